Source: an optimization exercise on an open RTL-to-GDS flow (aim: small area, a short achievable clock period and few clock cycles). Production flows keep margins and buffers that such runs may drop. RTL that was checked went through simulation tests only; none was proved equivalent to the original. The runs stand in the order in which they began. Some may have run side by side, so a run need not build on the results above it, and the first need not be the original design. Not every run is shown, and edits may drop behaviour that the tests do not exercise. Function not checked in runs 6 to 11, 20, 22 to 25, 28 to 30, 33 and 37: the RTL went through the layout flow alone. The clock input has no modelled driver; a real chip could not lean on it and would need a root buffer or a full tree. Power and IR drop assume default switching activity.

==> flow/config.mk <==
export PLATFORM = sky130hd
export DESIGN_NAME = wr_interconnect
export DESIGN_NICKNAME = wr_interconnect
export VERILOG_FILES = /design/flow/design.v
export SDC_FILE = /design/flow/constraint.sdc
export NUM_CORES = 4
export LEC_CHECK = 0
export CAP_MARGIN = 20
export CORE_MARGIN = 2
export CORE_UTILIZATION = 40
export SLEW_MARGIN = 20
==> flow/constraint.sdc <==
create_clock -name core_clock -period 5.0 [get_ports {clk}]
set_input_delay 1.0000 -clock core_clock [delete_from_list [all_inputs] [get_ports {clk}]]
set_output_delay 1.0000 -clock core_clock [all_outputs]
set_load 0.01 [all_outputs]
==> flow/design.v <==
module fifo # (
	parameter DATA_WIDTH = 8,
	parameter FIFO_DEPTH = 8
) 
(
	input                       clk,
	input                       rst_n,
	input      [DATA_WIDTH-1:0] idata,
	input                       ivalid,
	output reg                  iready,
	output reg [DATA_WIDTH-1:0] odata,
	output reg                  ovalid,
	input                       oready,
	output reg                  full,
	output                      almost_full
);
	wire [DATA_WIDTH-1:0] n_odata;
	wire n_almost_full, n_full, n_iready, n_ovalid;
	wire send, received;
	parameter PTR_WIDTH = $clog2(FIFO_DEPTH);   
	reg [DATA_WIDTH-1:0] fifo_data [FIFO_DEPTH-1:0];
	wire [DATA_WIDTH-1:0] n_fifo_data [FIFO_DEPTH-1:0];
	reg [ PTR_WIDTH-1:0] read_ptr, write_ptr;
	wire [ PTR_WIDTH-1:0] n_read_ptr, n_write_ptr;
	reg [PTR_WIDTH : 0] size, n_size;
	assign send = oready & ovalid;
	assign received = iready & ivalid;
	assign almost_full = n_full;
	assign n_full = (size >= FIFO_DEPTH-1 & received & ~send) | (full & ~send);
	assign n_iready = ~n_full;
	assign n_ovalid = ( size != 0 ) && ~send;
	assign n_odata = fifo_data[read_ptr];
	assign n_read_ptr = send ? (read_ptr == FIFO_DEPTH -1 ? 0 : read_ptr +1) : read_ptr;
	assign n_write_ptr = received ? (write_ptr == FIFO_DEPTH -1 ? 0 : write_ptr +1) : write_ptr;
	genvar idx;
	generate 
		for ( idx= 0;idx < FIFO_DEPTH ; idx = idx+1) begin
			assign n_fifo_data[idx] = (write_ptr == idx && received) ? idata : fifo_data[idx];
		end
	endgenerate
	always @(*) begin
		case({received, send})
			2'b10 : n_size = size +1;
			2'b01 : n_size = size -1;
			default : n_size = size;
		endcase
	end
	integer i;
	always @ (posedge clk or negedge rst_n) begin
		if (~rst_n) begin
			iready <= 1'd1;
			odata <= 0;
			ovalid <= 1'd0;
			full <= 1'd0;
			read_ptr <= 0;
			write_ptr <= 0;
			size <= 0;
			for (i = 0;i < FIFO_DEPTH ;i = i+1 )fifo_data[i] <= 0;
		end else begin
			iready <= n_iready;
			odata <= n_odata;
			ovalid <= n_ovalid;
			full <= n_full;
			read_ptr <= n_read_ptr;
			write_ptr <= n_write_ptr;
			size <= n_size;
			for (i = 0;i < FIFO_DEPTH ;i = i+1 )fifo_data[i] <= n_fifo_data[i];
		end
	end
endmodule
module MicroController #(parameter SWITCH = 8)(
    input clk,
    input rst_n,
    output reg m0_ready, m1_ready,
    input  m0_valid, m1_valid,
    output reg select,
    input fifo_iready,
    input fifo_almost_full, fifo_full
);
wire n_m0_ready, n_m1_ready;
wire n_select;
parameter SWITCH_BIT = $clog2(SWITCH);
reg [SWITCH_BIT-1 : 0] counter, n_counter;
assign n_m0_ready = ~fifo_almost_full & ~n_select;
assign n_m1_ready = ~fifo_almost_full &  n_select;
assign n_select = select ? ~(counter == SWITCH-1 && m1_ready && m1_valid) : (counter == SWITCH-1 && m0_ready && m0_valid);
always @(*) begin
    if ( (m0_ready & m0_valid) | (m1_ready & m1_valid) )n_counter = (counter == SWITCH-1) ? 0 : counter +1;
    else n_counter = counter;
end
always @(posedge clk or negedge rst_n) begin
    if (~rst_n) begin
        counter <= 0;
        m0_ready <= 1'b0;
        m1_ready <= 1'b0;
        select <= 1'b0;
    end else begin
        counter <= n_counter;
        m0_ready <= n_m0_ready;
        m1_ready <= n_m1_ready;
        select <= n_select;
    end
end
endmodule
module controller #(parameter SWITCH = 8)(
    input clk,
    input rst_n,
    output m0_awready, m1_awready, m0_wready, m1_wready,
    input  m0_awvalid, m1_awvalid, m0_wvalid, m1_wvalid,
    output aw_select, w_select,
    input awfifo_iready, wfifo_iready,
    input awfifo_almost_full, awfifo_full, wfifo_almost_full, wfifo_full
);
MicroController #(.SWITCH(SWITCH)) aw (.clk(clk), .rst_n(rst_n), .m0_ready(m0_awready), .m1_ready(m1_awready), 
    .m0_valid(m0_awvalid), .m1_valid(m1_awvalid), 
    .select(aw_select), .fifo_iready(awfifo_iready), .fifo_almost_full(awfifo_almost_full), .fifo_full(awfifo_full));
MicroController #(.SWITCH(SWITCH))  w(.clk(clk), .rst_n(rst_n), .m0_ready(m0_wready), .m1_ready(m1_wready), 
    .m0_valid(m0_wvalid), .m1_valid(m1_wvalid), 
    .select(w_select), .fifo_iready(wfifo_iready), .fifo_almost_full(wfifo_almost_full), .fifo_full(wfifo_full));
endmodule
module wr_interconnect #
(
    parameter DATA_WIDTH = 8,
    parameter ADDR_WIDTH = 16
)
(
	input         			clk,
	input         			rst_n,
	input  [ADDR_WIDTH-1:0] m0_awaddr,
	input         			m0_awvalid,
	output        			m0_awready,
	input  [DATA_WIDTH-1:0] m0_wdata,
	input         			m0_wvalid,
	output        			m0_wready,
	input  [ADDR_WIDTH-1:0] m1_awaddr,
	input         			m1_awvalid,
	output        			m1_awready,
	input  [DATA_WIDTH-1:0] m1_wdata,
	input         			m1_wvalid,
	output        			m1_wready,
	output [ADDR_WIDTH-1:0] mem_awaddr,
	output        			mem_awvalid,
	input         			mem_awready,
	output [DATA_WIDTH-1:0] mem_wdata,
	output        			mem_wvalid,
	input         			mem_wready
);
wire AWFIFO_iready, AWFIFO_full, AWFIFO_almost_full;
wire  WFIFO_iready,  WFIFO_full,  WFIFO_almost_full;
wire control_aw_sel, control_w_sel;
wire [ADDR_WIDTH-1 : 0] awaddr_sel;
wire [DATA_WIDTH-1 : 0] wdata_sel;
wire awvalid_sel, wvalid_sel;
assign awaddr_sel  = control_aw_sel ? m1_awaddr  : m0_awaddr;
assign awvalid_sel = (m0_awready & m0_awvalid) | (m1_awready & m1_awvalid);
assign  wdata_sel  = control_w_sel  ? m1_wdata   : m0_wdata;
assign  wvalid_sel = (m0_wready & m0_wvalid) | (m1_wready & m1_wvalid);
fifo #(.DATA_WIDTH(ADDR_WIDTH)) AWFIFO (.clk(clk), .rst_n(rst_n), .idata(awaddr_sel), .ivalid(awvalid_sel), 
	.iready(AWFIFO_iready), .odata(mem_awaddr), .ovalid(mem_awvalid), .oready(mem_awready), 
	.full(AWFIFO_full), .almost_full(AWFIFO_almost_full)); 
fifo #(.DATA_WIDTH(DATA_WIDTH)) WFIFO (.clk(clk), .rst_n(rst_n), .idata(wdata_sel), .ivalid(wvalid_sel), 
	.iready(WFIFO_iready), .odata(mem_wdata), .ovalid(mem_wvalid), .oready(mem_wready), 
	.full(WFIFO_full), .almost_full(WFIFO_almost_full));
controller Controller (.clk(clk), .rst_n(rst_n), .m0_awready(m0_awready), .m1_awready(m1_awready), 
	.m0_wready(m0_wready), .m1_wready(m1_wready), .m0_awvalid(m0_awvalid), .m1_awvalid(m1_awvalid), 
	.m0_wvalid(m0_wvalid), .m1_wvalid(m1_wvalid), .aw_select(control_aw_sel), .w_select(control_w_sel), 
	.awfifo_iready(AWFIFO_iready), .wfifo_iready(WFIFO_iready), .awfifo_almost_full(AWFIFO_almost_full), 
	.wfifo_almost_full(WFIFO_almost_full), .awfifo_full(AWFIFO_full), .wfifo_full(WFIFO_full)); 
endmodule
==> flow/run.sh <==
#!/bin/bash
# synth_recipe.tcl (not shown) runs the flow's synth.tcl, then flattens the netlist and writes it again
# the make line also repeats each setting of config.mk as NAME=value (left out here)
make -C /OpenROAD-flow-scripts/flow DESIGN_CONFIG=/design/flow/config.mk WORK_HOME=/design/flow/orfs CLKGATE_MAP_FILE= SYNTH_SCRIPT=/design/flow/synth_recipe.tcl finish
==> results of run 1 <==
## per-stage QoR
stage	setup WS, ns	total power [mW]	hold WS [ns]
2_1_floorplan	2.36	5.81	0.443
3_5_place_dp	1.60	6.87	0.465
4_1_cts	2.16	8.93	0.478
6_report	2.16	8.83	0.469
3_3_place_gp	1.66	6.78	0.456
5_1_grt	2.02	9.52	0.499
## power by group through the flow
| stage | registers (mW) | clock network [mW] | logic, mW |
|---|---|---|---|
| 6_report | 3.63 | 2.03 | 3.17 |
| 3_3_place_gp | 3.64 | 0 | 3.14 |
| 2_1_floorplan | 3.50 | 0 | 2.31 |
| 5_1_grt | 3.77 | 2.17 | 3.58 |
| 3_5_place_dp | 3.67 | 0 | 3.20 |
| 4_1_cts | 3.64 | 2.08 | 3.21 |
## cell usage in the layout, fill, tap and decap left out, drive strengths merged, types with 19 or more instances in the layout
cell / count
a21oi: 67
dfrtp: 252
nand2: 186
a221oi: 24
clkbuf: 45
nor2: 74
mux2: 19
mux2i: 24
a222oi: 24
clkdlybuf4s50: 84
ha: 34
o21ai: 163
## worst min-delay path, stage by stage (launching register included)
cell and delay [ns]:
dfrtp_1 0.34, nand2_1 0.05, nand2_1 0.05
## kinds of logic (layout without fill, tap and decap cells)
kind of cell	Yosys count	count (layout)	share of synthesized area (%)
mux	43	43	4.31
simple gates	299	299	11.1
flops	254	254	57.5
compound gates	321	321	17.9
buf+inv	88	170	4.60
fa+ha+maj	34	34	3.85
xor+xnor	10	10	0.792
## state kept, by name (all words and copies together) (netlist names), 3 cells and up
name and count:
AWFIFO.fifo_data 128, AWFIFO.odata 16, AWFIFO.read_ptr 3, AWFIFO.size 4, AWFIFO.write_ptr 3, Controller.aw.counter 3, Controller.w.counter 3, WFIFO.fifo_data 64
WFIFO.odata 8, WFIFO.read_ptr 3, WFIFO.size 4, WFIFO.write_ptr 3
## final cells by class
class                           instances  area, µm²
Fill cell                            2487      14100
Sequential cell                       254       6360
Multi-Input combinational cell        707       4190
Timing Repair Buffer                   99        961
Clock buffer                           45        866
Tap cell                              341        427
Inverter                               19       71.3
Clock inverter                          7       60.1
## metal layers
metal | vias to the layer above | share of wire [%] | global-route usage (%)
met3 | 23 | 4.9 | 2.47
met1 | 3758 | 50 | 27.9
met2 | 155 | 44 | 28.1
li1 | 3823 | - | -
met5 | - | 0 | 0
met4 | 0 | 1.2 | 3.49
## worst max-delay path by stage
stage | end | slack, ns | startpoint
global placement | WFIFO.size[2] | 1.66 | m0_wvalid
detailed placement | WFIFO.size[2] | 1.60 | m0_wvalid
global route | WFIFO.size[2] | 2.02 | m0_wvalid
floorplan | AWFIFO.size[2] | 2.36 | m0_awvalid
finish | WFIFO.size[2] | 2.16 | m0_wvalid
CTS | WFIFO.size[2] | 2.16 | m0_wvalid
==> flow_summary_export.csv, run 1 <==
group,metric,value,unit
floorplanning,num_io_pins,86,
clock_network,htree_levels,1,
worst_setup_path,crit_required,5.41,ns
worst_setup_path,r2r_cells,7,
worst_setup_path,path_cells,"clkdlybuf4s50_1 > a22o_2 > and2_1 > inv_1 > ha_1 > xor2_1 > ha_1 > a21oi_1 > xor2_1 > nor2_1 > xor2_1",
worst_setup_path,path_depth,11,
global_route,grt_max_degree,122,
worst_setup_path,crit_buf_inv,2,
clock_network,clockBufferDepth,3,
clock_network,cts_setup_buffers,0,
route,drt-wirelength-per-cell,17.7,µm
timing,skew,0.00708,ns
timing,setup_violations,0,
worst_setup_path,crit_type,"in2reg",
timing,timing.final.crit_share,56.8,%
worst_setup_path,crit_top_cell,"xor2_1",
clock_network,clock-sinks,254,
floorplanning,die_x,170,µm
worst_setup_path,timing.rr.end,"AWFIFO.odata[7]",
clock_network,clock_latency,0.53,ns
pwr,p_leak,5.79,nW
route,first_pass_iters,6,
worst_setup_path,endpoint_kind,"register",
pwr,p_per_area,683,mW/mm²
yosys,syn_nets,1139,
global_route,grt_pass1_vias,7590,
layout,utilization,47.9,%
yosys,synth_most_common_cell,"dfrtp_1",
timing,finalSetupTns,0,ns
pwr,p_sw,3.22,mW
yosys,yosys_warnings,5,
global_route,grt-ovfl-total,0,
yosys,synth_cells,1049,
clock_network,cts_tree,"built",
route,vias,7759,
layout,n_antenna_cell,0,
pwr,clockPowerShare,23.0,%
pwr,vdd_drop_max,0.000402,V
timing,period_needed,2.84,ns
layout,fin_area,0.0129,mm²
floorplanning,row_count,60,
worst_setup_path,crit_path_max_fanout,12,
clock_network,post_cts_resized,0,
clock_network,clk_pin_slew,0.06,ns
worst_setup_path,r2r_setup_slack,2.27,ns
yosys,syn_avg_cell_area,10.5,µm²
place,dpl.hpwl,16400,µm
timing,slew_violations,0,
route,drc,0,
pwr,internal_power,5.61,mW
layout,layout.nets,1199,
yosys,synth_common_cells,"dfrtp_1 (252), nand2_1 (186), o21ai_0 (157)",
place,place.gp.congestion,0.744,
hold_path,whs_path_depth,2,
yosys,ys.flop_type,"dfrtp_1",
yosys,postSynth.asyncResetShare,100,%
yosys,synth.distinct_cells,46,
worst_setup_path,cp_top_family,"buffers and inverters",
place,post_dp_cell_area,0.0120,mm²
yosys,yosysSeqAreaShare,57.5,%
floorplanning,die_h,170,µm
pwr,p_comb_share,35.8,%
layout,fin_cells,1472,
route,ant_nets,0,
route,drtIter0Drc,501,
global_route,antenna_found_initial,1,
yosys,ys_ff_latch,254,
clock_network,root_buffer,"clkbuf_16",
clock_network,cts_hold_buf,0,
pwr,power_switching_share,36.4,%
worst_setup_path,slowest_delay,0.50,ns
status,status,"complete, no violations",
yosys,synth_top_area_share,57.0,%
timing,grt_setup_unrepaired,"no",
worst_setup_path,r2r_start,"AWFIFO.read_ptr[2]",
layout,area_growth,17.0,%
floorplanning,initial_utilization,40.9,%
yosys,yosys.area.top_type,"dfrtp_1",
worst_setup_path,arrival,3.25,ns
timing,tightest_slew,0.938,ns
yosys,synth.cell_area,0.0111,mm²
timing,final_hold_viol_count,0,
floorplanning,core-area,0.0270,mm²
clock_network,cts_made_buffers,28,
route,wl,26100,µm
floorplanning,dieArea,0.0290,mm²
global_route,grt_pass1_wl,41900,µm
pwr,pwr-share-seq,41.1,%
hold_path,hp-class,"reg2reg",
job,max_cap_viol_count,0,
yosys,synth_area_leaders,"dfrtp_1 (57%), o21ai_0 (7.1%), nand2_1 (6.3%), ha_1 (3.8%), a21oi_1 (3.0%)",
worst_setup_path,start_kind,"input pin",
global_route,grtUsageTotal,18.3,%
yosys,synth-edff-count,0,
timing,fmax,352,MHz
worst_setup_path,slowest_stage,"clkdlybuf4s50_1",
hold_path,min_to,"Controller.w.counter[1]",
place,place.port_buffers,85,
place,dp_cells,1420,
hold_path,hold_path_startpoint,"Controller.w.counter[1]",
layout,drive_above_1_share,7.96,%
route,viasPerCell,5.27,
timing,slew_headroom,35.7,%
Testbench counts, summed over its fixed seeds: cycles 2,064.
==> inputs of run 2 (changes only) <==
==> flow/design.v (replaced) <==
module fifo #(
	parameter DATA_WIDTH = 8,
	parameter FIFO_DEPTH = 8,
	parameter SWITCH     = 8
)
(
	input                       clk,
	input                       rst_n,
	input      [DATA_WIDTH-1:0] m0_data,
	input                       m0_valid,
	output reg                  m0_ready,
	input      [DATA_WIDTH-1:0] m1_data,
	input                       m1_valid,
	output reg                  m1_ready,
	output reg [DATA_WIDTH-1:0] odata,
	output reg                  ovalid,
	input                       oready
);
	localparam NQ = FIFO_DEPTH - 1;            
	localparam CW = $clog2(SWITCH);
	reg  [CW-1:0]         cnt;                 
	reg                   sel;                 
	reg                   full;                
	reg  [NQ:1]           qv;                  
	reg  [DATA_WIDTH-1:0] qd [1:NQ];
	wire [DATA_WIDTH-1:0] in_d = sel ? m1_data : m0_data;
	wire acc  = (m0_valid & m0_ready) | (m1_valid & m1_ready);
	wire pop  = ovalid & oready;
	wire q_empty = ~|qv;
	wire h_load  = ~ovalid | oready;           
	wire [NQ:0] hole;
	assign hole[0] = ~ovalid;
	genvar j;
	generate
		for (j = 1; j <= NQ; j = j + 1) begin : g_hole
			assign hole[j] = hole[j-1] | ~qv[j];
		end
	endgenerate
	wire [NQ:0] allv = {qv, ovalid};
	reg one_hole;
	integer k;
	always @(*) begin
		one_hole = 1'b0;
		for (k = 0; k <= NQ; k = k + 1)
			one_hole = one_hole | (~allv[k] & (&(allv | ({{NQ{1'b0}}, 1'b1} << k))));
	end
	wire to_head = acc & q_empty & h_load;
	wire to_tail = acc & ~to_head;
	wire turn_end = acc & (cnt == SWITCH - 1);
	wire n_sel  = sel ^ turn_end;
	wire n_full = ~pop & (full | (one_hole & acc));
	always @(posedge clk) begin
		if (h_load) odata <= q_empty ? in_d : qd[1];
		if (hole[NQ]) qd[NQ] <= in_d;
	end
	generate
		for (j = 1; j < NQ; j = j + 1) begin : g_stage
			always @(posedge clk)
				if (hole[j]) qd[j] <= qd[j+1];
		end
	endgenerate
	reg [NQ:1] n_qv;
	always @(*) begin
		for (k = 1; k < NQ; k = k + 1)
			n_qv[k] = hole[k] ? qv[k+1] : qv[k];
		n_qv[NQ] = hole[NQ] ? to_tail : qv[NQ];
		if (~hole[1] & h_load) n_qv[1] = 1'b0;
	end
	always @(posedge clk or negedge rst_n) begin
		if (~rst_n) begin
			cnt      <= 0;
			sel      <= 1'b0;
			full     <= 1'b0;
			m0_ready <= 1'b1;
			m1_ready <= 1'b0;
			ovalid   <= 1'b0;
			qv       <= 0;
		end else begin
			if (acc) cnt <= (cnt == SWITCH - 1) ? 0 : cnt + 1'b1;
			sel      <= n_sel;
			full     <= n_full;
			m0_ready <= ~n_full & ~n_sel;
			m1_ready <= ~n_full &  n_sel;
			if (h_load) ovalid <= q_empty ? to_head : qv[1];
			qv       <= n_qv;
		end
	end
endmodule
module wr_interconnect #
(
    parameter DATA_WIDTH = 8,
    parameter ADDR_WIDTH = 16
)
(
	input         			clk,
	input         			rst_n,
	input  [ADDR_WIDTH-1:0] m0_awaddr,
	input         			m0_awvalid,
	output        			m0_awready,
	input  [DATA_WIDTH-1:0] m0_wdata,
	input         			m0_wvalid,
	output        			m0_wready,
	input  [ADDR_WIDTH-1:0] m1_awaddr,
	input         			m1_awvalid,
	output        			m1_awready,
	input  [DATA_WIDTH-1:0] m1_wdata,
	input         			m1_wvalid,
	output        			m1_wready,
	output [ADDR_WIDTH-1:0] mem_awaddr,
	output        			mem_awvalid,
	input         			mem_awready,
	output [DATA_WIDTH-1:0] mem_wdata,
	output        			mem_wvalid,
	input         			mem_wready
);
fifo #(.DATA_WIDTH(ADDR_WIDTH)) AWFIFO (.clk(clk), .rst_n(rst_n),
	.m0_data(m0_awaddr), .m0_valid(m0_awvalid), .m0_ready(m0_awready),
	.m1_data(m1_awaddr), .m1_valid(m1_awvalid), .m1_ready(m1_awready),
	.odata(mem_awaddr), .ovalid(mem_awvalid), .oready(mem_awready));
fifo #(.DATA_WIDTH(DATA_WIDTH)) WFIFO (.clk(clk), .rst_n(rst_n),
	.m0_data(m0_wdata), .m0_valid(m0_wvalid), .m0_ready(m0_wready),
	.m1_data(m1_wdata), .m1_valid(m1_wvalid), .m1_ready(m1_wready),
	.odata(mem_wdata), .ovalid(mem_wvalid), .oready(mem_wready));
endmodule
==> flow_summary_export.csv, run 2 <==
group,metric,value,unit
global_route,grt_pass1_wl,19800,µm
yosys,synth_most_common_cell,"edfxtp_1",
global_route,grtUsageTotal,12.8,%
clock_network,cts_made_buffers,24,
clock_network,root_buffer,"clkbuf_16",
place,place.port_buffers,85,
global_route,grt_max_degree,31,
layout,layout.nets,556,
timing,setup_violations,0,
layout,drive_above_1_share,20.1,%
pwr,p_per_area,660,mW/mm²
yosys,synth_common_cells,"edfxtp_1 (192), mux2_2 (43), dfrtp_1 (28)",
yosys,synth_cells,392,
global_route,antenna_found_initial,0,
timing,timing.final.crit_share,54.2,%
timing,tightest_slew,0.994,ns
yosys,ys.flop_type,"edfxtp_1",
yosys,synth_area_leaders,"edfxtp_1 (73%), dfrtp_1 (8.9%), mux2_2 (6.2%), mux2_4 (1.5%), nand2b_1 (0.87%)",
timing,finalSetupTns,0,ns
worst_setup_path,start_kind,"register",
floorplanning,initial_utilization,40.6,%
pwr,p_comb_share,18.2,%
layout,final_cell_mix,"edfxtp_1 (192), clkdlybuf4s50_1 (85), mux2_2 (43)",
layout,fill_cells,1622,
worst_setup_path,timing.rr.end,"AWFIFO.qd[5][4]",
pwr,internal_power,4.80,mW
clock_network,clk_pin_slew,0.06,ns
timing,slew_headroom,33.5,%
route,wl,13100,µm
worst_setup_path,slowest_stage,"nand3_1",
clock_network,clock-sinks,222,
route,viasPerCell,4.71,
timing,skew,0.0117,ns
timing,grt_setup_unrepaired,"no",
clock_network,cts_tree,"built",
global_route,grt-ovfl-total,0,
pwr,pwr-share-seq,55.8,%
route,vias,3666,
worst_setup_path,arrival,2.78,ns
clock_network,clock_latency,0.51,ns
yosys,syn_nets,452,
layout,top_regs,"AWFIFO.qd: 112 flops, WFIFO.qd: 56 flops, AWFIFO.odata: 16 flops",
yosys,synth-edff-count,192,
yosys,yosysSeqAreaShare,82.8,%
floorplanning,dieArea,0.0208,mm²
yosys,synth.cell_area,0.00787,mm²
route,drtIter0Drc,204,
layout,area_growth,24.4,%
floorplanning,die_h,144,µm
worst_setup_path,crit_path_max_fanout,18,
pwr,vdd_drop_max,0.000316,V
worst_setup_path,endpoint_kind,"register",
pwr,p_sw,1.65,mW
hold_path,hold_path_startpoint,"AWFIFO.qd[5][15]",
yosys,yosys_warnings,4,
clock_network,cts_hold_buf,0,
clock_network,clockBufferDepth,3,
timing,period_needed,2.71,ns
hold_path,hp-class,"reg2reg",
route,drc,0,
hold_path,min_to,"AWFIFO.qd[4][15]",
place,post_dp_cell_area,0.00901,mm²
worst_setup_path,path_cells,"nand3_1 > nor2_1 > nand2_1",
route,first_pass_iters,4,
pwr,clockPowerShare,26.0,%
worst_setup_path,r2r_cells,3,
route,ant_nets,0,
yosys,postSynth.asyncResetShare,13.5,%
layout,fin_area,0.00979,mm²
worst_setup_path,startpoint,"AWFIFO.qv[1]",
worst_setup_path,crit_type,"reg2reg",
yosys,yosys.area.top_type,"edfxtp_1",
floorplanning,row_count,51,
place,place.gp.congestion,0.768,
floorplanning,num_io_pins,86,
pwr,power_switching_share,25.6,%
pwr,p_leak,3.59,nW
worst_setup_path,r2r_setup_slack,2.29,ns
layout,mostFrequentLayoutCell,"edfxtp_1",
yosys,syn_avg_cell_area,20.1,µm²
yosys,synth.distinct_cells,41,
timing,slew_violations,0,
hold_path,whs_path_depth,0,
place,dp_cells,734,
job,max_cap_viol_count,0,
yosys,synth_top_area_share,73.3,%
timing,final_hold_viol_count,0,
layout,top_register,"AWFIFO.qd",
worst_setup_path,slowest_delay,0.77,ns
route,drt-wirelength-per-cell,16.8,µm
floorplanning,die_x,144,µm
yosys,ys_ff_latch,222,
clock_network,post_cts_resized,0,
floorplanning,core-area,0.0194,mm²
layout,fin_cells,778,
status,status,"complete, no violations",
clock_network,htree_levels,1,
layout,largest_register_ffs,112,
timing,fin_hold_ws,0.415,ns
worst_setup_path,crit_required,5.07,ns
place,dpl.hpwl,8630,µm
clock_network,cts_setup_buffers,0,
layout,n_antenna_cell,0,
timing,fmax,369,MHz
worst_setup_path,r2r_start,"AWFIFO.qv[1]",
global_route,grt_pass1_vias,3731,
-- run 2: cell types whose count changed in the layout (fill, tap and decap cells not counted), sizes merged, moves of 30 or more --
cell and change:
nand2 -167, edfxtp +192, mux2 +32, dfrtp -224
a21oi -64, ha -30, nor2 -70, o21ai -156
-- run 2: power groups by stage --
stage          registers [mW]  logic (mW)  clock network, mW
4_1_cts                  3.62        1.20               1.73
3_5_place_dp             3.65        1.19                  0
5_1_grt                  3.71        1.30               1.80
2_1_floorplan            3.51       0.710                  0
6_report                 3.60        1.18               1.68
3_3_place_gp             3.60        1.16                  0
-- run 2: worst max-delay path by stage --
stage / to / depth (start not counted)
after detailed placement: AWFIFO.full / 6
after CTS: AWFIFO.qd[5][2] / 3
final: AWFIFO.qd[5][4] / 3
after global placement: AWFIFO.full / 6
after global routing: AWFIFO.qd[5][2] / 3
after floorplan: AWFIFO.full / 5
-- run 2: layer usage --
layer  wire length [µm]  vias up  part of all wire, %  GRT usage [%]
met4                299        0                  2.3           4.14
li1                   -     1719                    -              -
met1               5800     1822                   44           16.5
met5                  0        -                    0              0
met2               6340      101                   49           21.6
met3                623       24                  4.8           2.88
-- run 2: worst max-delay path: cells and delay by family, from the launching register on --
kind / cells / cell delay, ns
DFF: 1 / 0.52
and+or+nand+nor: 3 / 1.75
-- run 2: final cells by class --
| type | instances | area, µm² | area share, % |
|---|---|---|---|
| Clock buffer | 32 | 682 | 6.97 |
| Clock inverter | 11 | 86.3 | 0.882 |
| Inverter | 8 | 30.0 | 0.307 |
| Multi-Input combinational cell | 153 | 1270 | 13.0 |
| Sequential cell | 222 | 6520 | 66.6 |
| Tap cell | 265 | 332 | 3.39 |
| Timing Repair Buffer | 87 | 870 | 8.88 |
-- run 2: kinds of logic (layout without fill, tap and decap cells) --
kind of cell,Yosys count,count (layout),share of synthesized area (%)
AND/OR/NAND/NOR,70,70,5.17
flip-flops,222,222,82.8
adder cells (fa/ha/maj),4,4,0.636
AO/OA/AOI/OAI,24,24,2.21
buffers and inverters,17,138,1.02
XOR/XNOR,4,4,0.445
multiplexers,51,51,7.68
-- run 2: through the flow --
| stage | util (%) | worst slack (ns) | power, mW |
|---|---|---|---|
| finish | 50.5 | 2.29 | 6.46 |
| global route | 50.5 | 2.03 | 6.80 |
| CTS | 50.4 | 2.22 | 6.55 |
| detailed placement | 46.4 | 1.85 | 4.84 |
| global placement | 46.4 | 1.89 | 4.76 |
| floorplan | - | 2.65 | 4.21 |
Testbench counts for the RTL of run 2, summed over its fixed seeds: cycles 1,032.
==> inputs of run 3 (changes only) <==
--- a/flow/config.mk
+++ b/flow/config.mk
@@ -8,4 +8,5 @@
 export CAP_MARGIN = 20
 export CORE_MARGIN = 2
 export CORE_UTILIZATION = 40
+export SETUP_SLACK_MARGIN = 3.0
 export SLEW_MARGIN = 20
==> flow_summary_export.csv, run 3 <==
group,metric,value,unit
global_route,grt_pass1_wl,20500,µm
global_route,grtUsageTotal,13.1,%
floorplanning,initial_utilization,40.6,%
clock_network,clk_pin_slew,0.06,ns
clock_network,htree_levels,1,
yosys,yosys.area.top_type,"edfxtp_1",
worst_setup_path,timing.rr.end,"AWFIFO.qd[7][14]",
timing,grt_setup_unrepaired,"yes",
status,status,"complete, no violations",
route,viasPerCell,4.72,
yosys,synth-edff-count,192,
floorplanning,core-area,0.0194,mm²
clock_network,clock_latency,0.51,ns
timing,tightest_slew,0.837,ns
timing,skew,0.0143,ns
worst_setup_path,crit_path_max_fanout,2,
floorplanning,die_x,144,µm
timing,slew_violations,0,
place,place.gp.congestion,0.750,
global_route,grt_max_degree,31,
layout,mostFrequentLayoutCell,"edfxtp_1",
hold_path,whs_path_depth,0,
yosys,ys_ff_latch,222,
yosys,syn_avg_cell_area,20.1,µm²
worst_setup_path,path_depth,1,
timing,fin_hold_ws,0.408,ns
floorplanning,dieArea,0.0208,mm²
clock_network,clockBufferDepth,3,
clock_network,cts_made_buffers,23,
layout,top_register,"AWFIFO.qd",
worst_setup_path,endpoint_kind,"output port",
layout,drive_above_1_share,30.6,%
place,dp_cells,734,
worst_setup_path,crit_type,"reg2out",
clock_network,root_buffer,"clkbuf_16",
timing,fmax,470,MHz
pwr,p_leak,3.66,nW
yosys,yosys_warnings,4,
route,wl,13400,µm
worst_setup_path,start_kind,"register",
yosys,synth_area_leaders,"edfxtp_1 (73%), dfrtp_1 (8.9%), mux2_2 (6.2%), mux2_4 (1.5%), nand2b_1 (0.87%)",
yosys,synth_top_area_share,73.3,%
global_route,grt-ovfl-total,0,
route,drt-wirelength-per-cell,16.9,µm
layout,layout.nets,569,
layout,largest_register_ffs,112,
clock_network,clock-sinks,222,
worst_setup_path,cp_top_family,"flip-flops",
pwr,p_per_area,656,mW/mm²
worst_setup_path,crit_buf_inv,1,
global_route,grt_pass1_vias,3753,
timing,final_hold_viol_count,0,
worst_setup_path,r2r_setup_slack,3.09,ns
hold_path,min_to,"AWFIFO.qd[5][10]",
timing,finalSetupTns,0,ns
worst_setup_path,slowest_stage,"dfstp_2",
yosys,synth_common_cells,"edfxtp_1 (192), mux2_2 (43), dfrtp_1 (28)",
route,vias,3736,
global_route,antenna_found_initial,0,
worst_setup_path,r2r_start,"AWFIFO.qv[1]",
worst_setup_path,path_cells,"buf_6",
layout,final_cell_mix,"edfxtp_1 (192), clkdlybuf4s50_1 (54), mux2_2 (43)",
yosys,synth.cell_area,0.00787,mm²
layout,area_growth,24.4,%
clock_network,cts_tree,"built",
timing,slew_headroom,44.1,%
yosys,synth_cells,392,
job,max_cap_viol_count,0,
worst_setup_path,slowest_delay,0.54,ns
worst_setup_path,crit_required,4.00,ns
layout,fin_cells,791,
floorplanning,row_count,51,
hold_path,hold_path_startpoint,"AWFIFO.qd[6][10]",
yosys,ys.flop_type,"edfxtp_1",
layout,n_antenna_cell,0,
yosys,synth_most_common_cell,"edfxtp_1",
place,place.port_buffers,85,
yosys,syn_nets,452,
layout,top_regs,"AWFIFO.qd: 112 flops, WFIFO.qd: 56 flops, AWFIFO.odata: 16 flops",
route,first_pass_iters,4,
worst_setup_path,r2r_cells,3,
pwr,vdd_drop_max,0.000303,V
clock_network,cts_hold_buf,0,
yosys,postSynth.asyncResetShare,13.5,%
timing,period_needed,2.13,ns
floorplanning,num_io_pins,86,
timing,timing.final.crit_share,42.6,%
floorplanning,die_h,144,µm
route,ant_nets,0,
route,drc,0,
layout,utilization,50.5,%
yosys,synth.distinct_cells,41,
worst_setup_path,arrival,1.13,ns
place,dpl.hpwl,8650,µm
layout,fill_cells,1630,
hold_path,hp-class,"reg2reg",
timing,setup_violations,0,
route,drtIter0Drc,238,
yosys,yosysSeqAreaShare,82.8,%
## run 3: area by class of cell
cell class	count	area, µm²	area share [%]
clock buffers	27	591	6.03
clock inverters	15	131	1.34
inverters	8	41.3	0.422
multi-input cells	153	1320	13.5
flip-flops and latches	222	6520	66.6
well taps	265	332	3.39
repair buffers	101	857	8.75
## run 3: how the worst max path moves through the flow
stage | slack (ns) | start | end
CTS | 2.85 | WFIFO.m0_ready | m0_wready
global placement | 2.18 | mem_awready | AWFIFO.full
finish | 2.87 | WFIFO.m0_ready | m0_wready
detailed placement | 2.11 | mem_awready | AWFIFO.full
global route | 2.83 | WFIFO.m0_ready | m0_wready
floorplan | 2.82 | mem_awready | AWFIFO.full
## run 3: layer usage
layer / global-route usage (%) / up-vias / share of wire, % / wire, µm
met5: 0 / - / 0 / 0
met4: 4.19 / 0 / 2.2 / 288
met3: 2.78 / 21 / 4.7 / 634
met2: 21.3 / 107 / 48 / 6390
met1: 17.8 / 1858 / 45 / 6070
li1: - / 1750 / - / -
## run 3: cells by family (layout without fill, tap and decap cells)
kind of cell | Yosys count | count (layout) | synth area share, %
DFF | 222 | 222 | 82.8
and+or+nand+nor | 70 | 70 | 5.17
muxes | 51 | 51 | 7.68
AOI/OAI and AO/OA | 24 | 24 | 2.21
buffers and inverters | 17 | 151 | 1.02
adders and majority gates | 4 | 4 | 0.636
xor gates and xnor gates | 4 | 4 | 0.445
## run 3: repair_timing
action | CTS | global route
pin swaps | 3 | 2
setup endpoints to repair | 100 | 87
setup buffers | 9 | 6
gates resized for setup | 133 | 6
gates cloned | 0 | 0
## run 3: where the power goes
group / switching, mW / internal (mW) / leakage [nW] / total, mW
Sequential: 0.386 / 3.20 / 2.33 / 3.59
Clock: 0.678 / 0.953 / 0.358 / 1.63
Combinational: 0.635 / 0.565 / 0.975 / 1.20
Total: 1.70 / 4.72 / 3.66 / 6.42
## run 3: through the flow
step	worst slack, ns	total power, mW	instance area, µm²
floorplan	2.82	4.22	7880
global placement	2.18	4.75	9020
detailed placement	2.11	4.85	9020
CTS	2.85	6.47	9710
global route	2.83	6.77	9790
finish	2.87	6.42	9790
==> inputs of run 4 (changes only) <==
--- a/flow/config.mk
+++ b/flow/config.mk
@@ -8,5 +8,5 @@
 export CAP_MARGIN = 20
 export CORE_MARGIN = 2
 export CORE_UTILIZATION = 40
-export SETUP_SLACK_MARGIN = 3.0
+export SETUP_SLACK_MARGIN = 3.4
 export SLEW_MARGIN = 20
==> flow_summary_export.csv, run 4 <==
group,metric,value,unit
global_route,grtUsageTotal,14.1,%
route,vias,4007,
worst_setup_path,arrival,1.13,ns
yosys,synthMuxAreaShare,7.68,%
layout,final_cell_mix,"edfxtp_1 (192), mux2_4 (50), buf_4 (49)",
route,first_pass_iters,5,
timing,period_needed,2.13,ns
floorplanning,dieArea,0.0208,mm²
pwr,p_leak,4.18,nW
worst_setup_path,crit_type,"reg2out",
clock_network,clk_pin_slew,0.06,ns
worst_setup_path,path_depth,1,
global_route,grt_pass1_wl,22300,µm
worst_setup_path,r2r_cells,3,
global_route,antenna_found_initial,0,
yosys,postSynth.asyncResetShare,13.5,%
timing,skew,0.0141,ns
clock_network,clock-sinks,222,
worst_setup_path,crit_required,4.00,ns
layout,utilization,53.3,%
worst_setup_path,endpoint_kind,"output port",
yosys,synth-compound-area-share,2.21,%
job,max_cap_viol_count,0,
yosys,synth_xor_area_share,0.445,%
yosys,synth_cells,392,
place,dpl.hpwl,8670,µm
pwr,p_total,6.71,mW
yosys,syn_avg_cell_area,20.1,µm²
place,place.gp.congestion,0.762,
timing,slew_headroom,66.8,%
yosys,yosys.area.top_type,"edfxtp_1",
yosys,synth_simple_gate_area_share,5.17,%
route,wl,14900,µm
yosys,ys_ff_latch,222,
pwr,p_per_area,649,mW/mm²
timing,final_hold_viol_count,0,
status,status,"complete, no violations",
clock_network,clock_latency,0.49,ns
timing,grt_setup_unrepaired,"yes",
yosys,synth_fa_ha_area_share,0.636,%
yosys,synth_common_cells,"edfxtp_1 (192), mux2_2 (43), dfrtp_1 (28)",
worst_setup_path,slowest_stage,"dfstp_2",
clock_network,cts_made_buffers,23,
floorplanning,row_count,51,
route,viasPerCell,4.82,
floorplanning,initial_utilization,40.6,%
route,drt-wirelength-per-cell,17.9,µm
floorplanning,die_x,144,µm
worst_setup_path,crit_path_max_fanout,2,
place,place.port_buffers,85,
layout,largest_register_ffs,112,
worst_setup_path,cp_top_family,"flip-flops",
worst_setup_path,path_cells,"buf_6",
pwr,vdd_drop_max,0.000312,V
clock_network,root_buffer,"clkbuf_16",
timing,setup_violations,0,
global_route,grt_pass1_vias,4117,
yosys,syn_nets,452,
layout,drive_above_1_share,41.1,%
layout,area_growth,31.4,%
route,drc,0,
yosys,yosys_warnings,4,
yosys,synth.distinct_cells,41,
global_route,grt-ovfl-total,0,
yosys,synth_top_area_share,73.3,%
layout,top_regs,"AWFIFO.qd: 112 flops, WFIFO.qd: 56 flops, AWFIFO.odata: 16 flops",
worst_setup_path,slowest_delay,0.54,ns
clock_network,cts_hold_buf,0,
yosys,synth.cell_area,0.00787,mm²
worst_setup_path,crit_buf_inv,1,
yosys,synth-edff-count,192,
clock_network,clockBufferDepth,3,
route,ant_nets,0,
yosys,synth_most_common_cell,"edfxtp_1",
yosys,synth_area_leaders,"edfxtp_1 (73%), dfrtp_1 (8.9%), mux2_2 (6.2%), mux2_4 (1.5%), nand2b_1 (0.87%)",
floorplanning,num_io_pins,86,
timing,timing.final.crit_share,42.6,%
yosys,ys.flop_type,"edfxtp_1",
layout,mostFrequentLayoutCell,"edfxtp_1",
hold_path,hp-class,"reg2reg",
floorplanning,core-area,0.0194,mm²
place,dp_cells,734,
worst_setup_path,start_kind,"register",
layout,layout.nets,612,
yosys,synth_top_family_by_area,"multiplexers",
global_route,grt_max_degree,31,
layout,top_register,"AWFIFO.qd",
timing,tightest_slew,0.497,ns
layout,n_antenna_cell,0,
yosys,yosysSeqAreaShare,82.8,%
route,drtIter0Drc,227,
hold_path,whs_path_depth,0,
layout,fin_cells,832,
clock_network,cts_tree,"built",
timing,fmax,470,MHz
clock_network,htree_levels,1,
timing,slew_violations,0,
worst_setup_path,r2r_setup_slack,3.34,ns
timing,finalSetupTns,0,ns
floorplanning,die_h,144,µm
## run 4: per-layer routing
metal  part of all wire, %  routed length (µm)  vias up  global-route usage [%]
met5                     0                   0        -                       0
met4                   1.7                 258        0                    3.32
met3                   4.3                 634       26                    2.12
met2                    52                7810      112                    25.4
met1                    42                6190     2036                    18.1
li1                      -                   -     1833                       -
## run 4: worst paths after layout
kind                            startpoint              end
min                         WFIFO.qd[4][7]   WFIFO.qd[3][7]
min reg2reg                 WFIFO.qd[4][7]   WFIFO.qd[3][7]
min in group asynchronous            rst_n        WFIFO.sel
max reg2reg                    WFIFO.qv[4]   WFIFO.odata[2]
max in group asynchronous            rst_n  AWFIFO.m0_ready
max                        AWFIFO.m0_ready       m0_awready
## run 4: metrics by stage
step | worst slack, ns | hold slack (ns) | cell area (µm²)
2_1_floorplan | 2.82 | 0.400 | 7910
3_5_place_dp | 2.10 | 0.405 | 9050
3_3_place_gp | 2.15 | 0.401 | 9050
4_1_cts | 2.85 | 0.408 | 10100
6_report | 2.87 | 0.412 | 10300
5_1_grt | 2.85 | 0.425 | 10300
## run 4: power breakdown
| part | leakage [nW] | switching [mW] | total, mW | internal [mW] |
|---|---|---|---|---|
| logic | 1.55 | 0.774 | 1.60 | 0.824 |
| clock network | 0.319 | 0.642 | 1.48 | 0.838 |
| registers | 2.32 | 0.412 | 3.63 | 3.22 |
## run 4: logic make-up (layout without fill, tap and decap cells)
| family | Yosys count | in the layout |
|---|---|---|
| mux | 51 | 51 |
| flops | 222 | 222 |
| xor+xnor | 4 | 4 |
| simple gates | 70 | 71 |
| buf+inv | 17 | 191 |
| compound gates | 24 | 24 |
| fa+ha+maj | 4 | 4 |
## run 4: final cells by class
cell class | count | area, µm²
clock buffer | 27 | 591
clock inverter | 13 | 57.6
fill | 1590 | 9060
inverter | 8 | 43.8
multi-input combinational | 154 | 1620
sequential | 222 | 6540
tap | 265 | 332
timing repair buffer | 143 | 1150
## run 4: worst reg2reg max path, stage by stage (launching register included)
cell	delay, ns
dfrtp_2	0.44
nor4_4	0.42
nand2_2	0.21
mux2_4	0.34
## run 4: repair_timing
action | 4_1_cts | 5_1_grt
pin swaps | 17 | 18
endpoints found under the setup margin | 234 | 134
buffers inserted | 42 | 15
gates cloned | 1 | 0
hold endpoints to repair | 0 | 0
resized for setup | 265 | 28
==> inputs of run 5 (changes only) <==
--- a/flow/config.mk
+++ b/flow/config.mk
@@ -8,5 +8,7 @@
 export CAP_MARGIN = 20
 export CORE_MARGIN = 2
 export CORE_UTILIZATION = 40
-export SETUP_SLACK_MARGIN = 3.4
+export CTS_BUF_LIST = sky130_fd_sc_hd__clkbuf_8
+export CTS_CLUSTER_SIZE = 30
+export SETUP_SLACK_MARGIN = 3.0
 export SLEW_MARGIN = 20
==> flow_summary_export.csv, run 5 <==
group,metric,value,unit
worst_setup_path,cp_top_family,"flip-flops",
layout,top_register,"AWFIFO.qd",
global_route,grt_pass1_wl,20800,µm
clock_network,cts_hold_buf,0,
route,top_layer_used,"met4",
worst_setup_path,r2r_cells,5,
worst_setup_path,endpoint_kind,"output port",
place,dp_cells,734,
yosys,synth_area_leaders,"edfxtp_1 (73%), dfrtp_1 (8.9%), mux2_2 (6.2%), mux2_4 (1.5%), nand2b_1 (0.87%)",
floorplanning,num_io_pins,86,
timing,period_needed,2.12,ns
worst_setup_path,r2r_setup_slack,3.14,ns
yosys,synth_cells,392,
route,wl_met3,801,µm
timing,setup_ws,2.88,ns
place,place.port_buffers,85,
yosys,yosys.area.top_type,"edfxtp_1",
clock_network,root_buffer,"clkbuf_8",
pwr,p_per_area,642,mW/mm²
yosys,synth-edff-count,192,
status,status,"complete, no violations",
job,max_cap_viol_count,0,
yosys,ys.flop_type,"edfxtp_1",
layout,top_regs,"AWFIFO.qd: 112 flops, WFIFO.qd: 56 flops, AWFIFO.odata: 16 flops",
yosys,syn_avg_cell_area,20.1,µm²
hold_path,hp-class,"reg2reg",
layout,mostFrequentLayoutCell,"edfxtp_1",
route,ant_nets,0,
yosys,synth.distinct_cells,41,
timing,fin_hold_ws,0.396,ns
place,pre_cts_ws,2.11,ns
clock_network,clk_pin_slew,0.06,ns
route,drt-wirelength-per-cell,16.7,µm
pwr,clockPowerShare,23.2,%
route,drtIter0Drc,218,
clock_network,clock_latency,0.51,ns
place,place.gp.congestion,0.750,
global_route,grtUsageTotal,13.4,%
yosys,ys_ff_latch,222,
route,wl,13600,µm
timing,slew_violations,0,
yosys,synth_most_common_cell,"edfxtp_1",
yosys,syn_nets,452,
layout,final_cell_mix,"edfxtp_1 (192), clkdlybuf4s50_1 (54), mux2_2 (43)",
floorplanning,dieArea,0.0208,mm²
clock_network,clock-sinks,222,
pwr,p_comb_share,19.3,%
route,drc,0,
floorplanning,row_count,51,
pwr,vdd_drop_max,0.000386,V
layout,fin_area,0.00975,mm²
clock_network,htree_levels,2,
worst_setup_path,start_kind,"register",
worst_setup_path,path_cells,"buf_6",
timing,finalSetupTns,0,ns
layout,utilization,50.3,%
timing,grt_setup_unrepaired,"yes",
timing,fmax,472,MHz
worst_setup_path,slowest_stage,"dfstp_2",
yosys,synth.cell_area,0.00787,mm²
clock_network,cts_made_buffers,36,
worst_setup_path,slowest_delay,0.54,ns
timing,skew,0.0272,ns
yosys,yosys_warnings,4,
timing,timing.final.crit_share,42.4,%
worst_setup_path,crit_buf_inv,1,
layout,n_antenna_cell,0,
timing,slew_headroom,42.6,%
worst_setup_path,arrival,1.12,ns
layout,fin_cells,815,
route,vias,3820,
worst_setup_path,timing.rr.end,"WFIFO.qd[7][5]",
layout,largest_register_ffs,112,
timing,final_hold_viol_count,0,
pwr,pwr-share-seq,57.4,%
route,routed-wl-met2,6480,µm
worst_setup_path,crit_path_max_fanout,2,
worst_setup_path,path_depth,1,
worst_setup_path,crit_required,4.00,ns
worst_setup_path,r2r_start,"WFIFO.ovalid",
worst_setup_path,startpoint,"WFIFO.m0_ready",
yosys,yosysSeqAreaShare,82.8,%
floorplanning,core-area,0.0194,mm²
pwr,internal_power,4.55,mW
pwr,power_switching_share,27.3,%
worst_setup_path,crit_path_end,"m0_wready",
floorplanning,die_x,144,µm
pwr,p_total,6.26,mW
global_route,antenna_found_initial,0,
layout,drive_above_1_share,31.3,%
route,wl_met1,5990,µm
global_route,grt_pass1_vias,3914,
place,post_dp_cell_area,0.00902,mm²
route,first_pass_iters,4,
route,viasPerCell,4.69,
timing,tightest_slew,0.859,ns
yosys,synth_common_cells,"edfxtp_1 (192), mux2_2 (43), dfrtp_1 (28)",
global_route,grt-ovfl-total,0,
layout,area_growth,23.9,%
worst_setup_path,crit_type,"reg2out",
layout,layout.nets,583,
clock_network,clockBufferDepth,3,
yosys,postSynth.asyncResetShare,13.5,%
yosys,synth_top_area_share,73.3,%
pwr,p_sw,1.71,mW
pwr,p_leak,3.70,nW
clock_network,cts_tree,"built",
timing,setup_violations,0,
floorplanning,initial_utilization,40.6,%
place,dpl.hpwl,8650,µm
floorplanning,die_h,144,µm
global_route,grt_max_degree,31,
## run 5: cell types whose count changed in the layout (fill, tap and decap cells not counted), moves of 5 or more
cell             delta
clkbuf_8           +39
mux2_2             +42
dlygate4sd2_1      -47
dfrtp_2            -11
dfrtp_1            +12
buf_6               -5
mux2_4             -42
inv_1               +7
clkdlybuf4s50_1    +53
clkbuf_16          -23
buf_4              -33
nand2_1             +5
## run 5: metal layers
metal	vias up	global-route usage, %
met4	0	5.57
met2	138	21.5
met3	32	3.41
met5	-	0
li1	1775	-
met1	1875	17.5
## run 5: what timing repair did
action                                  in CTS  in global routing
gates resized for setup                    134                  6
endpoints found under the setup margin     102                 81
hold endpoints to repair                     0                  0
setup buffers                               13                  3
pin swaps                                    4                  0
## run 5: how the worst min path moves through the flow
stage               depth (start not counted)             start  slack, ns          endpoint
floorplan                                   0   AWFIFO.qd[2][0]       0.40   AWFIFO.qd[1][0]
global route                                0  AWFIFO.qd[6][15]       0.41  AWFIFO.qd[5][15]
global placement                            0    WFIFO.qd[7][4]       0.40    WFIFO.qd[6][4]
CTS                                         0  AWFIFO.qd[6][15]       0.39  AWFIFO.qd[5][15]
detailed placement                          0   AWFIFO.qd[2][3]       0.40   AWFIFO.qd[1][3]
finish                                      0  AWFIFO.qd[6][15]       0.40  AWFIFO.qd[5][15]
## run 5: area by class of cell
class	instances	area [µm²]
Fill cell	1645	9650
Sequential cell	222	6520
Multi-Input combinational cell	153	1320
Timing Repair Buffer	102	865
Clock buffer	39	537
Tap cell	265	332
Clock inverter	26	135
Inverter	8	41.3
## run 5: power by group through the flow
stage	combinational (mW)	clock (mW)	sequential, mW
after floorplan	0.714	0	3.51
after global placement	1.16	0	3.60
after detailed placement	1.19	0	3.66
after CTS	1.20	1.50	3.62
after global routing	1.32	1.58	3.71
final	1.21	1.45	3.59
## run 5: cells by family (layout without fill, tap and decap cells)
group | after synthesis | in the layout | share of synthesized area, %
XOR/XNOR | 4 | 4 | 0.445
multiplexers | 51 | 51 | 7.68
AND/OR/NAND/NOR | 70 | 70 | 5.17
buffers and inverters | 17 | 175 | 1.02
AO/OA/AOI/OAI | 24 | 24 | 2.21
flip-flops | 222 | 222 | 82.8
adder cells (fa/ha/maj) | 4 | 4 | 0.636
==> inputs of run 6 (changes only) <==
--- a/flow/design.v
+++ b/flow/design.v
@@ -8,10 +8,10 @@
 	input                       rst_n,
 	input      [DATA_WIDTH-1:0] m0_data,
 	input                       m0_valid,
-	output reg                  m0_ready,
+	output                      m0_ready,
 	input      [DATA_WIDTH-1:0] m1_data,
 	input                       m1_valid,
-	output reg                  m1_ready,
+	output                      m1_ready,
 	output reg [DATA_WIDTH-1:0] odata,
 	output reg                  ovalid,
 	input                       oready
@@ -20,9 +20,12 @@
 	localparam CW = $clog2(SWITCH);
 	reg  [CW-1:0]         cnt;                 
 	reg                   sel;                 
-	reg                   full;                
+	reg                   m0_nrdy, m1_nrdy;    
 	reg  [NQ:1]           qv;                  
 	reg  [DATA_WIDTH-1:0] qd [1:NQ];
+	assign m0_ready = ~m0_nrdy;
+	assign m1_ready = ~m1_nrdy;
+	wire full = m0_nrdy & m1_nrdy;             
 	wire [DATA_WIDTH-1:0] in_d = sel ? m1_data : m0_data;
 	wire acc  = (m0_valid & m0_ready) | (m1_valid & m1_ready);
 	wire pop  = ovalid & oready;
@@ -70,17 +73,15 @@
 		if (~rst_n) begin
 			cnt      <= 0;
 			sel      <= 1'b0;
-			full     <= 1'b0;
-			m0_ready <= 1'b1;
-			m1_ready <= 1'b0;
+			m0_nrdy  <= 1'b0;
+			m1_nrdy  <= 1'b1;
 			ovalid   <= 1'b0;
 			qv       <= 0;
 		end else begin
 			if (acc) cnt <= (cnt == SWITCH - 1) ? 0 : cnt + 1'b1;
 			sel      <= n_sel;
-			full     <= n_full;
-			m0_ready <= ~n_full & ~n_sel;
-			m1_ready <= ~n_full &  n_sel;
+			m0_nrdy  <= n_full |  n_sel;
+			m1_nrdy  <= n_full | ~n_sel;
 			if (h_load) ovalid <= q_empty ? to_head : qv[1];
 			qv       <= n_qv;
 		end
--- a/flow/config.mk
+++ b/flow/config.mk
@@ -8,7 +8,8 @@
 export CAP_MARGIN = 20
 export CORE_MARGIN = 2
 export CORE_UTILIZATION = 40
-export CTS_BUF_LIST = sky130_fd_sc_hd__clkbuf_8
+export CTS_BUF_LIST = sky130_fd_sc_hd__clkbuf_4 sky130_fd_sc_hd__clkbuf_8 sky130_fd_sc_hd__clkbuf_16
+export CTS_CLUSTER_DIAMETER = 100
 export CTS_CLUSTER_SIZE = 30
 export SETUP_SLACK_MARGIN = 3.0
 export SLEW_MARGIN = 20
==> flow_summary_export.csv, run 6 <==
group,metric,value,unit
status,status,"complete, no violations",
place,dp_cells,731,
yosys,synth_xor_area_share,0.449,%
pwr,p_sw,1.45,mW
route,wl,12500,µm
floorplanning,initial_utilization,40.4,%
floorplanning,row_count,51,
layout,largest_register_ffs,112,
layout,fin_area,0.00933,mm²
layout,n_antenna_cell,0,
layout,top_regs,"AWFIFO.qd: 112 flops, WFIFO.qd: 56 flops, AWFIFO.odata: 16 flops",
layout,multi_input_area,0.00127,mm²
clock_network,cts_hold_buf,0,
clock_network,clock_latency,0.47,ns
timing,finalSetupTns,0,ns
yosys,syn_avg_cell_area,20.1,µm²
worst_setup_path,crit_type,"reg2out",
yosys,syn_nets,449,
layout,layout.nets,553,
yosys,synth_simple_gate_area_share,4.61,%
layout,final_cell_mix,"edfxtp_1 (192), clkdlybuf4s50_1 (53), mux2_2 (43)",
layout,mostFrequentLayoutCell,"edfxtp_1",
worst_setup_path,startpoint,"AWFIFO.m1_nrdy",
pwr,power_switching_share,26.3,%
yosys,synth-edff-count,192,
timing,setup_violations,0,
route,drc,0,
yosys,synth-compound-area-share,1.87,%
worst_setup_path,arrival,1.16,ns
yosys,synth.cell_area,0.00781,mm²
yosys,synth.distinct_cells,41,
pwr,clockPowerShare,18.3,%
pwr,pwr-share-seq,61.7,%
floorplanning,die_h,144,µm
place,post_dp_cell_area,0.00894,mm²
global_route,grt_max_degree,32,
place,place.gp.congestion,0.746,
layout,top_register,"AWFIFO.qd",
timing,final_hold_viol_count,0,
timing,fmax,462,MHz
worst_setup_path,slowest_stage,"dfstp_2",
clock_network,htree_levels,1,
global_route,antenna_found_initial,0,
clock_network,root_buffer,"clkbuf_16",
yosys,yosysSeqAreaShare,82.8,%
pwr,p_leak,3.51,nW
timing,period_needed,2.16,ns
yosys,yosys.area.top_type,"edfxtp_1",
global_route,grt_pass1_wl,19300,µm
floorplanning,num_io_pins,86,
yosys,synth_area_leaders,"edfxtp_1 (74%), dfrtp_1 (8.3%), mux2_2 (6.2%), mux2_4 (1.7%), nand2b_1 (0.80%)",
timing,timing.final.crit_share,43.3,%
route,viasPerCell,4.71,
place,place.port_buffers,85,
worst_setup_path,path_cells,"inv_2 > buf_6",
yosys,synth_common_cells,"edfxtp_1 (192), mux2_2 (43), dfrtp_1 (26)",
route,first_pass_iters,6,
timing,slew_violations,0,
yosys,ys.flop_type,"edfxtp_1",
global_route,grt-ovfl-total,0,
yosys,synth_top_area_share,73.8,%
timing,tightest_slew,0.792,ns
layout,fill_cells,1651,
worst_setup_path,slowest_delay,0.56,ns
route,drt-wirelength-per-cell,16.4,µm
yosys,yosys_warnings,4,
worst_setup_path,r2r_start,"AWFIFO.sel",
yosys,synth_cells,389,
layout,drive_above_1_share,26.8,%
layout,fin_cells,762,
worst_setup_path,crit_buf_inv,2,
clock_network,cts_tree,"built",
yosys,synthMuxAreaShare,8.06,%
place,dpl.hpwl,8530,µm
yosys,ys_ff_latch,220,
timing,grt_setup_unrepaired,"yes",
yosys,synth_most_common_cell,"edfxtp_1",
pwr,p_comb_share,20.0,%
worst_setup_path,endpoint_kind,"output port",
clock_network,clk_pin_slew,0.11,ns
job,max_cap_viol_count,0,
clock_network,cts_made_buffers,11,
floorplanning,dieArea,0.0207,mm²
clock_network,clockBufferDepth,3,
worst_setup_path,crit_path_max_fanout,2,
worst_setup_path,cp_top_family,"flip-flops",
yosys,synth_fa_ha_area_share,0.897,%
pwr,vdd_drop_max,0.000235,V
route,drtIter0Drc,186,
worst_setup_path,start_kind,"register",
floorplanning,die_x,144,µm
floorplanning,core-area,0.0193,mm²
layout,seqCellArea,0.00647,mm²
hold_path,hp-class,"reg2reg",
layout,area_growth,19.4,%
pwr,p_per_area,590,mW/mm²
global_route,grt_pass1_vias,3609,
yosys,postSynth.asyncResetShare,12.7,%
pwr,internal_power,4.06,mW
global_route,grtUsageTotal,12.3,%
route,vias,3587,
clock_network,clock-sinks,220,
hold_path,hold_path_startpoint,"AWFIFO.qd[6][12]",
timing,skew,0.0157,ns
timing,slew_headroom,47.0,%
yosys,synth_top_family_by_area,"multiplexers",
route,ant_nets,0,
worst_setup_path,crit_required,4.00,ns
run 6: cell types whose count changed after synthesis, sizes merged, moves of 3 or more:
cell,before,now
a21o,4,1
nand3,4,7
and3,2,5
nand4b,3,0
nor3,8,3
run 6: cells by family (layout without fill, tap and decap cells):
kind of cell             count (synthesis)  in the layout
adder cells (fa/ha/maj)                  6              6
flip-flops                             220            220
multiplexers                            53             53
XOR/XNOR                                 4              4
AND/OR/NAND/NOR                         64             64
AO/OA/AOI/OAI                           23             23
buffers and inverters                   19            127
run 6: layout make-up:
type                            instances  area share (%)
Sequential cell                       220            69.4
Tap cell                              265            3.56
Multi-Input combinational cell        150            13.7
Clock buffer                           16            3.54
Clock inverter                          1           0.174
Timing Repair Buffer                  100            9.23
Inverter                               10           0.443
run 6: path summary, 6_finish.rpt:
check | end | slack (ns) | cells after the start
max in group asynchronous | WFIFO.m1_nrdy | 3.77 | 2
worst max-delay path | m1_awready | 2.84 | 2
worst min-delay path | AWFIFO.qd[5][12] | 0.42 | 0
worst min register to register | AWFIFO.qd[5][12] | 0.42 | 0
min in group asynchronous | WFIFO.qv[2] | 0.92 | 2
worst max register to register | AWFIFO.odata[13] | 3.14 | 2
run 6: worst reg2reg max path, cell delays in order (launching register included):
cell and delay (ns):
dfrtp_1 0.87, mux2_2 0.47, mux2_4 0.28
run 6: routing by layer:
layer	GRT usage (%)	share of wire [%]
met5	0	0
met4	2.79	2.0
met3	1.97	4.1
met2	20.7	48
met1	16.9	46
run 6: power by group through the flow:
stage / Sequential, mW / Clock (mW) / Combinational, mW
after global placement: 3.42 / 0 / 1.07
after floorplan: 3.33 / 0 / 0.691
final: 3.39 / 1.01 / 1.10
after global routing: 3.49 / 1.11 / 1.22
after detailed placement: 3.46 / 0 / 1.10
after CTS: 3.41 / 1.05 / 1.05
run 6: through the flow:
stage | worst slack [ns] | utilization, % | power (mW) | hold WS [ns]
floorplan | 2.99 | - | 4.02 | 0.400
CTS | 2.69 | 47.8 | 5.51 | 0.429
detailed placement | 2.41 | 46.2 | 4.56 | 0.405
finish | 2.84 | 48.2 | 5.50 | 0.419
global placement | 2.55 | 46.2 | 4.48 | 0.401
global route | 2.79 | 48.2 | 5.82 | 0.435
run 6: repair_timing:
item / CTS / global route
setup endpoints to repair: 100 / 47
pin swaps: 3 / 0
setup buffers: 7 / 7
gates resized for setup: 128 / 9
==> inputs of run 7 (changes only) <==
--- a/flow/config.mk
+++ b/flow/config.mk
@@ -8,8 +8,8 @@
 export CAP_MARGIN = 20
 export CORE_MARGIN = 2
 export CORE_UTILIZATION = 40
-export CTS_BUF_LIST = sky130_fd_sc_hd__clkbuf_4 sky130_fd_sc_hd__clkbuf_8 sky130_fd_sc_hd__clkbuf_16
-export CTS_CLUSTER_DIAMETER = 100
-export CTS_CLUSTER_SIZE = 30
+export CTS_BUF_LIST = sky130_fd_sc_hd__clkbuf_8 sky130_fd_sc_hd__clkbuf_16
+export CTS_CLUSTER_DIAMETER = 80
+export CTS_CLUSTER_SIZE = 24
 export SETUP_SLACK_MARGIN = 3.0
 export SLEW_MARGIN = 20
==> flow_summary_export.csv, run 7 <==
group,metric,value,unit
status,status,"complete, no violations",
floorplanning,core-area,0.0193,mm²
timing,fin_hold_ws,0.408,ns
yosys,synth_top_area_share,73.8,%
global_route,grt_max_degree,29,
layout,drive_above_1_share,26.5,%
clock_network,cts_made_buffers,13,
floorplanning,row_count,51,
timing,slew_headroom,47.2,%
layout,layout.nets,554,
route,viasPerCell,4.69,
yosys,synth_cells,389,
yosys,syn_nets,449,
global_route,grt-ovfl-total,0,
worst_setup_path,path_depth,2,
place,dpl.hpwl,8530,µm
hold_path,hp-class,"reg2reg",
yosys,synth_area_leaders,"edfxtp_1 (74%), dfrtp_1 (8.3%), mux2_2 (6.2%), mux2_4 (1.7%), nand2b_1 (0.80%)",
worst_setup_path,crit_path_end,"m1_awready",
layout,top_register,"AWFIFO.qd",
timing,timing.final.crit_share,43.5,%
global_route,met2_usage,20.5,%
job,max_cap_viol_count,0,
pwr,p_comb_share,19.6,%
yosys,postSynth.asyncResetShare,12.7,%
worst_setup_path,crit_required,4.00,ns
worst_setup_path,cp_top_family,"flip-flops",
layout,mostFrequentLayoutCell,"edfxtp_1",
yosys,synth.distinct_cells,41,
yosys,yosys.area.top_type,"edfxtp_1",
pwr,p_sw,1.46,mW
yosys,yosysSeqAreaShare,82.8,%
worst_setup_path,r2r_start,"AWFIFO.sel",
yosys,synth-edff-count,192,
timing,setup_violations,0,
timing,skew,0.0238,ns
pwr,vdd_drop_max,0.000244,V
worst_setup_path,start_kind,"register",
worst_setup_path,arrival,1.17,ns
worst_setup_path,crit_buf_inv,2,
clock_network,root_buffer,"clkbuf_16",
floorplanning,die_h,144,µm
floorplanning,die_x,144,µm
place,post_dp_cell_area,0.00894,mm²
worst_setup_path,timing.rr.end,"AWFIFO.odata[13]",
pwr,power_switching_share,26.4,%
worst_setup_path,slowest_delay,0.56,ns
floorplanning,dieArea,0.0207,mm²
route,vias,3589,
pwr,pwr-share-seq,61.2,%
timing,finalSetupTns,0,ns
floorplanning,initial_utilization,40.4,%
clock_network,clock_latency,0.48,ns
route,first_pass_iters,4,
clock_network,cts_tree,"built",
pwr,clockPowerShare,19.2,%
yosys,ys.flop_type,"edfxtp_1",
pwr,internal_power,4.08,mW
timing,fmax,460,MHz
yosys,syn_avg_cell_area,20.1,µm²
global_route,grtUsageTotal,12.2,%
place,place.gp.congestion,0.746,
timing,period_needed,2.17,ns
global_route,grt_use_met3,1.77,%
worst_setup_path,r2r_setup_slack,3.13,ns
global_route,grt_pass1_wl,19300,µm
route,ant_nets,0,
clock_network,htree_levels,1,
worst_setup_path,startpoint,"AWFIFO.m1_nrdy",
worst_setup_path,r2r_cells,2,
yosys,ys_ff_latch,220,
place,place.port_buffers,85,
worst_setup_path,path_cells,"inv_2 > buf_6",
route,drtIter0Drc,160,
pwr,p_per_area,592,mW/mm²
route,drc,0,
worst_setup_path,crit_path_max_fanout,2,
layout,final_cell_mix,"edfxtp_1 (192), clkdlybuf4s50_1 (53), mux2_2 (43)",
timing,slew_violations,0,
route,drt-wirelength-per-cell,16.3,µm
layout,area_growth,19.9,%
worst_setup_path,slowest_stage,"dfstp_2",
layout,top_regs,"AWFIFO.qd: 112 flops, WFIFO.qd: 56 flops, AWFIFO.odata: 16 flops",
global_route,grtUsageMet1,17.0,%
pwr,p_leak,3.54,nW
global_route,grt_pass1_vias,3624,
clock_network,clockBufferDepth,3,
global_route,antenna_found_initial,0,
yosys,synth_common_cells,"edfxtp_1 (192), mux2_2 (43), dfrtp_1 (26)",
clock_network,clk_pin_slew,0.10,ns
worst_setup_path,crit_type,"reg2out",
yosys,synth_most_common_cell,"edfxtp_1",
route,wl,12500,µm
global_route,busiest_layer,"met2",
timing,grt_setup_unrepaired,"yes",
clock_network,clock-sinks,220,
floorplanning,num_io_pins,86,
layout,largest_register_ffs,112,
yosys,synth.cell_area,0.00781,mm²
yosys,yosys_warnings,4,
layout,fin_area,0.00936,mm²
timing,final_hold_viol_count,0,
layout,n_antenna_cell,0,
worst_setup_path,endpoint_kind,"output port",
timing,tightest_slew,0.789,ns
-- run 7: cell counts after synthesis --
No cell type changed its count.
-- run 7: kinds of logic after synthesis --
logic type,share of synthesized area (%)
buffers and inverters,1.27
xor gates and xnor gates,0.449
and+or+nand+nor,4.61
adders and majority gates,0.897
DFF,82.8
muxes,8.06
AOI/OAI and AO/OA,1.87
-- run 7: power by group through the flow --
stage	clock network [mW]	logic [mW]	registers, mW
after floorplan	0	0.691	3.33
after global placement	0	1.07	3.42
after detailed placement	0	1.10	3.46
after CTS	1.10	1.05	3.41
after global routing	1.17	1.21	3.49
final	1.06	1.09	3.39
-- run 7: repair_timing --
action	CTS	global route
gates resized for setup	128	9
pin swaps	3	0
setup endpoints to repair	100	47
hold buffers	0	0
gates cloned	0	0
buffers inserted	7	6
-- run 7: area by class of cell --
class                           count  area (µm²)
Clock inverter                      8        48.8
Inverter                           10        41.3
Clock buffer                       14         339
Multi-Input combinational cell    150        1270
Fill cell                        1648        9980
Sequential cell                   220        6470
Tap cell                          265         332
Timing Repair Buffer               99         853
-- run 7: how the worst min path moves through the flow --
stage,from,end,cells past startpoint
floorplan,AWFIFO.qd[2][0],AWFIFO.qd[1][0],0
global placement,AWFIFO.qd[4][9],AWFIFO.qd[3][9],0
detailed placement,AWFIFO.qd[3][3],AWFIFO.qd[2][3],0
CTS,AWFIFO.qd[6][14],AWFIFO.qd[5][14],0
global route,AWFIFO.qd[6][12],AWFIFO.qd[5][12],0
finish,AWFIFO.qd[6][1],AWFIFO.qd[5][1],0
-- run 7: per-layer routing --
layer,up-vias,wire (µm)
li1,1698,-
met2,85,5930
met5,-,0
met3,18,518
met1,1788,5810
met4,0,221
-- run 7: metrics by stage --
| stage | utilization [%] | instances | power (mW) | setup slack (ns) |
|---|---|---|---|---|
| 2_1_floorplan | - | 389 | 4.02 | 2.99 |
| 3_3_place_gp | 46.2 | 731 | 4.48 | 2.55 |
| 3_5_place_dp | 46.2 | 731 | 4.56 | 2.41 |
| 4_1_cts | 48.0 | 760 | 5.57 | 2.68 |
| 5_1_grt | 48.4 | 766 | 5.86 | 2.78 |
| 6_report | 48.4 | 766 | 5.54 | 2.83 |
==> inputs of run 8 (changes only) <==
==> flow/flow/run.sh (new file) <==
#!/bin/bash
# The standard ORFS layout (standard.sh) with a few knobs the flow
# settings do not reach:
#  - port buffers are plain buffers instead of the delay cell buffer_ports picks;
#  - repair may swap a cell for one of another footprint;
#  - CTS uses larger sink clusters and no dummy loads.
set -euo pipefail
bash standard.sh \
  MATCH_CELL_FOOTPRINT=0 \
  "BUFFER_PORTS_ARGS=-buffer_cell sky130_fd_sc_hd__buf_2" \
  finish > flow_standard.log 2>&1
==> flow/standard.sh (new file) <==
#!/bin/bash
# synth_recipe.tcl (not shown) runs the flow's synth.tcl, then flattens the netlist and writes it again
# the make line also repeats each setting of config.mk as NAME=value (left out here)
make -C /OpenROAD-flow-scripts/flow DESIGN_CONFIG=/design/flow/config.mk WORK_HOME=/design/flow/orfs CLKGATE_MAP_FILE= SYNTH_SCRIPT=/design/flow/synth_recipe.tcl "${@:-finish}"
--- a/flow/config.mk
+++ b/flow/config.mk
@@ -8,8 +8,8 @@
 export CAP_MARGIN = 20
 export CORE_MARGIN = 2
 export CORE_UTILIZATION = 40
-export CTS_BUF_LIST = sky130_fd_sc_hd__clkbuf_8 sky130_fd_sc_hd__clkbuf_16
-export CTS_CLUSTER_DIAMETER = 80
-export CTS_CLUSTER_SIZE = 24
+export CTS_BUF_LIST = sky130_fd_sc_hd__clkbuf_4 sky130_fd_sc_hd__clkbuf_8 sky130_fd_sc_hd__clkbuf_16
+export CTS_CLUSTER_DIAMETER = 100
+export CTS_CLUSTER_SIZE = 30
 export SETUP_SLACK_MARGIN = 3.0
 export SLEW_MARGIN = 20
removed: flow/run.sh
==> flow_summary_export.csv, run 8 <==
group,metric,value,unit
status,status,"complete, no violations",
worst_setup_path,cp_top_family,"flip-flops",
clock_network,cts_made_buffers,11,
route,ant_nets,0,
timing,timing.final.crit_share,43.3,%
yosys,synth-edff-count,192,
yosys,synth_most_common_cell,"edfxtp_1",
yosys,synth_common_cells,"edfxtp_1 (192), mux2_2 (43), dfrtp_1 (26)",
route,routed-wl-met2,5760,µm
yosys,yosys.area.top_type,"edfxtp_1",
place,dpl.hpwl,8290,µm
layout,top_register,"AWFIFO.qd",
route,top_layer_used,"met4",
timing,grt_setup_unrepaired,"yes",
timing,setup_violations,0,
worst_setup_path,start_kind,"register",
yosys,ys.flop_type,"edfxtp_1",
global_route,grtUsageTotal,11.6,%
route,vias,3518,
worst_setup_path,endpoint_kind,"output port",
yosys,yosys_warnings,4,
layout,area_growth,14.5,%
yosys,syn_avg_cell_area,20.1,µm²
floorplanning,row_count,51,
floorplanning,die_h,144,µm
timing,final_hold_viol_count,0,
worst_setup_path,slowest_delay,0.56,ns
pwr,p_leak,3.46,nW
yosys,synth.cell_area,0.00781,mm²
pwr,p_per_area,602,mW/mm²
layout,n_antenna_cell,0,
worst_setup_path,crit_type,"reg2out",
layout,final_cell_mix,"edfxtp_1 (192), buf_2 (81), mux2_2 (43)",
layout,top_regs,"AWFIFO.qd: 112 flops, WFIFO.qd: 56 flops, AWFIFO.odata: 16 flops",
layout,mostFrequentLayoutCell,"edfxtp_1",
place,place.port_buffers,85,
route,drtIter0Drc,203,
timing,fmax,462,MHz
global_route,antenna_found_initial,0,
route,viasPerCell,4.65,
route,wl,12000,µm
clock_network,cts_hold_buf,0,
route,wl_met1,5510,µm
worst_setup_path,crit_buf_inv,2,
timing,period_needed,2.16,ns
yosys,synth.distinct_cells,41,
job,max_cap_viol_count,0,
clock_network,clk_pin_slew,0.11,ns
yosys,synth_top_area_share,73.8,%
yosys,postSynth.asyncResetShare,12.7,%
place,place.gp.congestion,0.745,
yosys,ys_ff_latch,220,
worst_setup_path,crit_path_max_fanout,2,
worst_setup_path,arrival,1.16,ns
global_route,grt-ovfl-total,0,
clock_network,clock-sinks,220,
timing,slew_headroom,43.0,%
timing,slew_violations,0,
route,first_pass_iters,4,
clock_network,clock_latency,0.46,ns
layout,largest_register_ffs,112,
clock_network,htree_levels,1,
global_route,grt_max_degree,32,
floorplanning,initial_utilization,40.4,%
floorplanning,dieArea,0.0207,mm²
yosys,yosysSeqAreaShare,82.8,%
yosys,syn_nets,449,
layout,fin_cells,757,
clock_network,cts_tree,"built",
global_route,grt_pass1_wl,18300,µm
floorplanning,core-area,0.0193,mm²
clock_network,root_buffer,"clkbuf_16",
route,drt-wirelength-per-cell,15.8,µm
timing,skew,0.0200,ns
route,drc,0,
timing,finalSetupTns,0,ns
clock_network,clockBufferDepth,3,
worst_setup_path,crit_required,4.00,ns
yosys,synth_cells,389,
layout,drive_above_1_share,36.0,%
yosys,synth_area_leaders,"edfxtp_1 (74%), dfrtp_1 (8.3%), mux2_2 (6.2%), mux2_4 (1.7%), nand2b_1 (0.80%)",
pwr,vdd_drop_max,0.000307,V
hold_path,hp-class,"reg2reg",
timing,tightest_slew,0.853,ns
global_route,grt_pass1_vias,3449,
floorplanning,die_x,144,µm
route,wl_met3,520,µm
worst_setup_path,path_cells,"inv_2 > buf_6",
floorplanning,num_io_pins,86,
worst_setup_path,slowest_stage,"dfstp_2",
layout,layout.nets,548,
place,dp_cells,730,
run 8: cell counts after synthesis:
No cell type changed its count.
run 8: logic make-up after synthesis:
logic type      Yosys count  synth area share (%)
compound gates           23                  1.87
xor+xnor                  4                 0.449
mux                      53                  8.06
fa+ha+maj                 6                 0.897
simple gates             64                  4.61
flops                   220                  82.8
buf+inv                  19                  1.27
run 8: final timing paths:
check | slack, ns | start | cells past startpoint | endpoint
min reg2reg | 0.42 | WFIFO.qd[6][3] | 0 | WFIFO.qd[5][3]
max in group asynchronous | 3.94 | rst_n | 1 | WFIFO.ovalid
min in group asynchronous | 0.56 | rst_n | 1 | WFIFO.qv[5]
max reg2reg | 3.15 | AWFIFO.sel | 2 | AWFIFO.odata[8]
min | 0.42 | WFIFO.qd[6][3] | 0 | WFIFO.qd[5][3]
max | 2.84 | AWFIFO.m1_nrdy | 2 | m1_awready
run 8: worst reg2reg max path: stages, from the launching register on:
cell and delay (ns):
dfrtp_1 0.85, mux2_2 0.48, mux2_4 0.28
run 8: per-layer routing:
metal  vias up  GRT usage (%)
li1       1677              -
met1      1724           16.1
met2       102           19.5
met3        15           1.77
met4         0           2.68
met5         -              0
run 8: layout make-up:
| class | count | area [µm²] |
|---|---|---|
| Fill cell | 1649 | 10400 |
| Sequential cell | 220 | 6470 |
| Clock inverter | 1 | 20.0 |
| Multi-Input combinational cell | 150 | 1250 |
| Timing Repair Buffer | 95 | 526 |
| Clock buffer | 16 | 313 |
| Inverter | 10 | 37.5 |
| Tap cell | 265 | 332 |
run 8: where the power goes:
part,leakage (nW),switching (mW),internal [mW]
combinational,0.958,0.532,0.506
clock,0.168,0.532,0.452
sequential,2.33,0.349,3.02
total,3.46,1.41,3.98
run 8: repair_timing:
action | CTS | global route
setup endpoints to repair | 80 | 28
gates resized for setup | 5 | 4
buffers inserted | 10 | 0
hold endpoints to repair | 0 | 0
pin swaps | 2 | 0
run 8: per-stage QoR:
stage	total power [mW]	instance area [µm²]	hold WS, ns	util, %	setup slack [ns]
6_report	5.39	8940	0.417	46.3	2.84
3_5_place_dp	4.40	8510	0.405	44.0	2.61
3_3_place_gp	4.33	8510	0.400	44.0	2.67
4_1_cts	5.44	8930	0.413	46.2	2.81
2_1_floorplan	4.02	7810	0.400	-	2.99
5_1_grt	5.69	8940	0.415	46.3	2.80
==> inputs of run 9 (changes only) <==
--- a/flow/design.v
+++ b/flow/design.v
@@ -11,7 +11,7 @@
 	output                      m0_ready,
 	input      [DATA_WIDTH-1:0] m1_data,
 	input                       m1_valid,
-	output                      m1_ready,
+	output reg                  m1_ready,
 	output reg [DATA_WIDTH-1:0] odata,
 	output reg                  ovalid,
 	input                       oready
@@ -20,12 +20,11 @@
 	localparam CW = $clog2(SWITCH);
 	reg  [CW-1:0]         cnt;                 
 	reg                   sel;                 
-	reg                   m0_nrdy, m1_nrdy;    
+	reg                   m0_nrdy;             
 	reg  [NQ:1]           qv;                  
 	reg  [DATA_WIDTH-1:0] qd [1:NQ];
 	assign m0_ready = ~m0_nrdy;
-	assign m1_ready = ~m1_nrdy;
-	wire full = m0_nrdy & m1_nrdy;             
+	wire full = m0_nrdy & ~m1_ready;             
 	wire [DATA_WIDTH-1:0] in_d = sel ? m1_data : m0_data;
 	wire acc  = (m0_valid & m0_ready) | (m1_valid & m1_ready);
 	wire pop  = ovalid & oready;
@@ -74,14 +73,14 @@
 			cnt      <= 0;
 			sel      <= 1'b0;
 			m0_nrdy  <= 1'b0;
-			m1_nrdy  <= 1'b1;
+			m1_ready <= 1'b0;
 			ovalid   <= 1'b0;
 			qv       <= 0;
 		end else begin
 			if (acc) cnt <= (cnt == SWITCH - 1) ? 0 : cnt + 1'b1;
 			sel      <= n_sel;
 			m0_nrdy  <= n_full |  n_sel;
-			m1_nrdy  <= n_full | ~n_sel;
+			m1_ready <= ~n_full & n_sel;
 			if (h_load) ovalid <= q_empty ? to_head : qv[1];
 			qv       <= n_qv;
 		end
==> flow_summary_export.csv, run 9 <==
group,metric,value,unit
status,status,"complete, no violations",
layout,fin_area,0.00892,mm²
layout,seqCellArea,0.00647,mm²
pwr,vdd_drop_max,0.000247,V
global_route,grt-ovfl-total,0,
global_route,grtUsageTotal,11.9,%
timing,final_hold_viol_count,0,
layout,drive_above_1_share,35.5,%
clock_network,clockBufferDepth,3,
pwr,clockPowerShare,17.7,%
yosys,synth_fa_ha_area_share,0.643,%
route,drt-wirelength-per-cell,16.1,µm
worst_setup_path,arrival,1.07,ns
floorplanning,die_x,144,µm
layout,mostFrequentLayoutCell,"edfxtp_1",
floorplanning,dieArea,0.0206,mm²
pwr,pwr-share-seq,62.9,%
floorplanning,die_h,144,µm
clock_network,cts_made_buffers,11,
route,ant_nets,0,
yosys,ys_ff_latch,220,
clock_network,clk_pin_slew,0.10,ns
yosys,syn_avg_cell_area,19.8,µm²
route,wl,12300,µm
timing,period_needed,2.07,ns
yosys,synth_area_leaders,"edfxtp_1 (74%), dfrtp_1 (9.0%), mux2_2 (7.4%), nand2b_1 (0.96%), nand2_1 (0.82%)",
worst_setup_path,crit_path_max_fanout,1,
yosys,synth_most_common_cell,"edfxtp_1",
yosys,synthMuxAreaShare,7.38,%
place,place.port_buffers,85,
yosys,synth_cells,394,
floorplanning,core-area,0.0193,mm²
worst_setup_path,crit_type,"reg2out",
route,drc,0,
layout,multi_input_area,0.00122,mm²
hold_path,hp-class,"reg2reg",
yosys,synth.distinct_cells,45,
pwr,p_sw,1.49,mW
global_route,grt_pass1_wl,18600,µm
yosys,synth-edff-count,192,
floorplanning,num_io_pins,86,
worst_setup_path,slowest_stage,"edfxtp_1",
worst_setup_path,cp_top_family,"flip-flops",
layout,final_cell_mix,"edfxtp_1 (192), buf_2 (83), mux2_2 (51)",
clock_network,clock-sinks,220,
layout,area_growth,14.5,%
route,vias,3648,
worst_setup_path,crit_required,4.00,ns
global_route,grt_pass1_vias,3498,
worst_setup_path,endpoint_kind,"output port",
layout,largest_register_ffs,112,
timing,skew,0.0196,ns
pwr,power_switching_share,26.7,%
clock_network,clock_latency,0.46,ns
clock_network,htree_levels,1,
route,first_pass_iters,4,
place,post_dp_cell_area,0.00848,mm²
clock_network,root_buffer,"clkbuf_16",
yosys,synth-compound-area-share,2.64,%
timing,setup_violations,0,
timing,timing.final.crit_share,41.4,%
yosys,yosys.area.top_type,"edfxtp_1",
route,viasPerCell,4.79,
worst_setup_path,crit_buf_inv,1,
layout,layout.nets,552,
yosys,synth_common_cells,"edfxtp_1 (192), mux2_2 (51), dfrtp_1 (28)",
timing,slew_violations,0,
pwr,internal_power,4.08,mW
job,max_cap_viol_count,0,
global_route,antenna_found_initial,0,
pwr,p_per_area,624,mW/mm²
yosys,synth_top_area_share,74.1,%
clock_network,cts_tree,"built",
yosys,synth_simple_gate_area_share,4.36,%
timing,grt_setup_unrepaired,"yes",
floorplanning,row_count,51,
timing,slew_headroom,44.1,%
worst_setup_path,path_cells,"buf_2",
yosys,ys.flop_type,"edfxtp_1",
place,dpl.hpwl,8230,µm
yosys,syn_nets,454,
floorplanning,initial_utilization,40.4,%
layout,n_antenna_cell,0,
route,drtIter0Drc,214,
layout,top_register,"AWFIFO.qd",
layout,top_regs,"AWFIFO.qd: 112 flops, WFIFO.qd: 56 flops, AWFIFO.odata: 16 flops",
yosys,postSynth.asyncResetShare,12.7,%
place,place.gp.congestion,0.813,
pwr,p_leak,3.40,nW
yosys,synth_top_family_by_area,"multiplexers",
global_route,grt_max_degree,32,
timing,tightest_slew,0.836,ns
layout,fill_cells,1687,
timing,fmax,483,MHz
yosys,yosysSeqAreaShare,83.1,%
timing,finalSetupTns,0,ns
worst_setup_path,start_kind,"register",
yosys,yosys_warnings,4,
worst_setup_path,slowest_delay,0.44,ns
yosys,synth_xor_area_share,0.563,%
pwr,p_comb_share,19.4,%
pwr,p_total,5.57,mW
yosys,synth.cell_area,0.00778,mm²
==> run 9: cell count changes in the layout (fill, tap and decap cells not counted), moves of 3 or more <==
cell | before | now
nor2_1 | 5 | 2
and3_1 | 5 | 1
inv_1 | 8 | 11
mux2_4 | 9 | 0
nor2b_1 | 6 | 1
mux2_2 | 43 | 51
and2_1 | 0 | 3
nor3_1 | 2 | 6
==> run 9: worst paths after layout <==
check,slack [ns],depth (start not counted),end,startpoint
worst min-delay path,0.43,0,WFIFO.qd[2][6],WFIFO.qd[3][6]
worst max register to register,3.15,3,AWFIFO.odata[2],AWFIFO.qv[1]
min in group asynchronous,0.55,1,WFIFO.qv[6],rst_n
max in group asynchronous,3.98,1,AWFIFO.ovalid,rst_n
worst max-delay path,2.93,1,mem_wdata[4],WFIFO.odata[4]
worst min register to register,0.43,0,WFIFO.qd[2][6],WFIFO.qd[3][6]
==> run 9: power groups by stage <==
stage          clock network, mW  registers [mW]  logic, mW
5_1_grt                     1.08            3.61       1.20
2_1_floorplan                  0            3.44      0.699
6_report                   0.984            3.50       1.08
3_5_place_dp                   0            3.57       1.02
4_1_cts                     1.02            3.52       1.08
3_3_place_gp                   0            3.51      0.991
==> run 9: cell families (layout without fill, tap and decap cells) <==
family | after synthesis | count (layout)
multiplexers | 51 | 51
adder cells (fa/ha/maj) | 4 | 4
flip-flops | 220 | 220
AO/OA/AOI/OAI | 29 | 29
XOR/XNOR | 5 | 5
AND/OR/NAND/NOR | 63 | 63
buffers and inverters | 22 | 124
==> run 9: final cells by class <==
class	instances	share of cell area [%]
flip-flops and latches	220	72.6
multi-input cells	152	13.7
repair buffers	95	5.75
well taps	265	3.72
clock buffers	16	3.51
inverters	12	0.547
clock inverters	1	0.225
==> run 9: what timing repair did <==
action | CTS | global route
gates cloned | 0 | 0
endpoints found under the setup margin | 22 | 79
resized for setup | 4 | 5
pin swaps | 0 | 1
hold buffers | 0 | 0
endpoints found under the hold margin | 0 | 0
setup buffers | 7 | 3
==> run 9: metrics by stage <==
stage               setup WS, ns  hold WS (ns)  utilization, %  std cells
CTS                         2.92         0.430            46.1        758
global route                2.90         0.432            46.3        761
detailed placement          2.76         0.405            44.0        734
floorplan                   3.00         0.400               -        394
global placement            2.81         0.400            44.0        734
finish                      2.93         0.425            46.3        761
==> run 9: metal layers <==
| layer | vias to the layer above | track usage [%] | routed length, µm |
|---|---|---|---|
| met5 | - | 0 | 0 |
| met4 | 0 | 3.77 | 397 |
| met3 | 26 | 1.53 | 505 |
| met2 | 102 | 19.9 | 5920 |
| met1 | 1826 | 16.2 | 5460 |
| li1 | 1694 | - | - |
==> run 9: worst register-to-register path, stage by stage (launching register included) <==
cell	delay, ns
dfrtp_1	0.46
nor4_1	0.37
nand2_2	0.37
mux2_2	0.41
==> inputs of run 10 (changes only) <==
==> flow/flow/run.sh (replaced) <==
#!/bin/bash
set -euo pipefail
bash standard.sh MATCH_CELL_FOOTPRINT=0 "BUFFER_PORTS_ARGS=-buffer_cell sky130_fd_sc_hd__buf_2" "CTS_ARGS=-sink_clustering_enable -repair_clock_nets -dont_use_dummy_load -sink_clustering_size 30 -sink_clustering_max_diameter 100 -buf_list sky130_fd_sc_hd__clkbuf_16" finish > flow_standard.log 2>&1
==> flow_summary_export.csv, run 10 <==
group,metric,value,unit
route,vias,3632,
yosys,syn_avg_cell_area,19.8,µm²
timing,slew_violations,0,
layout,top_register,"AWFIFO.qd",
timing,setup_ws,2.93,ns
layout,final_cell_mix,"edfxtp_1 (192), buf_2 (83), mux2_2 (51)",
place,pre_cts_ws,2.76,ns
pwr,vdd_drop_max,0.000248,V
hold_path,whs_path_depth,0,
layout,layout.nets,551,
global_route,grt_max_degree,31,
status,status,"complete, no violations",
place,dpl.hpwl,8230,µm
route,first_pass_iters,5,
floorplanning,initial_utilization,40.4,%
route,drc,0,
layout,drive_above_1_share,34.6,%
timing,period_needed,2.07,ns
timing,finalSetupTns,0,ns
floorplanning,die_h,144,µm
clock_network,clk_pin_slew,0.11,ns
yosys,postSynth.asyncResetShare,12.7,%
timing,setup_violations,0,
worst_setup_path,slowest_delay,0.44,ns
worst_setup_path,crit_buf_inv,1,
global_route,grt-ovfl-total,0,
yosys,yosys.area.top_type,"edfxtp_1",
layout,largest_register_ffs,112,
clock_network,root_buffer,"clkbuf_16",
global_route,grt_pass1_vias,3490,
yosys,ys.flop_type,"edfxtp_1",
layout,area_growth,13.7,%
worst_setup_path,crit_path_max_fanout,1,
layout,mostFrequentLayoutCell,"edfxtp_1",
yosys,synth-edff-count,192,
floorplanning,dieArea,0.0206,mm²
yosys,yosys_warnings,4,
clock_network,cts_tree,"built",
yosys,ys_ff_latch,220,
yosys,synth.distinct_cells,45,
global_route,grtUsageTotal,11.8,%
worst_setup_path,timing.rr.end,"AWFIFO.odata[2]",
worst_setup_path,cp_top_family,"flip-flops",
yosys,synth_most_common_cell,"edfxtp_1",
worst_setup_path,slowest_stage,"edfxtp_1",
route,drtIter0Drc,204,
route,viasPerCell,4.82,
timing,fin_hold_ws,0.426,ns
layout,fill_cells,1688,
worst_setup_path,arrival,1.07,ns
worst_setup_path,endpoint_kind,"output port",
clock_network,cts_made_buffers,11,
route,drt-wirelength-per-cell,16.3,µm
floorplanning,row_count,51,
worst_setup_path,r2r_cells,3,
hold_path,hold_path_startpoint,"AWFIFO.qd[4][2]",
layout,top_regs,"AWFIFO.qd: 112 flops, WFIFO.qd: 56 flops, AWFIFO.odata: 16 flops",
yosys,yosysSeqAreaShare,83.1,%
hold_path,min_to,"AWFIFO.qd[3][2]",
place,place.port_buffers,85,
timing,fmax,484,MHz
global_route,antenna_found_initial,0,
timing,skew,0.0425,ns
worst_setup_path,r2r_setup_slack,3.15,ns
yosys,syn_nets,454,
worst_setup_path,path_cells,"buf_2",
worst_setup_path,r2r_start,"AWFIFO.qv[1]",
floorplanning,core-area,0.0193,mm²
timing,grt_setup_unrepaired,"yes",
yosys,synth.cell_area,0.00778,mm²
clock_network,clockBufferDepth,3,
yosys,synth_top_area_share,74.1,%
yosys,synth_common_cells,"edfxtp_1 (192), mux2_2 (51), dfrtp_1 (28)",
job,max_cap_viol_count,0,
floorplanning,num_io_pins,86,
global_route,grt_pass1_wl,18500,µm
timing,timing.final.crit_share,41.3,%
timing,final_hold_viol_count,0,
worst_setup_path,crit_type,"reg2out",
place,place.gp.congestion,0.813,
timing,tightest_slew,0.845,ns
hold_path,hp-class,"reg2reg",
clock_network,htree_levels,1,
clock_network,clock-sinks,220,
pwr,p_leak,3.37,nW
yosys,synth_area_leaders,"edfxtp_1 (74%), dfrtp_1 (9.0%), mux2_2 (7.4%), nand2b_1 (0.96%), nand2_1 (0.82%)",
worst_setup_path,crit_required,4.00,ns
clock_network,clock_latency,0.46,ns
worst_setup_path,start_kind,"register",
yosys,synth_cells,394,
floorplanning,die_x,144,µm
route,wl,12300,µm
layout,n_antenna_cell,0,
timing,slew_headroom,43.5,%
pwr,p_per_area,619,mW/mm²
route,ant_nets,0,
## run 10: cell count changes in the layout (fill, tap and decap cells not counted), sizes merged
cell and delta:
clkbuf -5, buf -1, inv -1
## run 10: through the flow
step	cells	area (µm²)	utilization, %	power (mW)
after global routing	754	8850	45.9	5.79
after detailed placement	734	8480	44.0	4.59
after floorplan	394	7780	-	4.14
after CTS	751	8810	45.7	5.53
after global placement	734	8480	44.0	4.50
final	754	8850	45.9	5.48
## run 10: cell families (layout without fill, tap and decap cells)
kind of cell	after synthesis	count (layout)	share of synthesized area, %
fa+ha+maj	4	4	0.643
xor+xnor	5	5	0.563
flops	220	220	83.1
mux	51	51	7.38
simple gates	63	63	4.36
compound gates	29	29	2.64
buf+inv	22	117	1.37
## run 10: worst max path at each step
stage	startpoint	endpoint	depth (start not counted)
CTS	WFIFO.odata[4]	mem_wdata[4]	1
finish	WFIFO.odata[4]	mem_wdata[4]	1
detailed placement	m0_wvalid	WFIFO.m0_nrdy	5
global placement	m0_wvalid	WFIFO.m0_nrdy	5
global route	WFIFO.odata[4]	mem_wdata[4]	1
floorplan	m0_wvalid	WFIFO.m0_nrdy	5
## run 10: cell type report
cell class | instances | area (µm²) | share of cell area [%]
Timing Repair Buffer | 94 | 505 | 5.71
Sequential cell | 220 | 6470 | 73.1
Inverter | 12 | 48.8 | 0.551
Multi-Input combinational cell | 152 | 1220 | 13.8
Clock buffer | 11 | 275 | 3.11
Tap cell | 265 | 332 | 3.75
## run 10: metal layers
| layer | up-vias | wire [µm] | GRT usage (%) |
|---|---|---|---|
| li1 | 1691 | - | - |
| met1 | 1830 | 5520 | 16.1 |
| met2 | 87 | 5970 | 19.9 |
| met3 | 24 | 433 | 1.53 |
| met4 | 0 | 388 | 3.77 |
| met5 | - | 0 | 0 |
## run 10: what timing repair did
item | CTS | global route
pin swaps | 0 | 1
buffers inserted | 6 | 3
setup endpoints to repair | 22 | 80
hold buffers | 0 | 0
resized for setup | 4 | 5
## run 10: worst reg2reg max path: cells and delay by family, from the launching register on
kind	cells	cell delay, ns
flip-flops	1	0.46
AND/OR/NAND/NOR	2	0.74
multiplexers	1	0.41
## run 10: power breakdown
part           internal, mW  switching, mW  total (mW)
Clock                 0.398          0.502       0.900
Combinational         0.473          0.602        1.08
Sequential             3.15          0.355        3.51
Total                  4.02           1.46        5.48
==> inputs of run 11 (changes only) <==
--- a/flow/config.mk
+++ b/flow/config.mk
@@ -5,6 +5,7 @@
 export SDC_FILE = /design/flow/constraint.sdc
 export NUM_CORES = 4
 export LEC_CHECK = 0
+export ABC_CLOCK_PERIOD_IN_PS = 1000
 export CAP_MARGIN = 20
 export CORE_MARGIN = 2
 export CORE_UTILIZATION = 40
==> flow_summary_export.csv, run 11 <==
group,metric,value,unit
status,status,"complete, no violations",
worst_setup_path,cp_top_family,"flip-flops",
job,max_cap_viol_count,0,
global_route,grt_pass1_wl,18500,µm
layout,mostFrequentLayoutCell,"edfxtp_1",
global_route,grt_max_degree,31,
yosys,synth_fa_ha_area_share,0.643,%
worst_setup_path,crit_buf_inv,1,
yosys,synth-edff-count,192,
clock_network,cts_tree,"built",
global_route,grtUsageTotal,11.8,%
yosys,synth_area_leaders,"edfxtp_1 (74%), dfrtp_1 (9.0%), mux2_2 (7.4%), nand2b_1 (0.96%), nand2_1 (0.82%)",
worst_setup_path,slowest_delay,0.44,ns
pwr,vdd_drop_max,0.000248,V
yosys,ys.flop_type,"edfxtp_1",
route,vias,3632,
layout,utilization,45.9,%
floorplanning,core-area,0.0193,mm²
timing,skew,0.0425,ns
yosys,synth_simple_gate_area_share,4.36,%
timing,setup_ws,2.93,ns
route,wl_met3,433,µm
yosys,synth_top_family_by_area,"multiplexers",
timing,fin_hold_ws,0.426,ns
pwr,p_per_area,619,mW/mm²
yosys,syn_avg_cell_area,19.8,µm²
route,wl_met1,5520,µm
clock_network,clk_pin_slew,0.11,ns
yosys,yosys.area.top_type,"edfxtp_1",
timing,final_hold_viol_count,0,
route,drt-wirelength-per-cell,16.3,µm
yosys,yosysSeqAreaShare,83.1,%
pwr,p_comb_share,19.6,%
route,drtIter0Drc,204,
timing,slew_headroom,43.5,%
floorplanning,die_x,144,µm
layout,area_growth,13.7,%
route,drc,0,
timing,period_needed,2.07,ns
global_route,grt_pass1_vias,3490,
yosys,postSynth.asyncResetShare,12.7,%
place,place.port_buffers,85,
yosys,synth_xor_area_share,0.563,%
hold_path,hp-class,"reg2reg",
floorplanning,dieArea,0.0206,mm²
yosys,syn_nets,454,
timing,tightest_slew,0.845,ns
yosys,synth.cell_area,0.00778,mm²
worst_setup_path,startpoint,"WFIFO.odata[4]",
timing,finalSetupTns,0,ns
yosys,synth-compound-area-share,2.64,%
pwr,clockPowerShare,16.4,%
yosys,yosys_warnings,4,
yosys,synth_top_area_share,74.1,%
worst_setup_path,arrival,1.07,ns
clock_network,cts_hold_buf,0,
yosys,synth.distinct_cells,45,
floorplanning,row_count,51,
floorplanning,initial_utilization,40.4,%
layout,layout.nets,551,
floorplanning,num_io_pins,86,
layout,top_register,"AWFIFO.qd",
place,pre_cts_ws,2.76,ns
pwr,p_leak,3.37,nW
clock_network,cts_made_buffers,11,
pwr,power_switching_share,26.6,%
place,dpl.hpwl,8230,µm
worst_setup_path,crit_required,4.00,ns
route,routed-wl-met2,5970,µm
timing,timing.final.crit_share,41.3,%
timing,slew_violations,0,
pwr,p_sw,1.46,mW
worst_setup_path,start_kind,"register",
clock_network,root_buffer,"clkbuf_16",
route,first_pass_iters,5,
route,ant_nets,0,
worst_setup_path,crit_type,"reg2out",
timing,setup_violations,0,
yosys,synth_cells,394,
yosys,synth_common_cells,"edfxtp_1 (192), mux2_2 (51), dfrtp_1 (28)",
layout,drive_above_1_share,34.6,%
worst_setup_path,endpoint_kind,"output port",
pwr,internal_power,4.02,mW
floorplanning,die_h,144,µm
clock_network,htree_levels,1,
yosys,synth_most_common_cell,"edfxtp_1",
clock_network,clock_latency,0.46,ns
clock_network,clock-sinks,220,
hold_path,hold_path_startpoint,"AWFIFO.qd[4][2]",
worst_setup_path,slowest_stage,"edfxtp_1",
layout,largest_register_ffs,112,
route,wl,12300,µm
timing,grt_setup_unrepaired,"yes",
worst_setup_path,r2r_start,"AWFIFO.qv[1]",
yosys,synthMuxAreaShare,7.38,%
worst_setup_path,path_cells,"buf_2",
pwr,pwr-share-seq,64.0,%
place,dp_cells,734,
timing,fmax,484,MHz
route,viasPerCell,4.82,
clock_network,clockBufferDepth,3,
layout,final_cell_mix,"edfxtp_1 (192), buf_2 (83), mux2_2 (51)",
yosys,ys_ff_latch,220,
worst_setup_path,crit_path_max_fanout,1,
place,place.gp.congestion,0.813,
layout,fin_cells,754,
route,top_layer_used,"met4",
global_route,grt-ovfl-total,0,
layout,top_regs,"AWFIFO.qd: 112 flops, WFIFO.qd: 56 flops, AWFIFO.odata: 16 flops",
layout,n_antenna_cell,0,
global_route,antenna_found_initial,0,
[run 11: kinds of logic (layout without fill, tap and decap cells)]
family                     after synthesis  after routing
DFF                                    220            220
and+or+nand+nor                         63             63
muxes                                   51             51
AOI/OAI and AO/OA                       29             29
buffers and inverters                   22            117
xor gates and xnor gates                 5              5
adders and majority gates                4              4
[run 11: power groups by stage]
| stage | logic (mW) | clock network [mW] | registers, mW |
|---|---|---|---|
| after floorplan | 0.699 | 0 | 3.44 |
| after global placement | 0.991 | 0 | 3.51 |
| after detailed placement | 1.02 | 0 | 3.57 |
| after CTS | 1.08 | 0.935 | 3.52 |
| after global routing | 1.19 | 0.989 | 3.61 |
| final | 1.08 | 0.900 | 3.51 |
[run 11: layout make-up]
type                            count  area, µm²
Timing Repair Buffer               94        505
Tap cell                          265        332
Clock buffer                       11        275
Multi-Input combinational cell    152       1220
Fill cell                        1688      10400
Sequential cell                   220       6470
Inverter                           12       48.8
[run 11: final timing paths]
check,end,slack (ns),depth (start not counted)
max,mem_wdata[4],2.93,1
max in group asynchronous,AWFIFO.cnt[2],3.97,1
min in group asynchronous,WFIFO.sel,0.55,1
min,AWFIFO.qd[3][2],0.43,0
min reg2reg,AWFIFO.qd[3][2],0.43,0
max reg2reg,AWFIFO.odata[2],3.15,3
[run 11: per-stage QoR]
step / total power, mW / instance area [µm²]
6_report: 5.48 / 8850
3_3_place_gp: 4.50 / 8480
5_1_grt: 5.79 / 8850
3_5_place_dp: 4.59 / 8480
4_1_cts: 5.53 / 8810
2_1_floorplan: 4.14 / 7780
[run 11: per-layer routing]
layer | GRT usage (%) | vias to the layer above
li1 | - | 1691
met1 | 16.1 | 1830
met2 | 19.9 | 87
met3 | 1.53 | 24
met4 | 3.77 | 0
met5 | 0 | -
[run 11: timing repair]
| action | in CTS | in global routing |
|---|---|---|
| pin swaps | 0 | 1 |
| setup endpoints to repair | 22 | 80 |
| buffers inserted | 6 | 3 |
| gates resized for setup | 4 | 5 |
==> inputs of run 12 (changes only) <==
--- a/flow/design.v
+++ b/flow/design.v
@@ -22,23 +22,22 @@
 	reg                   sel;                 
 	reg                   m0_nrdy;             
 	reg  [NQ:1]           qv;                  
+	reg                   q_empty;             
 	reg  [DATA_WIDTH-1:0] qd [1:NQ];
 	assign m0_ready = ~m0_nrdy;
 	wire full = m0_nrdy & ~m1_ready;             
 	wire [DATA_WIDTH-1:0] in_d = sel ? m1_data : m0_data;
 	wire acc  = (m0_valid & m0_ready) | (m1_valid & m1_ready);
 	wire pop  = ovalid & oready;
-	wire q_empty = ~|qv;
 	wire h_load  = ~ovalid | oready;           
+	wire [NQ:0] allv = {qv, ovalid};
 	wire [NQ:0] hole;
-	assign hole[0] = ~ovalid;
 	genvar j;
 	generate
-		for (j = 1; j <= NQ; j = j + 1) begin : g_hole
-			assign hole[j] = hole[j-1] | ~qv[j];
+		for (j = 0; j <= NQ; j = j + 1) begin : g_hole
+			assign hole[j] = ~&allv[j:0];
 		end
 	endgenerate
-	wire [NQ:0] allv = {qv, ovalid};
 	reg one_hole;
 	integer k;
 	always @(*) begin
@@ -48,9 +47,13 @@
 	end
 	wire to_head = acc & q_empty & h_load;
 	wire to_tail = acc & ~to_head;
-	wire turn_end = acc & (cnt == SWITCH - 1);
-	wire n_sel  = sel ^ turn_end;
-	wire n_full = ~pop & (full | (one_hole & acc));
+	wire sel_acc = sel ^ (cnt == SWITCH - 1);     
+	wire ful_acc = full | one_hole;               
+	wire n_m0_nrdy = acc ? (pop ? sel_acc : (sel_acc | ful_acc))
+	                     : (pop ? sel     : (sel     | full));
+	wire n_m1_rdy  = acc ? (pop ? sel_acc : (sel_acc & ~ful_acc))
+	                     : (pop ? sel     : (sel     & ~full));
+	wire n_sel     = acc ? sel_acc : sel;
 	always @(posedge clk) begin
 		if (h_load) odata <= q_empty ? in_d : qd[1];
 		if (hole[NQ]) qd[NQ] <= in_d;
@@ -76,11 +79,13 @@
 			m1_ready <= 1'b0;
 			ovalid   <= 1'b0;
 			qv       <= 0;
+			q_empty  <= 1'b1;
 		end else begin
 			if (acc) cnt <= (cnt == SWITCH - 1) ? 0 : cnt + 1'b1;
 			sel      <= n_sel;
-			m0_nrdy  <= n_full |  n_sel;
-			m1_ready <= ~n_full & n_sel;
+			m0_nrdy  <= n_m0_nrdy;
+			m1_ready <= n_m1_rdy;
+			q_empty  <= ~|n_qv;
 			if (h_load) ovalid <= q_empty ? to_head : qv[1];
 			qv       <= n_qv;
 		end
==> flow/flow/run.sh (replaced) <==
#!/bin/bash
set -euo pipefail
bash standard.sh MATCH_CELL_FOOTPRINT=0 "BUFFER_PORTS_ARGS=-buffer_cell sky130_fd_sc_hd__buf_1" "CTS_ARGS=-sink_clustering_enable -repair_clock_nets -dont_use_dummy_load -sink_clustering_size 30 -sink_clustering_max_diameter 100 -buf_list sky130_fd_sc_hd__clkbuf_16" finish > flow_standard.log 2>&1
--- a/flow/config.mk
+++ b/flow/config.mk
@@ -5,7 +5,6 @@
 export SDC_FILE = /design/flow/constraint.sdc
 export NUM_CORES = 4
 export LEC_CHECK = 0
-export ABC_CLOCK_PERIOD_IN_PS = 1000
 export CAP_MARGIN = 20
 export CORE_MARGIN = 2
 export CORE_UTILIZATION = 40
==> flow_summary_export.csv, run 12 <==
group,metric,value,unit
worst_setup_path,endpoint_kind,"output port",
floorplanning,core-area,0.0193,mm²
worst_setup_path,r2r_start,"AWFIFO.sel",
timing,final_hold_viol_count,0,
pwr,internal_power,3.94,mW
yosys,syn_avg_cell_area,20.1,µm²
clock_network,root_buffer,"clkbuf_16",
pwr,p_comb_share,19.4,%
timing,slew_violations,0,
global_route,grt_pass1_wl,18700,µm
clock_network,clockBufferDepth,3,
pwr,vdd_drop_max,0.000341,V
yosys,synth.cell_area,0.00782,mm²
floorplanning,dieArea,0.0207,mm²
route,wl,12100,µm
worst_setup_path,cp_top_family,"flip-flops",
layout,top_regs,"AWFIFO.qd: 112 flops, WFIFO.qd: 56 flops, AWFIFO.odata: 16 flops",
yosys,synth_top_area_share,73.7,%
clock_network,clk_pin_slew,0.11,ns
worst_setup_path,crit_type,"reg2out",
timing,setup_violations,0,
route,ant_nets,0,
route,viasPerCell,4.73,
yosys,yosys.area.top_type,"edfxtp_1",
floorplanning,die_x,144,µm
yosys,synth_cells,389,
global_route,grt_max_degree,31,
worst_setup_path,arrival,1.04,ns
yosys,synth-edff-count,192,
yosys,synth.distinct_cells,42,
yosys,postSynth.asyncResetShare,13.5,%
layout,layout.nets,547,
timing,fmax,491,MHz
pwr,p_per_area,605,mW/mm²
worst_setup_path,timing.rr.end,"AWFIFO.odata[3]",
global_route,grtUsageTotal,11.9,%
worst_setup_path,r2r_cells,2,
timing,slew_headroom,40.6,%
timing,period_needed,2.04,ns
hold_path,whs_path_depth,0,
floorplanning,row_count,51,
floorplanning,num_io_pins,86,
route,vias,3550,
worst_setup_path,crit_required,4.00,ns
pwr,clockPowerShare,16.8,%
yosys,synth_most_common_cell,"edfxtp_1",
worst_setup_path,r2r_setup_slack,3.11,ns
floorplanning,initial_utilization,40.5,%
hold_path,hold_path_startpoint,"AWFIFO.qd[7][10]",
yosys,synth_common_cells,"edfxtp_1 (192), mux2_2 (53), dfrtp_1 (28)",
worst_setup_path,crit_buf_inv,1,
clock_network,cts_tree,"built",
timing,tightest_slew,0.891,ns
yosys,yosysSeqAreaShare,83.3,%
clock_network,htree_levels,1,
pwr,p_sw,1.42,mW
global_route,grt_pass1_vias,3416,
layout,mostFrequentLayoutCell,"edfxtp_1",
yosys,synth_area_leaders,"edfxtp_1 (74%), dfrtp_1 (9.0%), mux2_2 (7.6%), nand2_1 (1.1%), nand2b_1 (0.80%)",
pwr,p_total,5.36,mW
layout,final_cell_mix,"edfxtp_1 (192), buf_1 (57), mux2_2 (53)",
layout,drive_above_1_share,24.9,%
clock_network,cts_made_buffers,11,
yosys,syn_nets,449,
route,drtIter0Drc,178,
layout,n_antenna_cell,0,
status,status,"complete, no violations",
timing,timing.final.crit_share,40.7,%
worst_setup_path,start_kind,"register",
timing,grt_setup_unrepaired,"yes",
clock_network,clock_latency,0.46,ns
job,max_cap_viol_count,0,
worst_setup_path,path_cells,"buf_6",
pwr,pwr-share-seq,63.9,%
layout,top_register,"AWFIFO.qd",
pwr,power_switching_share,26.4,%
hold_path,hp-class,"reg2reg",
worst_setup_path,slowest_stage,"dfrtp_2",
pwr,p_leak,3.18,nW
yosys,ys.flop_type,"edfxtp_1",
hold_path,min_to,"AWFIFO.qd[6][10]",
timing,skew,0.0389,ns
layout,area_growth,13.3,%
place,place.gp.congestion,0.761,
route,drt-wirelength-per-cell,16.2,µm
layout,largest_register_ffs,112,
place,dpl.hpwl,8480,µm
worst_setup_path,slowest_delay,0.45,ns
floorplanning,die_h,144,µm
layout,fill_cells,1672,
layout,utilization,45.8,%
route,drc,0,
yosys,yosys_warnings,4,
global_route,grt-ovfl-total,0,
layout,seqCellArea,0.00652,mm²
layout,multi_input_area,0.00127,mm²
clock_network,clock-sinks,222,
yosys,ys_ff_latch,222,
global_route,antenna_found_initial,0,
route,first_pass_iters,4,
place,place.port_buffers,85,
worst_setup_path,crit_path_max_fanout,2,
timing,finalSetupTns,0,ns
==> run 12: layout make-up <==
type	instances	share of cell area, %
Inverter	8	0.381
Tap cell	265	3.74
Sequential cell	222	73.6
Multi-Input combinational cell	151	14.3
Clock buffer	11	3.11
Timing Repair Buffer	93	4.89
==> run 12: how the worst max path moves through the flow <==
stage,startpoint,endpoint,cells past startpoint
after floorplan,mem_awready,AWFIFO.m1_ready,5
after global placement,mem_awready,AWFIFO.m1_ready,6
after detailed placement,mem_awready,AWFIFO.m1_ready,6
after CTS,WFIFO.ovalid,mem_wvalid,1
after global routing,WFIFO.m0_nrdy,m0_wready,2
final,WFIFO.ovalid,mem_wvalid,1
==> run 12: routing by layer <==
metal / global-route usage, % / part of all wire [%] / vias up / routed length (µm)
met4: 2.48 / 1.5 / 0 / 183
li1: - / - / 1682 / -
met3: 2.07 / 4.0 / 16 / 487
met2: 19.6 / 49 / 81 / 5990
met5: 0 / 0 / - / 0
met1: 16.9 / 45 / 1771 / 5460
==> run 12: per-stage QoR <==
stage / worst slack, ns / hold slack [ns] / cells / cell area [µm²]
finish: 2.96 / 0.388 / 750 / 8860
global route: 2.92 / 0.388 / 750 / 8860
CTS: 2.94 / 0.395 / 746 / 8810
detailed placement: 2.55 / 0.405 / 731 / 8450
global placement: 2.63 / 0.401 / 731 / 8450
floorplan: 2.92 / 0.400 / 389 / 7840
==> run 12: logic make-up after synthesis <==
family,Yosys count,share of synthesized area [%]
multiplexers,54,7.76
buffers and inverters,16,0.880
XOR/XNOR,7,0.784
AND/OR/NAND/NOR,65,4.53
AO/OA/AOI/OAI,21,2.08
flip-flops,222,83.3
adder cells (fa/ha/maj),4,0.640
==> run 12: what timing repair did <==
item | CTS | global route
gates cloned | 0 | 0
setup buffers | 4 | 4
hold buffers | 0 | 0
setup endpoints to repair | 63 | 28
gates resized for setup | 25 | 19
pin swaps | 0 | 0
==> run 12: power by group through the flow <==
stage / Sequential, mW / Clock (mW) / Combinational, mW
floorplan: 3.36 / 0 / 0.657
detailed placement: 3.49 / 0 / 0.932
global placement: 3.44 / 0 / 0.901
global route: 3.53 / 0.996 / 1.15
CTS: 3.44 / 0.947 / 1.01
finish: 3.42 / 0.899 / 1.04
==> run 12: worst register-to-register path, cell delays in order, from the launching register on <==
cell and delay (ns):
dfrtp_1 0.92, mux2_2 0.48, mux2_2 0.28
Testbench counts for the RTL of run 12, summed over its fixed seeds: cycles 1,032.
==> inputs of run 13 (changes only) <==
==> flow/flow/run.sh (replaced) <==
#!/bin/bash
set -euo pipefail
bash standard.sh MATCH_CELL_FOOTPRINT=0 "BUFFER_PORTS_ARGS=-buffer_cell sky130_fd_sc_hd__buf_1" "CTS_ARGS=-sink_clustering_enable -repair_clock_nets -dont_use_dummy_load -sink_clustering_size 20 -sink_clustering_max_diameter 80 -buf_list sky130_fd_sc_hd__clkbuf_8" finish > flow_standard.log 2>&1
==> flow_summary_export.csv, run 13 <==
group,metric,value,unit
route,vias,3573,
timing,grt_setup_unrepaired,"yes",
worst_setup_path,cp_top_family,"flip-flops",
global_route,grtUsageTotal,12.1,%
yosys,postSynth.asyncResetShare,13.5,%
global_route,grt_pass1_vias,3456,
yosys,ys.flop_type,"edfxtp_1",
layout,largest_register_ffs,112,
global_route,grt-ovfl-total,0,
yosys,synth.distinct_cells,42,
floorplanning,num_io_pins,86,
pwr,internal_power,3.83,mW
place,dpl.hpwl,8480,µm
layout,n_antenna_cell,0,
floorplanning,row_count,51,
yosys,synth_cells,389,
floorplanning,dieArea,0.0207,mm²
route,viasPerCell,4.73,
job,max_cap_viol_count,0,
worst_setup_path,crit_required,4.00,ns
yosys,yosys_warnings,4,
clock_network,clock-sinks,222,
floorplanning,die_x,144,µm
route,wl,12300,µm
clock_network,root_buffer,"clkbuf_8",
layout,area_growth,12.6,%
timing,period_needed,2.06,ns
global_route,grt_max_degree,31,
clock_network,clock_latency,0.49,ns
timing,slew_headroom,39.7,%
layout,top_regs,"AWFIFO.qd: 112 flops, WFIFO.qd: 56 flops, AWFIFO.odata: 16 flops",
timing,tightest_slew,0.905,ns
worst_setup_path,slowest_delay,0.45,ns
route,first_pass_iters,4,
yosys,synth-compound-area-share,2.08,%
layout,drive_above_1_share,26.1,%
global_route,grt_pass1_wl,18900,µm
yosys,synthMuxAreaShare,7.76,%
yosys,ys_ff_latch,222,
worst_setup_path,crit_buf_inv,1,
worst_setup_path,crit_type,"reg2out",
status,status,"complete, no violations",
layout,top_register,"AWFIFO.qd",
clock_network,cts_made_buffers,15,
pwr,p_comb_share,20.2,%
global_route,antenna_found_initial,0,
hold_path,hp-class,"reg2reg",
timing,slew_violations,0,
layout,final_cell_mix,"edfxtp_1 (192), buf_1 (56), mux2_2 (53)",
yosys,synth_fa_ha_area_share,0.640,%
route,drc,0,
route,drt-wirelength-per-cell,16.3,µm
floorplanning,die_h,144,µm
worst_setup_path,path_cells,"buf_6",
pwr,p_per_area,597,mW/mm²
yosys,synth_most_common_cell,"edfxtp_1",
yosys,synth_simple_gate_area_share,4.53,%
timing,finalSetupTns,0,ns
timing,setup_violations,0,
timing,timing.final.crit_share,41.3,%
worst_setup_path,crit_path_max_fanout,2,
floorplanning,core-area,0.0193,mm²
route,ant_nets,0,
clock_network,clk_pin_slew,0.12,ns
yosys,syn_nets,449,
worst_setup_path,endpoint_kind,"output port",
pwr,p_sw,1.43,mW
yosys,synth_top_area_share,73.7,%
yosys,synth_top_family_by_area,"multiplexers",
layout,fin_area,0.00881,mm²
timing,skew,0.0575,ns
clock_network,clockBufferDepth,3,
yosys,syn_avg_cell_area,20.1,µm²
worst_setup_path,slowest_stage,"dfrtp_2",
yosys,synth_common_cells,"edfxtp_1 (192), mux2_2 (53), dfrtp_1 (28)",
place,post_dp_cell_area,0.00845,mm²
pwr,clockPowerShare,14.7,%
place,place.port_buffers,85,
clock_network,htree_levels,1,
worst_setup_path,start_kind,"register",
pwr,p_leak,3.16,nW
timing,final_hold_viol_count,0,
yosys,yosys.area.top_type,"edfxtp_1",
route,drtIter0Drc,158,
floorplanning,initial_utilization,40.5,%
pwr,power_switching_share,27.1,%
pwr,pwr-share-seq,65.1,%
layout,mostFrequentLayoutCell,"edfxtp_1",
layout,layout.nets,553,
place,place.gp.congestion,0.761,
timing,fmax,484,MHz
yosys,yosysSeqAreaShare,83.3,%
yosys,synth.cell_area,0.00782,mm²
yosys,synth_area_leaders,"edfxtp_1 (74%), dfrtp_1 (9.0%), mux2_2 (7.6%), nand2_1 (1.1%), nand2b_1 (0.80%)",
worst_setup_path,arrival,1.06,ns
timing,fin_hold_ws,0.421,ns
yosys,synth_xor_area_share,0.784,%
clock_network,cts_tree,"built",
pwr,vdd_drop_max,0.000238,V
yosys,synth-edff-count,192,
==> run 13: per-layer routing <==
metal | global-route usage [%] | vias to the layer above | share of wire [%]
met1 | 17.0 | 1778 | 45
met3 | 2.23 | 17 | 4.4
li1 | - | 1692 | -
met4 | 2.94 | 0 | 1.6
met2 | 19.7 | 86 | 49
met5 | 0 | - | 0
==> run 13: path summary, 6_finish.rpt <==
check	from	endpoint	slack [ns]	cells after the start
min in group asynchronous	rst_n	WFIFO.qv[6]	0.56	1
setup reg to reg	WFIFO.qv[1]	WFIFO.q_empty	3.11	5
hold reg to reg	AWFIFO.qd[4][1]	AWFIFO.qd[3][1]	0.42	0
hold / removal	AWFIFO.qd[4][1]	AWFIFO.qd[3][1]	0.42	0
setup / recovery	WFIFO.ovalid	mem_wvalid	2.94	1
max in group asynchronous	rst_n	AWFIFO.m0_nrdy	3.88	1
==> run 13: through the flow <==
step	cells	utilization (%)	power (mW)	setup WS [ns]
2_1_floorplan	389	-	4.01	2.92
3_3_place_gp	731	43.7	4.34	2.63
3_5_place_dp	731	43.7	4.42	2.55
4_1_cts	753	45.3	5.28	2.90
5_1_grt	756	45.6	5.56	2.87
6_report	756	45.6	5.26	2.94
==> run 13: final cells by class <==
type	instances	area (µm²)
tap	265	332
multi-input combinational	151	1270
clock buffer	15	206
sequential	222	6520
timing repair buffer	95	449
inverter	8	33.8
fill	1685	10500
==> run 13: cell families (layout without fill, tap and decap cells) <==
| group | count (synthesis) | after routing |
|---|---|---|
| AOI/OAI and AO/OA | 21 | 21 |
| muxes | 54 | 54 |
| and+or+nand+nor | 65 | 65 |
| xor gates and xnor gates | 7 | 7 |
| DFF | 222 | 222 |
| adders and majority gates | 4 | 4 |
| buffers and inverters | 16 | 118 |
==> run 13: timing repair <==
action | 4_1_cts | 5_1_grt
setup endpoints to repair | 81 | 31
gates resized for setup | 29 | 16
setup buffers | 7 | 3
hold buffers | 0 | 0
==> run 13: power by group through the flow <==
stage	logic (mW)	registers (mW)	clock network [mW]
global placement	0.901	3.44	0
global route	1.16	3.53	0.869
floorplan	0.657	3.36	0
detailed placement	0.932	3.49	0
CTS	1.03	3.44	0.808
finish	1.06	3.42	0.774
==> inputs of run 14 (changes only) <==
==> flow/flow/run.sh (replaced) <==
#!/bin/bash
set -euo pipefail
bash standard.sh MATCH_CELL_FOOTPRINT=0 "BUFFER_PORTS_ARGS=-buffer_cell sky130_fd_sc_hd__buf_2" "CTS_ARGS=-sink_clustering_enable -repair_clock_nets -dont_use_dummy_load -sink_clustering_size 30 -sink_clustering_max_diameter 100 -buf_list sky130_fd_sc_hd__clkbuf_16" finish > flow_standard.log 2>&1
==> flow_summary_export.csv, run 14 <==
group,metric,value,unit
timing,finalSetupTns,0,ns
floorplanning,core-area,0.0193,mm²
yosys,yosys_warnings,4,
global_route,grt_pass1_wl,18600,µm
worst_setup_path,crit_type,"reg2out",
layout,mostFrequentLayoutCell,"edfxtp_1",
place,dpl.hpwl,8550,µm
clock_network,clk_pin_slew,0.11,ns
yosys,yosys.area.top_type,"edfxtp_1",
yosys,synth_common_cells,"edfxtp_1 (192), mux2_2 (53), dfrtp_1 (28)",
pwr,p_leak,3.34,nW
yosys,synth_area_leaders,"edfxtp_1 (74%), dfrtp_1 (9.0%), mux2_2 (7.6%), nand2_1 (1.1%), nand2b_1 (0.80%)",
global_route,antenna_found_initial,0,
route,drt-wirelength-per-cell,16.3,µm
timing,final_hold_viol_count,0,
timing,timing.final.crit_share,40.5,%
layout,fin_cells,751,
worst_setup_path,r2r_start,"AWFIFO.ovalid",
timing,slew_headroom,47.3,%
layout,fill_cells,1657,
route,drtIter0Drc,269,
timing,skew,0.0380,ns
worst_setup_path,slowest_stage,"edfxtp_1",
yosys,syn_avg_cell_area,20.1,µm²
yosys,ys_ff_latch,222,
place,pre_cts_ws,2.54,ns
clock_network,root_buffer,"clkbuf_16",
timing,fin_hold_ws,0.392,ns
route,viasPerCell,4.74,
worst_setup_path,cp_top_family,"flip-flops",
global_route,grt_pass1_vias,3503,
clock_network,cts_hold_buf,0,
yosys,synth.distinct_cells,42,
floorplanning,initial_utilization,40.5,%
pwr,p_per_area,602,mW/mm²
clock_network,cts_tree,"built",
timing,setup_violations,0,
worst_setup_path,r2r_cells,5,
worst_setup_path,arrival,1.03,ns
yosys,syn_nets,449,
status,status,"complete, no violations",
place,dp_cells,731,
worst_setup_path,crit_required,4.00,ns
worst_setup_path,start_kind,"register",
pwr,vdd_drop_max,0.000251,V
layout,n_antenna_cell,0,
worst_setup_path,path_cells,"buf_2",
clock_network,htree_levels,1,
timing,period_needed,2.03,ns
layout,top_register,"AWFIFO.qd",
timing,setup_ws,2.97,ns
layout,largest_register_ffs,112,
floorplanning,dieArea,0.0207,mm²
job,max_cap_viol_count,0,
global_route,grt-ovfl-total,0,
pwr,p_total,5.38,mW
global_route,grt_max_degree,31,
route,drc,0,
layout,utilization,46.2,%
yosys,synth_top_area_share,73.7,%
floorplanning,die_h,144,µm
layout,drive_above_1_share,37.0,%
yosys,ys.flop_type,"edfxtp_1",
clock_network,clock-sinks,222,
hold_path,min_to,"AWFIFO.qd[6][4]",
layout,seqCellArea,0.00652,mm²
hold_path,hold_path_startpoint,"AWFIFO.qd[7][4]",
global_route,grtUsageTotal,11.8,%
hold_path,hp-class,"reg2reg",
floorplanning,row_count,51,
clock_network,clockBufferDepth,3,
route,wl,12300,µm
worst_setup_path,r2r_setup_slack,3.15,ns
floorplanning,num_io_pins,86,
layout,final_cell_mix,"edfxtp_1 (192), buf_2 (82), mux2_2 (53)",
place,post_dp_cell_area,0.00855,mm²
worst_setup_path,endpoint_kind,"output port",
layout,layout.nets,548,
clock_network,clock_latency,0.46,ns
timing,grt_setup_unrepaired,"yes",
timing,fmax,493,MHz
worst_setup_path,slowest_delay,0.41,ns
yosys,postSynth.asyncResetShare,13.5,%
place,place.gp.congestion,0.758,
yosys,synth-edff-count,192,
yosys,synth_cells,389,
timing,tightest_slew,0.789,ns
layout,top_regs,"AWFIFO.qd: 112 flops, WFIFO.qd: 56 flops, AWFIFO.odata: 16 flops",
layout,fin_area,0.00894,mm²
yosys,synth_most_common_cell,"edfxtp_1",
worst_setup_path,crit_buf_inv,1,
route,first_pass_iters,4,
route,vias,3563,
floorplanning,die_x,144,µm
timing,slew_violations,0,
route,ant_nets,0,
hold_path,whs_path_depth,0,
place,place.port_buffers,85,
layout,area_growth,14.3,%
worst_setup_path,timing.rr.end,"AWFIFO.qd[5][12]",
layout,multi_input_area,0.00127,mm²
yosys,synth.cell_area,0.00782,mm²
yosys,yosysSeqAreaShare,83.3,%
worst_setup_path,crit_path_max_fanout,1,
clock_network,cts_made_buffers,11,
==> run 14: cell type report <==
| cell class | instances | share of cell area (%) |
|---|---|---|
| clock buffer | 11 | 3.08 |
| inverter | 8 | 0.378 |
| multi-input combinational | 151 | 14.2 |
| sequential | 222 | 72.9 |
| tap | 265 | 3.71 |
| timing repair buffer | 94 | 5.72 |
==> run 14: worst max-delay path by stage <==
| stage | slack (ns) | cells after the start | start | endpoint |
|---|---|---|---|---|
| 3_3_place_gp | 2.62 | 6 | mem_awready | AWFIFO.m1_ready |
| 6_report | 2.97 | 1 | WFIFO.odata[7] | mem_wdata[7] |
| 3_5_place_dp | 2.54 | 6 | mem_awready | AWFIFO.m1_ready |
| 5_1_grt | 2.92 | 1 | WFIFO.odata[7] | mem_wdata[7] |
| 4_1_cts | 2.93 | 1 | WFIFO.odata[7] | mem_wdata[7] |
| 2_1_floorplan | 2.92 | 5 | mem_awready | AWFIFO.m1_ready |
==> run 14: power by group <==
part           internal (mW)  switching [mW]  total (mW)
clock network          0.398           0.506       0.904
logic                  0.502           0.557        1.06
registers               3.06           0.361        3.42
==> run 14: repair_timing <==
item | CTS | global route
setup endpoints to repair | 65 | 43
buffers inserted | 6 | 3
pin swaps | 0 | 0
gates resized for setup | 10 | 3
==> run 14: kinds of logic (layout without fill, tap and decap cells) <==
family / after synthesis / after routing / share of synthesized area, %
flip-flops: 222 / 222 / 83.3
AND/OR/NAND/NOR: 65 / 65 / 4.53
multiplexers: 54 / 54 / 7.76
AO/OA/AOI/OAI: 21 / 21 / 2.08
buffers and inverters: 16 / 113 / 0.880
XOR/XNOR: 7 / 7 / 0.784
adder cells (fa/ha/maj): 4 / 4 / 0.640
==> run 14: routing by layer <==
metal  track usage (%)  vias up  wire (µm)
met4              2.22        0        181
met2              19.8       98       5960
met5                 0        -          0
met1              16.5     1762       5520
li1                  -     1686          -
met3              1.77       17        590
==> inputs of run 15 (changes only) <==
==> flow/flow/run.sh (replaced) <==
#!/bin/bash
set -euo pipefail
bash standard.sh MATCH_CELL_FOOTPRINT=0 "BUFFER_PORTS_ARGS=-buffer_cell sky130_fd_sc_hd__buf_1" "CTS_ARGS=-sink_clustering_enable -repair_clock_nets -dont_use_dummy_load -sink_clustering_size 30 -sink_clustering_max_diameter 100 -buf_list sky130_fd_sc_hd__clkbuf_16" finish > flow_standard.log 2>&1
--- a/flow/config.mk
+++ b/flow/config.mk
@@ -7,9 +7,10 @@
 export LEC_CHECK = 0
 export CAP_MARGIN = 20
 export CORE_MARGIN = 2
-export CORE_UTILIZATION = 40
+export CORE_UTILIZATION = 65
 export CTS_BUF_LIST = sky130_fd_sc_hd__clkbuf_4 sky130_fd_sc_hd__clkbuf_8 sky130_fd_sc_hd__clkbuf_16
 export CTS_CLUSTER_DIAMETER = 100
 export CTS_CLUSTER_SIZE = 30
+export PLACE_DENSITY = 0.75
 export SETUP_SLACK_MARGIN = 3.0
 export SLEW_MARGIN = 20
==> flow_summary_export.csv, run 15 <==
group,metric,value,unit
status,status,"complete, no violations",
place,place.port_buffers,85,
timing,slew_headroom,43.7,%
yosys,synth.distinct_cells,42,
clock_network,cts_hold_buf,0,
yosys,yosysSeqAreaShare,83.3,%
place,dp_cells,614,
layout,mostFrequentLayoutCell,"edfxtp_1",
global_route,grt_pass1_vias,3496,
pwr,vdd_drop_max,0.000364,V
floorplanning,row_count,40,
worst_setup_path,slowest_stage,"dfrtp_1",
pwr,p_leak,3.15,nW
worst_setup_path,arrival,1.04,ns
yosys,synth_most_common_cell,"edfxtp_1",
timing,tightest_slew,0.845,ns
global_route,grt_max_degree,31,
layout,top_regs,"AWFIFO.qd: 112 flops, WFIFO.qd: 56 flops, AWFIFO.odata: 16 flops",
global_route,grt_pass1_wl,18000,µm
route,first_pass_iters,4,
worst_setup_path,crit_type,"reg2out",
yosys,ys_ff_latch,222,
global_route,grtUsageTotal,18.2,%
pwr,p_per_area,613,mW/mm²
layout,layout.nets,547,
worst_setup_path,endpoint_kind,"output port",
timing,final_hold_viol_count,0,
worst_setup_path,crit_path_max_fanout,3,
yosys,synth_top_area_share,73.7,%
yosys,yosys.area.top_type,"edfxtp_1",
layout,largest_register_ffs,112,
floorplanning,core-area,0.0119,mm²
route,wl,11500,µm
clock_network,htree_levels,1,
yosys,syn_nets,449,
timing,skew,0.0422,ns
timing,finalSetupTns,0,ns
clock_network,cts_tree,"built",
route,drt-wirelength-per-cell,18.3,µm
floorplanning,die_x,114,µm
global_route,grt-ovfl-total,0,
worst_setup_path,path_cells,"inv_2 > buf_6",
worst_setup_path,crit_required,4.00,ns
layout,final_cell_mix,"edfxtp_1 (192), buf_1 (66), mux2_2 (53)",
layout,drive_above_1_share,22.9,%
timing,setup_violations,0,
worst_setup_path,slowest_delay,0.40,ns
timing,timing.final.crit_share,40.7,%
yosys,synth.cell_area,0.00782,mm²
route,viasPerCell,5.64,
clock_network,clock-sinks,222,
job,max_cap_viol_count,0,
clock_network,clock_latency,0.45,ns
place,place.gp.congestion,0.811,
global_route,antenna_found_initial,0,
floorplanning,die_h,114,µm
layout,top_register,"AWFIFO.qd",
clock_network,cts_made_buffers,11,
yosys,postSynth.asyncResetShare,13.5,%
timing,grt_setup_unrepaired,"yes",
route,drc,0,
layout,n_antenna_cell,0,
floorplanning,num_io_pins,86,
route,vias,3564,
yosys,synth_cells,389,
layout,area_growth,11.2,%
floorplanning,dieArea,0.0129,mm²
timing,fmax,491,MHz
timing,slew_violations,0,
yosys,syn_avg_cell_area,20.1,µm²
timing,fin_hold_ws,0.375,ns
clock_network,clockBufferDepth,3,
layout,fin_cells,632,
yosys,ys.flop_type,"edfxtp_1",
worst_setup_path,start_kind,"register",
hold_path,hp-class,"reg2reg",
yosys,synth_common_cells,"edfxtp_1 (192), mux2_2 (53), dfrtp_1 (28)",
yosys,yosys_warnings,4,
timing,period_needed,2.04,ns
yosys,synth_area_leaders,"edfxtp_1 (74%), dfrtp_1 (9.0%), mux2_2 (7.6%), nand2_1 (1.1%), nand2b_1 (0.80%)",
clock_network,clk_pin_slew,0.10,ns
route,ant_nets,0,
floorplanning,initial_utilization,65.9,%
place,dpl.hpwl,8040,µm
route,drtIter0Drc,279,
yosys,synth-edff-count,192,
clock_network,root_buffer,"clkbuf_16",
==> run 15: cells by family (layout without fill, tap and decap cells) <==
group	after synthesis	count (layout)	synth area share, %
mux	54	54	7.76
flops	222	222	83.3
compound gates	21	21	2.08
xor+xnor	7	7	0.784
simple gates	65	65	4.53
buf+inv	16	112	0.880
fa+ha+maj	4	4	0.640
==> run 15: power by group <==
part	total, mW	switching [mW]	internal [mW]
clock	0.889	0.491	0.397
combinational	1.02	0.547	0.474
sequential	3.43	0.367	3.06
==> run 15: path summary, 6_finish.rpt <==
path | from | end | slack [ns] | cells past startpoint
min in group asynchronous | rst_n | AWFIFO.m1_ready | 0.54 | 2
setup reg to reg | AWFIFO.sel | AWFIFO.odata[3] | 3.09 | 2
max in group asynchronous | rst_n | WFIFO.qv[3] | 4.13 | 2
setup / recovery | WFIFO.m0_nrdy | m0_wready | 2.96 | 2
hold / removal | WFIFO.qd[6][3] | WFIFO.qd[5][3] | 0.37 | 0
hold reg to reg | WFIFO.qd[6][3] | WFIFO.qd[5][3] | 0.37 | 0
==> run 15: final cells by class <==
class | instances | area (µm²)
Sequential cell | 222 | 6520
Fill cell | 691 | 3160
Multi-Input combinational cell | 151 | 1270
Timing Repair Buffer | 93 | 422
Clock buffer | 11 | 275
Tap cell | 147 | 184
Inverter | 8 | 33.8
==> run 15: layer usage <==
layer / up-vias / track usage (%) / share of wire [%]
li1: 1683 / - / -
met1: 1789 / 26.1 / 45
met2: 76 / 30.3 / 50
met3: 16 / 2.66 / 3.5
met4: 0 / 4.80 / 1.7
met5: - / 0 / 0
==> run 15: metrics by stage <==
stage / instance area (µm²) / util, % / total power, mW / setup slack (ns)
6_report: 8700 / 73.4 / 5.34 / 2.96
5_1_grt: 8700 / 73.4 / 5.61 / 2.91
4_1_cts: 8670 / 73.1 / 5.36 / 2.95
3_5_place_dp: 8310 / 70.0 / 4.41 / 2.57
3_3_place_gp: 8310 / 70.0 / 4.33 / 2.67
2_1_floorplan: 7840 / - / 4.01 / 2.92
==> run 15: what timing repair did <==
action,4_1_cts,5_1_grt
pin swaps,0,0
resized for setup,17,16
cloned,0,0
setup endpoints to repair,59,21
setup buffers,6,1
==> run 15: critical path, delay by kind of cell (launching register included) <==
family / cells / cell delay, ns
buf+inv: 2 / 0.18
flops: 1 / 0.40
==> inputs of run 16 (changes only) <==
--- a/flow/config.mk
+++ b/flow/config.mk
@@ -7,10 +7,9 @@
 export LEC_CHECK = 0
 export CAP_MARGIN = 20
 export CORE_MARGIN = 2
-export CORE_UTILIZATION = 65
+export CORE_UTILIZATION = 40
 export CTS_BUF_LIST = sky130_fd_sc_hd__clkbuf_4 sky130_fd_sc_hd__clkbuf_8 sky130_fd_sc_hd__clkbuf_16
 export CTS_CLUSTER_DIAMETER = 100
 export CTS_CLUSTER_SIZE = 30
-export PLACE_DENSITY = 0.75
-export SETUP_SLACK_MARGIN = 3.0
+export SETUP_SLACK_MARGIN = 3.3
 export SLEW_MARGIN = 20
==> flow_summary_export.csv, run 16 <==
group,metric,value,unit
hold_path,whs_path_depth,0,
worst_setup_path,startpoint,"AWFIFO.ovalid",
layout,top_register,"AWFIFO.qd",
worst_setup_path,start_kind,"register",
yosys,synth.distinct_cells,42,
yosys,synth_top_area_share,73.7,%
worst_setup_path,r2r_cells,7,
yosys,synth-edff-count,192,
yosys,synth_area_leaders,"edfxtp_1 (74%), dfrtp_1 (9.0%), mux2_2 (7.6%), nand2_1 (1.1%), nand2b_1 (0.80%)",
yosys,yosys_warnings,4,
floorplanning,initial_utilization,40.5,%
timing,grt_setup_unrepaired,"yes",
timing,period_needed,2.03,ns
place,pre_cts_ws,2.74,ns
layout,n_antenna_cell,0,
clock_network,htree_levels,1,
worst_setup_path,r2r_setup_slack,3.16,ns
route,wl,13200,µm
route,viasPerCell,4.88,
global_route,grtUsageTotal,12.5,%
clock_network,cts_made_buffers,11,
pwr,pwr-share-seq,62.4,%
clock_network,cts_tree,"built",
worst_setup_path,endpoint_kind,"output port",
yosys,yosysSeqAreaShare,83.3,%
worst_setup_path,slowest_delay,0.44,ns
job,max_cap_viol_count,0,
pwr,internal_power,4.02,mW
timing,finalSetupTns,0,ns
layout,largest_register_ffs,112,
yosys,ys.flop_type,"edfxtp_1",
pwr,power_switching_share,27.5,%
floorplanning,die_x,144,µm
global_route,grt_use_met3,1.70,%
place,place.port_buffers,85,
layout,fin_cells,767,
worst_setup_path,timing.rr.end,"AWFIFO.qd[5][15]",
worst_setup_path,path_depth,1,
layout,fin_area,0.00916,mm²
hold_path,hp-class,"reg2reg",
global_route,grt_pass1_wl,19500,µm
yosys,yosys.area.top_type,"edfxtp_1",
clock_network,clock_latency,0.46,ns
global_route,met2_usage,22.4,%
timing,timing.final.crit_share,40.6,%
floorplanning,core-area,0.0193,mm²
pwr,p_leak,3.28,nW
pwr,vdd_drop_max,0.000313,V
global_route,busiest_layer,"met2",
worst_setup_path,arrival,1.03,ns
worst_setup_path,crit_path_end,"mem_awvalid",
place,place.gp.congestion,0.751,
worst_setup_path,cp_top_family,"flip-flops",
timing,slew_headroom,46.9,%
layout,final_cell_mix,"edfxtp_1 (192), buf_1 (55), mux2_2 (53)",
floorplanning,die_h,144,µm
clock_network,clockBufferDepth,3,
floorplanning,dieArea,0.0207,mm²
yosys,synth_most_common_cell,"edfxtp_1",
global_route,antenna_found_initial,0,
worst_setup_path,slowest_stage,"dfrtp_2",
yosys,synth.cell_area,0.00782,mm²
route,vias,3745,
clock_network,root_buffer,"clkbuf_16",
layout,drive_above_1_share,31.1,%
yosys,ys_ff_latch,222,
layout,area_growth,17.1,%
worst_setup_path,path_cells,"buf_6",
clock_network,clk_pin_slew,0.11,ns
pwr,clockPowerShare,16.4,%
layout,utilization,47.4,%
layout,layout.nets,564,
place,dp_cells,731,
worst_setup_path,crit_buf_inv,1,
timing,fin_hold_ws,0.406,ns
floorplanning,row_count,51,
yosys,syn_avg_cell_area,20.1,µm²
route,drt-wirelength-per-cell,17.3,µm
yosys,syn_nets,449,
timing,setup_ws,2.97,ns
global_route,grtUsageMet1,16.4,%
worst_setup_path,crit_type,"reg2out",
timing,tightest_slew,0.797,ns
pwr,p_per_area,606,mW/mm²
pwr,p_sw,1.52,mW
route,first_pass_iters,4,
route,drtIter0Drc,191,
yosys,synth_common_cells,"edfxtp_1 (192), mux2_2 (53), dfrtp_1 (28)",
global_route,grt_pass1_vias,3662,
global_route,grt_max_degree,31,
worst_setup_path,r2r_start,"AWFIFO.ovalid",
route,ant_nets,0,
clock_network,clock-sinks,222,
timing,skew,0.0331,ns
timing,slew_violations,0,
place,dpl.hpwl,8290,µm
timing,fmax,492,MHz
pwr,p_total,5.55,mW
clock_network,cts_hold_buf,0,
route,drc,0,
status,status,"complete, no violations",
pwr,p_comb_share,21.2,%
floorplanning,num_io_pins,86,
place,post_dp_cell_area,0.00852,mm²
global_route,grt-ovfl-total,0,
layout,mostFrequentLayoutCell,"edfxtp_1",
layout,top_regs,"AWFIFO.qd: 112 flops, WFIFO.qd: 56 flops, AWFIFO.odata: 16 flops",
yosys,synth_cells,389,
timing,setup_violations,0,
yosys,postSynth.asyncResetShare,13.5,%
worst_setup_path,crit_path_max_fanout,3,
timing,final_hold_viol_count,0,
worst_setup_path,crit_required,4.00,ns
## run 16: cell counts after synthesis
Identical to the previous run, type by type.
## run 16: layout make-up
class / count / area (µm²)
fillers: 1615 / 10200
flip-flops and latches: 222 / 6530
well taps: 265 / 332
repair buffers: 107 / 573
multi-input cells: 154 / 1410
inverters: 8 / 37.5
clock buffers: 11 / 275
## run 16: cell families after synthesis
| logic type | after synthesis | synth area share (%) |
|---|---|---|
| adders and majority gates | 4 | 0.640 |
| and+or+nand+nor | 65 | 4.53 |
| DFF | 222 | 83.3 |
| muxes | 54 | 7.76 |
| buffers and inverters | 16 | 0.880 |
| AOI/OAI and AO/OA | 21 | 2.08 |
| xor gates and xnor gates | 7 | 0.784 |
## run 16: worst min-delay path by stage
stage,end,slack [ns],startpoint
after global routing,AWFIFO.qd[2][7],0.42,AWFIFO.qd[3][7]
final,AWFIFO.qd[2][8],0.41,AWFIFO.qd[3][8]
after detailed placement,AWFIFO.qd[2][8],0.40,AWFIFO.qd[3][8]
after global placement,AWFIFO.qd[5][1],0.40,AWFIFO.qd[6][1]
after CTS,AWFIFO.qd[2][8],0.41,AWFIFO.qd[3][8]
after floorplan,AWFIFO.qd[1][0],0.40,AWFIFO.qd[2][0]
## run 16: repair_timing
item / 4_1_cts / 5_1_grt
buffers inserted: 12 / 10
gates resized for setup: 32 / 27
gates cloned: 1 / 2
endpoints found under the setup margin: 159 / 91
pin swaps: 0 / 2
## run 16: power groups by stage
stage | Combinational [mW] | Clock, mW | Sequential, mW
floorplan | 0.686 | 0 | 3.36
global route | 1.28 | 1.01 | 3.55
detailed placement | 0.964 | 0 | 3.51
finish | 1.17 | 0.911 | 3.46
CTS | 1.09 | 0.945 | 3.46
global placement | 0.933 | 0 | 3.45
## run 16: routing by layer
layer | vias up | routed length, µm | part of all wire, %
li1 | 1728 | - | -
met1 | 1905 | 5830 | 44
met2 | 94 | 6670 | 50
met3 | 18 | 470 | 3.6
met4 | 0 | 260 | 2.0
met5 | - | 0 | 0
==> inputs of run 17 (changes only) <==
==> flow/flow/run.sh (replaced) <==
#!/bin/bash
set -euo pipefail
here=$(pwd)
bash standard.sh MATCH_CELL_FOOTPRINT=0 "BUFFER_PORTS_ARGS=-buffer_cell sky130_fd_sc_hd__buf_1" "CTS_ARGS=-sink_clustering_enable -repair_clock_nets -dont_use_dummy_load -sink_clustering_size 30 -sink_clustering_max_diameter 100 -buf_list sky130_fd_sc_hd__clkbuf_16" "POST_CTS_TCL=$here/flow/post_cts.tcl" finish > flow_standard.log 2>&1
==> flow/flow/post_cts.tcl (new file) <==
# Drop the H-tree's middle level: the root buffer then drives the leaf
# buffers directly, two buffers from the clock port to every register.
set mid {}
foreach inst [[ord::get_db_block] getInsts] {
  if {[regexp {^clkbuf_[1-9][0-9]*_[0-9]+__f_} [$inst getName]]} { lappend mid [$inst getName] }
}
puts "post_cts: removing [llength $mid] middle clock buffers: $mid"
if {[llength $mid]} {
  remove_buffers {*}$mid
  detailed_placement
  estimate_parasitics -placement
  report_clock_latency
}
--- a/flow/config.mk
+++ b/flow/config.mk
@@ -11,5 +11,5 @@
 export CTS_BUF_LIST = sky130_fd_sc_hd__clkbuf_4 sky130_fd_sc_hd__clkbuf_8 sky130_fd_sc_hd__clkbuf_16
 export CTS_CLUSTER_DIAMETER = 100
 export CTS_CLUSTER_SIZE = 30
-export SETUP_SLACK_MARGIN = 3.3
+export SETUP_SLACK_MARGIN = 3.1
 export SLEW_MARGIN = 20
==> flow_summary_export.csv, run 17 <==
group,metric,value,unit
yosys,synth_cells,389,
worst_setup_path,arrival,0.99,ns
layout,utilization,46.0,%
layout,top_register,"AWFIFO.qd",
timing,setup_violations,0,
place,dpl.hpwl,8360,µm
yosys,synth_common_cells,"edfxtp_1 (192), mux2_2 (53), dfrtp_1 (28)",
timing,period_needed,1.99,ns
route,drc,0,
timing,timing.final.crit_share,39.7,%
place,pre_cts_ws,2.63,ns
floorplanning,die_x,144,µm
route,ant_nets,0,
layout,multi_input_area,0.00130,mm²
worst_setup_path,crit_type,"reg2out",
timing,tightest_slew,0.773,ns
route,vias,3562,
layout,n_antenna_cell,0,
timing,final_hold_viol_count,0,
yosys,yosysSeqAreaShare,83.3,%
place,place.gp.congestion,0.787,
route,drt-wirelength-per-cell,16.3,µm
worst_setup_path,endpoint_kind,"output port",
yosys,syn_nets,449,
timing,finalSetupTns,0,ns
worst_setup_path,start_kind,"register",
yosys,syn_avg_cell_area,20.1,µm²
floorplanning,dieArea,0.0207,mm²
floorplanning,row_count,51,
yosys,synthMuxAreaShare,7.76,%
yosys,ys_ff_latch,222,
floorplanning,num_io_pins,86,
clock_network,clock_latency,0.39,ns
yosys,yosys.area.top_type,"edfxtp_1",
worst_setup_path,slowest_stage,"edfxtp_1",
timing,grt_setup_unrepaired,"yes",
global_route,antenna_found_initial,0,
clock_network,clock-sinks,222,
global_route,grt_pass1_vias,3428,
place,post_dp_cell_area,0.00846,mm²
floorplanning,initial_utilization,40.5,%
yosys,yosys_warnings,4,
route,drtIter0Drc,236,
layout,area_growth,13.7,%
floorplanning,core-area,0.0193,mm²
layout,top_regs,"AWFIFO.qd: 112 flops, WFIFO.qd: 56 flops, AWFIFO.odata: 16 flops",
route,first_pass_iters,4,
timing,slew_headroom,48.4,%
hold_path,hp-class,"reg2reg",
route,viasPerCell,4.73,
layout,final_cell_mix,"edfxtp_1 (192), buf_1 (54), mux2_2 (53)",
yosys,synth.distinct_cells,42,
timing,skew,0.0316,ns
yosys,synth-edff-count,192,
layout,seqCellArea,0.00652,mm²
status,status,"complete, no violations",
yosys,postSynth.asyncResetShare,13.5,%
worst_setup_path,path_cells,"clkbuf_2",
layout,fin_area,0.00889,mm²
yosys,synth.cell_area,0.00782,mm²
yosys,synth_simple_gate_area_share,4.53,%
worst_setup_path,cp_top_family,"flip-flops",
yosys,synth_xor_area_share,0.784,%
yosys,synth_top_area_share,73.7,%
worst_setup_path,slowest_delay,0.45,ns
yosys,synth_top_family_by_area,"multiplexers",
global_route,grt-ovfl-total,0,
worst_setup_path,crit_required,4.00,ns
global_route,grt_max_degree,31,
yosys,synth_fa_ha_area_share,0.640,%
worst_setup_path,crit_buf_inv,1,
route,wl,12300,µm
layout,layout.nets,550,
timing,slew_violations,0,
layout,fill_cells,1640,
layout,mostFrequentLayoutCell,"edfxtp_1",
timing,setup_ws,3.01,ns
place,place.port_buffers,85,
clock_network,clk_pin_slew,0.11,ns
pwr,p_leak,3.20,nW
job,max_cap_viol_count,0,
yosys,synth_area_leaders,"edfxtp_1 (74%), dfrtp_1 (9.0%), mux2_2 (7.6%), nand2_1 (1.1%), nand2b_1 (0.80%)",
layout,drive_above_1_share,27.3,%
global_route,grtUsageTotal,12.3,%
layout,largest_register_ffs,112,
global_route,grt_pass1_wl,18500,µm
floorplanning,die_h,144,µm
yosys,synth-compound-area-share,2.08,%
worst_setup_path,crit_path_max_fanout,1,
yosys,synth_most_common_cell,"edfxtp_1",
timing,fmax,503,MHz
yosys,ys.flop_type,"edfxtp_1",
pwr,vdd_drop_max,0.000263,V
pwr,p_per_area,598,mW/mm²
-- run 17: changes by cell type in the layout (fill, tap and decap cells not counted), moves of 2 or more --
cell	change
clkbuf_16	-2
nand2_1	+3
nand3_4	-4
buf_6	-2
dfrtp_1	+2
buf_4	-7
nand2_2	-3
nand3_2	+2
-- run 17: cells by family after synthesis --
logic type	Yosys count
xor gates and xnor gates	7
AOI/OAI and AO/OA	21
muxes	54
DFF	222
and+or+nand+nor	65
buffers and inverters	16
adders and majority gates	4
-- run 17: stage by stage --
step | cells | hold slack (ns) | power (mW)
3_3_place_gp | 731 | 0.401 | 4.36
6_report | 753 | 0.410 | 5.32
3_5_place_dp | 731 | 0.405 | 4.43
2_1_floorplan | 389 | 0.400 | 4.02
5_1_grt | 753 | 0.422 | 5.63
-- run 17: layer usage --
metal | track usage (%) | part of all wire (%) | vias up
li1 | - | - | 1686
met2 | 20.0 | 48 | 92
met4 | 4.75 | 2.4 | 0
met3 | 3.23 | 4.4 | 18
met1 | 15.9 | 45 | 1766
met5 | 0 | 0 | -
-- run 17: power breakdown --
group	total (mW)	switching (mW)	leakage (nW)	internal, mW
Sequential	3.42	0.363	2.35	3.06
Clock	0.812	0.486	0.111	0.327
Combinational	1.08	0.578	0.736	0.505
-- run 17: path summary, 6_finish.rpt --
kind | slack, ns | cells after the start | startpoint | end
max | 3.01 | 1 | WFIFO.odata[7] | mem_wdata[7]
min | 0.41 | 0 | AWFIFO.qd[6][0] | AWFIFO.qd[5][0]
max reg2reg | 3.18 | 7 | AWFIFO.ovalid | AWFIFO.q_empty
min reg2reg | 0.41 | 0 | AWFIFO.qd[6][0] | AWFIFO.qd[5][0]
max in group asynchronous | 3.75 | 1 | rst_n | AWFIFO.sel
min in group asynchronous | 0.66 | 1 | rst_n | WFIFO.qv[6]
-- run 17: area by class of cell --
type,instances,share of cell area (%)
Clock buffer,9,2.53
Inverter,8,0.422
Multi-Input combinational cell,152,14.6
Timing Repair Buffer,97,5.39
Tap cell,265,3.73
Sequential cell,222,73.3
==> inputs of run 18 (changes only) <==
--- a/flow/config.mk
+++ b/flow/config.mk
@@ -11,5 +11,5 @@
 export CTS_BUF_LIST = sky130_fd_sc_hd__clkbuf_4 sky130_fd_sc_hd__clkbuf_8 sky130_fd_sc_hd__clkbuf_16
 export CTS_CLUSTER_DIAMETER = 100
 export CTS_CLUSTER_SIZE = 30
-export SETUP_SLACK_MARGIN = 3.1
+export SETUP_SLACK_MARGIN = 3.2
 export SLEW_MARGIN = 20
==> flow_summary_export.csv, run 18 <==
group,metric,value,unit
worst_setup_path,endpoint_kind,"output port",
yosys,yosysSeqAreaShare,83.3,%
global_route,grt_pass1_wl,19000,µm
global_route,grt_pass1_vias,3646,
yosys,synth_common_cells,"edfxtp_1 (192), mux2_2 (53), dfrtp_1 (28)",
place,place.gp.congestion,0.774,
global_route,grt-ovfl-total,0,
place,post_dp_cell_area,0.00850,mm²
layout,top_register,"AWFIFO.qd",
layout,fin_area,0.00900,mm²
timing,grt_setup_unrepaired,"yes",
floorplanning,dieArea,0.0207,mm²
floorplanning,die_h,144,µm
global_route,antenna_found_initial,0,
yosys,synth.cell_area,0.00782,mm²
yosys,synth_top_area_share,73.7,%
worst_setup_path,slowest_stage,"dfrtp_2",
route,drc,0,
layout,layout.nets,558,
route,ant_nets,0,
layout,fin_cells,761,
clock_network,clock_latency,0.39,ns
timing,setup_violations,0,
yosys,syn_avg_cell_area,20.1,µm²
worst_setup_path,crit_type,"reg2out",
clock_network,clk_pin_slew,0.11,ns
timing,timing.final.crit_share,39.9,%
worst_setup_path,arrival,0.99,ns
hold_path,hold_path_startpoint,"WFIFO.qd[5][7]",
floorplanning,core-area,0.0193,mm²
timing,skew,0.0409,ns
layout,mostFrequentLayoutCell,"edfxtp_1",
timing,period_needed,1.99,ns
pwr,power_switching_share,27.2,%
pwr,p_comb_share,20.8,%
route,drt-wirelength-per-cell,17.1,µm
pwr,pwr-share-seq,63.8,%
worst_setup_path,start_kind,"register",
worst_setup_path,path_cells,"buf_6",
layout,final_cell_mix,"edfxtp_1 (192), mux2_2 (53), buf_1 (53)",
floorplanning,row_count,51,
layout,largest_register_ffs,112,
timing,slew_violations,0,
yosys,yosys.area.top_type,"edfxtp_1",
worst_setup_path,timing.rr.end,"WFIFO.qd[6][5]",
pwr,p_per_area,598,mW/mm²
layout,utilization,46.5,%
layout,seqCellArea,0.00652,mm²
route,first_pass_iters,4,
pwr,p_sw,1.46,mW
yosys,ys.flop_type,"edfxtp_1",
floorplanning,initial_utilization,40.5,%
global_route,grt_max_degree,31,
worst_setup_path,startpoint,"WFIFO.ovalid",
timing,slew_headroom,46.2,%
hold_path,whs_path_depth,0,
hold_path,min_to,"WFIFO.qd[4][7]",
global_route,grtUsageTotal,12.6,%
worst_setup_path,crit_path_max_fanout,5,
pwr,p_leak,3.25,nW
job,max_cap_viol_count,0,
route,wl,13000,µm
yosys,yosys_warnings,4,
yosys,synth.distinct_cells,42,
worst_setup_path,r2r_start,"WFIFO.ovalid",
worst_setup_path,r2r_cells,4,
layout,multi_input_area,0.00132,mm²
place,dp_cells,731,
pwr,vdd_drop_max,0.000257,V
place,place.port_buffers,85,
worst_setup_path,crit_buf_inv,1,
worst_setup_path,r2r_setup_slack,3.28,ns
worst_setup_path,crit_required,4.00,ns
yosys,synth-edff-count,192,
yosys,synth_most_common_cell,"edfxtp_1",
timing,fmax,502,MHz
layout,fill_cells,1622,
pwr,internal_power,3.92,mW
route,vias,3651,
route,viasPerCell,4.80,
floorplanning,num_io_pins,86,
timing,finalSetupTns,0,ns
timing,tightest_slew,0.807,ns
layout,n_antenna_cell,0,
floorplanning,die_x,144,µm
worst_setup_path,cp_top_family,"flip-flops",
yosys,synth_cells,389,
yosys,postSynth.asyncResetShare,13.5,%
clock_network,clock-sinks,222,
status,status,"complete, no violations",
yosys,synth_area_leaders,"edfxtp_1 (74%), dfrtp_1 (9.0%), mux2_2 (7.6%), nand2_1 (1.1%), nand2b_1 (0.80%)",
layout,top_regs,"AWFIFO.qd: 112 flops, WFIFO.qd: 56 flops, AWFIFO.odata: 16 flops",
yosys,syn_nets,449,
route,drtIter0Drc,250,
layout,area_growth,15.0,%
layout,drive_above_1_share,29.2,%
pwr,clockPowerShare,15.3,%
worst_setup_path,slowest_delay,0.47,ns
timing,final_hold_viol_count,0,
place,dpl.hpwl,8680,µm
yosys,ys_ff_latch,222,
hold_path,hp-class,"reg2reg",
-- run 18: routing by layer --
metal,vias to the layer above,wire [µm],GRT usage (%),part of all wire [%]
met5,-,0,0,0
met3,14,500,3.63,3.8
met2,75,6490,20.9,50
met1,1858,5820,16.2,45
met4,0,218,4.13,1.7
li1,1704,-,-,-
-- run 18: power groups by stage --
stage | combinational (mW) | clock, mW | sequential, mW
floorplan | 0.677 | 0 | 3.36
global placement | 0.919 | 0 | 3.45
detailed placement | 0.959 | 0 | 3.51
global route | 1.22 | 0.915 | 3.53
finish | 1.12 | 0.825 | 3.44
-- run 18: worst max-delay path by stage --
stage,endpoint,slack [ns],depth (start not counted)
after global routing,mem_wvalid,2.97,1
after global placement,AWFIFO.m0_nrdy,2.87,6
final,mem_wvalid,3.01,1
after floorplan,AWFIFO.m1_ready,3.11,5
after detailed placement,AWFIFO.qd[5][10],2.79,4
-- run 18: metrics by stage --
step                hold WS [ns]  setup slack [ns]  power [mW]
finish                     0.420              3.01        5.38
global route               0.433              2.97        5.67
detailed placement         0.405              2.79        4.47
global placement           0.401              2.87        4.37
floorplan                  0.400              3.11        4.04
-- run 18: cell type report --
class | instances | area share, %
Timing Repair Buffer | 104 | 6.20
Multi-Input combinational cell | 153 | 14.7
Inverter | 8 | 0.417
Clock buffer | 9 | 2.50
Sequential cell | 222 | 72.5
Tap cell | 265 | 3.69
-- run 18: cells by family after synthesis --
kind of cell / count (synthesis) / share of synthesized area, %
flops: 222 / 83.3
mux: 54 / 7.76
buf+inv: 16 / 0.880
fa+ha+maj: 4 / 0.640
xor+xnor: 7 / 0.784
compound gates: 21 / 2.08
simple gates: 65 / 4.53
==> inputs of run 19 (changes only) <==
--- a/flow/config.mk
+++ b/flow/config.mk
@@ -11,5 +11,6 @@
 export CTS_BUF_LIST = sky130_fd_sc_hd__clkbuf_4 sky130_fd_sc_hd__clkbuf_8 sky130_fd_sc_hd__clkbuf_16
 export CTS_CLUSTER_DIAMETER = 100
 export CTS_CLUSTER_SIZE = 30
-export SETUP_SLACK_MARGIN = 3.2
+export GPL_TIMING_DRIVEN = 1
+export SETUP_SLACK_MARGIN = 3.0
 export SLEW_MARGIN = 20
==> flow_summary_export.csv, run 19 <==
group,metric,value,unit
status,status,"complete, no violations",
floorplanning,initial_utilization,40.5,%
place,place.port_buffers,85,
layout,final_cell_mix,"edfxtp_1 (192), buf_1 (74), mux2_2 (53)",
place,place.gp.congestion,0.761,
worst_setup_path,cp_top_family,"flip-flops",
route,wl_met1,5370,µm
layout,fin_cells,746,
yosys,postSynth.asyncResetShare,13.5,%
timing,tightest_slew,0.889,ns
route,drc,0,
worst_setup_path,arrival,0.96,ns
pwr,vdd_drop_max,0.000341,V
route,routed-wl-met2,5960,µm
yosys,synth-edff-count,192,
clock_network,clock_latency,0.39,ns
timing,grt_setup_unrepaired,"yes",
timing,setup_ws,3.04,ns
yosys,yosys_warnings,4,
timing,setup_violations,0,
hold_path,hp-class,"reg2reg",
pwr,p_per_area,598,mW/mm²
layout,drive_above_1_share,20.8,%
floorplanning,core-area,0.0193,mm²
floorplanning,row_count,51,
route,vias,3531,
timing,slew_headroom,40.7,%
worst_setup_path,crit_path_max_fanout,2,
worst_setup_path,endpoint_kind,"output port",
route,wl_met3,626,µm
worst_setup_path,start_kind,"register",
place,pre_cts_ws,2.55,ns
yosys,synth_common_cells,"edfxtp_1 (192), mux2_2 (53), dfrtp_1 (28)",
global_route,grt_pass1_wl,18600,µm
yosys,synth_cells,389,
yosys,yosysSeqAreaShare,83.3,%
global_route,antenna_found_initial,0,
pwr,internal_power,3.85,mW
yosys,syn_nets,449,
pwr,p_comb_share,19.2,%
layout,layout.nets,543,
pwr,p_leak,3.09,nW
worst_setup_path,crit_type,"reg2out",
route,drt-wirelength-per-cell,16.2,µm
layout,largest_register_ffs,112,
clock_network,clk_pin_slew,0.10,ns
timing,period_needed,1.96,ns
route,drtIter0Drc,194,
floorplanning,die_h,144,µm
route,wl,12100,µm
layout,n_antenna_cell,0,
layout,fin_area,0.00877,mm²
yosys,ys.flop_type,"edfxtp_1",
floorplanning,die_x,144,µm
yosys,synth.cell_area,0.00782,mm²
global_route,grt-ovfl-total,0,
job,max_cap_viol_count,0,
timing,final_hold_viol_count,0,
route,top_layer_used,"met4",
global_route,grt_max_degree,31,
timing,slew_violations,0,
worst_setup_path,crit_required,4.00,ns
route,viasPerCell,4.73,
worst_setup_path,r2r_setup_slack,3.12,ns
yosys,yosys.area.top_type,"edfxtp_1",
yosys,syn_avg_cell_area,20.1,µm²
global_route,grt_pass1_vias,3378,
layout,area_growth,12.2,%
timing,skew,0.0393,ns
yosys,synth_area_leaders,"edfxtp_1 (74%), dfrtp_1 (9.0%), mux2_2 (7.6%), nand2_1 (1.1%), nand2b_1 (0.80%)",
pwr,p_sw,1.40,mW
yosys,synth_most_common_cell,"edfxtp_1",
floorplanning,dieArea,0.0207,mm²
worst_setup_path,slowest_stage,"dfrtp_2",
pwr,power_switching_share,26.7,%
place,post_dp_cell_area,0.00845,mm²
layout,top_register,"AWFIFO.qd",
pwr,clockPowerShare,15.6,%
place,dp_cells,731,
worst_setup_path,crit_buf_inv,1,
layout,mostFrequentLayoutCell,"edfxtp_1",
timing,timing.final.crit_share,39.2,%
yosys,synth_top_area_share,73.7,%
layout,top_regs,"AWFIFO.qd: 112 flops, WFIFO.qd: 56 flops, AWFIFO.odata: 16 flops",
floorplanning,num_io_pins,86,
worst_setup_path,path_cells,"buf_6",
route,ant_nets,0,
place,dpl.hpwl,8480,µm
timing,fmax,511,MHz
clock_network,clock-sinks,222,
timing,finalSetupTns,0,ns
yosys,synth.distinct_cells,42,
worst_setup_path,slowest_delay,0.45,ns
pwr,pwr-share-seq,65.2,%
route,first_pass_iters,4,
yosys,ys_ff_latch,222,
global_route,grtUsageTotal,12.4,%
==> run 19: cell types whose count changed in the layout (fill, tap and decap cells not counted), moves of 2 or more <==
cell      before  now
buf_1         53   74
buf_12         3    0
buf_4         16    6
clkbuf_2      29    7
nand2_1       20   22
nand2b_2       2    0
==> run 19: power by group through the flow <==
stage | combinational (mW) | sequential, mW | clock, mW
after floorplan | 0.657 | 3.36 | 0
after global placement | 0.901 | 3.44 | 0
after detailed placement | 0.932 | 3.49 | 0
after global routing | 1.11 | 3.53 | 0.912
final | 1.01 | 3.42 | 0.817
==> run 19: path summary, 6_finish.rpt <==
kind | to | start | depth (start not counted)
setup reg to reg | AWFIFO.odata[6] | AWFIFO.sel | 2
max in group asynchronous | AWFIFO.ovalid | rst_n | 1
setup / recovery | mem_wvalid | WFIFO.ovalid | 1
hold reg to reg | AWFIFO.qd[6][10] | AWFIFO.qd[7][10] | 0
hold / removal | AWFIFO.qd[6][10] | AWFIFO.qd[7][10] | 0
min in group asynchronous | WFIFO.qv[6] | rst_n | 1
==> run 19: cells by family after synthesis <==
group	synth area share (%)
flip-flops	83.3
multiplexers	7.76
AND/OR/NAND/NOR	4.53
adder cells (fa/ha/maj)	0.640
XOR/XNOR	0.784
buffers and inverters	0.880
AO/OA/AOI/OAI	2.08
==> run 19: metrics by stage <==
stage | power (mW) | utilization (%) | hold slack (ns)
after floorplan | 4.01 | - | 0.400
after detailed placement | 4.42 | 43.7 | 0.405
after global routing | 5.55 | 45.4 | 0.388
after global placement | 4.34 | 43.7 | 0.401
final | 5.25 | 45.4 | 0.379
==> run 19: final cells by class <==
cell class	count	area (µm²)
multi-input combinational	151	1270
clock buffer	9	225
timing repair buffer	91	397
tap	265	332
fill	1682	10600
sequential	222	6520
inverter	8	33.8
==> run 19: layer usage <==
metal	global-route usage, %	vias up
li1	-	1678
met1	16.9	1762
met2	19.6	81
met3	3.67	10
met4	3.10	0
met5	0	-
==> inputs of run 20 (changes only) <==
--- a/flow/design.v
+++ b/flow/design.v
@@ -22,13 +22,13 @@
 	reg                   sel;                 
 	reg                   m0_nrdy;             
 	reg  [NQ:1]           qv;                  
-	reg                   q_empty;             
 	reg  [DATA_WIDTH-1:0] qd [1:NQ];
 	assign m0_ready = ~m0_nrdy;
 	wire full = m0_nrdy & ~m1_ready;             
 	wire [DATA_WIDTH-1:0] in_d = sel ? m1_data : m0_data;
 	wire acc  = (m0_valid & m0_ready) | (m1_valid & m1_ready);
 	wire pop  = ovalid & oready;
+	wire q_empty = ~|qv;
 	wire h_load  = ~ovalid | oready;           
 	wire [NQ:0] allv = {qv, ovalid};
 	wire [NQ:0] hole;
@@ -79,13 +79,11 @@
 			m1_ready <= 1'b0;
 			ovalid   <= 1'b0;
 			qv       <= 0;
-			q_empty  <= 1'b1;
 		end else begin
 			if (acc) cnt <= (cnt == SWITCH - 1) ? 0 : cnt + 1'b1;
 			sel      <= n_sel;
 			m0_nrdy  <= n_m0_nrdy;
 			m1_ready <= n_m1_rdy;
-			q_empty  <= ~|n_qv;
 			if (h_load) ovalid <= q_empty ? to_head : qv[1];
 			qv       <= n_qv;
 		end
--- a/flow/config.mk
+++ b/flow/config.mk
@@ -11,6 +11,5 @@
 export CTS_BUF_LIST = sky130_fd_sc_hd__clkbuf_4 sky130_fd_sc_hd__clkbuf_8 sky130_fd_sc_hd__clkbuf_16
 export CTS_CLUSTER_DIAMETER = 100
 export CTS_CLUSTER_SIZE = 30
-export GPL_TIMING_DRIVEN = 1
 export SETUP_SLACK_MARGIN = 3.0
 export SLEW_MARGIN = 20
==> flow_summary_export.csv, run 20 <==
group,metric,value,unit
status,status,"complete, no violations",
layout,layout.nets,563,
timing,finalSetupTns,0,ns
yosys,synth.distinct_cells,39,
pwr,p_leak,3.22,nW
route,vias,3672,
worst_setup_path,crit_buf_inv,1,
global_route,grt_max_degree,31,
worst_setup_path,slowest_stage,"dfrtp_2",
yosys,syn_avg_cell_area,19.6,µm²
clock_network,clock_latency,0.39,ns
route,first_pass_iters,5,
place,dpl.hpwl,8370,µm
layout,mostFrequentLayoutCell,"edfxtp_1",
layout,final_cell_mix,"edfxtp_1 (192), buf_1 (77), mux2_2 (42)",
layout,n_antenna_cell,0,
timing,skew,0.0505,ns
yosys,synth_most_common_cell,"edfxtp_1",
timing,period_needed,1.99,ns
global_route,grt_pass1_vias,3577,
worst_setup_path,arrival,0.99,ns
yosys,synth_simple_gate_area_share,5.25,%
timing,slew_headroom,39.4,%
floorplanning,num_io_pins,86,
layout,fin_area,0.00883,mm²
floorplanning,die_x,144,µm
floorplanning,core-area,0.0193,mm²
hold_path,hp-class,"reg2reg",
place,post_dp_cell_area,0.00846,mm²
timing,slew_violations,0,
floorplanning,initial_utilization,40.6,%
global_route,grt_pass1_wl,19200,µm
worst_setup_path,startpoint,"WFIFO.ovalid",
global_route,grt-ovfl-total,0,
timing,grt_setup_unrepaired,"yes",
yosys,synth_xor_area_share,0.670,%
clock_network,clock-sinks,220,
worst_setup_path,start_kind,"register",
route,drt-wirelength-per-cell,16.5,µm
worst_setup_path,crit_required,4.00,ns
floorplanning,die_h,144,µm
layout,largest_register_ffs,112,
yosys,synth_common_cells,"edfxtp_1 (192), mux2_2 (42), dfrtp_1 (28)",
timing,fin_hold_ws,0.365,ns
floorplanning,row_count,51,
yosys,synth-compound-area-share,2.30,%
yosys,synthMuxAreaShare,7.56,%
worst_setup_path,slowest_delay,0.46,ns
route,drc,0,
timing,setup_violations,0,
pwr,p_per_area,614,mW/mm²
yosys,yosys_warnings,4,
layout,fill_cells,1680,
route,wl,12600,µm
yosys,yosys.area.top_type,"edfxtp_1",
place,place.gp.congestion,0.778,
yosys,yosysSeqAreaShare,82.4,%
layout,area_growth,12.5,%
yosys,synth_top_area_share,73.5,%
yosys,synth-edff-count,192,
worst_setup_path,path_cells,"buf_6",
worst_setup_path,path_depth,1,
yosys,synth.cell_area,0.00785,mm²
worst_setup_path,endpoint_kind,"output port",
worst_setup_path,r2r_start,"AWFIFO.sel",
route,ant_nets,0,
timing,fmax,502,MHz
worst_setup_path,r2r_cells,2,
yosys,synth_fa_ha_area_share,0.638,%
yosys,synth_top_family_by_area,"multiplexers",
route,drtIter0Drc,214,
hold_path,whs_path_depth,0,
global_route,antenna_found_initial,0,
job,max_cap_viol_count,0,
hold_path,hold_path_startpoint,"WFIFO.qd[5][7]",
timing,final_hold_viol_count,0,
worst_setup_path,crit_path_max_fanout,6,
worst_setup_path,cp_top_family,"flip-flops",
layout,top_register,"AWFIFO.qd",
worst_setup_path,crit_type,"reg2out",
clock_network,clk_pin_slew,0.11,ns
layout,top_regs,"AWFIFO.qd: 112 flops, WFIFO.qd: 56 flops, AWFIFO.odata: 16 flops",
yosys,postSynth.asyncResetShare,12.7,%
timing,timing.final.crit_share,39.8,%
timing,tightest_slew,0.906,ns
yosys,syn_nets,460,
yosys,ys.flop_type,"edfxtp_1",
yosys,synth_area_leaders,"edfxtp_1 (73%), dfrtp_1 (8.9%), mux2_2 (6.0%), mux2_4 (1.5%), nand2_1 (0.96%)",
route,viasPerCell,4.79,
global_route,grtUsageTotal,12.8,%
yosys,synth_cells,400,
layout,drive_above_1_share,19.0,%
pwr,p_total,5.42,mW
yosys,ys_ff_latch,220,
floorplanning,dieArea,0.0208,mm²
pwr,vdd_drop_max,0.000290,V
place,place.port_buffers,85,
-- run 20: logic make-up after synthesis --
family | Yosys count
xor+xnor | 6
mux | 50
fa+ha+maj | 4
compound gates | 26
buf+inv | 19
flops | 220
simple gates | 75
-- run 20: stage by stage --
| step | worst slack (ns) | utilization, % | cells |
|---|---|---|---|
| after floorplan | 3.03 | - | 400 |
| after global placement | 2.91 | 43.7 | 744 |
| after detailed placement | 2.86 | 43.7 | 744 |
| after global routing | 2.96 | 45.7 | 766 |
| final | 3.01 | 45.7 | 766 |
-- run 20: power by group --
| part | leakage [nW] | total, mW | switching, mW | internal [mW] |
|---|---|---|---|---|
| logic | 0.793 | 1.12 | 0.616 | 0.501 |
| clock network | 0.111 | 0.814 | 0.488 | 0.326 |
| registers | 2.32 | 3.49 | 0.372 | 3.12 |
-- run 20: layout make-up --
cell class | instances | area (µm²) | area share [%]
inverter | 12 | 45.0 | 0.510
sequential | 220 | 6470 | 73.3
multi-input combinational | 161 | 1300 | 14.7
tap | 265 | 332 | 3.76
clock buffer | 9 | 225 | 2.55
timing repair buffer | 99 | 459 | 5.20
-- run 20: path summary, 6_finish.rpt --
check                                   end  slack (ns)
setup / recovery                 mem_wvalid        3.01
min in group asynchronous      WFIFO.cnt[0]        0.59
hold reg to reg              WFIFO.qd[4][7]        0.36
max in group asynchronous       WFIFO.qv[5]        4.07
hold / removal               WFIFO.qd[4][7]        0.36
setup reg to reg           AWFIFO.odata[10]        3.11
-- run 20: routing by layer --
metal,vias to the layer above,share of wire [%],GRT usage [%],wire [µm]
li1,1715,-,-,-
met1,1842,44,17.0,5600
met2,101,49,20.7,6210
met3,14,5.1,3.25,638
met4,0,1.4,4.33,182
met5,-,0,0,0
==> inputs of run 21 (changes only) <==
--- a/flow/design.v
+++ b/flow/design.v
@@ -22,13 +22,13 @@
 	reg                   sel;                 
 	reg                   m0_nrdy;             
 	reg  [NQ:1]           qv;                  
+	reg                   q_empty;             
 	reg  [DATA_WIDTH-1:0] qd [1:NQ];
 	assign m0_ready = ~m0_nrdy;
 	wire full = m0_nrdy & ~m1_ready;             
 	wire [DATA_WIDTH-1:0] in_d = sel ? m1_data : m0_data;
 	wire acc  = (m0_valid & m0_ready) | (m1_valid & m1_ready);
 	wire pop  = ovalid & oready;
-	wire q_empty = ~|qv;
 	wire h_load  = ~ovalid | oready;           
 	wire [NQ:0] allv = {qv, ovalid};
 	wire [NQ:0] hole;
@@ -79,11 +79,13 @@
 			m1_ready <= 1'b0;
 			ovalid   <= 1'b0;
 			qv       <= 0;
+			q_empty  <= 1'b1;
 		end else begin
 			if (acc) cnt <= (cnt == SWITCH - 1) ? 0 : cnt + 1'b1;
 			sel      <= n_sel;
 			m0_nrdy  <= n_m0_nrdy;
 			m1_ready <= n_m1_rdy;
+			q_empty  <= ~|n_qv;
 			if (h_load) ovalid <= q_empty ? to_head : qv[1];
 			qv       <= n_qv;
 		end
==> flow_summary_export.csv, run 21 <==
group,metric,value,unit
yosys,synth-compound-area-share,2.08,%
worst_setup_path,slowest_delay,0.45,ns
floorplanning,die_x,144,µm
worst_setup_path,arrival,0.96,ns
layout,top_register,"AWFIFO.qd",
timing,period_needed,1.96,ns
yosys,synthMuxAreaShare,7.76,%
worst_setup_path,crit_path_end,"mem_wvalid",
route,drt-wirelength-per-cell,16.2,µm
route,wl,12100,µm
floorplanning,dieArea,0.0207,mm²
floorplanning,die_h,144,µm
global_route,antenna_found_initial,0,
yosys,synth_simple_gate_area_share,4.53,%
status,status,"complete, no violations",
layout,final_cell_mix,"edfxtp_1 (192), buf_1 (74), mux2_2 (53)",
yosys,syn_nets,449,
timing,finalSetupTns,0,ns
route,vias,3531,
pwr,vdd_drop_max,0.000341,V
global_route,grtUsageTotal,12.4,%
worst_setup_path,r2r_cells,2,
global_route,grt_pass1_vias,3378,
worst_setup_path,crit_buf_inv,1,
yosys,synth_common_cells,"edfxtp_1 (192), mux2_2 (53), dfrtp_1 (28)",
timing,skew,0.0393,ns
worst_setup_path,r2r_setup_slack,3.12,ns
worst_setup_path,slowest_stage,"dfrtp_2",
yosys,synth_fa_ha_area_share,0.640,%
worst_setup_path,cp_top_family,"flip-flops",
layout,top_regs,"AWFIFO.qd: 112 flops, WFIFO.qd: 56 flops, AWFIFO.odata: 16 flops",
yosys,synth_most_common_cell,"edfxtp_1",
timing,slew_violations,0,
yosys,ys.flop_type,"edfxtp_1",
yosys,synth-edff-count,192,
yosys,ys_ff_latch,222,
layout,drive_above_1_share,20.8,%
timing,tightest_slew,0.889,ns
timing,timing.final.crit_share,39.2,%
yosys,postSynth.asyncResetShare,13.5,%
floorplanning,row_count,51,
floorplanning,num_io_pins,86,
layout,largest_register_ffs,112,
worst_setup_path,endpoint_kind,"output port",
yosys,synth_top_area_share,73.7,%
yosys,yosysSeqAreaShare,83.3,%
yosys,synth_top_family_by_area,"multiplexers",
place,place.port_buffers,85,
worst_setup_path,timing.rr.end,"AWFIFO.odata[6]",
route,first_pass_iters,4,
pwr,p_total,5.25,mW
floorplanning,initial_utilization,40.5,%
worst_setup_path,crit_type,"reg2out",
clock_network,clock-sinks,222,
place,dpl.hpwl,8480,µm
yosys,synth.distinct_cells,42,
layout,area_growth,12.2,%
worst_setup_path,start_kind,"register",
yosys,yosys.area.top_type,"edfxtp_1",
layout,layout.nets,543,
pwr,p_per_area,598,mW/mm²
global_route,grt-ovfl-total,0,
route,ant_nets,0,
timing,setup_violations,0,
global_route,grt_max_degree,31,
yosys,yosys_warnings,4,
floorplanning,core-area,0.0193,mm²
timing,final_hold_viol_count,0,
worst_setup_path,path_depth,1,
worst_setup_path,crit_required,4.00,ns
yosys,synth.cell_area,0.00782,mm²
yosys,synth_cells,389,
place,dp_cells,731,
worst_setup_path,path_cells,"buf_6",
place,place.gp.congestion,0.761,
worst_setup_path,crit_path_max_fanout,2,
pwr,p_leak,3.09,nW
route,viasPerCell,4.73,
worst_setup_path,startpoint,"WFIFO.ovalid",
timing,grt_setup_unrepaired,"yes",
layout,fin_cells,746,
yosys,synth_xor_area_share,0.784,%
layout,n_antenna_cell,0,
yosys,syn_avg_cell_area,20.1,µm²
yosys,synth_area_leaders,"edfxtp_1 (74%), dfrtp_1 (9.0%), mux2_2 (7.6%), nand2_1 (1.1%), nand2b_1 (0.80%)",
worst_setup_path,r2r_start,"AWFIFO.sel",
hold_path,hp-class,"reg2reg",
timing,fmax,511,MHz
clock_network,clock_latency,0.39,ns
route,drc,0,
timing,slew_headroom,40.7,%
layout,mostFrequentLayoutCell,"edfxtp_1",
job,max_cap_viol_count,0,
clock_network,clk_pin_slew,0.10,ns
route,drtIter0Drc,194,
global_route,grt_pass1_wl,18600,µm
run 21: metal layers:
metal	global-route usage [%]	vias up	wire [µm]	part of all wire, %
met3	3.67	10	626	5.2
li1	-	1678	-	-
met5	0	-	0	0
met2	19.6	81	5960	49
met4	3.10	0	123	1.0
met1	16.9	1762	5370	44
run 21: per-stage QoR:
stage               setup slack, ns  hold slack, ns  utilization [%]  instance area [µm²]
finish                         3.04           0.379             45.4                 8770
global route                   2.99           0.388             45.4                 8770
detailed placement             2.55           0.405             43.7                 8450
global placement               2.63           0.401             43.7                 8450
floorplan                      2.92           0.400                -                 7840
run 21: power by group:
group	total [mW]	internal, mW	switching (mW)
Clock	0.817	0.327	0.490
Combinational	1.01	0.460	0.548
Sequential	3.42	3.06	0.365
Total	5.25	3.85	1.40
run 21: how the worst min path moves through the flow:
stage	start	end	slack (ns)	cells past startpoint
5_1_grt	AWFIFO.qd[7][10]	AWFIFO.qd[6][10]	0.39	0
3_5_place_dp	AWFIFO.qd[3][0]	AWFIFO.qd[2][0]	0.40	0
6_report	AWFIFO.qd[7][10]	AWFIFO.qd[6][10]	0.38	0
2_1_floorplan	AWFIFO.qd[2][0]	AWFIFO.qd[1][0]	0.40	0
3_3_place_gp	WFIFO.qd[7][4]	WFIFO.qd[6][4]	0.40	0
run 21: cells by family after synthesis:
logic type / count (synthesis)
AND/OR/NAND/NOR: 65
AO/OA/AOI/OAI: 21
XOR/XNOR: 7
flip-flops: 222
multiplexers: 54
adder cells (fa/ha/maj): 4
buffers and inverters: 16
run 21: layout make-up:
cell class	count	area, µm²
Timing Repair Buffer	91	397
Fill cell	1682	10600
Sequential cell	222	6520
Clock buffer	9	225
Tap cell	265	332
Inverter	8	33.8
Multi-Input combinational cell	151	1270
Testbench counts for the RTL of run 21, summed over its fixed seeds: cycles 1,032.
==> inputs of run 22 (changes only) <==
--- a/flow/design.v
+++ b/flow/design.v
@@ -55,7 +55,8 @@
 	                     : (pop ? sel     : (sel     & ~full));
 	wire n_sel     = acc ? sel_acc : sel;
 	always @(posedge clk) begin
-		if (h_load) odata <= q_empty ? in_d : qd[1];
+		odata <= ({DATA_WIDTH{h_load}} & (q_empty ? in_d : qd[1]))
+		       | ({DATA_WIDTH{~h_load}} & odata);
 		if (hole[NQ]) qd[NQ] <= in_d;
 	end
 	generate
@@ -75,20 +76,19 @@
 		if (~rst_n) begin
 			cnt      <= 0;
 			sel      <= 1'b0;
-			m0_nrdy  <= 1'b0;
-			m1_ready <= 1'b0;
-			ovalid   <= 1'b0;
 			qv       <= 0;
 			q_empty  <= 1'b1;
 		end else begin
 			if (acc) cnt <= (cnt == SWITCH - 1) ? 0 : cnt + 1'b1;
 			sel      <= n_sel;
-			m0_nrdy  <= n_m0_nrdy;
-			m1_ready <= n_m1_rdy;
 			q_empty  <= ~|n_qv;
-			if (h_load) ovalid <= q_empty ? to_head : qv[1];
 			qv       <= n_qv;
 		end
+	end
+	always @(posedge clk) begin
+		m0_nrdy  <= rst_n & n_m0_nrdy;
+		m1_ready <= rst_n & n_m1_rdy;
+		ovalid   <= rst_n & (h_load ? (q_empty ? to_head : qv[1]) : ovalid);
 	end
 endmodule
 module wr_interconnect #
==> flow_summary_export.csv, run 22 <==
group,metric,value,unit
job,max_cap_viol_count,0,
worst_setup_path,endpoint_kind,"output port",
yosys,ys.flop_type,"edfxtp_1",
global_route,grt_pass1_wl,18900,µm
floorplanning,die_x,144,µm
global_route,grt_pass1_vias,3511,
status,status,"complete, no violations",
global_route,grtUsageTotal,12.3,%
hold_path,whs_path_depth,0,
route,drtIter0Drc,206,
route,wl,12200,µm
yosys,synth_most_common_cell,"edfxtp_1",
layout,n_antenna_cell,0,
yosys,synth_cells,401,
yosys,yosys_warnings,4,
yosys,synth_area_leaders,"edfxtp_1 (74%), dfrtp_1 (7.0%), mux2_2 (4.0%), mux2_1 (3.2%), dfxtp_1 (1.5%)",
timing,fmax,509,MHz
route,viasPerCell,4.73,
place,place.port_buffers,85,
route,routed-wl-met2,6010,µm
clock_network,clock_latency,0.38,ns
timing,skew,0.0426,ns
layout,fill_cells,1658,
yosys,ys_ff_latch,222,
worst_setup_path,cp_top_family,"flip-flops",
worst_setup_path,crit_buf_inv,1,
worst_setup_path,path_cells,"clkbuf_2",
yosys,syn_nets,461,
timing,setup_violations,0,
layout,final_cell_mix,"edfxtp_1 (192), buf_1 (72), mux2_2 (28)",
worst_setup_path,start_kind,"register",
floorplanning,row_count,51,
layout,mostFrequentLayoutCell,"edfxtp_1",
floorplanning,core-area,0.0193,mm²
route,wl_met1,5600,µm
clock_network,clock-sinks,222,
worst_setup_path,crit_path_max_fanout,9,
timing,finalSetupTns,0,ns
pwr,p_leak,3.10,nW
global_route,grt_max_degree,31,
yosys,synth.cell_area,0.00782,mm²
layout,drive_above_1_share,14.5,%
yosys,postSynth.asyncResetShare,10.8,%
worst_setup_path,r2r_start,"AWFIFO.sel",
timing,grt_setup_unrepaired,"yes",
route,first_pass_iters,4,
timing,timing.final.crit_share,39.3,%
hold_path,hold_path_startpoint,"WFIFO.qd[4][6]",
yosys,yosysSeqAreaShare,82.9,%
timing,final_hold_viol_count,0,
place,dpl.hpwl,8830,µm
yosys,syn_avg_cell_area,19.5,µm²
worst_setup_path,crit_required,4.00,ns
hold_path,min_to,"WFIFO.qd[3][6]",
hold_path,hp-class,"reg2reg",
worst_setup_path,slowest_stage,"dfxtp_4",
timing,tightest_slew,0.829,ns
worst_setup_path,crit_type,"reg2out",
floorplanning,die_h,144,µm
worst_setup_path,slowest_delay,0.43,ns
floorplanning,num_io_pins,86,
yosys,synth.distinct_cells,45,
clock_network,clk_pin_slew,0.11,ns
route,top_layer_used,"met4",
timing,slew_violations,0,
yosys,synth_common_cells,"edfxtp_1 (192), mux2_2 (28), dfrtp_1 (22), mux2_1 (22), nand2_1 (22)",
worst_setup_path,r2r_cells,2,
layout,area_growth,11.7,%
worst_setup_path,arrival,0.97,ns
route,wl_met3,410,µm
route,drt-wirelength-per-cell,16.1,µm
layout,utilization,45.2,%
worst_setup_path,r2r_setup_slack,3.14,ns
layout,layout.nets,550,
route,ant_nets,0,
global_route,grt-ovfl-total,0,
yosys,synth_top_area_share,73.7,%
timing,period_needed,1.97,ns
place,place.gp.congestion,0.753,
pwr,p_per_area,560,mW/mm²
route,drc,0,
floorplanning,initial_utilization,40.5,%
pwr,vdd_drop_max,0.000212,V
timing,slew_headroom,44.6,%
floorplanning,dieArea,0.0207,mm²
global_route,antenna_found_initial,0,
yosys,synth-edff-count,192,
yosys,yosys.area.top_type,"edfxtp_1",
route,vias,3564,
-- run 22: worst max path at each step --
| stage | from | to | slack, ns | depth (start not counted) |
|---|---|---|---|---|
| floorplan | m1_awvalid | AWFIFO.q_empty | 3.07 | 5 |
| detailed placement | mem_awready | AWFIFO.q_empty | 2.61 | 5 |
| global route | AWFIFO.qv[1] | AWFIFO.qd[5][12] | 2.97 | 3 |
| global placement | mem_awready | AWFIFO.q_empty | 2.73 | 5 |
| finish | AWFIFO.ovalid | mem_awvalid | 3.03 | 1 |
-- run 22: final cells by class --
class / count / area [µm²] / area share [%]
timing repair buffer: 89 / 372 / 4.25
clock buffer: 9 / 225 / 2.58
inverter: 9 / 33.8 / 0.387
sequential: 222 / 6500 / 74.4
tap: 265 / 332 / 3.79
multi-input combinational: 159 / 1280 / 14.6
-- run 22: kinds of logic after synthesis --
group                    share of synthesized area, %
buffers and inverters                            1.09
XOR/XNOR                                        0.560
AO/OA/AOI/OAI                                    2.54
AND/OR/NAND/NOR                                  4.91
multiplexers                                     7.32
flip-flops                                       82.9
adder cells (fa/ha/maj)                         0.640
-- run 22: power by group --
group	internal, mW	total (mW)	switching (mW)	leakage [nW]
sequential	2.96	3.31	0.352	2.35
clock	0.327	0.813	0.486	0.111
combinational	0.354	0.774	0.420	0.634
-- run 22: stage by stage --
stage	instance area [µm²]	worst slack (ns)	power, mW	instances	hold WS, ns
final	8740	3.03	4.90	753	0.419
after global routing	8740	2.97	5.17	753	0.432
after detailed placement	8440	2.61	4.11	741	0.405
after global placement	8440	2.73	4.03	741	0.400
after floorplan	7830	3.07	3.75	401	0.400
-- run 22: worst reg2reg max path: stages (launching register included) --
cell and delay, ns:
dfrtp_1 0.86, mux2_1 0.47, mux2_2 0.29
-- run 22: layer usage --
| metal | global-route usage [%] | vias up |
|---|---|---|
| li1 | - | 1713 |
| met1 | 16.3 | 1773 |
| met2 | 20.5 | 67 |
| met3 | 2.93 | 11 |
| met4 | 3.56 | 0 |
| met5 | 0 | - |
==> inputs of run 23 (changes only) <==
--- a/flow/design.v
+++ b/flow/design.v
@@ -8,7 +8,7 @@
 	input                       rst_n,
 	input      [DATA_WIDTH-1:0] m0_data,
 	input                       m0_valid,
-	output                      m0_ready,
+	output reg                  m0_ready,
 	input      [DATA_WIDTH-1:0] m1_data,
 	input                       m1_valid,
 	output reg                  m1_ready,
@@ -21,16 +21,17 @@
 	reg  [CW-1:0]         cnt;                 
 	reg                   sel;                 
 	reg                   m0_nrdy;             
+	reg                   m1_rdy;              
+	reg                   hv;                  
 	reg  [NQ:1]           qv;                  
 	reg                   q_empty;             
 	reg  [DATA_WIDTH-1:0] qd [1:NQ];
-	assign m0_ready = ~m0_nrdy;
-	wire full = m0_nrdy & ~m1_ready;             
+	wire full = m0_nrdy & ~m1_rdy;               
 	wire [DATA_WIDTH-1:0] in_d = sel ? m1_data : m0_data;
-	wire acc  = (m0_valid & m0_ready) | (m1_valid & m1_ready);
-	wire pop  = ovalid & oready;
-	wire h_load  = ~ovalid | oready;           
-	wire [NQ:0] allv = {qv, ovalid};
+	wire acc  = (m0_valid & ~m0_nrdy) | (m1_valid & m1_rdy);
+	wire pop  = hv & oready;
+	wire h_load  = ~hv | oready;           
+	wire [NQ:0] allv = {qv, hv};
 	wire [NQ:0] hole;
 	genvar j;
 	generate
@@ -54,9 +55,11 @@
 	wire n_m1_rdy  = acc ? (pop ? sel_acc : (sel_acc & ~ful_acc))
 	                     : (pop ? sel     : (sel     & ~full));
 	wire n_sel     = acc ? sel_acc : sel;
+	wire only_s1   = (qv == 1);
+	wire n_q_empty = acc ? (q_empty & h_load) : (q_empty | (only_s1 & h_load));
+	wire n_hv      = h_load ? (q_empty ? to_head : qv[1]) : hv;
 	always @(posedge clk) begin
-		odata <= ({DATA_WIDTH{h_load}} & (q_empty ? in_d : qd[1]))
-		       | ({DATA_WIDTH{~h_load}} & odata);
+		if (h_load) odata <= q_empty ? in_d : qd[1];
 		if (hole[NQ]) qd[NQ] <= in_d;
 	end
 	generate
@@ -76,19 +79,25 @@
 		if (~rst_n) begin
 			cnt      <= 0;
 			sel      <= 1'b0;
+			m0_nrdy  <= 1'b0;
+			m1_rdy   <= 1'b0;
+			hv       <= 1'b0;
 			qv       <= 0;
 			q_empty  <= 1'b1;
 		end else begin
 			if (acc) cnt <= (cnt == SWITCH - 1) ? 0 : cnt + 1'b1;
 			sel      <= n_sel;
-			q_empty  <= ~|n_qv;
+			m0_nrdy  <= n_m0_nrdy;
+			m1_rdy   <= n_m1_rdy;
+			q_empty  <= n_q_empty;
+			hv       <= n_hv;
 			qv       <= n_qv;
 		end
 	end
 	always @(posedge clk) begin
-		m0_nrdy  <= rst_n & n_m0_nrdy;
-		m1_ready <= rst_n & n_m1_rdy;
-		ovalid   <= rst_n & (h_load ? (q_empty ? to_head : qv[1]) : ovalid);
+		m0_ready <= ~rst_n | ~n_m0_nrdy;
+		m1_ready <=  rst_n &  n_m1_rdy;
+		ovalid   <=  rst_n &  n_hv;
 	end
 endmodule
 module wr_interconnect #
==> flow_summary_export.csv, run 23 <==
group,metric,value,unit
hold_path,hp-class,"reg2reg",
pwr,vdd_drop_max,0.000309,V
route,viasPerCell,4.80,
route,drtIter0Drc,290,
worst_setup_path,crit_buf_inv,1,
yosys,synth_cells,417,
clock_network,clk_pin_slew,0.11,ns
layout,drive_above_1_share,16.5,%
worst_setup_path,crit_type,"reg2out",
worst_setup_path,cp_top_family,"flip-flops",
route,drt-wirelength-per-cell,16.5,µm
timing,setup_ws,3.07,ns
timing,fmax,518,MHz
global_route,grt_pass1_wl,19800,µm
timing,slew_violations,0,
layout,mostFrequentLayoutCell,"edfxtp_1",
yosys,synth_most_common_cell,"edfxtp_1",
layout,top_regs,"AWFIFO.qd: 112 flops, WFIFO.qd: 56 flops, AWFIFO.odata: 16 flops",
global_route,antenna_found_initial,0,
floorplanning,row_count,51,
route,vias,3689,
place,place.gp.congestion,0.783,
yosys,yosys_warnings,4,
timing,grt_setup_unrepaired,"yes",
layout,utilization,45.5,%
yosys,synth_top_area_share,71.8,%
yosys,ys_ff_latch,228,
global_route,grt_max_degree,37,
route,first_pass_iters,4,
floorplanning,initial_utilization,41.0,%
yosys,synth_common_cells,"edfxtp_1 (192), mux2_2 (52), dfrtp_1 (28), nand2_1 (28)",
timing,period_needed,1.93,ns
yosys,synth_area_leaders,"edfxtp_1 (72%), dfrtp_1 (8.7%), mux2_2 (7.3%), dfxtp_1 (1.5%), nand2_1 (1.3%)",
pwr,p_total,4.34,mW
yosys,postSynth.asyncResetShare,13.2,%
layout,layout.nets,565,
place,dpl.hpwl,8530,µm
layout,top_register,"AWFIFO.qd",
timing,timing.final.crit_share,38.6,%
worst_setup_path,path_cells,"buf_1",
worst_setup_path,path_depth,1,
floorplanning,die_h,146,µm
worst_setup_path,start_kind,"register",
timing,setup_violations,0,
place,pre_cts_ws,2.63,ns
layout,area_growth,11.1,%
worst_setup_path,slowest_stage,"edfxtp_1",
worst_setup_path,r2r_cells,5,
worst_setup_path,endpoint_kind,"output port",
timing,skew,0.0221,ns
route,wl,12700,µm
hold_path,whs_path_depth,0,
yosys,syn_nets,477,
global_route,grtUsageTotal,12.2,%
worst_setup_path,crit_required,4.00,ns
place,place.port_buffers,85,
status,status,"complete, no violations",
route,drc,0,
yosys,yosys.area.top_type,"edfxtp_1",
floorplanning,num_io_pins,86,
layout,final_cell_mix,"edfxtp_1 (192), buf_1 (81), mux2_2 (52)",
worst_setup_path,arrival,0.93,ns
clock_network,clock_latency,0.39,ns
timing,tightest_slew,0.880,ns
pwr,p_leak,3.22,nW
worst_setup_path,crit_path_max_fanout,1,
yosys,ys.flop_type,"edfxtp_1",
layout,largest_register_ffs,112,
worst_setup_path,slowest_delay,0.41,ns
timing,final_hold_viol_count,0,
route,ant_nets,0,
yosys,yosysSeqAreaShare,82.7,%
timing,finalSetupTns,0,ns
floorplanning,dieArea,0.0212,mm²
floorplanning,core-area,0.0196,mm²
global_route,grt-ovfl-total,0,
global_route,grt_pass1_vias,3692,
floorplanning,die_x,146,µm
yosys,synth-edff-count,192,
job,max_cap_viol_count,0,
layout,fill_cells,1722,
yosys,synth.cell_area,0.00803,mm²
clock_network,clock-sinks,228,
layout,n_antenna_cell,0,
yosys,synth.distinct_cells,36,
timing,slew_headroom,41.3,%
yosys,syn_avg_cell_area,19.2,µm²
pwr,p_per_area,486,mW/mm²
==> run 23: cell count changes after synthesis, sizes merged, moves of 3 or more <==
| cell | change |
|---|---|
| nor2b | +3 |
| nand2 | +6 |
| o21ai | +3 |
| buf | -4 |
| a21oi | -3 |
| dfrtp | +6 |
| xnor2 | +7 |
| nor3 | +3 |
| nand4b | -5 |
==> run 23: cells by family (layout without fill, tap and decap cells) <==
group | count (synthesis) | after routing | synth area share, %
XOR/XNOR | 10 | 10 | 1.09
multiplexers | 52 | 52 | 7.30
flip-flops | 228 | 228 | 82.7
AND/OR/NAND/NOR | 82 | 82 | 5.32
AO/OA/AOI/OAI | 24 | 24 | 2.04
buffers and inverters | 17 | 103 | 0.904
adder cells (fa/ha/maj) | 4 | 4 | 0.624
==> run 23: cell type report <==
class | count | area [µm²] | area share (%)
Clock buffer | 9 | 225 | 2.53
Inverter | 8 | 33.8 | 0.379
Multi-Input combinational cell | 172 | 1340 | 15.1
Sequential cell | 228 | 6640 | 74.5
Tap cell | 265 | 332 | 3.72
Timing Repair Buffer | 86 | 344 | 3.86
==> run 23: worst paths after layout <==
| check | slack (ns) | endpoint | startpoint |
|---|---|---|---|
| worst max-delay path | 3.07 | mem_awaddr[13] | AWFIFO.odata[13] |
| worst min-delay path | 0.40 | AWFIFO.qd[5][13] | AWFIFO.qd[6][13] |
| worst max register to register | 3.12 | AWFIFO.qd[5][1] | AWFIFO.hv |
| worst min register to register | 0.40 | AWFIFO.qd[5][13] | AWFIFO.qd[6][13] |
| max in group asynchronous | 3.68 | AWFIFO.sel | rst_n |
| min in group asynchronous | 0.72 | WFIFO.qv[6] | rst_n |
==> run 23: metrics by stage <==
stage                     instances  cell area, µm²  hold WS, ns
after floorplan                 417            8030        0.400
after global placement          758            8630        0.401
after detailed placement        758            8630        0.405
after global routing            768            8920        0.416
final                           768            8920        0.401
==> run 23: power by group <==
group          internal, mW  switching, mW  leakage (nW)
sequential             2.59          0.242          2.45
clock                 0.327          0.500         0.111
combinational         0.332          0.345         0.665
total                  3.25           1.09          3.22
==> run 23: metal layers <==
| metal | track usage (%) | vias up | wire length (µm) |
|---|---|---|---|
| met4 | 4.22 | 0 | 177 |
| met5 | 0 | - | 0 |
| met2 | 20.5 | 89 | 6420 |
| met1 | 16.0 | 1843 | 5600 |
| met3 | 2.51 | 13 | 506 |
| li1 | - | 1744 | - |
==> inputs of run 24 (changes only) <==
--- a/flow/design.v
+++ b/flow/design.v
@@ -8,7 +8,7 @@
 	input                       rst_n,
 	input      [DATA_WIDTH-1:0] m0_data,
 	input                       m0_valid,
-	output reg                  m0_ready,
+	output                      m0_ready,
 	input      [DATA_WIDTH-1:0] m1_data,
 	input                       m1_valid,
 	output reg                  m1_ready,
@@ -21,17 +21,17 @@
 	reg  [CW-1:0]         cnt;                 
 	reg                   sel;                 
 	reg                   m0_nrdy;             
-	reg                   m1_rdy;              
-	reg                   hv;                  
 	reg  [NQ:1]           qv;                  
 	reg                   q_empty;             
-	reg  [DATA_WIDTH-1:0] qd [1:NQ];
-	wire full = m0_nrdy & ~m1_rdy;               
+	reg  [DATA_WIDTH-1:0] qd [1:NQ];           
+	assign m0_ready = ~m0_nrdy;
+	wire full = m0_nrdy & ~m1_ready;             
 	wire [DATA_WIDTH-1:0] in_d = sel ? m1_data : m0_data;
-	wire acc  = (m0_valid & ~m0_nrdy) | (m1_valid & m1_rdy);
-	wire pop  = hv & oready;
-	wire h_load  = ~hv | oready;           
-	wire [NQ:0] allv = {qv, hv};
+	wire [DATA_WIDTH-1:0] in_n = sel ? ~m1_data : ~m0_data;
+	wire acc  = (m0_valid & m0_ready) | (m1_valid & m1_ready);
+	wire pop  = ovalid & oready;
+	wire h_load  = ~ovalid | oready;           
+	wire [NQ:0] allv = {qv, ovalid};
 	wire [NQ:0] hole;
 	genvar j;
 	generate
@@ -55,12 +55,9 @@
 	wire n_m1_rdy  = acc ? (pop ? sel_acc : (sel_acc & ~ful_acc))
 	                     : (pop ? sel     : (sel     & ~full));
 	wire n_sel     = acc ? sel_acc : sel;
-	wire only_s1   = (qv == 1);
-	wire n_q_empty = acc ? (q_empty & h_load) : (q_empty | (only_s1 & h_load));
-	wire n_hv      = h_load ? (q_empty ? to_head : qv[1]) : hv;
 	always @(posedge clk) begin
-		if (h_load) odata <= q_empty ? in_d : qd[1];
-		if (hole[NQ]) qd[NQ] <= in_d;
+		if (h_load) odata <= ~(q_empty ? in_n : qd[1]);
+		if (hole[NQ]) qd[NQ] <= in_n;
 	end
 	generate
 		for (j = 1; j < NQ; j = j + 1) begin : g_stage
@@ -80,24 +77,19 @@
 			cnt      <= 0;
 			sel      <= 1'b0;
 			m0_nrdy  <= 1'b0;
-			m1_rdy   <= 1'b0;
-			hv       <= 1'b0;
+			m1_ready <= 1'b0;
+			ovalid   <= 1'b0;
 			qv       <= 0;
 			q_empty  <= 1'b1;
 		end else begin
 			if (acc) cnt <= (cnt == SWITCH - 1) ? 0 : cnt + 1'b1;
 			sel      <= n_sel;
 			m0_nrdy  <= n_m0_nrdy;
-			m1_rdy   <= n_m1_rdy;
-			q_empty  <= n_q_empty;
-			hv       <= n_hv;
+			m1_ready <= n_m1_rdy;
+			q_empty  <= ~|n_qv;
+			if (h_load) ovalid <= q_empty ? to_head : qv[1];
 			qv       <= n_qv;
 		end
-	end
-	always @(posedge clk) begin
-		m0_ready <= ~rst_n | ~n_m0_nrdy;
-		m1_ready <=  rst_n &  n_m1_rdy;
-		ovalid   <=  rst_n &  n_hv;
 	end
 endmodule
 module wr_interconnect #
==> flow_summary_export.csv, run 24 <==
group,metric,value,unit
global_route,grt_max_degree,31,
worst_setup_path,cp_top_family,"flip-flops",
layout,n_antenna_cell,0,
floorplanning,dieArea,0.0206,mm²
route,vias,3564,
global_route,antenna_found_initial,0,
yosys,syn_nets,456,
route,ant_nets,0,
layout,layout.nets,555,
yosys,ys.flop_type,"edfxtp_1",
clock_network,clock_latency,0.39,ns
yosys,synth-edff-count,192,
layout,final_cell_mix,"edfxtp_1 (192), buf_1 (79), mux2i_1 (50)",
place,place.gp.congestion,0.786,
yosys,synth_cells,396,
route,drtIter0Drc,330,
global_route,grt-ovfl-total,0,
pwr,p_comb_share,17.8,%
worst_setup_path,r2r_setup_slack,3.12,ns
yosys,synthMuxAreaShare,6.72,%
timing,fmax,504,MHz
worst_setup_path,endpoint_kind,"output port",
yosys,synth_most_common_cell,"edfxtp_1",
route,drt-wirelength-per-cell,16.0,µm
yosys,synth.distinct_cells,40,
place,post_dp_cell_area,0.00841,mm²
yosys,yosys.area.top_type,"edfxtp_1",
hold_path,min_to,"WFIFO.qd[4][7]",
timing,period_needed,1.99,ns
global_route,grtUsageTotal,12.4,%
pwr,power_switching_share,27.5,%
hold_path,hp-class,"reg2reg",
pwr,p_per_area,588,mW/mm²
yosys,synth_simple_gate_area_share,4.56,%
yosys,yosys_warnings,4,
worst_setup_path,path_cells,"clkbuf_2",
floorplanning,die_h,144,µm
route,drc,0,
pwr,vdd_drop_max,0.000241,V
yosys,postSynth.asyncResetShare,13.5,%
pwr,internal_power,3.74,mW
route,wl,12100,µm
worst_setup_path,slowest_stage,"edfxtp_1",
worst_setup_path,arrival,0.99,ns
layout,fin_area,0.00879,mm²
worst_setup_path,timing.rr.end,"AWFIFO.m0_nrdy",
yosys,synth_area_leaders,"edfxtp_1 (74%), dfrtp_1 (9.0%), mux2i_1 (6.4%), nand2_1 (1.3%), nand2b_1 (0.72%)",
yosys,synth_xor_area_share,0.659,%
layout,drive_above_1_share,9.74,%
worst_setup_path,slowest_delay,0.45,ns
layout,area_growth,12.8,%
timing,timing.final.crit_share,39.7,%
hold_path,whs_path_depth,0,
worst_setup_path,crit_path_max_fanout,1,
floorplanning,row_count,51,
pwr,pwr-share-seq,66.4,%
route,viasPerCell,4.70,
yosys,synth.cell_area,0.00779,mm²
job,max_cap_viol_count,0,
clock_network,clk_pin_slew,0.11,ns
status,status,"complete, no violations",
worst_setup_path,startpoint,"AWFIFO.odata[12]",
route,first_pass_iters,5,
timing,slew_headroom,46.9,%
yosys,synth_top_area_share,74.0,%
worst_setup_path,r2r_start,"AWFIFO.qv[6]",
timing,final_hold_viol_count,0,
layout,top_regs,"AWFIFO.qd: 112 flops, WFIFO.qd: 56 flops, AWFIFO.odata: 16 flops",
yosys,yosysSeqAreaShare,83.7,%
timing,finalSetupTns,0,ns
worst_setup_path,crit_required,4.00,ns
yosys,ys_ff_latch,222,
timing,setup_violations,0,
yosys,synth_top_family_by_area,"multiplexers",
pwr,p_sw,1.42,mW
floorplanning,die_x,144,µm
worst_setup_path,crit_buf_inv,1,
worst_setup_path,r2r_cells,5,
pwr,clockPowerShare,15.8,%
layout,mostFrequentLayoutCell,"edfxtp_1",
place,dpl.hpwl,8720,µm
yosys,synth_common_cells,"edfxtp_1 (192), mux2i_1 (50), dfrtp_1 (28)",
yosys,syn_avg_cell_area,19.7,µm²
timing,grt_setup_unrepaired,"yes",
floorplanning,core-area,0.0193,mm²
floorplanning,initial_utilization,40.4,%
pwr,p_leak,3.17,nW
yosys,synth_fa_ha_area_share,0.643,%
global_route,grt_pass1_wl,18500,µm
clock_network,clock-sinks,222,
timing,slew_violations,0,
timing,tightest_slew,0.794,ns
layout,largest_register_ffs,112,
yosys,synth-compound-area-share,2.63,%
layout,top_register,"AWFIFO.qd",
floorplanning,num_io_pins,86,
global_route,grt_pass1_vias,3473,
timing,skew,0.0200,ns
worst_setup_path,crit_type,"reg2out",
hold_path,hold_path_startpoint,"WFIFO.qd[5][7]",
layout,fill_cells,1671,
worst_setup_path,start_kind,"register",
place,place.port_buffers,85,
-- run 24: power by group through the flow --
stage	sequential [mW]	combinational [mW]	clock, mW
global placement	3.45	0.808	0
finish	3.43	0.919	0.818
detailed placement	3.49	0.840	0
global route	3.52	1.02	0.909
floorplan	3.31	0.619	0
-- run 24: final cells by class --
type                    instances  area (µm²)  share of cell area [%]
repair buffers                 97         435                    4.96
flip-flops and latches        222        6520                    74.2
clock buffers                   9         225                    2.56
well taps                     265         332                    3.77
inverters                       8        33.8                   0.385
multi-input cells             157        1240                    14.1
-- run 24: kinds of logic after synthesis --
kind of cell	Yosys count
mux	52
buf+inv	17
simple gates	69
compound gates	27
xor+xnor	5
fa+ha+maj	4
flops	222
-- run 24: per-layer routing --
metal | vias to the layer above | track usage (%) | part of all wire (%)
met2 | 96 | 20.2 | 50
met1 | 1742 | 16.2 | 45
met4 | 0 | 5.57 | 1.8
met3 | 13 | 2.37 | 3.6
met5 | - | 0 | 0
li1 | 1713 | - | -
-- run 24: per-stage QoR --
step / util (%) / power (mW) / setup WS [ns] / cells / hold WS, ns
after floorplan: - / 3.93 / 3.00 / 396 / 0.400
after global placement: 43.7 / 4.25 / 2.73 / 738 / 0.400
after detailed placement: 43.7 / 4.33 / 2.59 / 738 / 0.405
after global routing: 45.6 / 5.45 / 2.96 / 758 / 0.411
final: 45.6 / 5.16 / 3.01 / 758 / 0.411
-- run 24: how the worst max path moves through the flow --
stage,slack (ns),depth (start not counted),to
after floorplan,3.00,4,AWFIFO.m0_nrdy
after detailed placement,2.59,4,AWFIFO.qd[7][13]
final,3.01,1,mem_awaddr[12]
after global placement,2.73,4,AWFIFO.qd[7][13]
after global routing,2.96,1,mem_awaddr[12]
==> inputs of run 25 (changes only) <==
==> flow/design.v (replaced) <==
module fifo #(
	parameter DATA_WIDTH = 8,
	parameter FIFO_DEPTH = 8,
	parameter SWITCH     = 8
)
(
	input                       clk,
	input                       rst_n,
	input      [DATA_WIDTH-1:0] m0_data,
	input                       m0_valid,
	output                      m0_ready,
	input      [DATA_WIDTH-1:0] m1_data,
	input                       m1_valid,
	output reg                  m1_ready,
	output reg [DATA_WIDTH-1:0] odata,
	output reg                  ovalid,
	input                       oready
);
	localparam NR = FIFO_DEPTH - 1;            
	localparam CW = $clog2(SWITCH);
	localparam RW = $clog2(NR + 1);
	reg  [CW-1:0]         cnt;                 
	reg                   sel;                 
	reg                   m0_nrdy;             
	reg  [RW-1:0]         len;                 
	reg  [RW-1:0]         tail;                
	reg                   take;                
	reg  [DATA_WIDTH-1:0] ring [0:NR-1];
	assign m0_ready = ~m0_nrdy;
	wire [DATA_WIDTH-1:0] in_d = sel ? m1_data : m0_data;
	wire acc    = (m0_valid & ~m0_nrdy) | (m1_valid & m1_ready);
	wire h_load = ~ovalid | oready;            
	wire r_empty = (len == 0);
	wire [RW:0] front_sum = tail + len - 1;
	wire [RW-1:0] front = (front_sum >= NR) ? front_sum - NR : front_sum;
	wire at_exit = ~r_empty & (front == NR - 1);
	wire ins = acc & ~(r_empty & h_load);      
	wire ext = h_load & at_exit;               
	wire [RW-1:0] n_len  = len + ins - ext;
	wire [RW-1:0] n_tail = (ins | tail == NR - 1) ? 0 : tail + 1'b1;
	wire n_take = (n_len == 0) | ((n_len != NR) & (n_tail == 0));
	wire turn_end = acc & (cnt == SWITCH - 1);
	wire n_sel    = sel ^ turn_end;
	wire [DATA_WIDTH-1:0] x_d = take ? in_d : ring[NR-1];
	integer i;
	always @(posedge clk) begin
		ring[0] <= x_d;
		for (i = 1; i < NR; i = i + 1)
			ring[i] <= ring[i-1];
		if (h_load) odata <= x_d;
	end
	always @(posedge clk or negedge rst_n) begin
		if (~rst_n) begin
			cnt      <= 0;
			sel      <= 1'b0;
			m0_nrdy  <= 1'b0;
			m1_ready <= 1'b0;
			ovalid   <= 1'b0;
			len      <= 0;
			tail     <= 0;
			take     <= 1'b1;
		end else begin
			if (acc) cnt <= (cnt == SWITCH - 1) ? 0 : cnt + 1'b1;
			sel      <= n_sel;
			m0_nrdy  <= ~n_take | n_sel;
			m1_ready <= n_take & n_sel;
			if (h_load) ovalid <= r_empty ? acc : at_exit;
			len      <= n_len;
			tail     <= n_tail;
			take     <= n_take;
		end
	end
endmodule
module wr_interconnect #
(
    parameter DATA_WIDTH = 8,
    parameter ADDR_WIDTH = 16
)
(
	input         			clk,
	input         			rst_n,
	input  [ADDR_WIDTH-1:0] m0_awaddr,
	input         			m0_awvalid,
	output        			m0_awready,
	input  [DATA_WIDTH-1:0] m0_wdata,
	input         			m0_wvalid,
	output        			m0_wready,
	input  [ADDR_WIDTH-1:0] m1_awaddr,
	input         			m1_awvalid,
	output        			m1_awready,
	input  [DATA_WIDTH-1:0] m1_wdata,
	input         			m1_wvalid,
	output        			m1_wready,
	output [ADDR_WIDTH-1:0] mem_awaddr,
	output        			mem_awvalid,
	input         			mem_awready,
	output [DATA_WIDTH-1:0] mem_wdata,
	output        			mem_wvalid,
	input         			mem_wready
);
fifo #(.DATA_WIDTH(ADDR_WIDTH)) AWFIFO (.clk(clk), .rst_n(rst_n),
	.m0_data(m0_awaddr), .m0_valid(m0_awvalid), .m0_ready(m0_awready),
	.m1_data(m1_awaddr), .m1_valid(m1_awvalid), .m1_ready(m1_awready),
	.odata(mem_awaddr), .ovalid(mem_awvalid), .oready(mem_awready));
fifo #(.DATA_WIDTH(DATA_WIDTH)) WFIFO (.clk(clk), .rst_n(rst_n),
	.m0_data(m0_wdata), .m0_valid(m0_wvalid), .m0_ready(m0_wready),
	.m1_data(m1_wdata), .m1_valid(m1_wvalid), .m1_ready(m1_wready),
	.odata(mem_wdata), .ovalid(mem_wvalid), .oready(mem_wready));
endmodule
==> flow_summary_export.csv, run 25 <==
group,metric,value,unit
floorplanning,dieArea,0.0168,mm²
worst_setup_path,crit_buf_inv,4,
layout,fin_area,0.00737,mm²
route,drtIter0Drc,95,
worst_setup_path,slowest_delay,0.44,ns
timing,skew,0.0350,ns
timing,final_hold_viol_count,0,
route,wl,9140,µm
status,status,"complete, no violations",
route,vias,3267,
yosys,synth_most_common_cell,"dfxtp_1",
yosys,postSynth.asyncResetShare,12.7,%
place,pre_cts_ws,0.715,ns
yosys,yosysSeqAreaShare,75.7,%
layout,final_cell_mix,"dfxtp_1 (168), buf_1 (83), nor2_1 (34)",
timing,setup_violations,0,
layout,fill_cells,1388,
clock_network,clock_latency,0.38,ns
timing,slew_violations,0,
global_route,grt_pass1_vias,3211,
floorplanning,initial_utilization,41.3,%
yosys,ys_ff_latch,220,
layout,mostFrequentLayoutCell,"dfxtp_1",
layout,drive_above_1_share,12.8,%
place,place.port_buffers,85,
yosys,synth_area_leaders,"dfxtp_1 (53%), edfxtp_1 (11%), dfrtp_1 (10%), ha_1 (4.4%), mux2i_1 (3.8%)",
global_route,grtUsageTotal,11.7,%
layout,layout.nets,632,
yosys,syn_nets,524,
worst_setup_path,slowest_stage,"fa_2",
pwr,p_per_area,809,mW/mm²
layout,n_antenna_cell,0,
global_route,grt_max_degree,33,
yosys,synth_top_area_share,53.2,%
yosys,synth.distinct_cells,42,
global_route,grt-ovfl-total,0,
floorplanning,core-area,0.0153,mm²
floorplanning,num_io_pins,86,
layout,multi_input_area,0.00149,mm²
layout,top_regs,"AWFIFO.ring: 112 flops, WFIFO.ring: 56 flops, AWFIFO.odata: 16 flops",
timing,period_needed,4.08,ns
timing,fmax,245,MHz
clock_network,clock-sinks,220,
worst_setup_path,crit_path_max_fanout,3,
global_route,grt_pass1_wl,14900,µm
yosys,syn_avg_cell_area,14.3,µm²
yosys,synth-edff-count,24,
layout,seqCellArea,0.00479,mm²
hold_path,hp-class,"reg2reg",
worst_setup_path,endpoint_kind,"register",
route,drt-wirelength-per-cell,12.0,µm
worst_setup_path,cp_top_family,"adder cells",
yosys,synth_cells,442,
timing,tightest_slew,1.01,ns
global_route,antenna_found_initial,0,
worst_setup_path,start_kind,"register",
floorplanning,die_x,130,µm
floorplanning,die_h,130,µm
place,dpl.hpwl,6000,µm
timing,timing.final.crit_share,81.5,%
timing,finalSetupTns,0,ns
yosys,synth.cell_area,0.00632,mm²
route,drc,0,
worst_setup_path,arrival,4.35,ns
route,viasPerCell,4.30,
timing,setup_ws,0.925,ns
yosys,ys.flop_type,"dfxtp_1",
pwr,p_leak,3.10,nW
worst_setup_path,path_cells,"inv_1 > ha_1 > inv_1 > ha_2 > fa_2 > and2_4 > or3_4 > a2111oi_4 > and2_1 > ha_1 > inv_2 > ha_4 > inv_2 > fa_2 > xnor2_2 > xnor2_2 > o22ai_2 > a221o_1",
worst_setup_path,crit_required,5.27,ns
pwr,vdd_drop_max,0.000530,V
route,ant_nets,0,
pwr,p_total,5.96,mW
yosys,yosys.area.top_type,"dfxtp_1",
floorplanning,row_count,45,
layout,area_growth,16.6,%
yosys,yosys_warnings,4,
job,max_cap_viol_count,0,
yosys,synth_common_cells,"dfxtp_1 (168), inv_1 (34), nor2_1 (34)",
layout,largest_register_ffs,112,
clock_network,clk_pin_slew,0.10,ns
route,first_pass_iters,4,
timing,slew_headroom,32.6,%
timing,grt_setup_unrepaired,"yes",
place,post_dp_cell_area,0.00692,mm²
layout,top_register,"AWFIFO.ring",
worst_setup_path,crit_type,"reg2reg",
place,place.gp.congestion,0.841,
-- run 25: path summary, 6_finish.rpt --
check | from | endpoint | slack (ns) | cells past startpoint
worst max-delay path | WFIFO.tail[1] | WFIFO.m0_nrdy | 0.92 | 18
worst min-delay path | AWFIFO.ring[2][0] | AWFIFO.ring[3][0] | 0.29 | 0
worst max register to register | WFIFO.tail[1] | WFIFO.m0_nrdy | 0.92 | 18
worst min register to register | AWFIFO.ring[2][0] | AWFIFO.ring[3][0] | 0.29 | 0
max in group asynchronous | rst_n | AWFIFO.take | 4.04 | 2
min in group asynchronous | rst_n | WFIFO.tail[2] | 0.60 | 2
-- run 25: logic make-up (layout without fill, tap and decap cells) --
kind of cell | Yosys count | count (layout) | share of synthesized area [%]
adders and majority gates | 26 | 26 | 5.62
xor gates and xnor gates | 8 | 8 | 1.35
buffers and inverters | 42 | 148 | 2.55
DFF | 220 | 220 | 75.7
AOI/OAI and AO/OA | 53 | 53 | 5.64
muxes | 27 | 27 | 4.34
and+or+nand+nor | 66 | 66 | 4.75
-- run 25: per-layer routing --
metal / routed length [µm] / global-route usage (%) / vias to the layer above
li1: - / - / 1668
met1: 4470 / 14.9 / 1501
met2: 3960 / 18.1 / 82
met3: 543 / 4.63 / 16
met4: 166 / 4.17 / 0
met5: 0 / 0 / -
-- run 25: layout make-up --
type	count	area share, %
inverter	34	1.73
sequential	220	65.0
clock buffer	9	3.06
multi-input combinational	180	20.2
timing repair buffer	105	6.45
tap	211	3.58
-- run 25: per-stage QoR --
step	utilization (%)	instances	hold slack (ns)
floorplan	-	442	0.310
global placement	45.2	732	0.310
detailed placement	45.2	732	0.312
global route	48.1	759	0.292
finish	48.1	759	0.291
-- run 25: power breakdown --
part	total, mW	leakage, nW	internal (mW)	switching, mW
clock network	0.799	0.111	0.326	0.473
logic	2.08	0.997	1.04	1.05
registers	3.08	1.99	2.75	0.331
total	5.96	3.10	4.11	1.85
==> inputs of run 26 (changes only) <==
--- a/flow/design.v
+++ b/flow/design.v
@@ -33,14 +33,18 @@
 	wire r_empty = (len == 0);
 	wire [RW:0] front_sum = tail + len - 1;
 	wire [RW-1:0] front = (front_sum >= NR) ? front_sum - NR : front_sum;
-	wire at_exit = ~r_empty & (front == NR - 1);
+	reg  at_exit;                              
 	wire ins = acc & ~(r_empty & h_load);      
 	wire ext = h_load & at_exit;               
-	wire [RW-1:0] n_len  = len + ins - ext;
-	wire [RW-1:0] n_tail = (ins | tail == NR - 1) ? 0 : tail + 1'b1;
-	wire n_take = (n_len == 0) | ((n_len != NR) & (n_tail == 0));
-	wire turn_end = acc & (cnt == SWITCH - 1);
-	wire n_sel    = sel ^ turn_end;
+	wire [RW-1:0] tail_inc = (tail == NR - 1) ? 0 : tail + 1'b1;
+	wire [RW-1:0] n_len  = ins ? len + 1'b1 : ext ? len - 1'b1 : len;
+	wire [RW-1:0] n_tail = ins ? 0 : tail_inc;
+	wire n_take = ins ? (len != NR - 1)
+	            : ext ? ((len == 1) | (tail == NR - 1))
+	            :       (r_empty | ((len != NR) & (tail == NR - 1)));
+	wire n_at_exit = ext ? (len != 1) : (~r_empty & (front == NR - 2));
+	wire sel_acc  = sel ^ (cnt == SWITCH - 1);    
+	wire n_sel    = acc ? sel_acc : sel;
 	wire [DATA_WIDTH-1:0] x_d = take ? in_d : ring[NR-1];
 	integer i;
 	always @(posedge clk) begin
@@ -59,6 +63,7 @@
 			len      <= 0;
 			tail     <= 0;
 			take     <= 1'b1;
+			at_exit  <= 1'b0;
 		end else begin
 			if (acc) cnt <= (cnt == SWITCH - 1) ? 0 : cnt + 1'b1;
 			sel      <= n_sel;
@@ -68,6 +73,7 @@
 			len      <= n_len;
 			tail     <= n_tail;
 			take     <= n_take;
+			at_exit  <= n_at_exit;
 		end
 	end
 endmodule
==> flow_summary_export.csv, run 26 <==
group,metric,value,unit
timing,timing.final.crit_share,40.7,%
hold_path,hold_path_startpoint,"AWFIFO.ring[3][0]",
clock_network,clock_latency,0.38,ns
floorplanning,die_h,131,µm
global_route,grt_pass1_vias,3181,
layout,top_register,"AWFIFO.ring",
global_route,antenna_found_initial,0,
floorplanning,num_io_pins,86,
clock_network,clk_pin_slew,0.10,ns
route,first_pass_iters,4,
layout,largest_register_ffs,112,
yosys,yosys_warnings,4,
layout,top_regs,"AWFIFO.ring: 112 flops, WFIFO.ring: 56 flops, AWFIFO.odata: 16 flops",
clock_network,clock-sinks,222,
yosys,ys_ff_latch,222,
route,drtIter0Drc,176,
route,drt-wirelength-per-cell,12.6,µm
timing,final_hold_viol_count,0,
global_route,grt-ovfl-total,0,
yosys,synth_common_cells,"dfxtp_1 (168), nor2_1 (33), a21oi_1 (30)",
timing,slew_headroom,35.7,%
global_route,grt_pass1_wl,15200,µm
floorplanning,dieArea,0.0171,mm²
worst_setup_path,arrival,2.34,ns
yosys,synth-edff-count,24,
timing,skew,0.0389,ns
place,place.gp.congestion,0.818,
timing,fin_hold_ws,0.285,ns
worst_setup_path,start_kind,"register",
place,place.port_buffers,85,
hold_path,hp-class,"reg2reg",
timing,fmax,492,MHz
route,vias,3387,
route,wl,9730,µm
yosys,synth_area_leaders,"dfxtp_1 (52%), edfxtp_1 (11%), dfrtp_1 (11%), ha_1 (5.1%), mux2i_1 (3.7%)",
layout,fill_cells,1423,
yosys,ys.flop_type,"dfxtp_1",
global_route,grt_max_degree,33,
worst_setup_path,r2r_start,"WFIFO.tail[1]",
yosys,yosys.area.top_type,"dfxtp_1",
yosys,synth.cell_area,0.00644,mm²
worst_setup_path,endpoint_kind,"register",
layout,final_cell_mix,"dfxtp_1 (168), buf_1 (78), nor2_1 (32)",
floorplanning,row_count,46,
timing,setup_violations,0,
global_route,grtUsageTotal,11.8,%
route,ant_nets,0,
route,viasPerCell,4.38,
yosys,synth_cells,459,
floorplanning,die_x,131,µm
yosys,synth_top_area_share,52.2,%
place,dpl.hpwl,6540,µm
timing,period_needed,2.03,ns
floorplanning,initial_utilization,40.7,%
pwr,vdd_drop_max,0.000449,V
timing,finalSetupTns,0,ns
pwr,p_per_area,726,mW/mm²
route,drc,0,
layout,area_growth,15.0,%
worst_setup_path,crit_required,5.31,ns
pwr,p_leak,3.05,nW
status,status,"complete, no violations",
timing,grt_setup_unrepaired,"yes",
floorplanning,core-area,0.0158,mm²
layout,layout.nets,643,
yosys,synth.distinct_cells,45,
layout,n_antenna_cell,0,
worst_setup_path,crit_type,"reg2reg",
timing,slew_violations,0,
yosys,synth_most_common_cell,"dfxtp_1",
timing,tightest_slew,0.964,ns
yosys,syn_avg_cell_area,14.0,µm²
worst_setup_path,crit_path_max_fanout,2,
job,max_cap_viol_count,0,
yosys,yosysSeqAreaShare,75.1,%
layout,drive_above_1_share,10.2,%
layout,mostFrequentLayoutCell,"dfxtp_1",
yosys,postSynth.asyncResetShare,13.5,%
worst_setup_path,startpoint,"WFIFO.tail[1]",
yosys,syn_nets,543,
-- run 26: cell count changes after synthesis, sizes merged, moves of 3 or more --
cell and delta:
ha +4, nand3 +7, or2 -3, inv -6, a31oi +3, nand2 +4
-- run 26: worst paths after layout --
check | slack [ns] | cells after the start | endpoint
max in group asynchronous | 3.78 | 1 | WFIFO.cnt[0]
min in group asynchronous | 0.68 | 1 | WFIFO.ovalid
hold / removal | 0.29 | 0 | AWFIFO.ring[4][0]
hold reg to reg | 0.29 | 0 | AWFIFO.ring[4][0]
setup reg to reg | 2.97 | 9 | WFIFO.at_exit
setup / recovery | 2.97 | 9 | WFIFO.at_exit
-- run 26: area by class of cell --
| cell class | count | area (µm²) | share of cell area (%) |
|---|---|---|---|
| clock buffer | 9 | 225 | 3.04 |
| multi-input combinational | 200 | 1540 | 20.7 |
| sequential | 222 | 4840 | 65.3 |
| tap | 216 | 270 | 3.65 |
| timing repair buffer | 97 | 418 | 5.64 |
| inverter | 29 | 119 | 1.61 |
-- run 26: routing by layer --
| layer | track usage [%] | up-vias | wire, µm |
|---|---|---|---|
| li1 | - | 1730 | - |
| met1 | 14.8 | 1598 | 4600 |
| met2 | 19.0 | 51 | 4610 |
| met3 | 3.95 | 8 | 395 |
| met4 | 4.32 | 0 | 121 |
| met5 | 0 | - | 0 |
-- run 26: cells by family (layout without fill, tap and decap cells) --
kind of cell             Yosys count  in the layout  share of synthesized area [%]
multiplexers                      26             26                           4.08
AND/OR/NAND/NOR                   75             75                           5.65
AO/OA/AOI/OAI                     62             62                           5.93
flip-flops                       222            222                           75.1
XOR/XNOR                           9              9                           1.22
adder cells (fa/ha/maj)           28             28                           5.67
buffers and inverters             37            135                           2.31
-- run 26: where the power goes --
| group | total, mW | switching (mW) | internal (mW) |
|---|---|---|---|
| sequential | 3.10 | 0.345 | 2.76 |
| clock | 0.798 | 0.472 | 0.326 |
| combinational | 1.48 | 0.805 | 0.674 |
-- run 26: through the flow --
step | area, µm² | utilization (%) | power, mW | setup WS (ns) | std cells
floorplan | 6460 | - | 4.00 | 2.99 | 459
detailed placement | 7010 | 44.3 | 4.44 | 2.71 | 752
finish | 7410 | 46.8 | 5.38 | 2.97 | 773
global placement | 7010 | 44.3 | 4.35 | 2.77 | 752
global route | 7410 | 46.8 | 5.79 | 2.86 | 773
-- run 26: worst max-delay path, stage by stage, from the launching register on --
cell      delay (ns)
dfrtp_1         0.39
inv_2           0.06
ha_4            0.26
inv_2           0.04
ha_4            0.15
fa_1            0.47
xnor2_1         0.15
o31ai_1         0.19
o21ai_1         0.13
a21boi_1        0.13
Testbench counts for the RTL of run 26, summed over its fixed seeds: cycles 1,032.
==> inputs of run 27 (changes only) <==
--- a/flow/design.v
+++ b/flow/design.v
@@ -24,6 +24,7 @@
 	reg                   m0_nrdy;             
 	reg  [RW-1:0]         len;                 
 	reg  [RW-1:0]         tail;                
+	reg  [RW-1:0]         front;               
 	reg                   take;                
 	reg  [DATA_WIDTH-1:0] ring [0:NR-1];
 	assign m0_ready = ~m0_nrdy;
@@ -31,14 +32,14 @@
 	wire acc    = (m0_valid & ~m0_nrdy) | (m1_valid & m1_ready);
 	wire h_load = ~ovalid | oready;            
 	wire r_empty = (len == 0);
-	wire [RW:0] front_sum = tail + len - 1;
-	wire [RW-1:0] front = (front_sum >= NR) ? front_sum - NR : front_sum;
 	reg  at_exit;                              
 	wire ins = acc & ~(r_empty & h_load);      
 	wire ext = h_load & at_exit;               
 	wire [RW-1:0] tail_inc = (tail == NR - 1) ? 0 : tail + 1'b1;
 	wire [RW-1:0] n_len  = ins ? len + 1'b1 : ext ? len - 1'b1 : len;
 	wire [RW-1:0] n_tail = ins ? 0 : tail_inc;
+	wire [RW-1:0] front_inc = (front == NR - 1) ? 0 : front + 1'b1;
+	wire [RW-1:0] n_front = ext ? front : (ins & r_empty) ? 0 : front_inc;
 	wire n_take = ins ? (len != NR - 1)
 	            : ext ? ((len == 1) | (tail == NR - 1))
 	            :       (r_empty | ((len != NR) & (tail == NR - 1)));
@@ -62,6 +63,7 @@
 			ovalid   <= 1'b0;
 			len      <= 0;
 			tail     <= 0;
+			front    <= 0;
 			take     <= 1'b1;
 			at_exit  <= 1'b0;
 		end else begin
@@ -72,6 +74,7 @@
 			if (h_load) ovalid <= r_empty ? acc : at_exit;
 			len      <= n_len;
 			tail     <= n_tail;
+			front    <= n_front;
 			take     <= n_take;
 			at_exit  <= n_at_exit;
 		end
==> flow_summary_export.csv, run 27 <==
group,metric,value,unit
global_route,grt_pass1_vias,3585,
floorplanning,initial_utilization,41.0,%
global_route,antenna_found_initial,0,
timing,slew_violations,0,
timing,fmax,509,MHz
floorplanning,die_h,132,µm
timing,slew_headroom,28.6,%
clock_network,clock_latency,0.39,ns
floorplanning,row_count,46,
status,status,"complete, no violations",
hold_path,hp-class,"reg2reg",
floorplanning,die_x,132,µm
worst_setup_path,slowest_delay,0.43,ns
layout,top_register,"AWFIFO.ring",
route,vias,3421,
layout,layout.nets,623,
pwr,p_leak,2.99,nW
yosys,yosys.area.top_type,"dfxtp_1",
floorplanning,dieArea,0.0173,mm²
timing,period_needed,1.97,ns
pwr,vdd_drop_max,0.000241,V
yosys,yosys_warnings,4,
timing,grt_setup_unrepaired,"yes",
yosys,synth_cells,464,
layout,drive_above_1_share,7.10,%
layout,final_cell_mix,"dfxtp_1 (168), buf_1 (75), nor2_1 (40)",
route,drt-wirelength-per-cell,13.0,µm
global_route,grtUsageTotal,12.2,%
yosys,synth_top_area_share,51.6,%
worst_setup_path,cp_top_family,"flip-flops",
route,first_pass_iters,4,
route,wl,9910,µm
layout,largest_register_ffs,112,
global_route,grt-ovfl-total,0,
clock_network,clk_pin_slew,0.11,ns
floorplanning,num_io_pins,86,
route,drtIter0Drc,176,
timing,timing.final.crit_share,39.3,%
worst_setup_path,crit_path_max_fanout,3,
yosys,synth_most_common_cell,"dfxtp_1",
timing,tightest_slew,1.07,ns
clock_network,clock-sinks,228,
yosys,syn_nets,536,
timing,finalSetupTns,0,ns
layout,area_growth,12.3,%
yosys,synth_common_cells,"dfxtp_1 (168), nor2_1 (40), dfrtp_1 (34)",
layout,mostFrequentLayoutCell,"dfxtp_1",
worst_setup_path,start_kind,"register",
route,ant_nets,0,
yosys,syn_avg_cell_area,14.0,µm²
yosys,synth.distinct_cells,45,
worst_setup_path,crit_required,4.00,ns
route,viasPerCell,4.47,
yosys,synth_area_leaders,"dfxtp_1 (52%), dfrtp_1 (13%), edfxtp_1 (11%), mux2i_1 (4.5%), ha_1 (3.1%)",
yosys,synth.cell_area,0.00651,mm²
pwr,p_per_area,681,mW/mm²
layout,utilization,46.0,%
timing,skew,0.0275,ns
worst_setup_path,endpoint_kind,"output port",
timing,setup_violations,0,
layout,top_regs,"AWFIFO.ring: 112 flops, WFIFO.ring: 56 flops, AWFIFO.odata: 16 flops",
worst_setup_path,slowest_stage,"dfrtp_1",
worst_setup_path,path_cells,"buf_2",
place,place.gp.congestion,0.768,
worst_setup_path,crit_buf_inv,1,
yosys,postSynth.asyncResetShare,15.8,%
yosys,ys_ff_latch,228,
place,dpl.hpwl,6710,µm
floorplanning,core-area,0.0159,mm²
job,max_cap_viol_count,0,
place,place.port_buffers,85,
yosys,yosysSeqAreaShare,76.6,%
yosys,ys.flop_type,"dfxtp_1",
global_route,grt_max_degree,37,
yosys,synth-edff-count,24,
global_route,grt_pass1_wl,16800,µm
place,pre_cts_ws,2.62,ns
worst_setup_path,arrival,0.97,ns
timing,final_hold_viol_count,0,
timing,setup_ws,3.03,ns
route,drc,0,
worst_setup_path,crit_type,"reg2out",
layout,n_antenna_cell,0,
==> run 27: cell count changes after synthesis, sizes merged, moves of 3 or more <==
cell,before,now
a31oi,4,1
dfrtp,28,34
nor2,33,40
a21oi,30,33
ha,26,16
inv,28,13
mux2i,24,29
nand2,14,29
a21o,2,6
==> run 27: layout make-up <==
cell class                      count  area (µm²)
Tap cell                          216         270
Clock buffer                        9         225
Inverter                           13        56.3
Timing Repair Buffer               87         359
Sequential cell                   228        4990
Fill cell                        1460        8570
Multi-Input combinational cell    212        1420
==> run 27: path summary, 6_finish.rpt <==
| path | startpoint | end | slack [ns] | cells after the start |
|---|---|---|---|---|
| max | AWFIFO.m1_ready | m1_awready | 3.03 | 1 |
| min | AWFIFO.ring[3][7] | AWFIFO.ring[4][7] | 0.31 | 0 |
| max reg2reg | AWFIFO.sel | AWFIFO.odata[0] | 3.21 | 2 |
| min reg2reg | AWFIFO.ring[3][7] | AWFIFO.ring[4][7] | 0.31 | 0 |
| max in group asynchronous | rst_n | AWFIFO.at_exit | 3.69 | 1 |
| min in group asynchronous | rst_n | WFIFO.cnt[1] | 0.72 | 1 |
==> run 27: cell families after synthesis <==
family / count (synthesis) / share of synthesized area (%)
and+or+nand+nor: 97 / 6.84
AOI/OAI and AO/OA: 61 / 5.90
xor gates and xnor gates: 6 / 0.807
DFF: 228 / 76.6
buffers and inverters: 24 / 1.82
adders and majority gates: 16 / 3.07
muxes: 32 / 4.98
==> run 27: layer usage <==
| metal | share of wire [%] | GRT usage, % | up-vias |
|---|---|---|---|
| li1 | - | - | 1726 |
| met1 | 47 | 14.9 | 1634 |
| met2 | 47 | 19.7 | 41 |
| met3 | 3.3 | 3.78 | 20 |
| met4 | 2.5 | 5.68 | 0 |
| met5 | 0 | 0 | - |
==> run 27: per-stage QoR <==
stage / hold WS, ns / std cells / instance area [µm²] / total power [mW]
floorplan: 0.310 / 464 / 6530 / 3.84
global placement: 0.310 / 754 / 7050 / 4.13
detailed placement: 0.312 / 754 / 7050 / 4.20
global route: 0.315 / 765 / 7310 / 5.34
finish: 0.307 / 765 / 7310 / 4.98
==> run 27: where the power goes <==
part | switching (mW) | total (mW) | internal (mW) | leakage, nW
clock | 0.488 | 0.815 | 0.327 | 0.111
combinational | 0.537 | 0.953 | 0.416 | 0.784
sequential | 0.395 | 3.21 | 2.82 | 2.09
==> run 27: worst register-to-register path, cell delays in order (launching register included) <==
cell	delay, ns
dfrtp_1	1.07
mux2i_1	0.30
a21oi_1	0.13
Testbench counts for the RTL of run 27, summed over its fixed seeds: cycles 1,032.
==> inputs of run 28 (changes only) <==
--- a/flow/design.v
+++ b/flow/design.v
@@ -22,7 +22,7 @@
 	reg  [CW-1:0]         cnt;                 
 	reg                   sel;                 
 	reg                   m0_nrdy;             
-	reg  [RW-1:0]         len;                 
+	reg                   r_empty;             
 	reg  [RW-1:0]         tail;                
 	reg  [RW-1:0]         front;               
 	reg                   take;                
@@ -31,19 +31,22 @@
 	wire [DATA_WIDTH-1:0] in_d = sel ? m1_data : m0_data;
 	wire acc    = (m0_valid & ~m0_nrdy) | (m1_valid & m1_ready);
 	wire h_load = ~ovalid | oready;            
-	wire r_empty = (len == 0);
+	wire [RW-1:0] f_m_t = (front >= tail) ? front - tail : front + NR - tail;
+	wire len1 = ~r_empty & (f_m_t == 0);
+	wire len6 = (f_m_t == NR - 2);
+	wire full = (f_m_t == NR - 1);
 	reg  at_exit;                              
 	wire ins = acc & ~(r_empty & h_load);      
 	wire ext = h_load & at_exit;               
 	wire [RW-1:0] tail_inc = (tail == NR - 1) ? 0 : tail + 1'b1;
-	wire [RW-1:0] n_len  = ins ? len + 1'b1 : ext ? len - 1'b1 : len;
+	wire n_r_empty = ins ? 1'b0 : ext ? len1 : r_empty;
 	wire [RW-1:0] n_tail = ins ? 0 : tail_inc;
 	wire [RW-1:0] front_inc = (front == NR - 1) ? 0 : front + 1'b1;
 	wire [RW-1:0] n_front = ext ? front : (ins & r_empty) ? 0 : front_inc;
-	wire n_take = ins ? (len != NR - 1)
-	            : ext ? ((len == 1) | (tail == NR - 1))
-	            :       (r_empty | ((len != NR) & (tail == NR - 1)));
-	wire n_at_exit = ext ? (len != 1) : (~r_empty & (front == NR - 2));
+	wire n_take = ins ? (r_empty | ~len6)
+	            : ext ? (len1 | (tail == NR - 1))
+	            :       (r_empty | (~full & (tail == NR - 1)));
+	wire n_at_exit = ext ? ~len1 : (~r_empty & (front == NR - 2));
 	wire sel_acc  = sel ^ (cnt == SWITCH - 1);    
 	wire n_sel    = acc ? sel_acc : sel;
 	wire [DATA_WIDTH-1:0] x_d = take ? in_d : ring[NR-1];
@@ -61,7 +64,7 @@
 			m0_nrdy  <= 1'b0;
 			m1_ready <= 1'b0;
 			ovalid   <= 1'b0;
-			len      <= 0;
+			r_empty  <= 1'b1;
 			tail     <= 0;
 			front    <= 0;
 			take     <= 1'b1;
@@ -72,7 +75,7 @@
 			m0_nrdy  <= ~n_take | n_sel;
 			m1_ready <= n_take & n_sel;
 			if (h_load) ovalid <= r_empty ? acc : at_exit;
-			len      <= n_len;
+			r_empty  <= n_r_empty;
 			tail     <= n_tail;
 			front    <= n_front;
 			take     <= n_take;
==> flow_summary_export.csv, run 28 <==
group,metric,value,unit
status,status,"complete, no violations",
pwr,p_sw,1.84,mW
clock_network,clk_pin_slew,0.11,ns
timing,grt_setup_unrepaired,"yes",
hold_path,whs_path_depth,0,
global_route,grtUsageTotal,12.7,%
layout,final_cell_mix,"dfxtp_1 (168), buf_1 (76), a21oi_1 (35)",
global_route,grt-ovfl-total,0,
yosys,synth.cell_area,0.00657,mm²
layout,top_regs,"AWFIFO.ring: 112 flops, WFIFO.ring: 56 flops, AWFIFO.odata: 16 flops",
layout,utilization,48.9,%
yosys,yosysSeqAreaShare,74.5,%
floorplanning,die_x,132,µm
floorplanning,core-area,0.0159,mm²
timing,setup_violations,0,
layout,layout.nets,666,
pwr,power_switching_share,31.3,%
place,dpl.hpwl,6980,µm
timing,tightest_slew,0.986,ns
worst_setup_path,arrival,2.53,ns
job,max_cap_viol_count,0,
layout,fill_cells,1399,
global_route,grt_max_degree,33,
layout,top_register,"AWFIFO.ring",
place,place.gp.congestion,0.769,
pwr,p_per_area,754,mW/mm²
pwr,pwr-share-seq,53.5,%
yosys,ys.flop_type,"dfxtp_1",
yosys,synth_most_common_cell,"dfxtp_1",
yosys,postSynth.asyncResetShare,14.3,%
timing,fmax,446,MHz
layout,fin_cells,808,
timing,slew_headroom,34.3,%
worst_setup_path,crit_required,5.29,ns
worst_setup_path,endpoint_kind,"register",
floorplanning,die_h,132,µm
floorplanning,initial_utilization,41.2,%
floorplanning,num_io_pins,86,
pwr,clockPowerShare,13.8,%
route,first_pass_iters,4,
hold_path,hp-class,"reg2reg",
clock_network,clock_latency,0.38,ns
pwr,internal_power,4.05,mW
pwr,p_leak,3.16,nW
timing,finalSetupTns,0,ns
yosys,synth_common_cells,"dfxtp_1 (168), a21oi_1 (36), mux2i_1 (29), nor2_1 (29), dfrtp_1 (28)",
global_route,grt_pass1_wl,17300,µm
global_route,grt_pass1_vias,3596,
layout,mostFrequentLayoutCell,"dfxtp_1",
yosys,syn_avg_cell_area,13.8,µm²
yosys,syn_nets,549,
route,drc,0,
yosys,yosys.area.top_type,"dfxtp_1",
worst_setup_path,start_kind,"register",
layout,n_antenna_cell,0,
place,post_dp_cell_area,0.00714,mm²
floorplanning,row_count,46,
yosys,ys_ff_latch,224,
layout,drive_above_1_share,17.4,%
worst_setup_path,r2r_setup_slack,2.76,ns
timing,timing.final.crit_share,44.9,%
place,dp_cells,766,
pwr,p_total,5.89,mW
yosys,synth.distinct_cells,50,
timing,slew_violations,0,
route,wl,10900,µm
yosys,synth-edff-count,24,
layout,fin_area,0.00780,mm²
route,ant_nets,0,
yosys,synth_cells,477,
route,vias,3726,
place,place.port_buffers,85,
route,viasPerCell,4.61,
yosys,synth_area_leaders,"dfxtp_1 (51%), edfxtp_1 (11%), dfrtp_1 (11%), mux2i_1 (4.4%), a21oi_1 (2.7%)",
floorplanning,dieArea,0.0175,mm²
timing,final_hold_viol_count,0,
layout,area_growth,18.8,%
global_route,antenna_found_initial,0,
yosys,yosys_warnings,4,
route,drt-wirelength-per-cell,13.4,µm
worst_setup_path,crit_type,"reg2reg",
clock_network,clock-sinks,224,
yosys,synth_top_area_share,51.2,%
timing,skew,0.0255,ns
worst_setup_path,r2r_cells,7,
pwr,vdd_drop_max,0.000503,V
worst_setup_path,crit_path_max_fanout,6,
layout,largest_register_ffs,112,
timing,period_needed,2.24,ns
pwr,p_comb_share,32.6,%
route,drtIter0Drc,133,
## run 28: critical path, cell delays in order, from the launching register on
cell,delay [ns]
dfrtp_1,0.47
ha_1,0.40
nand2_1,0.18
o211a_1,0.28
or3_1,0.39
mux2i_1,0.18
a22oi_2,0.10
and2_1,0.15
## run 28: cells by family (layout without fill, tap and decap cells)
family / Yosys count / in the layout / synth area share [%]
AO/OA/AOI/OAI: 81 / 81 / 8.17
AND/OR/NAND/NOR: 92 / 93 / 6.92
adder cells (fa/ha/maj): 16 / 16 / 3.51
flip-flops: 224 / 224 / 74.5
XOR/XNOR: 2 / 2 / 0.267
multiplexers: 32 / 32 / 4.94
buffers and inverters: 30 / 144 / 1.73
## run 28: worst paths after layout
path                                  start          endpoint
setup / recovery            AWFIFO.front[2]   AWFIFO.m1_ready
hold / removal             WFIFO.ring[3][6]  WFIFO.ring[4][6]
setup reg to reg            AWFIFO.front[2]   AWFIFO.m1_ready
hold reg to reg            WFIFO.ring[3][6]  WFIFO.ring[4][6]
max in group asynchronous             rst_n    AWFIFO.tail[1]
min in group asynchronous             rst_n     AWFIFO.cnt[1]
## run 28: final cells by class
class / instances / area, µm² / share of cell area (%)
sequential: 224 / 4890 / 62.7
multi-input combinational: 224 / 1760 / 22.6
timing repair buffer: 117 / 582 / 7.46
tap: 216 / 270 / 3.46
clock buffer: 9 / 225 / 2.89
inverter: 18 / 70.1 / 0.898
## run 28: metal layers
layer | share of wire [%] | up-vias | routed length [µm] | GRT usage [%]
li1 | - | 1854 | - | -
met2 | 46 | 98 | 5010 | 20.1
met1 | 46 | 1752 | 5040 | 16.1
met5 | 0 | - | 0 | 0
met3 | 4.7 | 22 | 507 | 3.04
met4 | 2.8 | 0 | 306 | 7.00
## run 28: metrics by stage
| stage | setup slack [ns] | hold WS, ns |
|---|---|---|
| 2_1_floorplan | 2.76 | 0.310 |
| 3_3_place_gp | 2.54 | 0.310 |
| 3_5_place_dp | 2.47 | 0.312 |
| 5_1_grt | 2.66 | 0.310 |
| 6_report | 2.76 | 0.310 |
## run 28: power by group through the flow
stage          Sequential, mW  Clock, mW  Combinational, mW
3_5_place_dp             3.21          0               1.38
5_1_grt                  3.26      0.910               2.11
2_1_floorplan            3.07          0               1.07
3_3_place_gp             3.17          0               1.32
6_report                 3.15      0.813               1.92
==> inputs of run 29 (changes only) <==
--- a/flow/design.v
+++ b/flow/design.v
@@ -22,34 +22,34 @@
 	reg  [CW-1:0]         cnt;                 
 	reg                   sel;                 
 	reg                   m0_nrdy;             
-	reg                   r_empty;             
+	reg  [RW-1:0]         len;                 
 	reg  [RW-1:0]         tail;                
 	reg  [RW-1:0]         front;               
 	reg                   take;                
 	reg  [DATA_WIDTH-1:0] ring [0:NR-1];
 	assign m0_ready = ~m0_nrdy;
-	wire [DATA_WIDTH-1:0] in_d = sel ? m1_data : m0_data;
 	wire acc    = (m0_valid & ~m0_nrdy) | (m1_valid & m1_ready);
 	wire h_load = ~ovalid | oready;            
-	wire [RW-1:0] f_m_t = (front >= tail) ? front - tail : front + NR - tail;
-	wire len1 = ~r_empty & (f_m_t == 0);
-	wire len6 = (f_m_t == NR - 2);
-	wire full = (f_m_t == NR - 1);
+	wire r_empty = (len == 0);
 	reg  at_exit;                              
 	wire ins = acc & ~(r_empty & h_load);      
 	wire ext = h_load & at_exit;               
 	wire [RW-1:0] tail_inc = (tail == NR - 1) ? 0 : tail + 1'b1;
-	wire n_r_empty = ins ? 1'b0 : ext ? len1 : r_empty;
+	wire [RW-1:0] n_len  = ins ? len + 1'b1 : ext ? len - 1'b1 : len;
 	wire [RW-1:0] n_tail = ins ? 0 : tail_inc;
 	wire [RW-1:0] front_inc = (front == NR - 1) ? 0 : front + 1'b1;
 	wire [RW-1:0] n_front = ext ? front : (ins & r_empty) ? 0 : front_inc;
-	wire n_take = ins ? (r_empty | ~len6)
-	            : ext ? (len1 | (tail == NR - 1))
-	            :       (r_empty | (~full & (tail == NR - 1)));
-	wire n_at_exit = ext ? ~len1 : (~r_empty & (front == NR - 2));
+	wire n_take = ins ? (len != NR - 1)
+	            : ext ? ((len == 1) | (tail == NR - 1))
+	            :       (r_empty | ((len != NR) & (tail == NR - 1)));
+	wire n_at_exit = ext ? (len != 1) : (~r_empty & (front == NR - 2));
 	wire sel_acc  = sel ^ (cnt == SWITCH - 1);    
 	wire n_sel    = acc ? sel_acc : sel;
-	wire [DATA_WIDTH-1:0] x_d = take ? in_d : ring[NR-1];
+	wire s_m0 = take & ~sel;
+	wire s_m1 = take &  sel;
+	wire [DATA_WIDTH-1:0] x_d = ({DATA_WIDTH{s_m0}} & m0_data)
+	                          | ({DATA_WIDTH{s_m1}} & m1_data)
+	                          | ({DATA_WIDTH{~take}} & ring[NR-1]);
 	integer i;
 	always @(posedge clk) begin
 		ring[0] <= x_d;
@@ -64,7 +64,7 @@
 			m0_nrdy  <= 1'b0;
 			m1_ready <= 1'b0;
 			ovalid   <= 1'b0;
-			r_empty  <= 1'b1;
+			len      <= 0;
 			tail     <= 0;
 			front    <= 0;
 			take     <= 1'b1;
@@ -75,7 +75,7 @@
 			m0_nrdy  <= ~n_take | n_sel;
 			m1_ready <= n_take & n_sel;
 			if (h_load) ovalid <= r_empty ? acc : at_exit;
-			r_empty  <= n_r_empty;
+			len      <= n_len;
 			tail     <= n_tail;
 			front    <= n_front;
 			take     <= n_take;
==> flow_summary_export.csv, run 29 <==
group,metric,value,unit
floorplanning,row_count,46,
yosys,yosysSeqAreaShare,77.2,%
place,dpl.hpwl,6370,µm
timing,finalSetupTns,0,ns
clock_network,clock_latency,0.38,ns
yosys,synth_top_area_share,52.1,%
job,max_cap_viol_count,0,
global_route,grt-ovfl-total,0,
yosys,yosys_warnings,4,
layout,area_growth,13.4,%
timing,fmax,515,MHz
floorplanning,die_x,131,µm
layout,top_register,"AWFIFO.ring",
worst_setup_path,endpoint_kind,"register",
route,drtIter0Drc,220,
global_route,grtUsageTotal,11.4,%
timing,tightest_slew,0.941,ns
worst_setup_path,crit_path_max_fanout,21,
yosys,ys_ff_latch,228,
layout,layout.nets,614,
timing,period_needed,1.94,ns
clock_network,clk_pin_slew,0.11,ns
floorplanning,core-area,0.0158,mm²
route,first_pass_iters,4,
route,viasPerCell,4.50,
layout,top_regs,"AWFIFO.ring: 112 flops, WFIFO.ring: 56 flops, AWFIFO.odata: 16 flops",
layout,mostFrequentLayoutCell,"dfxtp_1",
route,ant_nets,0,
worst_setup_path,slowest_delay,0.38,ns
route,vias,3400,
floorplanning,num_io_pins,86,
yosys,ys.flop_type,"dfxtp_1",
timing,fin_hold_ws,0.327,ns
pwr,p_leak,2.98,nW
floorplanning,initial_utilization,40.8,%
worst_setup_path,start_kind,"input pin",
timing,slew_violations,0,
worst_setup_path,crit_required,5.25,ns
yosys,synth-edff-count,24,
global_route,grt_max_degree,37,
timing,skew,0.0241,ns
yosys,synth.distinct_cells,44,
layout,final_cell_mix,"dfxtp_1 (168), buf_1 (77), nor2_1 (38)",
yosys,synth_common_cells,"dfxtp_1 (168), nor2_1 (38), dfrtp_1 (34)",
worst_setup_path,crit_type,"in2reg",
timing,final_hold_viol_count,0,
route,drt-wirelength-per-cell,12.5,µm
layout,largest_register_ffs,112,
floorplanning,die_h,131,µm
worst_setup_path,slowest_stage,"a21oi_2",
pwr,p_per_area,689,mW/mm²
timing,grt_setup_unrepaired,"no",
route,wl,9440,µm
yosys,postSynth.asyncResetShare,15.8,%
global_route,grt_pass1_wl,14700,µm
yosys,synth_area_leaders,"dfxtp_1 (52%), dfrtp_1 (13%), edfxtp_1 (11%), mux2i_1 (4.0%), ha_1 (3.1%)",
status,status,"complete, no violations",
yosys,synth.cell_area,0.00646,mm²
clock_network,clock-sinks,228,
timing,timing.final.crit_share,38.8,%
worst_setup_path,arrival,2.19,ns
yosys,synth_cells,449,
yosys,syn_nets,521,
pwr,vdd_drop_max,0.000245,V
yosys,yosys.area.top_type,"dfxtp_1",
layout,drive_above_1_share,8.70,%
global_route,antenna_found_initial,0,
layout,n_antenna_cell,0,
timing,setup_violations,0,
place,place.port_buffers,85,
route,drc,0,
place,place.gp.congestion,0.710,
yosys,syn_avg_cell_area,14.4,µm²
floorplanning,dieArea,0.0172,mm²
yosys,synth_most_common_cell,"dfxtp_1",
global_route,grt_pass1_vias,3147,
timing,slew_headroom,37.2,%
hold_path,hp-class,"reg2reg",
worst_setup_path,path_cells,"buf_1 > nor2b_4 > inv_8 > a21oi_2 > nor3_1 > a211o_1",
## run 29: cell types whose count changed after synthesis, moves of 5 or more
cell      previous run  this run
inv_1               18         9
dfrtp_1             28        34
nand2_1             22        16
a211oi_1             5         0
and2_1               9         0
nor2_1              29        38
clkbuf_1            11         5
a21oi_1             36        30
## run 29: through the flow
step	power [mW]	utilization (%)	instance area (µm²)	worst slack (ns)	cells
floorplan	3.89	-	6480	2.83	449
global placement	4.17	44.3	7010	2.38	739
detailed placement	4.25	44.3	7010	2.29	739
global route	5.40	46.2	7320	3.00	756
finish	5.04	46.2	7320	3.06	756
## run 29: area by class of cell
| class | count | area (µm²) |
|---|---|---|
| fill | 1430 | 8510 |
| tap | 216 | 270 |
| clock buffer | 9 | 225 |
| multi-input combinational | 200 | 1390 |
| sequential | 228 | 4990 |
| inverter | 10 | 45.0 |
| timing repair buffer | 93 | 402 |
## run 29: layer usage
layer / global-route usage, % / wire length [µm] / part of all wire (%)
met1: 14.7 / 4580 / 49
met2: 17.3 / 4240 / 45
met3: 4.07 / 445 / 4.7
met4: 5.19 / 167 / 1.8
met5: 0 / 0 / 0
## run 29: where the power goes
group | leakage (nW) | switching (mW) | internal (mW) | total, mW
Sequential | 2.09 | 0.381 | 2.82 | 3.20
Combinational | 0.779 | 0.559 | 0.465 | 1.02
Clock | 0.111 | 0.489 | 0.327 | 0.816
## run 29: cell families after synthesis
| group | after synthesis | share of synthesized area, % |
|---|---|---|
| simple gates | 81 | 5.95 |
| compound gates | 66 | 6.47 |
| mux | 31 | 4.90 |
| xor+xnor | 6 | 0.814 |
| flops | 228 | 77.2 |
| buf+inv | 21 | 1.51 |
| fa+ha+maj | 16 | 3.10 |
## run 29: critical path, delay by kind of cell
kind	cells	cell delay [ns]
and+or+nand+nor	2	0.32
AOI/OAI and AO/OA	2	0.66
buffers and inverters	2	0.21
## run 29: worst paths after layout
| check | from | endpoint | slack (ns) | cells past startpoint |
|---|---|---|---|---|
| max | mem_awready | AWFIFO.len[1] | 3.06 | 6 |
| min | AWFIFO.ring[5][14] | AWFIFO.ring[6][14] | 0.33 | 0 |
| max reg2reg | AWFIFO.len[0] | AWFIFO.len[1] | 3.18 | 7 |
| min reg2reg | AWFIFO.ring[5][14] | AWFIFO.ring[6][14] | 0.33 | 0 |
| max in group asynchronous | rst_n | AWFIFO.m0_nrdy | 3.70 | 1 |
| min in group asynchronous | rst_n | WFIFO.cnt[2] | 0.72 | 1 |
==> inputs of run 30 (changes only) <==
--- a/flow/design.v
+++ b/flow/design.v
@@ -23,33 +23,35 @@
 	reg                   sel;                 
 	reg                   m0_nrdy;             
 	reg  [RW-1:0]         len;                 
-	reg  [RW-1:0]         tail;                
-	reg  [RW-1:0]         front;               
+	reg  [2:0]            tail;                
+	reg  [2:0]            front;               
 	reg                   take;                
 	reg  [DATA_WIDTH-1:0] ring [0:NR-1];
 	assign m0_ready = ~m0_nrdy;
+	wire [DATA_WIDTH-1:0] in_d = sel ? m1_data : m0_data;
 	wire acc    = (m0_valid & ~m0_nrdy) | (m1_valid & m1_ready);
 	wire h_load = ~ovalid | oready;            
 	wire r_empty = (len == 0);
 	reg  at_exit;                              
 	wire ins = acc & ~(r_empty & h_load);      
 	wire ext = h_load & at_exit;               
-	wire [RW-1:0] tail_inc = (tail == NR - 1) ? 0 : tail + 1'b1;
+	localparam [2:0] SLOT0 = 3'b001, SLOT5 = 3'b110, SLOT6 = 3'b100;
+	wire [2:0] tail_inc  = {tail[1:0], tail[2] ^ tail[1]};
 	wire [RW-1:0] n_len  = ins ? len + 1'b1 : ext ? len - 1'b1 : len;
-	wire [RW-1:0] n_tail = ins ? 0 : tail_inc;
-	wire [RW-1:0] front_inc = (front == NR - 1) ? 0 : front + 1'b1;
-	wire [RW-1:0] n_front = ext ? front : (ins & r_empty) ? 0 : front_inc;
+	wire [2:0] n_tail = ins ? SLOT0 : tail_inc;
+	wire [2:0] front_inc = {front[1:0], front[2] ^ front[1]};
+	wire [2:0] n_front = ext ? front : (ins & r_empty) ? SLOT0 : front_inc;
 	wire n_take = ins ? (len != NR - 1)
-	            : ext ? ((len == 1) | (tail == NR - 1))
-	            :       (r_empty | ((len != NR) & (tail == NR - 1)));
-	wire n_at_exit = ext ? (len != 1) : (~r_empty & (front == NR - 2));
+	            : ext ? ((len == 1) | (tail == SLOT6))
+	            :       (r_empty | ((len != NR) & (tail == SLOT6)));
+	wire n_at_exit = ext ? (len != 1) : (~r_empty & (front == SLOT5));
 	wire sel_acc  = sel ^ (cnt == SWITCH - 1);    
 	wire n_sel    = acc ? sel_acc : sel;
-	wire s_m0 = take & ~sel;
-	wire s_m1 = take &  sel;
-	wire [DATA_WIDTH-1:0] x_d = ({DATA_WIDTH{s_m0}} & m0_data)
-	                          | ({DATA_WIDTH{s_m1}} & m1_data)
-	                          | ({DATA_WIDTH{~take}} & ring[NR-1]);
+	wire [DATA_WIDTH-1:0] x_d = take ? in_d : ring[NR-1];
+	always @(posedge clk) begin
+		tail  <= n_tail;
+		front <= n_front;
+	end
 	integer i;
 	always @(posedge clk) begin
 		ring[0] <= x_d;
@@ -65,8 +67,6 @@
 			m1_ready <= 1'b0;
 			ovalid   <= 1'b0;
 			len      <= 0;
-			tail     <= 0;
-			front    <= 0;
 			take     <= 1'b1;
 			at_exit  <= 1'b0;
 		end else begin
@@ -76,8 +76,6 @@
 			m1_ready <= n_take & n_sel;
 			if (h_load) ovalid <= r_empty ? acc : at_exit;
 			len      <= n_len;
-			tail     <= n_tail;
-			front    <= n_front;
 			take     <= n_take;
 			at_exit  <= n_at_exit;
 		end
==> flow_summary_export.csv, run 30 <==
group,metric,value,unit
layout,utilization,45.7,%
pwr,p_sw,1.41,mW
pwr,clockPowerShare,16.2,%
global_route,grtUsageTotal,11.8,%
floorplanning,dieArea,0.0172,mm²
job,max_cap_viol_count,0,
route,drt-wirelength-per-cell,13.0,µm
pwr,pwr-share-seq,64.4,%
worst_setup_path,crit_type,"reg2out",
layout,area_growth,12.1,%
layout,n_antenna_cell,0,
global_route,busiest_layer,"met2",
route,drc,0,
place,dpl.hpwl,6600,µm
timing,grt_setup_unrepaired,"yes",
timing,tightest_slew,0.934,ns
floorplanning,core-area,0.0158,mm²
worst_setup_path,arrival,0.96,ns
route,vias,3249,
layout,fin_area,0.00724,mm²
yosys,syn_avg_cell_area,14.8,µm²
layout,drive_above_1_share,6.54,%
pwr,power_switching_share,28.0,%
global_route,grt-ovfl-total,0,
pwr,p_leak,2.90,nW
yosys,ys_ff_latch,228,
pwr,internal_power,3.62,mW
global_route,grt_use_met3,3.66,%
worst_setup_path,endpoint_kind,"output port",
floorplanning,initial_utilization,40.8,%
timing,slew_violations,0,
yosys,synth_top_area_share,54.0,%
timing,timing.final.crit_share,39.2,%
worst_setup_path,r2r_setup_slack,3.25,ns
global_route,antenna_found_initial,0,
floorplanning,die_x,131,µm
timing,final_hold_viol_count,0,
yosys,syn_nets,507,
place,place.port_buffers,85,
timing,skew,0.0262,ns
hold_path,hold_path_startpoint,"AWFIFO.ring[1][15]",
worst_setup_path,crit_buf_inv,1,
timing,slew_headroom,37.7,%
floorplanning,num_io_pins,86,
route,viasPerCell,4.41,
yosys,ys.flop_type,"dfxtp_1",
clock_network,clock-sinks,228,
pwr,vdd_drop_max,0.000213,V
floorplanning,die_h,131,µm
pwr,p_comb_share,19.4,%
global_route,met2_usage,18.7,%
yosys,synth-edff-count,30,
global_route,grt_max_degree,33,
worst_setup_path,start_kind,"register",
yosys,postSynth.asyncResetShare,10.5,%
pwr,p_per_area,695,mW/mm²
worst_setup_path,slowest_delay,0.42,ns
worst_setup_path,r2r_start,"WFIFO.len[0]",
yosys,synth.distinct_cells,55,
worst_setup_path,cp_top_family,"flip-flops",
yosys,yosys_warnings,4,
place,place.gp.congestion,0.747,
hold_path,min_to,"AWFIFO.ring[2][15]",
route,ant_nets,0,
yosys,synth_cells,435,
timing,fmax,510,MHz
layout,mostFrequentLayoutCell,"dfxtp_1",
timing,fin_hold_ws,0.313,ns
clock_network,clk_pin_slew,0.11,ns
yosys,yosysSeqAreaShare,77.2,%
clock_network,clock_latency,0.38,ns
layout,top_register,"AWFIFO.ring",
worst_setup_path,slowest_stage,"dfrtp_1",
yosys,yosys.area.top_type,"dfxtp_1",
yosys,synth_area_leaders,"dfxtp_1 (54%), edfxtp_1 (14%), dfrtp_1 (8.5%), mux2i_1 (3.7%), ha_1 (3.1%)",
hold_path,whs_path_depth,0,
route,first_pass_iters,4,
worst_setup_path,timing.rr.end,"WFIFO.len[1]",
global_route,grtUsageMet1,15.2,%
timing,period_needed,1.96,ns
layout,largest_register_ffs,112,
place,post_dp_cell_area,0.00699,mm²
status,status,"complete, no violations",
layout,layout.nets,594,
timing,finalSetupTns,0,ns
layout,final_cell_mix,"dfxtp_1 (174), buf_1 (80), edfxtp_1 (30), a21oi_1 (30), nor2_1 (26)",
worst_setup_path,crit_path_max_fanout,2,
worst_setup_path,path_cells,"clkbuf_2",
yosys,synth_most_common_cell,"dfxtp_1",
floorplanning,row_count,46,
yosys,synth.cell_area,0.00646,mm²
timing,setup_violations,0,
hold_path,hp-class,"reg2reg",
worst_setup_path,crit_required,4.00,ns
global_route,grt_pass1_vias,3199,
global_route,grt_pass1_wl,15200,µm
route,drtIter0Drc,165,
yosys,synth_common_cells,"dfxtp_1 (174), a21oi_1 (30), edfxtp_1 (30)",
layout,top_regs,"AWFIFO.ring: 112 flops, WFIFO.ring: 56 flops, AWFIFO.odata: 16 flops",
route,wl,9560,µm
pwr,p_total,5.03,mW
worst_setup_path,r2r_cells,6,
-- run 30: cells by family (layout without fill, tap and decap cells) --
group / Yosys count / in the layout / share of synthesized area [%]
AO/OA/AOI/OAI: 64 / 64 / 6.76
multiplexers: 28 / 28 / 4.42
AND/OR/NAND/NOR: 68 / 68 / 5.64
flip-flops: 228 / 228 / 77.2
XOR/XNOR: 9 / 9 / 1.22
adder cells (fa/ha/maj): 16 / 16 / 3.10
buffers and inverters: 22 / 107 / 1.61
-- run 30: through the flow --
step           instances  setup slack [ns]
3_3_place_gp         726              2.64
6_report             736              3.04
3_5_place_dp         726              2.56
2_1_floorplan        435              3.01
5_1_grt              736              2.98
-- run 30: power groups by stage --
stage / logic (mW) / registers (mW) / clock network [mW]
after floorplan: 0.739 / 3.16 / 0
after global placement: 0.933 / 3.26 / 0
after detailed placement: 0.975 / 3.30 / 0
after global routing: 1.10 / 3.36 / 0.923
final: 0.974 / 3.24 / 0.815
-- run 30: cell type report --
cell class / instances / area, µm²
Sequential cell: 228 / 4990
Fill cell: 1401 / 8590
Clock buffer: 9 / 225
Tap cell: 216 / 270
Inverter: 11 / 46.3
Multi-Input combinational cell: 185 / 1370
Timing Repair Buffer: 87 / 340
-- run 30: layer usage --
metal / vias to the layer above / wire (µm)
met5: - / 0
met4: 0 / 167
met3: 14 / 340
met2: 48 / 4510
met1: 1549 / 4540
li1: 1638 / -
-- run 30: worst max-delay path by stage --
stage | startpoint | endpoint | slack, ns | cells past startpoint
floorplan | m0_wvalid | WFIFO.front[1] | 3.01 | 4
global placement | m1_wvalid | WFIFO.cnt[2] | 2.64 | 4
detailed placement | m1_wvalid | WFIFO.m1_ready | 2.56 | 5
global route | WFIFO.m0_nrdy | m0_wready | 2.98 | 2
finish | WFIFO.ovalid | mem_wvalid | 3.04 | 1
-- run 30: worst reg2reg max path: stages, from the launching register on --
cell       delay (ns)
dfrtp_1          0.44
inv_1            0.13
ha_1             0.19
nor2b_1          0.29
a2bb2oi_2        0.18
or3_1            0.34
o211ai_1         0.10
==> inputs of run 31 (changes only) <==
--- a/flow/design.v
+++ b/flow/design.v
@@ -48,10 +48,6 @@
 	wire sel_acc  = sel ^ (cnt == SWITCH - 1);    
 	wire n_sel    = acc ? sel_acc : sel;
 	wire [DATA_WIDTH-1:0] x_d = take ? in_d : ring[NR-1];
-	always @(posedge clk) begin
-		tail  <= n_tail;
-		front <= n_front;
-	end
 	integer i;
 	always @(posedge clk) begin
 		ring[0] <= x_d;
@@ -67,6 +63,8 @@
 			m1_ready <= 1'b0;
 			ovalid   <= 1'b0;
 			len      <= 0;
+			tail     <= SLOT0;
+			front    <= SLOT0;
 			take     <= 1'b1;
 			at_exit  <= 1'b0;
 		end else begin
@@ -76,6 +74,8 @@
 			m1_ready <= n_take & n_sel;
 			if (h_load) ovalid <= r_empty ? acc : at_exit;
 			len      <= n_len;
+			tail     <= n_tail;
+			front    <= n_front;
 			take     <= n_take;
 			at_exit  <= n_at_exit;
 		end
==> flow_summary_export.csv, run 31 <==
group,metric,value,unit
route,first_pass_iters,4,
route,vias,3233,
route,drtIter0Drc,133,
timing,period_needed,1.92,ns
worst_setup_path,crit_required,4.00,ns
yosys,synth_area_leaders,"dfxtp_1 (52%), dfrtp_1 (12%), edfxtp_1 (11%), mux2i_1 (3.7%), ha_1 (3.1%)",
pwr,p_leak,2.95,nW
global_route,antenna_found_initial,0,
floorplanning,dieArea,0.0171,mm²
timing,slew_headroom,36.3,%
yosys,synth_top_area_share,52.5,%
worst_setup_path,endpoint_kind,"output port",
timing,grt_setup_unrepaired,"no",
timing,fin_hold_ws,0.323,ns
yosys,postSynth.asyncResetShare,15.8,%
job,max_cap_viol_count,0,
route,viasPerCell,4.33,
pwr,p_per_area,690,mW/mm²
yosys,synth_cells,438,
layout,mostFrequentLayoutCell,"dfxtp_1",
layout,largest_register_ffs,112,
timing,final_hold_viol_count,0,
global_route,grt_pass1_vias,3093,
floorplanning,die_x,131,µm
floorplanning,die_h,131,µm
hold_path,whs_path_depth,0,
yosys,synth_common_cells,"dfxtp_1 (168), nor2_1 (32), dfrtp_1 (30)",
timing,slew_violations,0,
worst_setup_path,start_kind,"register",
layout,fill_cells,1440,
global_route,grt_max_degree,37,
status,status,"complete, no violations",
layout,top_regs,"AWFIFO.ring: 112 flops, WFIFO.ring: 56 flops, AWFIFO.odata: 16 flops",
yosys,syn_nets,510,
floorplanning,initial_utilization,40.6,%
yosys,yosys_warnings,4,
worst_setup_path,r2r_cells,2,
floorplanning,num_io_pins,86,
timing,timing.final.crit_share,38.4,%
timing,skew,0.0162,ns
layout,drive_above_1_share,9.43,%
layout,utilization,46.1,%
layout,top_register,"AWFIFO.ring",
worst_setup_path,slowest_delay,0.42,ns
yosys,ys_ff_latch,228,
clock_network,clk_pin_slew,0.10,ns
layout,final_cell_mix,"dfxtp_1 (168), buf_1 (80), nor2_1 (32)",
global_route,grt_pass1_wl,14400,µm
pwr,p_total,5.02,mW
timing,finalSetupTns,0,ns
route,wl,9360,µm
clock_network,clock_latency,0.38,ns
layout,layout.nets,604,
floorplanning,row_count,46,
worst_setup_path,path_depth,1,
yosys,synth-edff-count,24,
worst_setup_path,path_cells,"clkbuf_2",
worst_setup_path,crit_path_max_fanout,2,
global_route,grtUsageTotal,11.2,%
yosys,syn_avg_cell_area,14.6,µm²
yosys,synth.distinct_cells,37,
timing,fmax,520,MHz
worst_setup_path,arrival,0.92,ns
worst_setup_path,slowest_stage,"dfrtp_1",
pwr,vdd_drop_max,0.000375,V
route,ant_nets,0,
place,place.port_buffers,85,
clock_network,clock-sinks,228,
worst_setup_path,cp_top_family,"flip-flops",
place,place.gp.congestion,0.739,
timing,tightest_slew,0.956,ns
worst_setup_path,crit_type,"reg2out",
layout,n_antenna_cell,0,
layout,area_growth,13.4,%
hold_path,hp-class,"reg2reg",
global_route,grt-ovfl-total,0,
yosys,synth.cell_area,0.00641,mm²
route,drt-wirelength-per-cell,12.6,µm
yosys,ys.flop_type,"dfxtp_1",
yosys,yosysSeqAreaShare,77.9,%
timing,setup_violations,0,
yosys,synth_most_common_cell,"dfxtp_1",
route,drc,0,
yosys,yosys.area.top_type,"dfxtp_1",
worst_setup_path,crit_buf_inv,1,
floorplanning,core-area,0.0158,mm²
place,dpl.hpwl,6090,µm
[run 31: worst reg2reg max path: cells and delay by family, from the launching register on]
family / cells / cell delay, ns
XOR/XNOR: 1 / 0.23
flip-flops: 1 / 0.98
AND/OR/NAND/NOR: 1 / 0.41
[run 31: worst paths after layout]
path                                       start                to  slack [ns]
worst max-delay path                WFIFO.ovalid        mem_wvalid        3.08
worst min-delay path            WFIFO.ring[5][3]  WFIFO.ring[6][3]        0.32
worst max register to register        AWFIFO.sel    AWFIFO.m0_nrdy        3.26
worst min register to register  WFIFO.ring[5][3]  WFIFO.ring[6][3]        0.32
max in group asynchronous                  rst_n     WFIFO.at_exit        3.68
min in group asynchronous                  rst_n   AWFIFO.m1_ready        0.74
[run 31: area by class of cell]
class | count | area [µm²] | share of cell area, %
Timing Repair Buffer | 94 | 405 | 5.58
Clock buffer | 9 | 225 | 3.10
Tap cell | 216 | 270 | 3.72
Inverter | 10 | 37.5 | 0.516
Sequential cell | 228 | 4990 | 68.7
Multi-Input combinational cell | 189 | 1340 | 18.4
[run 31: report_power, final]
group | leakage (nW) | total (mW) | switching (mW) | internal, mW
Clock | 0.111 | 0.803 | 0.477 | 0.326
Sequential | 2.08 | 3.22 | 0.379 | 2.84
Combinational | 0.766 | 0.990 | 0.537 | 0.453
[run 31: cell families after synthesis]
group	synth area share (%)
adders and majority gates	3.12
muxes	4.45
DFF	77.9
xor gates and xnor gates	1.37
buffers and inverters	1.62
and+or+nand+nor	6.71
AOI/OAI and AO/OA	4.84
[run 31: through the flow]
step / cell area [µm²] / setup slack, ns / cells
final: 7270 / 3.08 / 746
after floorplan: 6430 / 2.92 / 438
after detailed placement: 6940 / 2.43 / 727
after global routing: 7270 / 3.02 / 746
after global placement: 6940 / 2.49 / 727
[run 31: metal layers]
layer	up-vias	wire length [µm]	GRT usage, %
met5	-	0	0
met4	0	188	4.82
met2	67	4170	17.3
li1	1632	-	-
met3	14	428	3.87
met1	1520	4580	14.3
Testbench counts for the RTL of run 31, summed over its fixed seeds: cycles 1,032.
==> inputs of run 32 (changes only) <==
--- a/flow/design.v
+++ b/flow/design.v
@@ -37,7 +37,9 @@
 	wire ext = h_load & at_exit;               
 	localparam [2:0] SLOT0 = 3'b001, SLOT5 = 3'b110, SLOT6 = 3'b100;
 	wire [2:0] tail_inc  = {tail[1:0], tail[2] ^ tail[1]};
-	wire [RW-1:0] n_len  = ins ? len + 1'b1 : ext ? len - 1'b1 : len;
+	wire [2:0] n_len = {len[2] ^ ((ins & len[1] & len[0]) | (ext & ~len[1] & ~len[0])),
+	                    len[1] ^ ((ins & len[0]) | (ext & ~len[0])),
+	                    len[0] ^ (ins | ext)};
 	wire [2:0] n_tail = ins ? SLOT0 : tail_inc;
 	wire [2:0] front_inc = {front[1:0], front[2] ^ front[1]};
 	wire [2:0] n_front = ext ? front : (ins & r_empty) ? SLOT0 : front_inc;
@@ -48,6 +50,10 @@
 	wire sel_acc  = sel ^ (cnt == SWITCH - 1);    
 	wire n_sel    = acc ? sel_acc : sel;
 	wire [DATA_WIDTH-1:0] x_d = take ? in_d : ring[NR-1];
+	always @(posedge clk) begin
+		tail  <= n_tail;
+		front <= n_front;
+	end
 	integer i;
 	always @(posedge clk) begin
 		ring[0] <= x_d;
@@ -63,19 +69,15 @@
 			m1_ready <= 1'b0;
 			ovalid   <= 1'b0;
 			len      <= 0;
-			tail     <= SLOT0;
-			front    <= SLOT0;
 			take     <= 1'b1;
 			at_exit  <= 1'b0;
 		end else begin
-			if (acc) cnt <= (cnt == SWITCH - 1) ? 0 : cnt + 1'b1;
+			cnt      <= cnt ^ {acc & cnt[1] & cnt[0], acc & cnt[0], acc};
 			sel      <= n_sel;
 			m0_nrdy  <= ~n_take | n_sel;
 			m1_ready <= n_take & n_sel;
 			if (h_load) ovalid <= r_empty ? acc : at_exit;
 			len      <= n_len;
-			tail     <= n_tail;
-			front    <= n_front;
 			take     <= n_take;
 			at_exit  <= n_at_exit;
 		end
==> flow_summary_export.csv, run 32 <==
group,metric,value,unit
worst_setup_path,crit_type,"reg2out",
place,place.port_buffers,85,
pwr,p_per_area,704,mW/mm²
route,drc,0,
worst_setup_path,timing.rr.end,"WFIFO.m1_ready",
route,drtIter0Drc,118,
place,dpl.hpwl,5480,µm
worst_setup_path,r2r_start,"WFIFO.len[1]",
floorplanning,die_h,128,µm
worst_setup_path,slowest_stage,"edfxtp_1",
pwr,vdd_drop_max,0.000310,V
yosys,synth_most_common_cell,"dfxtp_1",
route,wl_met1,4420,µm
timing,finalSetupTns,0,ns
global_route,grt_pass1_wl,13800,µm
yosys,postSynth.asyncResetShare,10.5,%
timing,setup_violations,0,
worst_setup_path,crit_buf_inv,1,
worst_setup_path,r2r_setup_slack,3.23,ns
yosys,yosys_warnings,4,
yosys,ys.flop_type,"dfxtp_1",
timing,setup_ws,3.04,ns
timing,final_hold_viol_count,0,
timing,fmax,511,MHz
layout,drive_above_1_share,7.63,%
layout,largest_register_ffs,112,
worst_setup_path,cp_top_family,"flip-flops",
layout,final_cell_mix,"dfxtp_1 (174), buf_1 (75), a21oi_1 (31)",
layout,mostFrequentLayoutCell,"dfxtp_1",
worst_setup_path,arrival,0.96,ns
yosys,synth.distinct_cells,31,
floorplanning,core-area,0.0151,mm²
layout,utilization,45.9,%
route,ant_nets,0,
global_route,antenna_found_initial,0,
floorplanning,dieArea,0.0163,mm²
route,top_layer_used,"met4",
yosys,synth_area_leaders,"dfxtp_1 (57%), edfxtp_1 (15%), dfrtp_1 (9.0%), mux2i_1 (3.9%), a21oi_1 (2.6%)",
yosys,synth-edff-count,30,
yosys,ys_ff_latch,228,
clock_network,clock_latency,0.39,ns
worst_setup_path,path_cells,"clkbuf_2",
route,first_pass_iters,4,
layout,layout.nets,558,
floorplanning,num_io_pins,86,
yosys,yosysSeqAreaShare,81.5,%
yosys,synth_common_cells,"dfxtp_1 (174), a21oi_1 (32), edfxtp_1 (30), nor2_1 (30), mux2i_1 (24)",
layout,top_regs,"AWFIFO.ring: 112 flops, WFIFO.ring: 56 flops, AWFIFO.odata: 16 flops",
route,drt-wirelength-per-cell,12.5,µm
hold_path,hp-class,"reg2reg",
worst_setup_path,endpoint_kind,"output port",
place,place.gp.congestion,0.807,
yosys,synth_top_area_share,56.9,%
timing,timing.final.crit_share,39.2,%
timing,skew,0.0257,ns
hold_path,min_to,"WFIFO.ring[4][4]",
pwr,p_leak,2.76,nW
global_route,grtUsageTotal,11.2,%
floorplanning,initial_utilization,40.6,%
global_route,grt_max_degree,33,
route,wl_met3,461,µm
timing,period_needed,1.96,ns
global_route,grt-ovfl-total,0,
worst_setup_path,crit_required,4.00,ns
hold_path,hold_path_startpoint,"WFIFO.ring[3][4]",
worst_setup_path,r2r_cells,5,
floorplanning,row_count,45,
timing,grt_setup_unrepaired,"yes",
global_route,grt_pass1_vias,2843,
hold_path,whs_path_depth,0,
timing,slew_violations,0,
yosys,synth.cell_area,0.00612,mm²
clock_network,clk_pin_slew,0.10,ns
route,routed-wl-met2,3450,µm
worst_setup_path,slowest_delay,0.43,ns
clock_network,clock-sinks,228,
timing,tightest_slew,0.980,ns
layout,area_growth,13.2,%
layout,top_register,"AWFIFO.ring",
worst_setup_path,start_kind,"register",
route,viasPerCell,4.36,
yosys,synth_cells,408,
place,pre_cts_ws,2.11,ns
route,wl,8580,µm
job,max_cap_viol_count,0,
timing,slew_headroom,34.6,%
yosys,yosys.area.top_type,"dfxtp_1",
yosys,syn_avg_cell_area,15.0,µm²
worst_setup_path,crit_path_max_fanout,1,
floorplanning,die_x,128,µm
yosys,syn_nets,466,
status,status,"complete, no violations",
layout,n_antenna_cell,0,
route,vias,2993,
-- run 32: where the power goes --
group / leakage [nW] / internal [mW] / switching [mW]
Sequential: 2.04 / 2.85 / 0.384
Clock: 0.111 / 0.327 / 0.486
Combinational: 0.604 / 0.380 / 0.451
-- run 32: area by class of cell --
cell class	count	area, µm²
inverters	6	30.0
repair buffers	90	369
clock buffers	9	225
flip-flops and latches	228	4990
fillers	1371	8160
multi-input cells	164	1080
repair inverters	1	5.00
well taps	188	235
-- run 32: metrics by stage --
stage	power, mW	area [µm²]	hold WS (ns)	cells
after floorplan	3.75	6120	0.310	408
after detailed placement	4.08	6640	0.312	672
final	4.88	6930	0.330	686
after global placement	4.02	6640	0.310	672
after global routing	5.21	6930	0.338	686
-- run 32: worst reg2reg max path: stages, from the launching register on --
cell      delay (ns)
dfrtp_1         0.47
or3_4           0.44
a211oi_2        0.21
o21ai_1         0.09
a32o_2          0.29
and2_1          0.14
-- run 32: layer usage --
| layer | global-route usage (%) | up-vias |
|---|---|---|
| li1 | - | 1535 |
| met1 | 15.1 | 1354 |
| met2 | 15.9 | 88 |
| met3 | 3.09 | 16 |
| met4 | 6.92 | 0 |
| met5 | 0 | - |
-- run 32: worst max path at each step --
| stage | depth (start not counted) | startpoint | to |
|---|---|---|---|
| after floorplan | 6 | mem_awready | AWFIFO.m1_ready |
| after global placement | 7 | mem_awready | AWFIFO.m1_ready |
| after detailed placement | 7 | mem_awready | AWFIFO.m1_ready |
| after global routing | 7 | mem_awready | AWFIFO.m1_ready |
| final | 1 | AWFIFO.odata[11] | mem_awaddr[11] |
-- run 32: kinds of logic after synthesis --
group,count (synthesis),share of synthesized area [%]
flip-flops,228,81.5
AND/OR/NAND/NOR,72,5.93
AO/OA/AOI/OAI,50,4.95
multiplexers,24,3.92
XOR/XNOR,16,2.29
buffers and inverters,16,1.02
adder cells (fa/ha/maj),2,0.409
Testbench counts for the RTL of run 32, summed over its fixed seeds: cycles 1,032.
==> inputs of run 33 (changes only) <==
--- a/flow/design.v
+++ b/flow/design.v
@@ -25,17 +25,17 @@
 	reg  [RW-1:0]         len;                 
 	reg  [2:0]            tail;                
 	reg  [2:0]            front;               
-	reg                   take;                
 	reg  [DATA_WIDTH-1:0] ring [0:NR-1];
 	assign m0_ready = ~m0_nrdy;
 	wire [DATA_WIDTH-1:0] in_d = sel ? m1_data : m0_data;
 	wire acc    = (m0_valid & ~m0_nrdy) | (m1_valid & m1_ready);
 	wire h_load = ~ovalid | oready;            
 	wire r_empty = (len == 0);
-	reg  at_exit;                              
+	localparam [2:0] SLOT0 = 3'b001, SLOT5 = 3'b110, SLOT6 = 3'b100;
+	wire take    = r_empty | ((tail == SLOT0) & (len != NR));
+	wire at_exit = ~r_empty & (front == SLOT6);
 	wire ins = acc & ~(r_empty & h_load);      
 	wire ext = h_load & at_exit;               
-	localparam [2:0] SLOT0 = 3'b001, SLOT5 = 3'b110, SLOT6 = 3'b100;
 	wire [2:0] tail_inc  = {tail[1:0], tail[2] ^ tail[1]};
 	wire [2:0] n_len = {len[2] ^ ((ins & len[1] & len[0]) | (ext & ~len[1] & ~len[0])),
 	                    len[1] ^ ((ins & len[0]) | (ext & ~len[0])),
@@ -46,7 +46,6 @@
 	wire n_take = ins ? (len != NR - 1)
 	            : ext ? ((len == 1) | (tail == SLOT6))
 	            :       (r_empty | ((len != NR) & (tail == SLOT6)));
-	wire n_at_exit = ext ? (len != 1) : (~r_empty & (front == SLOT5));
 	wire sel_acc  = sel ^ (cnt == SWITCH - 1);    
 	wire n_sel    = acc ? sel_acc : sel;
 	wire [DATA_WIDTH-1:0] x_d = take ? in_d : ring[NR-1];
@@ -69,8 +68,6 @@
 			m1_ready <= 1'b0;
 			ovalid   <= 1'b0;
 			len      <= 0;
-			take     <= 1'b1;
-			at_exit  <= 1'b0;
 		end else begin
 			cnt      <= cnt ^ {acc & cnt[1] & cnt[0], acc & cnt[0], acc};
 			sel      <= n_sel;
@@ -78,8 +75,6 @@
 			m1_ready <= n_take & n_sel;
 			if (h_load) ovalid <= r_empty ? acc : at_exit;
 			len      <= n_len;
-			take     <= n_take;
-			at_exit  <= n_at_exit;
 		end
 	end
 endmodule
==> flow_summary_export.csv, run 33 <==
group,metric,value,unit
layout,drive_above_1_share,18.6,%
pwr,p_per_area,733,mW/mm²
place,dp_cells,686,
layout,layout.nets,549,
yosys,ys_ff_latch,224,
worst_setup_path,start_kind,"register",
pwr,p_leak,2.81,nW
global_route,grt_max_degree,31,
worst_setup_path,crit_type,"reg2out",
yosys,synth-edff-count,30,
worst_setup_path,slowest_stage,"dfrtp_1",
timing,finalSetupTns,0,ns
timing,tightest_slew,0.795,ns
timing,timing.final.crit_share,39.0,%
timing,final_hold_viol_count,0,
worst_setup_path,crit_required,4.00,ns
route,drtIter0Drc,118,
timing,slew_violations,0,
route,drc,0,
timing,fmax,512,MHz
place,place.gp.congestion,0.780,
floorplanning,dieArea,0.0167,mm²
yosys,synth.cell_area,0.00628,mm²
worst_setup_path,crit_buf_inv,2,
yosys,syn_nets,457,
worst_setup_path,path_cells,"inv_2 > buf_6",
route,first_pass_iters,4,
worst_setup_path,crit_path_max_fanout,2,
worst_setup_path,cp_top_family,"flip-flops",
timing,setup_violations,0,
global_route,grt_pass1_wl,14800,µm
route,drt-wirelength-per-cell,13.1,µm
floorplanning,initial_utilization,41.2,%
clock_network,clock-sinks,224,
layout,top_register,"AWFIFO.ring",
clock_network,clock_latency,0.38,ns
yosys,postSynth.asyncResetShare,8.93,%
place,place.port_buffers,85,
global_route,grt-ovfl-total,0,
yosys,synth_area_leaders,"dfxtp_1 (55%), edfxtp_1 (14%), mux2_2 (8.8%), dfrtp_1 (8.0%), xnor2_1 (1.3%)",
hold_path,hp-class,"reg2reg",
yosys,synth_cells,399,
timing,period_needed,1.95,ns
yosys,yosys.area.top_type,"dfxtp_1",
yosys,yosysSeqAreaShare,77.8,%
floorplanning,row_count,45,
place,dpl.hpwl,6030,µm
layout,largest_register_ffs,112,
global_route,antenna_found_initial,0,
route,wl,9200,µm
layout,mostFrequentLayoutCell,"dfxtp_1",
floorplanning,die_h,129,µm
timing,grt_setup_unrepaired,"yes",
worst_setup_path,arrival,0.95,ns
pwr,vdd_drop_max,0.000359,V
floorplanning,num_io_pins,86,
layout,fin_cells,700,
job,max_cap_viol_count,0,
yosys,ys.flop_type,"dfxtp_1",
layout,area_growth,13.9,%
timing,skew,0.0268,ns
yosys,yosys_warnings,4,
status,status,"complete, no violations",
yosys,synth.distinct_cells,54,
yosys,synth_most_common_cell,"dfxtp_1",
floorplanning,die_x,129,µm
layout,n_antenna_cell,0,
yosys,syn_avg_cell_area,15.7,µm²
yosys,synth_top_area_share,55.5,%
floorplanning,core-area,0.0153,mm²
timing,slew_headroom,47.0,%
clock_network,clk_pin_slew,0.10,ns
route,viasPerCell,4.39,
layout,top_regs,"AWFIFO.ring: 112 flops, WFIFO.ring: 56 flops, AWFIFO.odata: 16 flops",
yosys,synth_common_cells,"dfxtp_1 (174), mux2_2 (49), edfxtp_1 (30)",
layout,final_cell_mix,"dfxtp_1 (174), buf_1 (78), mux2_2 (49)",
layout,fill_cells,1349,
worst_setup_path,slowest_delay,0.41,ns
global_route,grt_pass1_vias,3073,
route,vias,3072,
global_route,grtUsageTotal,11.7,%
route,ant_nets,0,
worst_setup_path,endpoint_kind,"output port",
-- run 33: worst register-to-register path: stages, from the launching register on --
cell and delay [ns]:
dfrtp_1 0.53, nor3_2 0.42, a211oi_1 0.12, a221o_1 0.37, a221o_1 0.32
-- run 33: cells by family (layout without fill, tap and decap cells) --
kind of cell	count (synthesis)	count (layout)	synth area share (%)
and+or+nand+nor	60	60	5.68
adders and majority gates	2	2	0.398
DFF	224	224	77.8
buffers and inverters	19	109	1.53
AOI/OAI and AO/OA	32	32	4.02
muxes	49	49	8.78
xor gates and xnor gates	13	13	1.81
-- run 33: power by group --
part | internal (mW) | switching (mW)
clock | 0.326 | 0.480
combinational | 0.638 | 0.571
sequential | 2.86 | 0.368
-- run 33: worst paths after layout --
check,startpoint,slack (ns),depth (start not counted),end
min reg2reg,AWFIFO.ring[3][3],0.31,0,AWFIFO.ring[4][3]
max reg2reg,AWFIFO.len[0],3.11,4,AWFIFO.m0_nrdy
max in group asynchronous,rst_n,4.19,2,AWFIFO.m0_nrdy
min in group asynchronous,rst_n,0.58,2,AWFIFO.len[0]
max,WFIFO.m0_nrdy,3.05,2,m0_wready
min,AWFIFO.ring[3][3],0.31,0,AWFIFO.ring[4][3]
-- run 33: layout make-up --
class	instances	area [µm²]	area share, %
tap	211	264	3.69
clock buffer	9	225	3.15
inverter	9	37.5	0.525
sequential	224	4880	68.3
multi-input combinational	156	1330	18.6
timing repair buffer	91	410	5.74
-- run 33: layer usage --
layer	vias up	global-route usage, %	wire length [µm]	part of all wire (%)
li1	1541	-	-	-
met1	1462	15.3	4420	48
met2	57	18.1	4200	46
met3	12	3.76	407	4.4
met4	0	4.73	170	1.8
met5	-	0	0	0
-- run 33: per-stage QoR --
step | util, % | instance area [µm²] | hold slack [ns] | setup slack (ns) | power, mW
floorplan | - | 6290 | 0.310 | 2.78 | 4.03
global placement | 44.7 | 6820 | 0.310 | 2.07 | 4.32
detailed placement | 44.7 | 6820 | 0.312 | 1.99 | 4.39
global route | 46.9 | 7150 | 0.321 | 2.98 | 5.58
finish | 46.9 | 7150 | 0.309 | 3.05 | 5.25
==> inputs of run 34 (changes only) <==
--- a/flow/design.v
+++ b/flow/design.v
@@ -25,17 +25,17 @@
 	reg  [RW-1:0]         len;                 
 	reg  [2:0]            tail;                
 	reg  [2:0]            front;               
+	reg                   take;                
 	reg  [DATA_WIDTH-1:0] ring [0:NR-1];
 	assign m0_ready = ~m0_nrdy;
 	wire [DATA_WIDTH-1:0] in_d = sel ? m1_data : m0_data;
 	wire acc    = (m0_valid & ~m0_nrdy) | (m1_valid & m1_ready);
 	wire h_load = ~ovalid | oready;            
 	wire r_empty = (len == 0);
-	localparam [2:0] SLOT0 = 3'b001, SLOT5 = 3'b110, SLOT6 = 3'b100;
-	wire take    = r_empty | ((tail == SLOT0) & (len != NR));
-	wire at_exit = ~r_empty & (front == SLOT6);
+	reg  at_exit;                              
 	wire ins = acc & ~(r_empty & h_load);      
 	wire ext = h_load & at_exit;               
+	localparam [2:0] SLOT0 = 3'b001, SLOT5 = 3'b110, SLOT6 = 3'b100;
 	wire [2:0] tail_inc  = {tail[1:0], tail[2] ^ tail[1]};
 	wire [2:0] n_len = {len[2] ^ ((ins & len[1] & len[0]) | (ext & ~len[1] & ~len[0])),
 	                    len[1] ^ ((ins & len[0]) | (ext & ~len[0])),
@@ -46,6 +46,7 @@
 	wire n_take = ins ? (len != NR - 1)
 	            : ext ? ((len == 1) | (tail == SLOT6))
 	            :       (r_empty | ((len != NR) & (tail == SLOT6)));
+	wire n_at_exit = ext ? (len != 1) : (~r_empty & (front == SLOT5));
 	wire sel_acc  = sel ^ (cnt == SWITCH - 1);    
 	wire n_sel    = acc ? sel_acc : sel;
 	wire [DATA_WIDTH-1:0] x_d = take ? in_d : ring[NR-1];
@@ -68,6 +69,8 @@
 			m1_ready <= 1'b0;
 			ovalid   <= 1'b0;
 			len      <= 0;
+			take     <= 1'b1;
+			at_exit  <= 1'b0;
 		end else begin
 			cnt      <= cnt ^ {acc & cnt[1] & cnt[0], acc & cnt[0], acc};
 			sel      <= n_sel;
@@ -75,6 +78,8 @@
 			m1_ready <= n_take & n_sel;
 			if (h_load) ovalid <= r_empty ? acc : at_exit;
 			len      <= n_len;
+			take     <= n_take;
+			at_exit  <= n_at_exit;
 		end
 	end
 endmodule
--- a/flow/config.mk
+++ b/flow/config.mk
@@ -5,6 +5,7 @@
 export SDC_FILE = /design/flow/constraint.sdc
 export NUM_CORES = 4
 export LEC_CHECK = 0
+export ABC_AREA = 1
 export CAP_MARGIN = 20
 export CORE_MARGIN = 2
 export CORE_UTILIZATION = 40
==> flow_summary_export.csv, run 34 <==
group,metric,value,unit
status,status,"complete, no violations",
place,post_dp_cell_area,0.00687,mm²
layout,final_cell_mix,"dfxtp_1 (174), nand2_1 (85), buf_1 (77)",
yosys,synth_cells,481,
worst_setup_path,r2r_setup_slack,3.31,ns
floorplanning,dieArea,0.0170,mm²
yosys,synth.cell_area,0.00637,mm²
timing,final_hold_viol_count,0,
timing,slew_violations,0,
route,vias,3385,
layout,n_antenna_cell,0,
worst_setup_path,crit_buf_inv,1,
yosys,ys.flop_type,"dfxtp_1",
clock_network,clock-sinks,228,
clock_network,clk_pin_slew,0.10,ns
route,drt-wirelength-per-cell,12.4,µm
layout,fill_cells,1433,
place,place.port_buffers,85,
timing,tightest_slew,0.691,ns
floorplanning,die_h,130,µm
layout,layout.nets,625,
worst_setup_path,arrival,0.96,ns
global_route,antenna_found_initial,0,
route,first_pass_iters,4,
layout,drive_above_1_share,11.5,%
yosys,syn_avg_cell_area,13.2,µm²
place,place.gp.congestion,0.758,
worst_setup_path,crit_type,"reg2out",
layout,area_growth,11.9,%
global_route,grt_max_degree,33,
worst_setup_path,slowest_stage,"edfxtp_1",
worst_setup_path,r2r_cells,5,
yosys,yosys.area.top_type,"dfxtp_1",
route,wl,9650,µm
yosys,synth-edff-count,30,
worst_setup_path,r2r_start,"AWFIFO.sel",
worst_setup_path,crit_path_max_fanout,1,
layout,top_regs,"AWFIFO.ring: 112 flops, WFIFO.ring: 56 flops, AWFIFO.odata: 16 flops",
worst_setup_path,cp_top_family,"flip-flops",
worst_setup_path,path_depth,1,
timing,slew_headroom,53.9,%
global_route,grtUsageTotal,12.0,%
timing,setup_violations,0,
yosys,ys_ff_latch,228,
worst_setup_path,endpoint_kind,"output port",
pwr,p_total,5.12,mW
timing,fin_hold_ws,0.316,ns
timing,period_needed,1.96,ns
worst_setup_path,crit_required,4.00,ns
yosys,synth_area_leaders,"dfxtp_1 (55%), edfxtp_1 (14%), dfrtp_1 (8.6%), nand2_1 (5.0%), a31oi_1 (2.4%)",
layout,top_register,"AWFIFO.ring",
timing,grt_setup_unrepaired,"yes",
yosys,synth_most_common_cell,"dfxtp_1",
yosys,yosysSeqAreaShare,78.3,%
layout,largest_register_ffs,112,
pwr,p_leak,2.97,nW
timing,finalSetupTns,0,ns
worst_setup_path,crit_path_end,"mem_awaddr[2]",
yosys,synth.distinct_cells,31,
job,max_cap_viol_count,0,
yosys,yosys_warnings,4,
worst_setup_path,slowest_delay,0.42,ns
global_route,grt_pass1_vias,3169,
global_route,grt-ovfl-total,0,
hold_path,hp-class,"reg2reg",
floorplanning,num_io_pins,86,
route,ant_nets,0,
clock_network,clock_latency,0.38,ns
worst_setup_path,startpoint,"AWFIFO.odata[2]",
floorplanning,initial_utilization,40.6,%
route,drc,0,
worst_setup_path,timing.rr.end,"AWFIFO.m0_nrdy",
place,dpl.hpwl,6450,µm
layout,fin_area,0.00713,mm²
global_route,grt_pass1_wl,15200,µm
yosys,synth_common_cells,"dfxtp_1 (174), nand2_1 (85), nor2_1 (32)",
floorplanning,die_x,130,µm
floorplanning,core-area,0.0157,mm²
yosys,syn_nets,539,
worst_setup_path,path_cells,"clkbuf_2",
place,dp_cells,770,
layout,mostFrequentLayoutCell,"dfxtp_1",
timing,timing.final.crit_share,39.3,%
route,drtIter0Drc,185,
layout,fin_cells,781,
yosys,postSynth.asyncResetShare,10.5,%
yosys,synth_top_area_share,54.7,%
worst_setup_path,start_kind,"register",
pwr,vdd_drop_max,0.000222,V
route,viasPerCell,4.33,
pwr,p_per_area,719,mW/mm²
timing,fmax,509,MHz
floorplanning,row_count,46,
timing,skew,0.0265,ns
run 34: cell count changes after synthesis, sizes merged, moves of 4 or more:
| cell | before | now |
|---|---|---|
| nand2 | 11 | 102 |
| mux2 | 49 | 0 |
| nor2 | 11 | 36 |
| a31oi | 0 | 24 |
| nand3 | 3 | 24 |
| inv | 9 | 25 |
| and2 | 6 | 0 |
| nor2b | 6 | 0 |
| nor3b | 6 | 0 |
| nor3 | 4 | 0 |
run 34: how the worst min path moves through the flow:
stage	cells after the start	from	slack [ns]	end
floorplan	0	AWFIFO.ring[0][0]	0.31	AWFIFO.ring[1][0]
global placement	0	AWFIFO.ring[4][7]	0.31	AWFIFO.ring[5][7]
detailed placement	0	WFIFO.ring[0][1]	0.31	WFIFO.ring[1][1]
global route	0	AWFIFO.ring[3][2]	0.33	AWFIFO.ring[4][2]
finish	0	AWFIFO.ring[3][2]	0.32	AWFIFO.ring[4][2]
run 34: cell families (layout without fill, tap and decap cells):
group           Yosys count  count (layout)  synth area share, %
simple gates            166             166                 13.1
fa+ha+maj                 2               2                0.393
flops                   228             228                 78.3
compound gates           34              34                 3.38
buf+inv                  39             123                 3.24
xor+xnor                 12              12                 1.65
run 34: through the flow:
stage                     util (%)  worst slack [ns]
after floorplan                  -              3.04
after global placement        43.7              2.78
final                         45.4              3.04
after global routing          45.4              2.98
after detailed placement      43.7              2.73
run 34: metal layers:
layer  track usage (%)  share of wire [%]
met1              15.6                 48
met2              18.1                 46
met3              4.22                4.2
met4              5.19                2.0
met5                 0                  0
run 34: cell type report:
type,count,area [µm²],area share [%]
Clock buffer,9,225,3.16
Inverter,26,110,1.54
Multi-Input combinational cell,214,1180,16.5
Sequential cell,228,4990,70.0
Tap cell,216,270,3.79
Timing Repair Buffer,88,358,5.02
run 34: report_power, final:
group	switching (mW)	internal, mW
clock network	0.491	0.327
registers	0.419	2.88
logic	0.625	0.381
Testbench counts for the RTL of run 34, summed over its fixed seeds: cycles 1,032.
==> inputs of run 35 (changes only) <==
--- a/flow/config.mk
+++ b/flow/config.mk
@@ -5,12 +5,12 @@
 export SDC_FILE = /design/flow/constraint.sdc
 export NUM_CORES = 4
 export LEC_CHECK = 0
-export ABC_AREA = 1
 export CAP_MARGIN = 20
 export CORE_MARGIN = 2
-export CORE_UTILIZATION = 40
+export CORE_UTILIZATION = 60
 export CTS_BUF_LIST = sky130_fd_sc_hd__clkbuf_4 sky130_fd_sc_hd__clkbuf_8 sky130_fd_sc_hd__clkbuf_16
 export CTS_CLUSTER_DIAMETER = 100
 export CTS_CLUSTER_SIZE = 30
+export PLACE_DENSITY = 0.7
 export SETUP_SLACK_MARGIN = 3.0
 export SLEW_MARGIN = 20
==> flow_summary_export.csv, run 35 <==
group,metric,value,unit
floorplanning,num_io_pins,86,
clock_network,clock-sinks,228,
yosys,syn_nets,466,
yosys,syn_avg_cell_area,15.0,µm²
layout,top_regs,"AWFIFO.ring: 112 flops, WFIFO.ring: 56 flops, AWFIFO.odata: 16 flops",
global_route,grtUsageTotal,16.3,%
timing,tightest_slew,0.948,ns
layout,top_register,"AWFIFO.ring",
worst_setup_path,crit_type,"in2reg",
clock_network,clock_latency,0.38,ns
floorplanning,die_x,105,µm
layout,largest_register_ffs,112,
timing,setup_violations,0,
timing,slew_violations,0,
worst_setup_path,arrival,2.20,ns
worst_setup_path,path_cells,"buf_1 > nor2b_4 > clkinvlp_4 > a21oi_1 > o21ai_1 > a32o_2 > and2_1",
floorplanning,die_h,105,µm
yosys,synth_top_area_share,56.9,%
place,pre_cts_ws,2.21,ns
route,drc,0,
timing,fmax,513,MHz
route,viasPerCell,4.79,
timing,setup_ws,3.05,ns
route,drtIter0Drc,99,
yosys,synth_common_cells,"dfxtp_1 (174), a21oi_1 (32), edfxtp_1 (30), nor2_1 (30), mux2i_1 (24)",
yosys,yosys.area.top_type,"dfxtp_1",
global_route,grt_pass1_vias,2854,
status,status,"complete, no violations",
yosys,ys_ff_latch,228,
layout,area_growth,12.3,%
timing,finalSetupTns,0,ns
yosys,synth_cells,408,
worst_setup_path,crit_path_max_fanout,5,
pwr,vdd_drop_max,0.000371,V
route,drt-wirelength-per-cell,13.1,µm
floorplanning,dieArea,0.0110,mm²
place,dpl.hpwl,5450,µm
pwr,p_total,4.87,mW
place,post_dp_cell_area,0.00657,mm²
yosys,synth.distinct_cells,31,
layout,layout.nets,560,
floorplanning,initial_utilization,62.3,%
worst_setup_path,start_kind,"input pin",
place,place.port_buffers,85,
global_route,antenna_found_initial,0,
route,ant_nets,0,
yosys,synth_most_common_cell,"dfxtp_1",
worst_setup_path,crit_required,5.25,ns
layout,fin_cells,633,
layout,utilization,70.0,%
timing,skew,0.0297,ns
hold_path,hp-class,"reg2reg",
yosys,synth-edff-count,30,
route,vias,3031,
pwr,p_leak,2.75,nW
floorplanning,row_count,36,
timing,grt_setup_unrepaired,"no",
layout,final_cell_mix,"dfxtp_1 (174), buf_1 (83), a21oi_1 (32)",
worst_setup_path,slowest_delay,0.28,ns
place,dp_cells,617,
pwr,p_per_area,709,mW/mm²
yosys,postSynth.asyncResetShare,10.5,%
global_route,grt_pass1_wl,13900,µm
global_route,grt_max_degree,33,
yosys,synth.cell_area,0.00612,mm²
yosys,ys.flop_type,"dfxtp_1",
timing,slew_headroom,36.8,%
timing,timing.final.crit_share,39.0,%
global_route,grt-ovfl-total,0,
yosys,yosysSeqAreaShare,81.5,%
layout,fill_cells,715,
layout,n_antenna_cell,0,
yosys,synth_area_leaders,"dfxtp_1 (57%), edfxtp_1 (15%), dfrtp_1 (9.0%), mux2i_1 (3.9%), a21oi_1 (2.6%)",
layout,drive_above_1_share,6.80,%
timing,period_needed,1.95,ns
worst_setup_path,endpoint_kind,"register",
route,first_pass_iters,4,
yosys,yosys_warnings,4,
layout,mostFrequentLayoutCell,"dfxtp_1",
clock_network,clk_pin_slew,0.10,ns
worst_setup_path,slowest_stage,"a32o_2",
floorplanning,core-area,0.00982,mm²
job,max_cap_viol_count,0,
timing,final_hold_viol_count,0,
route,wl,8280,µm
place,place.gp.congestion,0.780,
layout,fin_area,0.00687,mm²
timing,fin_hold_ws,0.310,ns
==> run 35: changes by cell type after synthesis, moves of 7 or more <==
cell / change
a21oi_1: +30
nand3_1: -13
nand2_4: -8
mux2i_1: +24
and2_1: +10
xnor2_1: +8
nand2_2: -9
nand2_1: -71
clkbuf_1: +7
inv_1: -10
a31oi_1: -22
==> run 35: routing by layer <==
| layer | part of all wire [%] | global-route usage, % |
|---|---|---|
| met1 | 51 | 23.6 |
| met2 | 42 | 23.2 |
| met3 | 5.5 | 5.55 |
| met4 | 1.4 | 5.43 |
| met5 | 0 | 0 |
==> run 35: report_power, final <==
part           switching [mW]  internal, mW  total [mW]  leakage [nW]
Combinational           0.443         0.381       0.825         0.596
Sequential              0.389          2.85        3.24          2.04
Clock                   0.480         0.326       0.807         0.111
Total                    1.31          3.56        4.87          2.75
==> run 35: area by class of cell <==
class / count / area (µm²) / area share, %
sequential: 228 / 4990 / 72.6
multi-input combinational: 164 / 1080 / 15.7
timing repair buffer: 92 / 380 / 5.53
clock buffer: 9 / 225 / 3.28
tap: 133 / 166 / 2.42
inverter: 6 / 30.0 / 0.437
timing repair inverter: 1 / 5.00 / 0.0728
==> run 35: final timing paths <==
kind | from | to | slack [ns] | cells after the start
min reg2reg | WFIFO.ring[0][4] | WFIFO.ring[1][4] | 0.31 | 0
min | WFIFO.ring[0][4] | WFIFO.ring[1][4] | 0.31 | 0
max | mem_wready | WFIFO.m1_ready | 3.05 | 7
min in group asynchronous | rst_n | WFIFO.len[2] | 0.58 | 2
max reg2reg | AWFIFO.sel | AWFIFO.odata[10] | 3.26 | 2
max in group asynchronous | rst_n | WFIFO.take | 4.10 | 2
==> run 35: critical path, delay by kind of cell <==
family	cells	cell delay (ns)
buffers and inverters	2	0.23
AO/OA/AOI/OAI	3	0.66
AND/OR/NAND/NOR	2	0.30
==> run 35: cells by family after synthesis <==
group / share of synthesized area, %
simple gates: 5.93
fa+ha+maj: 0.409
buf+inv: 1.02
xor+xnor: 2.29
mux: 3.92
flops: 81.5
compound gates: 4.95
==> inputs of run 36 (changes only) <==
--- a/flow/config.mk
+++ b/flow/config.mk
@@ -7,10 +7,9 @@
 export LEC_CHECK = 0
 export CAP_MARGIN = 20
 export CORE_MARGIN = 2
-export CORE_UTILIZATION = 60
+export CORE_UTILIZATION = 25
 export CTS_BUF_LIST = sky130_fd_sc_hd__clkbuf_4 sky130_fd_sc_hd__clkbuf_8 sky130_fd_sc_hd__clkbuf_16
 export CTS_CLUSTER_DIAMETER = 100
 export CTS_CLUSTER_SIZE = 30
-export PLACE_DENSITY = 0.7
 export SETUP_SLACK_MARGIN = 3.0
 export SLEW_MARGIN = 20
==> flow_summary_export.csv, run 36 <==
group,metric,value,unit
yosys,synth_most_common_cell,"dfxtp_1",
layout,area_growth,16.4,%
layout,largest_register_ffs,112,
yosys,synthMuxAreaShare,3.92,%
timing,timing.final.crit_share,39.3,%
route,drc,0,
job,max_cap_viol_count,0,
route,ant_nets,0,
pwr,p_leak,2.77,nW
timing,slew_violations,0,
layout,mostFrequentLayoutCell,"dfxtp_1",
layout,utilization,29.5,%
timing,fmax,508,MHz
layout,fin_area,0.00712,mm²
worst_setup_path,crit_path_max_fanout,4,
timing,final_hold_viol_count,0,
layout,drive_above_1_share,8.63,%
route,drt-wirelength-per-cell,10.9,µm
yosys,synth_common_cells,"dfxtp_1 (174), a21oi_1 (32), edfxtp_1 (30), nor2_1 (30), mux2i_1 (24)",
floorplanning,row_count,57,
yosys,synth_top_area_share,56.9,%
floorplanning,initial_utilization,25.3,%
yosys,synth-compound-area-share,4.95,%
timing,skew,0.00753,ns
route,top_layer_used,"met4",
layout,n_antenna_cell,0,
global_route,grt-ovfl-total,0,
timing,setup_violations,0,
worst_setup_path,arrival,2.25,ns
floorplanning,dieArea,0.0258,mm²
route,viasPerCell,3.64,
timing,tightest_slew,1.00,ns
yosys,synth_xor_area_share,2.29,%
worst_setup_path,endpoint_kind,"register",
clock_network,clock-sinks,228,
yosys,synth_area_leaders,"dfxtp_1 (57%), edfxtp_1 (15%), dfrtp_1 (9.0%), mux2i_1 (3.9%), a21oi_1 (2.6%)",
yosys,synth-edff-count,30,
layout,top_regs,"AWFIFO.ring: 112 flops, WFIFO.ring: 56 flops, AWFIFO.odata: 16 flops",
layout,layout.nets,558,
yosys,synth.distinct_cells,31,
route,wl,8970,µm
pwr,p_per_area,688,mW/mm²
floorplanning,core-area,0.0242,mm²
clock_network,clk_pin_slew,0.10,ns
pwr,vdd_drop_max,0.000281,V
place,dp_cells,808,
yosys,synth_fa_ha_area_share,0.409,%
worst_setup_path,start_kind,"input pin",
layout,fill_cells,2445,
timing,grt_setup_unrepaired,"yes",
global_route,grtUsageTotal,7.23,%
global_route,antenna_found_initial,0,
route,routed-wl-met2,3570,µm
worst_setup_path,crit_required,5.28,ns
worst_setup_path,crit_type,"in2reg",
clock_network,clock_latency,0.38,ns
yosys,syn_avg_cell_area,15.0,µm²
worst_setup_path,slowest_stage,"a32o_2",
timing,period_needed,1.97,ns
status,status,"complete, no violations",
place,post_dp_cell_area,0.00681,mm²
yosys,syn_nets,466,
layout,top_register,"AWFIFO.ring",
yosys,synth_cells,408,
layout,final_cell_mix,"dfxtp_1 (174), buf_1 (73), a21oi_1 (32)",
floorplanning,num_io_pins,86,
yosys,synth.cell_area,0.00612,mm²
yosys,yosys.area.top_type,"dfxtp_1",
route,vias,2991,
route,first_pass_iters,4,
layout,fin_cells,822,
floorplanning,die_x,160,µm
global_route,grt_max_degree,33,
yosys,synth_simple_gate_area_share,5.93,%
floorplanning,die_h,160,µm
timing,slew_headroom,33.2,%
layout,multi_input_area,0.00108,mm²
pwr,p_total,4.90,mW
worst_setup_path,slowest_delay,0.29,ns
route,drtIter0Drc,103,
place,dpl.hpwl,5720,µm
hold_path,hp-class,"reg2reg",
yosys,synth_top_family_by_area,"simple AND/OR/NAND/NOR gates",
route,wl_met1,4630,µm
timing,setup_ws,3.03,ns
layout,seqCellArea,0.00499,mm²
global_route,grt_pass1_vias,2754,
global_route,grt_pass1_wl,14000,µm
yosys,ys_ff_latch,228,
worst_setup_path,path_cells,"buf_1 > nor2b_4 > clkinvlp_4 > a21oi_1 > o21ai_1 > a32o_2 > and2_1",
route,wl_met3,556,µm
yosys,postSynth.asyncResetShare,10.5,%
yosys,yosysSeqAreaShare,81.5,%
place,place.gp.congestion,0.716,
timing,fin_hold_ws,0.327,ns
place,pre_cts_ws,2.11,ns
timing,finalSetupTns,0,ns
yosys,ys.flop_type,"dfxtp_1",
yosys,yosys_warnings,4,
place,place.port_buffers,85,
## run 36: worst paths after layout
kind,start,to,slack (ns),cells after the start
max in group asynchronous,rst_n,WFIFO.take,4.11,2
min,AWFIFO.ring[2][14],AWFIFO.ring[3][14],0.33,0
max,mem_awready,AWFIFO.m1_ready,3.03,7
min reg2reg,AWFIFO.ring[2][14],AWFIFO.ring[3][14],0.33,0
min in group asynchronous,rst_n,WFIFO.len[1],0.60,2
max reg2reg,AWFIFO.len[1],AWFIFO.m1_ready,3.23,5
## run 36: logic make-up after synthesis
| logic type | after synthesis |
|---|---|
| AO/OA/AOI/OAI | 50 |
| XOR/XNOR | 16 |
| adder cells (fa/ha/maj) | 2 |
| buffers and inverters | 16 |
| flip-flops | 228 |
| multiplexers | 24 |
| AND/OR/NAND/NOR | 72 |
## run 36: area by class of cell
type                            count  share of cell area (%)
Timing Repair inverter              1                   0.105
Multi-Input combinational cell    164                    15.1
Sequential cell                   228                    70.0
Tap cell                          324                    5.69
Inverter                            6                   0.421
Clock buffer                        9                    3.16
Timing Repair Buffer               90                    5.48
## run 36: worst max-delay path, delay by kind of cell
| kind | cells | cell delay (ns) |
|---|---|---|
| AOI/OAI and AO/OA | 3 | 0.66 |
| buffers and inverters | 2 | 0.26 |
| and+or+nand+nor | 2 | 0.33 |
## run 36: layer usage
layer,up-vias,track usage (%)
li1,1535,-
met1,1353,9.59
met2,90,10.3
met3,13,2.87
met4,0,3.48
met5,-,0
## run 36: report_power, final
group	total, mW	switching (mW)	internal, mW
Clock	0.825	0.498	0.327
Combinational	0.847	0.456	0.391
Sequential	3.23	0.382	2.85
==> inputs of run 37 (changes only) <==
--- a/flow/design.v
+++ b/flow/design.v
@@ -8,7 +8,7 @@
 	input                       rst_n,
 	input      [DATA_WIDTH-1:0] m0_data,
 	input                       m0_valid,
-	output                      m0_ready,
+	output reg                  m0_ready,
 	input      [DATA_WIDTH-1:0] m1_data,
 	input                       m1_valid,
 	output reg                  m1_ready,
@@ -22,15 +22,16 @@
 	reg  [CW-1:0]         cnt;                 
 	reg                   sel;                 
 	reg                   m0_nrdy;             
+	reg                   m1_rdy;              
+	reg                   hv;                  
 	reg  [RW-1:0]         len;                 
 	reg  [2:0]            tail;                
 	reg  [2:0]            front;               
 	reg                   take;                
 	reg  [DATA_WIDTH-1:0] ring [0:NR-1];
-	assign m0_ready = ~m0_nrdy;
 	wire [DATA_WIDTH-1:0] in_d = sel ? m1_data : m0_data;
-	wire acc    = (m0_valid & ~m0_nrdy) | (m1_valid & m1_ready);
-	wire h_load = ~ovalid | oready;            
+	wire acc    = (m0_valid & ~m0_nrdy) | (m1_valid & m1_rdy);
+	wire h_load = ~hv | oready;            
 	wire r_empty = (len == 0);
 	reg  at_exit;                              
 	wire ins = acc & ~(r_empty & h_load);      
@@ -49,6 +50,18 @@
 	wire n_at_exit = ext ? (len != 1) : (~r_empty & (front == SLOT5));
 	wire sel_acc  = sel ^ (cnt == SWITCH - 1);    
 	wire n_sel    = acc ? sel_acc : sel;
+	wire tk_ins  = (len != NR - 1);
+	wire tk_ext  = (len == 1) | (tail == SLOT6);
+	wire tk_none = r_empty | ((len != NR) & (tail == SLOT6));
+	wire tk_h0a0 = tk_none;
+	wire tk_h0a1 = tk_ins;
+	wire tk_h1a0 = at_exit ? tk_ext : tk_none;
+	wire tk_h1a1 = r_empty ? tk_h1a0 : tk_ins;
+	wire n_m1_rdy  = h_load ? (acc ? tk_h1a1 & sel_acc : tk_h1a0 & sel)
+	                        : (acc ? tk_h0a1 & sel_acc : tk_h0a0 & sel);
+	wire n_m0_nrdy = h_load ? (acc ? ~tk_h1a1 | sel_acc : ~tk_h1a0 | sel)
+	                        : (acc ? ~tk_h0a1 | sel_acc : ~tk_h0a0 | sel);
+	wire n_hv = h_load ? (r_empty ? acc : at_exit) : hv;
 	wire [DATA_WIDTH-1:0] x_d = take ? in_d : ring[NR-1];
 	always @(posedge clk) begin
 		tail  <= n_tail;
@@ -66,21 +79,26 @@
 			cnt      <= 0;
 			sel      <= 1'b0;
 			m0_nrdy  <= 1'b0;
-			m1_ready <= 1'b0;
-			ovalid   <= 1'b0;
+			m1_rdy   <= 1'b0;
+			hv       <= 1'b0;
 			len      <= 0;
 			take     <= 1'b1;
 			at_exit  <= 1'b0;
 		end else begin
 			cnt      <= cnt ^ {acc & cnt[1] & cnt[0], acc & cnt[0], acc};
 			sel      <= n_sel;
-			m0_nrdy  <= ~n_take | n_sel;
-			m1_ready <= n_take & n_sel;
-			if (h_load) ovalid <= r_empty ? acc : at_exit;
+			m0_nrdy  <= n_m0_nrdy;
+			m1_rdy   <= n_m1_rdy;
+			hv       <= n_hv;
 			len      <= n_len;
 			take     <= n_take;
 			at_exit  <= n_at_exit;
 		end
+	end
+	always @(posedge clk) begin
+		m0_ready <= ~rst_n | ~n_m0_nrdy;
+		m1_ready <=  rst_n &  n_m1_rdy;
+		ovalid   <=  rst_n &  n_hv;
 	end
 endmodule
 module wr_interconnect #
--- a/flow/config.mk
+++ b/flow/config.mk
@@ -7,7 +7,7 @@
 export LEC_CHECK = 0
 export CAP_MARGIN = 20
 export CORE_MARGIN = 2
-export CORE_UTILIZATION = 25
+export CORE_UTILIZATION = 40
 export CTS_BUF_LIST = sky130_fd_sc_hd__clkbuf_4 sky130_fd_sc_hd__clkbuf_8 sky130_fd_sc_hd__clkbuf_16
 export CTS_CLUSTER_DIAMETER = 100
 export CTS_CLUSTER_SIZE = 30
==> flow_summary_export.csv, run 37 <==
group,metric,value,unit
clock_network,clock-sinks,234,
place,place.port_buffers,85,
floorplanning,die_h,133,µm
route,drc,0,
pwr,pwr-share-seq,64.4,%
hold_path,hp-class,"reg2reg",
yosys,synth_top_area_share,53.7,%
worst_setup_path,slowest_stage,"edfxtp_1",
worst_setup_path,slowest_delay,0.40,ns
pwr,p_per_area,701,mW/mm²
worst_setup_path,crit_type,"reg2out",
timing,setup_violations,0,
yosys,yosys_warnings,4,
status,status,"complete, no violations",
route,drt-wirelength-per-cell,13.6,µm
layout,final_cell_mix,"dfxtp_1 (180), buf_1 (80), a21oi_1 (39)",
layout,layout.nets,610,
global_route,grt_pass1_wl,17300,µm
worst_setup_path,crit_buf_inv,1,
place,post_dp_cell_area,0.00720,mm²
layout,fin_cells,770,
route,wl,10500,µm
global_route,grt_pass1_vias,3468,
floorplanning,row_count,47,
timing,timing.final.crit_share,38.3,%
timing,slew_headroom,62.5,%
yosys,synth_most_common_cell,"dfxtp_1",
global_route,antenna_found_initial,0,
timing,grt_setup_unrepaired,"no",
layout,n_antenna_cell,0,
worst_setup_path,arrival,0.92,ns
layout,fill_cells,1523,
route,viasPerCell,4.63,
layout,top_register,"AWFIFO.ring",
timing,fmax,522,MHz
timing,slew_violations,0,
timing,finalSetupTns,0,ns
layout,area_growth,11.1,%
yosys,synth_area_leaders,"dfxtp_1 (54%), edfxtp_1 (13%), dfrtp_1 (8.2%), mux2i_1 (3.6%), a21oi_1 (2.9%)",
clock_network,clock_latency,0.38,ns
yosys,synth_common_cells,"dfxtp_1 (180), a21oi_1 (39), edfxtp_1 (30)",
place,dpl.hpwl,6860,µm
worst_setup_path,start_kind,"register",
pwr,p_comb_share,19.7,%
layout,largest_register_ffs,112,
route,ant_nets,0,
yosys,synth_cells,474,
worst_setup_path,path_cells,"clkbuf_2",
worst_setup_path,crit_required,4.00,ns
yosys,ys_ff_latch,234,
global_route,grt-ovfl-total,0,
place,place.gp.congestion,0.867,
floorplanning,num_io_pins,86,
global_route,grtUsageTotal,12.3,%
timing,tightest_slew,0.562,ns
timing,skew,0.0164,ns
clock_network,clk_pin_slew,0.10,ns
route,drtIter0Drc,188,
worst_setup_path,r2r_cells,4,
yosys,syn_avg_cell_area,14.1,µm²
pwr,vdd_drop_max,0.000294,V
layout,mostFrequentLayoutCell,"dfxtp_1",
pwr,p_sw,1.51,mW
worst_setup_path,path_depth,1,
yosys,postSynth.asyncResetShare,10.3,%
yosys,synth.cell_area,0.00671,mm²
global_route,grt_max_degree,33,
worst_setup_path,crit_path_max_fanout,1,
job,max_cap_viol_count,0,
layout,fin_area,0.00745,mm²
place,dp_cells,760,
floorplanning,initial_utilization,40.7,%
yosys,yosysSeqAreaShare,76.2,%
pwr,internal_power,3.72,mW
timing,fin_hold_ws,0.334,ns
pwr,power_switching_share,28.8,%
worst_setup_path,cp_top_family,"flip-flops",
timing,final_hold_viol_count,0,
pwr,p_leak,2.99,nW
floorplanning,core-area,0.0165,mm²
hold_path,whs_path_depth,0,
route,vias,3562,
pwr,clockPowerShare,15.8,%
worst_setup_path,endpoint_kind,"output port",
yosys,yosys.area.top_type,"dfxtp_1",
timing,period_needed,1.92,ns
floorplanning,dieArea,0.0178,mm²
layout,top_regs,"AWFIFO.ring: 112 flops, WFIFO.ring: 56 flops, AWFIFO.odata: 16 flops",
yosys,syn_nets,532,
route,first_pass_iters,5,
layout,utilization,45.3,%
yosys,synth-edff-count,30,
yosys,ys.flop_type,"dfxtp_1",
yosys,synth.distinct_cells,55,
floorplanning,die_x,133,µm
layout,drive_above_1_share,6.36,%
==> run 37: worst paths after layout <==
check	startpoint	to	slack, ns
min in group asynchronous	rst_n	WFIFO.len[1]	0.51
hold / removal	WFIFO.ring[3][5]	WFIFO.ring[4][5]	0.33
hold reg to reg	WFIFO.ring[3][5]	WFIFO.ring[4][5]	0.33
setup reg to reg	WFIFO.sel	WFIFO.m1_ready	3.26
setup / recovery	AWFIFO.odata[11]	mem_awaddr[11]	3.08
max in group asynchronous	rst_n	AWFIFO.take	3.88
==> run 37: routing by layer <==
metal / GRT usage, % / up-vias / share of wire (%)
li1: - / 1762 / -
met1: 17.3 / 1685 / 49
met2: 18.6 / 103 / 44
met3: 3.31 / 12 / 5.5
met4: 4.14 / 0 / 1.4
met5: 0 / - / 0
==> run 37: cell families after synthesis <==
kind of cell,Yosys count,share of synthesized area (%)
and+or+nand+nor,82,6.79
xor gates and xnor gates,21,2.74
muxes,24,3.58
DFF,234,76.2
adders and majority gates,2,0.373
AOI/OAI and AO/OA,81,8.04
buffers and inverters,30,2.31
==> run 37: area by class of cell <==
cell class                      count  area [µm²]  share of cell area, %
Inverter                           10        42.5                  0.571
Clock buffer                        9         225                   3.02
Timing Repair Buffer               86         333                   4.47
Timing Repair inverter              1        5.00                 0.0671
Multi-Input combinational cell    210        1460                   19.6
Tap cell                          220         275                   3.69
Sequential cell                   234        5110                   68.5
==> run 37: power by group through the flow <==
| stage | clock network, mW | registers, mW | logic, mW |
|---|---|---|---|
| detailed placement | 0 | 3.42 | 1.02 |
| finish | 0.828 | 3.36 | 1.03 |
| global route | 0.933 | 3.49 | 1.16 |
| floorplan | 0 | 3.22 | 0.876 |
| global placement | 0 | 3.37 | 0.988 |
==> run 37: stage by stage <==
step | worst slack (ns) | total power [mW]
final | 3.08 | 5.22
after global routing | 2.99 | 5.58
after detailed placement | 2.26 | 4.44
after global placement | 2.32 | 4.36
after floorplan | 2.97 | 4.10
==> inputs of run 38 (changes only) <==
==> flow/design.v: back to that of run 32 <==
--- a/flow/config.mk
+++ b/flow/config.mk
@@ -11,5 +11,5 @@
 export CTS_BUF_LIST = sky130_fd_sc_hd__clkbuf_4 sky130_fd_sc_hd__clkbuf_8 sky130_fd_sc_hd__clkbuf_16
 export CTS_CLUSTER_DIAMETER = 100
 export CTS_CLUSTER_SIZE = 30
-export SETUP_SLACK_MARGIN = 3.0
+export SETUP_SLACK_MARGIN = 0
 export SLEW_MARGIN = 20
==> flow_summary_export.csv, run 38 <==
group,metric,value,unit
hold_path,min_to,"WFIFO.ring[3][4]",
global_route,met2_usage,16.9,%
global_route,grtUsageTotal,10.9,%
yosys,synth.distinct_cells,31,
worst_setup_path,r2r_cells,6,
global_route,grt_use_met3,3.67,%
global_route,grt_pass1_wl,13600,µm
yosys,yosys_warnings,4,
layout,final_cell_mix,"dfxtp_1 (174), buf_1 (85), a21oi_1 (32)",
timing,final_hold_viol_count,0,
route,vias,3005,
global_route,grt_pass1_vias,2952,
pwr,p_total,4.83,mW
worst_setup_path,timing.rr.end,"AWFIFO.m1_ready",
job,max_cap_viol_count,0,
yosys,yosys.area.top_type,"dfxtp_1",
hold_path,hold_path_startpoint,"WFIFO.ring[2][4]",
yosys,synth_most_common_cell,"dfxtp_1",
yosys,postSynth.asyncResetShare,10.5,%
clock_network,clock_latency,0.38,ns
layout,largest_register_ffs,112,
global_route,grt-ovfl-total,0,
yosys,yosysSeqAreaShare,81.5,%
layout,n_antenna_cell,0,
route,wl,8370,µm
yosys,syn_nets,466,
route,drtIter0Drc,115,
floorplanning,dieArea,0.0163,mm²
floorplanning,core-area,0.0151,mm²
layout,top_register,"AWFIFO.ring",
layout,drive_above_1_share,3.65,%
route,ant_nets,0,
worst_setup_path,r2r_start,"AWFIFO.ovalid",
global_route,antenna_found_initial,0,
timing,finalSetupTns,0,ns
route,drt-wirelength-per-cell,12.3,µm
yosys,synth_common_cells,"dfxtp_1 (174), a21oi_1 (32), edfxtp_1 (30), nor2_1 (30), mux2i_1 (24)",
place,place.port_buffers,85,
floorplanning,die_x,128,µm
yosys,ys_ff_latch,228,
floorplanning,die_h,128,µm
worst_setup_path,crit_type,"in2reg",
hold_path,whs_path_depth,0,
layout,utilization,45.5,%
timing,period_needed,2.47,ns
worst_setup_path,r2r_setup_slack,2.81,ns
route,viasPerCell,4.41,
place,dp_cells,672,
timing,tightest_slew,0.981,ns
timing,skew,0.0275,ns
floorplanning,initial_utilization,40.6,%
layout,fin_cells,681,
layout,layout.nets,553,
worst_setup_path,crit_required,5.33,ns
worst_setup_path,start_kind,"input pin",
timing,fmax,405,MHz
route,drc,0,
timing,setup_violations,0,
worst_setup_path,endpoint_kind,"register",
layout,area_growth,12.2,%
yosys,synth_area_leaders,"dfxtp_1 (57%), edfxtp_1 (15%), dfrtp_1 (9.0%), mux2i_1 (3.9%), a21oi_1 (2.6%)",
global_route,grt_max_degree,33,
timing,timing.final.crit_share,49.3,%
yosys,synth_cells,408,
yosys,synth-edff-count,30,
timing,slew_violations,0,
clock_network,clk_pin_slew,0.11,ns
global_route,grtUsageMet1,13.7,%
worst_setup_path,crit_path_max_fanout,20,
yosys,synth_top_area_share,56.9,%
hold_path,hp-class,"reg2reg",
status,status,"complete, no violations",
floorplanning,num_io_pins,86,
global_route,busiest_layer,"met2",
pwr,p_leak,2.71,nW
floorplanning,row_count,45,
route,first_pass_iters,4,
timing,slew_headroom,34.6,%
yosys,synth.cell_area,0.00612,mm²
worst_setup_path,arrival,2.79,ns
pwr,p_per_area,704,mW/mm²
pwr,vdd_drop_max,0.000278,V
clock_network,clock-sinks,228,
place,dpl.hpwl,5410,µm
place,place.gp.congestion,0.796,
yosys,syn_avg_cell_area,15.0,µm²
layout,top_regs,"AWFIFO.ring: 112 flops, WFIFO.ring: 56 flops, AWFIFO.odata: 16 flops",
layout,mostFrequentLayoutCell,"dfxtp_1",
timing,grt_setup_unrepaired,"no",
yosys,ys.flop_type,"dfxtp_1",
-- run 38: worst max-delay path, cell delays in order --
cell	delay (ns)
buf_1	0.12
nor2b_4	0.06
inv_1	0.57
nand2_1	0.37
a41oi_1	0.34
a32o_1	0.20
and2_1	0.13
-- run 38: how the worst max path moves through the flow --
| stage | cells after the start | slack (ns) | startpoint | end |
|---|---|---|---|---|
| 3_3_place_gp | 7 | 2.17 | mem_awready | AWFIFO.m1_ready |
| 6_report | 7 | 2.53 | mem_awready | AWFIFO.m1_ready |
| 2_1_floorplan | 6 | 2.70 | mem_awready | AWFIFO.m1_ready |
| 5_1_grt | 7 | 2.33 | mem_awready | AWFIFO.m1_ready |
| 3_5_place_dp | 7 | 2.10 | mem_awready | AWFIFO.m1_ready |
-- run 38: area by class of cell --
type                    count  area (µm²)
well taps                 188         235
clock buffers               9         225
flip-flops and latches    228        4990
repair buffers             86         327
fillers                  1370        8220
inverters                   6        22.5
multi-input cells         164        1070
-- run 38: stage by stage --
stage	instance area, µm²	setup slack, ns	hold WS [ns]
global route	6870	2.33	0.315
floorplan	6120	2.70	0.310
finish	6870	2.53	0.317
global placement	6640	2.17	0.310
detailed placement	6640	2.10	0.312
-- run 38: kinds of logic (layout without fill, tap and decap cells) --
group	after synthesis	after routing	share of synthesized area (%)
buffers and inverters	16	101	1.02
XOR/XNOR	16	16	2.29
flip-flops	228	228	81.5
AND/OR/NAND/NOR	72	72	5.93
multiplexers	24	24	3.92
adder cells (fa/ha/maj)	2	2	0.409
AO/OA/AOI/OAI	50	50	4.95
-- run 38: layer usage --
metal | wire [µm] | up-vias | share of wire, %
li1 | - | 1527 | -
met1 | 4200 | 1375 | 50
met2 | 3470 | 93 | 41
met3 | 536 | 10 | 6.4
met4 | 162 | 0 | 1.9
met5 | 0 | - | 0
-- run 38: report_power, final --
part / leakage [nW] / switching [mW] / internal [mW] / total [mW]
registers: 2.04 / 0.382 / 2.85 / 3.23
logic: 0.553 / 0.434 / 0.354 / 0.788
clock network: 0.111 / 0.488 / 0.327 / 0.814
total: 2.71 / 1.30 / 3.53 / 4.83
Testbench counts for the RTL of run 38, summed over its fixed seeds: cycles 1,032.
==> inputs of run 39 (changes only) <==
--- a/flow/config.mk
+++ b/flow/config.mk
@@ -11,5 +11,5 @@
 export CTS_BUF_LIST = sky130_fd_sc_hd__clkbuf_4 sky130_fd_sc_hd__clkbuf_8 sky130_fd_sc_hd__clkbuf_16
 export CTS_CLUSTER_DIAMETER = 100
 export CTS_CLUSTER_SIZE = 30
-export SETUP_SLACK_MARGIN = 0
+export SETUP_SLACK_MARGIN = 2.9
 export SLEW_MARGIN = 20
==> flow_summary_export.csv, run 39 <==
group,metric,value,unit
floorplanning,initial_utilization,40.6,%
job,max_cap_viol_count,0,
place,pre_cts_ws,2.07,ns
clock_network,clock_latency,0.38,ns
worst_setup_path,crit_required,5.32,ns
timing,tightest_slew,0.960,ns
layout,n_antenna_cell,0,
place,place.gp.congestion,0.794,
timing,skew,0.0138,ns
status,status,"complete, no violations",
place,place.port_buffers,85,
layout,final_cell_mix,"dfxtp_1 (174), buf_1 (85), a21oi_1 (32)",
timing,fmax,488,MHz
layout,fin_area,0.00692,mm²
global_route,antenna_found_initial,0,
global_route,grt_pass1_wl,13800,µm
floorplanning,row_count,45,
layout,layout.nets,557,
worst_setup_path,r2r_start,"AWFIFO.len[1]",
yosys,synth_common_cells,"dfxtp_1 (174), a21oi_1 (32), edfxtp_1 (30), nor2_1 (30), mux2i_1 (24)",
route,viasPerCell,4.39,
layout,utilization,45.8,%
worst_setup_path,path_cells,"buf_1 > nor2b_4 > clkinvlp_4 > a311o_1 > o21ai_0 > a32o_1 > and2_1",
layout,fill_cells,1358,
route,drt-wirelength-per-cell,12.8,µm
yosys,synth.distinct_cells,31,
layout,mostFrequentLayoutCell,"dfxtp_1",
worst_setup_path,slowest_stage,"a311o_1",
layout,fin_cells,685,
timing,period_needed,2.05,ns
worst_setup_path,slowest_delay,0.41,ns
yosys,synth-edff-count,30,
yosys,synth_top_area_share,56.9,%
layout,top_regs,"AWFIFO.ring: 112 flops, WFIFO.ring: 56 flops, AWFIFO.odata: 16 flops",
worst_setup_path,arrival,2.37,ns
timing,setup_violations,0,
yosys,yosys.area.top_type,"dfxtp_1",
timing,setup_ws,2.95,ns
timing,timing.final.crit_share,40.9,%
layout,largest_register_ffs,112,
global_route,grt_max_degree,33,
yosys,postSynth.asyncResetShare,10.5,%
timing,grt_setup_unrepaired,"no",
place,dpl.hpwl,5530,µm
worst_setup_path,crit_path_end,"AWFIFO.m1_ready",
worst_setup_path,r2r_setup_slack,3.25,ns
worst_setup_path,crit_path_max_fanout,4,
global_route,grtUsageTotal,11.2,%
yosys,syn_nets,466,
timing,slew_headroom,36.0,%
pwr,vdd_drop_max,0.000342,V
worst_setup_path,startpoint,"mem_awready",
global_route,grt-ovfl-total,0,
layout,seqCellArea,0.00499,mm²
timing,finalSetupTns,0,ns
worst_setup_path,start_kind,"input pin",
yosys,ys.flop_type,"dfxtp_1",
route,first_pass_iters,4,
route,vias,3006,
yosys,yosys_warnings,4,
timing,slew_violations,0,
yosys,synth_area_leaders,"dfxtp_1 (57%), edfxtp_1 (15%), dfrtp_1 (9.0%), mux2i_1 (3.9%), a21oi_1 (2.6%)",
route,drtIter0Drc,122,
floorplanning,die_x,128,µm
route,ant_nets,0,
place,post_dp_cell_area,0.00664,mm²
pwr,p_per_area,705,mW/mm²
worst_setup_path,timing.rr.end,"AWFIFO.m1_ready",
floorplanning,dieArea,0.0163,mm²
floorplanning,num_io_pins,86,
yosys,syn_avg_cell_area,15.0,µm²
route,drc,0,
yosys,synth_cells,408,
worst_setup_path,r2r_cells,5,
layout,drive_above_1_share,4.83,%
floorplanning,die_h,128,µm
pwr,p_leak,2.72,nW
global_route,grt_pass1_vias,2852,
worst_setup_path,endpoint_kind,"register",
hold_path,hp-class,"reg2reg",
yosys,synth_most_common_cell,"dfxtp_1",
layout,multi_input_area,0.00107,mm²
floorplanning,core-area,0.0151,mm²
layout,area_growth,13.0,%
yosys,yosysSeqAreaShare,81.5,%
worst_setup_path,crit_type,"in2reg",
yosys,synth.cell_area,0.00612,mm²
timing,final_hold_viol_count,0,
yosys,ys_ff_latch,228,
place,dp_cells,672,
route,wl,8780,µm
layout,top_register,"AWFIFO.ring",
clock_network,clk_pin_slew,0.10,ns
clock_network,clock-sinks,228,
-- run 39: cell counts after synthesis --
No cell type changed its count.
-- run 39: critical path: cells and delay by family --
kind / cells / cell delay [ns]
AOI/OAI and AO/OA: 3 / 0.77
and+or+nand+nor: 2 / 0.34
buffers and inverters: 2 / 0.26
-- run 39: worst min path at each step --
| stage | endpoint | cells after the start | start |
|---|---|---|---|
| finish | AWFIFO.ring[2][1] | 0 | AWFIFO.ring[1][1] |
| global placement | WFIFO.ring[1][1] | 0 | WFIFO.ring[0][1] |
| global route | AWFIFO.ring[2][1] | 0 | AWFIFO.ring[1][1] |
| detailed placement | AWFIFO.ring[3][12] | 0 | AWFIFO.ring[2][12] |
| floorplan | AWFIFO.ring[1][0] | 0 | AWFIFO.ring[0][0] |
-- run 39: final cells by class --
| type | instances | area share [%] |
|---|---|---|
| Inverter | 6 | 0.434 |
| Timing Repair Buffer | 89 | 5.23 |
| Multi-Input combinational cell | 164 | 15.5 |
| Tap cell | 188 | 3.40 |
| Clock buffer | 9 | 3.26 |
| Timing Repair inverter | 1 | 0.0724 |
| Sequential cell | 228 | 72.1 |
-- run 39: layer usage --
layer | wire (µm) | GRT usage, % | share of wire (%)
met5 | 0 | 0 | 0
met2 | 3750 | 17.4 | 43
met4 | 226 | 6.79 | 2.6
met1 | 4340 | 14.2 | 49
met3 | 469 | 2.88 | 5.3
-- run 39: stage by stage --
stage                     power [mW]  hold WS, ns
after global routing            5.18        0.339
after detailed placement        4.09        0.312
after floorplan                 3.75        0.310
final                           4.87        0.320
after global placement          4.02        0.310
-- run 39: cell families after synthesis --
logic type,synth area share (%)
AOI/OAI and AO/OA,4.95
muxes,3.92
buffers and inverters,1.02
DFF,81.5
and+or+nand+nor,5.93
xor gates and xnor gates,2.29
adders and majority gates,0.409
-- run 39: power by group --
part | leakage [nW] | switching [mW] | internal (mW) | total, mW
Combinational | 0.566 | 0.454 | 0.369 | 0.823
Sequential | 2.04 | 0.383 | 2.85 | 3.23
Clock | 0.111 | 0.490 | 0.327 | 0.817

what the ideal ports hide:
The results above use ideal ports. As a check the final layouts listed here were re-extracted and re-timed, cells and wires unchanged.
Step 1 assumes that a clkbuf_16 drives the clock port and a buf_2 every other input.
Step 2, shift: input delay + t, output delay - t, t = (earliest + latest rising clock arrival at the registers) / 2. This alone moves slack from input paths to output paths.
a / b / c = ideal ports / drivers / drivers and shift; a / b = the first two.
| run | t (ns) | setup WS [ns] | worst register clock-pin slew, ns |
|---|---|---|---|
| run 1 | 0.573 | 2.160 / 2.188 / 1.614 | 0.06 / 0.06 |
| run 2 | 0.541 | 2.292 / 2.292 / 1.868 | 0.06 / 0.06 |
| run 3 | 0.540 | 2.871 / 2.827 / 2.521 | 0.07 / 0.07 |
| run 4 | 0.521 | 2.872 / 2.835 / 2.853 | 0.06 / 0.06 |
| run 5 | 0.532 | 2.881 / 2.843 / 2.543 | 0.07 / 0.07 |
| run 6 | 0.496 | 2.837 / 2.799 / 2.658 | 0.11 / 0.11 |
| run 7 | 0.502 | 2.827 / 2.789 / 2.635 | 0.10 / 0.10 |
| run 8 | 0.485 | 2.837 / 2.799 / 2.809 | 0.11 / 0.11 |
| run 9 | 0.492 | 2.931 / 2.892 / 2.711 | 0.11 / 0.11 |
| run 10 | 0.479 | 2.934 / 2.896 / 2.712 | 0.11 / 0.11 |
| run 11 | 0.479 | 2.934 / 2.896 / 2.712 | 0.11 / 0.11 |
| run 12 | 0.481 | 2.963 / 2.924 / 2.701 | 0.11 / 0.11 |
| run 13 | 0.498 | 2.936 / 2.900 / 2.693 | 0.12 / 0.12 |
| run 14 | 0.478 | 2.974 / 2.937 / 2.805 | 0.11 / 0.11 |
| run 15 | 0.477 | 2.964 / 2.927 / 2.742 | 0.11 / 0.11 |
| run 16 | 0.487 | 2.969 / 2.929 / 2.891 | 0.11 / 0.11 |
| run 17 | 0.407 | 3.013 / 2.976 / 2.802 | 0.11 / 0.11 |
| run 18 | 0.414 | 3.007 / 2.965 / 2.907 | 0.11 / 0.11 |
| run 19 | 0.405 | 3.041 / 3.003 / 2.700 | 0.11 / 0.11 |
| run 20 | 0.407 | 3.008 / 2.969 / 2.891 | 0.11 / 0.11 |
| run 21 | 0.405 | 3.041 / 3.003 / 2.700 | 0.11 / 0.11 |
| run 22 | 0.399 | 3.035 / 2.996 / 2.808 | 0.11 / 0.11 |
| run 23 | 0.414 | 3.068 / 3.028 / 2.733 | 0.11 / 0.11 |
| run 24 | 0.421 | 3.014 / 2.969 / 2.711 | 0.11 / 0.11 |
| run 25 | 0.401 | 0.925 / 0.925 / 0.925 | 0.10 / 0.10 |
| run 26 | 0.397 | 2.967 / 2.967 / 2.731 | 0.10 / 0.10 |
| run 27 | 0.413 | 3.034 / 2.994 / 2.718 | 0.11 / 0.11 |
| run 28 | 0.408 | 2.757 / 2.757 / 2.631 | 0.11 / 0.11 |
| run 29 | 0.407 | 3.059 / 3.023 / 2.660 | 0.11 / 0.11 |
| run 30 | 0.408 | 3.040 / 3.002 / 2.777 | 0.11 / 0.11 |
| run 31 | 0.409 | 3.079 / 3.040 / 2.739 | 0.10 / 0.10 |
| run 32 | 0.410 | 3.042 / 3.005 / 2.659 | 0.11 / 0.11 |
| run 33 | 0.407 | 3.048 / 3.010 / 2.720 | 0.11 / 0.11 |
| run 34 | 0.410 | 3.036 / 2.997 / 2.753 | 0.11 / 0.11 |
| run 35 | 0.402 | 3.052 / 3.022 / 2.665 | 0.11 / 0.11 |
| run 36 | 0.416 | 3.033 / 3.023 / 2.630 | 0.10 / 0.10 |
| run 37 | 0.411 | 3.083 / 3.046 / 2.691 | 0.11 / 0.11 |
| run 38 | 0.404 | 2.534 / 2.546 / 2.142 | 0.11 / 0.11 |
| run 39 | 0.413 | 2.953 / 2.966 / 2.553 | 0.10 / 0.10 |
After both steps every run listed still meets setup and hold. For run 1, which loses most, drivers alone change the setup slack by +0.028 ns; drivers and shift together by -0.546 ns.
